Source: an optimization exercise on an open RTL-to-GDS flow (aim: small area and few clock cycles per item). Production flows keep margins and buffers that such runs may drop.
In this exercise RTL edits were held to simulation tests only and were not proved equivalent to the original.
Order is by start time. A run may have started before the one above it ended, and the first run may already hold edits.
Some runs may be left out. An edit can pass the tests and still lose a function that they never use.
Power is estimated from default activity; no workload was simulated.

**design/flow/constraint.sdc**
```tcl
create_clock -name core_clock -period 90.0 [get_ports {clk}]
set_input_delay 18.0000 -clock core_clock [delete_from_list [all_inputs] [get_ports {clk}]]
set_output_delay 18.0000 -clock core_clock [all_outputs]
set_load 0.01 [all_outputs]
```
**design/flow/run.sh**
```bash
#!/bin/bash
# synth_recipe.tcl (not shown) runs the flow's synth.tcl, then flattens the netlist and writes it again
# the make line also repeats each setting of config.mk as NAME=value (left out here)
make -C /OpenROAD-flow-scripts/flow DESIGN_CONFIG=/design/flow/config.mk WORK_HOME=/design/flow/orfs CLKGATE_MAP_FILE= SYNTH_SCRIPT=/design/flow/synth_recipe.tcl finish
```
**design/flow/config.mk**
```make
export PLATFORM = sky130hd
export DESIGN_NAME = RSA_TOP
export DESIGN_NICKNAME = RSA_TOP
export VERILOG_FILES = /design/flow/design.v
export SDC_FILE = /design/flow/constraint.sdc
export NUM_CORES = 4
export LEC_CHECK = 0
export CAP_MARGIN = 20
export CORE_MARGIN = 2
export CORE_UTILIZATION = 40
export SLEW_MARGIN = 20
```
**design/flow/design.v**
```verilog
module RSA_IP #(parameter WIDTH = 3) (
    IN_P, IN_Q, IN_E,
    OUT_N, OUT_D 
);
input  [WIDTH-1:0]   IN_P, IN_Q;
input  [WIDTH*2-1:0] IN_E;
output [WIDTH*2-1:0] OUT_N, OUT_D;
genvar k ; 
assign OUT_N = IN_P * IN_Q ;
wire [WIDTH*2-2:0] phi_N ;
assign phi_N = (IN_P - 1) * (IN_Q - 1) ;
wire        [WIDTH*2-2:0] r        [0:2*WIDTH-1] ;
wire signed [WIDTH*2-1:0] t        [0:2*WIDTH-1] ;
wire        [4:0]         quotient [0:2*WIDTH-1] ;
assign r[0] = phi_N ;
assign t[0] = 0 ;
assign quotient[0] = 0 ;
assign r[1] = IN_E ;
assign t[1] = 1 ;
assign quotient[1] = 0 ;
generate
	for (k=2 ; k< (2*WIDTH) ; k=k+1) begin : gen_d_level
		assign quotient[k] = r[k-2]  /  r[k-1] ; 
		assign t[k] = (r[k-1] ==1)? t[k-1]         : t[k-2]  - quotient[k] * t[k-1] ;
		assign r[k] = (r[k-1] ==1)? 1 				: r[k-2]  - quotient[k] * r[k-1] ;
	end
endgenerate
assign OUT_D =(t[(2*WIDTH)-1] > 0 ) ? t[(2*WIDTH)-1] : t[(2*WIDTH)-1] + phi_N; 
endmodule
module RSA_TOP (
    clk, rst_n, in_valid,
    in_p, in_q, in_e, in_c,
    out_valid, out_m
);
input clk, rst_n, in_valid;
input [3:0] in_p, in_q;
input [7:0] in_e, in_c;
output reg out_valid;
output reg [7:0] out_m;
parameter WIDTH = 4 ;
parameter ST_IN = 0 ;
parameter ST_OUT = 1 ;  
reg current_state  ;
reg next_state  ;
reg  [WIDTH*2-1:0] c_text , c_wait_1 ;
reg  [WIDTH-1  :0] get_p, get_q ;
reg  [WIDTH*2-1:0] get_e ;
reg  [WIDTH*2-1:0] decrypted_text  ;
reg  [WIDTH*2-1:0] decrypted_text_wait_1  ;
wire [WIDTH*2-1:0] OUT_D, OUT_N ;
reg  [WIDTH*2-1:0] private_D , private_N ;
reg  [2:0] count_number ;
reg  [2:0] count_out ; 
integer i  ;
reg count_1 ;
always@(posedge clk, negedge rst_n)
begin
	if(!rst_n)
		begin
			count_1 <= 'd0 ;
		end
	else if (current_state == ST_IN)
		begin
			if (in_valid) begin
				if(count_1 !=1) 
					count_1 <= count_1 + 'd1 ;
			end
		end
	else
		count_1 <= 'd0 ;
end	
reg [2:0] count_8 ;
always@(posedge clk, negedge rst_n)
begin
	if(!rst_n)
		begin
			count_8 <= 'd0 ;
		end
	else if (current_state == ST_IN)
		begin
			if (in_valid) begin
				count_8 <= count_8 + 'd1 ;
			end
		end
	else if (current_state == ST_OUT)
		begin
			count_8 <= count_8 + 'd1 ;
		end
	else
		count_8 <= 'd0 ;
end
always@(posedge clk, negedge rst_n)
begin
	if(!rst_n)
		begin
			get_e <='d0;
			get_p <='d0;
			get_q <='d0;
		end
	else 
		begin
			if (count_1 == 0)
				begin
					get_e <= in_e ;
					get_p <= in_p ;
					get_q <= in_q ;
				end
		end	
end
always@(posedge clk, negedge rst_n)
begin
	if(!rst_n)
		begin
				c_text <= 'd0;
		end
	else if (current_state == ST_IN)
		begin
			if(in_valid ) 
				c_text <= in_c;
		end
end
always@ (posedge clk , negedge rst_n )begin
	if (!rst_n )begin
		c_wait_1 <= 'd0 ;
	end else begin
		c_wait_1 <= c_text ;
	end
end
always@(posedge clk, negedge rst_n)
begin
	if(!rst_n)begin
			private_D <= 'd0;
			private_N <= 'd0;
	end
	else if (current_state == ST_IN)begin
			if (count_1 == 1)begin
				private_D <= OUT_D;
				private_N <= OUT_N;
			end
	end
end
RSA_IP #(.WIDTH(WIDTH)) U0 ( .IN_P(get_p) , .IN_Q(get_q) , .IN_E(get_e) , .OUT_N (OUT_N) , .OUT_D (OUT_D) )  ; 
wire [WIDTH*2-1:0] a0 , a1  ;
wire [WIDTH*4-1:0] a0_square ;
assign a0 = c_wait_1 % private_N ;	 
assign a0_square = a0*a0 ;  
assign a1 = (a0_square)  % private_N ;	 
reg [WIDTH*2-1:0] pipe_a0 , pipe_a1 ;
always@(posedge clk , negedge rst_n)begin
	if (!rst_n)begin
		pipe_a0    <= 'd0 ;
		pipe_a1    <= 'd0 ;
	end else begin
		pipe_a0 <= a0 ;
		pipe_a1 <= a1 ;
	end
end
wire [WIDTH*2-1:0] a0_a1_value ; 
reg [WIDTH*2-1:0] tmp_1_to_2 ;
wire [WIDTH*2-1:0] a2, a3 ;
wire [WIDTH*4-1:0] pipe_a1_square  ;
wire [WIDTH*4-1:0] a2_square   ;
wire [WIDTH*4-1:0] pipe_a0_mult_a1 ;
assign pipe_a1_square  = (pipe_a1 * pipe_a1) ;
assign pipe_a0_mult_a1 = (pipe_a0 * pipe_a1) ; 
assign a2_square   = (a2      * a2 ) ; 
assign a0_a1_value = (pipe_a0_mult_a1  ) % private_N ; 
assign a2          = (pipe_a1_square   ) % private_N ;
assign a3      = (a2_square    ) % private_N ; 
always@(*)begin
	if (private_D[0] == 1  && private_D[1] == 1)begin
		tmp_1_to_2 = a0_a1_value ;
	end else if (private_D[0] == 1  && private_D[1] == 0)begin
		tmp_1_to_2 = pipe_a0 ;
	end else if (private_D[0] == 0  && private_D[1] == 1)begin
		tmp_1_to_2 = pipe_a1 ;
	end else begin   
		tmp_1_to_2 = 0 ;
	end
end
reg [WIDTH*2-1:0] pipe_a3 , pipe_tmp1 , pipe_a2;
always@(posedge clk , negedge rst_n)begin
	if (!rst_n)begin
		pipe_a3    <= 'd0 ;
		pipe_tmp1  <= 'd0 ;
		pipe_a2    <= 'd0 ;
	end else begin
		pipe_tmp1  <= tmp_1_to_2 ;
		pipe_a3    <= a3 ;
		pipe_a2    <= a2 ; 
	end
end
reg [WIDTH*2-1:0] tmp_2_to_3 ;
wire [WIDTH*2-1:0] a4, a5 ;
wire [WIDTH*4-1:0] pipe_a3_square  ;
wire [WIDTH*4-1:0] tmp_a4_square   ;
assign pipe_a3_square  = (pipe_a3 * pipe_a3 ) ;
assign tmp_a4_square   = (a4  * a4  ) ;
assign a4 = (pipe_a3_square )%private_N ; 
assign a5 = (tmp_a4_square  )%private_N ;
wire [WIDTH*4-1:0] pipe_a2_a3 ;
assign pipe_a2_a3 = pipe_a2 * pipe_a3 ; 
wire [WIDTH*2-1:0] a2_a3_value ;
assign a2_a3_value = pipe_a2_a3% private_N ; 
always@(*)begin
	if (private_D[2] == 1  && private_D[3] == 1)begin
		tmp_2_to_3 = a2_a3_value ;
	end else if (private_D[2] == 1  && private_D[3] == 0)begin
		tmp_2_to_3 = pipe_a2 ;
	end else if (private_D[2] == 0  && private_D[3] == 1)begin
		tmp_2_to_3 = pipe_a3 ;
	end else begin   
		tmp_2_to_3 = 0 ;
	end
end
reg [WIDTH*2-1:0] pipe_a5 , pipe_tmp2_0 , pipe_a4 , pipe_tmp2_1 ;
reg in_valid_3 ; 
always@(posedge clk , negedge rst_n)begin
	if (!rst_n)begin
		pipe_a5        <= 'd0 ;
		pipe_a4        <= 'd0 ;
		pipe_tmp2_0    <= 'd0 ;
		pipe_tmp2_1    <= 'd0 ;
	end else begin
		pipe_a5      <= a5 ;
		pipe_a4      <= a4 ;
		pipe_tmp2_0  <= pipe_tmp1 ; 
		pipe_tmp2_1  <= tmp_2_to_3 ; 
	end
end
reg [WIDTH*2-1:0] tmp_3_to_4_0 , tmp_3_to_4_1 ;
wire [WIDTH*2-1:0] a6 ;
wire [WIDTH*4-1:0] pipe_a5_square ;
assign pipe_a5_square = (pipe_a5 * pipe_a5 ) ;
assign a6     = (pipe_a5_square)%private_N ; 
wire [WIDTH*4-1:0] pipe_a4_a5 ;
assign pipe_a4_a5  = pipe_a4 * pipe_a5 ; 
wire [WIDTH*2-1:0] a4_a5_value ;
assign a4_a5_value = pipe_a4_a5 % private_N ; 
wire [WIDTH*4-1:0] pipe_tmp0_tmp1 ;
assign pipe_tmp0_tmp1 = pipe_tmp2_0 * pipe_tmp2_1 ; 
wire [WIDTH*2-1:0] tmp0_tmp1_value ;
assign tmp0_tmp1_value = pipe_tmp0_tmp1 % private_N ; 
always@(*)begin    
	if (private_D[4] == 1  && private_D[5] == 1)begin
		tmp_3_to_4_0 = a4_a5_value ;
	end else if (private_D[4] == 1  && private_D[5] == 0)begin
		tmp_3_to_4_0 = pipe_a4 ;
	end else if (private_D[4] == 0  && private_D[5] == 1)begin
		tmp_3_to_4_0 = pipe_a5 ;
	end else begin   
		tmp_3_to_4_0 = 0 ;
	end
end
always@(*)begin
	if (pipe_tmp2_0 == 0  && pipe_tmp2_1 == 0)begin
		tmp_3_to_4_1 = 0 ;
	end else if (pipe_tmp2_0 == 0 ) begin
		tmp_3_to_4_1 = pipe_tmp2_1 ;
	end else if (pipe_tmp2_1 == 0)begin
		tmp_3_to_4_1 = pipe_tmp2_0 ;
	end else begin  
		tmp_3_to_4_1 = tmp0_tmp1_value ;
	end
end
reg [WIDTH*2-1:0] pipe_a6 , pipe_tmp3_0 , pipe_tmp3_1 ;
always@(posedge clk , negedge rst_n)begin
	if (!rst_n)begin
		pipe_a6	     <= 'd0 ;
		pipe_tmp3_0  <= 'd0 ;
	 	pipe_tmp3_1  <= 'd0 ; 
	end else begin
		pipe_a6	      <= a6 ;
		pipe_tmp3_0   <= tmp_3_to_4_0 ; 
		pipe_tmp3_1   <= tmp_3_to_4_1 ; 
	end
end
reg [WIDTH*2-1:0] tmp_4_to_5 ; 
wire [WIDTH*4-1:0] pipe_tmp3_0_tmp3_1 ;
assign pipe_tmp3_0_tmp3_1 = pipe_tmp3_0 * pipe_tmp3_1 ;
wire [WIDTH*2-1:0] tmp3_0_tmp3_1_value ;
assign  tmp3_0_tmp3_1_value = pipe_tmp3_0_tmp3_1 % private_N ; 
always@(*)begin
	if (pipe_tmp3_0 == 0  && pipe_tmp3_1 == 0)begin
		tmp_4_to_5 = 0 ;
	end else if (pipe_tmp3_0 == 0 ) begin
		tmp_4_to_5 = pipe_tmp3_1 ;
	end else if (pipe_tmp3_1 == 0)begin
		tmp_4_to_5 = pipe_tmp3_0 ;
	end else begin  
		tmp_4_to_5 = tmp3_0_tmp3_1_value ;
	end
end
reg [WIDTH*2-1:0] pipe_tmp5_0, pipe_tmp5_1 ;
always@(posedge clk , negedge rst_n)begin
	if (!rst_n)begin
		pipe_tmp5_0 <= 'd0 ;
		pipe_tmp5_1 <= 'd0 ;
	end else begin
		pipe_tmp5_0 <= pipe_a6 ;
		pipe_tmp5_1 <= tmp_4_to_5 ; 
	end
end
reg [WIDTH*2-1:0] tmp_5_to_6 ; 
wire [WIDTH*4-1:0] pipe_tmp5_0_tmp5_1 ;
assign pipe_tmp5_0_tmp5_1 = pipe_tmp5_0 * pipe_tmp5_1 ;
wire [WIDTH*2-1:0] tmp5_0_tmp5_1_value ;
assign tmp5_0_tmp5_1_value = pipe_tmp5_0_tmp5_1 % private_N ; 
always@(*)begin
	if (private_D[6] == 0  && pipe_tmp5_1 == 0)begin
		tmp_5_to_6 = 0 ;
	end else if (private_D[6] == 0 ) begin
		tmp_5_to_6 = pipe_tmp5_1 ;
	end else if (pipe_tmp5_1 == 0)begin
		tmp_5_to_6 = pipe_tmp5_0 ;
	end else begin  
		tmp_5_to_6 = tmp5_0_tmp5_1_value ;
	end
end
always@(posedge clk , negedge rst_n)begin
	if (!rst_n)begin
		decrypted_text <= 'd0 ;
	end else begin
		decrypted_text <= tmp_5_to_6 ; 
	end
end
always@(posedge clk , negedge rst_n)
begin
	if(!rst_n)
		begin
			out_valid <= 'd0; 
			out_m     <= 'd0; 
		end
	else if (current_state == ST_OUT)
		begin
			out_valid <= 'd1 ;
			out_m	  <= decrypted_text ;
		end
	else 
		begin
			out_valid <= 'd0 ;
			out_m	  <= 'd0 ;
		end
end
always@ (posedge clk , negedge rst_n)
begin
	if (!rst_n ) begin
		current_state <= ST_IN ;
	end else begin
		current_state <= next_state ;
	end
end
always@(*)begin
	case(current_state)
		ST_IN : begin
				if (count_8 == 7 )
					next_state = ST_OUT ; 
				else 
					next_state = ST_IN ; 
		end
		ST_OUT : begin
				if (count_8 == 7)
					next_state = ST_IN ;
				else 
					next_state = ST_OUT ; 
		end
		default : next_state = ST_IN ; 
	endcase
end
endmodule
```
==> results of run 1 <==
-- cells by family after synthesis --
family | Yosys count | share of synthesized area
flip-flops | 180 | 0.0423
AND/OR/NAND/NOR | 4796 | 0.219
other | 2 | 0.0000706
XOR/XNOR | 718 | 0.0601
AO/OA/AOI/OAI | 3742 | 0.239
adder cells (fa/ha/maj) | 2507 | 0.332
multiplexers | 542 | 0.0560
buffers and inverters | 1448 | 0.0517
-- cells in the mapped netlist (all sizes together) (230+ instances only) --
master  count  area share
ha       1973        0.23
nand2    1310       0.046
nor2     1153       0.041
inv      1095       0.039
o21a      839       0.059
nor3      819       0.039
o21ai     757       0.036
a21oi     668       0.032
fa        527       0.099
xnor2     482       0.040
o31ai     377       0.027
mux2      350       0.038
a21o      342       0.024
and2      334       0.020
clkbuf    303       0.011
xor2      230       0.019
-- area by class of cell --
class	count	area [sq um]
Fill cell	27500	153000
Timing Repair Buffer	172	1430
Antenna cell	5	12.5
Clock inverter	15	196
Sequential cell	180	4520
Inverter	1101	4190
Tap cell	3533	4420
Clock buffer	17	425
Multi-Input combinational cell	12300	96600
-- per-stage QoR --
stage / instance area [sq um] / hold slack (ns) / std cells
detailed placement: 111000 / 0.335 / 17300
finish: 112000 / 0.353 / 17300
global route: 112000 / 0.359 / 17300
CTS: 112000 / 0.354 / 17300
floorplan: 106000 / 0.331 / 13900
global placement: 111000 / 0.332 / 17300
-- routing by layer --
| layer | up-vias | GRT usage | part of all wire | routed length, um |
|---|---|---|---|---|
| met1 | 45700 | 0.302 | 0.51 | 145000 |
| li1 | 50000 | - | - | - |
| met5 | - | 0 | 0 | 0 |
| met2 | 1398 | 0.343 | 0.45 | 128000 |
| met4 | 0 | 0.0303 | 0.012 | 3290 |
| met3 | 166 | 0.0133 | 0.033 | 9420 |
-- final timing paths --
check | startpoint | endpoint | slack (ns) | depth (start not counted)
max | get_q[0] | private_D[0] | 6.09 | 384
min | pipe_tmp1[3] | pipe_tmp2_0[3] | 0.35 | 0
max reg2reg | get_q[0] | private_D[0] | 6.09 | 384
min reg2reg | pipe_tmp1[3] | pipe_tmp2_0[3] | 0.35 | 0
max in group asynchronous | rst_n | private_N[0] | 71.03 | 2
min in group asynchronous | rst_n | decrypted_text[0] | 17.42 | 1
-- repair_timing --
item | 4_1_cts | 5_1_grt
endpoints found under the setup margin | 0 | 23
gates resized for setup | 0 | 41
buffers inserted | 0 | 2
hold buffers | 0 | 0
==> run_results.csv, run 1 <==
group,metric,value,unit
flow_run,maxCapViolations,0,
floorplan,die-width,520,um
setup_path,path_delay_family,"compound AO/OA/AOI/OAI gates",
timing,min_period,83.91,ns
setup_path,crit_required,90.44,ns
floorplan,rows,189,
cts,clk_pin_slew_worst_paths,0.09,ns
cts,cts_sinks,180,
setup_path,crit_type,"reg -> reg",
timing,clock.fmax,11.9,MHz
floorplan,die-area,270000,sq um
logic_synthesis,syn_area,106000,sq um
setup_path,cp-end-kind,"flop",
logic_synthesis,synth_edf_count,0,
finish,final_common_cell,"ha_1",
finish,areaGrowthSynthToFinish,5.11,%
timing,finalSetupViolCount,0,
finish,layout-drive-gt1-share,0.0588,
placement,io_buffer_count,34,
routing,viasPerCell,5.61,
timing,fin_ws,6.09,ns
placement,dp_hpwl,226,mm
timing,worstMarginPinSlew,1.05,ns
timing,hold_violations,0,
cts,cts_made_buffers,17,
routing,drt_iter0_drc,5678,
global_route,antenna_found_initial,12,
finish,num-nets-final,16300,
logic_synthesis,synth_async_sr_flop_share,1.00,
global_route,track_usage,0.208,
outcome,status,"finished clean",
global_route,grt_max_degree,87,
logic_synthesis,synth_flop_cell,"dfrtp_1",
timing,skew,0.0356,ns
setup_path,arrival,84.35,ns
logic_synthesis,synth.distinct_cells,139,
finish,fin_util,0.422,
setup_path,crit_fanout,19,
timing,maxSlewViolCount,0,
routing,firstDrtPassIters,7,
timing,fin_crit_sh,0.932,
global_route,grt_first_pass_wirelength,474,mm
routing,antenna_left,0,
logic_synthesis,seq_area_frac_synth,0.0423,
setup_path,startpoint_type,"flop",
floorplan,start_util,0.402,
timing,tns,0,ns
floorplan,boundaryPins,36,
routing,routed_wl,285,mm
finish,layout_common_cells,"ha_1, nand2_1, nor2_1",
setup_path,cp.buffers_inverters,23,
routing,post-route-drc-count,0,
global_route,overflow,0,
setup_path,crit_top_cell,"ha_1",
logic_synthesis,synthCells,13900,
logic_synthesis,ys_ff_latch,180,
cts,htree_levels,4,
setup_path,cp_slowest_stage_delay,0.73,ns
routing,avgRoutedWirePerCell,16.4,um
floorplan,core-area,265000,sq um
setup_path,cp_slowest_cell,"or4_1",
floorplan,fp.dieH,520,um
cts,cts_tree,"yes",
cts,cts_root_buf,"clkbuf_16",
cts,clockBufferDepth,2,
timing,slew_headroom,0.281,
routing,route.vias.total,97200,
placement,dp_slack,3.07,ns
placement,place.gp.congestion,0.865,
cts,insertion_delay,0.56,ns
logic_synthesis,ys_warn_count,2,
logic_synthesis,syn_area_per_cell,7.63,sq um
worst_hold_path,min_path_type,"reg -> reg",
global_route,grt_pass1_vias,91600,
Testbench counts, summed over its fixed seeds: cycles 5,440, items 2,560.
Power of run 1 is left out: the tool's default activity adds up to more than one toggle a clock period on the data nets, which glitch-free logic cannot reach.
==> inputs of run 2 (changes only) <==
==> design/flow/design.v (replaced) <==
module RSA_IP (
    IN_P, IN_Q, IN_E,
    A_SEL, B_SEL, E1, E3, E5
);
input  [3:0] IN_P, IN_Q;
input  [7:0] IN_E;
output [2:0] A_SEL;
output [1:0] B_SEL;
output       E1, E3;
output [1:0] E5;
wire [3:0] lo = (IN_P < IN_Q) ? IN_P : IN_Q;
wire [3:0] hi = (IN_P < IN_Q) ? IN_Q : IN_P;
reg [2:0] a_sel;
reg [1:0] b_sel;
always @(*) begin
	case (lo)
		4'd2:    a_sel = 3'd0;
		4'd3:    a_sel = 3'd1;
		4'd5:    a_sel = 3'd2;
		4'd7:    a_sel = 3'd3;
		default: a_sel = 3'd4;
	endcase
	case (hi)
		4'd5:    b_sel = 2'd0;
		4'd7:    b_sel = 2'd1;
		4'd11:   b_sel = 2'd2;
		default: b_sel = 2'd3;
	endcase
end
wire [3:0] e_mod3 = IN_E % 3;
wire [3:0] e_mod5 = IN_E % 5;
assign A_SEL = a_sel;
assign B_SEL = b_sel;
assign E1    = IN_E[1];
assign E3    = e_mod3[1];
assign E5    = e_mod5[1:0] - 2'd1;
endmodule
module RSA_TOP (
    clk, rst_n, in_valid,
    in_p, in_q, in_e, in_c,
    out_valid, out_m
);
input clk, rst_n, in_valid;
input [3:0] in_p, in_q;
input [7:0] in_e, in_c;
output out_valid;
output [7:0] out_m;
reg  [2:0] cnt;
always @(posedge clk, negedge rst_n) begin
	if (!rst_n)
		cnt <= 3'd0;
	else if (in_valid)
		cnt <= cnt + 3'd1;
	else
		cnt <= 3'd0;
end
wire       first = (cnt == 3'd0);
wire [2:0] k_a;
wire [1:0] k_b;
wire       k_e1, k_e3;
wire [1:0] k_e5;
RSA_IP U0 (.IN_P(in_p), .IN_Q(in_q), .IN_E(in_e),
           .A_SEL(k_a), .B_SEL(k_b), .E1(k_e1), .E3(k_e3), .E5(k_e5));
reg  [8:0] key_r;
wire [8:0] key = first ? {k_a, k_b, k_e1, k_e3, k_e5} : key_r;
always @(posedge clk) key_r <= key;
wire [2:0] a_sel = key[8:6];
wire [1:0] b_sel = key[5:4];
wire       e1    = key[3];
wire       e3    = key[2];
wire [1:0] e5    = key[1:0];
wire [7:0] c = in_c;
wire [3:0] r3  = c % 3;
wire [3:0] r5  = c % 5;
wire [3:0] r7  = c % 7;
wire [3:0] r11 = c % 11;
wire [3:0] r13 = c % 13;
function [3:0] pow5; input [3:0] x; input [0:0] k;
	case ({k, x})
		{1'd0, 4'd0}: pow5 = 4'd0;
		{1'd0, 4'd1}: pow5 = 4'd1;
		{1'd0, 4'd2}: pow5 = 4'd2;
		{1'd0, 4'd3}: pow5 = 4'd3;
		{1'd0, 4'd4}: pow5 = 4'd4;
		{1'd1, 4'd0}: pow5 = 4'd0;
		{1'd1, 4'd1}: pow5 = 4'd1;
		{1'd1, 4'd2}: pow5 = 4'd3;
		{1'd1, 4'd3}: pow5 = 4'd2;
		{1'd1, 4'd4}: pow5 = 4'd4;
		default: pow5 = 4'bxxxx;
	endcase
endfunction
function [3:0] pow7; input [3:0] x; input [0:0] k;
	case ({k, x})
		{1'd0, 4'd0}: pow7 = 4'd0;
		{1'd0, 4'd1}: pow7 = 4'd1;
		{1'd0, 4'd2}: pow7 = 4'd2;
		{1'd0, 4'd3}: pow7 = 4'd3;
		{1'd0, 4'd4}: pow7 = 4'd4;
		{1'd0, 4'd5}: pow7 = 4'd5;
		{1'd0, 4'd6}: pow7 = 4'd6;
		{1'd1, 4'd0}: pow7 = 4'd0;
		{1'd1, 4'd1}: pow7 = 4'd1;
		{1'd1, 4'd2}: pow7 = 4'd4;
		{1'd1, 4'd3}: pow7 = 4'd5;
		{1'd1, 4'd4}: pow7 = 4'd2;
		{1'd1, 4'd5}: pow7 = 4'd3;
		{1'd1, 4'd6}: pow7 = 4'd6;
		default: pow7 = 4'bxxxx;
	endcase
endfunction
function [3:0] pow11; input [3:0] x; input [1:0] k;
	case ({k, x})
		{2'd0, 4'd0}: pow11 = 4'd0;
		{2'd0, 4'd1}: pow11 = 4'd1;
		{2'd0, 4'd2}: pow11 = 4'd2;
		{2'd0, 4'd3}: pow11 = 4'd3;
		{2'd0, 4'd4}: pow11 = 4'd4;
		{2'd0, 4'd5}: pow11 = 4'd5;
		{2'd0, 4'd6}: pow11 = 4'd6;
		{2'd0, 4'd7}: pow11 = 4'd7;
		{2'd0, 4'd8}: pow11 = 4'd8;
		{2'd0, 4'd9}: pow11 = 4'd9;
		{2'd0, 4'd10}: pow11 = 4'd10;
		{2'd1, 4'd0}: pow11 = 4'd0;
		{2'd1, 4'd1}: pow11 = 4'd1;
		{2'd1, 4'd2}: pow11 = 4'd8;
		{2'd1, 4'd3}: pow11 = 4'd5;
		{2'd1, 4'd4}: pow11 = 4'd9;
		{2'd1, 4'd5}: pow11 = 4'd4;
		{2'd1, 4'd6}: pow11 = 4'd7;
		{2'd1, 4'd7}: pow11 = 4'd2;
		{2'd1, 4'd8}: pow11 = 4'd6;
		{2'd1, 4'd9}: pow11 = 4'd3;
		{2'd1, 4'd10}: pow11 = 4'd10;
		{2'd2, 4'd0}: pow11 = 4'd0;
		{2'd2, 4'd1}: pow11 = 4'd1;
		{2'd2, 4'd2}: pow11 = 4'd7;
		{2'd2, 4'd3}: pow11 = 4'd9;
		{2'd2, 4'd4}: pow11 = 4'd5;
		{2'd2, 4'd5}: pow11 = 4'd3;
		{2'd2, 4'd6}: pow11 = 4'd8;
		{2'd2, 4'd7}: pow11 = 4'd6;
		{2'd2, 4'd8}: pow11 = 4'd2;
		{2'd2, 4'd9}: pow11 = 4'd4;
		{2'd2, 4'd10}: pow11 = 4'd10;
		{2'd3, 4'd0}: pow11 = 4'd0;
		{2'd3, 4'd1}: pow11 = 4'd1;
		{2'd3, 4'd2}: pow11 = 4'd6;
		{2'd3, 4'd3}: pow11 = 4'd4;
		{2'd3, 4'd4}: pow11 = 4'd3;
		{2'd3, 4'd5}: pow11 = 4'd9;
		{2'd3, 4'd6}: pow11 = 4'd2;
		{2'd3, 4'd7}: pow11 = 4'd8;
		{2'd3, 4'd8}: pow11 = 4'd7;
		{2'd3, 4'd9}: pow11 = 4'd5;
		{2'd3, 4'd10}: pow11 = 4'd10;
		default: pow11 = 4'bxxxx;
	endcase
endfunction
function [3:0] pow13; input [3:0] x; input [1:0] k;
	case ({k, x})
		{2'd0, 4'd0}: pow13 = 4'd0;
		{2'd0, 4'd1}: pow13 = 4'd1;
		{2'd0, 4'd2}: pow13 = 4'd2;
		{2'd0, 4'd3}: pow13 = 4'd3;
		{2'd0, 4'd4}: pow13 = 4'd4;
		{2'd0, 4'd5}: pow13 = 4'd5;
		{2'd0, 4'd6}: pow13 = 4'd6;
		{2'd0, 4'd7}: pow13 = 4'd7;
		{2'd0, 4'd8}: pow13 = 4'd8;
		{2'd0, 4'd9}: pow13 = 4'd9;
		{2'd0, 4'd10}: pow13 = 4'd10;
		{2'd0, 4'd11}: pow13 = 4'd11;
		{2'd0, 4'd12}: pow13 = 4'd12;
		{2'd1, 4'd0}: pow13 = 4'd0;
		{2'd1, 4'd1}: pow13 = 4'd1;
		{2'd1, 4'd2}: pow13 = 4'd6;
		{2'd1, 4'd3}: pow13 = 4'd9;
		{2'd1, 4'd4}: pow13 = 4'd10;
		{2'd1, 4'd5}: pow13 = 4'd5;
		{2'd1, 4'd6}: pow13 = 4'd2;
		{2'd1, 4'd7}: pow13 = 4'd11;
		{2'd1, 4'd8}: pow13 = 4'd8;
		{2'd1, 4'd9}: pow13 = 4'd3;
		{2'd1, 4'd10}: pow13 = 4'd4;
		{2'd1, 4'd11}: pow13 = 4'd7;
		{2'd1, 4'd12}: pow13 = 4'd12;
		{2'd2, 4'd0}: pow13 = 4'd0;
		{2'd2, 4'd1}: pow13 = 4'd1;
		{2'd2, 4'd2}: pow13 = 4'd11;
		{2'd2, 4'd3}: pow13 = 4'd3;
		{2'd2, 4'd4}: pow13 = 4'd4;
		{2'd2, 4'd5}: pow13 = 4'd8;
		{2'd2, 4'd6}: pow13 = 4'd7;
		{2'd2, 4'd7}: pow13 = 4'd6;
		{2'd2, 4'd8}: pow13 = 4'd5;
		{2'd2, 4'd9}: pow13 = 4'd9;
		{2'd2, 4'd10}: pow13 = 4'd10;
		{2'd2, 4'd11}: pow13 = 4'd2;
		{2'd2, 4'd12}: pow13 = 4'd12;
		{2'd3, 4'd0}: pow13 = 4'd0;
		{2'd3, 4'd1}: pow13 = 4'd1;
		{2'd3, 4'd2}: pow13 = 4'd7;
		{2'd3, 4'd3}: pow13 = 4'd9;
		{2'd3, 4'd4}: pow13 = 4'd10;
		{2'd3, 4'd5}: pow13 = 4'd8;
		{2'd3, 4'd6}: pow13 = 4'd11;
		{2'd3, 4'd7}: pow13 = 4'd2;
		{2'd3, 4'd8}: pow13 = 4'd5;
		{2'd3, 4'd9}: pow13 = 4'd3;
		{2'd3, 4'd10}: pow13 = 4'd4;
		{2'd3, 4'd11}: pow13 = 4'd6;
		{2'd3, 4'd12}: pow13 = 4'd12;
		default: pow13 = 4'bxxxx;
	endcase
endfunction
function [3:0] crt_h; input [2:0] ai; input [1:0] bi; input [3:0] s;
	case ({ai, bi, s})
		{3'd0, 2'd0, 4'd0}: crt_h = 4'd0;
		{3'd0, 2'd0, 4'd1}: crt_h = 4'd3;
		{3'd0, 2'd0, 4'd2}: crt_h = 4'd1;
		{3'd0, 2'd0, 4'd3}: crt_h = 4'd4;
		{3'd0, 2'd0, 4'd4}: crt_h = 4'd2;
		{3'd0, 2'd1, 4'd0}: crt_h = 4'd0;
		{3'd0, 2'd1, 4'd1}: crt_h = 4'd4;
		{3'd0, 2'd1, 4'd2}: crt_h = 4'd1;
		{3'd0, 2'd1, 4'd3}: crt_h = 4'd5;
		{3'd0, 2'd1, 4'd4}: crt_h = 4'd2;
		{3'd0, 2'd1, 4'd5}: crt_h = 4'd6;
		{3'd0, 2'd1, 4'd6}: crt_h = 4'd3;
		{3'd0, 2'd2, 4'd0}: crt_h = 4'd0;
		{3'd0, 2'd2, 4'd1}: crt_h = 4'd6;
		{3'd0, 2'd2, 4'd2}: crt_h = 4'd1;
		{3'd0, 2'd2, 4'd3}: crt_h = 4'd7;
		{3'd0, 2'd2, 4'd4}: crt_h = 4'd2;
		{3'd0, 2'd2, 4'd5}: crt_h = 4'd8;
		{3'd0, 2'd2, 4'd6}: crt_h = 4'd3;
		{3'd0, 2'd2, 4'd7}: crt_h = 4'd9;
		{3'd0, 2'd2, 4'd8}: crt_h = 4'd4;
		{3'd0, 2'd2, 4'd9}: crt_h = 4'd10;
		{3'd0, 2'd2, 4'd10}: crt_h = 4'd5;
		{3'd0, 2'd3, 4'd0}: crt_h = 4'd0;
		{3'd0, 2'd3, 4'd1}: crt_h = 4'd7;
		{3'd0, 2'd3, 4'd2}: crt_h = 4'd1;
		{3'd0, 2'd3, 4'd3}: crt_h = 4'd8;
		{3'd0, 2'd3, 4'd4}: crt_h = 4'd2;
		{3'd0, 2'd3, 4'd5}: crt_h = 4'd9;
		{3'd0, 2'd3, 4'd6}: crt_h = 4'd3;
		{3'd0, 2'd3, 4'd7}: crt_h = 4'd10;
		{3'd0, 2'd3, 4'd8}: crt_h = 4'd4;
		{3'd0, 2'd3, 4'd9}: crt_h = 4'd11;
		{3'd0, 2'd3, 4'd10}: crt_h = 4'd5;
		{3'd0, 2'd3, 4'd11}: crt_h = 4'd12;
		{3'd0, 2'd3, 4'd12}: crt_h = 4'd6;
		{3'd1, 2'd0, 4'd0}: crt_h = 4'd0;
		{3'd1, 2'd0, 4'd1}: crt_h = 4'd2;
		{3'd1, 2'd0, 4'd2}: crt_h = 4'd4;
		{3'd1, 2'd0, 4'd3}: crt_h = 4'd1;
		{3'd1, 2'd0, 4'd4}: crt_h = 4'd3;
		{3'd1, 2'd1, 4'd0}: crt_h = 4'd0;
		{3'd1, 2'd1, 4'd1}: crt_h = 4'd5;
		{3'd1, 2'd1, 4'd2}: crt_h = 4'd3;
		{3'd1, 2'd1, 4'd3}: crt_h = 4'd1;
		{3'd1, 2'd1, 4'd4}: crt_h = 4'd6;
		{3'd1, 2'd1, 4'd5}: crt_h = 4'd4;
		{3'd1, 2'd1, 4'd6}: crt_h = 4'd2;
		{3'd1, 2'd2, 4'd0}: crt_h = 4'd0;
		{3'd1, 2'd2, 4'd1}: crt_h = 4'd4;
		{3'd1, 2'd2, 4'd2}: crt_h = 4'd8;
		{3'd1, 2'd2, 4'd3}: crt_h = 4'd1;
		{3'd1, 2'd2, 4'd4}: crt_h = 4'd5;
		{3'd1, 2'd2, 4'd5}: crt_h = 4'd9;
		{3'd1, 2'd2, 4'd6}: crt_h = 4'd2;
		{3'd1, 2'd2, 4'd7}: crt_h = 4'd6;
		{3'd1, 2'd2, 4'd8}: crt_h = 4'd10;
		{3'd1, 2'd2, 4'd9}: crt_h = 4'd3;
		{3'd1, 2'd2, 4'd10}: crt_h = 4'd7;
		{3'd1, 2'd3, 4'd0}: crt_h = 4'd0;
		{3'd1, 2'd3, 4'd1}: crt_h = 4'd9;
		{3'd1, 2'd3, 4'd2}: crt_h = 4'd5;
		{3'd1, 2'd3, 4'd3}: crt_h = 4'd1;
		{3'd1, 2'd3, 4'd4}: crt_h = 4'd10;
		{3'd1, 2'd3, 4'd5}: crt_h = 4'd6;
		{3'd1, 2'd3, 4'd6}: crt_h = 4'd2;
		{3'd1, 2'd3, 4'd7}: crt_h = 4'd11;
		{3'd1, 2'd3, 4'd8}: crt_h = 4'd7;
		{3'd1, 2'd3, 4'd9}: crt_h = 4'd3;
		{3'd1, 2'd3, 4'd10}: crt_h = 4'd12;
		{3'd1, 2'd3, 4'd11}: crt_h = 4'd8;
		{3'd1, 2'd3, 4'd12}: crt_h = 4'd4;
		{3'd2, 2'd1, 4'd0}: crt_h = 4'd0;
		{3'd2, 2'd1, 4'd1}: crt_h = 4'd3;
		{3'd2, 2'd1, 4'd2}: crt_h = 4'd6;
		{3'd2, 2'd1, 4'd3}: crt_h = 4'd2;
		{3'd2, 2'd1, 4'd4}: crt_h = 4'd5;
		{3'd2, 2'd1, 4'd5}: crt_h = 4'd1;
		{3'd2, 2'd1, 4'd6}: crt_h = 4'd4;
		{3'd2, 2'd2, 4'd0}: crt_h = 4'd0;
		{3'd2, 2'd2, 4'd1}: crt_h = 4'd9;
		{3'd2, 2'd2, 4'd2}: crt_h = 4'd7;
		{3'd2, 2'd2, 4'd3}: crt_h = 4'd5;
		{3'd2, 2'd2, 4'd4}: crt_h = 4'd3;
		{3'd2, 2'd2, 4'd5}: crt_h = 4'd1;
		{3'd2, 2'd2, 4'd6}: crt_h = 4'd10;
		{3'd2, 2'd2, 4'd7}: crt_h = 4'd8;
		{3'd2, 2'd2, 4'd8}: crt_h = 4'd6;
		{3'd2, 2'd2, 4'd9}: crt_h = 4'd4;
		{3'd2, 2'd2, 4'd10}: crt_h = 4'd2;
		{3'd2, 2'd3, 4'd0}: crt_h = 4'd0;
		{3'd2, 2'd3, 4'd1}: crt_h = 4'd8;
		{3'd2, 2'd3, 4'd2}: crt_h = 4'd3;
		{3'd2, 2'd3, 4'd3}: crt_h = 4'd11;
		{3'd2, 2'd3, 4'd4}: crt_h = 4'd6;
		{3'd2, 2'd3, 4'd5}: crt_h = 4'd1;
		{3'd2, 2'd3, 4'd6}: crt_h = 4'd9;
		{3'd2, 2'd3, 4'd7}: crt_h = 4'd4;
		{3'd2, 2'd3, 4'd8}: crt_h = 4'd12;
		{3'd2, 2'd3, 4'd9}: crt_h = 4'd7;
		{3'd2, 2'd3, 4'd10}: crt_h = 4'd2;
		{3'd2, 2'd3, 4'd11}: crt_h = 4'd10;
		{3'd2, 2'd3, 4'd12}: crt_h = 4'd5;
		{3'd3, 2'd2, 4'd0}: crt_h = 4'd0;
		{3'd3, 2'd2, 4'd1}: crt_h = 4'd8;
		{3'd3, 2'd2, 4'd2}: crt_h = 4'd5;
		{3'd3, 2'd2, 4'd3}: crt_h = 4'd2;
		{3'd3, 2'd2, 4'd4}: crt_h = 4'd10;
		{3'd3, 2'd2, 4'd5}: crt_h = 4'd7;
		{3'd3, 2'd2, 4'd6}: crt_h = 4'd4;
		{3'd3, 2'd2, 4'd7}: crt_h = 4'd1;
		{3'd3, 2'd2, 4'd8}: crt_h = 4'd9;
		{3'd3, 2'd2, 4'd9}: crt_h = 4'd6;
		{3'd3, 2'd2, 4'd10}: crt_h = 4'd3;
		{3'd3, 2'd3, 4'd0}: crt_h = 4'd0;
		{3'd3, 2'd3, 4'd1}: crt_h = 4'd2;
		{3'd3, 2'd3, 4'd2}: crt_h = 4'd4;
		{3'd3, 2'd3, 4'd3}: crt_h = 4'd6;
		{3'd3, 2'd3, 4'd4}: crt_h = 4'd8;
		{3'd3, 2'd3, 4'd5}: crt_h = 4'd10;
		{3'd3, 2'd3, 4'd6}: crt_h = 4'd12;
		{3'd3, 2'd3, 4'd7}: crt_h = 4'd1;
		{3'd3, 2'd3, 4'd8}: crt_h = 4'd3;
		{3'd3, 2'd3, 4'd9}: crt_h = 4'd5;
		{3'd3, 2'd3, 4'd10}: crt_h = 4'd7;
		{3'd3, 2'd3, 4'd11}: crt_h = 4'd9;
		{3'd3, 2'd3, 4'd12}: crt_h = 4'd11;
		{3'd4, 2'd3, 4'd0}: crt_h = 4'd0;
		{3'd4, 2'd3, 4'd1}: crt_h = 4'd6;
		{3'd4, 2'd3, 4'd2}: crt_h = 4'd12;
		{3'd4, 2'd3, 4'd3}: crt_h = 4'd5;
		{3'd4, 2'd3, 4'd4}: crt_h = 4'd11;
		{3'd4, 2'd3, 4'd5}: crt_h = 4'd4;
		{3'd4, 2'd3, 4'd6}: crt_h = 4'd10;
		{3'd4, 2'd3, 4'd7}: crt_h = 4'd3;
		{3'd4, 2'd3, 4'd8}: crt_h = 4'd9;
		{3'd4, 2'd3, 4'd9}: crt_h = 4'd2;
		{3'd4, 2'd3, 4'd10}: crt_h = 4'd8;
		{3'd4, 2'd3, 4'd11}: crt_h = 4'd1;
		{3'd4, 2'd3, 4'd12}: crt_h = 4'd7;
		default: crt_h = 4'bxxxx;
	endcase
endfunction
wire [3:0] y2  = {3'd0, c[0]};
wire [3:0] y3  = r3;
wire [3:0] y5  = pow5(r5, e1);
wire [3:0] y7  = pow7(r7, e3);
wire [3:0] y11 = pow11(r11, e5);
wire [3:0] y13 = pow13(r13, {e1, e3});
reg [3:0] ya, yb, bv, av;
always @(*) begin
	case (a_sel)
		3'd0: begin ya = y2;  av = 4'd2;  end
		3'd1: begin ya = y3;  av = 4'd3;  end
		3'd2: begin ya = y5;  av = 4'd5;  end
		3'd3: begin ya = y7;  av = 4'd7;  end
		default: begin ya = y11; av = 4'd11; end
	endcase
	case (b_sel)
		2'd0: begin yb = y5;  bv = 4'd5;  end
		2'd1: begin yb = y7;  bv = 4'd7;  end
		2'd2: begin yb = y11; bv = 4'd11; end
		default: begin yb = y13; bv = 4'd13; end
	endcase
end
wire [4:0] df = {1'b0, yb} - {1'b0, ya};
wire [3:0] s  = df[4] ? df[3:0] + bv : df[3:0];
wire [3:0] h  = crt_h(a_sel, b_sel, s);
wire [7:0] m  = ya + av * h;
assign out_valid = in_valid & rst_n;
assign out_m     = out_valid ? m : 8'd0;
endmodule
--- a/design/flow/config.mk
+++ b/design/flow/config.mk
@@ -6,6 +6,7 @@
 export NUM_CORES = 4
 export LEC_CHECK = 0
+export ABC_AREA = 1
 export CAP_MARGIN = 20
 export CORE_MARGIN = 2
-export CORE_UTILIZATION = 40
+export CORE_UTILIZATION = 60
 export SLEW_MARGIN = 20
==> run_results.csv, run 2 <==
group,metric,value,unit
timing,fin_crit_sh,0.553,
cts,cts_made_buffers,3,
routing,avgRoutedWirePerCell,12.0,um
setup_path,crit_required,72.00,ns
cts,insertion_delay,0.25,ns
cts,htree_levels,1,
routing,drt_iter0_drc,625,
setup_path,cp_slowest_stage_delay,0.85,ns
global_route,overflow,0,
floorplan,die-area,16500,sq um
setup_path,arrival,31.76,ns
global_route,track_usage,0.278,
routing,firstDrtPassIters,6,
floorplan,start_util,0.612,
timing,maxSlewViolCount,0,
logic_synthesis,yosys.area.top_type,"nand2_1",
finish,layout-drive-gt1-share,0.122,
floorplan,die-width,128,um
logic_synthesis,synth_async_sr_flop_share,0.250,
logic_synthesis,synthCells,1688,
timing,tns,0,ns
logic_synthesis,yosysTopAreaCellShare,0.206,
logic_synthesis,synth_commonest_cells,"nand2_1, inv_1, nand3_1, nor2_1, ha_1",
worst_hold_path,min_path_type,"reg -> reg",
placement,place.gp.congestion,0.954,
finish,num-nets-final,1825,
logic_synthesis,synth.distinct_cells,64,
cts,cts_tree,"yes",
floorplan,boundaryPins,36,
global_route,antenna_found_initial,0,
logic_synthesis,ys_ff_latch,12,
setup_path,crit_fanout,21,
floorplan,core-area,15100,sq um
floorplan,rows,45,
flow_run,maxCapViolations,0,
timing,worstMarginPinSlew,0.793,ns
timing,hold_violations,0,
timing,fin_ws,40.24,ns
cts,clk_pin_slew_worst_paths,0.05,ns
setup_path,startpoint_type,"input pin",
cts,cts_resized,0,
setup_path,cp-end-kind,"primary output",
finish,largest_reg_flops,9,
logic_synthesis,syn_area_per_cell,5.49,sq um
setup_path,crit_type,"in -> out",
logic_synthesis,synth_edf_count,0,
routing,viasPerCell,5.44,
finish,areaGrowthSynthToFinish,6.04,%
timing,clock.fmax,20.1,MHz
global_route,grt_pass1_vias,9215,
cts,postCtsHoldBufs,0,
logic_synthesis,seq_area_frac_synth,0.0275,
global_route,grt_max_degree,26,
placement,place_area,9750,sq um
finish,fill_cells,1527,
timing,rsz0062_at_grt,"false",
logic_synthesis,synth_flop_cell,"dfxtp_1",
logic_synthesis,synth.area.top_cells,"nand2_1, ha_1, nand3_1",
outcome,status,"finished clean",
logic_synthesis,synth_most_common_cell,"nand2_1",
setup_path,cp_slowest_cell,"clkdlybuf4s50_1",
finish,top_register,"key_r",
finish,final_common_cell,"nand2_1",
floorplan,fp.dieH,128,um
timing,finalSetupViolCount,0,
logic_synthesis,syn_area,9270,sq um
routing,route.vias.total,10300,
routing,routed_wl,22.7,mm
finish,layout_common_cells,"nand2_1, inv_1, nand3_1",
placement,dp_slack,40.34,ns
global_route,grt_first_pass_wirelength,40.0,mm
finish,reg_top3,"key_r x9, cnt x3",
logic_synthesis,ys_warn_count,2,
placement,dp_hpwl,18.7,mm
timing,whs,0.455,ns
cts,cts_setup_buffers,0,
finish,final_cell_area,9830,sq um
timing,slew_headroom,0.469,
setup_path,crit_top_cell,"nand2_1",
finish,diodes,0,
routing,post-route-drc-count,0,
cts,cts_sinks,12,
routing,antenna_left,0,
placement,io_buffer_count,35,
cts,clockBufferDepth,2,
timing,min_period,49.76,ns
cts,cts_root_buf,"clkbuf_16",
timing,skew,0.00431,ns
-- run 2: cell types whose count changed in the layout (fill, tap and decap cells not counted), sizes merged, moves of 330 or more --
| cell | change |
|---|---|
| a21o | -340 |
| o31ai | -374 |
| ha | -1888 |
| inv | -850 |
| and2 | -330 |
| nor2 | -980 |
| fa | -518 |
| nand2 | -737 |
| o21ai | -661 |
| o21a | -838 |
| mux2 | -350 |
| xnor2 | -475 |
| nor3 | -809 |
| a21oi | -620 |
-- run 2: worst paths after layout --
path / endpoint / startpoint / slack (ns) / cells past startpoint
hold / removal: cnt[0] / cnt[0] / 0.46 / 1
max in group asynchronous: cnt[2] / rst_n / 71.89 / 1
setup reg to reg: key_r[4] / cnt[0] / 87.66 / 9
min in group asynchronous: cnt[0] / rst_n / 17.95 / 1
setup / recovery: out_m[7] / in_c[5] / 40.24 / 85
hold reg to reg: cnt[0] / cnt[0] / 0.46 / 1
-- run 2: layout make-up --
type | instances | area (sq um) | share of cell area
multi-input cells | 1383 | 7860 | 0.799
inverters | 261 | 985 | 0.100
repair buffers | 43 | 410 | 0.0417
flip-flops and latches | 12 | 255 | 0.0260
well taps | 188 | 235 | 0.0239
clock buffers | 4 | 88.8 | 0.00903
-- run 2: cell families (layout without fill, tap and decap cells) --
kind of cell,count (synthesis),count (layout),synth area share
buffers and inverters,293,308,0.125
DFF,12,12,0.0275
and+or+nand+nor,1048,1048,0.539
adders and majority gates,94,94,0.134
xor gates and xnor gates,45,45,0.0470
AOI/OAI and AO/OA,196,196,0.127
-- run 2: per-stage QoR --
step | util | std cells
2_1_floorplan | - | 1688
3_3_place_gp | 0.643 | 1887
3_5_place_dp | 0.643 | 1887
4_1_cts | 0.649 | 1891
5_1_grt | 0.649 | 1891
6_report | 0.649 | 1891
-- run 2: worst max-delay path: cells and delay by family --
| family | cells | cell delay (ns) |
|---|---|---|
| adder cells (fa/ha/maj) | 11 | 3.56 |
| AO/OA/AOI/OAI | 10 | 1.41 |
| XOR/XNOR | 1 | 0.20 |
| AND/OR/NAND/NOR | 44 | 5.39 |
| buffers and inverters | 19 | 3.17 |
-- run 2: routing by layer --
| metal | track usage | wire [um] | part of all wire | vias up |
|---|---|---|---|---|
| met3 | 0.0138 | 949 | 0.042 | 42 |
| met5 | 0 | 0 | 0 | - |
| li1 | - | - | - | 5472 |
| met2 | 0.503 | 10800 | 0.47 | 262 |
| met1 | 0.367 | 10600 | 0.47 | 4510 |
| met4 | 0.0575 | 365 | 0.016 | 0 |
Testbench counts for the RTL of run 2, summed over its fixed seeds: cycles 2,560, items 2,560.
Power of run 2 is left out for the same reason.
==> inputs of run 3 (changes only) <==
==> design/flow/design.v (replaced) <==
module RSA_IP (
    IN_P, IN_Q, IN_E,
    S_SEL, L_SEL, E1, E3, E5
);
input  [3:0] IN_P, IN_Q;
input  [7:0] IN_E;
output [2:0] S_SEL;
output [1:0] L_SEL;
output       E1, E3;
output [1:0] E5;
tab_pair u_pair (.x({IN_Q, IN_P}), .y({L_SEL, S_SEL}));
tab_e3   u_e3   (.x(IN_E[6:1]), .y(E3));
tab_e5   u_e5   (.x(IN_E[6:1]), .y(E5));
assign E1 = IN_E[1];
endmodule
module tab_e3 (input [5:0] x, output [0:0] y);
  wire new_n8, new_n9, new_n10, new_n11, new_n12, new_n13, new_n14, new_n15, new_n16, new_n17, new_n18, new_n19, new_n20, new_n21, new_n22, new_n23, new_n24, new_n25, new_n26;
  assign new_n8 = ~x[1] & x[4];
  assign new_n9 = ~x[2] & x[3];
  assign new_n10 = x[5] & new_n9;
  assign new_n11 = x[2] & ~x[3];
  assign new_n12 = ~x[5] & new_n11;
  assign new_n13 = ~new_n10 & ~new_n12;
  assign new_n14 = x[5] & ~new_n11;
  assign new_n15 = ~new_n9 & ~new_n14;
  assign new_n16 = x[0] & new_n15;
  assign new_n17 = new_n13 & ~new_n16;
  assign new_n18 = ~x[0] & ~new_n15;
  assign new_n19 = new_n17 & ~new_n18;
  assign new_n20 = ~new_n8 & ~new_n19;
  assign new_n21 = x[1] & ~x[4];
  assign new_n22 = x[0] & ~new_n13;
  assign new_n23 = ~new_n17 & ~new_n22;
  assign new_n24 = ~new_n21 & ~new_n23;
  assign new_n25 = new_n20 & new_n24;
  assign new_n26 = ~new_n20 & ~new_n24;
  assign y[0] = new_n25 | new_n26;
endmodule
module tab_e5 (input [5:0] x, output [1:0] y);
  wire new_n9, new_n10, new_n11, new_n12, new_n13, new_n14, new_n15, new_n16, new_n17, new_n18, new_n19, new_n20, new_n21, new_n22, new_n23, new_n24, new_n25, new_n26, new_n27, new_n28, new_n29, new_n30, new_n32, new_n33, new_n34, new_n35, new_n36, new_n37;
  assign new_n9 = x[1] & ~x[3];
  assign new_n10 = ~x[1] & x[3];
  assign new_n11 = ~new_n9 & ~new_n10;
  assign new_n12 = ~x[0] & x[2];
  assign new_n13 = ~x[4] & new_n12;
  assign new_n14 = ~x[5] & ~new_n13;
  assign new_n15 = x[4] & ~new_n12;
  assign new_n16 = x[0] & ~x[2];
  assign new_n17 = x[5] & ~new_n16;
  assign new_n18 = ~new_n15 & new_n17;
  assign new_n19 = ~new_n14 & ~new_n18;
  assign new_n20 = new_n11 & new_n19;
  assign new_n21 = ~new_n9 & ~new_n20;
  assign new_n22 = new_n15 & ~new_n16;
  assign new_n23 = x[5] & new_n12;
  assign new_n24 = ~new_n16 & ~new_n23;
  assign new_n25 = ~x[4] & ~new_n24;
  assign new_n26 = ~new_n22 & ~new_n25;
  assign new_n27 = new_n14 & ~new_n16;
  assign new_n28 = new_n26 & ~new_n27;
  assign new_n29 = ~new_n21 & ~new_n28;
  assign new_n30 = new_n21 & new_n26;
  assign y[1] = ~new_n29 & ~new_n30;
  assign new_n32 = ~new_n11 & y[1];
  assign new_n33 = new_n9 & ~new_n26;
  assign new_n34 = new_n10 & new_n27;
  assign new_n35 = ~new_n33 & ~new_n34;
  assign new_n36 = ~new_n32 & new_n35;
  assign new_n37 = ~new_n19 & ~new_n36;
  assign y[0] = new_n20 | new_n37;
endmodule
module tab_pair (input [7:0] x, output [4:0] y);
  wire new_n14, new_n15, new_n16, new_n17, new_n18, new_n19, new_n20, new_n21, new_n22, new_n23, new_n24, new_n25, new_n26, new_n27, new_n28, new_n29, new_n30, new_n31, new_n32, new_n34, new_n35, new_n36, new_n37, new_n38, new_n39, new_n40, new_n41, new_n42, new_n43, new_n44, new_n45, new_n46, new_n47, new_n48, new_n49, new_n50, new_n51, new_n52, new_n53, new_n54, new_n56, new_n57, new_n60, new_n61;
  assign new_n14 = x[1] & x[2];
  assign new_n15 = ~x[7] & ~new_n14;
  assign new_n16 = x[5] & new_n15;
  assign new_n17 = x[3] & ~new_n16;
  assign new_n18 = x[5] & x[6];
  assign new_n19 = x[1] & ~new_n18;
  assign new_n20 = x[7] & ~new_n19;
  assign new_n21 = ~x[2] & x[6];
  assign new_n22 = ~x[3] & ~x[7];
  assign new_n23 = x[2] & ~x[6];
  assign new_n24 = new_n22 & ~new_n23;
  assign new_n25 = ~new_n21 & new_n24;
  assign new_n26 = ~x[5] & ~x[6];
  assign new_n27 = ~x[1] & ~x[2];
  assign new_n28 = ~new_n26 & ~new_n27;
  assign new_n29 = x[0] & x[4];
  assign new_n30 = new_n28 & new_n29;
  assign new_n31 = ~new_n25 & new_n30;
  assign new_n32 = ~new_n20 & new_n31;
  assign y[0] = ~new_n17 & new_n32;
  assign new_n34 = ~x[3] & ~new_n18;
  assign new_n35 = ~x[2] & ~x[3];
  assign new_n36 = x[1] & ~new_n35;
  assign new_n37 = ~new_n34 & ~new_n36;
  assign new_n38 = new_n15 & ~new_n37;
  assign new_n39 = ~x[2] & ~x[5];
  assign new_n40 = ~x[1] & ~x[6];
  assign new_n41 = ~new_n39 & ~new_n40;
  assign new_n42 = ~new_n15 & new_n41;
  assign new_n43 = ~new_n34 & new_n42;
  assign new_n44 = ~x[6] & ~x[7];
  assign new_n45 = ~x[4] & ~new_n44;
  assign new_n46 = ~x[0] & ~new_n35;
  assign new_n47 = new_n28 & ~new_n46;
  assign new_n48 = ~new_n45 & new_n47;
  assign new_n49 = ~new_n43 & new_n48;
  assign new_n50 = ~new_n38 & new_n49;
  assign new_n51 = x[3] & x[7];
  assign new_n52 = x[2] & ~new_n51;
  assign new_n53 = ~new_n44 & new_n52;
  assign new_n54 = new_n50 & new_n53;
  assign y[4] = ~new_n22 & new_n49;
  assign new_n56 = ~x[7] & new_n21;
  assign new_n57 = y[4] & new_n56;
  assign y[1] = new_n54 | new_n57;
  assign y[2] = new_n50 & new_n51;
  assign new_n60 = ~x[3] & ~x[6];
  assign new_n61 = x[7] & new_n60;
  assign y[3] = new_n50 & ~new_n61;
endmodule
module RSA_TOP (
    clk, rst_n, in_valid,
    in_p, in_q, in_e, in_c,
    out_valid, out_m
);
input clk, rst_n, in_valid;
input [3:0] in_p, in_q;
input [7:0] in_e, in_c;
output out_valid;
output [7:0] out_m;
reg  [2:0] cnt;
always @(posedge clk, negedge rst_n) begin
	if (!rst_n)
		cnt <= 3'd0;
	else if (in_valid)
		cnt <= cnt + 3'd1;
	else
		cnt <= 3'd0;
end
wire       first = (cnt == 3'd0);
wire [2:0] k_s;
wire [1:0] k_l;
wire       k_e1, k_e3;
wire [1:0] k_e5;
RSA_IP U0 (.IN_P(in_p), .IN_Q(in_q), .IN_E(in_e),
           .S_SEL(k_s), .L_SEL(k_l), .E1(k_e1), .E3(k_e3), .E5(k_e5));
reg  [8:0] key_r;
wire [8:0] key = first ? {k_s, k_l, k_e1, k_e3, k_e5} : key_r;
always @(posedge clk) key_r <= key;
wire [2:0] s_sel = key[8:6];
wire [1:0] l_sel = key[5:4];
wire       e1    = key[3];
wire       e3    = key[2];
wire [1:0] e5    = key[1:0];
wire [7:0] c  = in_c;
wire [3:0] ch = c[7:4];
wire [3:0] cl = c[3:0];
wire [4:0] t1  = ch + cl;                        
wire [4:0] t7  = {ch, 1'b0} + cl;                
wire [5:0] t13 = {ch, 1'b0} + ch + cl;           
wire [5:0] t11 = c[4:0] + (4'd11 - c[7:5]);      
wire [1:0] y3;
wire [2:0] y5, y7;
wire [3:0] r11, r13, y11, y13;
tab_y3  u_y3  (.x(t1), .y(y3));
tab_y5  u_y5  (.x({e1, t1}), .y(y5));
tab_y7  u_y7  (.x({e3, t7}), .y(y7));
tab_r11 u_r11 (.x(t11), .y(r11));
tab_p11 u_p11 (.x({e5, r11}), .y(y11));
tab_r13 u_r13 (.x(t13), .y(r13));
tab_p13 u_p13 (.x({e1, e3, r13}), .y(y13));
reg [3:0] ys, yl, sv, lv;
always @(*) begin
	case (s_sel)
		3'd0:    begin ys = {3'd0, c[0]}; sv = 4'd2;  end
		3'd1:    begin ys = {2'd0, y3};   sv = 4'd3;  end
		3'd2:    begin ys = {1'd0, y5};   sv = 4'd5;  end
		3'd3:    begin ys = {1'd0, y7};   sv = 4'd7;  end
		default: begin ys = y11;          sv = 4'd11; end
	endcase
	case (l_sel)
		2'd0:    begin yl = {1'd0, y5}; lv = 4'd5;  end
		2'd1:    begin yl = {1'd0, y7}; lv = 4'd7;  end
		2'd2:    begin yl = y11;        lv = 4'd11; end
		default: begin yl = y13;        lv = 4'd13; end
	endcase
end
wire [3:0] ylm;                                   
tab_ymod u_ymod (.x({s_sel, yl}), .y(ylm));
wire [4:0] df = {1'b0, ys} - {1'b0, ylm};
wire [3:0] s  = df[4] ? df[3:0] + sv : df[3:0];   
wire [3:0] g;
tab_g u_g (.x({s_sel, l_sel, s}), .y(g));
wire [7:0] m  = yl + lv * g;
assign out_valid = in_valid & rst_n;
assign out_m     = out_valid ? m : 8'd0;
endmodule
module tab_y3 (input [4:0] x, output [1:0] y);
  wire new_n8, new_n9, new_n10, new_n11, new_n12, new_n13, new_n14, new_n15, new_n16, new_n17, new_n18, new_n19, new_n20, new_n21, new_n22, new_n24, new_n25;
  assign new_n8 = ~x[1] & x[2];
  assign new_n9 = ~x[3] & ~new_n8;
  assign new_n10 = x[4] & ~new_n9;
  assign new_n11 = x[1] & ~x[2];
  assign new_n12 = x[3] & new_n11;
  assign new_n13 = ~x[3] & ~new_n11;
  assign new_n14 = ~x[4] & ~new_n8;
  assign new_n15 = new_n13 & ~new_n14;
  assign new_n16 = ~new_n12 & ~new_n15;
  assign new_n17 = ~new_n10 & ~new_n16;
  assign new_n18 = ~x[0] & ~new_n17;
  assign new_n19 = ~new_n13 & new_n14;
  assign new_n20 = ~new_n15 & ~new_n19;
  assign new_n21 = ~new_n10 & new_n20;
  assign new_n22 = x[0] & ~new_n21;
  assign y[0] = ~new_n18 & ~new_n22;
  assign new_n24 = new_n18 & ~new_n20;
  assign new_n25 = x[0] & new_n17;
  assign y[1] = new_n24 | new_n25;
endmodule
module tab_y5 (input [5:0] x, output [2:0] y);
  wire new_n10, new_n11, new_n12, new_n13, new_n14, new_n15, new_n16, new_n17, new_n18, new_n19, new_n20, new_n21, new_n22, new_n23, new_n24, new_n25, new_n26, new_n27, new_n29, new_n30, new_n31, new_n32, new_n33, new_n35, new_n36;
  assign new_n10 = ~x[0] & x[2];
  assign new_n11 = ~x[3] & new_n10;
  assign new_n12 = x[0] & ~x[2];
  assign new_n13 = ~x[4] & ~new_n12;
  assign new_n14 = x[3] & ~new_n13;
  assign new_n15 = ~new_n11 & ~new_n14;
  assign new_n16 = ~new_n10 & new_n13;
  assign new_n17 = new_n15 & ~new_n16;
  assign new_n18 = x[1] & new_n17;
  assign new_n19 = x[4] & new_n12;
  assign new_n20 = ~x[3] & ~new_n19;
  assign new_n21 = x[1] & new_n20;
  assign new_n22 = ~new_n17 & ~new_n21;
  assign new_n23 = ~new_n18 & ~new_n22;
  assign new_n24 = ~x[1] & ~new_n20;
  assign new_n25 = ~new_n21 & ~new_n24;
  assign new_n26 = ~x[4] & ~new_n15;
  assign new_n27 = ~new_n14 & ~new_n26;
  assign y[1] = ~new_n25 & new_n27;
  assign new_n29 = ~x[5] & y[1];
  assign new_n30 = ~new_n23 & new_n29;
  assign new_n31 = x[1] & new_n26;
  assign new_n32 = new_n23 & ~new_n29;
  assign new_n33 = ~new_n31 & ~new_n32;
  assign y[0] = new_n30 | ~new_n33;
  assign new_n35 = ~x[1] & new_n26;
  assign new_n36 = new_n18 & ~new_n20;
  assign y[2] = new_n35 | new_n36;
endmodule
module tab_y7 (input [5:0] x, output [2:0] y);
  wire new_n10, new_n11, new_n12, new_n13, new_n14, new_n15, new_n16, new_n17, new_n18, new_n19, new_n20, new_n21, new_n22, new_n24, new_n25, new_n26, new_n27, new_n28, new_n29, new_n31, new_n32;
  assign new_n10 = x[0] & x[3];
  assign new_n11 = ~x[0] & ~x[3];
  assign new_n12 = ~new_n10 & ~new_n11;
  assign new_n13 = ~x[1] & ~x[4];
  assign new_n14 = x[2] & ~new_n13;
  assign new_n15 = new_n12 & new_n14;
  assign new_n16 = x[1] & x[4];
  assign new_n17 = ~new_n13 & ~new_n16;
  assign new_n18 = ~new_n10 & ~new_n15;
  assign new_n19 = new_n17 & new_n18;
  assign new_n20 = ~new_n13 & ~new_n19;
  assign new_n21 = x[2] & new_n20;
  assign new_n22 = ~new_n12 & ~new_n21;
  assign y[0] = ~new_n15 & ~new_n22;
  assign new_n24 = ~new_n17 & ~new_n18;
  assign new_n25 = ~new_n19 & ~new_n24;
  assign new_n26 = ~x[5] & new_n25;
  assign new_n27 = ~x[2] & ~new_n20;
  assign new_n28 = ~new_n21 & ~new_n27;
  assign new_n29 = x[5] & ~new_n28;
  assign y[1] = ~new_n26 & ~new_n29;
  assign new_n31 = ~x[5] & ~new_n28;
  assign new_n32 = x[5] & new_n25;
  assign y[2] = ~new_n31 & ~new_n32;
endmodule
module tab_r11 (input [5:0] x, output [3:0] y);
  wire new_n11, new_n12, new_n13, new_n14, new_n15, new_n16, new_n17, new_n18, new_n19, new_n20, new_n21, new_n22, new_n23, new_n24, new_n25, new_n26, new_n27, new_n28, new_n29, new_n30, new_n31, new_n32, new_n33, new_n34, new_n35, new_n36, new_n37, new_n38, new_n40, new_n41, new_n42, new_n43, new_n44, new_n45, new_n46, new_n47, new_n48, new_n49, new_n51, new_n52, new_n53, new_n54, new_n55, new_n56, new_n57, new_n58, new_n59, new_n60, new_n61, new_n62, new_n64, new_n65, new_n66, new_n67, new_n68;
  assign new_n11 = x[3] & ~x[4];
  assign new_n12 = x[0] & x[1];
  assign new_n13 = ~x[2] & ~new_n12;
  assign new_n14 = new_n11 & ~new_n13;
  assign new_n15 = x[1] & x[2];
  assign new_n16 = x[0] & ~x[5];
  assign new_n17 = new_n15 & new_n16;
  assign new_n18 = ~x[4] & x[5];
  assign new_n19 = ~x[0] & new_n18;
  assign new_n20 = x[2] & x[3];
  assign new_n21 = new_n19 & ~new_n20;
  assign new_n22 = x[3] & new_n16;
  assign new_n23 = ~new_n21 & ~new_n22;
  assign new_n24 = ~x[1] & ~x[2];
  assign new_n25 = new_n19 & new_n24;
  assign new_n26 = x[4] & ~x[5];
  assign new_n27 = ~new_n15 & new_n26;
  assign new_n28 = ~new_n24 & new_n27;
  assign new_n29 = ~new_n25 & ~new_n28;
  assign new_n30 = new_n13 & new_n26;
  assign new_n31 = ~x[0] & ~x[1];
  assign new_n32 = x[2] & new_n18;
  assign new_n33 = ~new_n31 & new_n32;
  assign new_n34 = ~new_n30 & ~new_n33;
  assign new_n35 = ~x[3] & ~new_n34;
  assign new_n36 = x[3] & ~new_n29;
  assign new_n37 = ~x[4] & new_n17;
  assign new_n38 = ~new_n36 & ~new_n37;
  assign y[2] = new_n35 | ~new_n38;
  assign new_n40 = ~new_n29 & ~y[2];
  assign new_n41 = ~new_n23 & ~new_n40;
  assign new_n42 = ~new_n17 & ~new_n41;
  assign new_n43 = ~new_n14 & ~new_n42;
  assign new_n44 = ~x[0] & ~x[5];
  assign new_n45 = new_n11 & new_n44;
  assign new_n46 = x[2] & new_n45;
  assign new_n47 = ~x[0] & ~x[3];
  assign new_n48 = new_n27 & new_n47;
  assign new_n49 = ~new_n46 & ~new_n48;
  assign y[0] = new_n43 | ~new_n49;
  assign new_n51 = x[2] & ~new_n23;
  assign new_n52 = new_n26 & ~new_n47;
  assign new_n53 = ~x[1] & ~new_n52;
  assign new_n54 = ~new_n25 & new_n53;
  assign new_n55 = ~new_n51 & new_n54;
  assign new_n56 = ~x[2] & ~x[5];
  assign new_n57 = x[0] & ~x[3];
  assign new_n58 = ~x[4] & new_n57;
  assign new_n59 = ~new_n56 & new_n58;
  assign new_n60 = x[1] & ~new_n45;
  assign new_n61 = ~new_n48 & new_n60;
  assign new_n62 = ~new_n59 & new_n61;
  assign y[1] = ~new_n55 & ~new_n62;
  assign new_n64 = new_n11 & new_n13;
  assign new_n65 = ~new_n25 & new_n64;
  assign new_n66 = x[1] & new_n20;
  assign new_n67 = new_n26 & new_n66;
  assign new_n68 = ~new_n65 & ~new_n67;
  assign y[3] = new_n40 | ~new_n68;
endmodule
module tab_p11 (input [5:0] x, output [3:0] y);
  wire new_n11, new_n12, new_n13, new_n14, new_n15, new_n16, new_n17, new_n18, new_n19, new_n20, new_n21, new_n22, new_n23, new_n24, new_n25, new_n26, new_n27, new_n28, new_n29, new_n31, new_n32, new_n33, new_n34, new_n35, new_n36, new_n37, new_n38, new_n40, new_n41, new_n42, new_n43, new_n44, new_n45, new_n46, new_n47, new_n48, new_n49, new_n51, new_n52, new_n53;
  assign new_n11 = ~x[0] & ~x[2];
  assign new_n12 = x[2] & ~x[4];
  assign new_n13 = x[0] & ~new_n12;
  assign new_n14 = ~x[0] & new_n12;
  assign new_n15 = ~new_n13 & ~new_n14;
  assign new_n16 = x[2] & ~new_n15;
  assign new_n17 = ~new_n11 & ~new_n16;
  assign new_n18 = ~x[5] & ~new_n17;
  assign new_n19 = ~x[3] & x[4];
  assign new_n20 = ~x[1] & ~x[4];
  assign new_n21 = ~new_n19 & ~new_n20;
  assign new_n22 = ~x[2] & new_n21;
  assign new_n23 = ~x[1] & ~x[3];
  assign new_n24 = ~new_n11 & new_n23;
  assign new_n25 = x[5] & ~new_n24;
  assign new_n26 = ~new_n22 & new_n25;
  assign new_n27 = ~x[1] & ~x[2];
  assign new_n28 = x[3] & ~new_n27;
  assign new_n29 = ~new_n26 & ~new_n28;
  assign y[0] = ~new_n18 & new_n29;
  assign new_n31 = x[5] & ~new_n15;
  assign new_n32 = ~x[2] & new_n23;
  assign new_n33 = x[5] & ~new_n32;
  assign new_n34 = x[1] & x[2];
  assign new_n35 = ~new_n21 & ~new_n34;
  assign new_n36 = ~new_n33 & new_n35;
  assign new_n37 = ~new_n31 & ~new_n36;
  assign new_n38 = ~new_n11 & new_n28;
  assign y[1] = new_n37 & ~new_n38;
  assign new_n40 = ~new_n28 & ~new_n32;
  assign new_n41 = ~x[0] & ~x[1];
  assign new_n42 = x[0] & x[1];
  assign new_n43 = ~new_n41 & ~new_n42;
  assign new_n44 = ~x[5] & new_n43;
  assign new_n45 = ~x[4] & ~new_n43;
  assign new_n46 = ~new_n44 & ~new_n45;
  assign new_n47 = x[2] & ~new_n46;
  assign new_n48 = ~x[2] & new_n46;
  assign new_n49 = ~new_n47 & ~new_n48;
  assign y[2] = new_n40 & ~new_n49;
  assign new_n51 = new_n11 & new_n28;
  assign new_n52 = ~new_n37 & new_n40;
  assign new_n53 = new_n49 & new_n52;
  assign y[3] = new_n51 | new_n53;
endmodule
module tab_r13 (input [5:0] x, output [3:0] y);
  wire new_n11, new_n12, new_n13, new_n14, new_n15, new_n16, new_n17, new_n18, new_n19, new_n20, new_n21, new_n22, new_n23, new_n24, new_n25, new_n26, new_n28, new_n29, new_n30, new_n31, new_n32, new_n33, new_n34, new_n35, new_n36, new_n38, new_n39, new_n40, new_n41, new_n42, new_n43, new_n44, new_n45, new_n46, new_n47, new_n48, new_n49, new_n51, new_n52, new_n53;
  assign new_n11 = ~x[1] & ~x[2];
  assign new_n12 = x[3] & ~new_n11;
  assign new_n13 = x[4] & ~new_n12;
  assign new_n14 = x[2] & ~x[4];
  assign new_n15 = x[3] & new_n14;
  assign new_n16 = ~x[5] & ~new_n15;
  assign new_n17 = x[1] & x[2];
  assign new_n18 = ~x[3] & ~new_n17;
  assign new_n19 = ~new_n16 & ~new_n18;
  assign new_n20 = ~new_n13 & ~new_n19;
  assign new_n21 = ~x[0] & ~new_n20;
  assign new_n22 = x[1] & ~x[5];
  assign new_n23 = ~x[5] & new_n13;
  assign new_n24 = ~new_n22 & ~new_n23;
  assign new_n25 = new_n21 & ~new_n24;
  assign new_n26 = x[0] & new_n20;
  assign y[0] = new_n25 | new_n26;
  assign new_n28 = x[0] & new_n17;
  assign new_n29 = ~x[3] & ~x[4];
  assign new_n30 = x[5] & new_n29;
  assign new_n31 = ~new_n28 & new_n30;
  assign new_n32 = x[4] & new_n20;
  assign new_n33 = ~new_n31 & ~new_n32;
  assign new_n34 = ~new_n25 & new_n33;
  assign new_n35 = new_n22 & new_n34;
  assign new_n36 = ~x[1] & ~new_n34;
  assign y[1] = new_n35 | new_n36;
  assign new_n38 = ~new_n23 & ~new_n31;
  assign new_n39 = ~new_n21 & ~new_n38;
  assign new_n40 = new_n11 & ~new_n39;
  assign new_n41 = x[0] & x[2];
  assign new_n42 = ~x[5] & ~new_n17;
  assign new_n43 = ~new_n41 & new_n42;
  assign new_n44 = ~new_n20 & new_n43;
  assign new_n45 = new_n14 & new_n16;
  assign new_n46 = ~new_n11 & ~new_n45;
  assign new_n47 = ~new_n44 & new_n46;
  assign new_n48 = ~new_n40 & ~new_n47;
  assign new_n49 = new_n17 & ~new_n33;
  assign y[2] = new_n48 | new_n49;
  assign new_n51 = ~new_n38 & new_n47;
  assign new_n52 = x[3] & new_n43;
  assign new_n53 = ~new_n32 & new_n52;
  assign y[3] = new_n51 | new_n53;
endmodule
module tab_p13 (input [5:0] x, output [3:0] y);
  wire new_n11, new_n12, new_n13, new_n14, new_n15, new_n16, new_n17, new_n18, new_n19, new_n21, new_n22, new_n23, new_n24, new_n25, new_n26, new_n27, new_n28, new_n29, new_n30, new_n31, new_n32, new_n33, new_n34, new_n35, new_n37, new_n38, new_n39, new_n40, new_n41, new_n42, new_n43, new_n45, new_n46, new_n47, new_n48, new_n49, new_n50, new_n51;
  assign new_n11 = x[1] & x[3];
  assign new_n12 = x[0] & x[2];
  assign new_n13 = ~new_n11 & ~new_n12;
  assign new_n14 = x[5] & ~new_n13;
  assign new_n15 = ~x[1] & ~x[3];
  assign new_n16 = x[5] & ~new_n15;
  assign new_n17 = ~x[0] & ~new_n16;
  assign new_n18 = x[2] & x[3];
  assign new_n19 = ~new_n17 & ~new_n18;
  assign y[0] = ~new_n14 & new_n19;
  assign new_n21 = x[0] & ~x[2];
  assign new_n22 = ~x[2] & ~x[4];
  assign new_n23 = ~x[0] & x[2];
  assign new_n24 = x[4] & new_n23;
  assign new_n25 = x[0] & ~x[3];
  assign new_n26 = ~x[0] & x[3];
  assign new_n27 = ~new_n25 & ~new_n26;
  assign new_n28 = ~new_n24 & new_n27;
  assign new_n29 = ~new_n22 & new_n28;
  assign new_n30 = new_n21 & new_n29;
  assign new_n31 = x[1] & new_n22;
  assign new_n32 = x[1] & ~new_n21;
  assign new_n33 = ~new_n24 & ~new_n32;
  assign new_n34 = ~x[3] & ~new_n33;
  assign new_n35 = ~new_n31 & ~new_n34;
  assign y[1] = new_n30 | ~new_n35;
  assign new_n37 = x[1] & x[4];
  assign new_n38 = ~new_n28 & ~new_n37;
  assign new_n39 = ~new_n29 & ~new_n38;
  assign new_n40 = y[0] & new_n39;
  assign new_n41 = x[1] & ~new_n22;
  assign new_n42 = ~new_n28 & ~new_n41;
  assign new_n43 = ~y[0] & new_n42;
  assign y[3] = new_n40 | new_n43;
  assign new_n45 = ~new_n26 & ~new_n37;
  assign new_n46 = ~x[2] & ~new_n45;
  assign new_n47 = x[2] & ~x[3];
  assign new_n48 = ~new_n37 & new_n47;
  assign new_n49 = ~new_n46 & ~new_n48;
  assign new_n50 = ~y[3] & ~new_n49;
  assign new_n51 = new_n18 & y[3];
  assign y[2] = new_n50 | new_n51;
endmodule
module tab_ymod (input [6:0] x, output [3:0] y);
  wire new_n12, new_n13, new_n14, new_n15, new_n16, new_n17, new_n18, new_n19, new_n20, new_n21, new_n22, new_n23, new_n24, new_n25, new_n26, new_n27, new_n28, new_n29, new_n30, new_n31, new_n32, new_n33, new_n34, new_n35, new_n36, new_n37, new_n38, new_n39, new_n40, new_n41, new_n42, new_n43, new_n44, new_n45, new_n47, new_n48, new_n49, new_n50, new_n51, new_n52, new_n53, new_n54, new_n55, new_n56, new_n57, new_n58, new_n59, new_n60, new_n61, new_n62, new_n64, new_n65, new_n67;
  assign new_n12 = x[1] & x[3];
  assign new_n13 = ~x[5] & ~new_n12;
  assign new_n14 = ~x[2] & ~x[6];
  assign new_n15 = ~new_n13 & new_n14;
  assign new_n16 = ~x[4] & ~x[5];
  assign new_n17 = x[1] & ~x[4];
  assign new_n18 = x[2] & ~x[5];
  assign new_n19 = ~x[1] & x[4];
  assign new_n20 = ~new_n18 & ~new_n19;
  assign new_n21 = ~new_n17 & new_n20;
  assign new_n22 = ~x[6] & ~new_n21;
  assign new_n23 = ~new_n16 & ~new_n22;
  assign new_n24 = x[3] & ~new_n21;
  assign new_n25 = ~new_n23 & ~new_n24;
  assign new_n26 = ~new_n15 & ~new_n25;
  assign new_n27 = x[5] & ~x[6];
  assign new_n28 = x[4] & new_n27;
  assign new_n29 = x[6] & new_n16;
  assign new_n30 = ~new_n28 & ~new_n29;
  assign new_n31 = ~x[0] & ~x[1];
  assign new_n32 = ~new_n30 & new_n31;
  assign new_n33 = new_n26 & new_n32;
  assign new_n34 = x[1] & ~x[2];
  assign new_n35 = ~x[1] & ~x[3];
  assign new_n36 = x[5] & ~new_n35;
  assign new_n37 = ~new_n34 & new_n36;
  assign new_n38 = new_n18 & new_n19;
  assign new_n39 = x[3] & x[4];
  assign new_n40 = ~new_n38 & ~new_n39;
  assign new_n41 = ~new_n37 & new_n40;
  assign new_n42 = x[0] & ~new_n41;
  assign new_n43 = ~x[0] & new_n41;
  assign new_n44 = ~new_n42 & ~new_n43;
  assign new_n45 = ~new_n26 & new_n44;
  assign y[0] = new_n33 | new_n45;
  assign new_n47 = new_n14 & new_n26;
  assign new_n48 = ~new_n17 & new_n27;
  assign new_n49 = ~new_n29 & ~new_n48;
  assign new_n50 = x[3] & ~new_n19;
  assign new_n51 = x[2] & new_n50;
  assign new_n52 = ~new_n49 & ~new_n51;
  assign new_n53 = x[1] & new_n52;
  assign new_n54 = ~new_n34 & ~new_n50;
  assign new_n55 = ~new_n12 & new_n27;
  assign new_n56 = ~new_n54 & new_n55;
  assign new_n57 = ~new_n53 & ~new_n56;
  assign new_n58 = new_n42 & ~new_n57;
  assign new_n59 = ~new_n42 & new_n57;
  assign new_n60 = ~new_n58 & ~new_n59;
  assign new_n61 = ~new_n47 & ~new_n60;
  assign new_n62 = x[0] & new_n26;
  assign y[1] = ~new_n61 & ~new_n62;
  assign new_n64 = new_n52 & ~new_n62;
  assign new_n65 = ~x[2] & ~new_n58;
  assign y[2] = new_n64 & ~new_n65;
  assign new_n67 = x[3] & x[6];
  assign y[3] = new_n64 & new_n67;
endmodule
module tab_g (input [8:0] x, output [3:0] y);
  wire new_n14, new_n15, new_n16, new_n17, new_n18, new_n19, new_n20, new_n21, new_n22, new_n23, new_n24, new_n25, new_n26, new_n27, new_n28, new_n29, new_n30, new_n31, new_n32, new_n33, new_n34, new_n35, new_n36, new_n37, new_n38, new_n39, new_n40, new_n41, new_n42, new_n43, new_n44, new_n45, new_n46, new_n47, new_n48, new_n49, new_n50, new_n51, new_n52, new_n53, new_n54, new_n55, new_n56, new_n57, new_n58, new_n59, new_n60, new_n61, new_n62, new_n63, new_n65, new_n66, new_n67, new_n68, new_n69, new_n70, new_n71, new_n72, new_n73, new_n74, new_n75, new_n76, new_n77, new_n78, new_n79, new_n80, new_n81, new_n82, new_n83, new_n84, new_n85, new_n87, new_n88, new_n89, new_n90, new_n91, new_n93;
  assign new_n14 = ~x[1] & x[2];
  assign new_n15 = x[1] & x[6];
  assign new_n16 = ~new_n14 & ~new_n15;
  assign new_n17 = ~x[0] & ~new_n16;
  assign new_n18 = x[4] & new_n17;
  assign new_n19 = x[5] & x[7];
  assign new_n20 = x[0] & ~x[2];
  assign new_n21 = ~x[4] & x[6];
  assign new_n22 = new_n20 & new_n21;
  assign new_n23 = ~x[7] & new_n22;
  assign new_n24 = ~new_n19 & ~new_n23;
  assign new_n25 = new_n14 & new_n21;
  assign new_n26 = ~new_n24 & ~new_n25;
  assign new_n27 = ~new_n18 & new_n26;
  assign new_n28 = x[4] & ~x[6];
  assign new_n29 = x[7] & ~new_n28;
  assign new_n30 = ~x[1] & new_n20;
  assign new_n31 = ~x[7] & ~new_n21;
  assign new_n32 = x[1] & ~x[2];
  assign new_n33 = ~x[0] & new_n32;
  assign new_n34 = ~new_n31 & new_n33;
  assign new_n35 = ~new_n30 & ~new_n34;
  assign new_n36 = ~new_n29 & ~new_n35;
  assign new_n37 = ~x[6] & new_n20;
  assign new_n38 = ~new_n36 & new_n37;
  assign new_n39 = ~x[0] & x[6];
  assign new_n40 = x[2] & new_n39;
  assign new_n41 = ~new_n38 & ~new_n40;
  assign new_n42 = new_n27 & new_n41;
  assign new_n43 = new_n24 & ~new_n36;
  assign new_n44 = ~x[8] & ~new_n43;
  assign new_n45 = ~new_n42 & new_n44;
  assign new_n46 = x[5] & ~x[7];
  assign new_n47 = x[8] & new_n46;
  assign new_n48 = new_n28 & new_n47;
  assign new_n49 = x[1] & new_n48;
  assign new_n50 = ~new_n45 & ~new_n49;
  assign new_n51 = x[0] & x[4];
  assign new_n52 = ~x[1] & ~new_n51;
  assign new_n53 = ~x[3] & ~x[8];
  assign new_n54 = x[6] & new_n19;
  assign new_n55 = new_n53 & new_n54;
  assign new_n56 = ~new_n52 & new_n55;
  assign new_n57 = ~x[0] & x[3];
  assign new_n58 = x[0] & ~x[3];
  assign new_n59 = ~new_n57 & ~new_n58;
  assign new_n60 = new_n48 & ~new_n59;
  assign new_n61 = ~new_n56 & ~new_n60;
  assign new_n62 = ~x[2] & ~new_n61;
  assign new_n63 = x[3] & ~new_n62;
  assign y[0] = ~new_n50 & ~new_n63;
  assign new_n65 = ~new_n18 & new_n39;
  assign new_n66 = ~x[4] & new_n32;
  assign new_n67 = ~x[6] & ~new_n66;
  assign new_n68 = ~new_n15 & ~new_n67;
  assign new_n69 = ~new_n24 & new_n68;
  assign new_n70 = ~new_n65 & new_n69;
  assign new_n71 = new_n19 & new_n22;
  assign new_n72 = ~x[2] & ~x[7];
  assign new_n73 = new_n18 & new_n72;
  assign new_n74 = ~new_n71 & ~new_n73;
  assign new_n75 = ~new_n70 & new_n74;
  assign new_n76 = new_n53 & ~new_n75;
  assign new_n77 = x[3] & ~new_n36;
  assign new_n78 = new_n48 & ~new_n77;
  assign new_n79 = x[7] & new_n28;
  assign new_n80 = new_n53 & new_n79;
  assign new_n81 = ~x[1] & new_n80;
  assign new_n82 = ~new_n78 & ~new_n81;
  assign new_n83 = ~x[0] & x[2];
  assign new_n84 = ~new_n20 & ~new_n83;
  assign new_n85 = ~new_n82 & ~new_n84;
  assign y[1] = new_n76 | new_n85;
  assign new_n87 = new_n32 & new_n80;
  assign new_n88 = new_n50 & new_n87;
  assign new_n89 = new_n17 & new_n53;
  assign new_n90 = new_n27 & new_n89;
  assign new_n91 = ~new_n62 & ~new_n90;
  assign y[2] = new_n88 | ~new_n91;
  assign new_n93 = x[0] & ~new_n62;
  assign y[3] = new_n78 & new_n93;
endmodule
==> run_results.csv, run 3 <==
group,metric,value,unit
logic_synthesis,syn_area,4470,sq um
power_and_ir_drop,clkPwrFrac,0.060,
logic_synthesis,synth_edf_count,0,
setup_path,r2r_cells,9,
logic_synthesis,yosys.area.top_type,"nand2_1",
power_and_ir_drop,irDropWorstVdd,0.0115,mV
floorplan,die-width,90.3,um
timing,finalSetupViolCount,0,
cts,cts_root_buf,"clkbuf_8",
setup_path,cp-end-kind,"primary output",
setup_path,cp_slowest_stage_delay,0.69,ns
logic_synthesis,yosysTopAreaCellShare,0.158,
logic_synthesis,synth_flop_cell,"dfxtp_1",
floorplan,fp.dieH,90.3,um
timing,min_period,47.24,ns
logic_synthesis,synth_async_sr_flop_share,0.250,
placement,dp_hpwl,8.91,mm
cts,cts_setup_buffers,0,
floorplan,core-area,7250,sq um
timing,rsz0062_at_grt,"false",
power_and_ir_drop,netSwitchingFraction,0.590,
logic_synthesis,synth_most_common_cell,"nand2_1",
global_route,antenna_found_initial,0,
cts,cts_tree,"yes",
setup_path,critPathLaunch,"in_c[4]",
power_and_ir_drop,p_sw,0.0598,mW
power_and_ir_drop,p_leak,2.64,nW
cts,cts_made_buffers,3,
power_and_ir_drop,p_int,0.0415,mW
global_route,track_usage,0.264,
worst_hold_path,min_from,"cnt[0]",
logic_synthesis,synth.area.top_cells,"nand2_1, ha_1, inv_1",
routing,viasPerCell,5.47,
placement,place_area,4910,sq um
setup_path,crit_fanout,8,
cts,postCtsHoldBufs,0,
routing,antenna_left,0,
timing,clock.fmax,21.2,MHz
cts,clk_pin_slew_worst_paths,0.05,ns
finish,diodes,0,
timing,hold_violations,0,
global_route,grt_max_degree,16,
routing,route.vias.total,4781,
timing,fin_ws,42.76,ns
setup_path,arrival,29.24,ns
floorplan,rows,31,
finish,final_cells,874,
cts,cts_resized,0,
setup_path,cp_slowest_cell,"clkdlybuf4s50_1",
worst_hold_path,min_path_type,"reg -> reg",
setup_path,crit_required,72.00,ns
finish,final_common_cell,"nand2_1",
setup_path,reg2reg_slack,88.09,ns
finish,reg_top3,"key_r x9, cnt x3",
logic_synthesis,synth_commonest_cells,"nand2_1, inv_1, nand3_1, ha_1, nor2_1",
floorplan,die-area,8160,sq um
setup_path,reg2reg_to,"key_r[7]",
routing,firstDrtPassIters,5,
finish,final_cell_area,4960,sq um
cts,insertion_delay,0.25,ns
floorplan,start_util,0.617,
cts,htree_levels,1,
global_route,overflow,0,
cts,clockBufferDepth,2,
floorplan,boundaryPins,36,
routing,routed_wl,10.4,mm
placement,io_buffer_count,33,
timing,worstMarginPinSlew,0.650,ns
routing,post-route-drc-count,0,
timing,tns,0,ns
outcome,status,"finished clean",
timing,skew,0.00837,ns
finish,top_register,"key_r",
cts,cts_sinks,12,
setup_path,crit_type,"in -> out",
logic_synthesis,seq_area_frac_synth,0.0571,
logic_synthesis,ys_ff_latch,12,
logic_synthesis,syn_area_per_cell,6.04,sq um
routing,avgRoutedWirePerCell,11.9,um
finish,layout-drive-gt1-share,0.105,
power_and_ir_drop,p_seq_frac,0.062,
setup_path,worstReg2RegStart,"cnt[0]",
logic_synthesis,synth.distinct_cells,51,
placement,dp_slack,42.80,ns
power_and_ir_drop,p_per_area,20.4,nW/um^2
global_route,grt_first_pass_wirelength,19.1,mm
finish,largest_reg_flops,9,
finish,fill_cells,668,
worst_hold_path,hold_end,"cnt[0]",
global_route,grt_pass1_vias,4580,
flow_run,maxCapViolations,0,
timing,fin_crit_sh,0.525,
power_and_ir_drop,comb_power_share,0.878,
timing,whs,0.450,ns
routing,drt_iter0_drc,250,
finish,areaGrowthSynthToFinish,11.0,%
finish,num-nets-final,875,
worst_hold_path,hold_depth,1,
placement,dp.cells,870,
timing,maxSlewViolCount,0,
timing,slew_headroom,0.562,
setup_path,crit_top_cell,"nand2_1",
setup_path,startpoint_type,"input pin",
logic_synthesis,ys_warn_count,1,
placement,place.gp.congestion,0.944,
logic_synthesis,synthCells,741,
finish,layout_common_cells,"nand2_1, inv_1, nand3_1",
-- run 3: cell types whose count changed in the layout (fill, tap and decap cells not counted), moves of 30 or more --
cell,delta
ha_1,-30
inv_1,-81
nand2_1,-321
nand2_2,-33
nand3_1,-125
nor2_1,-90
xor2_1,-30
-- run 3: through the flow --
step	total power, mW	utilization
finish	0.101	0.684
floorplan	0.0757	-
detailed placement	0.0943	0.677
global route	0.116	0.684
CTS	0.101	0.684
global placement	0.0914	0.677
-- run 3: per-layer routing --
metal | vias up | track usage | wire (um)
li1 | 2486 | - | -
met4 | 0 | 0.0551 | 140
met5 | - | 0 | 0
met1 | 2153 | 0.322 | 4580
met3 | 19 | 0.0150 | 361
met2 | 123 | 0.509 | 5310
-- run 3: worst max path at each step --
| stage | to | slack, ns |
|---|---|---|
| after floorplan | out_m[7] | 44.98 |
| after detailed placement | out_m[7] | 42.80 |
| after global routing | out_m[7] | 41.65 |
| after CTS | out_m[7] | 42.79 |
| after global placement | out_m[7] | 42.92 |
| final | out_m[7] | 42.76 |
-- run 3: area by class of cell --
type | count | area [sq um] | share of cell area
multi-input combinational | 580 | 3650 | 0.736
timing repair buffer | 33 | 330 | 0.0665
clock buffer | 4 | 55.1 | 0.0111
sequential | 12 | 255 | 0.0514
tap | 99 | 124 | 0.0250
inverter | 146 | 548 | 0.110
-- run 3: cells by family after synthesis --
group                      synth area share
adders and majority gates             0.230
AOI/OAI and AO/OA                     0.154
DFF                                  0.0571
buffers and inverters                 0.127
xor gates and xnor gates             0.0269
and+or+nand+nor                       0.406
-- run 3: critical path, delay by kind of cell --
kind / cells / cell delay (ns)
buf+inv: 12 / 2.05
fa+ha+maj: 12 / 4.73
simple gates: 22 / 2.25
compound gates: 14 / 2.20
-- run 3: power groups by stage --
stage                     Clock [mW]  Sequential (mW)  Combinational (mW)
after floorplan                    0          0.00636              0.0693
after global placement             0          0.00641              0.0850
after detailed placement           0          0.00644              0.0879
after CTS                    0.00610          0.00634              0.0881
after global routing         0.00635          0.00642               0.103
final                        0.00604          0.00633              0.0889
Testbench counts for the RTL of run 3, summed over its fixed seeds: cycles 2,560, items 2,560.
==> inputs of run 4 (changes only) <==
==> design/flow/design.v (replaced) <==
module RSA_IP (
    IN_P, IN_Q, IN_E,
    S_SEL, L_SEL, E1, E3, E5
);
input  [3:0] IN_P, IN_Q;
input  [7:0] IN_E;
output [2:0] S_SEL;
output [1:0] L_SEL;
output       E1, E3;
output [1:0] E5;
tab_pair u_pair (.x({IN_Q, IN_P}), .y({L_SEL, S_SEL}));
tab_e35  u_e35  (.x(IN_E[6:1]), .y({E5, E3}));
assign E1 = IN_E[1];
endmodule
module tab_e35 (input [5:0] x, output [2:0] y);
  wire new_n10, new_n11, new_n12, new_n13, new_n14, new_n15, new_n16, new_n17, new_n18, new_n19, new_n20, new_n21, new_n22, new_n23, new_n24, new_n25, new_n26, new_n27, new_n28, new_n29, new_n30, new_n31, new_n32, new_n33, new_n34, new_n35, new_n36, new_n37, new_n39, new_n40, new_n41, new_n42, new_n43, new_n44, new_n45, new_n46, new_n47, new_n48, new_n50, new_n51, new_n52, new_n53, new_n54, new_n55, new_n56;
  assign new_n10 = x[2] & ~x[4];
  assign new_n11 = ~x[0] & new_n10;
  assign new_n12 = ~x[2] & x[4];
  assign new_n13 = x[0] & new_n12;
  assign new_n14 = x[0] & ~new_n10;
  assign new_n15 = ~new_n12 & ~new_n14;
  assign new_n16 = ~new_n13 & ~new_n15;
  assign new_n17 = ~x[2] & new_n16;
  assign new_n18 = ~new_n11 & ~new_n17;
  assign new_n19 = x[2] & ~new_n14;
  assign new_n20 = ~new_n12 & ~new_n19;
  assign new_n21 = ~x[1] & x[3];
  assign new_n22 = ~x[5] & new_n21;
  assign new_n23 = x[1] & ~x[3];
  assign new_n24 = ~new_n21 & ~new_n23;
  assign new_n25 = x[5] & ~new_n24;
  assign new_n26 = ~x[5] & ~new_n23;
  assign new_n27 = ~new_n25 & ~new_n26;
  assign new_n28 = ~x[3] & new_n27;
  assign new_n29 = ~new_n22 & ~new_n28;
  assign new_n30 = x[1] & new_n26;
  assign new_n31 = ~new_n25 & ~new_n30;
  assign new_n32 = new_n29 & new_n31;
  assign new_n33 = ~new_n20 & ~new_n32;
  assign new_n34 = new_n20 & new_n29;
  assign new_n35 = ~new_n33 & ~new_n34;
  assign new_n36 = new_n18 & ~new_n35;
  assign new_n37 = ~new_n18 & new_n31;
  assign y[0] = ~new_n36 & ~new_n37;
  assign new_n39 = ~new_n15 & new_n27;
  assign new_n40 = x[5] & new_n23;
  assign new_n41 = new_n15 & new_n40;
  assign new_n42 = ~new_n21 & ~new_n26;
  assign new_n43 = new_n11 & ~new_n22;
  assign new_n44 = ~new_n42 & new_n43;
  assign new_n45 = ~new_n41 & ~new_n44;
  assign new_n46 = ~new_n39 & new_n45;
  assign new_n47 = ~new_n11 & ~new_n13;
  assign new_n48 = new_n22 & new_n47;
  assign y[1] = ~new_n46 | new_n48;
  assign new_n50 = new_n43 & new_n46;
  assign new_n51 = ~new_n11 & new_n41;
  assign new_n52 = new_n16 & ~new_n42;
  assign new_n53 = new_n13 & new_n42;
  assign new_n54 = ~new_n44 & ~new_n53;
  assign new_n55 = ~new_n52 & new_n54;
  assign new_n56 = ~new_n51 & new_n55;
  assign y[2] = new_n50 | ~new_n56;
endmodule
module tab_pair (input [7:0] x, output [4:0] y);
  wire new_n14, new_n15, new_n16, new_n17, new_n18, new_n19, new_n20, new_n21, new_n22, new_n23, new_n24, new_n25, new_n26, new_n27, new_n28, new_n29, new_n30, new_n31, new_n32, new_n34, new_n35, new_n36, new_n37, new_n38, new_n39, new_n40, new_n41, new_n42, new_n43, new_n44, new_n45, new_n46, new_n47, new_n48, new_n49, new_n50, new_n51, new_n52, new_n53, new_n54, new_n56, new_n57, new_n60, new_n61;
  assign new_n14 = x[1] & x[2];
  assign new_n15 = ~x[7] & ~new_n14;
  assign new_n16 = x[5] & new_n15;
  assign new_n17 = x[3] & ~new_n16;
  assign new_n18 = x[5] & x[6];
  assign new_n19 = x[1] & ~new_n18;
  assign new_n20 = x[7] & ~new_n19;
  assign new_n21 = ~x[2] & x[6];
  assign new_n22 = ~x[3] & ~x[7];
  assign new_n23 = x[2] & ~x[6];
  assign new_n24 = new_n22 & ~new_n23;
  assign new_n25 = ~new_n21 & new_n24;
  assign new_n26 = ~x[5] & ~x[6];
  assign new_n27 = ~x[1] & ~x[2];
  assign new_n28 = ~new_n26 & ~new_n27;
  assign new_n29 = x[0] & x[4];
  assign new_n30 = new_n28 & new_n29;
  assign new_n31 = ~new_n25 & new_n30;
  assign new_n32 = ~new_n20 & new_n31;
  assign y[0] = ~new_n17 & new_n32;
  assign new_n34 = ~x[3] & ~new_n18;
  assign new_n35 = ~x[2] & ~x[3];
  assign new_n36 = x[1] & ~new_n35;
  assign new_n37 = ~new_n34 & ~new_n36;
  assign new_n38 = new_n15 & ~new_n37;
  assign new_n39 = ~x[2] & ~x[5];
  assign new_n40 = ~x[1] & ~x[6];
  assign new_n41 = ~new_n39 & ~new_n40;
  assign new_n42 = ~new_n15 & new_n41;
  assign new_n43 = ~new_n34 & new_n42;
  assign new_n44 = ~x[6] & ~x[7];
  assign new_n45 = ~x[4] & ~new_n44;
  assign new_n46 = ~x[0] & ~new_n35;
  assign new_n47 = new_n28 & ~new_n46;
  assign new_n48 = ~new_n45 & new_n47;
  assign new_n49 = ~new_n43 & new_n48;
  assign new_n50 = ~new_n38 & new_n49;
  assign new_n51 = x[3] & x[7];
  assign new_n52 = x[2] & ~new_n51;
  assign new_n53 = ~new_n44 & new_n52;
  assign new_n54 = new_n50 & new_n53;
  assign y[4] = ~new_n22 & new_n49;
  assign new_n56 = ~x[7] & new_n21;
  assign new_n57 = y[4] & new_n56;
  assign y[1] = new_n54 | new_n57;
  assign y[2] = new_n50 & new_n51;
  assign new_n60 = ~x[3] & ~x[6];
  assign new_n61 = x[7] & new_n60;
  assign y[3] = new_n50 & ~new_n61;
endmodule
module RSA_TOP (
    clk, rst_n, in_valid,
    in_p, in_q, in_e, in_c,
    out_valid, out_m
);
input clk, rst_n, in_valid;
input [3:0] in_p, in_q;
input [7:0] in_e, in_c;
output out_valid;
output [7:0] out_m;
function [4:0] add4;
	input [3:0] a, b;
	input ci;
	integer i;
	reg cy;
	begin
		cy = ci;
		for (i = 0; i < 4; i = i + 1) begin
			add4[i] = a[i] ^ b[i] ^ cy;
			cy = (a[i] & b[i]) | (cy & (a[i] ^ b[i]));
		end
		add4[4] = cy;
	end
endfunction
reg  [2:0] cnt;
always @(posedge clk, negedge rst_n) begin
	if (!rst_n)
		cnt <= 3'd0;
	else
		cnt <= {in_valid & (cnt[2] ^ (cnt[1] & cnt[0])),
		        in_valid & (cnt[1] ^ cnt[0]),
		        in_valid & ~cnt[0]};
end
wire       first = ~(cnt[2] | cnt[1] | cnt[0]);
wire [2:0] k_s;
wire [1:0] k_l;
wire       k_e1, k_e3;
wire [1:0] k_e5;
RSA_IP U0 (.IN_P(in_p), .IN_Q(in_q), .IN_E(in_e),
           .S_SEL(k_s), .L_SEL(k_l), .E1(k_e1), .E3(k_e3), .E5(k_e5));
reg  [8:0] key_r;
wire [8:0] key = first ? {k_s, k_l, k_e1, k_e3, k_e5} : key_r;
always @(posedge clk) key_r <= key;
wire [2:0] s_sel = key[8:6];
wire [1:0] l_sel = key[5:4];
wire       e1    = key[3];
wire       e3    = key[2];
wire [1:0] e5    = key[1:0];
wire [7:0] c = in_c;
wire [1:0] r3;
wire [2:0] r5, r7, y5, y7;
wire [3:0] r11, r13, y11, y13;
tab_r3    u_r3    (.x(c), .y(r3));
tab_r5    u_r5    (.x(c), .y(r5));
tab_r7    u_r7    (.x(c), .y(r7));
tab_r1113 u_r1113 (.x(c), .y({r13, r11}));
tab_p5    u_p5    (.x({e1, r5}), .y(y5));
tab_p7    u_p7    (.x({e3, r7}), .y(y7));
tab_p11   u_p11   (.x({e5, r11}), .y(y11));
tab_p13   u_p13   (.x({e1, e3, r13}), .y(y13));
reg [3:0] ys, yl, sv;
always @(*) begin
	case (s_sel)
		3'd0:    begin ys = {3'd0, c[0]}; sv = 4'd2;  end
		3'd1:    begin ys = {2'd0, r3};   sv = 4'd3;  end
		3'd2:    begin ys = {1'd0, y5};   sv = 4'd5;  end
		3'd3:    begin ys = {1'd0, y7};   sv = 4'd7;  end
		default: begin ys = y11;          sv = 4'd11; end
	endcase
	case (l_sel)
		2'd0:    yl = {1'd0, y5};
		2'd1:    yl = {1'd0, y7};
		2'd2:    yl = y11;
		default: yl = y13;
	endcase
end
wire [3:0] ylm;                                   
tab_ymod u_ymod (.x({s_sel, yl}), .y(ylm));
wire [4:0] df = add4(ys, ~ylm, 1'b1);             
wire [4:0] da = add4(df[3:0], sv, 1'b0);
wire [3:0] s  = df[4] ? df[3:0] : da[3:0];        
wire [7:0] lg;                                    
tab_lg u_lg (.x({s_sel, l_sel, s}), .y(lg));
wire [4:0] lo = add4(lg[3:0], yl, 1'b0);
wire [3:0] hi;
assign hi[0] = lg[4] ^ lo[4];
assign hi[1] = lg[5] ^ (lg[4] & lo[4]);
assign hi[2] = lg[6] ^ (lg[5] & lg[4] & lo[4]);
assign hi[3] = lg[7] ^ (lg[6] & lg[5] & lg[4] & lo[4]);
wire [7:0] m  = {hi, lo[3:0]};
assign out_valid = in_valid & rst_n;
assign out_m     = out_valid ? m : 8'd0;
endmodule
module tab_r3 (input [7:0] x, output [1:0] y);
  wire new_n11, new_n12, new_n13, new_n14, new_n15, new_n16, new_n17, new_n18, new_n19, new_n20, new_n21, new_n22, new_n23, new_n24, new_n25, new_n26, new_n27, new_n28, new_n29, new_n30, new_n31, new_n32, new_n33, new_n34, new_n35, new_n36, new_n37, new_n38, new_n39, new_n40, new_n41, new_n42, new_n44, new_n45, new_n46, new_n47, new_n48, new_n49, new_n50;
  assign new_n11 = x[1] & x[3];
  assign new_n12 = ~x[0] & ~new_n11;
  assign new_n13 = ~x[1] & ~x[3];
  assign new_n14 = x[0] & ~new_n13;
  assign new_n15 = ~new_n12 & ~new_n14;
  assign new_n16 = x[4] & x[6];
  assign new_n17 = ~x[5] & ~x[7];
  assign new_n18 = new_n16 & new_n17;
  assign new_n19 = ~x[4] & ~x[6];
  assign new_n20 = x[5] & x[7];
  assign new_n21 = ~new_n17 & ~new_n20;
  assign new_n22 = new_n19 & new_n21;
  assign new_n23 = ~new_n18 & ~new_n22;
  assign new_n24 = x[2] & ~new_n23;
  assign new_n25 = x[5] & ~new_n16;
  assign new_n26 = ~new_n19 & ~new_n25;
  assign new_n27 = x[2] & ~x[7];
  assign new_n28 = new_n26 & new_n27;
  assign new_n29 = new_n23 & ~new_n28;
  assign new_n30 = ~x[7] & new_n29;
  assign new_n31 = ~x[2] & ~new_n26;
  assign new_n32 = new_n30 & new_n31;
  assign new_n33 = ~new_n24 & ~new_n32;
  assign new_n34 = ~new_n15 & ~new_n33;
  assign new_n35 = x[0] & new_n11;
  assign new_n36 = new_n12 & ~new_n13;
  assign new_n37 = ~new_n35 & ~new_n36;
  assign new_n38 = ~new_n30 & new_n37;
  assign new_n39 = ~new_n15 & new_n37;
  assign new_n40 = new_n29 & ~new_n39;
  assign new_n41 = ~new_n38 & ~new_n40;
  assign new_n42 = new_n33 & ~new_n41;
  assign y[0] = ~new_n34 & ~new_n42;
  assign new_n44 = ~new_n15 & new_n29;
  assign new_n45 = ~new_n30 & ~new_n39;
  assign new_n46 = ~new_n44 & ~new_n45;
  assign new_n47 = new_n33 & ~new_n46;
  assign new_n48 = ~x[7] & new_n35;
  assign new_n49 = ~new_n36 & ~new_n48;
  assign new_n50 = ~new_n33 & new_n49;
  assign y[1] = ~new_n47 & ~new_n50;
endmodule
module tab_r5 (input [7:0] x, output [2:0] y);
  wire new_n12, new_n13, new_n14, new_n15, new_n16, new_n17, new_n18, new_n19, new_n20, new_n21, new_n22, new_n23, new_n24, new_n25, new_n26, new_n27, new_n28, new_n29, new_n30, new_n31, new_n32, new_n33, new_n34, new_n35, new_n36, new_n37, new_n38, new_n39, new_n40, new_n41, new_n42, new_n43, new_n44, new_n45, new_n46, new_n47, new_n48, new_n49, new_n50, new_n51, new_n52, new_n53, new_n54, new_n55, new_n56, new_n57, new_n58, new_n59, new_n61, new_n62, new_n63, new_n64, new_n65, new_n67;
  assign new_n12 = ~x[0] & x[2];
  assign new_n13 = x[0] & ~x[2];
  assign new_n14 = ~new_n12 & ~new_n13;
  assign new_n15 = x[4] & ~x[6];
  assign new_n16 = ~x[5] & ~new_n15;
  assign new_n17 = x[5] & new_n15;
  assign new_n18 = ~new_n16 & ~new_n17;
  assign new_n19 = ~x[7] & new_n18;
  assign new_n20 = x[1] & ~x[3];
  assign new_n21 = ~x[1] & x[3];
  assign new_n22 = ~new_n20 & ~new_n21;
  assign new_n23 = ~new_n19 & new_n22;
  assign new_n24 = ~x[6] & new_n16;
  assign new_n25 = x[7] & ~new_n24;
  assign new_n26 = ~x[5] & ~x[7];
  assign new_n27 = new_n23 & new_n26;
  assign new_n28 = ~x[4] & x[6];
  assign new_n29 = new_n20 & ~new_n26;
  assign new_n30 = ~new_n28 & new_n29;
  assign new_n31 = ~x[7] & new_n21;
  assign new_n32 = new_n18 & new_n31;
  assign new_n33 = ~new_n30 & ~new_n32;
  assign new_n34 = ~new_n27 & new_n33;
  assign new_n35 = ~new_n25 & new_n34;
  assign new_n36 = new_n23 & new_n35;
  assign new_n37 = new_n27 & new_n28;
  assign new_n38 = ~x[1] & ~x[5];
  assign new_n39 = new_n28 & ~new_n38;
  assign new_n40 = ~new_n28 & new_n38;
  assign new_n41 = ~new_n39 & ~new_n40;
  assign new_n42 = new_n31 & ~new_n41;
  assign new_n43 = new_n19 & new_n20;
  assign new_n44 = ~new_n42 & ~new_n43;
  assign new_n45 = ~new_n37 & new_n44;
  assign new_n46 = ~new_n36 & new_n45;
  assign new_n47 = ~new_n14 & ~new_n46;
  assign new_n48 = ~x[0] & x[7];
  assign new_n49 = ~new_n15 & ~new_n48;
  assign new_n50 = new_n41 & new_n49;
  assign new_n51 = new_n34 & ~new_n50;
  assign new_n52 = new_n14 & new_n51;
  assign new_n53 = ~new_n12 & ~new_n52;
  assign new_n54 = new_n35 & new_n53;
  assign new_n55 = new_n47 & new_n54;
  assign new_n56 = ~new_n12 & new_n46;
  assign new_n57 = ~new_n25 & ~new_n34;
  assign new_n58 = ~new_n47 & new_n57;
  assign new_n59 = ~new_n56 & new_n58;
  assign y[2] = new_n55 | new_n59;
  assign new_n61 = ~new_n46 & new_n53;
  assign new_n62 = ~new_n14 & ~new_n51;
  assign new_n63 = ~new_n52 & ~new_n62;
  assign new_n64 = ~new_n25 & ~new_n63;
  assign new_n65 = ~new_n61 & new_n64;
  assign y[0] = ~y[2] & new_n65;
  assign new_n67 = new_n46 & ~new_n54;
  assign y[1] = ~new_n61 & ~new_n67;
endmodule
module tab_r7 (input [7:0] x, output [2:0] y);
  wire new_n12, new_n13, new_n14, new_n15, new_n16, new_n17, new_n18, new_n19, new_n20, new_n21, new_n22, new_n23, new_n24, new_n25, new_n26, new_n27, new_n28, new_n29, new_n30, new_n31, new_n32, new_n33, new_n34, new_n35, new_n36, new_n37, new_n38, new_n39, new_n40, new_n41, new_n42, new_n43, new_n44, new_n45, new_n46, new_n47, new_n48, new_n49, new_n50, new_n52, new_n53, new_n55, new_n56;
  assign new_n12 = ~x[4] & ~x[5];
  assign new_n13 = ~x[6] & new_n12;
  assign new_n14 = x[7] & ~new_n13;
  assign new_n15 = x[2] & x[7];
  assign new_n16 = ~x[2] & ~x[5];
  assign new_n17 = x[3] & x[6];
  assign new_n18 = ~x[3] & ~x[6];
  assign new_n19 = x[0] & ~new_n18;
  assign new_n20 = ~new_n17 & ~new_n19;
  assign new_n21 = x[1] & ~new_n20;
  assign new_n22 = new_n16 & ~new_n21;
  assign new_n23 = x[2] & x[5];
  assign new_n24 = x[0] & new_n17;
  assign new_n25 = ~x[1] & ~new_n24;
  assign new_n26 = ~x[0] & new_n18;
  assign new_n27 = ~new_n25 & ~new_n26;
  assign new_n28 = ~new_n16 & new_n27;
  assign new_n29 = ~new_n23 & ~new_n28;
  assign new_n30 = new_n23 & new_n27;
  assign new_n31 = ~new_n29 & ~new_n30;
  assign new_n32 = ~new_n22 & ~new_n31;
  assign new_n33 = x[4] & new_n32;
  assign new_n34 = ~new_n15 & ~new_n33;
  assign new_n35 = new_n20 & ~new_n26;
  assign new_n36 = ~new_n24 & ~new_n35;
  assign new_n37 = ~new_n29 & ~new_n36;
  assign new_n38 = new_n29 & new_n36;
  assign new_n39 = ~new_n37 & ~new_n38;
  assign new_n40 = ~new_n34 & new_n39;
  assign new_n41 = ~new_n14 & ~new_n40;
  assign new_n42 = ~x[1] & new_n20;
  assign new_n43 = ~new_n21 & ~new_n42;
  assign new_n44 = ~new_n37 & ~new_n43;
  assign new_n45 = ~new_n21 & new_n28;
  assign new_n46 = ~new_n44 & ~new_n45;
  assign new_n47 = ~x[4] & ~x[7];
  assign new_n48 = new_n46 & ~new_n47;
  assign new_n49 = new_n32 & new_n48;
  assign new_n50 = ~new_n39 & ~new_n49;
  assign y[0] = new_n41 & ~new_n50;
  assign new_n52 = ~new_n46 & new_n47;
  assign new_n53 = ~new_n48 & ~new_n52;
  assign y[1] = new_n41 & new_n53;
  assign new_n55 = ~new_n32 & ~new_n48;
  assign new_n56 = ~new_n49 & ~new_n55;
  assign y[2] = new_n41 & new_n56;
endmodule
module tab_r1113 (input [7:0] x, output [7:0] y);
  wire new_n17, new_n18, new_n19, new_n20, new_n21, new_n22, new_n23, new_n24, new_n25, new_n26, new_n27, new_n28, new_n29, new_n30, new_n31, new_n32, new_n33, new_n34, new_n35, new_n36, new_n37, new_n38, new_n39, new_n40, new_n41, new_n42, new_n43, new_n44, new_n45, new_n46, new_n47, new_n48, new_n49, new_n50, new_n51, new_n52, new_n53, new_n54, new_n55, new_n56, new_n57, new_n58, new_n59, new_n60, new_n61, new_n62, new_n63, new_n64, new_n65, new_n66, new_n67, new_n68, new_n69, new_n70, new_n71, new_n73, new_n74, new_n75, new_n76, new_n77, new_n78, new_n79, new_n80, new_n81, new_n83, new_n84, new_n85, new_n86, new_n87, new_n88, new_n89, new_n91, new_n92, new_n93, new_n94, new_n95, new_n97, new_n98, new_n99, new_n100, new_n101, new_n102, new_n103, new_n104, new_n105, new_n106, new_n107, new_n108, new_n109, new_n110, new_n111, new_n112, new_n113, new_n114, new_n115, new_n116, new_n117, new_n118, new_n119, new_n120, new_n121, new_n122, new_n123, new_n124, new_n125, new_n126, new_n127, new_n128, new_n129, new_n130, new_n131, new_n132, new_n133, new_n134, new_n135, new_n136, new_n137, new_n139, new_n140, new_n141, new_n142, new_n143, new_n144, new_n145, new_n146, new_n147, new_n148, new_n149, new_n150, new_n151, new_n152, new_n153, new_n155, new_n156, new_n157, new_n158, new_n159, new_n160, new_n161, new_n162, new_n163, new_n164, new_n165, new_n166, new_n167, new_n168, new_n169, new_n170, new_n171, new_n173, new_n174, new_n175, new_n176, new_n177, new_n178, new_n179, new_n180, new_n181, new_n182, new_n183, new_n184;
  assign new_n17 = x[1] & ~x[5];
  assign new_n18 = x[0] & ~x[6];
  assign new_n19 = new_n17 & new_n18;
  assign new_n20 = x[3] & ~new_n19;
  assign new_n21 = x[1] & ~x[6];
  assign new_n22 = ~x[1] & x[6];
  assign new_n23 = ~x[0] & x[5];
  assign new_n24 = ~new_n22 & ~new_n23;
  assign new_n25 = ~new_n21 & ~new_n24;
  assign new_n26 = new_n20 & ~new_n25;
  assign new_n27 = x[7] & new_n26;
  assign new_n28 = x[0] & ~x[5];
  assign new_n29 = new_n22 & ~new_n28;
  assign new_n30 = x[3] & new_n29;
  assign new_n31 = x[2] & ~new_n30;
  assign new_n32 = ~new_n27 & new_n31;
  assign new_n33 = new_n21 & ~new_n23;
  assign new_n34 = x[4] & ~new_n33;
  assign new_n35 = ~new_n25 & ~new_n34;
  assign new_n36 = ~x[7] & ~new_n20;
  assign new_n37 = new_n35 & new_n36;
  assign new_n38 = ~new_n32 & ~new_n37;
  assign new_n39 = ~x[4] & ~new_n38;
  assign new_n40 = x[3] & new_n39;
  assign new_n41 = x[2] & new_n35;
  assign new_n42 = ~x[3] & ~new_n41;
  assign new_n43 = ~new_n39 & new_n42;
  assign new_n44 = ~new_n40 & ~new_n43;
  assign new_n45 = ~new_n23 & ~new_n28;
  assign new_n46 = ~new_n44 & new_n45;
  assign new_n47 = x[1] & ~x[4];
  assign new_n48 = ~new_n29 & ~new_n47;
  assign new_n49 = x[2] & new_n48;
  assign new_n50 = new_n42 & new_n49;
  assign new_n51 = x[3] & new_n41;
  assign new_n52 = new_n28 & new_n35;
  assign new_n53 = new_n48 & ~new_n52;
  assign new_n54 = ~x[2] & ~x[3];
  assign new_n55 = x[3] & new_n23;
  assign new_n56 = ~new_n54 & ~new_n55;
  assign new_n57 = ~new_n53 & ~new_n56;
  assign new_n58 = ~new_n51 & ~new_n57;
  assign new_n59 = ~new_n50 & new_n58;
  assign new_n60 = ~x[2] & x[3];
  assign new_n61 = ~new_n35 & new_n60;
  assign new_n62 = new_n38 & ~new_n61;
  assign new_n63 = ~x[0] & x[4];
  assign new_n64 = ~new_n62 & new_n63;
  assign new_n65 = ~new_n59 & new_n64;
  assign new_n66 = new_n44 & ~new_n45;
  assign new_n67 = ~new_n65 & new_n66;
  assign new_n68 = ~new_n46 & ~new_n67;
  assign new_n69 = ~x[4] & ~x[5];
  assign new_n70 = ~x[6] & new_n69;
  assign new_n71 = x[7] & ~new_n70;
  assign y[0] = ~new_n68 & ~new_n71;
  assign new_n73 = ~new_n23 & ~new_n46;
  assign new_n74 = ~x[4] & ~new_n40;
  assign new_n75 = ~new_n21 & ~new_n22;
  assign new_n76 = new_n74 & new_n75;
  assign new_n77 = ~new_n74 & ~new_n75;
  assign new_n78 = ~new_n76 & ~new_n77;
  assign new_n79 = new_n73 & ~new_n78;
  assign new_n80 = ~new_n73 & new_n78;
  assign new_n81 = ~new_n71 & ~new_n80;
  assign y[1] = ~new_n79 & new_n81;
  assign new_n83 = ~x[4] & ~x[7];
  assign new_n84 = new_n59 & ~new_n83;
  assign new_n85 = ~new_n41 & ~new_n61;
  assign new_n86 = ~new_n71 & new_n85;
  assign new_n87 = new_n84 & new_n86;
  assign new_n88 = ~new_n26 & new_n83;
  assign new_n89 = ~new_n85 & new_n88;
  assign y[2] = new_n87 | new_n89;
  assign new_n91 = x[4] & ~x[7];
  assign new_n92 = ~new_n62 & ~new_n91;
  assign new_n93 = ~new_n70 & ~new_n83;
  assign new_n94 = new_n62 & new_n93;
  assign new_n95 = ~new_n92 & ~new_n94;
  assign y[3] = ~new_n84 & new_n95;
  assign new_n97 = x[3] & x[5];
  assign new_n98 = ~x[3] & ~x[5];
  assign new_n99 = ~new_n97 & ~new_n98;
  assign new_n100 = ~new_n17 & new_n99;
  assign new_n101 = ~x[2] & new_n100;
  assign new_n102 = x[2] & ~new_n99;
  assign new_n103 = ~x[0] & x[6];
  assign new_n104 = x[3] & ~new_n103;
  assign new_n105 = ~x[1] & x[2];
  assign new_n106 = ~new_n18 & new_n105;
  assign new_n107 = ~new_n104 & new_n106;
  assign new_n108 = new_n102 & ~new_n107;
  assign new_n109 = ~x[1] & x[5];
  assign new_n110 = ~new_n60 & ~new_n109;
  assign new_n111 = ~new_n97 & new_n103;
  assign new_n112 = ~new_n110 & new_n111;
  assign new_n113 = ~new_n108 & ~new_n112;
  assign new_n114 = ~new_n101 & new_n113;
  assign new_n115 = ~x[7] & ~new_n114;
  assign new_n116 = x[3] & new_n17;
  assign new_n117 = ~new_n32 & new_n116;
  assign new_n118 = ~x[7] & ~new_n103;
  assign new_n119 = new_n54 & ~new_n118;
  assign new_n120 = ~x[1] & new_n119;
  assign new_n121 = ~x[7] & new_n18;
  assign new_n122 = ~new_n109 & new_n121;
  assign new_n123 = x[2] & new_n100;
  assign new_n124 = ~new_n122 & new_n123;
  assign new_n125 = ~new_n120 & ~new_n124;
  assign new_n126 = ~new_n117 & new_n125;
  assign new_n127 = ~new_n115 & ~new_n126;
  assign new_n128 = ~x[4] & ~new_n127;
  assign new_n129 = ~new_n98 & ~new_n101;
  assign new_n130 = ~new_n18 & ~new_n103;
  assign new_n131 = ~new_n129 & new_n130;
  assign new_n132 = ~new_n112 & ~new_n130;
  assign new_n133 = new_n129 & new_n132;
  assign new_n134 = ~new_n131 & ~new_n133;
  assign new_n135 = ~new_n128 & new_n134;
  assign new_n136 = new_n128 & ~new_n134;
  assign new_n137 = ~new_n71 & ~new_n136;
  assign y[4] = ~new_n135 & new_n137;
  assign new_n139 = ~new_n127 & new_n134;
  assign new_n140 = x[4] & ~new_n139;
  assign new_n141 = ~x[7] & ~new_n140;
  assign new_n142 = ~new_n103 & ~new_n139;
  assign new_n143 = ~new_n18 & ~new_n142;
  assign new_n144 = ~new_n17 & ~new_n109;
  assign new_n145 = new_n143 & ~new_n144;
  assign new_n146 = ~new_n120 & new_n143;
  assign new_n147 = new_n144 & ~new_n146;
  assign new_n148 = ~new_n145 & ~new_n147;
  assign new_n149 = new_n141 & ~new_n148;
  assign new_n150 = ~new_n141 & new_n148;
  assign new_n151 = x[0] & new_n119;
  assign new_n152 = ~new_n71 & ~new_n151;
  assign new_n153 = ~new_n150 & new_n152;
  assign y[5] = ~new_n149 & new_n153;
  assign new_n155 = x[3] & y[2];
  assign new_n156 = ~new_n93 & new_n127;
  assign new_n157 = ~new_n97 & ~new_n102;
  assign new_n158 = ~new_n71 & ~new_n157;
  assign new_n159 = ~new_n115 & new_n158;
  assign new_n160 = ~new_n156 & ~new_n159;
  assign new_n161 = ~new_n155 & ~new_n160;
  assign new_n162 = ~y[5] & new_n161;
  assign new_n163 = ~x[2] & ~new_n109;
  assign new_n164 = ~new_n17 & new_n103;
  assign new_n165 = new_n163 & ~new_n164;
  assign new_n166 = x[5] & new_n33;
  assign new_n167 = new_n103 & new_n105;
  assign new_n168 = ~x[4] & ~new_n167;
  assign new_n169 = ~new_n166 & new_n168;
  assign new_n170 = ~new_n165 & new_n169;
  assign new_n171 = new_n115 & ~new_n170;
  assign y[7] = new_n156 | new_n171;
  assign new_n173 = x[7] & new_n87;
  assign new_n174 = ~new_n115 & ~new_n173;
  assign new_n175 = ~y[7] & ~new_n174;
  assign new_n176 = x[1] & ~new_n100;
  assign new_n177 = ~new_n18 & ~new_n176;
  assign new_n178 = new_n163 & ~new_n177;
  assign new_n179 = ~new_n103 & new_n116;
  assign new_n180 = ~new_n107 & ~new_n179;
  assign new_n181 = ~new_n178 & new_n180;
  assign new_n182 = new_n91 & ~new_n181;
  assign new_n183 = ~new_n127 & new_n182;
  assign new_n184 = ~new_n175 & ~new_n183;
  assign y[6] = new_n162 | ~new_n184;
endmodule
module tab_p5 (input [3:0] x, output [2:0] y);
  wire new_n8, new_n9, new_n10, new_n11, new_n14;
  assign new_n8 = x[1] & x[3];
  assign new_n9 = ~x[0] & ~new_n8;
  assign new_n10 = x[0] & new_n8;
  assign new_n11 = ~x[2] & ~new_n10;
  assign y[0] = ~new_n9 & new_n11;
  assign y[1] = x[1] & ~x[2];
  assign new_n14 = ~x[0] & ~x[1];
  assign y[2] = x[2] & new_n14;
endmodule
module tab_p7 (input [3:0] x, output [2:0] y);
  wire new_n8, new_n10, new_n11, new_n12, new_n13, new_n15, new_n16, new_n17;
  assign new_n8 = x[1] & x[2];
  assign y[0] = x[0] & ~new_n8;
  assign new_n10 = x[0] & new_n8;
  assign new_n11 = ~x[2] & x[3];
  assign new_n12 = ~x[1] & ~x[3];
  assign new_n13 = ~new_n11 & ~new_n12;
  assign y[1] = ~new_n10 & new_n13;
  assign new_n15 = ~x[1] & x[3];
  assign new_n16 = ~x[2] & ~x[3];
  assign new_n17 = ~new_n15 & ~new_n16;
  assign y[2] = ~new_n10 & new_n17;
endmodule
module tab_p11 (input [5:0] x, output [3:0] y);
  wire new_n11, new_n12, new_n13, new_n14, new_n15, new_n16, new_n17, new_n18, new_n19, new_n20, new_n21, new_n22, new_n23, new_n24, new_n25, new_n26, new_n27, new_n28, new_n29, new_n31, new_n32, new_n33, new_n34, new_n35, new_n36, new_n37, new_n38, new_n40, new_n41, new_n42, new_n43, new_n44, new_n45, new_n46, new_n47, new_n48, new_n49, new_n51, new_n52, new_n53;
  assign new_n11 = ~x[0] & ~x[2];
  assign new_n12 = x[2] & ~x[4];
  assign new_n13 = x[0] & ~new_n12;
  assign new_n14 = ~x[0] & new_n12;
  assign new_n15 = ~new_n13 & ~new_n14;
  assign new_n16 = x[2] & ~new_n15;
  assign new_n17 = ~new_n11 & ~new_n16;
  assign new_n18 = ~x[5] & ~new_n17;
  assign new_n19 = ~x[3] & x[4];
  assign new_n20 = ~x[1] & ~x[4];
  assign new_n21 = ~new_n19 & ~new_n20;
  assign new_n22 = ~x[2] & new_n21;
  assign new_n23 = ~x[1] & ~x[3];
  assign new_n24 = ~new_n11 & new_n23;
  assign new_n25 = x[5] & ~new_n24;
  assign new_n26 = ~new_n22 & new_n25;
  assign new_n27 = ~x[1] & ~x[2];
  assign new_n28 = x[3] & ~new_n27;
  assign new_n29 = ~new_n26 & ~new_n28;
  assign y[0] = ~new_n18 & new_n29;
  assign new_n31 = x[5] & ~new_n15;
  assign new_n32 = ~x[2] & new_n23;
  assign new_n33 = x[5] & ~new_n32;
  assign new_n34 = x[1] & x[2];
  assign new_n35 = ~new_n21 & ~new_n34;
  assign new_n36 = ~new_n33 & new_n35;
  assign new_n37 = ~new_n31 & ~new_n36;
  assign new_n38 = ~new_n11 & new_n28;
  assign y[1] = new_n37 & ~new_n38;
  assign new_n40 = ~new_n28 & ~new_n32;
  assign new_n41 = ~x[0] & ~x[1];
  assign new_n42 = x[0] & x[1];
  assign new_n43 = ~new_n41 & ~new_n42;
  assign new_n44 = ~x[5] & new_n43;
  assign new_n45 = ~x[4] & ~new_n43;
  assign new_n46 = ~new_n44 & ~new_n45;
  assign new_n47 = x[2] & ~new_n46;
  assign new_n48 = ~x[2] & new_n46;
  assign new_n49 = ~new_n47 & ~new_n48;
  assign y[2] = new_n40 & ~new_n49;
  assign new_n51 = new_n11 & new_n28;
  assign new_n52 = ~new_n37 & new_n40;
  assign new_n53 = new_n49 & new_n52;
  assign y[3] = new_n51 | new_n53;
endmodule
module tab_p13 (input [5:0] x, output [3:0] y);
  wire new_n11, new_n12, new_n13, new_n14, new_n15, new_n16, new_n17, new_n18, new_n19, new_n21, new_n22, new_n23, new_n24, new_n25, new_n26, new_n27, new_n28, new_n29, new_n30, new_n31, new_n32, new_n33, new_n34, new_n35, new_n37, new_n38, new_n39, new_n40, new_n41, new_n42, new_n43, new_n45, new_n46, new_n47, new_n48, new_n49, new_n50, new_n51;
  assign new_n11 = x[1] & x[3];
  assign new_n12 = x[0] & x[2];
  assign new_n13 = ~new_n11 & ~new_n12;
  assign new_n14 = x[5] & ~new_n13;
  assign new_n15 = ~x[1] & ~x[3];
  assign new_n16 = x[5] & ~new_n15;
  assign new_n17 = ~x[0] & ~new_n16;
  assign new_n18 = x[2] & x[3];
  assign new_n19 = ~new_n17 & ~new_n18;
  assign y[0] = ~new_n14 & new_n19;
  assign new_n21 = x[0] & ~x[2];
  assign new_n22 = ~x[2] & ~x[4];
  assign new_n23 = ~x[0] & x[2];
  assign new_n24 = x[4] & new_n23;
  assign new_n25 = x[0] & ~x[3];
  assign new_n26 = ~x[0] & x[3];
  assign new_n27 = ~new_n25 & ~new_n26;
  assign new_n28 = ~new_n24 & new_n27;
  assign new_n29 = ~new_n22 & new_n28;
  assign new_n30 = new_n21 & new_n29;
  assign new_n31 = x[1] & new_n22;
  assign new_n32 = x[1] & ~new_n21;
  assign new_n33 = ~new_n24 & ~new_n32;
  assign new_n34 = ~x[3] & ~new_n33;
  assign new_n35 = ~new_n31 & ~new_n34;
  assign y[1] = new_n30 | ~new_n35;
  assign new_n37 = x[1] & x[4];
  assign new_n38 = ~new_n28 & ~new_n37;
  assign new_n39 = ~new_n29 & ~new_n38;
  assign new_n40 = y[0] & new_n39;
  assign new_n41 = x[1] & ~new_n22;
  assign new_n42 = ~new_n28 & ~new_n41;
  assign new_n43 = ~y[0] & new_n42;
  assign y[3] = new_n40 | new_n43;
  assign new_n45 = ~new_n26 & ~new_n37;
  assign new_n46 = ~x[2] & ~new_n45;
  assign new_n47 = x[2] & ~x[3];
  assign new_n48 = ~new_n37 & new_n47;
  assign new_n49 = ~new_n46 & ~new_n48;
  assign new_n50 = ~y[3] & ~new_n49;
  assign new_n51 = new_n18 & y[3];
  assign y[2] = new_n50 | new_n51;
endmodule
module tab_ymod (input [6:0] x, output [3:0] y);
  wire new_n12, new_n13, new_n14, new_n15, new_n16, new_n17, new_n18, new_n19, new_n20, new_n21, new_n22, new_n23, new_n24, new_n25, new_n26, new_n27, new_n28, new_n29, new_n30, new_n31, new_n32, new_n33, new_n34, new_n35, new_n36, new_n37, new_n38, new_n39, new_n40, new_n41, new_n42, new_n44, new_n45, new_n46, new_n47, new_n48, new_n49, new_n50, new_n51, new_n52, new_n53, new_n54, new_n55, new_n56, new_n57, new_n58, new_n59, new_n60, new_n61, new_n63, new_n64, new_n65, new_n66, new_n68;
  assign new_n12 = ~x[4] & ~x[5];
  assign new_n13 = ~x[1] & x[4];
  assign new_n14 = x[1] & ~x[4];
  assign new_n15 = x[2] & ~x[5];
  assign new_n16 = ~new_n14 & ~new_n15;
  assign new_n17 = ~new_n13 & new_n16;
  assign new_n18 = x[3] & ~new_n17;
  assign new_n19 = new_n12 & ~new_n18;
  assign new_n20 = x[1] & x[3];
  assign new_n21 = ~x[5] & ~new_n20;
  assign new_n22 = ~x[2] & ~x[6];
  assign new_n23 = ~new_n21 & new_n22;
  assign new_n24 = ~new_n19 & ~new_n23;
  assign new_n25 = ~new_n12 & ~new_n14;
  assign new_n26 = ~new_n24 & ~new_n25;
  assign new_n27 = ~x[1] & new_n15;
  assign new_n28 = ~x[3] & new_n25;
  assign new_n29 = ~new_n27 & new_n28;
  assign new_n30 = ~new_n26 & ~new_n29;
  assign new_n31 = x[0] & new_n30;
  assign new_n32 = ~x[3] & ~x[6];
  assign new_n33 = ~new_n17 & new_n32;
  assign new_n34 = new_n24 & ~new_n33;
  assign new_n35 = x[6] & new_n12;
  assign new_n36 = x[5] & ~x[6];
  assign new_n37 = x[4] & new_n36;
  assign new_n38 = ~new_n35 & ~new_n37;
  assign new_n39 = ~x[1] & ~new_n38;
  assign new_n40 = new_n34 & ~new_n39;
  assign new_n41 = ~x[0] & ~new_n30;
  assign new_n42 = ~new_n40 & ~new_n41;
  assign y[0] = ~new_n31 & new_n42;
  assign new_n44 = ~x[2] & x[3];
  assign new_n45 = ~x[6] & new_n44;
  assign new_n46 = new_n24 & new_n45;
  assign new_n47 = ~x[1] & new_n36;
  assign new_n48 = x[3] & new_n38;
  assign new_n49 = new_n47 & new_n48;
  assign new_n50 = ~x[3] & ~new_n38;
  assign new_n51 = x[2] & ~new_n50;
  assign new_n52 = ~new_n12 & new_n32;
  assign new_n53 = new_n38 & ~new_n52;
  assign new_n54 = x[1] & ~new_n53;
  assign new_n55 = ~new_n51 & new_n54;
  assign new_n56 = ~new_n49 & ~new_n55;
  assign new_n57 = ~new_n46 & new_n56;
  assign new_n58 = new_n31 & ~new_n57;
  assign new_n59 = x[0] & new_n34;
  assign new_n60 = ~new_n31 & new_n57;
  assign new_n61 = ~new_n59 & ~new_n60;
  assign y[1] = ~new_n58 & new_n61;
  assign new_n63 = ~new_n47 & ~new_n50;
  assign new_n64 = x[2] & ~new_n48;
  assign new_n65 = ~new_n63 & new_n64;
  assign new_n66 = ~new_n58 & ~new_n65;
  assign y[2] = ~new_n59 & ~new_n66;
  assign new_n68 = new_n35 & new_n44;
  assign y[3] = ~new_n31 & new_n68;
endmodule
module tab_lg (input [8:0] x, output [7:0] y);
  wire new_n18, new_n19, new_n20, new_n21, new_n22, new_n23, new_n24, new_n25, new_n26, new_n27, new_n28, new_n29, new_n30, new_n31, new_n32, new_n33, new_n34, new_n35, new_n36, new_n37, new_n38, new_n39, new_n40, new_n41, new_n42, new_n43, new_n44, new_n45, new_n46, new_n47, new_n48, new_n49, new_n50, new_n51, new_n52, new_n53, new_n54, new_n55, new_n56, new_n57, new_n58, new_n59, new_n60, new_n61, new_n62, new_n63, new_n64, new_n65, new_n66, new_n67, new_n68, new_n69, new_n70, new_n71, new_n72, new_n73, new_n74, new_n76, new_n77, new_n78, new_n79, new_n80, new_n81, new_n82, new_n83, new_n84, new_n85, new_n86, new_n87, new_n88, new_n89, new_n90, new_n91, new_n92, new_n93, new_n94, new_n95, new_n96, new_n97, new_n98, new_n99, new_n100, new_n101, new_n102, new_n103, new_n104, new_n106, new_n107, new_n108, new_n109, new_n110, new_n111, new_n113, new_n114, new_n115, new_n116, new_n117, new_n118, new_n119, new_n120, new_n121, new_n122, new_n124, new_n125, new_n126, new_n127, new_n129, new_n130, new_n131, new_n132, new_n133, new_n134, new_n135, new_n136, new_n138, new_n139, new_n140, new_n142, new_n143, new_n144, new_n145, new_n146;
  assign new_n18 = x[0] & ~x[1];
  assign new_n19 = ~x[0] & x[1];
  assign new_n20 = ~new_n18 & ~new_n19;
  assign new_n21 = ~x[0] & x[2];
  assign new_n22 = x[0] & ~x[6];
  assign new_n23 = ~new_n21 & ~new_n22;
  assign new_n24 = new_n20 & new_n23;
  assign new_n25 = x[0] & x[7];
  assign new_n26 = x[1] & ~x[6];
  assign new_n27 = ~x[8] & new_n26;
  assign new_n28 = ~new_n25 & new_n27;
  assign new_n29 = ~new_n24 & ~new_n28;
  assign new_n30 = ~x[0] & ~x[7];
  assign new_n31 = ~new_n25 & ~new_n30;
  assign new_n32 = x[4] & ~new_n26;
  assign new_n33 = ~new_n31 & new_n32;
  assign new_n34 = new_n29 & ~new_n33;
  assign new_n35 = x[5] & ~new_n34;
  assign new_n36 = x[4] & new_n30;
  assign new_n37 = ~x[3] & ~x[8];
  assign new_n38 = x[4] & ~x[6];
  assign new_n39 = x[7] & ~new_n38;
  assign new_n40 = ~x[5] & new_n39;
  assign new_n41 = new_n37 & ~new_n40;
  assign new_n42 = ~new_n36 & ~new_n41;
  assign new_n43 = x[1] & ~x[7];
  assign new_n44 = ~x[4] & x[6];
  assign new_n45 = new_n43 & ~new_n44;
  assign new_n46 = ~new_n20 & ~new_n45;
  assign new_n47 = ~x[5] & ~new_n46;
  assign new_n48 = ~x[2] & x[6];
  assign new_n49 = ~x[4] & new_n48;
  assign new_n50 = ~new_n43 & new_n49;
  assign new_n51 = x[7] & new_n44;
  assign new_n52 = x[2] & ~new_n51;
  assign new_n53 = ~new_n50 & ~new_n52;
  assign new_n54 = ~new_n47 & new_n53;
  assign new_n55 = ~new_n42 & new_n54;
  assign new_n56 = x[8] & new_n38;
  assign new_n57 = ~new_n51 & ~new_n56;
  assign new_n58 = x[5] & ~new_n57;
  assign new_n59 = x[7] & x[8];
  assign new_n60 = ~x[3] & ~new_n59;
  assign new_n61 = new_n58 & new_n60;
  assign new_n62 = x[7] & ~new_n22;
  assign new_n63 = ~new_n48 & new_n62;
  assign new_n64 = x[0] & ~x[2];
  assign new_n65 = ~x[7] & new_n48;
  assign new_n66 = ~new_n64 & ~new_n65;
  assign new_n67 = ~new_n63 & new_n66;
  assign new_n68 = new_n37 & ~new_n67;
  assign new_n69 = ~new_n61 & ~new_n68;
  assign new_n70 = x[5] & ~new_n69;
  assign new_n71 = ~x[1] & ~x[7];
  assign new_n72 = x[4] & ~new_n71;
  assign new_n73 = new_n70 & new_n72;
  assign new_n74 = ~new_n55 & ~new_n73;
  assign y[0] = ~new_n35 & ~new_n74;
  assign new_n76 = ~x[0] & ~x[8];
  assign new_n77 = x[0] & x[8];
  assign new_n78 = ~new_n76 & ~new_n77;
  assign new_n79 = x[1] & ~new_n78;
  assign new_n80 = x[2] & ~new_n22;
  assign new_n81 = ~new_n44 & new_n80;
  assign new_n82 = new_n25 & new_n38;
  assign new_n83 = ~new_n49 & ~new_n82;
  assign new_n84 = ~new_n81 & new_n83;
  assign new_n85 = ~new_n76 & ~new_n84;
  assign new_n86 = ~new_n79 & ~new_n85;
  assign new_n87 = x[1] & ~new_n84;
  assign new_n88 = ~new_n86 & ~new_n87;
  assign new_n89 = new_n70 & new_n88;
  assign new_n90 = ~new_n21 & ~new_n64;
  assign new_n91 = new_n61 & ~new_n90;
  assign new_n92 = ~new_n89 & ~new_n91;
  assign new_n93 = ~x[2] & ~new_n38;
  assign new_n94 = x[1] & ~new_n93;
  assign new_n95 = new_n92 & ~new_n94;
  assign new_n96 = ~new_n92 & new_n94;
  assign new_n97 = ~new_n95 & ~new_n96;
  assign new_n98 = x[3] & x[8];
  assign new_n99 = x[1] & x[7];
  assign new_n100 = ~x[2] & ~new_n99;
  assign new_n101 = ~new_n98 & new_n100;
  assign new_n102 = ~x[6] & new_n55;
  assign new_n103 = ~new_n70 & ~new_n102;
  assign new_n104 = ~new_n101 & ~new_n103;
  assign y[5] = ~new_n97 & new_n104;
  assign new_n106 = x[5] & ~y[5];
  assign new_n107 = ~new_n74 & ~new_n106;
  assign new_n108 = x[4] & new_n107;
  assign new_n109 = new_n31 & new_n108;
  assign new_n110 = new_n64 & new_n71;
  assign new_n111 = new_n58 & new_n110;
  assign y[7] = new_n92 & new_n111;
  assign new_n113 = ~new_n109 & ~y[7];
  assign new_n114 = ~new_n31 & ~new_n38;
  assign new_n115 = x[4] & ~new_n62;
  assign new_n116 = ~new_n39 & ~new_n115;
  assign new_n117 = ~new_n114 & ~new_n116;
  assign new_n118 = new_n29 & ~new_n40;
  assign new_n119 = ~new_n69 & new_n118;
  assign new_n120 = x[4] & new_n119;
  assign new_n121 = new_n89 & ~new_n120;
  assign new_n122 = new_n119 & ~new_n121;
  assign y[3] = ~new_n107 & new_n122;
  assign new_n124 = ~new_n117 & y[3];
  assign new_n125 = new_n92 & ~new_n124;
  assign new_n126 = ~new_n113 & new_n125;
  assign new_n127 = new_n113 & ~new_n125;
  assign y[1] = new_n126 | new_n127;
  assign new_n129 = ~x[5] & new_n55;
  assign new_n130 = ~new_n120 & ~new_n129;
  assign new_n131 = ~new_n89 & ~new_n130;
  assign new_n132 = ~new_n121 & ~new_n131;
  assign new_n133 = ~y[5] & new_n132;
  assign new_n134 = x[4] & new_n132;
  assign new_n135 = x[0] & y[5];
  assign new_n136 = ~new_n134 & new_n135;
  assign y[2] = ~new_n133 & ~new_n136;
  assign new_n138 = ~x[5] & new_n120;
  assign new_n139 = ~new_n108 & ~new_n138;
  assign new_n140 = ~y[1] & ~new_n139;
  assign y[4] = new_n89 | new_n140;
  assign new_n142 = ~y[0] & ~new_n88;
  assign new_n143 = y[1] & new_n142;
  assign new_n144 = ~new_n42 & ~new_n143;
  assign new_n145 = new_n70 & ~new_n144;
  assign new_n146 = new_n69 & y[0];
  assign y[6] = new_n145 | new_n146;
endmodule
==> run_results.csv, run 4 <==
group,metric,value,unit
outcome,status,"finished clean",
finish,num-nets-final,853,
global_route,track_usage,0.301,
floorplan,rows,30,
setup_path,cp_slowest_cell,"clkdlybuf4s50_1",
setup_path,crit_top_cell,"nand2_1",
setup_path,reg2reg_to,"key_r[5]",
power_and_ir_drop,totalPowerFinal,0.123,mW
setup_path,path_delay_family,"adder cells",
setup_path,reg2reg_slack,87.79,ns
worst_hold_path,min_path_type,"reg -> reg",
global_route,overflow,0,
logic_synthesis,syn_area_per_cell,5.57,sq um
power_and_ir_drop,p_leak,2.44,nW
cts,cts_setup_buffers,0,
floorplan,die-area,7670,sq um
routing,routed_wl,11.4,mm
finish,layout_common_cells,"nand2_1, inv_1, nor2_1",
setup_path,cp-end-kind,"primary output",
timing,min_period,46.20,ns
logic_synthesis,ys_ff_latch,12,
finish,fin_util,0.684,
finish,final_common_cell,"nand2_1",
finish,fill_cells,638,
logic_synthesis,yosys.area.top_type,"nand2_1",
power_and_ir_drop,irDropWorstVdd,0.0133,mV
logic_synthesis,ys_warn_count,1,
timing,finalSetupViolCount,0,
routing,antenna_left,0,
placement,place.gp.congestion,0.982,
setup_path,crit_required,72.00,ns
finish,diodes,0,
cts,cts_tree,"yes",
timing,maxSlewViolCount,0,
finish,reg_top3,"key_r x9, cnt x3",
setup_path,cp.buffers_inverters,10,
setup_path,startpoint_type,"input pin",
logic_synthesis,synth.distinct_cells,58,
finish,top_register,"key_r",
cts,insertion_delay,0.25,ns
routing,post-route-drc-count,0,
cts,cts_resized,0,
timing,fin_ws,43.80,ns
setup_path,cp_slowest_stage_delay,0.91,ns
logic_synthesis,synth_async_sr_flop_share,0.250,
global_route,antenna_found_initial,0,
setup_path,worstReg2RegStart,"cnt[0]",
placement,io_buffer_count,33,
timing,rsz0062_at_grt,"false",
cts,cts_sinks,12,
global_route,grt_pass1_vias,4602,
setup_path,path_depth,58,
setup_path,crit_end,"out_m[4]",
timing,fin_crit_sh,0.513,
floorplan,fp.dieH,87.6,um
routing,avgRoutedWirePerCell,13.0,um
cts,clockBufferDepth,2,
finish,layout-drive-gt1-share,0.101,
logic_synthesis,synth_flop_cell,"dfxtp_1",
placement,dp_hpwl,9.26,mm
timing,tns,0,ns
setup_path,r2r_cells,4,
logic_synthesis,seq_area_frac_synth,0.0609,
setup_path,critPathLaunch,"in_c[3]",
cts,cts_made_buffers,3,
finish,largest_reg_flops,9,
floorplan,start_util,0.617,
flow_run,maxCapViolations,0,
floorplan,die-width,87.6,um
logic_synthesis,synth_edf_count,0,
logic_synthesis,syn_area,4190,sq um
cts,clk_pin_slew_worst_paths,0.06,ns
routing,drt_iter0_drc,284,
finish,areaGrowthSynthToFinish,10.9,%
logic_synthesis,synthCells,752,
placement,dp.cells,873,
placement,dp_slack,43.91,ns
timing,slew_headroom,0.534,
logic_synthesis,synth_commonest_cells,"nand2_1, inv_1, nor2_1, nand3_1, o21ai_0",
routing,firstDrtPassIters,6,
finish,final_cells,877,
power_and_ir_drop,p_per_area,26.5,nW/um^2
setup_path,crit_fanout,13,
routing,route.vias.total,4943,
timing,skew,0.00173,ns
global_route,grt_first_pass_wirelength,19.1,mm
routing,viasPerCell,5.64,
logic_synthesis,yosysTopAreaCellShare,0.197,
timing,clock.fmax,21.6,MHz
cts,htree_levels,1,
floorplan,core-area,6790,sq um
logic_synthesis,synth.area.top_cells,"nand2_1, ha_1, inv_1",
cts,postCtsHoldBufs,0,
global_route,grt_max_degree,17,
setup_path,arrival,28.20,ns
cts,cts_root_buf,"clkbuf_8",
setup_path,crit_type,"in -> out",
logic_synthesis,synth_most_common_cell,"nand2_1",
floorplan,boundaryPins,36,
timing,worstMarginPinSlew,0.692,ns
timing,hold_violations,0,
## run 4: power breakdown
part	total, mW	internal, mW	switching, mW
clock network	0.00618	0.00388	0.00230
logic	0.110	0.0400	0.0702
registers	0.00652	0.00620	0.000320
## run 4: cell type report
| type | instances | area (sq um) | area share |
|---|---|---|---|
| clock buffers | 4 | 55.1 | 0.0118 |
| inverters | 121 | 460 | 0.0991 |
| flip-flops and latches | 12 | 255 | 0.0549 |
| well taps | 96 | 120 | 0.0258 |
| multi-input cells | 611 | 3430 | 0.737 |
| repair buffers | 33 | 330 | 0.0711 |
## run 4: tightest hold or removal path, delay by kind of cell, from the launching register on
family	cells	cell delay (ns)
flops	1	0.33
compound gates	1	0.09
buf+inv	1	0.05
## run 4: how the worst min path moves through the flow
stage              from       end  slack [ns]  depth (start not counted)
2_1_floorplan  key_r[0]  key_r[0]        0.46                          2
3_3_place_gp   key_r[0]  key_r[0]        0.48                          2
3_5_place_dp   key_r[0]  key_r[0]        0.49                          2
4_1_cts        key_r[0]  key_r[0]        0.51                          2
5_1_grt        key_r[0]  key_r[0]        0.52                          2
6_report       key_r[0]  key_r[0]        0.50                          2
## run 4: through the flow
stage	cell area, sq um	hold slack [ns]
detailed placement	4590	0.493
finish	4650	0.501
global placement	4590	0.481
global route	4650	0.520
CTS	4650	0.508
floorplan	4190	0.459
## run 4: per-layer routing
layer	part of all wire	global-route usage	vias to the layer above
met5	0	0	-
li1	-	-	2515
met4	0.042	0.144	0
met3	0.049	0.0217	46
met2	0.49	0.572	195
met1	0.42	0.337	2187
## run 4: logic make-up after synthesis
group	count (synthesis)	share of synthesized area
and+or+nand+nor	441	0.476
buffers and inverters	129	0.122
AOI/OAI and AO/OA	122	0.184
adders and majority gates	44	0.149
DFF	12	0.0609
xor gates and xnor gates	4	0.00836
Testbench counts for the RTL of run 4, summed over its fixed seeds: cycles 2,560, items 2,560.
==> inputs of run 5 (changes only) <==
==> design/flow/flow/run.sh (new file) <==
#!/bin/bash
# Layout flow: the standard ORFS flow (standard.sh), with two changes:
#  - synthesis maps with an area-oriented ABC script (flow/abc_area.script)
#    instead of ORFS's delay-oriented one; everything else in synthesis,
#    including the register mapping and naming, is the standard synthesis;
#  - port buffers use sky130_fd_sc_hd__buf_1.
# ORFS's scripts are copied unchanged into ./scripts_local except for
# abc_area.script. Each tool's output goes to the ORFS logs under orfs/logs;
# make's own output goes to ./flow_make.log.
set -euo pipefail
W=$(pwd)
rm -rf "$W/scripts_local"
cp -r "$FLOW_HOME/scripts" "$W/scripts_local"
chmod -R u+w "$W/scripts_local"
cp "$W/flow/abc_area.script" "$W/scripts_local/abc_area.script"
bash "$W/standard.sh" "SCRIPTS_DIR=$W/scripts_local" \
  "BUFFER_PORTS_ARGS=-buffer_cell sky130_fd_sc_hd__buf_1" finish > "$W/flow_make.log" 2>&1
==> design/flow/flow/abc_area.script (new file) <==
strash
dch -f
amap
topo
==> design/flow/standard.sh (new file) <==
#!/bin/bash
# synth_recipe.tcl (not shown) runs the flow's synth.tcl, then flattens the netlist and writes it again
# the make line also repeats each setting of config.mk as NAME=value (left out here)
make -C /OpenROAD-flow-scripts/flow DESIGN_CONFIG=/design/flow/config.mk WORK_HOME=/design/flow/orfs CLKGATE_MAP_FILE= SYNTH_SCRIPT=/design/flow/synth_recipe.tcl "${@:-finish}"
--- a/design/flow/config.mk
+++ b/design/flow/config.mk
@@ -9,4 +9,4 @@
 export CAP_MARGIN = 20
 export CORE_MARGIN = 2
-export CORE_UTILIZATION = 60
+export CORE_UTILIZATION = 65
 export SLEW_MARGIN = 20
removed: design/flow/run.sh
==> run_results.csv, run 5 <==
group,metric,value,unit
outcome,status,"finished clean",
finish,largest_reg_flops,9,
logic_synthesis,ys_warn_count,1,
cts,postCtsHoldBufs,0,
setup_path,startpoint_type,"input pin",
cts,cts_sinks,12,
routing,viasPerCell,6.38,
cts,htree_levels,1,
global_route,antenna_found_initial,0,
logic_synthesis,syn_area,3460,sq um
timing,clock.fmax,20.1,MHz
placement,place_area,3690,sq um
setup_path,r2r_cells,5,
floorplan,core-area,5110,sq um
logic_synthesis,synth_xor_area_frac,0,
logic_synthesis,synth_commonest_cells,"nor2_1, clkinv_1, o21ai_0, nand2_1, a21oi_1",
floorplan,die-area,5920,sq um
floorplan,rows,26,
global_route,overflow,0,
logic_synthesis,synth_async_sr_flop_share,0.250,
routing,antenna_left,0,
worst_hold_path,min_from,"cnt[0]",
setup_path,reg2reg_slack,87.40,ns
routing,post-route-drc-count,0,
worst_hold_path,hold_end,"cnt[0]",
power_and_ir_drop,irDropWorstVdd,0.0251,mV
timing,fin_crit_sh,0.553,
finish,final_cell_area,3750,sq um
timing,worstMarginPinSlew,0.986,ns
floorplan,fp.dieH,76.9,um
routing,drt_iter0_drc,354,
setup_path,crit_fanout,13,
timing,whs,0.459,ns
logic_synthesis,synth.distinct_cells,45,
setup_path,cp-end-kind,"primary output",
logic_synthesis,synthSimpleGateAreaFrac,0.300,
setup_path,cp_slowest_stage_delay,0.54,ns
timing,finalSetupViolCount,0,
power_and_ir_drop,p_per_area,27.9,nW/um^2
placement,io_buffer_count,33,
cts,clk_pin_slew_worst_paths,0.05,ns
finish,layout-drive-gt1-share,0.0116,
worst_hold_path,min_path_type,"reg -> reg",
worst_hold_path,hold_depth,1,
placement,dp_slack,40.62,ns
routing,firstDrtPassIters,5,
floorplan,start_util,0.677,
cts,cts_tree,"yes",
setup_path,arrival,31.81,ns
power_and_ir_drop,comb_power_share,0.883,
global_route,track_usage,0.338,
finish,final_common_cell,"nor2_1",
power_and_ir_drop,p_leak,1.38,nW
cts,clockBufferDepth,2,
power_and_ir_drop,netSwitchingFraction,0.583,
routing,routed_wl,9.80,mm
global_route,grt_first_pass_wirelength,17.2,mm
finish,diodes,0,
cts,cts_root_buf,"clkbuf_8",
setup_path,crit_top_cell,"clkinv_1",
logic_synthesis,synth_top_family_by_area,"compound AO/OA/AOI/OAI gates",
power_and_ir_drop,p_sw,0.0608,mW
logic_synthesis,yosysTopAreaCellShare,0.123,
global_route,grt_pass1_vias,4113,
cts,cts_setup_buffers,0,
timing,fin_ws,40.19,ns
power_and_ir_drop,p_seq_frac,0.063,
logic_synthesis,syn_area_per_cell,6.13,sq um
timing,min_period,49.81,ns
flow_run,maxCapViolations,0,
finish,areaGrowthSynthToFinish,8.36,%
timing,skew,0.00666,ns
placement,dp_hpwl,7.82,mm
timing,tns,0,ns
logic_synthesis,synth_most_common_cell,"nor2_1",
finish,layout_common_cells,"nor2_1, clkinv_1, o21ai_0",
logic_synthesis,synthCells,564,
logic_synthesis,muxShareOfSynthArea,0,
logic_synthesis,synth.area.top_cells,"ha_1, nor2_1, clkinv_1",
timing,rsz0062_at_grt,"false",
setup_path,worstReg2RegStart,"cnt[2]",
logic_synthesis,synth_edf_count,0,
power_and_ir_drop,clkPwrFrac,0.055,
cts,insertion_delay,0.24,ns
logic_synthesis,ys_ff_latch,12,
finish,top_register,"key_r",
global_route,grt_max_degree,21,
logic_synthesis,seq_area_frac_synth,0.0738,
power_and_ir_drop,p_int,0.0436,mW
placement,dp.cells,670,
floorplan,boundaryPins,36,
finish,final_cells,674,
finish,num-nets-final,676,
logic_synthesis,yosys.area.top_type,"ha_1",
placement,place.gp.congestion,0.993,
cts,cts_made_buffers,3,
cts,cts_resized,0,
routing,avgRoutedWirePerCell,14.5,um
finish,reg_top3,"key_r x9, cnt x3",
timing,maxSlewViolCount,0,
logic_synthesis,synth-compound-area-share,0.351,
setup_path,cp_slowest_cell,"fa_1",
setup_path,crit_required,72.00,ns
timing,slew_headroom,0.326,
setup_path,crit_type,"in -> out",
floorplan,die-width,76.9,um
routing,route.vias.total,4301,
logic_synthesis,synth_flop_cell,"dfxtp_1",
timing,hold_violations,0,
logic_synthesis,synthAdderAreaFrac,0.181,
setup_path,reg2reg_to,"key_r[4]",
[run 5: changes by cell type after synthesis, sizes merged, moves of 13 or more]
cell	before	now
nand2	243	46
o22ai	6	22
nand3	75	7
nor2b	0	13
inv	120	0
nor3	12	26
nand4	13	0
nor2	86	113
clkinv	1	86
[run 5: final cells by class]
type / instances / area, sq um
Tap cell: 70 / 87.6
Inverter: 86 / 323
Fill cell: 466 / 1360
Sequential cell: 12 / 255
Timing Repair Buffer: 36 / 146
Multi-Input combinational cell: 466 / 2880
Clock buffer: 4 / 55.1
[run 5: worst max-delay path by stage]
stage / slack (ns) / to / from
final: 40.19 / out_m[5] / in_c[3]
after global routing: 38.74 / out_m[5] / in_c[3]
after CTS: 40.60 / out_m[5] / in_c[3]
after detailed placement: 40.62 / out_m[5] / in_c[3]
after global placement: 41.07 / out_m[5] / in_c[3]
after floorplan: 43.16 / out_m[5] / in_c[5]
[run 5: cells by family after synthesis]
logic type | after synthesis
buf+inv | 86
flops | 12
fa+ha+maj | 44
simple gates | 235
compound gates | 187
[run 5: power by group through the flow]
stage / logic [mW] / registers (mW) / clock network [mW]
detailed placement: 0.0894 / 0.00663 / 0
floorplan: 0.0691 / 0.00657 / 0
CTS: 0.0897 / 0.00654 / 0.00585
finish: 0.0921 / 0.00654 / 0.00571
global route: 0.105 / 0.00666 / 0.00610
global placement: 0.0863 / 0.00663 / 0
[run 5: layer usage]
metal / track usage / up-vias / wire [um]
met5: 0 / - / 0
li1: - / 2129 / -
met2: 0.567 / 209 / 4480
met4: 0.0982 / 0 / 158
met1: 0.460 / 1940 / 4360
met3: 0.0318 / 23 / 803
[run 5: worst max-delay path, delay by kind of cell]
family	cells	cell delay, ns
adder cells (fa/ha/maj)	8	3.03
buffers and inverters	17	3.16
AND/OR/NAND/NOR	15	1.95
AO/OA/AOI/OAI	24	5.69
[run 5: through the flow]
stage | utilization | power, mW
after CTS | 0.733 | 0.102
after global placement | 0.723 | 0.0930
after detailed placement | 0.723 | 0.0960
final | 0.733 | 0.104
after global routing | 0.733 | 0.117
after floorplan | - | 0.0757
==> inputs of run 6 (changes only) <==
--- a/design/flow/flow/run.sh
+++ b/design/flow/flow/run.sh
@@ -4,4 +4,6 @@
 #    instead of ORFS's delay-oriented one; everything else in synthesis,
 #    including the register mapping and naming, is the standard synthesis;
+#  - yosys's full/half-adder extraction is skipped (ADDER_MAP_FILE empty), so
+#    ABC maps all of the logic;
 #  - port buffers use sky130_fd_sc_hd__buf_1.
 # ORFS's scripts are copied unchanged into ./scripts_local except for
@@ -14,4 +16,4 @@
 chmod -R u+w "$W/scripts_local"
 cp "$W/flow/abc_area.script" "$W/scripts_local/abc_area.script"
-bash "$W/standard.sh" "SCRIPTS_DIR=$W/scripts_local" \
+bash "$W/standard.sh" "SCRIPTS_DIR=$W/scripts_local" "ADDER_MAP_FILE=" \
   "BUFFER_PORTS_ARGS=-buffer_cell sky130_fd_sc_hd__buf_1" finish > "$W/flow_make.log" 2>&1
==> design/flow/flow/abc_area.script (replaced) <==
strash
ifraig
dch -f
amap -F 100 -A 100
topo
--- a/design/flow/config.mk
+++ b/design/flow/config.mk
@@ -9,4 +9,5 @@
 export CAP_MARGIN = 20
 export CORE_MARGIN = 2
-export CORE_UTILIZATION = 65
+export CORE_UTILIZATION = 75
+export CTS_BUF_LIST = sky130_fd_sc_hd__clkbuf_4
 export SLEW_MARGIN = 20
==> run_results.csv, run 6 <==
group,metric,value,unit
cts,cts_resized,0,
setup_path,crit_type,"in -> out",
logic_synthesis,synthCells,572,
logic_synthesis,yosys.area.top_type,"nor2_1",
timing,worstMarginPinSlew,0.939,ns
finish,largest_reg_flops,9,
routing,drt_iter0_drc,481,
power_and_ir_drop,p_leak,1.07,nW
routing,avgRoutedWirePerCell,14.7,um
setup_path,crit_top_cell,"nor2_1",
cts,insertion_delay,0.27,ns
setup_path,reg2reg_slack,87.46,ns
logic_synthesis,synth_flop_cell,"dfxtp_1",
finish,areaGrowthSynthToFinish,7.36,%
routing,post-route-drc-count,0,
worst_hold_path,hold_end,"cnt[0]",
routing,routed_wl,9.71,mm
worst_hold_path,hold_depth,1,
cts,cts_setup_buffers,0,
logic_synthesis,syn_area_per_cell,5.41,sq um
floorplan,core-area,4000,sq um
global_route,grt_pass1_vias,3739,
global_route,overflow,0,
floorplan,die-width,68.2,um
logic_synthesis,synth_edf_count,0,
timing,min_period,50.10,ns
floorplan,rows,23,
timing,slew_headroom,0.374,
setup_path,cp_slowest_cell,"a222oi_1",
finish,final_common_cell,"nor2_1",
routing,antenna_left,0,
logic_synthesis,seq_area_frac_synth,0.0825,
global_route,grt_max_degree,18,
cts,clk_pin_slew_worst_paths,0.08,ns
routing,viasPerCell,6.97,
setup_path,arrival,32.10,ns
floorplan,die-area,4660,sq um
logic_synthesis,synth_most_common_cell,"nor2_1",
timing,rsz0062_at_grt,"false",
setup_path,crit_required,72.00,ns
flow_run,maxCapViolations,0,
cts,postCtsHoldBufs,0,
timing,hold_violations,0,
setup_path,cp-end-kind,"primary output",
finish,layout-drive-gt1-share,0.00818,
floorplan,fp.dieH,68.2,um
routing,firstDrtPassIters,7,
routing,route.vias.total,4606,
cts,cts_tree,"yes",
placement,dp_hpwl,7.56,mm
finish,top_register,"key_r",
finish,diodes,0,
cts,cts_sinks,12,
floorplan,boundaryPins,36,
finish,fill_cells,296,
cts,cts_root_buf,"clkbuf_4",
placement,io_buffer_count,33,
setup_path,r2r_cells,5,
global_route,antenna_found_initial,0,
timing,clock.fmax,20.0,MHz
placement,dp.cells,657,
global_route,track_usage,0.411,
cts,cts_made_buffers,3,
outcome,status,"finished clean",
setup_path,cp_slowest_stage_delay,0.62,ns
placement,place.gp.congestion,1.07,
timing,fin_crit_sh,0.557,
setup_path,worstReg2RegStart,"cnt[2]",
setup_path,crit_fanout,15,
logic_synthesis,ys_ff_latch,12,
global_route,grt_first_pass_wirelength,15.2,mm
power_and_ir_drop,irDropWorstVdd,0.0219,mV
cts,htree_levels,1,
logic_synthesis,yosysTopAreaCellShare,0.144,
logic_synthesis,synth.distinct_cells,45,
placement,place_area,3300,sq um
setup_path,startpoint_type,"input pin",
logic_synthesis,synth_async_sr_flop_share,0.250,
setup_path,reg2reg_to,"key_r[4]",
worst_hold_path,min_path_type,"reg -> reg",
cts,clockBufferDepth,2,
finish,num-nets-final,639,
floorplan,start_util,0.774,
timing,skew,0.00692,ns
finish,reg_top3,"key_r x9, cnt x3",
timing,maxSlewViolCount,0,
worst_hold_path,min_from,"cnt[0]",
finish,final_cell_area,3320,sq um
finish,final_cells,661,
power_and_ir_drop,p_per_area,23.7,nW/um^2
finish,layout_common_cells,"nor2_1, o21ai_0, clkinv_1",
logic_synthesis,synth_commonest_cells,"nor2_1, o21ai_0, clkinv_1, a21oi_1, nand2_1",
logic_synthesis,synth.area.top_cells,"nor2_1, o21ai_0, clkinv_1",
timing,tns,0,ns
logic_synthesis,ys_warn_count,1,
logic_synthesis,syn_area,3100,sq um
timing,finalSetupViolCount,0,
## run 6: worst max-delay path by stage
stage | depth (start not counted) | from | end
floorplan | 70 | in_c[5] | out_m[7]
global placement | 71 | in_c[5] | out_m[7]
detailed placement | 71 | in_c[5] | out_m[7]
CTS | 71 | in_c[1] | out_m[7]
global route | 71 | in_c[1] | out_m[6]
finish | 71 | in_c[5] | out_m[7]
## run 6: area by class of cell
| cell class | count | area (sq um) | area share |
|---|---|---|---|
| clock buffers | 3 | 22.5 | 0.00678 |
| flip-flops and latches | 12 | 255 | 0.0768 |
| well taps | 50 | 62.6 | 0.0188 |
| multi-input cells | 480 | 2540 | 0.764 |
| clock inverters | 1 | 3.75 | 0.00113 |
| repair buffers | 35 | 139 | 0.0418 |
| inverters | 80 | 300 | 0.0904 |
## run 6: worst max-delay path: cells and delay by family
kind / cells / cell delay, ns
AOI/OAI and AO/OA: 37 / 8.09
and+or+nand+nor: 21 / 3.34
buffers and inverters: 13 / 2.65
## run 6: cell families (layout without fill, tap and decap cells)
| logic type | Yosys count | in the layout | synth area share |
|---|---|---|---|
| AO/OA/AOI/OAI | 254 | 254 | 0.507 |
| buffers and inverters | 80 | 119 | 0.0970 |
| flip-flops | 12 | 12 | 0.0825 |
| AND/OR/NAND/NOR | 224 | 224 | 0.308 |
| XOR/XNOR | 2 | 2 | 0.00566 |
## run 6: routing by layer
metal / part of all wire / routed length, um / track usage
met1: 0.39 / 3770 / 0.520
met4: 0.036 / 351 / 0.178
met3: 0.13 / 1260 / 0.0395
met2: 0.45 / 4320 / 0.705
met5: 0 / 0 / 0
## run 6: where the power goes
part           total (mW)  leakage (nW)  switching (mW)  internal, mW
registers         0.00632         0.114        0.000239       0.00608
clock network     0.00342        0.0154         0.00181       0.00160
logic              0.0689         0.939          0.0466        0.0223
total              0.0787          1.07          0.0486        0.0300
## run 6: stage by stage
stage	power (mW)	hold slack [ns]	utilization	worst slack, ns
global route	0.0869	0.492	0.831	38.32
detailed placement	0.0724	0.462	0.824	40.52
CTS	0.0759	0.472	0.831	40.46
finish	0.0787	0.471	0.831	39.90
global placement	0.0699	0.447	0.824	40.97
floorplan	0.0579	0.430	-	43.37
==> inputs of run 7 (changes only) <==
--- a/design/flow/flow/run.sh
+++ b/design/flow/flow/run.sh
@@ -1,4 +1,4 @@
 #!/bin/bash
-# Layout flow: the standard ORFS flow (standard.sh), with two changes:
+# Layout flow: the standard ORFS flow (standard.sh), with these changes:
 #  - synthesis maps with an area-oriented ABC script (flow/abc_area.script)
 #    instead of ORFS's delay-oriented one; everything else in synthesis,
==> run_results.csv, run 7 <==
group,metric,value,unit
outcome,status,"finished clean",
floorplan,rows,23,
finish,reg_top3,"key_r x9, cnt x3",
finish,final_common_cell,"nor2_1",
logic_synthesis,synth_commonest_cells,"nor2_1, o21ai_0, clkinv_1, a21oi_1, nand2_1",
finish,num-nets-final,639,
floorplan,boundaryPins,36,
setup_path,crit_fanout,15,
setup_path,startpoint_type,"input pin",
placement,io_buffer_count,33,
setup_path,cp_slowest_cell,"a222oi_1",
logic_synthesis,synthCells,572,
setup_path,crit_required,72.00,ns
global_route,overflow,0,
cts,clockBufferDepth,2,
timing,whs,0.471,ns
cts,cts_resized,0,
cts,postCtsHoldBufs,0,
finish,largest_reg_flops,9,
logic_synthesis,synth_flop_cell,"dfxtp_1",
routing,met2_length,4.32,mm
timing,tns,0,ns
floorplan,die-area,4660,sq um
logic_synthesis,synth.distinct_cells,45,
global_route,grt_max_degree,18,
finish,diodes,0,
setup_path,arrival,32.10,ns
routing,drt_iter0_drc,481,
cts,clk_pin_slew_worst_paths,0.08,ns
logic_synthesis,yosysTopAreaCellShare,0.144,
logic_synthesis,seq_area_frac_synth,0.0825,
timing,finalSetupViolCount,0,
power_and_ir_drop,totalPowerFinal,0.0787,mW
global_route,antenna_found_initial,0,
routing,viasPerCell,6.97,
finish,areaGrowthSynthToFinish,7.36,%
logic_synthesis,synth_edf_count,0,
logic_synthesis,yosys.area.top_type,"nor2_1",
logic_synthesis,syn_area_per_cell,5.41,sq um
logic_synthesis,synth_async_sr_flop_share,0.250,
setup_path,reg2reg_slack,87.46,ns
cts,insertion_delay,0.27,ns
timing,rsz0062_at_grt,"false",
timing,clock.fmax,20.0,MHz
routing,post-route-drc-count,0,
worst_hold_path,min_path_type,"reg -> reg",
finish,fin_util,0.831,
finish,top_register,"key_r",
floorplan,core-area,4000,sq um
routing,route.vias.total,4606,
floorplan,start_util,0.774,
timing,maxSlewViolCount,0,
logic_synthesis,ys_warn_count,1,
routing,firstDrtPassIters,7,
logic_synthesis,ys_ff_latch,12,
routing,routed_wl,9.71,mm
timing,slew_headroom,0.374,
timing,worstMarginPinSlew,0.939,ns
cts,cts_tree,"yes",
logic_synthesis,synth_most_common_cell,"nor2_1",
routing,avgRoutedWirePerCell,14.7,um
logic_synthesis,syn_area,3100,sq um
global_route,grt_pass1_vias,3739,
timing,min_period,50.10,ns
global_route,grt_first_pass_wirelength,15.2,mm
setup_path,cp_slowest_stage_delay,0.62,ns
power_and_ir_drop,irDropWorstVdd,0.0219,mV
setup_path,crit_type,"in -> out",
global_route,track_usage,0.411,
timing,fin_crit_sh,0.557,
routing,top_layer,"met4",
routing,antenna_left,0,
floorplan,die-width,68.2,um
routing,dr_wl_met3,1.26,mm
finish,layout_common_cells,"nor2_1, o21ai_0, clkinv_1",
flow_run,maxCapViolations,0,
logic_synthesis,synth.area.top_cells,"nor2_1, o21ai_0, clkinv_1",
power_and_ir_drop,p_leak,1.07,nW
timing,skew,0.00692,ns
routing,wl_met1,3.77,mm
setup_path,crit_top_cell,"nor2_1",
setup_path,cp-end-kind,"primary output",
power_and_ir_drop,p_per_area,23.7,nW/um^2
cts,cts_made_buffers,3,
placement,dp_hpwl,7.56,mm
cts,cts_root_buf,"clkbuf_4",
cts,htree_levels,1,
floorplan,fp.dieH,68.2,um
timing,hold_violations,0,
placement,place.gp.congestion,1.07,
finish,layout-drive-gt1-share,0.00818,
cts,cts_sinks,12,
cts,cts_setup_buffers,0,
-- run 7: power by group --
part	internal, mW	leakage, nW	switching (mW)	total (mW)
sequential	0.00608	0.114	0.000239	0.00632
combinational	0.0223	0.939	0.0466	0.0689
clock	0.00160	0.0154	0.00181	0.00342
-- run 7: worst paths after layout --
path | cells past startpoint | end | startpoint
setup / recovery | 71 | out_m[7] | in_c[5]
min in group asynchronous | 1 | cnt[0] | rst_n
hold / removal | 1 | cnt[0] | cnt[0]
setup reg to reg | 5 | key_r[4] | cnt[2]
hold reg to reg | 1 | cnt[0] | cnt[0]
max in group asynchronous | 1 | cnt[0] | rst_n
-- run 7: area by class of cell --
cell class / instances / area [sq um]
sequential: 12 / 255
fill: 296 / 677
tap: 50 / 62.6
timing repair buffer: 35 / 139
clock buffer: 3 / 22.5
inverter: 80 / 300
clock inverter: 1 / 3.75
multi-input combinational: 480 / 2540
-- run 7: cells by family after synthesis --
logic type / share of synthesized area
AND/OR/NAND/NOR: 0.308
AO/OA/AOI/OAI: 0.507
buffers and inverters: 0.0970
flip-flops: 0.0825
XOR/XNOR: 0.00566
-- run 7: per-layer routing --
metal	track usage	vias to the layer above
met5	0	-
met4	0.178	0
met3	0.0395	66
met2	0.705	345
met1	0.520	1982
li1	-	2213
-- run 7: critical path, delay by kind of cell --
family | cells | cell delay [ns]
AOI/OAI and AO/OA | 37 | 8.09
buffers and inverters | 13 | 2.65
and+or+nand+nor | 21 | 3.34
-- run 7: metrics by stage --
stage / cells / area (sq um) / setup WS (ns)
after floorplan: 572 / 3100 / 43.37
after global placement: 657 / 3300 / 40.97
after detailed placement: 657 / 3300 / 40.52
after CTS: 661 / 3320 / 40.46
after global routing: 661 / 3320 / 38.32
final: 661 / 3320 / 39.90
==> inputs of run 8 (changes only) <==
--- a/design/flow/design.v
+++ b/design/flow/design.v
@@ -14,53 +14,53 @@
 endmodule
 module tab_e35 (input [5:0] x, output [2:0] y);
-  wire new_n10, new_n11, new_n12, new_n13, new_n14, new_n15, new_n16, new_n17, new_n18, new_n19, new_n20, new_n21, new_n22, new_n23, new_n24, new_n25, new_n26, new_n27, new_n28, new_n29, new_n30, new_n31, new_n32, new_n33, new_n34, new_n35, new_n36, new_n37, new_n39, new_n40, new_n41, new_n42, new_n43, new_n44, new_n45, new_n46, new_n47, new_n48, new_n50, new_n51, new_n52, new_n53, new_n54, new_n55, new_n56;
-  assign new_n10 = x[2] & ~x[4];
-  assign new_n11 = ~x[0] & new_n10;
-  assign new_n12 = ~x[2] & x[4];
-  assign new_n13 = x[0] & new_n12;
-  assign new_n14 = x[0] & ~new_n10;
-  assign new_n15 = ~new_n12 & ~new_n14;
-  assign new_n16 = ~new_n13 & ~new_n15;
-  assign new_n17 = ~x[2] & new_n16;
-  assign new_n18 = ~new_n11 & ~new_n17;
-  assign new_n19 = x[2] & ~new_n14;
-  assign new_n20 = ~new_n12 & ~new_n19;
-  assign new_n21 = ~x[1] & x[3];
-  assign new_n22 = ~x[5] & new_n21;
-  assign new_n23 = x[1] & ~x[3];
-  assign new_n24 = ~new_n21 & ~new_n23;
-  assign new_n25 = x[5] & ~new_n24;
-  assign new_n26 = ~x[5] & ~new_n23;
-  assign new_n27 = ~new_n25 & ~new_n26;
-  assign new_n28 = ~x[3] & new_n27;
-  assign new_n29 = ~new_n22 & ~new_n28;
-  assign new_n30 = x[1] & new_n26;
-  assign new_n31 = ~new_n25 & ~new_n30;
-  assign new_n32 = new_n29 & new_n31;
-  assign new_n33 = ~new_n20 & ~new_n32;
-  assign new_n34 = new_n20 & new_n29;
-  assign new_n35 = ~new_n33 & ~new_n34;
-  assign new_n36 = new_n18 & ~new_n35;
-  assign new_n37 = ~new_n18 & new_n31;
-  assign y[0] = ~new_n36 & ~new_n37;
-  assign new_n39 = ~new_n15 & new_n27;
-  assign new_n40 = x[5] & new_n23;
-  assign new_n41 = new_n15 & new_n40;
-  assign new_n42 = ~new_n21 & ~new_n26;
-  assign new_n43 = new_n11 & ~new_n22;
-  assign new_n44 = ~new_n42 & new_n43;
-  assign new_n45 = ~new_n41 & ~new_n44;
-  assign new_n46 = ~new_n39 & new_n45;
-  assign new_n47 = ~new_n11 & ~new_n13;
-  assign new_n48 = new_n22 & new_n47;
-  assign y[1] = ~new_n46 | new_n48;
-  assign new_n50 = new_n43 & new_n46;
-  assign new_n51 = ~new_n11 & new_n41;
-  assign new_n52 = new_n16 & ~new_n42;
-  assign new_n53 = new_n13 & new_n42;
-  assign new_n54 = ~new_n44 & ~new_n53;
-  assign new_n55 = ~new_n52 & new_n54;
-  assign new_n56 = ~new_n51 & new_n55;
-  assign y[2] = new_n50 | ~new_n56;
+  wire new_n10, new_n11, new_n12, new_n13, new_n14, new_n15, new_n16, new_n17, new_n18, new_n19, new_n20, new_n21, new_n22, new_n23, new_n24, new_n25, new_n26, new_n27, new_n28, new_n29, new_n30, new_n31, new_n32, new_n33, new_n34, new_n35, new_n37, new_n38, new_n39, new_n40, new_n41, new_n42, new_n43, new_n44, new_n45, new_n46, new_n47, new_n48, new_n49, new_n51, new_n52, new_n53, new_n54, new_n55, new_n56;
+  assign new_n10 = ~x[0] & ~x[4];
+  assign new_n11 = ~x[2] & ~new_n10;
+  assign new_n12 = x[0] & x[4];
+  assign new_n13 = x[2] & ~new_n12;
+  assign new_n14 = ~new_n11 & ~new_n13;
+  assign new_n15 = x[1] & ~new_n12;
+  assign new_n16 = ~new_n14 & ~new_n15;
+  assign new_n17 = x[2] & new_n10;
+  assign new_n18 = x[1] & ~new_n11;
+  assign new_n19 = ~new_n17 & new_n18;
+  assign new_n20 = ~new_n16 & ~new_n19;
+  assign new_n21 = x[5] & new_n20;
+  assign new_n22 = x[1] & ~new_n14;
+  assign new_n23 = ~x[2] & new_n12;
+  assign new_n24 = ~new_n11 & ~new_n12;
+  assign new_n25 = ~new_n23 & ~new_n24;
+  assign new_n26 = ~new_n10 & ~new_n25;
+  assign new_n27 = ~x[1] & ~new_n26;
+  assign new_n28 = ~new_n22 & ~new_n27;
+  assign new_n29 = ~x[5] & new_n28;
+  assign new_n30 = ~new_n21 & ~new_n29;
+  assign new_n31 = ~x[3] & ~new_n30;
+  assign new_n32 = ~x[5] & ~new_n20;
+  assign new_n33 = x[3] & ~new_n21;
+  assign new_n34 = ~new_n32 & new_n33;
+  assign new_n35 = ~new_n28 & new_n34;
+  assign y[0] = new_n31 | new_n35;
+  assign new_n37 = ~x[3] & x[5];
+  assign new_n38 = x[1] & new_n37;
+  assign new_n39 = x[3] & ~x[5];
+  assign new_n40 = ~x[1] & new_n39;
+  assign new_n41 = ~new_n38 & ~new_n40;
+  assign new_n42 = ~x[1] & ~new_n37;
+  assign new_n43 = ~new_n39 & ~new_n42;
+  assign new_n44 = new_n17 & ~new_n43;
+  assign new_n45 = ~new_n24 & new_n43;
+  assign new_n46 = ~new_n44 & ~new_n45;
+  assign new_n47 = new_n41 & ~new_n46;
+  assign new_n48 = ~new_n23 & ~new_n41;
+  assign new_n49 = new_n46 & new_n48;
+  assign y[1] = new_n47 | new_n49;
+  assign new_n51 = new_n19 & new_n49;
+  assign new_n52 = new_n25 & ~new_n43;
+  assign new_n53 = new_n17 & new_n41;
+  assign new_n54 = new_n23 & new_n43;
+  assign new_n55 = ~new_n53 & ~new_n54;
+  assign new_n56 = ~new_n52 & new_n55;
+  assign y[2] = new_n51 | ~new_n56;
 endmodule
 module tab_pair (input [7:0] x, output [4:0] y);
@@ -164,14 +164,16 @@
 wire       e3    = key[2];
 wire [1:0] e5    = key[1:0];
-wire [7:0] c = in_c;
+wire [7:0] c  = in_c;
+wire [4:0] sq = add4(c[7:4], c[3:0], 1'b0);
+wire [4:0] q  = add4(sq[3:0], 4'd0, sq[4]);       
+wire [4:0] t7 = add4(c[3:0], {c[6:4], 1'b0}, 1'b0);
+wire [4:0] t7x = {t7[4] | c[7], t7[3:0]};         
 wire [1:0] r3;
-wire [2:0] r5, r7, y5, y7;
+wire [2:0] y5, y7;
 wire [3:0] r11, r13, y11, y13;
-tab_r3    u_r3    (.x(c), .y(r3));
-tab_r5    u_r5    (.x(c), .y(r5));
-tab_r7    u_r7    (.x(c), .y(r7));
+tab_q3    u_q3    (.x(q[3:0]), .y(r3));
+tab_q5    u_q5    (.x({e1, q[3:0]}), .y(y5));
+tab_y7    u_y7    (.x({e3, t7x}), .y(y7));
 tab_r1113 u_r1113 (.x(c), .y({r13, r11}));
-tab_p5    u_p5    (.x({e1, r5}), .y(y5));
-tab_p7    u_p7    (.x({e3, r7}), .y(y7));
 tab_p11   u_p11   (.x({e5, r11}), .y(y11));
 tab_p13   u_p13   (.x({e1, e3, r13}), .y(y13));
@@ -209,156 +211,71 @@
 assign out_m     = out_valid ? m : 8'd0;
 endmodule
-module tab_r3 (input [7:0] x, output [1:0] y);
-  wire new_n11, new_n12, new_n13, new_n14, new_n15, new_n16, new_n17, new_n18, new_n19, new_n20, new_n21, new_n22, new_n23, new_n24, new_n25, new_n26, new_n27, new_n28, new_n29, new_n30, new_n31, new_n32, new_n33, new_n34, new_n35, new_n36, new_n37, new_n38, new_n39, new_n40, new_n41, new_n42, new_n44, new_n45, new_n46, new_n47, new_n48, new_n49, new_n50;
-  assign new_n11 = x[1] & x[3];
+module tab_q3 (input [3:0] x, output [1:0] y);
+  wire new_n7, new_n8, new_n9, new_n10, new_n11, new_n12, new_n13, new_n14, new_n15, new_n16, new_n17, new_n19;
+  assign new_n7 = ~x[1] & ~x[3];
+  assign new_n8 = x[2] & new_n7;
+  assign new_n9 = x[1] & x[3];
+  assign new_n10 = ~x[2] & new_n9;
+  assign new_n11 = ~new_n8 & ~new_n10;
   assign new_n12 = ~x[0] & ~new_n11;
-  assign new_n13 = ~x[1] & ~x[3];
-  assign new_n14 = x[0] & ~new_n13;
-  assign new_n15 = ~new_n12 & ~new_n14;
-  assign new_n16 = x[4] & x[6];
-  assign new_n17 = ~x[5] & ~x[7];
-  assign new_n18 = new_n16 & new_n17;
-  assign new_n19 = ~x[4] & ~x[6];
-  assign new_n20 = x[5] & x[7];
-  assign new_n21 = ~new_n17 & ~new_n20;
-  assign new_n22 = new_n19 & new_n21;
-  assign new_n23 = ~new_n18 & ~new_n22;
-  assign new_n24 = x[2] & ~new_n23;
-  assign new_n25 = x[5] & ~new_n16;
-  assign new_n26 = ~new_n19 & ~new_n25;
-  assign new_n27 = x[2] & ~x[7];
-  assign new_n28 = new_n26 & new_n27;
-  assign new_n29 = new_n23 & ~new_n28;
-  assign new_n30 = ~x[7] & new_n29;
-  assign new_n31 = ~x[2] & ~new_n26;
-  assign new_n32 = new_n30 & new_n31;
-  assign new_n33 = ~new_n24 & ~new_n32;
-  assign new_n34 = ~new_n15 & ~new_n33;
-  assign new_n35 = x[0] & new_n11;
-  assign new_n36 = new_n12 & ~new_n13;
-  assign new_n37 = ~new_n35 & ~new_n36;
-  assign new_n38 = ~new_n30 & new_n37;
-  assign new_n39 = ~new_n15 & new_n37;
-  assign new_n40 = new_n29 & ~new_n39;
-  assign new_n41 = ~new_n38 & ~new_n40;
-  assign new_n42 = new_n33 & ~new_n41;
-  assign y[0] = ~new_n34 & ~new_n42;
-  assign new_n44 = ~new_n15 & new_n29;
-  assign new_n45 = ~new_n30 & ~new_n39;
-  assign new_n46 = ~new_n44 & ~new_n45;
-  assign new_n47 = new_n33 & ~new_n46;
-  assign new_n48 = ~x[7] & new_n35;
-  assign new_n49 = ~new_n36 & ~new_n48;
-  assign new_n50 = ~new_n33 & new_n49;
-  assign y[1] = ~new_n47 & ~new_n50;
-endmodule
-module tab_r5 (input [7:0] x, output [2:0] y);
-  wire new_n12, new_n13, new_n14, new_n15, new_n16, new_n17, new_n18, new_n19, new_n20, new_n21, new_n22, new_n23, new_n24, new_n25, new_n26, new_n27, new_n28, new_n29, new_n30, new_n31, new_n32, new_n33, new_n34, new_n35, new_n36, new_n37, new_n38, new_n39, new_n40, new_n41, new_n42, new_n43, new_n44, new_n45, new_n46, new_n47, new_n48, new_n49, new_n50, new_n51, new_n52, new_n53, new_n54, new_n55, new_n56, new_n57, new_n58, new_n59, new_n61, new_n62, new_n63, new_n64, new_n65, new_n67;
+  assign new_n13 = x[0] & new_n11;
+  assign new_n14 = x[2] & ~new_n9;
+  assign new_n15 = ~new_n7 & ~new_n10;
+  assign new_n16 = ~new_n14 & new_n15;
+  assign new_n17 = new_n13 & ~new_n16;
+  assign y[0] = new_n12 | new_n17;
+  assign new_n19 = ~x[0] & ~new_n16;
+  assign y[1] = ~new_n13 & ~new_n19;
+endmodule
+module tab_q5 (input [4:0] x, output [2:0] y);
+  wire new_n9, new_n10, new_n11, new_n12, new_n13, new_n14, new_n15, new_n16, new_n17, new_n18, new_n19, new_n20, new_n21, new_n22, new_n23, new_n25, new_n27, new_n28;
+  assign new_n9 = x[0] & ~x[2];
+  assign new_n10 = ~x[1] & x[3];
+  assign new_n11 = ~new_n9 & new_n10;
   assign new_n12 = ~x[0] & x[2];
-  assign new_n13 = x[0] & ~x[2];
-  assign new_n14 = ~new_n12 & ~new_n13;
-  assign new_n15 = x[4] & ~x[6];
-  assign new_n16 = ~x[5] & ~new_n15;
-  assign new_n17 = x[5] & new_n15;
-  assign new_n18 = ~new_n16 & ~new_n17;
-  assign new_n19 = ~x[7] & new_n18;
-  assign new_n20 = x[1] & ~x[3];
-  assign new_n21 = ~x[1] & x[3];
-  assign new_n22 = ~new_n20 & ~new_n21;
-  assign new_n23 = ~new_n19 & new_n22;
-  assign new_n24 = ~x[6] & new_n16;
-  assign new_n25 = x[7] & ~new_n24;
-  assign new_n26 = ~x[5] & ~x[7];
-  assign new_n27 = new_n23 & new_n26;
-  assign new_n28 = ~x[4] & x[6];
-  assign new_n29 = new_n20 & ~new_n26;
-  assign new_n30 = ~new_n28 & new_n29;
-  assign new_n31 = ~x[7] & new_n21;
-  assign new_n32 = new_n18 & new_n31;
-  assign new_n33 = ~new_n30 & ~new_n32;
-  assign new_n34 = ~new_n27 & new_n33;
-  assign new_n35 = ~new_n25 & new_n34;
-  assign new_n36 = new_n23 & new_n35;
-  assign new_n37 = new_n27 & new_n28;
-  assign new_n38 = ~x[1] & ~x[5];
-  assign new_n39 = new_n28 & ~new_n38;
-  assign new_n40 = ~new_n28 & new_n38;
-  assign new_n41 = ~new_n39 & ~new_n40;
-  assign new_n42 = new_n31 & ~new_n41;
-  assign new_n43 = new_n19 & new_n20;
-  assign new_n44 = ~new_n42 & ~new_n43;
-  assign new_n45 = ~new_n37 & new_n44;
-  assign new_n46 = ~new_n36 & new_n45;
-  assign new_n47 = ~new_n14 & ~new_n46;
-  assign new_n48 = ~x[0] & x[7];
-  assign new_n49 = ~new_n15 & ~new_n48;
-  assign new_n50 = new_n41 & new_n49;
-  assign new_n51 = new_n34 & ~new_n50;
-  assign new_n52 = new_n14 & new_n51;
-  assign new_n53 = ~new_n12 & ~new_n52;
-  assign new_n54 = new_n35 & new_n53;
-  assign new_n55 = new_n47 & new_n54;
-  assign new_n56 = ~new_n12 & new_n46;
-  assign new_n57 = ~new_n25 & ~new_n34;
-  assign new_n58 = ~new_n47 & new_n57;
-  assign new_n59 = ~new_n56 & new_n58;
-  assign y[2] = new_n55 | new_n59;
-  assign new_n61 = ~new_n46 & new_n53;
-  assign new_n62 = ~new_n14 & ~new_n51;
-  assign new_n63 = ~new_n52 & ~new_n62;
-  assign new_n64 = ~new_n25 & ~new_n63;
-  assign new_n65 = ~new_n61 & new_n64;
-  assign y[0] = ~y[2] & new_n65;
-  assign new_n67 = new_n46 & ~new_n54;
-  assign y[1] = ~new_n61 & ~new_n67;
-endmodule
-module tab_r7 (input [7:0] x, output [2:0] y);
-  wire new_n12, new_n13, new_n14, new_n15, new_n16, new_n17, new_n18, new_n19, new_n20, new_n21, new_n22, new_n23, new_n24, new_n25, new_n26, new_n27, new_n28, new_n29, new_n30, new_n31, new_n32, new_n33, new_n34, new_n35, new_n36, new_n37, new_n38, new_n39, new_n40, new_n41, new_n42, new_n43, new_n44, new_n45, new_n46, new_n47, new_n48, new_n49, new_n50, new_n52, new_n53, new_n55, new_n56;
-  assign new_n12 = ~x[4] & ~x[5];
-  assign new_n13 = ~x[6] & new_n12;
-  assign new_n14 = x[7] & ~new_n13;
-  assign new_n15 = x[2] & x[7];
-  assign new_n16 = ~x[2] & ~x[5];
-  assign new_n17 = x[3] & x[6];
-  assign new_n18 = ~x[3] & ~x[6];
-  assign new_n19 = x[0] & ~new_n18;
-  assign new_n20 = ~new_n17 & ~new_n19;
-  assign new_n21 = x[1] & ~new_n20;
-  assign new_n22 = new_n16 & ~new_n21;
-  assign new_n23 = x[2] & x[5];
-  assign new_n24 = x[0] & new_n17;
-  assign new_n25 = ~x[1] & ~new_n24;
-  assign new_n26 = ~x[0] & new_n18;
-  assign new_n27 = ~new_n25 & ~new_n26;
-  assign new_n28 = ~new_n16 & new_n27;
-  assign new_n29 = ~new_n23 & ~new_n28;
-  assign new_n30 = new_n23 & new_n27;
-  assign new_n31 = ~new_n29 & ~new_n30;
-  assign new_n32 = ~new_n22 & ~new_n31;
-  assign new_n33 = x[4] & new_n32;
-  assign new_n34 = ~new_n15 & ~new_n33;
-  assign new_n35 = new_n20 & ~new_n26;
-  assign new_n36 = ~new_n24 & ~new_n35;
-  assign new_n37 = ~new_n29 & ~new_n36;
-  assign new_n38 = new_n29 & new_n36;
-  assign new_n39 = ~new_n37 & ~new_n38;
-  assign new_n40 = ~new_n34 & new_n39;
-  assign new_n41 = ~new_n14 & ~new_n40;
-  assign new_n42 = ~x[1] & new_n20;
-  assign new_n43 = ~new_n21 & ~new_n42;
-  assign new_n44 = ~new_n37 & ~new_n43;
-  assign new_n45 = ~new_n21 & new_n28;
-  assign new_n46 = ~new_n44 & ~new_n45;
-  assign new_n47 = ~x[4] & ~x[7];
-  assign new_n48 = new_n46 & ~new_n47;
-  assign new_n49 = new_n32 & new_n48;
-  assign new_n50 = ~new_n39 & ~new_n49;
-  assign y[0] = new_n41 & ~new_n50;
-  assign new_n52 = ~new_n46 & new_n47;
-  assign new_n53 = ~new_n48 & ~new_n52;
-  assign y[1] = new_n41 & new_n53;
-  assign new_n55 = ~new_n32 & ~new_n48;
-  assign new_n56 = ~new_n49 & ~new_n55;
-  assign y[2] = new_n41 & new_n56;
+  assign new_n13 = ~x[4] & ~new_n12;
+  assign new_n14 = x[4] & new_n12;
+  assign new_n15 = ~new_n13 & ~new_n14;
+  assign new_n16 = new_n11 & ~new_n15;
+  assign new_n17 = x[1] & ~x[3];
+  assign new_n18 = x[4] & new_n17;
+  assign new_n19 = new_n9 & ~new_n10;
+  assign new_n20 = ~new_n18 & new_n19;
+  assign new_n21 = ~new_n9 & new_n17;
+  assign new_n22 = ~new_n13 & new_n21;
+  assign new_n23 = ~new_n20 & ~new_n22;
+  assign y[0] = new_n16 | ~new_n23;
+  assign new_n25 = ~new_n12 & new_n17;
+  assign y[1] = new_n11 | new_n25;
+  assign new_n27 = ~new_n10 & ~new_n12;
+  assign new_n28 = ~new_n11 & ~new_n17;
+  assign y[2] = ~new_n27 & new_n28;
+endmodule
+module tab_y7 (input [5:0] x, output [2:0] y);
+  wire new_n10, new_n11, new_n12, new_n13, new_n14, new_n15, new_n16, new_n17, new_n18, new_n19, new_n20, new_n21, new_n22, new_n24, new_n25, new_n26, new_n27, new_n28, new_n29, new_n31, new_n32;
+  assign new_n10 = x[0] & x[3];
+  assign new_n11 = ~x[0] & ~x[3];
+  assign new_n12 = ~new_n10 & ~new_n11;
+  assign new_n13 = ~x[1] & ~x[4];
+  assign new_n14 = x[2] & ~new_n13;
+  assign new_n15 = new_n12 & new_n14;
+  assign new_n16 = x[1] & x[4];
+  assign new_n17 = ~new_n13 & ~new_n16;
+  assign new_n18 = ~new_n10 & ~new_n15;
+  assign new_n19 = new_n17 & new_n18;
+  assign new_n20 = ~new_n13 & ~new_n19;
+  assign new_n21 = x[2] & new_n20;
+  assign new_n22 = ~new_n12 & ~new_n21;
+  assign y[0] = ~new_n15 & ~new_n22;
+  assign new_n24 = ~new_n17 & ~new_n18;
+  assign new_n25 = ~new_n19 & ~new_n24;
+  assign new_n26 = ~x[5] & new_n25;
+  assign new_n27 = ~x[2] & ~new_n20;
+  assign new_n28 = ~new_n21 & ~new_n27;
+  assign new_n29 = x[5] & ~new_n28;
+  assign y[1] = ~new_n26 & ~new_n29;
+  assign new_n31 = ~x[5] & ~new_n28;
+  assign new_n32 = x[5] & new_n25;
+  assign y[2] = ~new_n31 & ~new_n32;
 endmodule
 module tab_r1113 (input [7:0] x, output [7:0] y);
@@ -534,29 +451,4 @@
   assign y[6] = new_n162 | ~new_n184;
 endmodule
-module tab_p5 (input [3:0] x, output [2:0] y);
-  wire new_n8, new_n9, new_n10, new_n11, new_n14;
-  assign new_n8 = x[1] & x[3];
-  assign new_n9 = ~x[0] & ~new_n8;
-  assign new_n10 = x[0] & new_n8;
-  assign new_n11 = ~x[2] & ~new_n10;
-  assign y[0] = ~new_n9 & new_n11;
-  assign y[1] = x[1] & ~x[2];
-  assign new_n14 = ~x[0] & ~x[1];
-  assign y[2] = x[2] & new_n14;
-endmodule
-module tab_p7 (input [3:0] x, output [2:0] y);
-  wire new_n8, new_n10, new_n11, new_n12, new_n13, new_n15, new_n16, new_n17;
-  assign new_n8 = x[1] & x[2];
-  assign y[0] = x[0] & ~new_n8;
-  assign new_n10 = x[0] & new_n8;
-  assign new_n11 = ~x[2] & x[3];
-  assign new_n12 = ~x[1] & ~x[3];
-  assign new_n13 = ~new_n11 & ~new_n12;
-  assign y[1] = ~new_n10 & new_n13;
-  assign new_n15 = ~x[1] & x[3];
-  assign new_n16 = ~x[2] & ~x[3];
-  assign new_n17 = ~new_n15 & ~new_n16;
-  assign y[2] = ~new_n10 & new_n17;
-endmodule
 module tab_p11 (input [5:0] x, output [3:0] y);
   wire new_n11, new_n12, new_n13, new_n14, new_n15, new_n16, new_n17, new_n18, new_n19, new_n20, new_n21, new_n22, new_n23, new_n24, new_n25, new_n26, new_n27, new_n28, new_n29, new_n31, new_n32, new_n33, new_n34, new_n35, new_n36, new_n37, new_n38, new_n40, new_n41, new_n42, new_n43, new_n44, new_n45, new_n46, new_n47, new_n48, new_n49, new_n51, new_n52, new_n53;
@@ -652,63 +544,61 @@
 endmodule
 module tab_ymod (input [6:0] x, output [3:0] y);
-  wire new_n12, new_n13, new_n14, new_n15, new_n16, new_n17, new_n18, new_n19, new_n20, new_n21, new_n22, new_n23, new_n24, new_n25, new_n26, new_n27, new_n28, new_n29, new_n30, new_n31, new_n32, new_n33, new_n34, new_n35, new_n36, new_n37, new_n38, new_n39, new_n40, new_n41, new_n42, new_n44, new_n45, new_n46, new_n47, new_n48, new_n49, new_n50, new_n51, new_n52, new_n53, new_n54, new_n55, new_n56, new_n57, new_n58, new_n59, new_n60, new_n61, new_n63, new_n64, new_n65, new_n66, new_n68;
+  wire new_n12, new_n13, new_n14, new_n15, new_n16, new_n18, new_n19, new_n20, new_n21, new_n22, new_n23, new_n24, new_n25, new_n26, new_n27, new_n28, new_n29, new_n30, new_n31, new_n32, new_n33, new_n34, new_n35, new_n36, new_n37, new_n38, new_n39, new_n40, new_n41, new_n42, new_n43, new_n44, new_n45, new_n46, new_n47, new_n48, new_n49, new_n50, new_n51, new_n53, new_n54, new_n55, new_n56, new_n57, new_n58, new_n59, new_n60, new_n61, new_n62, new_n63, new_n65, new_n66;
   assign new_n12 = ~x[4] & ~x[5];
-  assign new_n13 = ~x[1] & x[4];
-  assign new_n14 = x[1] & ~x[4];
-  assign new_n15 = x[2] & ~x[5];
-  assign new_n16 = ~new_n14 & ~new_n15;
-  assign new_n17 = ~new_n13 & new_n16;
-  assign new_n18 = x[3] & ~new_n17;
-  assign new_n19 = new_n12 & ~new_n18;
-  assign new_n20 = x[1] & x[3];
-  assign new_n21 = ~x[5] & ~new_n20;
-  assign new_n22 = ~x[2] & ~x[6];
-  assign new_n23 = ~new_n21 & new_n22;
-  assign new_n24 = ~new_n19 & ~new_n23;
-  assign new_n25 = ~new_n12 & ~new_n14;
-  assign new_n26 = ~new_n24 & ~new_n25;
-  assign new_n27 = ~x[1] & new_n15;
-  assign new_n28 = ~x[3] & new_n25;
-  assign new_n29 = ~new_n27 & new_n28;
-  assign new_n30 = ~new_n26 & ~new_n29;
-  assign new_n31 = x[0] & new_n30;
-  assign new_n32 = ~x[3] & ~x[6];
-  assign new_n33 = ~new_n17 & new_n32;
-  assign new_n34 = new_n24 & ~new_n33;
-  assign new_n35 = x[6] & new_n12;
-  assign new_n36 = x[5] & ~x[6];
-  assign new_n37 = x[4] & new_n36;
-  assign new_n38 = ~new_n35 & ~new_n37;
-  assign new_n39 = ~x[1] & ~new_n38;
-  assign new_n40 = new_n34 & ~new_n39;
-  assign new_n41 = ~x[0] & ~new_n30;
-  assign new_n42 = ~new_n40 & ~new_n41;
-  assign y[0] = ~new_n31 & new_n42;
-  assign new_n44 = ~x[2] & x[3];
-  assign new_n45 = ~x[6] & new_n44;
-  assign new_n46 = new_n24 & new_n45;
-  assign new_n47 = ~x[1] & new_n36;
-  assign new_n48 = x[3] & new_n38;
-  assign new_n49 = new_n47 & new_n48;
-  assign new_n50 = ~x[3] & ~new_n38;
-  assign new_n51 = x[2] & ~new_n50;
-  assign new_n52 = ~new_n12 & new_n32;
-  assign new_n53 = new_n38 & ~new_n52;
-  assign new_n54 = x[1] & ~new_n53;
-  assign new_n55 = ~new_n51 & new_n54;
-  assign new_n56 = ~new_n49 & ~new_n55;
-  assign new_n57 = ~new_n46 & new_n56;
-  assign new_n58 = new_n31 & ~new_n57;
-  assign new_n59 = x[0] & new_n34;
-  assign new_n60 = ~new_n31 & new_n57;
-  assign new_n61 = ~new_n59 & ~new_n60;
-  assign y[1] = ~new_n58 & new_n61;
-  assign new_n63 = ~new_n47 & ~new_n50;
-  assign new_n64 = x[2] & ~new_n48;
-  assign new_n65 = ~new_n63 & new_n64;
-  assign new_n66 = ~new_n58 & ~new_n65;
-  assign y[2] = ~new_n59 & ~new_n66;
-  assign new_n68 = new_n35 & new_n44;
-  assign y[3] = ~new_n31 & new_n68;
+  assign new_n13 = x[6] & new_n12;
+  assign new_n14 = ~x[2] & x[3];
+  assign new_n15 = x[0] & x[1];
+  assign new_n16 = new_n14 & ~new_n15;
+  assign y[3] = new_n13 & new_n16;
+  assign new_n18 = x[3] & ~y[3];
+  assign new_n19 = x[0] & new_n18;
+  assign new_n20 = x[4] & ~new_n15;
+  assign new_n21 = ~x[0] & ~x[1];
+  assign new_n22 = ~new_n20 & ~new_n21;
+  assign new_n23 = x[5] & ~new_n22;
+  assign new_n24 = x[2] & ~new_n23;
+  assign new_n25 = ~x[5] & ~new_n20;
+  assign new_n26 = ~x[6] & ~new_n25;
+  assign new_n27 = ~new_n24 & new_n26;
+  assign new_n28 = ~new_n13 & ~new_n27;
+  assign new_n29 = ~new_n19 & ~new_n28;
+  assign new_n30 = ~x[1] & new_n18;
+  assign new_n31 = x[4] & x[5];
+  assign new_n32 = ~new_n12 & ~new_n31;
+  assign new_n33 = new_n30 & ~new_n32;
+  assign new_n34 = ~x[0] & ~new_n33;
+  assign new_n35 = new_n29 & ~new_n34;
+  assign new_n36 = ~x[1] & ~x[5];
+  assign new_n37 = x[1] & ~x[4];
+  assign new_n38 = ~new_n36 & ~new_n37;
+  assign new_n39 = new_n14 & new_n38;
+  assign new_n40 = x[2] & ~x[3];
+  assign new_n41 = ~new_n12 & new_n40;
+  assign new_n42 = ~new_n38 & new_n41;
+  assign new_n43 = ~new_n39 & ~new_n42;
+  assign new_n44 = ~x[5] & new_n40;
+  assign new_n45 = ~x[2] & ~x[4];
+  assign new_n46 = ~new_n44 & ~new_n45;
+  assign new_n47 = x[0] & ~new_n46;
+  assign new_n48 = new_n43 & ~new_n47;
+  assign new_n49 = x[0] & ~new_n43;
+  assign new_n50 = ~x[6] & ~new_n49;
+  assign new_n51 = ~new_n48 & new_n50;
+  assign y[0] = new_n35 | new_n51;
+  assign new_n53 = ~x[2] & ~new_n32;
+  assign new_n54 = new_n18 & ~new_n53;
+  assign new_n55 = x[1] & ~new_n54;
+  assign new_n56 = new_n30 & new_n32;
+  assign new_n57 = ~new_n55 & ~new_n56;
+  assign new_n58 = new_n29 & ~new_n57;
+  assign new_n59 = ~new_n20 & new_n49;
+  assign new_n60 = x[4] & new_n21;
+  assign new_n61 = x[3] & ~new_n60;
+  assign new_n62 = x[2] & ~new_n61;
+  assign new_n63 = ~new_n59 & ~new_n62;
+  assign y[2] = ~new_n28 & ~new_n63;
+  assign new_n65 = ~x[6] & new_n49;
+  assign new_n66 = ~y[2] & new_n65;
+  assign y[1] = new_n58 | new_n66;
 endmodule
 module tab_lg (input [8:0] x, output [7:0] y);
==> design/flow/flow/abc_area.script (replaced) <==
strash
ifraig
dch -f
amap -F 300 -A 300 -E 0
topo
==> run_results.csv, run 8 <==
group,metric,value,unit
routing,drt_iter0_drc,635,
setup_path,cp_slowest_stage_delay,0.92,ns
cts,cts_resized,0,
finish,final_common_cell,"nand2_1",
placement,place.gp.congestion,1.07,
placement,io_buffer_count,33,
logic_synthesis,synth_async_sr_flop_share,0.250,
logic_synthesis,synth.distinct_cells,41,
global_route,grt_use_met2,0.720,
routing,post-route-drc-count,0,
finish,top_register,"key_r",
power_and_ir_drop,totalPowerFinal,0.0935,mW
placement,dp_slack,40.90,ns
setup_path,arrival,32.02,ns
global_route,use_met3,0.0933,
finish,final_cells,632,
cts,insertion_delay,0.30,ns
global_route,track_usage,0.437,
timing,fin_ws,39.98,ns
flow_run,maxCapViolations,0,
setup_path,cp.buffers_inverters,13,
timing,whs,0.508,ns
finish,final_cell_area,3210,sq um
routing,routed_wl,9.79,mm
cts,clk_pin_slew_worst_paths,0.08,ns
floorplan,die-width,67.2,um
cts,clockBufferDepth,2,
setup_path,cp_slowest_cell,"o21ai_0",
cts,cts_setup_buffers,0,
setup_path,crit_type,"in -> out",
finish,diodes,0,
floorplan,fp.dieH,67.2,um
routing,firstDrtPassIters,10,
power_and_ir_drop,p_per_area,29.1,nW/um^2
timing,slew_headroom,0.250,
timing,hold_violations,0,
timing,fin_crit_sh,0.556,
global_route,antenna_found_initial,0,
cts,postCtsHoldBufs,0,
outcome,status,"finished clean",
cts,cts_tree,"yes",
setup_path,cp-end-kind,"primary output",
finish,layout-drive-gt1-share,0.00685,
floorplan,boundaryPins,36,
cts,cts_sinks,12,
logic_synthesis,synth_commonest_cells,"nand2_1, clkinv_1, a21oi_1, o21ai_0, nor2_1",
cts,cts_made_buffers,3,
finish,layout_common_cells,"nand2_1, clkinv_1, a21oi_1",
timing,finalSetupViolCount,0,
floorplan,die-area,4520,sq um
global_route,grt_first_pass_wirelength,15.8,mm
timing,skew,0.00809,ns
logic_synthesis,seq_area_frac_synth,0.0852,
power_and_ir_drop,p_leak,1.13,nW
finish,num-nets-final,612,
cts,htree_levels,1,
logic_synthesis,synth_most_common_cell,"nand2_1",
floorplan,rows,22,
setup_path,crit_top_cell,"clkinv_1",
setup_path,startpoint_type,"input pin",
floorplan,core-area,3740,sq um
setup_path,crit_fanout,8,
finish,areaGrowthSynthToFinish,7.27,%
logic_synthesis,yosys.area.top_type,"a21oi_1",
global_route,grt_use_met1,0.525,
logic_synthesis,synth_edf_count,0,
timing,worstMarginPinSlew,1.11,ns
timing,maxSlewViolCount,0,
global_route,grt_max_degree,16,
logic_synthesis,synth.area.top_cells,"a21oi_1, nand2_1, clkinv_1",
global_route,overflow,0,
worst_hold_path,min_path_type,"reg -> reg",
placement,dp.cells,628,
placement,dp_hpwl,7.35,mm
finish,fin_util,0.858,
logic_synthesis,syn_area,3000,sq um
routing,viasPerCell,7.25,
setup_path,crit_required,72.00,ns
setup_path,path_delay_family,"compound AO/OA/AOI/OAI gates",
logic_synthesis,ys_warn_count,1,
finish,reg_top3,"key_r x9, cnt x3",
power_and_ir_drop,irDropWorstVdd,0.0342,mV
placement,place_area,3190,sq um
floorplan,start_util,0.800,
routing,avgRoutedWirePerCell,15.5,um
routing,route.vias.total,4583,
cts,cts_root_buf,"clkbuf_4",
finish,largest_reg_flops,9,
logic_synthesis,yosysTopAreaCellShare,0.137,
timing,tns,0,ns
global_route,busiest_layer,"met2",
timing,min_period,50.02,ns
logic_synthesis,synth_flop_cell,"dfxtp_1",
routing,antenna_left,0,
logic_synthesis,synthCells,546,
timing,rsz0062_at_grt,"false",
logic_synthesis,ys_ff_latch,12,
timing,clock.fmax,20.0,MHz
logic_synthesis,syn_area_per_cell,5.49,sq um
global_route,grt_pass1_vias,3871,
[run 8: changes by cell type after synthesis, sizes merged, moves of 6 or more]
cell and change:
nor2 -80, nand2 +61, o21ai -32, a21oi +23, nor3 -13, o32ai -10
a32oi +9, o211ai -7, o22ai +7, clkinv +6
[run 8: final timing paths]
path	start	endpoint	slack, ns	depth (start not counted)
max	in_c[0]	out_m[6]	39.98	65
min	cnt[2]	cnt[2]	0.51	1
max reg2reg	cnt[0]	key_r[7]	86.72	4
min reg2reg	cnt[2]	cnt[2]	0.51	1
max in group asynchronous	rst_n	cnt[1]	72.31	1
min in group asynchronous	rst_n	cnt[2]	17.51	1
[run 8: kinds of logic after synthesis]
group	after synthesis	synth area share
buffers and inverters	86	0.108
AO/OA/AOI/OAI	254	0.529
XOR/XNOR	4	0.0117
flip-flops	12	0.0852
AND/OR/NAND/NOR	190	0.266
[run 8: report_power, final]
part	internal (mW)	leakage, nW	switching, mW
clock	0.00162	0.0154	0.00203
combinational	0.0262	1.00	0.0573
sequential	0.00608	0.114	0.000293
[run 8: layer usage]
metal,up-vias,share of wire
met5,-,0
met4,0,0.046
met3,95,0.15
met2,441,0.43
met1,1928,0.37
li1,2119,-
[run 8: layout make-up]
| type | count | area, sq um |
|---|---|---|
| clock buffers | 3 | 22.5 |
| inverters | 86 | 323 |
| multi-input cells | 448 | 2420 |
| repair buffers | 34 | 131 |
| well taps | 48 | 60.1 |
| fillers | 258 | 531 |
| flip-flops and latches | 12 | 255 |
| clock inverters | 1 | 3.75 |
Testbench counts for the RTL of run 8, summed over its fixed seeds: cycles 2,560, items 2,560.
==> inputs of run 9 (changes only) <==
--- a/design/flow/design.v
+++ b/design/flow/design.v
@@ -65,54 +65,51 @@
 endmodule
 module tab_pair (input [7:0] x, output [4:0] y);
-  wire new_n14, new_n15, new_n16, new_n17, new_n18, new_n19, new_n20, new_n21, new_n22, new_n23, new_n24, new_n25, new_n26, new_n27, new_n28, new_n29, new_n30, new_n31, new_n32, new_n34, new_n35, new_n36, new_n37, new_n38, new_n39, new_n40, new_n41, new_n42, new_n43, new_n44, new_n45, new_n46, new_n47, new_n48, new_n49, new_n50, new_n51, new_n52, new_n53, new_n54, new_n56, new_n57, new_n60, new_n61;
+  wire new_n14, new_n15, new_n16, new_n17, new_n18, new_n19, new_n20, new_n21, new_n22, new_n23, new_n24, new_n25, new_n26, new_n27, new_n28, new_n29, new_n30, new_n31, new_n32, new_n33, new_n34, new_n35, new_n36, new_n37, new_n38, new_n40, new_n41, new_n42, new_n43, new_n44, new_n45, new_n46, new_n47, new_n48, new_n49, new_n51, new_n52, new_n53, new_n55, new_n56, new_n58;
   assign new_n14 = x[1] & x[2];
   assign new_n15 = ~x[7] & ~new_n14;
-  assign new_n16 = x[5] & new_n15;
-  assign new_n17 = x[3] & ~new_n16;
-  assign new_n18 = x[5] & x[6];
-  assign new_n19 = x[1] & ~new_n18;
-  assign new_n20 = x[7] & ~new_n19;
-  assign new_n21 = ~x[2] & x[6];
-  assign new_n22 = ~x[3] & ~x[7];
-  assign new_n23 = x[2] & ~x[6];
-  assign new_n24 = new_n22 & ~new_n23;
-  assign new_n25 = ~new_n21 & new_n24;
-  assign new_n26 = ~x[5] & ~x[6];
-  assign new_n27 = ~x[1] & ~x[2];
-  assign new_n28 = ~new_n26 & ~new_n27;
-  assign new_n29 = x[0] & x[4];
-  assign new_n30 = new_n28 & new_n29;
-  assign new_n31 = ~new_n25 & new_n30;
-  assign new_n32 = ~new_n20 & new_n31;
-  assign y[0] = ~new_n17 & new_n32;
-  assign new_n34 = ~x[3] & ~new_n18;
-  assign new_n35 = ~x[2] & ~x[3];
-  assign new_n36 = x[1] & ~new_n35;
-  assign new_n37 = ~new_n34 & ~new_n36;
-  assign new_n38 = new_n15 & ~new_n37;
-  assign new_n39 = ~x[2] & ~x[5];
-  assign new_n40 = ~x[1] & ~x[6];
-  assign new_n41 = ~new_n39 & ~new_n40;
-  assign new_n42 = ~new_n15 & new_n41;
-  assign new_n43 = ~new_n34 & new_n42;
-  assign new_n44 = ~x[6] & ~x[7];
-  assign new_n45 = ~x[4] & ~new_n44;
-  assign new_n46 = ~x[0] & ~new_n35;
-  assign new_n47 = new_n28 & ~new_n46;
-  assign new_n48 = ~new_n45 & new_n47;
-  assign new_n49 = ~new_n43 & new_n48;
-  assign new_n50 = ~new_n38 & new_n49;
-  assign new_n51 = x[3] & x[7];
-  assign new_n52 = x[2] & ~new_n51;
-  assign new_n53 = ~new_n44 & new_n52;
-  assign new_n54 = new_n50 & new_n53;
-  assign y[4] = ~new_n22 & new_n49;
-  assign new_n56 = ~x[7] & new_n21;
-  assign new_n57 = y[4] & new_n56;
-  assign y[1] = new_n54 | new_n57;
-  assign y[2] = new_n50 & new_n51;
-  assign new_n60 = ~x[3] & ~x[6];
-  assign new_n61 = x[7] & new_n60;
-  assign y[3] = new_n50 & ~new_n61;
+  assign new_n16 = x[5] & x[6];
+  assign new_n17 = ~x[3] & ~new_n16;
+  assign new_n18 = ~x[2] & ~x[5];
+  assign new_n19 = ~x[1] & ~x[6];
+  assign new_n20 = ~new_n18 & ~new_n19;
+  assign new_n21 = ~new_n17 & new_n20;
+  assign new_n22 = ~new_n15 & new_n21;
+  assign new_n23 = ~x[1] & ~x[2];
+  assign new_n24 = ~x[5] & ~x[6];
+  assign new_n25 = ~new_n23 & ~new_n24;
+  assign new_n26 = ~new_n22 & new_n25;
+  assign new_n27 = ~x[2] & ~x[6];
+  assign new_n28 = ~x[6] & ~x[7];
+  assign new_n29 = x[2] & ~new_n28;
+  assign new_n30 = ~new_n27 & ~new_n29;
+  assign new_n31 = x[1] & x[7];
+  assign new_n32 = ~x[3] & ~new_n31;
+  assign new_n33 = ~new_n30 & new_n32;
+  assign new_n34 = x[5] & ~x[7];
+  assign new_n35 = x[3] & ~new_n34;
+  assign new_n36 = x[0] & x[4];
+  assign new_n37 = ~new_n35 & new_n36;
+  assign new_n38 = ~new_n33 & new_n37;
+  assign y[0] = new_n26 & new_n38;
+  assign new_n40 = x[5] & x[7];
+  assign new_n41 = ~new_n15 & ~new_n40;
+  assign new_n42 = ~x[2] & x[3];
+  assign new_n43 = ~new_n17 & ~new_n42;
+  assign new_n44 = ~new_n41 & ~new_n43;
+  assign new_n45 = ~x[2] & ~x[3];
+  assign new_n46 = ~x[0] & ~new_n45;
+  assign new_n47 = ~x[4] & ~new_n28;
+  assign new_n48 = ~new_n46 & ~new_n47;
+  assign new_n49 = new_n26 & new_n48;
+  assign y[3] = ~new_n44 & new_n49;
+  assign new_n51 = x[2] & x[6];
+  assign new_n52 = y[3] & new_n51;
+  assign new_n53 = ~x[3] & ~x[7];
+  assign y[4] = new_n49 & ~new_n53;
+  assign new_n55 = ~new_n27 & ~y[3];
+  assign new_n56 = y[4] & new_n55;
+  assign y[1] = new_n52 | new_n56;
+  assign new_n58 = x[3] & x[7];
+  assign y[2] = new_n49 & new_n58;
 endmodule
 module RSA_TOP (
@@ -280,266 +277,254 @@
 endmodule
 module tab_r1113 (input [7:0] x, output [7:0] y);
-  wire new_n17, new_n18, new_n19, new_n20, new_n21, new_n22, new_n23, new_n24, new_n25, new_n26, new_n27, new_n28, new_n29, new_n30, new_n31, new_n32, new_n33, new_n34, new_n35, new_n36, new_n37, new_n38, new_n39, new_n40, new_n41, new_n42, new_n43, new_n44, new_n45, new_n46, new_n47, new_n48, new_n49, new_n50, new_n51, new_n52, new_n53, new_n54, new_n55, new_n56, new_n57, new_n58, new_n59, new_n60, new_n61, new_n62, new_n63, new_n64, new_n65, new_n66, new_n67, new_n68, new_n69, new_n70, new_n71, new_n73, new_n74, new_n75, new_n76, new_n77, new_n78, new_n79, new_n80, new_n81, new_n83, new_n84, new_n85, new_n86, new_n87, new_n88, new_n89, new_n91, new_n92, new_n93, new_n94, new_n95, new_n97, new_n98, new_n99, new_n100, new_n101, new_n102, new_n103, new_n104, new_n105, new_n106, new_n107, new_n108, new_n109, new_n110, new_n111, new_n112, new_n113, new_n114, new_n115, new_n116, new_n117, new_n118, new_n119, new_n120, new_n121, new_n122, new_n123, new_n124, new_n125, new_n126, new_n127, new_n128, new_n129, new_n130, new_n131, new_n132, new_n133, new_n134, new_n135, new_n136, new_n137, new_n139, new_n140, new_n141, new_n142, new_n143, new_n144, new_n145, new_n146, new_n147, new_n148, new_n149, new_n150, new_n151, new_n152, new_n153, new_n155, new_n156, new_n157, new_n158, new_n159, new_n160, new_n161, new_n162, new_n163, new_n164, new_n165, new_n166, new_n167, new_n168, new_n169, new_n170, new_n171, new_n173, new_n174, new_n175, new_n176, new_n177, new_n178, new_n179, new_n180, new_n181, new_n182, new_n183, new_n184;
-  assign new_n17 = x[1] & ~x[5];
-  assign new_n18 = x[0] & ~x[6];
-  assign new_n19 = new_n17 & new_n18;
-  assign new_n20 = x[3] & ~new_n19;
-  assign new_n21 = x[1] & ~x[6];
-  assign new_n22 = ~x[1] & x[6];
-  assign new_n23 = ~x[0] & x[5];
+  wire new_n17, new_n18, new_n19, new_n20, new_n21, new_n22, new_n23, new_n24, new_n25, new_n26, new_n27, new_n28, new_n29, new_n30, new_n31, new_n32, new_n33, new_n34, new_n35, new_n36, new_n37, new_n38, new_n39, new_n40, new_n41, new_n42, new_n43, new_n44, new_n45, new_n46, new_n47, new_n48, new_n49, new_n50, new_n51, new_n52, new_n53, new_n54, new_n55, new_n56, new_n57, new_n58, new_n59, new_n60, new_n61, new_n62, new_n63, new_n64, new_n65, new_n66, new_n67, new_n68, new_n69, new_n70, new_n72, new_n73, new_n74, new_n75, new_n76, new_n77, new_n78, new_n79, new_n80, new_n81, new_n82, new_n83, new_n84, new_n85, new_n86, new_n87, new_n88, new_n89, new_n90, new_n91, new_n92, new_n93, new_n94, new_n95, new_n96, new_n97, new_n98, new_n99, new_n100, new_n101, new_n102, new_n103, new_n104, new_n105, new_n106, new_n107, new_n109, new_n110, new_n111, new_n112, new_n113, new_n114, new_n115, new_n116, new_n117, new_n118, new_n119, new_n121, new_n122, new_n123, new_n124, new_n125, new_n126, new_n127, new_n128, new_n130, new_n131, new_n132, new_n133, new_n135, new_n136, new_n137, new_n138, new_n139, new_n140, new_n141, new_n142, new_n143, new_n144, new_n145, new_n146, new_n147, new_n148, new_n149, new_n150, new_n151, new_n152, new_n153, new_n154, new_n155, new_n157, new_n158, new_n159, new_n160, new_n161, new_n162, new_n163, new_n164, new_n165, new_n166, new_n167, new_n168, new_n170, new_n171, new_n172, new_n173, new_n174;
+  assign new_n17 = ~x[2] & ~x[3];
+  assign new_n18 = x[1] & ~x[5];
+  assign new_n19 = ~x[1] & x[5];
+  assign new_n20 = ~new_n18 & ~new_n19;
+  assign new_n21 = ~x[7] & ~new_n20;
+  assign new_n22 = ~x[0] & x[6];
+  assign new_n23 = x[0] & ~x[6];
   assign new_n24 = ~new_n22 & ~new_n23;
-  assign new_n25 = ~new_n21 & ~new_n24;
-  assign new_n26 = new_n20 & ~new_n25;
-  assign new_n27 = x[7] & new_n26;
-  assign new_n28 = x[0] & ~x[5];
-  assign new_n29 = new_n22 & ~new_n28;
-  assign new_n30 = x[3] & new_n29;
-  assign new_n31 = x[2] & ~new_n30;
-  assign new_n32 = ~new_n27 & new_n31;
-  assign new_n33 = new_n21 & ~new_n23;
-  assign new_n34 = x[4] & ~new_n33;
-  assign new_n35 = ~new_n25 & ~new_n34;
-  assign new_n36 = ~x[7] & ~new_n20;
-  assign new_n37 = new_n35 & new_n36;
-  assign new_n38 = ~new_n32 & ~new_n37;
-  assign new_n39 = ~x[4] & ~new_n38;
-  assign new_n40 = x[3] & new_n39;
-  assign new_n41 = x[2] & new_n35;
-  assign new_n42 = ~x[3] & ~new_n41;
-  assign new_n43 = ~new_n39 & new_n42;
-  assign new_n44 = ~new_n40 & ~new_n43;
-  assign new_n45 = ~new_n23 & ~new_n28;
-  assign new_n46 = ~new_n44 & new_n45;
-  assign new_n47 = x[1] & ~x[4];
-  assign new_n48 = ~new_n29 & ~new_n47;
-  assign new_n49 = x[2] & new_n48;
-  assign new_n50 = new_n42 & new_n49;
-  assign new_n51 = x[3] & new_n41;
-  assign new_n52 = new_n28 & new_n35;
-  assign new_n53 = new_n48 & ~new_n52;
-  assign new_n54 = ~x[2] & ~x[3];
-  assign new_n55 = x[3] & new_n23;
-  assign new_n56 = ~new_n54 & ~new_n55;
-  assign new_n57 = ~new_n53 & ~new_n56;
-  assign new_n58 = ~new_n51 & ~new_n57;
-  assign new_n59 = ~new_n50 & new_n58;
-  assign new_n60 = ~x[2] & x[3];
-  assign new_n61 = ~new_n35 & new_n60;
-  assign new_n62 = new_n38 & ~new_n61;
-  assign new_n63 = ~x[0] & x[4];
-  assign new_n64 = ~new_n62 & new_n63;
-  assign new_n65 = ~new_n59 & new_n64;
-  assign new_n66 = new_n44 & ~new_n45;
-  assign new_n67 = ~new_n65 & new_n66;
-  assign new_n68 = ~new_n46 & ~new_n67;
-  assign new_n69 = ~x[4] & ~x[5];
-  assign new_n70 = ~x[6] & new_n69;
-  assign new_n71 = x[7] & ~new_n70;
-  assign y[0] = ~new_n68 & ~new_n71;
-  assign new_n73 = ~new_n23 & ~new_n46;
-  assign new_n74 = ~x[4] & ~new_n40;
-  assign new_n75 = ~new_n21 & ~new_n22;
-  assign new_n76 = new_n74 & new_n75;
-  assign new_n77 = ~new_n74 & ~new_n75;
-  assign new_n78 = ~new_n76 & ~new_n77;
-  assign new_n79 = new_n73 & ~new_n78;
-  assign new_n80 = ~new_n73 & new_n78;
-  assign new_n81 = ~new_n71 & ~new_n80;
-  assign y[1] = ~new_n79 & new_n81;
-  assign new_n83 = ~x[4] & ~x[7];
-  assign new_n84 = new_n59 & ~new_n83;
-  assign new_n85 = ~new_n41 & ~new_n61;
-  assign new_n86 = ~new_n71 & new_n85;
-  assign new_n87 = new_n84 & new_n86;
-  assign new_n88 = ~new_n26 & new_n83;
-  assign new_n89 = ~new_n85 & new_n88;
-  assign y[2] = new_n87 | new_n89;
-  assign new_n91 = x[4] & ~x[7];
-  assign new_n92 = ~new_n62 & ~new_n91;
-  assign new_n93 = ~new_n70 & ~new_n83;
-  assign new_n94 = new_n62 & new_n93;
-  assign new_n95 = ~new_n92 & ~new_n94;
-  assign y[3] = ~new_n84 & new_n95;
-  assign new_n97 = x[3] & x[5];
-  assign new_n98 = ~x[3] & ~x[5];
-  assign new_n99 = ~new_n97 & ~new_n98;
-  assign new_n100 = ~new_n17 & new_n99;
-  assign new_n101 = ~x[2] & new_n100;
-  assign new_n102 = x[2] & ~new_n99;
-  assign new_n103 = ~x[0] & x[6];
-  assign new_n104 = x[3] & ~new_n103;
-  assign new_n105 = ~x[1] & x[2];
-  assign new_n106 = ~new_n18 & new_n105;
-  assign new_n107 = ~new_n104 & new_n106;
-  assign new_n108 = new_n102 & ~new_n107;
-  assign new_n109 = ~x[1] & x[5];
-  assign new_n110 = ~new_n60 & ~new_n109;
-  assign new_n111 = ~new_n97 & new_n103;
-  assign new_n112 = ~new_n110 & new_n111;
-  assign new_n113 = ~new_n108 & ~new_n112;
-  assign new_n114 = ~new_n101 & new_n113;
-  assign new_n115 = ~x[7] & ~new_n114;
-  assign new_n116 = x[3] & new_n17;
-  assign new_n117 = ~new_n32 & new_n116;
-  assign new_n118 = ~x[7] & ~new_n103;
-  assign new_n119 = new_n54 & ~new_n118;
-  assign new_n120 = ~x[1] & new_n119;
-  assign new_n121 = ~x[7] & new_n18;
-  assign new_n122 = ~new_n109 & new_n121;
-  assign new_n123 = x[2] & new_n100;
-  assign new_n124 = ~new_n122 & new_n123;
-  assign new_n125 = ~new_n120 & ~new_n124;
-  assign new_n126 = ~new_n117 & new_n125;
-  assign new_n127 = ~new_n115 & ~new_n126;
-  assign new_n128 = ~x[4] & ~new_n127;
-  assign new_n129 = ~new_n98 & ~new_n101;
-  assign new_n130 = ~new_n18 & ~new_n103;
-  assign new_n131 = ~new_n129 & new_n130;
-  assign new_n132 = ~new_n112 & ~new_n130;
-  assign new_n133 = new_n129 & new_n132;
-  assign new_n134 = ~new_n131 & ~new_n133;
-  assign new_n135 = ~new_n128 & new_n134;
-  assign new_n136 = new_n128 & ~new_n134;
-  assign new_n137 = ~new_n71 & ~new_n136;
-  assign y[4] = ~new_n135 & new_n137;
-  assign new_n139 = ~new_n127 & new_n134;
-  assign new_n140 = x[4] & ~new_n139;
-  assign new_n141 = ~x[7] & ~new_n140;
-  assign new_n142 = ~new_n103 & ~new_n139;
-  assign new_n143 = ~new_n18 & ~new_n142;
-  assign new_n144 = ~new_n17 & ~new_n109;
-  assign new_n145 = new_n143 & ~new_n144;
-  assign new_n146 = ~new_n120 & new_n143;
-  assign new_n147 = new_n144 & ~new_n146;
-  assign new_n148 = ~new_n145 & ~new_n147;
-  assign new_n149 = new_n141 & ~new_n148;
-  assign new_n150 = ~new_n141 & new_n148;
-  assign new_n151 = x[0] & new_n119;
-  assign new_n152 = ~new_n71 & ~new_n151;
-  assign new_n153 = ~new_n150 & new_n152;
-  assign y[5] = ~new_n149 & new_n153;
-  assign new_n155 = x[3] & y[2];
-  assign new_n156 = ~new_n93 & new_n127;
-  assign new_n157 = ~new_n97 & ~new_n102;
-  assign new_n158 = ~new_n71 & ~new_n157;
-  assign new_n159 = ~new_n115 & new_n158;
-  assign new_n160 = ~new_n156 & ~new_n159;
-  assign new_n161 = ~new_n155 & ~new_n160;
-  assign new_n162 = ~y[5] & new_n161;
-  assign new_n163 = ~x[2] & ~new_n109;
-  assign new_n164 = ~new_n17 & new_n103;
-  assign new_n165 = new_n163 & ~new_n164;
-  assign new_n166 = x[5] & new_n33;
-  assign new_n167 = new_n103 & new_n105;
-  assign new_n168 = ~x[4] & ~new_n167;
-  assign new_n169 = ~new_n166 & new_n168;
-  assign new_n170 = ~new_n165 & new_n169;
-  assign new_n171 = new_n115 & ~new_n170;
-  assign y[7] = new_n156 | new_n171;
-  assign new_n173 = x[7] & new_n87;
-  assign new_n174 = ~new_n115 & ~new_n173;
-  assign new_n175 = ~y[7] & ~new_n174;
-  assign new_n176 = x[1] & ~new_n100;
-  assign new_n177 = ~new_n18 & ~new_n176;
-  assign new_n178 = new_n163 & ~new_n177;
-  assign new_n179 = ~new_n103 & new_n116;
-  assign new_n180 = ~new_n107 & ~new_n179;
-  assign new_n181 = ~new_n178 & new_n180;
-  assign new_n182 = new_n91 & ~new_n181;
-  assign new_n183 = ~new_n127 & new_n182;
-  assign new_n184 = ~new_n175 & ~new_n183;
-  assign y[6] = new_n162 | ~new_n184;
+  assign new_n25 = ~new_n21 & new_n24;
+  assign new_n26 = new_n17 & ~new_n25;
+  assign new_n27 = ~x[4] & ~x[6];
+  assign new_n28 = ~x[5] & new_n27;
+  assign new_n29 = x[7] & ~new_n28;
+  assign new_n30 = ~x[1] & ~x[5];
+  assign new_n31 = ~x[4] & new_n30;
+  assign new_n32 = ~x[7] & ~new_n22;
+  assign new_n33 = new_n31 & ~new_n32;
+  assign new_n34 = ~new_n29 & new_n33;
+  assign new_n35 = ~new_n26 & new_n34;
+  assign new_n36 = x[3] & x[5];
+  assign new_n37 = ~x[1] & new_n22;
+  assign new_n38 = x[5] & new_n37;
+  assign new_n39 = ~x[3] & new_n38;
+  assign new_n40 = x[2] & ~new_n39;
+  assign new_n41 = x[1] & ~new_n22;
+  assign new_n42 = ~new_n23 & new_n30;
+  assign new_n43 = ~new_n41 & ~new_n42;
+  assign new_n44 = x[3] & ~x[5];
+  assign new_n45 = ~x[1] & ~new_n44;
+  assign new_n46 = x[1] & new_n44;
+  assign new_n47 = ~new_n45 & ~new_n46;
+  assign new_n48 = ~new_n43 & ~new_n47;
+  assign new_n49 = ~new_n22 & new_n48;
+  assign new_n50 = ~new_n40 & ~new_n49;
+  assign new_n51 = ~x[3] & x[5];
+  assign new_n52 = ~new_n44 & ~new_n51;
+  assign new_n53 = ~new_n50 & ~new_n52;
+  assign new_n54 = ~new_n36 & ~new_n53;
+  assign new_n55 = ~x[0] & ~new_n54;
+  assign new_n56 = x[4] & x[6];
+  assign new_n57 = new_n55 & new_n56;
+  assign new_n58 = new_n23 & new_n54;
+  assign new_n59 = x[2] & x[3];
+  assign new_n60 = ~new_n22 & ~new_n59;
+  assign new_n61 = ~new_n36 & new_n60;
+  assign new_n62 = ~new_n23 & ~new_n61;
+  assign new_n63 = ~x[4] & ~new_n62;
+  assign new_n64 = ~new_n58 & ~new_n63;
+  assign new_n65 = ~new_n57 & new_n64;
+  assign new_n66 = new_n20 & ~new_n31;
+  assign new_n67 = new_n65 & ~new_n66;
+  assign new_n68 = new_n20 & ~new_n65;
+  assign new_n69 = ~x[7] & ~new_n68;
+  assign new_n70 = ~new_n67 & new_n69;
+  assign y[5] = new_n35 | new_n70;
+  assign new_n72 = ~new_n42 & ~new_n51;
+  assign new_n73 = ~new_n38 & ~new_n44;
+  assign new_n74 = new_n72 & new_n73;
+  assign new_n75 = ~new_n50 & ~new_n74;
+  assign new_n76 = x[1] & new_n23;
+  assign new_n77 = ~new_n37 & ~new_n76;
+  assign new_n78 = ~x[5] & ~new_n77;
+  assign new_n79 = x[3] & x[4];
+  assign new_n80 = x[6] & ~new_n79;
+  assign new_n81 = new_n19 & new_n80;
+  assign new_n82 = ~x[3] & ~x[4];
+  assign new_n83 = ~new_n37 & new_n79;
+  assign new_n84 = ~new_n82 & ~new_n83;
+  assign new_n85 = ~new_n81 & new_n84;
+  assign new_n86 = ~new_n78 & new_n85;
+  assign new_n87 = x[7] & ~new_n86;
+  assign new_n88 = new_n75 & new_n87;
+  assign new_n89 = ~new_n17 & ~new_n59;
+  assign new_n90 = ~x[7] & ~new_n89;
+  assign new_n91 = new_n86 & new_n90;
+  assign new_n92 = ~x[4] & ~new_n41;
+  assign new_n93 = ~x[0] & x[5];
+  assign new_n94 = ~x[6] & ~new_n93;
+  assign new_n95 = ~new_n18 & ~new_n94;
+  assign new_n96 = new_n92 & new_n95;
+  assign new_n97 = ~x[7] & ~new_n96;
+  assign new_n98 = x[1] & x[4];
+  assign new_n99 = new_n94 & new_n98;
+  assign new_n100 = new_n97 & ~new_n99;
+  assign new_n101 = new_n89 & ~new_n100;
+  assign new_n102 = ~new_n86 & new_n100;
+  assign new_n103 = ~new_n101 & ~new_n102;
+  assign new_n104 = ~new_n91 & new_n103;
+  assign new_n105 = ~new_n88 & new_n104;
+  assign new_n106 = new_n22 & new_n105;
+  assign new_n107 = y[5] & new_n106;
+  assign y[3] = ~new_n29 & new_n105;
+  assign new_n109 = x[2] & ~new_n100;
+  assign new_n110 = ~x[4] & new_n97;
+  assign new_n111 = ~new_n109 & ~new_n110;
+  assign new_n112 = ~y[3] & ~new_n111;
+  assign new_n113 = ~x[0] & ~new_n52;
+  assign new_n114 = x[0] & new_n52;
+  assign new_n115 = ~new_n113 & ~new_n114;
+  assign new_n116 = new_n112 & ~new_n115;
+  assign new_n117 = ~new_n112 & new_n115;
+  assign new_n118 = ~new_n116 & ~new_n117;
+  assign new_n119 = ~new_n29 & ~new_n118;
+  assign y[0] = ~new_n107 & new_n119;
+  assign new_n121 = ~new_n113 & ~new_n117;
+  assign new_n122 = ~new_n27 & ~new_n56;
+  assign new_n123 = ~new_n47 & new_n122;
+  assign new_n124 = new_n47 & ~new_n122;
+  assign new_n125 = ~new_n123 & ~new_n124;
+  assign new_n126 = ~new_n121 & new_n125;
+  assign new_n127 = new_n121 & ~new_n125;
+  assign new_n128 = ~new_n126 & ~new_n127;
+  assign y[1] = ~new_n29 & ~new_n128;
+  assign new_n130 = ~x[2] & ~new_n29;
+  assign new_n131 = ~new_n102 & ~new_n130;
+  assign new_n132 = new_n102 & new_n130;
+  assign new_n133 = ~new_n131 & ~new_n132;
+  assign y[2] = ~new_n105 & new_n133;
+  assign new_n135 = y[5] & new_n89;
+  assign new_n136 = x[7] & y[2];
+  assign new_n137 = ~new_n34 & ~new_n136;
+  assign new_n138 = ~x[4] & ~new_n52;
+  assign new_n139 = ~new_n25 & new_n138;
+  assign new_n140 = x[2] & ~new_n29;
+  assign new_n141 = ~new_n139 & new_n140;
+  assign new_n142 = new_n138 & new_n141;
+  assign new_n143 = new_n137 & ~new_n142;
+  assign new_n144 = ~new_n135 & ~new_n143;
+  assign new_n145 = new_n137 & new_n138;
+  assign new_n146 = new_n135 & new_n145;
+  assign new_n147 = ~new_n144 & ~new_n146;
+  assign new_n148 = x[0] & new_n54;
+  assign new_n149 = ~new_n55 & ~new_n148;
+  assign new_n150 = new_n122 & ~new_n149;
+  assign new_n151 = ~new_n122 & new_n149;
+  assign new_n152 = ~new_n150 & ~new_n151;
+  assign new_n153 = ~new_n29 & new_n152;
+  assign new_n154 = new_n147 & new_n153;
+  assign new_n155 = ~new_n147 & ~new_n152;
+  assign y[4] = new_n154 | new_n155;
+  assign new_n157 = new_n76 & new_n85;
+  assign new_n158 = new_n51 & new_n92;
+  assign new_n159 = ~new_n34 & ~new_n158;
+  assign new_n160 = ~new_n157 & new_n159;
+  assign new_n161 = x[4] & ~new_n38;
+  assign new_n162 = ~new_n48 & new_n161;
+  assign new_n163 = new_n141 & ~new_n162;
+  assign new_n164 = new_n160 & new_n163;
+  assign new_n165 = new_n72 & new_n162;
+  assign new_n166 = new_n160 & ~new_n165;
+  assign new_n167 = ~new_n75 & new_n130;
+  assign new_n168 = ~new_n166 & new_n167;
+  assign y[6] = new_n164 | new_n168;
+  assign new_n170 = ~x[4] & y[6];
+  assign new_n171 = ~x[2] & new_n52;
+  assign new_n172 = ~x[7] & ~new_n171;
+  assign new_n173 = ~new_n75 & new_n172;
+  assign new_n174 = ~new_n170 & new_n173;
+  assign y[7] = ~new_n147 | new_n174;
 endmodule
 module tab_p11 (input [5:0] x, output [3:0] y);
-  wire new_n11, new_n12, new_n13, new_n14, new_n15, new_n16, new_n17, new_n18, new_n19, new_n20, new_n21, new_n22, new_n23, new_n24, new_n25, new_n26, new_n27, new_n28, new_n29, new_n31, new_n32, new_n33, new_n34, new_n35, new_n36, new_n37, new_n38, new_n40, new_n41, new_n42, new_n43, new_n44, new_n45, new_n46, new_n47, new_n48, new_n49, new_n51, new_n52, new_n53;
-  assign new_n11 = ~x[0] & ~x[2];
-  assign new_n12 = x[2] & ~x[4];
-  assign new_n13 = x[0] & ~new_n12;
-  assign new_n14 = ~x[0] & new_n12;
+  wire new_n11, new_n12, new_n13, new_n14, new_n15, new_n16, new_n17, new_n18, new_n19, new_n20, new_n21, new_n22, new_n23, new_n24, new_n25, new_n26, new_n27, new_n28, new_n29, new_n31, new_n32, new_n33, new_n34, new_n35, new_n36, new_n37, new_n38, new_n39, new_n41, new_n42, new_n43, new_n44, new_n45, new_n46, new_n47, new_n48, new_n49, new_n51, new_n52;
+  assign new_n11 = x[1] & x[3];
+  assign new_n12 = ~x[2] & ~new_n11;
+  assign new_n13 = ~x[1] & ~x[4];
+  assign new_n14 = ~x[3] & x[4];
   assign new_n15 = ~new_n13 & ~new_n14;
-  assign new_n16 = x[2] & ~new_n15;
-  assign new_n17 = ~new_n11 & ~new_n16;
-  assign new_n18 = ~x[5] & ~new_n17;
-  assign new_n19 = ~x[3] & x[4];
-  assign new_n20 = ~x[1] & ~x[4];
-  assign new_n21 = ~new_n19 & ~new_n20;
-  assign new_n22 = ~x[2] & new_n21;
-  assign new_n23 = ~x[1] & ~x[3];
-  assign new_n24 = ~new_n11 & new_n23;
-  assign new_n25 = x[5] & ~new_n24;
-  assign new_n26 = ~new_n22 & new_n25;
-  assign new_n27 = ~x[1] & ~x[2];
-  assign new_n28 = x[3] & ~new_n27;
-  assign new_n29 = ~new_n26 & ~new_n28;
-  assign y[0] = ~new_n18 & new_n29;
-  assign new_n31 = x[5] & ~new_n15;
-  assign new_n32 = ~x[2] & new_n23;
-  assign new_n33 = x[5] & ~new_n32;
-  assign new_n34 = x[1] & x[2];
-  assign new_n35 = ~new_n21 & ~new_n34;
-  assign new_n36 = ~new_n33 & new_n35;
-  assign new_n37 = ~new_n31 & ~new_n36;
-  assign new_n38 = ~new_n11 & new_n28;
-  assign y[1] = new_n37 & ~new_n38;
-  assign new_n40 = ~new_n28 & ~new_n32;
-  assign new_n41 = ~x[0] & ~x[1];
-  assign new_n42 = x[0] & x[1];
+  assign new_n16 = new_n12 & new_n15;
+  assign new_n17 = ~x[1] & ~x[3];
+  assign new_n18 = ~x[0] & ~x[2];
+  assign new_n19 = new_n17 & ~new_n18;
+  assign new_n20 = x[5] & ~new_n19;
+  assign new_n21 = ~new_n16 & new_n20;
+  assign new_n22 = x[2] & ~x[3];
+  assign new_n23 = x[0] & x[4];
+  assign new_n24 = ~x[0] & ~x[4];
+  assign new_n25 = ~new_n23 & ~new_n24;
+  assign new_n26 = new_n22 & new_n25;
+  assign new_n27 = x[0] & new_n12;
+  assign new_n28 = ~x[5] & ~new_n27;
+  assign new_n29 = ~new_n26 & new_n28;
+  assign y[0] = ~new_n21 & ~new_n29;
+  assign new_n31 = new_n12 & ~new_n17;
+  assign new_n32 = ~new_n22 & ~new_n31;
+  assign new_n33 = ~x[5] & ~new_n32;
+  assign new_n34 = ~new_n18 & ~new_n33;
+  assign new_n35 = ~new_n17 & ~new_n34;
+  assign new_n36 = x[5] & new_n26;
+  assign new_n37 = ~new_n35 & ~new_n36;
+  assign new_n38 = ~x[2] & ~x[5];
+  assign new_n39 = ~new_n15 & new_n38;
+  assign y[1] = ~new_n37 & ~new_n39;
+  assign new_n41 = x[0] & ~x[1];
+  assign new_n42 = ~x[0] & x[1];
   assign new_n43 = ~new_n41 & ~new_n42;
-  assign new_n44 = ~x[5] & new_n43;
-  assign new_n45 = ~x[4] & ~new_n43;
+  assign new_n44 = x[4] & new_n43;
+  assign new_n45 = x[5] & ~new_n43;
   assign new_n46 = ~new_n44 & ~new_n45;
-  assign new_n47 = x[2] & ~new_n46;
-  assign new_n48 = ~x[2] & new_n46;
+  assign new_n47 = ~new_n22 & ~new_n46;
+  assign new_n48 = ~new_n31 & new_n46;
   assign new_n49 = ~new_n47 & ~new_n48;
-  assign y[2] = new_n40 & ~new_n49;
-  assign new_n51 = new_n11 & new_n28;
-  assign new_n52 = ~new_n37 & new_n40;
-  assign new_n53 = new_n49 & new_n52;
-  assign y[3] = new_n51 | new_n53;
+  assign y[2] = ~new_n32 & ~new_n49;
+  assign new_n51 = new_n11 & y[1];
+  assign new_n52 = ~y[1] & new_n49;
+  assign y[3] = new_n51 | new_n52;
 endmodule
 module tab_p13 (input [5:0] x, output [3:0] y);
-  wire new_n11, new_n12, new_n13, new_n14, new_n15, new_n16, new_n17, new_n18, new_n19, new_n21, new_n22, new_n23, new_n24, new_n25, new_n26, new_n27, new_n28, new_n29, new_n30, new_n31, new_n32, new_n33, new_n34, new_n35, new_n37, new_n38, new_n39, new_n40, new_n41, new_n42, new_n43, new_n45, new_n46, new_n47, new_n48, new_n49, new_n50, new_n51;
-  assign new_n11 = x[1] & x[3];
-  assign new_n12 = x[0] & x[2];
-  assign new_n13 = ~new_n11 & ~new_n12;
-  assign new_n14 = x[5] & ~new_n13;
-  assign new_n15 = ~x[1] & ~x[3];
-  assign new_n16 = x[5] & ~new_n15;
-  assign new_n17 = ~x[0] & ~new_n16;
-  assign new_n18 = x[2] & x[3];
-  assign new_n19 = ~new_n17 & ~new_n18;
-  assign y[0] = ~new_n14 & new_n19;
-  assign new_n21 = x[0] & ~x[2];
-  assign new_n22 = ~x[2] & ~x[4];
-  assign new_n23 = ~x[0] & x[2];
-  assign new_n24 = x[4] & new_n23;
-  assign new_n25 = x[0] & ~x[3];
-  assign new_n26 = ~x[0] & x[3];
-  assign new_n27 = ~new_n25 & ~new_n26;
-  assign new_n28 = ~new_n24 & new_n27;
-  assign new_n29 = ~new_n22 & new_n28;
-  assign new_n30 = new_n21 & new_n29;
-  assign new_n31 = x[1] & new_n22;
-  assign new_n32 = x[1] & ~new_n21;
-  assign new_n33 = ~new_n24 & ~new_n32;
-  assign new_n34 = ~x[3] & ~new_n33;
-  assign new_n35 = ~new_n31 & ~new_n34;
-  assign y[1] = new_n30 | ~new_n35;
-  assign new_n37 = x[1] & x[4];
-  assign new_n38 = ~new_n28 & ~new_n37;
-  assign new_n39 = ~new_n29 & ~new_n38;
-  assign new_n40 = y[0] & new_n39;
-  assign new_n41 = x[1] & ~new_n22;
-  assign new_n42 = ~new_n28 & ~new_n41;
-  assign new_n43 = ~y[0] & new_n42;
-  assign y[3] = new_n40 | new_n43;
-  assign new_n45 = ~new_n26 & ~new_n37;
-  assign new_n46 = ~x[2] & ~new_n45;
-  assign new_n47 = x[2] & ~x[3];
-  assign new_n48 = ~new_n37 & new_n47;
-  assign new_n49 = ~new_n46 & ~new_n48;
-  assign new_n50 = ~y[3] & ~new_n49;
-  assign new_n51 = new_n18 & y[3];
-  assign y[2] = new_n50 | new_n51;
+  wire new_n11, new_n12, new_n13, new_n14, new_n15, new_n16, new_n17, new_n18, new_n19, new_n21, new_n22, new_n23, new_n24, new_n25, new_n26, new_n27, new_n28, new_n29, new_n30, new_n32, new_n33, new_n34, new_n35, new_n36, new_n37, new_n38, new_n39, new_n40, new_n41, new_n42, new_n43, new_n44, new_n45, new_n46, new_n47, new_n49, new_n50;
+  assign new_n11 = ~x[1] & ~x[3];
+  assign new_n12 = x[5] & ~new_n11;
+  assign new_n13 = ~x[0] & ~new_n12;
+  assign new_n14 = x[2] & x[3];
+  assign new_n15 = x[0] & x[2];
+  assign new_n16 = x[1] & x[3];
+  assign new_n17 = ~new_n15 & ~new_n16;
+  assign new_n18 = x[5] & ~new_n17;
+  assign new_n19 = ~new_n14 & ~new_n18;
+  assign y[0] = ~new_n13 & new_n19;
+  assign new_n21 = x[2] & ~x[3];
+  assign new_n22 = ~x[0] & ~x[3];
+  assign new_n23 = ~x[2] & ~x[4];
+  assign new_n24 = ~new_n22 & ~new_n23;
+  assign new_n25 = ~new_n21 & new_n24;
+  assign new_n26 = x[1] & ~new_n25;
+  assign new_n27 = x[0] & x[3];
+  assign new_n28 = ~new_n21 & ~new_n27;
+  assign new_n29 = x[4] & ~new_n15;
+  assign new_n30 = ~new_n28 & new_n29;
+  assign y[1] = new_n26 | new_n30;
+  assign new_n32 = x[1] & x[4];
+  assign new_n33 = new_n21 & ~new_n32;
+  assign new_n34 = ~x[0] & x[3];
+  assign new_n35 = ~new_n32 & ~new_n34;
+  assign new_n36 = ~x[2] & ~new_n35;
+  assign new_n37 = ~new_n33 & ~new_n36;
+  assign new_n38 = ~new_n22 & ~new_n27;
+  assign new_n39 = x[4] & new_n21;
+  assign new_n40 = ~new_n38 & ~new_n39;
+  assign new_n41 = new_n32 & ~new_n40;
+  assign new_n42 = new_n23 & ~new_n38;
+  assign new_n43 = ~new_n41 & ~new_n42;
+  assign new_n44 = y[0] & ~new_n43;
+  assign new_n45 = x[1] & ~new_n23;
+  assign new_n46 = ~new_n40 & ~new_n45;
+  assign new_n47 = ~y[0] & new_n46;
+  assign y[3] = new_n44 | new_n47;
+  assign new_n49 = ~new_n37 & ~y[3];
+  assign new_n50 = new_n37 & new_n47;
+  assign y[2] = new_n49 | new_n50;
 endmodule
 module tab_ymod (input [6:0] x, output [3:0] y);
==> design/flow/flow/abc_area.script (replaced) <==
strash
ifraig
dch -f
amap
strash
ifraig
dch -f
amap -F 300 -A 300 -E 0
topo
==> run_results.csv, run 9 <==
group,metric,value,unit
outcome,status,"finished clean",
setup_path,crit_type,"in -> out",
floorplan,die-width,66.0,um
finish,num-nets-final,589,
logic_synthesis,synth_async_sr_flop_share,0.250,
routing,post-route-drc-count,0,
global_route,overflow,0,
logic_synthesis,synthCells,521,
timing,clock.fmax,20.2,MHz
logic_synthesis,synth_edf_count,0,
logic_synthesis,yosysTopAreaCellShare,0.124,
global_route,grt_first_pass_wirelength,14.8,mm
logic_synthesis,synth_most_common_cell,"nand2_1",
finish,final_common_cell,"nand2_1",
logic_synthesis,ys_ff_latch,12,
timing,worstMarginPinSlew,0.910,ns
global_route,antenna_found_initial,0,
logic_synthesis,synth_xor_area_frac,0.00304,
placement,dp.cells,605,
cts,postCtsHoldBufs,0,
routing,dr_wl_met3,1.19,mm
cts,cts_setup_buffers,0,
setup_path,cp-end-kind,"primary output",
cts,cts_resized,0,
finish,top_register,"key_r",
finish,layout-drive-gt1-share,0.0107,
routing,avgRoutedWirePerCell,15.0,um
finish,areaGrowthSynthToFinish,8.07,%
floorplan,boundaryPins,36,
finish,final_cells,609,
placement,dp_hpwl,7.04,mm
placement,io_buffer_count,33,
power_and_ir_drop,irDropWorstVdd,0.0306,mV
routing,wl_met1,3.55,mm
logic_synthesis,synthSimpleGateAreaFrac,0.253,
timing,rsz0062_at_grt,"false",
timing,skew,0.00505,ns
routing,met2_length,4.02,mm
finish,fill_cells,254,
setup_path,crit_fanout,10,
floorplan,start_util,0.782,
setup_path,critPathLaunch,"in_c[0]",
routing,drt_iter0_drc,560,
cts,insertion_delay,0.27,ns
flow_run,maxCapViolations,0,
routing,routed_wl,9.11,mm
cts,cts_sinks,12,
logic_synthesis,synth_top_family_by_area,"compound AO/OA/AOI/OAI gates",
global_route,grt_pass1_vias,3568,
timing,min_period,49.48,ns
floorplan,core-area,3690,sq um
routing,route.vias.total,4242,
global_route,track_usage,0.413,
floorplan,fp.dieH,66.0,um
timing,fin_crit_sh,0.550,
cts,cts_made_buffers,3,
logic_synthesis,seq_area_frac_synth,0.0885,
routing,firstDrtPassIters,6,
floorplan,rows,22,
timing,hold_violations,0,
setup_path,arrival,31.48,ns
routing,antenna_left,0,
routing,top_layer,"met4",
cts,cts_root_buf,"clkbuf_4",
timing,finalSetupViolCount,0,
logic_synthesis,synth_commonest_cells,"nand2_1, clkinv_1, a21oi_1, nor2_1, o21ai_0",
setup_path,cp_slowest_cell,"a311oi_1",
setup_path,r2r_cells,5,
setup_path,worstReg2RegStart,"cnt[0]",
cts,htree_levels,1,
logic_synthesis,yosys.area.top_type,"nand2_1",
cts,clockBufferDepth,2,
logic_synthesis,synth-compound-area-share,0.558,
floorplan,die-area,4360,sq um
power_and_ir_drop,p_leak,1.13,nW
logic_synthesis,synthAdderAreaFrac,0,
logic_synthesis,syn_area,2890,sq um
timing,maxSlewViolCount,0,
setup_path,cp_slowest_stage_delay,0.67,ns
setup_path,startpoint_type,"input pin",
timing,tns,0,ns
setup_path,crit_required,72.00,ns
power_and_ir_drop,p_per_area,29.8,nW/um^2
logic_synthesis,synth_flop_cell,"dfxtp_1",
finish,reg_top3,"key_r x9, cnt x3",
power_and_ir_drop,totalPowerFinal,0.0930,mW
logic_synthesis,syn_area_per_cell,5.54,sq um
finish,layout_common_cells,"nand2_1, clkinv_1, a21oi_1",
finish,diodes,0,
worst_hold_path,hold_depth,1,
worst_hold_path,min_from,"cnt[2]",
logic_synthesis,muxShareOfSynthArea,0,
logic_synthesis,synth.distinct_cells,36,
logic_synthesis,ys_warn_count,1,
cts,cts_tree,"yes",
worst_hold_path,min_path_type,"reg -> reg",
finish,largest_reg_flops,9,
global_route,grt_max_degree,15,
placement,place.gp.congestion,1.01,
routing,viasPerCell,6.97,
timing,slew_headroom,0.378,
cts,clk_pin_slew_worst_paths,0.08,ns
logic_synthesis,synth.area.top_cells,"nand2_1, a21oi_1, clkinv_1",
run 9: cell types whose count changed after synthesis, moves of 6 or more:
| cell | change |
|---|---|
| o22ai_1 | +11 |
| nor2_1 | +11 |
| a31oi_1 | +6 |
| nand2_1 | -14 |
| a21o_1 | +8 |
| a21oi_1 | -17 |
| clkinv_1 | -11 |
| nand3_1 | -8 |
run 9: logic make-up (layout without fill, tap and decap cells):
kind of cell	count (synthesis)	in the layout
AOI/OAI and AO/OA	255	255
and+or+nand+nor	178	178
buffers and inverters	75	115
DFF	12	12
xor gates and xnor gates	1	1
run 9: cell type report:
cell class / count / area (sq um) / share of cell area
timing repair buffer: 36 / 146 / 0.0470
inverter: 75 / 282 / 0.0903
sequential: 12 / 255 / 0.0819
clock inverter: 1 / 3.75 / 0.00120
clock buffer: 3 / 22.5 / 0.00722
multi-input combinational: 434 / 2350 / 0.753
tap: 48 / 60.1 / 0.0193
run 9: final timing paths:
| kind | to | slack, ns |
|---|---|---|
| setup / recovery | out_m[7] | 40.52 |
| min in group asynchronous | cnt[1] | 17.54 |
| hold / removal | cnt[2] | 0.51 |
| setup reg to reg | key_r[7] | 87.43 |
| max in group asynchronous | cnt[0] | 72.29 |
| hold reg to reg | cnt[2] | 0.51 |
run 9: through the flow:
stage | hold slack [ns] | instance area (sq um) | setup slack (ns) | util
after floorplan | 0.463 | 2890 | 44.11 | -
after global placement | 0.485 | 3090 | 41.59 | 0.838
after detailed placement | 0.496 | 3090 | 41.16 | 0.838
after CTS | 0.506 | 3120 | 41.09 | 0.845
after global routing | 0.542 | 3120 | 39.38 | 0.845
final | 0.505 | 3120 | 40.52 | 0.845
run 9: worst max-delay path, delay by kind of cell:
family	cells	cell delay (ns)
AO/OA/AOI/OAI	35	7.97
buffers and inverters	14	2.90
AND/OR/NAND/NOR	20	2.59
run 9: power breakdown:
part	leakage (nW)	total [mW]	internal [mW]	switching (mW)
registers	0.115	0.00655	0.00622	0.000333
clock network	0.0154	0.00336	0.00160	0.00176
logic	1.00	0.0831	0.0265	0.0566
run 9: routing by layer:
metal	track usage	up-vias
met5	0	-
met4	0.181	0
met3	0.0562	53
met2	0.693	336
met1	0.525	1805
li1	-	2048
Testbench counts for the RTL of run 9, summed over its fixed seeds: cycles 2,560, items 2,560.
==> inputs of run 10 (changes only) <==
==> design/flow/design.v (replaced) <==
module RSA_IP (
    IN_P, IN_Q, IN_E,
    S_SEL, L_SEL, E1, E3, E5
);
input  [3:0] IN_P, IN_Q;
input  [7:0] IN_E;
output [2:0] S_SEL;
output [1:0] L_SEL;
output       E1, E3;
output [1:0] E5;
tab_pair u_pair (.x({IN_Q, IN_P}), .y({L_SEL, S_SEL}));
tab_e35  u_e35  (.x(IN_E[6:1]), .y({E5, E3}));
assign E1 = IN_E[1];
endmodule
module tab_e35 (input [5:0] x, output [2:0] y);
  wire new_n10, new_n11, new_n12, new_n13, new_n14, new_n15, new_n16, new_n17, new_n18, new_n19, new_n20, new_n21, new_n22, new_n23, new_n24, new_n25, new_n26, new_n27, new_n28, new_n29, new_n30, new_n31, new_n32, new_n33, new_n34, new_n35, new_n37, new_n38, new_n39, new_n40, new_n41, new_n42, new_n43, new_n44, new_n45, new_n46, new_n47, new_n48, new_n49, new_n51, new_n52, new_n53, new_n54, new_n55, new_n56;
  assign new_n10 = ~x[0] & ~x[4];
  assign new_n11 = ~x[2] & ~new_n10;
  assign new_n12 = x[0] & x[4];
  assign new_n13 = x[2] & ~new_n12;
  assign new_n14 = ~new_n11 & ~new_n13;
  assign new_n15 = x[1] & ~new_n12;
  assign new_n16 = ~new_n14 & ~new_n15;
  assign new_n17 = x[2] & new_n10;
  assign new_n18 = x[1] & ~new_n11;
  assign new_n19 = ~new_n17 & new_n18;
  assign new_n20 = ~new_n16 & ~new_n19;
  assign new_n21 = x[5] & new_n20;
  assign new_n22 = x[1] & ~new_n14;
  assign new_n23 = ~x[2] & new_n12;
  assign new_n24 = ~new_n11 & ~new_n12;
  assign new_n25 = ~new_n23 & ~new_n24;
  assign new_n26 = ~new_n10 & ~new_n25;
  assign new_n27 = ~x[1] & ~new_n26;
  assign new_n28 = ~new_n22 & ~new_n27;
  assign new_n29 = ~x[5] & new_n28;
  assign new_n30 = ~new_n21 & ~new_n29;
  assign new_n31 = ~x[3] & ~new_n30;
  assign new_n32 = ~x[5] & ~new_n20;
  assign new_n33 = x[3] & ~new_n21;
  assign new_n34 = ~new_n32 & new_n33;
  assign new_n35 = ~new_n28 & new_n34;
  assign y[0] = new_n31 | new_n35;
  assign new_n37 = ~x[3] & x[5];
  assign new_n38 = x[1] & new_n37;
  assign new_n39 = x[3] & ~x[5];
  assign new_n40 = ~x[1] & new_n39;
  assign new_n41 = ~new_n38 & ~new_n40;
  assign new_n42 = ~x[1] & ~new_n37;
  assign new_n43 = ~new_n39 & ~new_n42;
  assign new_n44 = new_n17 & ~new_n43;
  assign new_n45 = ~new_n24 & new_n43;
  assign new_n46 = ~new_n44 & ~new_n45;
  assign new_n47 = new_n41 & ~new_n46;
  assign new_n48 = ~new_n23 & ~new_n41;
  assign new_n49 = new_n46 & new_n48;
  assign y[1] = new_n47 | new_n49;
  assign new_n51 = new_n19 & new_n49;
  assign new_n52 = new_n25 & ~new_n43;
  assign new_n53 = new_n17 & new_n41;
  assign new_n54 = new_n23 & new_n43;
  assign new_n55 = ~new_n53 & ~new_n54;
  assign new_n56 = ~new_n52 & new_n55;
  assign y[2] = new_n51 | ~new_n56;
endmodule
module tab_pair (input [7:0] x, output [4:0] y);
  wire new_n14, new_n15, new_n16, new_n17, new_n18, new_n19, new_n20, new_n21, new_n22, new_n23, new_n24, new_n25, new_n26, new_n27, new_n28, new_n29, new_n30, new_n31, new_n32, new_n33, new_n34, new_n35, new_n36, new_n37, new_n38, new_n39, new_n40, new_n41, new_n42, new_n44, new_n45, new_n46, new_n47, new_n48, new_n50, new_n52, new_n53;
  assign new_n14 = x[2] & x[6];
  assign new_n15 = x[1] & x[5];
  assign new_n16 = ~new_n14 & ~new_n15;
  assign new_n17 = x[5] & x[6];
  assign new_n18 = ~x[3] & ~new_n17;
  assign new_n19 = x[1] & x[2];
  assign new_n20 = ~x[7] & ~new_n19;
  assign new_n21 = ~new_n18 & ~new_n20;
  assign new_n22 = ~new_n16 & new_n21;
  assign new_n23 = ~x[2] & ~x[3];
  assign new_n24 = ~x[0] & ~new_n23;
  assign new_n25 = ~x[6] & ~x[7];
  assign new_n26 = ~x[4] & ~new_n25;
  assign new_n27 = ~x[5] & ~x[6];
  assign new_n28 = ~x[1] & ~x[2];
  assign new_n29 = ~new_n27 & ~new_n28;
  assign new_n30 = ~new_n26 & new_n29;
  assign new_n31 = ~new_n24 & new_n30;
  assign new_n32 = ~new_n22 & new_n31;
  assign new_n33 = ~x[3] & ~x[7];
  assign new_n34 = ~x[2] & ~x[6];
  assign new_n35 = ~new_n14 & ~new_n34;
  assign new_n36 = new_n33 & ~new_n35;
  assign new_n37 = ~x[1] & x[7];
  assign new_n38 = x[3] & ~x[5];
  assign new_n39 = x[0] & x[4];
  assign new_n40 = ~new_n38 & new_n39;
  assign new_n41 = ~new_n37 & new_n40;
  assign new_n42 = ~new_n36 & new_n41;
  assign y[0] = new_n32 & new_n42;
  assign new_n44 = x[1] & x[3];
  assign new_n45 = ~new_n18 & ~new_n44;
  assign new_n46 = ~x[6] & x[7];
  assign new_n47 = ~new_n20 & ~new_n46;
  assign new_n48 = ~new_n45 & ~new_n47;
  assign y[3] = new_n32 & ~new_n48;
  assign new_n50 = new_n14 & y[3];
  assign y[4] = new_n32 & ~new_n33;
  assign new_n52 = ~new_n34 & ~y[3];
  assign new_n53 = y[4] & new_n52;
  assign y[1] = new_n50 | new_n53;
  assign y[2] = new_n21 & new_n32;
endmodule
module RSA_TOP (
    clk, rst_n, in_valid,
    in_p, in_q, in_e, in_c,
    out_valid, out_m
);
input clk, rst_n, in_valid;
input [3:0] in_p, in_q;
input [7:0] in_e, in_c;
output out_valid;
output [7:0] out_m;
function [4:0] add4;
	input [3:0] a, b;
	input ci;
	integer i;
	reg cy;
	begin
		cy = ci;
		for (i = 0; i < 4; i = i + 1) begin
			add4[i] = a[i] ^ b[i] ^ cy;
			cy = (a[i] & b[i]) | (cy & (a[i] ^ b[i]));
		end
		add4[4] = cy;
	end
endfunction
reg  [2:0] cnt;
always @(posedge clk, negedge rst_n) begin
	if (!rst_n)
		cnt <= 3'd0;
	else
		cnt <= {in_valid & (cnt[2] ^ (cnt[1] & cnt[0])),
		        in_valid & (cnt[1] ^ cnt[0]),
		        in_valid & ~cnt[0]};
end
wire       first = ~(cnt[2] | cnt[1] | cnt[0]);
wire [2:0] k_s;
wire [1:0] k_l;
wire       k_e1, k_e3;
wire [1:0] k_e5;
RSA_IP U0 (.IN_P(in_p), .IN_Q(in_q), .IN_E(in_e),
           .S_SEL(k_s), .L_SEL(k_l), .E1(k_e1), .E3(k_e3), .E5(k_e5));
reg  [8:0] key_r;
wire [8:0] key = first ? {k_s, k_l, k_e1, k_e3, k_e5} : key_r;
always @(posedge clk) key_r <= key;
wire [2:0] s_sel = key[8:6];
wire [1:0] l_sel = key[5:4];
wire       e1    = key[3];
wire       e3    = key[2];
wire [1:0] e5    = key[1:0];
wire [7:0] c  = in_c;
wire [4:0] sq = add4(c[7:4], c[3:0], 1'b0);
wire [4:0] q  = add4(sq[3:0], 4'd0, sq[4]);       
wire [4:0] t7 = add4(c[3:0], {c[6:4], 1'b0}, 1'b0);
wire [4:0] t7x = {t7[4] | c[7], t7[3:0]};         
wire [1:0] r3;
wire [2:0] y5, y7;
wire [3:0] r11, r13, y11, y13;
tab_q3    u_q3    (.x(q[3:0]), .y(r3));
tab_q5    u_q5    (.x({e1, q[3:0]}), .y(y5));
tab_y7    u_y7    (.x({e3, t7x}), .y(y7));
tab_r1113 u_r1113 (.x(c), .y({r13, r11}));
tab_p11   u_p11   (.x({e5, r11}), .y(y11));
tab_p13   u_p13   (.x({e1, e3, r13}), .y(y13));
reg [3:0] ys, yl, sv;
always @(*) begin
	case (s_sel)
		3'd0:    begin ys = {3'd0, c[0]}; sv = 4'd2;  end
		3'd1:    begin ys = {2'd0, r3};   sv = 4'd3;  end
		3'd2:    begin ys = {1'd0, y5};   sv = 4'd5;  end
		3'd3:    begin ys = {1'd0, y7};   sv = 4'd7;  end
		default: begin ys = y11;          sv = 4'd11; end
	endcase
	case (l_sel)
		2'd0:    yl = {1'd0, y5};
		2'd1:    yl = {1'd0, y7};
		2'd2:    yl = y11;
		default: yl = y13;
	endcase
end
wire [3:0] ylm;                                   
tab_ymod u_ymod (.x({s_sel, yl}), .y(ylm));
wire [4:0] df = add4(ys, ~ylm, 1'b1);             
wire [4:0] da = add4(df[3:0], sv, 1'b0);
wire [3:0] s  = df[4] ? df[3:0] : da[3:0];        
wire [7:0] lg;                                    
tab_lg u_lg (.x({s_sel, l_sel, s}), .y(lg));
wire [4:0] lo = add4(lg[3:0], yl, 1'b0);
wire [3:0] hi;
assign hi[0] = lg[4] ^ lo[4];
assign hi[1] = lg[5] ^ (lg[4] & lo[4]);
assign hi[2] = lg[6] ^ (lg[5] & lg[4] & lo[4]);
assign hi[3] = lg[7] ^ (lg[6] & lg[5] & lg[4] & lo[4]);
wire [7:0] m  = {hi, lo[3:0]};
assign out_valid = in_valid & rst_n;
assign out_m     = out_valid ? m : 8'd0;
endmodule
module tab_q3 (input [3:0] x, output [1:0] y);
  wire new_n7, new_n8, new_n9, new_n10, new_n11, new_n12, new_n13, new_n14, new_n15, new_n16, new_n17, new_n19;
  assign new_n7 = ~x[1] & ~x[3];
  assign new_n8 = x[2] & new_n7;
  assign new_n9 = x[1] & x[3];
  assign new_n10 = ~x[2] & new_n9;
  assign new_n11 = ~new_n8 & ~new_n10;
  assign new_n12 = ~x[0] & ~new_n11;
  assign new_n13 = x[0] & new_n11;
  assign new_n14 = x[2] & ~new_n9;
  assign new_n15 = ~new_n7 & ~new_n10;
  assign new_n16 = ~new_n14 & new_n15;
  assign new_n17 = new_n13 & ~new_n16;
  assign y[0] = new_n12 | new_n17;
  assign new_n19 = ~x[0] & ~new_n16;
  assign y[1] = ~new_n13 & ~new_n19;
endmodule
module tab_q5 (input [4:0] x, output [2:0] y);
  wire new_n9, new_n10, new_n11, new_n12, new_n13, new_n14, new_n15, new_n16, new_n17, new_n18, new_n19, new_n20, new_n21, new_n22, new_n24, new_n25, new_n27;
  assign new_n9 = ~x[0] & x[2];
  assign new_n10 = ~x[4] & ~new_n9;
  assign new_n11 = x[1] & ~x[3];
  assign new_n12 = ~new_n10 & new_n11;
  assign new_n13 = x[0] & ~x[2];
  assign new_n14 = ~x[1] & x[3];
  assign new_n15 = new_n13 & ~new_n14;
  assign new_n16 = ~new_n12 & new_n15;
  assign new_n17 = new_n12 & ~new_n13;
  assign new_n18 = ~new_n13 & new_n14;
  assign new_n19 = x[4] & new_n9;
  assign new_n20 = ~new_n10 & ~new_n19;
  assign new_n21 = new_n18 & ~new_n20;
  assign new_n22 = ~new_n17 & ~new_n21;
  assign y[0] = new_n16 | ~new_n22;
  assign new_n24 = ~new_n11 & ~new_n18;
  assign new_n25 = new_n9 & ~new_n18;
  assign y[1] = ~new_n24 & ~new_n25;
  assign new_n27 = ~new_n9 & ~new_n14;
  assign y[2] = new_n24 & ~new_n27;
endmodule
module tab_y7 (input [5:0] x, output [2:0] y);
  wire new_n10, new_n11, new_n12, new_n13, new_n14, new_n15, new_n16, new_n17, new_n18, new_n19, new_n20, new_n21, new_n23, new_n24, new_n25, new_n26, new_n27, new_n28, new_n29, new_n31, new_n32;
  assign new_n10 = ~x[1] & ~x[4];
  assign new_n11 = x[2] & ~new_n10;
  assign new_n12 = x[0] & x[3];
  assign new_n13 = ~x[0] & ~x[3];
  assign new_n14 = ~new_n12 & ~new_n13;
  assign new_n15 = ~new_n11 & new_n14;
  assign new_n16 = ~new_n13 & ~new_n15;
  assign new_n17 = x[1] & x[4];
  assign new_n18 = ~new_n10 & ~new_n17;
  assign new_n19 = ~new_n16 & new_n18;
  assign new_n20 = new_n11 & ~new_n19;
  assign new_n21 = ~new_n14 & new_n20;
  assign y[0] = new_n15 | new_n21;
  assign new_n23 = new_n16 & ~new_n18;
  assign new_n24 = ~new_n19 & ~new_n23;
  assign new_n25 = ~x[5] & new_n24;
  assign new_n26 = ~new_n10 & ~new_n19;
  assign new_n27 = ~x[2] & ~new_n26;
  assign new_n28 = ~new_n20 & ~new_n27;
  assign new_n29 = x[5] & ~new_n28;
  assign y[1] = ~new_n25 & ~new_n29;
  assign new_n31 = ~x[5] & ~new_n28;
  assign new_n32 = x[5] & new_n24;
  assign y[2] = ~new_n31 & ~new_n32;
endmodule
module tab_r1113 (input [7:0] x, output [7:0] y);
  wire new_n17, new_n18, new_n19, new_n20, new_n21, new_n22, new_n23, new_n24, new_n25, new_n26, new_n27, new_n28, new_n29, new_n30, new_n31, new_n32, new_n33, new_n34, new_n35, new_n36, new_n37, new_n38, new_n39, new_n40, new_n41, new_n42, new_n43, new_n44, new_n45, new_n46, new_n47, new_n48, new_n49, new_n50, new_n51, new_n52, new_n53, new_n54, new_n55, new_n56, new_n57, new_n58, new_n59, new_n60, new_n61, new_n62, new_n63, new_n64, new_n65, new_n66, new_n67, new_n68, new_n69, new_n70, new_n71, new_n72, new_n73, new_n74, new_n75, new_n76, new_n77, new_n78, new_n79, new_n80, new_n81, new_n82, new_n83, new_n84, new_n85, new_n86, new_n87, new_n88, new_n90, new_n91, new_n92, new_n93, new_n94, new_n96, new_n97, new_n98, new_n99, new_n100, new_n102, new_n104, new_n105, new_n106, new_n107, new_n108, new_n109, new_n110, new_n111, new_n112, new_n113, new_n114, new_n115, new_n116, new_n117, new_n118, new_n119, new_n120, new_n121, new_n122, new_n123, new_n124, new_n125, new_n126, new_n127, new_n129, new_n130, new_n131, new_n132, new_n133, new_n134, new_n135, new_n136, new_n137, new_n138, new_n139, new_n141, new_n142, new_n143, new_n144, new_n145, new_n146, new_n147, new_n148, new_n149, new_n151, new_n152, new_n153, new_n154, new_n155;
  assign new_n17 = ~x[4] & ~x[5];
  assign new_n18 = ~x[6] & new_n17;
  assign new_n19 = x[7] & ~new_n18;
  assign new_n20 = x[1] & ~x[6];
  assign new_n21 = x[0] & new_n20;
  assign new_n22 = ~x[3] & x[5];
  assign new_n23 = x[3] & ~x[5];
  assign new_n24 = ~new_n22 & ~new_n23;
  assign new_n25 = ~x[4] & ~new_n24;
  assign new_n26 = new_n21 & new_n25;
  assign new_n27 = ~x[2] & x[3];
  assign new_n28 = ~x[0] & x[5];
  assign new_n29 = ~new_n20 & new_n28;
  assign new_n30 = ~x[1] & x[6];
  assign new_n31 = ~x[7] & ~new_n30;
  assign new_n32 = ~new_n29 & new_n31;
  assign new_n33 = ~x[4] & new_n32;
  assign new_n34 = x[0] & ~new_n22;
  assign new_n35 = x[4] & new_n23;
  assign new_n36 = ~new_n34 & ~new_n35;
  assign new_n37 = x[4] & new_n30;
  assign new_n38 = new_n36 & new_n37;
  assign new_n39 = ~new_n33 & ~new_n38;
  assign new_n40 = new_n27 & ~new_n39;
  assign new_n41 = x[2] & ~x[3];
  assign new_n42 = x[2] & new_n23;
  assign new_n43 = ~x[4] & ~new_n42;
  assign new_n44 = ~new_n36 & ~new_n43;
  assign new_n45 = new_n20 & new_n44;
  assign new_n46 = ~new_n41 & ~new_n45;
  assign new_n47 = ~new_n20 & ~new_n30;
  assign new_n48 = x[2] & new_n24;
  assign new_n49 = ~x[4] & new_n28;
  assign new_n50 = ~new_n48 & new_n49;
  assign new_n51 = ~new_n44 & ~new_n50;
  assign new_n52 = new_n47 & ~new_n51;
  assign new_n53 = ~new_n47 & new_n51;
  assign new_n54 = ~new_n52 & ~new_n53;
  assign new_n55 = x[3] & ~x[7];
  assign new_n56 = new_n54 & new_n55;
  assign new_n57 = ~x[4] & ~new_n56;
  assign new_n58 = new_n46 & ~new_n57;
  assign new_n59 = ~x[2] & new_n23;
  assign new_n60 = x[1] & x[4];
  assign new_n61 = new_n59 & new_n60;
  assign new_n62 = ~new_n17 & ~new_n41;
  assign new_n63 = ~x[1] & ~new_n62;
  assign new_n64 = ~new_n25 & new_n63;
  assign new_n65 = ~new_n48 & new_n64;
  assign new_n66 = ~new_n61 & ~new_n65;
  assign new_n67 = x[7] & ~new_n66;
  assign new_n68 = ~x[0] & new_n67;
  assign new_n69 = ~new_n27 & new_n39;
  assign new_n70 = ~new_n68 & new_n69;
  assign new_n71 = ~new_n46 & new_n57;
  assign new_n72 = new_n70 & ~new_n71;
  assign new_n73 = ~new_n58 & new_n72;
  assign new_n74 = ~new_n40 & ~new_n73;
  assign new_n75 = ~new_n26 & ~new_n74;
  assign new_n76 = x[3] & ~new_n75;
  assign new_n77 = x[0] & ~x[5];
  assign new_n78 = ~new_n28 & ~new_n77;
  assign new_n79 = new_n20 & ~new_n28;
  assign new_n80 = x[4] & ~new_n79;
  assign new_n81 = x[2] & ~new_n80;
  assign new_n82 = ~new_n33 & ~new_n81;
  assign new_n83 = new_n78 & new_n82;
  assign new_n84 = ~new_n78 & ~new_n82;
  assign new_n85 = ~new_n83 & ~new_n84;
  assign new_n86 = ~new_n76 & ~new_n85;
  assign new_n87 = new_n76 & new_n85;
  assign new_n88 = ~new_n86 & ~new_n87;
  assign y[0] = ~new_n19 & ~new_n88;
  assign new_n90 = ~x[3] & ~new_n82;
  assign new_n91 = new_n85 & ~new_n90;
  assign new_n92 = ~new_n74 & ~new_n91;
  assign new_n93 = new_n54 & ~new_n68;
  assign new_n94 = ~new_n19 & ~new_n93;
  assign y[1] = ~new_n92 & new_n94;
  assign new_n96 = ~x[4] & ~new_n32;
  assign new_n97 = new_n46 & ~new_n96;
  assign new_n98 = ~new_n70 & ~new_n97;
  assign new_n99 = new_n70 & new_n97;
  assign new_n100 = ~new_n98 & ~new_n99;
  assign y[2] = ~new_n19 & ~new_n100;
  assign new_n102 = ~new_n19 & ~new_n90;
  assign y[3] = new_n75 & new_n102;
  assign new_n104 = x[0] & ~new_n67;
  assign new_n105 = ~new_n68 & ~new_n104;
  assign new_n106 = ~new_n66 & new_n105;
  assign new_n107 = ~new_n19 & ~new_n106;
  assign new_n108 = x[6] & new_n105;
  assign new_n109 = ~x[6] & ~new_n105;
  assign new_n110 = ~new_n108 & ~new_n109;
  assign new_n111 = ~x[3] & ~x[5];
  assign new_n112 = new_n59 & ~new_n60;
  assign new_n113 = ~x[2] & new_n22;
  assign new_n114 = ~new_n21 & new_n25;
  assign new_n115 = ~new_n113 & ~new_n114;
  assign new_n116 = ~x[0] & ~x[1];
  assign new_n117 = x[3] & ~new_n116;
  assign new_n118 = new_n31 & new_n117;
  assign new_n119 = ~new_n115 & ~new_n118;
  assign new_n120 = ~new_n112 & ~new_n119;
  assign new_n121 = ~new_n111 & new_n120;
  assign new_n122 = x[4] & new_n121;
  assign new_n123 = ~x[4] & ~new_n121;
  assign new_n124 = ~new_n122 & ~new_n123;
  assign new_n125 = new_n110 & new_n124;
  assign new_n126 = ~new_n110 & ~new_n124;
  assign new_n127 = ~new_n125 & ~new_n126;
  assign y[4] = new_n107 & ~new_n127;
  assign new_n129 = new_n35 & new_n120;
  assign new_n130 = x[5] & ~new_n122;
  assign new_n131 = ~new_n129 & ~new_n130;
  assign new_n132 = x[1] & new_n131;
  assign new_n133 = ~x[1] & ~new_n131;
  assign new_n134 = ~new_n132 & ~new_n133;
  assign new_n135 = ~x[7] & ~new_n108;
  assign new_n136 = ~new_n125 & new_n135;
  assign new_n137 = ~new_n134 & new_n136;
  assign new_n138 = new_n134 & ~new_n136;
  assign new_n139 = ~new_n137 & ~new_n138;
  assign y[5] = new_n107 & ~new_n139;
  assign new_n141 = ~new_n123 & ~new_n129;
  assign new_n142 = x[2] & ~new_n141;
  assign new_n143 = ~x[2] & new_n141;
  assign new_n144 = ~new_n142 & ~new_n143;
  assign new_n145 = ~new_n133 & ~new_n138;
  assign new_n146 = new_n144 & ~new_n145;
  assign new_n147 = ~new_n144 & new_n145;
  assign new_n148 = ~new_n146 & ~new_n147;
  assign new_n149 = ~new_n19 & ~new_n68;
  assign y[6] = ~new_n148 & new_n149;
  assign new_n151 = ~new_n17 & new_n48;
  assign new_n152 = new_n120 & ~new_n151;
  assign new_n153 = ~new_n146 & ~new_n152;
  assign new_n154 = new_n146 & new_n152;
  assign new_n155 = ~new_n153 & ~new_n154;
  assign y[7] = ~new_n19 & ~new_n155;
endmodule
module tab_p11 (input [5:0] x, output [3:0] y);
  wire new_n11, new_n12, new_n13, new_n14, new_n15, new_n16, new_n17, new_n18, new_n19, new_n20, new_n21, new_n22, new_n23, new_n24, new_n25, new_n26, new_n27, new_n28, new_n29, new_n31, new_n32, new_n33, new_n34, new_n35, new_n36, new_n37, new_n38, new_n39, new_n41, new_n42, new_n43, new_n44, new_n45, new_n46, new_n47, new_n48, new_n49, new_n51, new_n52;
  assign new_n11 = x[1] & x[3];
  assign new_n12 = ~x[2] & ~new_n11;
  assign new_n13 = ~x[1] & ~x[4];
  assign new_n14 = ~x[3] & x[4];
  assign new_n15 = ~new_n13 & ~new_n14;
  assign new_n16 = new_n12 & new_n15;
  assign new_n17 = ~x[1] & ~x[3];
  assign new_n18 = ~x[0] & ~x[2];
  assign new_n19 = new_n17 & ~new_n18;
  assign new_n20 = x[5] & ~new_n19;
  assign new_n21 = ~new_n16 & new_n20;
  assign new_n22 = x[2] & ~x[3];
  assign new_n23 = x[0] & x[4];
  assign new_n24 = ~x[0] & ~x[4];
  assign new_n25 = ~new_n23 & ~new_n24;
  assign new_n26 = new_n22 & new_n25;
  assign new_n27 = x[0] & new_n12;
  assign new_n28 = ~x[5] & ~new_n27;
  assign new_n29 = ~new_n26 & new_n28;
  assign y[0] = ~new_n21 & ~new_n29;
  assign new_n31 = new_n12 & ~new_n17;
  assign new_n32 = ~new_n22 & ~new_n31;
  assign new_n33 = ~x[5] & ~new_n32;
  assign new_n34 = ~new_n18 & ~new_n33;
  assign new_n35 = ~new_n17 & ~new_n34;
  assign new_n36 = x[5] & new_n26;
  assign new_n37 = ~new_n35 & ~new_n36;
  assign new_n38 = ~x[2] & ~x[5];
  assign new_n39 = ~new_n15 & new_n38;
  assign y[1] = ~new_n37 & ~new_n39;
  assign new_n41 = x[0] & ~x[1];
  assign new_n42 = ~x[0] & x[1];
  assign new_n43 = ~new_n41 & ~new_n42;
  assign new_n44 = x[4] & new_n43;
  assign new_n45 = x[5] & ~new_n43;
  assign new_n46 = ~new_n44 & ~new_n45;
  assign new_n47 = ~new_n22 & ~new_n46;
  assign new_n48 = ~new_n31 & new_n46;
  assign new_n49 = ~new_n47 & ~new_n48;
  assign y[2] = ~new_n32 & ~new_n49;
  assign new_n51 = new_n11 & y[1];
  assign new_n52 = ~y[1] & new_n49;
  assign y[3] = new_n51 | new_n52;
endmodule
module tab_p13 (input [5:0] x, output [3:0] y);
  wire new_n11, new_n12, new_n13, new_n14, new_n15, new_n16, new_n17, new_n18, new_n19, new_n21, new_n22, new_n23, new_n24, new_n25, new_n26, new_n27, new_n28, new_n29, new_n30, new_n32, new_n33, new_n34, new_n35, new_n36, new_n37, new_n38, new_n39, new_n40, new_n41, new_n42, new_n43, new_n44, new_n45, new_n46, new_n47, new_n49, new_n50;
  assign new_n11 = ~x[1] & ~x[3];
  assign new_n12 = x[5] & ~new_n11;
  assign new_n13 = ~x[0] & ~new_n12;
  assign new_n14 = x[2] & x[3];
  assign new_n15 = x[0] & x[2];
  assign new_n16 = x[1] & x[3];
  assign new_n17 = ~new_n15 & ~new_n16;
  assign new_n18 = x[5] & ~new_n17;
  assign new_n19 = ~new_n14 & ~new_n18;
  assign y[0] = ~new_n13 & new_n19;
  assign new_n21 = x[2] & ~x[3];
  assign new_n22 = ~x[0] & ~x[3];
  assign new_n23 = ~x[2] & ~x[4];
  assign new_n24 = ~new_n22 & ~new_n23;
  assign new_n25 = ~new_n21 & new_n24;
  assign new_n26 = x[1] & ~new_n25;
  assign new_n27 = x[0] & x[3];
  assign new_n28 = ~new_n21 & ~new_n27;
  assign new_n29 = x[4] & ~new_n15;
  assign new_n30 = ~new_n28 & new_n29;
  assign y[1] = new_n26 | new_n30;
  assign new_n32 = x[1] & x[4];
  assign new_n33 = new_n21 & ~new_n32;
  assign new_n34 = ~x[0] & x[3];
  assign new_n35 = ~new_n32 & ~new_n34;
  assign new_n36 = ~x[2] & ~new_n35;
  assign new_n37 = ~new_n33 & ~new_n36;
  assign new_n38 = ~new_n22 & ~new_n27;
  assign new_n39 = x[4] & new_n21;
  assign new_n40 = ~new_n38 & ~new_n39;
  assign new_n41 = new_n32 & ~new_n40;
  assign new_n42 = new_n23 & ~new_n38;
  assign new_n43 = ~new_n41 & ~new_n42;
  assign new_n44 = y[0] & ~new_n43;
  assign new_n45 = x[1] & ~new_n23;
  assign new_n46 = ~new_n40 & ~new_n45;
  assign new_n47 = ~y[0] & new_n46;
  assign y[3] = new_n44 | new_n47;
  assign new_n49 = ~new_n37 & ~y[3];
  assign new_n50 = new_n37 & new_n47;
  assign y[2] = new_n49 | new_n50;
endmodule
module tab_ymod (input [6:0] x, output [3:0] y);
  wire new_n12, new_n13, new_n14, new_n15, new_n16, new_n17, new_n18, new_n19, new_n20, new_n21, new_n22, new_n23, new_n24, new_n25, new_n26, new_n27, new_n28, new_n29, new_n30, new_n31, new_n32, new_n33, new_n34, new_n35, new_n36, new_n37, new_n38, new_n39, new_n40, new_n41, new_n42, new_n43, new_n44, new_n45, new_n46, new_n48, new_n49, new_n50, new_n51, new_n52, new_n53, new_n54, new_n55, new_n56, new_n58, new_n59, new_n60, new_n61, new_n63;
  assign new_n12 = x[4] & x[5];
  assign new_n13 = ~x[6] & ~new_n12;
  assign new_n14 = ~x[1] & x[5];
  assign new_n15 = new_n13 & ~new_n14;
  assign new_n16 = x[2] & ~new_n15;
  assign new_n17 = x[2] & x[3];
  assign new_n18 = ~new_n16 & ~new_n17;
  assign new_n19 = new_n13 & ~new_n18;
  assign new_n20 = x[3] & ~new_n12;
  assign new_n21 = ~x[1] & ~new_n20;
  assign new_n22 = x[2] & ~new_n14;
  assign new_n23 = ~x[4] & ~x[5];
  assign new_n24 = x[1] & x[3];
  assign new_n25 = ~new_n23 & ~new_n24;
  assign new_n26 = ~new_n22 & new_n25;
  assign new_n27 = ~new_n21 & new_n26;
  assign new_n28 = ~x[5] & new_n27;
  assign new_n29 = x[6] & ~new_n23;
  assign new_n30 = x[3] & x[6];
  assign new_n31 = x[2] & new_n12;
  assign new_n32 = ~new_n30 & ~new_n31;
  assign new_n33 = x[1] & ~new_n32;
  assign new_n34 = ~new_n29 & ~new_n33;
  assign new_n35 = ~new_n28 & new_n34;
  assign new_n36 = ~new_n19 & new_n35;
  assign new_n37 = ~x[1] & x[4];
  assign new_n38 = ~x[5] & ~new_n37;
  assign new_n39 = new_n22 & ~new_n38;
  assign new_n40 = ~x[2] & ~x[4];
  assign new_n41 = ~new_n14 & new_n40;
  assign new_n42 = x[3] & ~new_n41;
  assign new_n43 = ~new_n39 & ~new_n42;
  assign new_n44 = x[0] & ~new_n43;
  assign new_n45 = ~x[0] & new_n43;
  assign new_n46 = ~new_n44 & ~new_n45;
  assign y[0] = new_n36 & new_n46;
  assign new_n48 = ~x[0] & ~new_n29;
  assign new_n49 = ~new_n36 & ~new_n48;
  assign new_n50 = x[1] & ~new_n17;
  assign new_n51 = ~new_n13 & new_n50;
  assign new_n52 = ~new_n27 & ~new_n51;
  assign new_n53 = new_n44 & ~new_n52;
  assign new_n54 = ~new_n16 & new_n44;
  assign new_n55 = new_n52 & ~new_n54;
  assign new_n56 = ~new_n53 & ~new_n55;
  assign y[1] = ~new_n49 & new_n56;
  assign new_n58 = ~x[0] & new_n37;
  assign new_n59 = x[3] & ~new_n58;
  assign new_n60 = new_n16 & ~new_n59;
  assign new_n61 = ~new_n53 & ~new_n60;
  assign y[2] = ~new_n49 & ~new_n61;
  assign new_n63 = ~x[2] & new_n30;
  assign y[3] = ~new_n49 & new_n63;
endmodule
module tab_lg (input [8:0] x, output [7:0] y);
  wire new_n18, new_n19, new_n20, new_n21, new_n22, new_n23, new_n24, new_n25, new_n26, new_n27, new_n28, new_n29, new_n30, new_n31, new_n32, new_n33, new_n34, new_n35, new_n36, new_n37, new_n38, new_n39, new_n40, new_n41, new_n42, new_n43, new_n44, new_n45, new_n46, new_n47, new_n48, new_n49, new_n50, new_n51, new_n52, new_n53, new_n54, new_n55, new_n56, new_n57, new_n58, new_n59, new_n60, new_n61, new_n62, new_n63, new_n64, new_n65, new_n66, new_n67, new_n68, new_n69, new_n70, new_n71, new_n72, new_n73, new_n74, new_n75, new_n76, new_n77, new_n78, new_n79, new_n80, new_n81, new_n82, new_n84, new_n85, new_n86, new_n87, new_n88, new_n89, new_n90, new_n91, new_n92, new_n93, new_n94, new_n95, new_n96, new_n97, new_n98, new_n99, new_n100, new_n101, new_n102, new_n103, new_n104, new_n105, new_n106, new_n107, new_n108, new_n109, new_n110, new_n111, new_n112, new_n113, new_n114, new_n115, new_n116, new_n117, new_n118, new_n119, new_n120, new_n121, new_n122, new_n123, new_n125, new_n126, new_n127, new_n128, new_n129, new_n130, new_n134, new_n136, new_n138, new_n139;
  assign new_n18 = ~x[0] & ~x[2];
  assign new_n19 = x[3] & ~new_n18;
  assign new_n20 = x[4] & ~x[6];
  assign new_n21 = ~x[7] & new_n20;
  assign new_n22 = x[8] & ~new_n21;
  assign new_n23 = x[5] & ~new_n22;
  assign new_n24 = ~x[2] & ~x[3];
  assign new_n25 = x[8] & ~new_n24;
  assign new_n26 = new_n23 & new_n25;
  assign new_n27 = ~new_n19 & new_n26;
  assign new_n28 = ~x[3] & ~x[8];
  assign new_n29 = x[7] & ~new_n20;
  assign new_n30 = new_n28 & ~new_n29;
  assign new_n31 = ~x[1] & ~x[2];
  assign new_n32 = ~x[4] & x[6];
  assign new_n33 = ~new_n31 & ~new_n32;
  assign new_n34 = new_n31 & new_n32;
  assign new_n35 = ~new_n33 & ~new_n34;
  assign new_n36 = new_n30 & ~new_n35;
  assign new_n37 = ~x[3] & new_n23;
  assign new_n38 = ~new_n36 & ~new_n37;
  assign new_n39 = ~x[1] & x[4];
  assign new_n40 = ~new_n32 & ~new_n39;
  assign new_n41 = x[7] & ~new_n40;
  assign new_n42 = ~x[8] & ~new_n41;
  assign new_n43 = ~new_n38 & ~new_n42;
  assign new_n44 = ~x[2] & new_n43;
  assign new_n45 = ~new_n27 & ~new_n44;
  assign new_n46 = x[5] & x[7];
  assign new_n47 = new_n28 & new_n46;
  assign new_n48 = ~x[6] & ~new_n39;
  assign new_n49 = ~x[0] & ~new_n48;
  assign new_n50 = x[0] & ~x[6];
  assign new_n51 = ~x[2] & new_n50;
  assign new_n52 = ~x[1] & new_n32;
  assign new_n53 = ~new_n51 & ~new_n52;
  assign new_n54 = ~new_n49 & new_n53;
  assign new_n55 = new_n47 & ~new_n54;
  assign new_n56 = ~new_n45 & ~new_n55;
  assign new_n57 = x[1] & ~x[6];
  assign new_n58 = new_n56 & new_n57;
  assign new_n59 = new_n45 & new_n55;
  assign new_n60 = ~new_n58 & ~new_n59;
  assign new_n61 = ~x[0] & ~new_n57;
  assign new_n62 = x[1] & ~new_n50;
  assign new_n63 = ~new_n61 & new_n62;
  assign new_n64 = ~new_n38 & ~new_n63;
  assign new_n65 = new_n60 & ~new_n64;
  assign new_n66 = x[1] & ~x[2];
  assign new_n67 = ~x[0] & ~x[4];
  assign new_n68 = x[0] & x[4];
  assign new_n69 = ~new_n67 & ~new_n68;
  assign new_n70 = ~x[6] & new_n69;
  assign new_n71 = x[6] & ~new_n69;
  assign new_n72 = ~new_n70 & ~new_n71;
  assign new_n73 = new_n66 & ~new_n72;
  assign new_n74 = x[2] & ~new_n71;
  assign new_n75 = ~x[1] & ~new_n50;
  assign new_n76 = new_n74 & new_n75;
  assign new_n77 = ~new_n73 & ~new_n76;
  assign new_n78 = ~new_n47 & ~new_n77;
  assign new_n79 = ~x[0] & x[1];
  assign new_n80 = new_n43 & new_n79;
  assign new_n81 = ~new_n27 & new_n77;
  assign new_n82 = ~new_n80 & new_n81;
  assign y[5] = ~new_n78 & ~new_n82;
  assign new_n84 = ~new_n60 & y[5];
  assign new_n85 = ~new_n65 & ~new_n84;
  assign new_n86 = x[5] & new_n85;
  assign new_n87 = x[0] & new_n31;
  assign new_n88 = ~x[6] & ~x[7];
  assign new_n89 = x[1] & new_n18;
  assign new_n90 = ~new_n88 & new_n89;
  assign new_n91 = ~new_n87 & ~new_n90;
  assign new_n92 = ~new_n39 & ~new_n91;
  assign new_n93 = new_n42 & ~new_n92;
  assign new_n94 = x[0] & new_n74;
  assign new_n95 = x[6] & x[7];
  assign new_n96 = ~new_n20 & ~new_n95;
  assign new_n97 = new_n18 & ~new_n96;
  assign new_n98 = ~new_n94 & ~new_n97;
  assign new_n99 = ~new_n93 & new_n98;
  assign new_n100 = ~new_n38 & new_n99;
  assign new_n101 = new_n30 & ~new_n91;
  assign new_n102 = ~x[5] & new_n101;
  assign new_n103 = ~new_n99 & new_n102;
  assign new_n104 = ~new_n100 & ~new_n103;
  assign new_n105 = ~x[6] & ~new_n21;
  assign new_n106 = new_n87 & ~new_n105;
  assign new_n107 = new_n66 & ~new_n69;
  assign new_n108 = new_n61 & new_n74;
  assign new_n109 = ~new_n107 & ~new_n108;
  assign new_n110 = x[7] & ~new_n109;
  assign new_n111 = ~new_n106 & ~new_n110;
  assign new_n112 = ~new_n38 & ~new_n111;
  assign new_n113 = ~new_n102 & ~new_n112;
  assign new_n114 = new_n102 & new_n112;
  assign new_n115 = ~new_n113 & ~new_n114;
  assign new_n116 = ~new_n80 & ~new_n115;
  assign new_n117 = ~y[5] & new_n116;
  assign new_n118 = x[4] & ~new_n117;
  assign new_n119 = new_n104 & new_n118;
  assign new_n120 = ~new_n86 & new_n119;
  assign new_n121 = ~x[4] & new_n117;
  assign new_n122 = ~new_n104 & ~new_n118;
  assign new_n123 = ~new_n121 & new_n122;
  assign y[4] = new_n120 | new_n123;
  assign new_n125 = x[5] & new_n101;
  assign new_n126 = ~y[4] & new_n125;
  assign new_n127 = ~new_n99 & new_n117;
  assign new_n128 = new_n85 & ~new_n127;
  assign new_n129 = new_n102 & ~new_n128;
  assign new_n130 = new_n60 & ~new_n129;
  assign y[0] = new_n126 | ~new_n130;
  assign y[7] = new_n26 & new_n87;
  assign y[1] = ~new_n104 | y[7];
  assign new_n134 = ~new_n86 & y[4];
  assign y[2] = ~new_n116 | new_n134;
  assign new_n136 = new_n34 & ~new_n102;
  assign y[3] = new_n128 & ~new_n136;
  assign new_n138 = ~new_n60 & new_n127;
  assign new_n139 = x[0] & new_n56;
  assign y[6] = new_n138 | new_n139;
endmodule
==> run_results.csv, run 10 <==
group,metric,value,unit
outcome,status,"finished clean",
logic_synthesis,ys_ff_latch,12,
routing,drt_iter0_drc,461,
finish,diodes,0,
routing,post-route-drc-count,0,
power_and_ir_drop,irDropWorstVdd,0.0405,mV
setup_path,crit_fanout,11,
finish,final_cell_area,3110,sq um
placement,io_buffer_count,33,
timing,min_period,48.47,ns
routing,avgRoutedWirePerCell,14.7,um
floorplan,core-area,3660,sq um
setup_path,cp-end-kind,"primary output",
timing,slew_headroom,0.416,
routing,viasPerCell,6.87,
worst_hold_path,min_path_type,"reg -> reg",
finish,final_common_cell,"nand2_1",
routing,firstDrtPassIters,8,
cts,cts_setup_buffers,0,
logic_synthesis,syn_area_per_cell,5.42,sq um
timing,worstMarginPinSlew,0.853,ns
placement,place_area,3080,sq um
setup_path,cp_slowest_cell,"o311ai_0",
logic_synthesis,synth_most_common_cell,"nand2_1",
finish,top_register,"key_r",
global_route,overflow,0,
flow_run,maxCapViolations,0,
logic_synthesis,synthCells,530,
finish,layout_common_cells,"nand2_1, a21oi_1, clkinv_1",
cts,cts_made_buffers,3,
cts,clockBufferDepth,2,
power_and_ir_drop,totalPowerFinal,0.104,mW
logic_synthesis,ys_warn_count,1,
power_and_ir_drop,p_per_area,33.3,nW/um^2
timing,fin_ws,41.53,ns
timing,clock.fmax,20.6,MHz
placement,place.gp.congestion,0.987,
timing,finalSetupViolCount,0,
timing,rsz0062_at_grt,"false",
logic_synthesis,synth_edf_count,0,
global_route,antenna_found_initial,0,
floorplan,rows,22,
floorplan,boundaryPins,36,
global_route,grt_max_degree,14,
placement,dp_hpwl,6.96,mm
cts,cts_root_buf,"clkbuf_4",
setup_path,cp_slowest_stage_delay,0.77,ns
cts,cts_sinks,12,
setup_path,startpoint_type,"input pin",
setup_path,crit_required,72.00,ns
finish,areaGrowthSynthToFinish,8.10,%
cts,cts_resized,0,
setup_path,crit_top_cell,"a21oi_1",
logic_synthesis,synth_flop_cell,"dfxtp_1",
logic_synthesis,synth.distinct_cells,38,
logic_synthesis,seq_area_frac_synth,0.0889,
logic_synthesis,synth_commonest_cells,"nand2_1, a21oi_1, clkinv_1, nor2_1, o21ai_0",
routing,route.vias.total,4243,
placement,dp_slack,42.19,ns
setup_path,arrival,30.47,ns
cts,htree_levels,1,
finish,final_cells,618,
floorplan,fp.dieH,65.9,um
global_route,grt_first_pass_wirelength,15.1,mm
logic_synthesis,synth_async_sr_flop_share,0.250,
logic_synthesis,synth.area.top_cells,"a21oi_1, nand2_1, clkinv_1",
floorplan,die-area,4340,sq um
routing,routed_wl,9.09,mm
logic_synthesis,syn_area,2870,sq um
timing,tns,0,ns
finish,num-nets-final,598,
finish,largest_reg_flops,9,
floorplan,die-width,65.9,um
timing,skew,0.00556,ns
setup_path,crit_type,"in -> out",
finish,reg_top3,"key_r x9, cnt x3",
global_route,grt_pass1_vias,3616,
cts,cts_tree,"yes",
routing,antenna_left,0,
timing,hold_violations,0,
timing,maxSlewViolCount,0,
cts,postCtsHoldBufs,0,
logic_synthesis,yosys.area.top_type,"a21oi_1",
logic_synthesis,yosysTopAreaCellShare,0.141,
finish,layout-drive-gt1-share,0.0105,
floorplan,start_util,0.785,
global_route,track_usage,0.423,
timing,fin_crit_sh,0.539,
placement,dp.cells,614,
cts,insertion_delay,0.28,ns
cts,clk_pin_slew_worst_paths,0.07,ns
power_and_ir_drop,p_leak,1.20,nW
run 10: layout make-up:
cell class	instances	area, sq um
multi-input combinational	444	2340
clock buffer	3	22.5
sequential	12	255
tap	48	60.1
clock inverter	1	3.75
inverter	74	278
timing repair buffer	36	146
fill	263	556
run 10: metal layers:
layer,up-vias,wire length (um),global-route usage
li1,2032,-,-
met4,0,276,0.164
met2,322,4030,0.684
met3,53,1110,0.0733
met5,-,0,0
met1,1836,3670,0.554
run 10: worst paths after layout:
path	start	to	slack, ns	depth (start not counted)
min in group asynchronous	rst_n	cnt[0]	17.53	1
min	cnt[2]	cnt[2]	0.52	1
max in group asynchronous	rst_n	cnt[0]	72.30	1
max	in_c[3]	out_m[5]	41.53	58
min reg2reg	cnt[2]	cnt[2]	0.52	1
max reg2reg	cnt[1]	key_r[4]	87.56	5
run 10: cells by family after synthesis:
family,count (synthesis),share of synthesized area
compound gates,243,0.521
simple gates,198,0.284
buf+inv,74,0.0967
flops,12,0.0888
xor+xnor,3,0.00915
run 10: stage by stage:
step                hold WS, ns   util
finish                    0.519  0.848
detailed placement        0.500  0.841
global route              0.525  0.848
global placement          0.483  0.841
CTS                       0.513  0.848
floorplan                 0.463      -
run 10: report_power, final:
group	internal, mW	switching, mW
Combinational	0.0290	0.0646
Clock	0.00161	0.00181
Sequential	0.00614	0.000300
run 10: critical path, delay by kind of cell:
family	cells	cell delay (ns)
compound gates	33	8.22
simple gates	15	1.98
buf+inv	9	2.09
xor+xnor	1	0.16
Testbench counts for the RTL of run 10, summed over its fixed seeds: cycles 2,560, items 2,560.
==> inputs of run 11 (changes only) <==
==> design/flow/flow/abc_area.script (replaced) <==
strash
dch
amap -F 300 -A 300 -E 0
strash
dch
amap -F 300 -A 300 -E 0
topo
==> run_results.csv, run 11 <==
group,metric,value,unit
outcome,status,"finished clean",
cts,cts_resized,0,
global_route,overflow,0,
floorplan,start_util,0.776,
setup_path,crit_fanout,11,
setup_path,startpoint_type,"input pin",
timing,hold_violations,0,
placement,io_buffer_count,33,
cts,clockBufferDepth,2,
finish,final_cells,619,
logic_synthesis,synth_most_common_cell,"nand2_1",
setup_path,crit_required,72.00,ns
timing,maxSlewViolCount,0,
logic_synthesis,syn_area_per_cell,5.35,sq um
finish,final_common_cell,"nand2_1",
power_and_ir_drop,p_leak,1.09,nW
power_and_ir_drop,totalPowerFinal,0.0902,mW
routing,firstDrtPassIters,5,
floorplan,fp.dieH,65.5,um
timing,clock.fmax,20.6,MHz
finish,layout_common_cells,"nand2_1, a21oi_1, clkinv_1",
logic_synthesis,syn_area,2840,sq um
timing,worstMarginPinSlew,1.15,ns
placement,place.gp.congestion,0.969,
setup_path,crit_top_cell,"a21oi_1",
timing,slew_headroom,0.235,
routing,post-route-drc-count,0,
logic_synthesis,synth_edf_count,0,
floorplan,die-width,65.5,um
logic_synthesis,synthCells,531,
setup_path,critPathLaunch,"in_c[3]",
floorplan,core-area,3660,sq um
logic_synthesis,synth_flop_cell,"dfxtp_1",
finish,reg_top3,"key_r x9, cnt x3",
logic_synthesis,synth_async_sr_flop_share,0.250,
logic_synthesis,seq_area_frac_synth,0.0899,
setup_path,cp_slowest_cell,"o21ai_0",
cts,cts_tree,"yes",
timing,tns,0,ns
finish,num-nets-final,599,
power_and_ir_drop,irDropWorstVdd,0.0382,mV
logic_synthesis,ys_warn_count,1,
finish,areaGrowthSynthToFinish,8.19,%
setup_path,arrival,30.64,ns
finish,diodes,0,
routing,antenna_left,0,
setup_path,cp_slowest_stage_delay,0.84,ns
global_route,antenna_found_initial,0,
global_route,track_usage,0.404,
floorplan,die-area,4300,sq um
setup_path,cp-end-kind,"primary output",
placement,dp_hpwl,6.89,mm
timing,skew,0.00516,ns
routing,drt_iter0_drc,428,
worst_hold_path,min_from,"cnt[2]",
floorplan,boundaryPins,36,
cts,clk_pin_slew_worst_paths,0.08,ns
finish,largest_reg_flops,9,
flow_run,maxCapViolations,0,
routing,avgRoutedWirePerCell,14.5,um
cts,htree_levels,1,
logic_synthesis,yosysTopAreaCellShare,0.148,
cts,postCtsHoldBufs,0,
timing,fin_crit_sh,0.540,
setup_path,crit_type,"in -> out",
logic_synthesis,synth_commonest_cells,"nand2_1, a21oi_1, clkinv_1, nor2_1, o21ai_0",
logic_synthesis,yosys.area.top_type,"a21oi_1",
timing,min_period,48.64,ns
cts,cts_root_buf,"clkbuf_4",
timing,finalSetupViolCount,0,
finish,top_register,"key_r",
global_route,grt_first_pass_wirelength,14.3,mm
logic_synthesis,synth.distinct_cells,33,
timing,rsz0062_at_grt,"false",
routing,route.vias.total,4212,
worst_hold_path,min_path_type,"reg -> reg",
setup_path,worstReg2RegStart,"cnt[1]",
routing,viasPerCell,6.80,
logic_synthesis,ys_ff_latch,12,
power_and_ir_drop,p_per_area,29.4,nW/um^2
floorplan,rows,22,
global_route,grt_pass1_vias,3501,
cts,cts_sinks,12,
placement,dp.cells,615,
cts,cts_made_buffers,3,
global_route,grt_max_degree,13,
timing,whs,0.528,ns
finish,layout-drive-gt1-share,0.0105,
routing,routed_wl,8.99,mm
cts,cts_setup_buffers,0,
cts,insertion_delay,0.29,ns
logic_synthesis,synth.area.top_cells,"a21oi_1, nand2_1, clkinv_1",
## run 11: changes by cell type after synthesis, sizes merged, moves of 4 or more
cell	before	now
clkinv	74	82
o22ai	38	44
a31oi	9	14
nand3	14	20
a222oi	5	1
nor2	53	47
a21o	15	7
## run 11: critical path, delay by kind of cell
kind | cells | cell delay (ns)
simple gates | 18 | 2.74
buf+inv | 11 | 2.41
compound gates | 34 | 7.47
## run 11: power by group
group          switching, mW  total (mW)  internal, mW
clock                0.00205     0.00366       0.00162
sequential          0.000291     0.00639       0.00610
combinational         0.0557      0.0802        0.0245
## run 11: worst paths after layout
kind	slack, ns	to	cells after the start
worst min-delay path	0.53	cnt[2]	1
min in group asynchronous	17.51	cnt[0]	1
worst max register to register	87.12	key_r[6]	5
worst max-delay path	41.36	out_m[7]	63
worst min register to register	0.53	cnt[2]	1
max in group asynchronous	72.31	cnt[1]	1
## run 11: layout make-up
type / instances / area, sq um
timing repair buffer: 36 / 146
tap: 48 / 60.1
clock inverter: 1 / 3.75
fill: 263 / 588
sequential: 12 / 255
inverter: 82 / 308
clock buffer: 3 / 22.5
multi-input combinational: 437 / 2280
## run 11: per-stage QoR
step	setup slack [ns]	cell area (sq um)	util
after floorplan	44.47	2840	-
after CTS	41.96	3070	0.839
after global placement	42.45	3050	0.832
after global routing	40.06	3070	0.839
final	41.36	3070	0.839
after detailed placement	42.01	3050	0.832
## run 11: cells by family after synthesis
group	synth area share
buffers and inverters	0.108
and+or+nand+nor	0.272
AOI/OAI and AO/OA	0.526
xor gates and xnor gates	0.00308
DFF	0.0899
## run 11: metal layers
metal | wire length [um] | part of all wire | GRT usage | vias to the layer above
met5 | 0 | 0 | 0 | -
met4 | 218 | 0.024 | 0.172 | 0
met3 | 1060 | 0.12 | 0.0668 | 43
met2 | 4080 | 0.45 | 0.681 | 307
met1 | 3630 | 0.40 | 0.507 | 1811
li1 | - | - | - | 2051

==> what the ideal ports hide <==
How much do the figures lean on ideal ports? The routed layouts below were timed once more, with nothing changed but the port constraints.
Step 1: set_driving_cell puts a clkbuf_16 on clk and a buf_2 on each other input, an assumption about the parent block.
Step 2 adds t to the input delays and takes it off the output delays; t is the mean of the earliest and latest rising clock arrival at the registers after step 1. Input paths then give back, and output paths get back, about the clock's delay inside the block.
Three values: ideal ports, drivers, drivers and shift; two values: the first two.
run | t, ns | setup WS [ns] | clock arrival spread, ns | worst slew at a driven data input, ns
run 1 | 0.647 | 6.089 / 6.089 / 6.089 | 0.035 / 0.035 | 0.08
run 2 | 0.271 | 40.240 / 40.218 / 40.218 | 0.005 / 0.004 | 0.03
run 3 | 0.269 | 42.758 / 42.736 / 42.736 | 0.008 / 0.009 | 0.03
run 4 | 0.272 | 43.805 / 43.781 / 43.781 | 0.002 / 0.002 | 0.03
run 5 | 0.256 | 40.190 / 40.162 / 40.162 | 0.007 / 0.007 | 0.03
run 6 | 0.291 | 39.896 / 39.869 / 39.869 | 0.007 / 0.007 | 0.03
run 7 | 0.291 | 39.896 / 39.869 / 39.869 | 0.007 / 0.007 | 0.03
run 8 | 0.313 | 39.981 / 39.959 / 39.959 | 0.009 / 0.008 | 0.03
run 9 | 0.286 | 40.516 / 40.494 / 40.494 | 0.005 / 0.005 | 0.03
run 10 | 0.293 | 41.533 / 41.510 / 41.510 | 0.006 / 0.006 | 0.04
run 11 | 0.310 | 41.357 / 41.335 / 41.335 | 0.006 / 0.005 | 0.04
After both steps setup and hold are still met in every run listed. For run 5, which loses most, drivers alone change the setup slack by -0.028 ns; drivers and shift together by -0.028 ns.
